Source: an optimization exercise on an open RTL-to-GDS flow (aim: small area and a short achievable clock period). Production flows keep margins and buffers that such runs may drop. At most, simulation tests tie the RTL to the original design; equivalence was not proved. Order is by start time. A run may have started before the one above it ended, and the first run may already hold edits. Not every run is shown, and edits may drop behaviour that the tests do not exercise. Function not checked in runs 2 to 9, 11, 17 to 22, 24 to 30 and 40: the RTL went through the layout flow alone. Power is estimated from default activity; no workload was simulated.

`flow/config.mk`:
```
export PLATFORM = sky130hd
export DESIGN_NAME = mac_unit
export DESIGN_NICKNAME = mac_unit
export VERILOG_FILES = /design/flow/design.v
export SDC_FILE = /design/flow/constraint.sdc
export NUM_CORES = 4
export LEC_CHECK = 0
export CAP_MARGIN = 20
export CORE_MARGIN = 2
export CORE_UTILIZATION = 40
export SLEW_MARGIN = 20
```
`flow/constraint.sdc`:
```
create_clock -name core_clock -period 7.0 [get_ports {clk}]
set_input_delay 1.4000 -clock core_clock [delete_from_list [all_inputs] [get_ports {clk}]]
set_output_delay 1.4000 -clock core_clock [all_outputs]
set_load 0.01 [all_outputs]
```
`flow/design.v`:
```
module mac_unit #(
    parameter AW = 16,
    parameter BW = 16,
    parameter ACCW = 40,
    parameter SIGNED = 0
)(
    input  wire clk,
    input  wire rst_n,
    input  wire en,
    input  wire valid_in,
    input  wire [AW-1:0] a,
    input  wire [BW-1:0] b,
    output reg  valid_out,
    output reg  [ACCW-1:0] acc_out
);
    localparam MW = AW + BW;
    reg [MW-1:0] prod_reg;
    reg          valid_reg;
    wire [MW-1:0] mult;
    generate
        if (SIGNED) begin
            assign mult = $signed($signed(a)) * $signed($signed(b));
        end else begin
            assign mult = a * b;
        end
    endgenerate
    always @(posedge clk) begin
        if (!rst_n) begin
            prod_reg <= {MW{1'b0}};
            valid_reg <= 1'b0;
        end else begin
            prod_reg <= mult;
            valid_reg <= valid_in;
        end
    end
    always @(posedge clk) begin
        if (!rst_n) begin
            acc_out <= {ACCW{1'b0}};
            valid_out <= 1'b0;
        end else begin
            valid_out <= valid_reg;
            if (en && valid_reg) begin
                if (MW <= ACCW) begin
                    if (SIGNED)
                        acc_out <= $signed(acc_out) + $signed({{(ACCW-MW){prod_reg[MW-1]}}, prod_reg});
                    else
                        acc_out <= acc_out + {{(ACCW-MW){1'b0}}, prod_reg};
                end else begin
                    acc_out <= acc_out + prod_reg[MW-1 -: ACCW];
                end
            end
        end
    end
endmodule
```
`flow/run.sh`:
```
#!/bin/bash
# synth_recipe.tcl (not shown) runs the flow's synth.tcl, then flattens the netlist and writes it again
# the make line also repeats each setting of config.mk as NAME=value (left out here)
make -C /OpenROAD-flow-scripts/flow DESIGN_CONFIG=/design/flow/config.mk WORK_HOME=/design/flow/orfs CLKGATE_MAP_FILE= SYNTH_SCRIPT=/design/flow/synth_recipe.tcl finish
```
==> flow_summary.yaml, run 1 <==
run_status:
  outcome: "finished clean"
sta:
  period_share: 0.9718
  setup_violations: 0
  rsz0062_at_grt: "false"
  slew_viol_final: 0
  skew_ns: 0.007263
  worst_slew_pin_slew_ns: 0.8250
  fmax_mhz: 147.0
  fin_crit_ns: 6.802
  max_slew_margin: 0.4487
  hold_violations: 0
  hold_ws_ns: 0.4732
  fin_ws_ns: 0.1977
worst_setup_path:
  critPathCaptureType: "flop"
  startpoint_type: "input port"
  path_class: "input port to flop"
  worst-path-max-fanout: 5
  crit_required_ns: 7.23
  reg2reg_depth: 8
  r2r_slack_ns: 4.08
  cp.arrival_ns: 7.03
floorplan:
  die_area_sq_mm: 0.03394
  start_util: 0.4025
  ios: 77
  core_area_sq_mm: 0.03229
  die_w_microns: 184.2
  rows: 66
  dieHeight_microns: 184.2
final_layout:
  diodes: 0
  drive_above_1_share: 0.1070
  largest_reg_flops: 40
  design_area_sq_mm: 0.01544
  stdcell_count: 2153
  area_delta_synth_final_pct: 18.79
  nets: 2073
grt:
  grt_pass1_wl_mm: 55.23
  grt_max_degree: 46
  overflow: 0
  grt_pass1_vias: 11084
  track_usage: 0.2010
  grt_antenna_before_repair: 0
yosys:
  synth-edff-count: 0
  synthCells: 1550
  ys_seq_area_frac: 0.1140
  synth_cell_types: 63
  yosys-top-cells-area: "fa_1 (30%), ha_1 (13%), dfxtp_1 (11%), and2_1 (6.9%), inv_1 (6.9%)"
  synth_largest_area_cell: "fa_1"
  syn_area_sq_mm: 0.01299
  ys.warnings.count: 1
  async_flop_share: 0
  ys_seq_elements: 74
  ys.flop_type: "dfxtp_1"
  avgSynthCellArea_sq_um: 8.384
  netlist.area_leader.share: 0.3004
clocking:
  cts_tree: "built"
  clock_latency_ns: 0.34
  clock-sinks: 74
  clk_pin_slew_ns: 0.06
  holdBufCountCts: 0
  clockBufferDepth: 2
  cts-buffers-inserted: 9
  htreeDepth: 3
  root_buffer: "clkbuf_16"
placement:
  dp.cells: 2131
  port_buffers: 76
  pre_cts_ws_ns: -0.6226
  gp_congestion: 0.8665
  hpwlAfterDp_mm: 27.82
  placed_area_sq_mm: 0.01507
routing:
  drtPass1Iterations: 5
  num_vias: 10803
  initialDrtViolationCount: 719
  route.detailed.drc: 0
  vias_per_cell: 5.018
  wire_per_inst_microns: 15.30
  postRouteAntennaNets: 0
  wl_mm: 32.93
min_path:
  whs_path_depth: 2
  hp-class: "flop to flop"
flow_run:
  cap_violations: 0
## critical path, stage by stage
cell and delay, ns:
clkdlybuf4s50_1 0.46, buf_4 0.15, nand2_1 0.07, fa_1 0.45, fa_1 0.49, inv_1 0.05
fa_1 0.52, fa_1 0.44, fa_1 0.49, inv_1 0.05, fa_1 0.47, inv_1 0.04
ha_1 0.30, nand2_2 0.06, or4_1 0.51, or3_1 0.33, o211ai_2 0.10, and2_4 0.20
a41oi_2 0.11, mux2_4 0.32
## repair_timing
| item | CTS | global route |
|---|---|---|
| buffers inserted | 2 | 3 |
| cloned | 1 | 0 |
| resized for setup | 32 | 34 |
| pin swaps | 14 | 6 |
| setup endpoints to repair | 8 | 14 |
## metrics by stage
stage | TNS, ns | utilization
after floorplan | 0 | -
after global placement | -5.013 | 0.4668
after detailed placement | -6.239 | 0.4668
after CTS | 0 | 0.4779
after global routing | 0 | 0.4781
final | 0 | 0.4781
## cells by family (layout without fill, tap and decap cells)
group,Yosys count,in the layout,share of synthesized area
flip-flops,74,74,0.1140
AND/OR/NAND/NOR,532,532,0.1996
XOR/XNOR,33,33,0.02224
AO/OA/AOI/OAI,252,252,0.1283
multiplexers,17,17,0.01348
buffers and inverters,311,472,0.09099
adder cells (fa/ha/maj),331,331,0.4313
## path summary, 6_finish.rpt
kind	from	endpoint
worst max-delay path	a[0]	prod_reg[31]$_SDFF_PN0_
worst min-delay path	acc_out[39]$_SDFFE_PN0P_	acc_out[39]$_SDFFE_PN0P_
worst max register to register	acc_out[6]$_SDFFE_PN0P_	acc_out[39]$_SDFFE_PN0P_
worst min register to register	acc_out[39]$_SDFFE_PN0P_	acc_out[39]$_SDFFE_PN0P_
## metal layers
metal / wire length [microns] / GRT usage / up-vias
met5: 0 / 0 / -
met4: 479 / 0.04224 / 0
met3: 1399 / 0.01996 / 43
met2: 15060 / 0.3343 / 274
met1: 16000 / 0.2843 / 5166
li1: - / - / 5320
## synthesized netlist by cell type, types with 3 or more instances
library cell	count
a211oi_1	14
a21o_1	22
a21oi_1	80
a221o_1	5
a221oi_1	3
a31o_2	3
a31oi_1	7
a41oi_1	8
and2_1	144
and3_1	10
buf_1	3
buf_2	3
buf_4	3
clkbuf_1	62
dfxtp_1	74
fa_1	195
ha_1	136
inv_1	240
mux2i_1	16
nand2_1	211
nand2b_1	15
nand3_1	21
nand3b_1	4
nand4_1	12
nor2_1	68
nor2b_1	9
nor3_1	19
nor4_1	3
o2111a_1	4
o211ai_1	9
o21a_1	17
o21ai_0	44
o21ai_1	4
o21bai_1	3
o311ai_0	3
o31a_1	3
or2_2	3
or3_1	6
xnor2_1	15
xor2_1	18
## area by class of cell
| cell class | count | area [sq um] |
|---|---|---|
| flip-flops and latches | 74 | 1481 |
| well taps | 442 | 553.0 |
| clock inverters | 6 | 91.34 |
| inverters | 240 | 900.9 |
| clock buffers | 10 | 229.0 |
| multi-input cells | 1165 | 10350 |
| fillers | 3197 | 16850 |
| repair buffers | 216 | 1834 |
## cell usage in the layout (no fill, tap or decap), types with 17 or more instances in the layout
| cell type | instances |
|---|---|
| inv_1 | 240 |
| nand2_1 | 211 |
| fa_1 | 193 |
| and2_1 | 143 |
| ha_1 | 136 |
| buf_4 | 132 |
| a21oi_1 | 80 |
| dfxtp_1 | 74 |
| nor2_1 | 68 |
| clkdlybuf4s50_1 | 46 |
| o21ai_0 | 44 |
| a21o_1 | 22 |
| nand3_1 | 21 |
| nor3_1 | 19 |
| xor2_1 | 18 |
| o21a_1 | 17 |
Power of run 1 is not shown: the default activity estimate is doubtful for this run.
--- run 2: outline of the changes from run 1 ---
flow/design.v: 54 -> 1276 lines; modules unchanged: 0
  mac_unit: edited, 54 -> 1267 lines, shown in part
  mac_fa: new, 5 lines
  mac_ha: new, 4 lines
==> module mac_unit, changes in run 2, first 15 of 1293 lines <==
@@ -13,42 +13,1255 @@
     output reg  valid_out,
     output reg  [ACCW-1:0] acc_out
 );
-    localparam MW = AW + BW;
-    reg [MW-1:0] prod_reg;
-    reg          valid_reg;
-    wire [MW-1:0] mult;
-    generate
-        if (SIGNED) begin
-            assign mult = $signed($signed(a)) * $signed($signed(b));
-        end else begin
-            assign mult = a * b;
-        end
-    endgenerate
==> module mac_fa as of run 2 <==
module mac_fa (input wire a, input wire b, input wire ci,
               output wire s, output wire co);
  assign s = a ^ b ^ ci;
  assign co = (a & b) | (a & ci) | (b & ci);
endmodule
==> module mac_ha as of run 2 <==
module mac_ha (input wire a, input wire b, output wire s, output wire co);
  assign s = a ^ b;
  assign co = a & b;
endmodule
--- a/flow/config.mk
+++ b/flow/config.mk
@@ -9,3 +9,5 @@
 export CORE_MARGIN = 2
 export CORE_UTILIZATION = 40
 export SLEW_MARGIN = 20
+export SYNTH_HIERARCHICAL = 1
+export SYNTH_MINIMUM_KEEP_SIZE = 0
==> run 2 against run 1 <==
  * Synthesized area down 20%
  * Cell area decreased by 18%
  * The layout now fails its checks (setup timing)
  * Setup slack got worse by 0.76 ns
  * Global-route usage increased by 2.9 points
  * Cell count decreased by 35%
  * Count of clock-buffer cells in the layout is 1 lower
  * Sequential share of layout area up 4.3 points
  * Die area is 20% lower
  * Maximum frequency down 10%
==> flow_summary.yaml, run 2 <==
sta:
  slew_viol_final: 0
  period_share: 1.080
  fmax_mhz: 132.3
  setup_violations: 23
  max_slew_margin: 0.3572
  fin_ws_ns: -0.5610
  fin_crit_ns: 7.561
  rsz0062_at_grt: "true"
  skew_ns: 0.01475
  worst_slew_pin_slew_ns: 0.9583
  hold_violations: 0
  hold_ws_ns: 0.4710
clocking:
  holdBufCountCts: 0
  clock-sinks: 88
  clock_latency_ns: 0.34
  root_buffer: "clkbuf_16"
  htreeDepth: 3
  clockBufferDepth: 2
  clk_pin_slew_ns: 0.07
  cts_tree: "built"
  cts-buffers-inserted: 9
yosys:
  synthCells: 936
  ys_seq_area_frac: 0.1695
  synth-edff-count: 0
  post-synth-top-count-cell: "and2_1"
  ys.warnings.count: 7
  yosys-top-cells-area: "fa_1 (46%), dfxtp_1 (17%), and2_1 (16%), ha_1 (2.0%), clkbuf_1 (1.6%)"
  ys.flop_type: "dfxtp_1"
  synth_cell_types: 62
  async_flop_share: 0
  ys_seq_elements: 88
  syn_area_sq_mm: 0.01039
  netlist.area_leader.share: 0.4623
  synth_largest_area_cell: "fa_1"
  synthTopCellsByCount: "and2_1 (262), fa_1 (240), dfxtp_1 (88)"
  avgSynthCellArea_sq_um: 11.10
placement:
  gp_congestion: 0.8973
  pre_cts_ws_ns: -0.8135
  placed_area_sq_mm: 0.01209
  hpwlAfterDp_mm: 22.98
  port_buffers: 76
floorplan:
  die_w_microns: 165.2
  core_area_sq_mm: 0.02533
  die_area_sq_mm: 0.02729
  start_util: 0.4103
  rows: 58
  dieHeight_microns: 165.2
  ios: 77
final_layout:
  mostFrequentLayoutCells: "and2_1 (249), fa_1 (206), dfxtp_1 (87), buf_4 (76), clkdlybuf4s50_1 (62)"
  area_delta_synth_final_pct: 22.36
  nets: 1353
  diodes: 0
  fill_cells: 2261
  largest_reg_flops: 46
  fin_util: 0.5021
  final_common_cell: "and2_1"
  drive_above_1_share: 0.1869
  regMostFlops: "pr"
  design_area_sq_mm: 0.01272
worst_setup_path:
  worst-path-max-fanout: 2
  critPathCaptureType: "flop"
  path_class: "flop to flop"
  crit_required_ns: 7.24
  timing.rr.end: "acc_out[31]$_SDFFE_PN0P_"
  startpoint_type: "flop"
  cp.arrival_ns: 7.80
  reg2reg_depth: 23
  r2r_slack_ns: -0.56
  reg2reg_from: "acc_out[1]$_SDFFE_PN0P_"
grt:
  grt_antenna_before_repair: 2
  grt_max_degree: 52
  overflow: 0
  grt_pass1_vias: 8137
  grt_pass1_wl_mm: 46.82
  track_usage: 0.2297
routing:
  postRouteAntennaNets: 0
  vias_per_cell: 5.348
  drtPass1Iterations: 5
  num_vias: 7460
  wl_mm: 29.45
  route.detailed.drc: 0
  wire_per_inst_microns: 21.11
  initialDrtViolationCount: 463
run_status:
  outcome: "complete, but fails checks"
  failed_checks: "setup timing"
power:
  ir_drop_v: 0.0002196
  leakagePower_uw: 0.005171
  power_density_mw_per_mm2: 349.7
min_path:
  whs_endpoint: "acc_out[39]$_SDFFE_PN0P_"
  worstHoldStart: "acc_out[39]$_SDFFE_PN0P_"
  whs_path_depth: 2
  hp-class: "flop to flop"
flow_run:
  cap_violations: 0
-- run 2: cell count changes in the layout (fill, tap and decap cells not counted), sizes merged, moves of 32 or more --
cell | before | now
inv | 240 | 7
nand2 | 212 | 39
ha | 136 | 17
and2 | 144 | 262
a21oi | 80 | 25
buf | 139 | 91
fa | 195 | 240
nor2 | 68 | 28
o21ai | 48 | 16
-- run 2: worst max path at each step --
stage | startpoint | end | depth (start not counted)
2_1_floorplan | acc_out[1]$_SDFFE_PN0P_ | acc_out[31]$_SDFFE_PN0P_ | 23
3_3_place_gp | a[1] | pr[17]$_DFF_P_ | 17
3_5_place_dp | a[1] | pr[17]$_DFF_P_ | 17
4_1_cts | acc_out[1]$_SDFFE_PN0P_ | acc_out[33]$_SDFFE_PN0P_ | 23
5_1_grt | acc_out[1]$_SDFFE_PN0P_ | acc_out[31]$_SDFFE_PN0P_ | 23
6_report | acc_out[1]$_SDFFE_PN0P_ | acc_out[31]$_SDFFE_PN0P_ | 23
-- run 2: layout make-up --
class	count	area (sq um)	area share
Inverter	6	22.52	0.001771
Multi-Input combinational cell	791	8760	0.6889
Sequential cell	88	1763	0.1386
Tap cell	330	412.9	0.03247
Clock buffer	9	225.2	0.01771
Timing Repair Buffer	164	1455	0.1144
Clock inverter	7	77.57	0.006101
-- run 2: critical path, cell delays in order (launching register included) --
cell and delay [ns]:
dfxtp_2 0.33, fa_2 0.38, fa_2 0.35, fa_2 0.35
fa_2 0.35, fa_2 0.35, fa_2 0.35, fa_2 0.34
fa_2 0.34, fa_2 0.34, fa_2 0.35, fa_2 0.35
fa_2 0.35, fa_2 0.34, fa_2 0.35, fa_2 0.36
fa_2 0.36, ha_4 0.18, a211oi_4 0.22, o21ai_1 0.10
o211ai_1 0.19, a211oi_2 0.14, or4_1 0.47, a41o_1 0.23
-- run 2: power by group --
group	internal (uW)	switching, uW	leakage (uW)
Sequential	680	104	0.000729
Combinational	1470	1710	0.00430
Clock	280	205	0.000146
-- run 2: metrics by stage --
step                      power (uW)  setup TNS, ns  std cells
after floorplan                 2852         -4.925        936
final                           4446         -9.167       1395
after global routing            4886         -13.61       1395
after global placement          3662         -11.15       1367
after CTS                       4369         -9.546       1391
after detailed placement        3711         -11.89       1367
-- run 2: timing repair --
action | in CTS | in global routing
buffers inserted | 8 | 4
gates resized for setup | 55 | 35
pin swaps | 28 | 22
endpoints found under the setup margin | 24 | 26
-- run 2: kinds of logic (layout without fill, tap and decap cells) --
logic type	Yosys count	count (layout)	synth area share
AO/OA/AOI/OAI	108	108	0.07164
multiplexers	8	8	0.007706
adder cells (fa/ha/maj)	257	257	0.4828
AND/OR/NAND/NOR	399	399	0.2288
flip-flops	88	88	0.1695
XOR/XNOR	19	19	0.01601
buffers and inverters	57	186	0.02360
-- run 2: Yosys stat by module, one instance, submodules excluded --
module / cells inside / flops+latches
mac_unit: 696 / 88
mac_fa: 1 / 0
-- run 2: layer usage --
metal  GRT usage  wire length, microns
met2      0.3695                 13610
met1      0.3202                 13350
met4     0.08024                   847
met3     0.03097                  1640
met5           0                     0
## Run 3: large edit since run 2, in outline
flow/design.v: 1276 -> 947 lines; modules unchanged: 2
  mac_unit: edited, 1267 -> 938 lines, shown in part
==> module mac_unit as of run 3, first 65 of 938 lines <==
module mac_unit #(
    parameter AW = 16,
    parameter BW = 16,
    parameter ACCW = 40,
    parameter SIGNED = 0
)(
    input  wire clk,
    input  wire rst_n,
    input  wire en,
    input  wire valid_in,
    input  wire [AW-1:0] a,
    input  wire [BW-1:0] b,
    output reg  valid_out,
    output reg  [ACCW-1:0] acc_out
);
  reg [42:0] pr;
  reg valid_reg;
  wire one1;
  wire two2;
  wire neg3;
  wire q4;
  wire q5;
  wire q6;
  wire q7;
  wire q8;
  wire q9;
  wire q10;
  wire q11;
  wire q12;
  wire q13;
  wire q14;
  wire q15;
  wire q16;
  wire q17;
  wire q18;
  wire q19;
  wire q20;
  wire nn21;
  wire one22;
  wire two23;
  wire neg24;
  wire q25;
  wire q26;
  wire q27;
  wire q28;
  wire q29;
  wire q30;
  wire q31;
  wire q32;
  wire q33;
  wire q34;
  wire q35;
  wire q36;
  wire q37;
  wire q38;
  wire q39;
  wire q40;
  wire q41;
  wire nn42;
  wire one43;
  wire two44;
  wire neg45;
  wire q46;
  wire q47;
  wire q48;
==> run 3 against run 2 <==
  * Setup slack improved by 0.048 ns
  * Sequential power is 3.3% lower
  * Count of clock-buffer cells in the layout up 5
  * Wire length increased by 23%
  * Cell area grew 14%
  * Register-to-register slack improved by 0.05 ns
  * Sequential share of layout area fell by 2.3 points
  * Total power fell by 11%
  * Still fails the layout checks on setup timing
  * Maximum frequency increased by 0.64%
  * Combinational power shrank 13%
==> flow_summary.yaml, run 3 <==
placement:
  gp_congestion: 0.8765
  port_buffers: 76
  hpwlAfterDp_mm: 27.48
routing:
  initialDrtViolationCount: 1173
  postRouteAntennaNets: 0
  wl_mm: 36.26
  num_vias: 11197
  drtPass1Iterations: 5
  wire_per_inst_microns: 18.56
  vias_per_cell: 5.730
  route.detailed.drc: 0
yosys:
  synth_cell_types: 54
  ys.flop_type: "dfxtp_1"
  post-synth-top-count-cell: "a21oi_1"
  synth-edff-count: 0
  netlist.area_leader.share: 0.2784
  synth-xor-area-share: 0.02367
  synthCells: 1537
  synth_top_family_by_area: "adder cells"
  yosys.area_share.adder: 0.3719
  synth_compound_area_frac: 0.2519
  ys_seq_elements: 84
  post_synth_and_or_nand_nor_area_fraction: 0.1546
  async_flop_share: 0
  synth_mux_area_frac: 0.0007955
  yosys-top-cells-area: "fa_1 (28%), dfxtp_1 (13%), a21oi_1 (9.6%), maj3_1 (8.4%), o31ai_1 (5.5%)"
  syn_area_sq_mm: 0.01258
  ys.warnings.count: 7
  ys_seq_area_frac: 0.1336
  synthTopCellsByCount: "a21oi_1 (241), nand2_1 (185), fa_1 (175)"
  synth_largest_area_cell: "fa_1"
  avgSynthCellArea_sq_um: 8.187
worst_setup_path:
  critPathCaptureType: "flop"
  startpoint_type: "flop"
  crit_required_ns: 7.26
  worst-path-max-fanout: 3
  path_class: "flop to flop"
  cp.arrival_ns: 7.77
final_layout:
  largest_reg_flops: 42
  nets: 1774
  diodes: 0
  area_delta_synth_final_pct: 15.20
  final_common_cell: "a21oi_1"
  regMostFlops: "pr"
  mostFrequentLayoutCells: "a21oi_1 (237), nand2_1 (179), fa_1 (146), nor2b_1 (105), maj3_1 (105)"
  drive_above_1_share: 0.1232
clocking:
  holdBufCountCts: 0
  htreeDepth: 3
  cts-buffers-inserted: 9
  cts_tree: "built"
  clock_latency_ns: 0.34
  clock-sinks: 84
  clk_pin_slew_ns: 0.06
  root_buffer: "clkbuf_16"
  clockBufferDepth: 2
sta:
  skew_ns: 0.008051
  fin_crit_ns: 7.513
  setup_violations: 20
  period_share: 1.073
  fin_ws_ns: -0.5133
  max_slew_margin: 0.3654
  slew_viol_final: 0
  finalSetupTns_ns: -6.917
  rsz0062_at_grt: "true"
  fmax_mhz: 133.1
  hold_violations: 0
  worst_slew_pin_slew_ns: 0.9519
power:
  ir_drop_v: 0.0001757
  leakagePower_uw: 0.005098
  power_density_mw_per_mm2: 272.3
  total_power_uw: 3947
floorplan:
  die_w_microns: 181.4
  dieHeight_microns: 181.4
  ios: 77
  rows: 64
  die_area_sq_mm: 0.03289
  start_util: 0.4092
  core_area_sq_mm: 0.03075
flow_run:
  cap_violations: 0
min_path:
  hp-class: "flop to flop"
run_status:
  outcome: "complete, but fails checks"
  failed_checks: "setup timing"
grt:
  grt_pass1_vias: 10442
  overflow: 0
  track_usage: 0.2213
  grt_pass1_wl_mm: 58.26
  grt_antenna_before_repair: 0
  grt_max_degree: 96
## run 3: cell count changes in the layout (fill, tap and decap cells not counted), sizes merged, moves of 105 or more
cell and delta:
a21oi +217, and2 -241, maj3 +105, nand2 +146, nor2b +107, o22ai +106
## run 3: worst paths after layout
kind                            from                       end  slack, ns  depth (start not counted)
min                valid_reg$_DFF_P_      valid_out$_SDFF_PN0_       0.48                          1
min reg2reg        valid_reg$_DFF_P_      valid_out$_SDFF_PN0_       0.48                          1
max reg2reg  acc_out[0]$_SDFFE_PN0P_  acc_out[36]$_SDFFE_PN0P_      -0.51                         24
max          acc_out[0]$_SDFFE_PN0P_  acc_out[36]$_SDFFE_PN0P_      -0.51                         24
## run 3: layout make-up
| class | count | area [sq um] |
|---|---|---|
| well taps | 396 | 495.5 |
| clock buffers | 14 | 254.0 |
| inverters | 18 | 68.82 |
| repair buffers | 172 | 1579 |
| clock inverters | 2 | 10.01 |
| flip-flops and latches | 84 | 1683 |
| multi-input cells | 1268 | 10410 |
| fillers | 2967 | 16250 |
## run 3: cell families after synthesis
group,count (synthesis)
xor gates and xnor gates,34
and+or+nand+nor,405
other,2
AOI/OAI and AO/OA,521
muxes,1
buffers and inverters,200
adders and majority gates,290
DFF,84
## run 3: stage by stage
step                      hold slack [ns]    util  cell area (sq um)  setup slack [ns]  cells
after floorplan                    0.4484       -              12790           -0.2965   1552
after CTS                          0.4940  0.4673              14370           -0.5200   1951
after global placement             0.4636  0.4553              14000           -0.4939   1929
after global routing               0.5086  0.4714              14500           -0.7033   1954
final                              0.4844  0.4714              14500           -0.5133   1954
after detailed placement           0.4777  0.4562              14030           -0.5244   1930
## run 3: worst max-delay path: stages, from the launching register on
cell	delay, ns
dfxtp_2	0.33
fa_2	0.38
fa_2	0.35
fa_2	0.35
fa_2	0.34
fa_2	0.34
fa_2	0.35
fa_2	0.35
fa_2	0.36
fa_2	0.35
fa_2	0.36
fa_2	0.35
fa_2	0.35
fa_2	0.35
fa_2	0.35
fa_2	0.35
fa_2	0.36
ha_4	0.18
ha_4	0.16
a311oi_4	0.30
o311ai_4	0.17
a31oi_4	0.24
a21oi_2	0.08
xnor2_1	0.13
a211oi_2	0.22
## run 3: Yosys stat by module (local to each module, per instance)
module    flip-flops and latches  cells
mac_fa                         0      1
mac_unit                      84   1362
## run 3: power breakdown
group	total [uW]	internal [uW]	switching, uW
clock network	424	249	175
registers	758	663	94.4
logic	2770	1240	1520
## run 3: per-layer routing
layer,global-route usage,part of all wire
met5,0,0
met1,0.3293,0.48
met4,0.07740,0.029
met2,0.3309,0.44
met3,0.02560,0.056
## run 3: what timing repair did
item | 4_1_cts | 5_1_grt
gates resized for setup | 18 | 25
setup endpoints to repair | 21 | 22
buffers inserted | 7 | 4
pin swaps | 30 | 17
==> run 4: too many edits to list; what changed since run 3 <==
flow/design.v: 947 -> 947 lines; modules unchanged: 2
  mac_unit: edited, 938 -> 938 lines, shown in part
==> module mac_unit as of run 4, first 65 of 938 lines <==
module mac_unit #(
    parameter AW = 16,
    parameter BW = 16,
    parameter ACCW = 40,
    parameter SIGNED = 0
)(
    input  wire clk,
    input  wire rst_n,
    input  wire en,
    input  wire valid_in,
    input  wire [AW-1:0] a,
    input  wire [BW-1:0] b,
    output reg  valid_out,
    output reg  [ACCW-1:0] acc_out
);
  reg [64:0] pr;
  reg valid_reg;
  wire one1;
  wire two2;
  wire neg3;
  wire q4;
  wire q5;
  wire q6;
  wire q7;
  wire q8;
  wire q9;
  wire q10;
  wire q11;
  wire q12;
  wire q13;
  wire q14;
  wire q15;
  wire q16;
  wire q17;
  wire q18;
  wire q19;
  wire q20;
  wire nn21;
  wire one22;
  wire two23;
  wire neg24;
  wire q25;
  wire q26;
  wire q27;
  wire q28;
  wire q29;
  wire q30;
  wire q31;
  wire q32;
  wire q33;
  wire q34;
  wire q35;
  wire q36;
  wire q37;
  wire q38;
  wire q39;
  wire q40;
  wire q41;
  wire nn42;
  wire one43;
  wire two44;
  wire neg45;
  wire q46;
  wire q47;
  wire q48;
==> run 4 against run 3 <==
  * The run now finishes clean
  * Clock power grew 26%
  * First-iteration DRC count shrank 8.2%
  * Setup slack gained 2.3 ns
  * Critical endpoint is now pr[38]$_DFF_P_
  * Largest power group unchanged
==> flow_summary.yaml, run 4 <==
run_status:
  outcome: "finished clean"
clocking:
  clk_pin_slew_ns: 0.08
  holdBufCountCts: 0
  cts-buffers-inserted: 9
  clock-sinks: 106
  clockBufferDepth: 2
  clock_latency_ns: 0.36
  post-cts-setup-buffer-count: 0
  root_buffer: "clkbuf_16"
  htreeDepth: 3
  cts_tree: "built"
  ctsResizeCount: 0
grt:
  grt_max_degree: 93
  use_met1: 0.3306
  grt_use_met2: 0.3690
  overflow: 0
  use_met3: 0.02882
  grt_antenna_before_repair: 1
  grt_pass1_vias: 12175
  track_usage: 0.2323
  grt_pass1_wl_mm: 67.23
  grt_busiest_layer: "met2"
final_layout:
  largest_reg_flops: 64
  design_area_sq_mm: 0.01536
  diodes: 0
  mostFrequentLayoutCells: "a21oi_1 (271), nand2_1 (197), fa_1 (145), nor2b_1 (107), dfxtp_1 (106)"
  area_delta_synth_final_pct: 9.597
  fill_cells: 3506
  regMostFlops: "pr"
  final_common_cell: "a21oi_1"
  drive_above_1_share: 0.05239
  nets: 1964
yosys:
  yosys-top-cells-area: "fa_1 (21%), dfxtp_1 (15%), a21oi_1 (9.7%), maj3_1 (7.5%), ha_1 (6.2%)"
  netlist.area_leader.share: 0.2071
  synthCells: 1745
  syn_area_sq_mm: 0.01402
  async_flop_share: 0
  synthTopCellsByCount: "a21oi_1 (271), nand2_1 (197), clkbuf_1 (170)"
  synth-edff-count: 0
  ys.warnings.count: 7
  synth_cell_types: 58
  post-synth-top-count-cell: "a21oi_1"
  synth_largest_area_cell: "fa_1"
  ys.flop_type: "dfxtp_1"
  avgSynthCellArea_sq_um: 8.032
  ys_seq_area_frac: 0.1514
  ys_seq_elements: 106
routing:
  postRouteAntennaNets: 0
  route.detailed.drc: 0
  drtPass1Iterations: 6
  wire_per_inst_microns: 19.10
  initialDrtViolationCount: 1077
  wl_mm: 41.51
  vias_per_cell: 5.829
  num_vias: 12667
floorplan:
  core_area_sq_mm: 0.03454
  start_util: 0.4058
  ios: 77
  die_area_sq_mm: 0.03655
  rows: 68
  die_w_microns: 191.2
  dieHeight_microns: 191.2
sta:
  period_share: 0.7472
  hold_violations: 0
  fmax_mhz: 191.2
  max_slew_margin: 0.2636
  slew_viol_final: 0
  setup_violations: 0
  finalSetupTns_ns: 0
  fin_crit_ns: 5.230
  worst_slew_pin_slew_ns: 1.101
  rsz0062_at_grt: "false"
  skew_ns: 0.01434
worst_setup_path:
  startpoint_type: "input port"
  worst-path-max-fanout: 34
  critPathCaptureType: "flop"
  path_class: "input port to flop"
  crit_required_ns: 7.24
  cp.arrival_ns: 5.47
min_path:
  hp-class: "flop to flop"
power:
  total_power_uw: 5624
  ir_drop_v: 0.0001934
  power_density_mw_per_mm2: 366.1
  leakagePower_uw: 0.005786
placement:
  placed_area_sq_mm: 0.01505
  gp_congestion: 0.8751
  hpwlAfterDp_mm: 30.35
  port_buffers: 76
flow_run:
  cap_violations: 0
-- run 4: cell types whose count changed after synthesis, sizes merged, moves of 9 or more --
| cell | delta |
|---|---|
| ha | +60 |
| clkbuf | +33 |
| a21oi | +32 |
| fa | -30 |
| buf | -26 |
| o21ai | +25 |
| a21o | +23 |
| dfxtp | +22 |
| nand2 | +12 |
| xnor2 | +11 |
| nor2 | +9 |
-- run 4: Yosys stat by module (local to each module, per instance) --
module / copies in the design / flops+latches
mac_fa: 144 / 0
mac_ha: 31 / 0
mac_unit: 1 / 106
-- run 4: logic make-up (layout without fill, tap and decap cells) --
group / after synthesis / count (layout) / synth area share
AO/OA/AOI/OAI: 606 / 606 / 0.2620
XOR/XNOR: 46 / 46 / 0.02875
adder cells (fa/ha/maj): 320 / 320 / 0.3446
buffers and inverters: 213 / 171 / 0.05758
flip-flops: 106 / 106 / 0.1514
multiplexers: 2 / 2 / 0.001428
other: 2 / 17 / 0.0005358
AND/OR/NAND/NOR: 450 / 450 / 0.1537
-- run 4: routing by layer --
metal / part of all wire / vias up
met1: 0.47 / 6103
met4: 0.021 / 0
met3: 0.060 / 50
met5: 0 / -
met2: 0.45 / 379
li1: - / 6135
-- run 4: layout make-up --
class | instances | area, sq um | share of cell area
Tap cell | 455 | 569.3 | 0.03706
Inverter | 25 | 93.84 | 0.006109
Timing Repair Buffer | 130 | 1121 | 0.07298
Multi-Input combinational cell | 1441 | 11140 | 0.7254
Clock buffer | 10 | 239.0 | 0.01556
Clock inverter | 6 | 72.57 | 0.004724
Sequential cell | 106 | 2122 | 0.1381
-- run 4: final timing paths --
path	start	endpoint	slack, ns	cells after the start
setup / recovery	b[6]	pr[38]$_DFF_P_	1.77	12
hold / removal	acc_out[1]$_SDFFE_PN0P_	acc_out[1]$_SDFFE_PN0P_	0.48	2
setup reg to reg	acc_out[10]$_SDFFE_PN0P_	acc_out[26]$_SDFFE_PN0P_	3.66	11
hold reg to reg	acc_out[1]$_SDFFE_PN0P_	acc_out[1]$_SDFFE_PN0P_	0.48	2
-- run 4: per-stage QoR --
stage	instances	setup WS [ns]	utilization	hold slack, ns
detailed placement	2157	1.416	0.4358	0.4702
finish	2173	1.770	0.4447	0.4791
CTS	2173	1.812	0.4448	0.4847
floorplan	1760	2.277	-	0.4483
global route	2173	1.517	0.4447	0.5010
global placement	2157	1.461	0.4358	0.4605
-- run 4: worst max-delay path: stages --
cell             delay, ns
clkdlybuf4s50_1       0.46
buf_4                 0.33
clkinv_1              0.51
nor2_1                0.21
buf_4                 0.24
a21oi_1               0.09
o22ai_1               0.16
a21oi_1               0.09
fa_1                  0.60
fa_1                  0.43
fa_1                  0.52
fa_1                  0.43
-- run 4: report_power, final --
part           leakage [uW]  total [uW]  internal, uW  switching, uW
clock              0.000150         533           291            242
sequential         0.000881        1040           852            187
combinational       0.00475        4050          1750           2310
==> run 5: too many edits to list; what changed since run 4 <==
flow/design.v: 947 -> 1276 lines; modules unchanged: 2
  mac_unit: edited, 938 -> 1267 lines, shown in part
==> module mac_unit as of run 5, first 67 of 1267 lines <==
module mac_unit #(
    parameter AW = 16,
    parameter BW = 16,
    parameter ACCW = 40,
    parameter SIGNED = 0
)(
    input  wire clk,
    input  wire rst_n,
    input  wire en,
    input  wire valid_in,
    input  wire [AW-1:0] a,
    input  wire [BW-1:0] b,
    output reg  valid_out,
    output reg  [ACCW-1:0] acc_out
);
  reg [60:0] pr;
  reg valid_reg;
  wire p1;
  wire p2;
  wire p3;
  wire p4;
  wire p5;
  wire p6;
  wire p7;
  wire p8;
  wire p9;
  wire p10;
  wire p11;
  wire p12;
  wire p13;
  wire p14;
  wire p15;
  wire p16;
  wire p17;
  wire p18;
  wire p19;
  wire p20;
  wire p21;
  wire p22;
  wire p23;
  wire p24;
  wire p25;
  wire p26;
  wire p27;
  wire p28;
  wire p29;
  wire p30;
  wire p31;
  wire p32;
  wire p33;
  wire p34;
  wire p35;
  wire p36;
  wire p37;
  wire p38;
  wire p39;
  wire p40;
  wire p41;
  wire p42;
  wire p43;
  wire p44;
  wire p45;
  wire p46;
  wire p47;
  wire p48;
  wire p49;
  wire p50;
==> run 5 against run 4 <==
  * Flip-flop and latch count down 3
  * Non-clock buffer count down 53
  * Critical path type unchanged
  * Hold slack worse by 0.0050 ns
  * Cell count fell by 33%
  * Total power is 14% lower
  * Combinational power shrank 16%
  * Sequential power is 8% lower
  * Wire length fell by 32%
  * First-iteration DRC count shrank 63%
  * Utilization grew 0.57 points
==> flow_summary.yaml, run 5 <==
worst_setup_path:
  reg2reg_from: "acc_out[15]$_SDFFE_PN0P_"
  crit_path_cell_trace: "clkdlybuf4s50_1 > and2_1 > fa_1 > fa_1 > fa_1 > fa_1 > fa_1 > fa_1"
  crit_required_ns: 7.23
  startpoint_type: "input port"
  timing.rr.end: "acc_out[26]$_SDFFE_PN0P_"
  reg2reg_depth: 11
  cpMaxStageDelayCell: "clkdlybuf4s50_1"
  path_class: "input port to flop"
  crit_top_cell: "fa_1"
  crit_end: "pr[34]$_DFF_P_"
  critPathCaptureType: "flop"
  critical_path.startpoint: "a[6]"
  max_stage_delay_ns: 0.76
  cp.arrival_ns: 5.31
  worst-path-max-fanout: 16
  r2r_slack_ns: 3.69
grt:
  grt_antenna_before_repair: 0
  overflow: 0
  track_usage: 0.2033
  grt_max_degree: 61
  grt_pass1_wl_mm: 44.79
  grt_pass1_vias: 7971
floorplan:
  rows: 61
  core_area_sq_mm: 0.02755
  die_area_sq_mm: 0.02913
  dieHeight_microns: 170.7
  ios: 77
  start_util: 0.4033
  die_w_microns: 170.7
routing:
  vias_per_cell: 5.152
  wl_mm: 28.05
  postRouteAntennaNets: 0
  initialDrtViolationCount: 394
  wire_per_inst_microns: 19.37
  num_vias: 7460
  route.detailed.drc: 0
  drtPass1Iterations: 7
final_layout:
  stdcell_count: 1448
  regMostFlops: "pr"
  nets: 1373
  final-seq-area_sq_mm: 0.002062
  fill_cells: 2607
  area_delta_synth_final_pct: 11.69
  design_area_sq_mm: 0.01241
  final_common_cell: "and2_1"
  multi_input_area_sq_mm: 0.008758
  mostFrequentLayoutCells: "and2_1 (286), fa_1 (225), dfxtp_1 (103), clkdlybuf4s50_1 (75), nand2_1 (61)"
  drive_above_1_share: 0.03929
  largest_reg_flops: 61
  fin_util: 0.4504
yosys:
  ys_seq_area_frac: 0.1856
  netlist.area_leader.share: 0.4054
  synth_cell_types: 60
  ys.flop_type: "dfxtp_1"
  yosys-top-cells-area: "fa_1 (41%), dfxtp_1 (19%), and2_1 (16%), ha_1 (5.4%), nand2_1 (2.1%)"
  synthTopCellsByCount: "and2_1 (286), fa_1 (225), dfxtp_1 (103)"
  synthCells: 1031
  avgSynthCellArea_sq_um: 10.78
  ys_seq_elements: 103
  ys.warnings.count: 7
  async_flop_share: 0
  syn_area_sq_mm: 0.01111
  post-synth-top-count-cell: "and2_1"
  synth-edff-count: 0
  synth_largest_area_cell: "fa_1"
placement:
  placed_area_sq_mm: 0.01211
  port_buffers: 76
  gp_congestion: 0.8494
  dp.cells: 1431
  pre_cts_ws_ns: 1.591
  hpwlAfterDp_mm: 21.57
sta:
  fin_crit_ns: 5.087
  fmax_mhz: 196.6
  worst_slew_pin_slew_ns: 0.9367
  skew_ns: 0.01231
  max_slew_margin: 0.3755
  finalSetupTns_ns: 0
  period_share: 0.7267
  rsz0062_at_grt: "false"
  slew_viol_final: 0
  setup_violations: 0
  hold_violations: 0
  fin_ws_ns: 1.913
clocking:
  cts_tree: "built"
  post-cts-setup-buffer-count: 0
  clock-sinks: 103
  clock_latency_ns: 0.36
  htreeDepth: 3
  root_buffer: "clkbuf_16"
  ctsResizeCount: 0
  clockBufferDepth: 2
  cts-buffers-inserted: 9
  clk_pin_slew_ns: 0.08
  holdBufCountCts: 0
power:
  power_density_mw_per_mm2: 390.6
  leakagePower_uw: 0.005190
  ir_drop_v: 0.0002480
flow_run:
  cap_violations: 0
run_status:
  outcome: "finished clean"
min_path:
  hp-class: "flop to flop"
-- run 5: changes by cell type after synthesis, sizes merged, moves of 80 or more --
cell,delta
clkbuf,-127
o31ai,-89
o22ai,-104
nand2,-135
and2,+268
nor2b,-102
maj3,-105
fa,+80
a21oi,-236
-- run 5: critical path, delay by kind of cell --
family	cells	cell delay [ns]
AND/OR/NAND/NOR	1	0.36
adder cells (fa/ha/maj)	6	2.78
buffers and inverters	1	0.76
-- run 5: through the flow --
stage	power [uW]	hold slack, ns
floorplan	3462	0.4484
global route	5334	0.5106
finish	4847	0.4741
detailed placement	4377	0.4694
global placement	4332	0.4520
CTS	4899	0.4803
-- run 5: per-module statistics from Yosys (local to each module, per instance) --
module | flops+latches | cells | area [sq um]
mac_fa | 0 | 1 | 20.02
mac_ha | 0 | 1 | 12.51
mac_unit | 103 | 791 | 6427
-- run 5: area by class of cell --
type	instances	area share
clock buffer	9	0.01815
tap	378	0.03811
inverter	15	0.004537
antenna	1	0.0002016
timing repair buffer	77	0.06150
multi-input combinational	858	0.7057
sequential	103	0.1661
clock inverter	7	0.005646
-- run 5: worst min path at each step --
stage,cells after the start,start,end,slack [ns]
2_1_floorplan,1,valid_reg$_DFF_P_,valid_out$_SDFF_PN0_,0.45
3_3_place_gp,2,acc_out[39]$_SDFFE_PN0P_,acc_out[39]$_SDFFE_PN0P_,0.45
3_5_place_dp,2,acc_out[39]$_SDFFE_PN0P_,acc_out[39]$_SDFFE_PN0P_,0.47
4_1_cts,2,acc_out[39]$_SDFFE_PN0P_,acc_out[39]$_SDFFE_PN0P_,0.48
5_1_grt,2,acc_out[39]$_SDFFE_PN0P_,acc_out[39]$_SDFFE_PN0P_,0.51
6_report,2,acc_out[39]$_SDFFE_PN0P_,acc_out[39]$_SDFFE_PN0P_,0.47
-- run 5: kinds of logic after synthesis --
logic type / after synthesis / synth area share
mux: 2 / 0.001802
xor+xnor: 26 / 0.02049
simple gates: 421 / 0.2218
fa+ha+maj: 273 / 0.4594
flops: 103 / 0.1856
buf+inv: 70 / 0.02691
compound gates: 136 / 0.08400
-- run 5: power breakdown --
group / switching [uW] / internal (uW)
clock: 249 / 252
sequential: 159 / 799
combinational: 1920 / 1460
total: 2330 / 2510
-- run 5: routing by layer --
layer | global-route usage | wire length, microns | share of wire
met5 | 0 | 0 | 0
met1 | 0.2695 | 12460 | 0.44
met2 | 0.3570 | 14390 | 0.51
met4 | 0.04496 | 442 | 0.016
met3 | 0.02475 | 764 | 0.027
==> run 6, diff against run 5 <==
--- a/flow/config.mk
+++ b/flow/config.mk
@@ -8,6 +8,7 @@
 export CAP_MARGIN = 20
 export CORE_MARGIN = 2
 export CORE_UTILIZATION = 40
+export SETUP_SLACK_MARGIN = 2
 export SLEW_MARGIN = 20
 export SYNTH_HIERARCHICAL = 1
 export SYNTH_MINIMUM_KEEP_SIZE = 0
==> run 6 against run 5 <==
  * Global-route usage about the same
  * Largest cell class unchanged
  * Cell area up 0.22%
  * Maximum frequency up 4.6%
  * Hold slack better by 0.0029 ns
  * Die area unchanged
==> flow_summary.yaml, run 6 <==
sta:
  period_share: 0.6949
  fmax_mhz: 205.6
  worst_slew_pin_slew_ns: 0.9509
  rsz0062_at_grt: "false"
  max_slew_margin: 0.3661
  setup_violations: 0
  finalSetupTns_ns: 0
  hold_violations: 0
  slew_viol_final: 0
  hold_ws_ns: 0.4769
  skew_ns: 0.01234
  fin_ws_ns: 2.136
  fin_crit_ns: 4.864
yosys:
  ys_seq_elements: 103
  post-synth-top-count-cell: "and2_1"
  synth_top_family_by_area: "adder cells"
  yosys-top-cells-area: "fa_1 (41%), dfxtp_1 (19%), and2_1 (16%), ha_1 (5.4%), nand2_1 (2.1%)"
  synthTopCellsByCount: "and2_1 (286), fa_1 (225), dfxtp_1 (103)"
  avgSynthCellArea_sq_um: 10.78
  synthCells: 1031
  synth_compound_area_frac: 0.08400
  ys_seq_area_frac: 0.1856
  async_flop_share: 0
  synth_cell_types: 60
  yosys.area_share.adder: 0.4594
  netlist.area_leader.share: 0.4054
  ys.flop_type: "dfxtp_1"
  ys.warnings.count: 7
  syn_area_sq_mm: 0.01111
  synth-edff-count: 0
  post_synth_and_or_nand_nor_area_fraction: 0.2218
  synth-xor-area-share: 0.02049
  synth_mux_area_frac: 0.001802
  synth_largest_area_cell: "fa_1"
floorplan:
  rows: 61
  die_w_microns: 170.7
  ios: 77
  die_area_sq_mm: 0.02913
  core_area_sq_mm: 0.02755
  start_util: 0.4033
  dieHeight_microns: 170.7
placement:
  placed_area_sq_mm: 0.01211
  gp_congestion: 0.8494
  pre_cts_ws_ns: 1.591
  port_buffers: 76
  hpwlAfterDp_mm: 21.57
clocking:
  htreeDepth: 3
  post-cts-setup-buffer-count: 0
  clock_latency_ns: 0.36
  holdBufCountCts: 0
  clock-sinks: 103
  clk_pin_slew_ns: 0.08
  ctsResizeCount: 2
  cts_tree: "built"
  clockBufferDepth: 2
  root_buffer: "clkbuf_16"
  cts-buffers-inserted: 9
final_layout:
  final_common_cell: "and2_1"
  multi_input_area_sq_mm: 0.008758
  area_delta_synth_final_pct: 11.94
  mostFrequentLayoutCells: "and2_1 (286), fa_1 (225), dfxtp_1 (103), nand2_1 (61), clkdlybuf4s50_1 (60)"
  final-seq-area_sq_mm: 0.002062
  design_area_sq_mm: 0.01244
  drive_above_1_share: 0.03929
  regMostFlops: "pr"
  diodes: 0
  largest_reg_flops: 61
  nets: 1373
  fill_cells: 2603
worst_setup_path:
  critPathCaptureType: "flop"
  startpoint_type: "input port"
  reg2reg_depth: 11
  crit_required_ns: 7.23
  worst-path-max-fanout: 16
  path_class: "input port to flop"
  cp.arrival_ns: 5.10
routing:
  vias_per_cell: 5.159
  postRouteAntennaNets: 0
  route.detailed.drc: 0
  initialDrtViolationCount: 346
  num_vias: 7465
  wire_per_inst_microns: 19.36
  drtPass1Iterations: 6
  wl_mm: 28.01
grt:
  grt_pass1_wl_mm: 44.81
  overflow: 0
  grt_antenna_before_repair: 0
  grt_max_degree: 61
  grt_pass1_vias: 7971
  track_usage: 0.2034
power:
  power_density_mw_per_mm2: 389.7
  leakagePower_uw: 0.005312
  ir_drop_v: 0.0002494
flow_run:
  cap_violations: 0
min_path:
  hp-class: "flop to flop"
  whs_path_depth: 2
run_status:
  outcome: "finished clean"
==> run 6: cell count changes in the layout (fill, tap and decap cells not counted) <==
cell             delta
diode_2             -1
clkdlybuf4s50_1    -15
dlygate4sd2_1       +2
dlymetal6s2s_1     +13
==> run 6: power breakdown <==
group	internal, uW	switching (uW)
Sequential	799	159
Clock	252	248
Combinational	1460	1930
==> run 6: critical path, cell delays in order <==
cell	delay, ns
clkdlybuf4s50_1	0.76
and2_1	0.31
ha_1	0.31
fa_1	0.57
fa_1	0.43
fa_1	0.39
fa_1	0.52
fa_1	0.41
==> run 6: path summary, 6_finish.rpt <==
| path | startpoint | end | slack [ns] |
|---|---|---|---|
| setup / recovery | b[4] | pr[32]$_DFF_P_ | 2.14 |
| hold / removal | acc_out[39]$_SDFFE_PN0P_ | acc_out[39]$_SDFFE_PN0P_ | 0.48 |
| setup reg to reg | acc_out[15]$_SDFFE_PN0P_ | acc_out[26]$_SDFFE_PN0P_ | 3.67 |
| hold reg to reg | acc_out[39]$_SDFFE_PN0P_ | acc_out[39]$_SDFFE_PN0P_ | 0.48 |
==> run 6: routing by layer <==
| metal | routed length [microns] | track usage |
|---|---|---|
| met1 | 12380 | 0.2697 |
| met2 | 14320 | 0.3570 |
| met3 | 863 | 0.02475 |
| met4 | 445 | 0.04496 |
| met5 | 0 | 0 |
==> run 6: cell type report <==
class,instances,share of cell area
Clock buffer,9,0.01811
Clock inverter,7,0.005633
Inverter,15,0.004527
Multi-Input combinational cell,858,0.7042
Sequential cell,103,0.1658
Tap cell,378,0.03802
Timing Repair Buffer,77,0.06378
==> run 6: cell families (layout without fill, tap and decap cells) <==
logic type,Yosys count,in the layout
xor gates and xnor gates,26,26
buffers and inverters,70,108
DFF,103,103
muxes,2,2
and+or+nand+nor,421,421
adders and majority gates,273,273
AOI/OAI and AO/OA,136,136
==> run 6: stage by stage <==
step,utilization,total power (uW),std cells
final,0.4514,4847,1447
after global routing,0.4514,5333,1447
after CTS,0.4501,4899,1447
after detailed placement,0.4394,4377,1431
after global placement,0.4394,4332,1431
after floorplan,-,3462,1031
==> run 6: per-module statistics from Yosys (local to each module, per instance) <==
module / area, sq um / flops+latches / times used
mac_unit: 6427 / 103 / 1
mac_fa: 20.02 / 0 / 224
mac_ha: 12.51 / 0 / 16
==> run 7, diff against run 6 <==
--- a/flow/config.mk
+++ b/flow/config.mk
@@ -8,7 +8,7 @@
 export CAP_MARGIN = 20
 export CORE_MARGIN = 2
 export CORE_UTILIZATION = 40
-export SETUP_SLACK_MARGIN = 2
+export SETUP_SLACK_MARGIN = 3
 export SLEW_MARGIN = 20
 export SYNTH_HIERARCHICAL = 1
 export SYNTH_MINIMUM_KEEP_SIZE = 0
==> run 7 against run 6 <==
  * Setup slack improved by 0.66 ns
  * Clock power is 3% lower
  * First-iteration DRC count decreased by 23%
  * Clock skew fell by 0.0047 ns
  * Sequential share of layout area fell by 0.27 points
  * Synthesized cell count unchanged
  * Global-route usage about the same
  * Cell count grew 0.48%
  * Non-clock buffer count rose by 7
  * Utilization up 0.75 points
  * Register-to-register slack better by 0.05 ns
  * Critical path type unchanged
==> flow_summary.yaml, run 7 <==
final_layout:
  nets: 1380
  regMostFlops: "pr"
  diodes: 0
  drive_above_1_share: 0.1375
  largest_reg_flops: 61
  area_delta_synth_final_pct: 13.80
  fin_util: 0.4590
  stdcell_count: 1454
  mostFrequentLayoutCells: "and2_1 (266), fa_1 (179), dfxtp_1 (103), nand2_1 (61), ha_1 (47)"
  design_area_sq_mm: 0.01265
  final_common_cell: "and2_1"
clocking:
  holdBufCountCts: 0
  htreeDepth: 3
  clk_pin_slew_ns: 0.07
  clock_latency_ns: 0.36
  cts_tree: "built"
  clockBufferDepth: 2
  cts-buffers-inserted: 9
  root_buffer: "clkbuf_16"
  clock-sinks: 103
yosys:
  synthCells: 1031
  avgSynthCellArea_sq_um: 10.78
  syn_area_sq_mm: 0.01111
  ys_seq_elements: 103
  synth_mux_area_frac: 0.001802
  synth_compound_area_frac: 0.08400
  ys.warnings.count: 7
  synthTopCellsByCount: "and2_1 (286), fa_1 (225), dfxtp_1 (103)"
  yosys-top-cells-area: "fa_1 (41%), dfxtp_1 (19%), and2_1 (16%), ha_1 (5.4%), nand2_1 (2.1%)"
  post_synth_and_or_nand_nor_area_fraction: 0.2218
  async_flop_share: 0
  synth_largest_area_cell: "fa_1"
  synth_cell_types: 60
  synth-edff-count: 0
  ys_seq_area_frac: 0.1856
  ys.flop_type: "dfxtp_1"
  netlist.area_leader.share: 0.4054
  yosys.area_share.adder: 0.4594
  synth_top_family_by_area: "adder cells"
  post-synth-top-count-cell: "and2_1"
  synth-xor-area-share: 0.02049
grt:
  grt_max_degree: 61
  grt_use_met2: 0.3545
  grt_pass1_wl_mm: 45.02
  use_met1: 0.2707
  overflow: 0
  use_met3: 0.02845
  track_usage: 0.2037
  grt_busiest_layer: "met2"
  grt_antenna_before_repair: 0
  grt_pass1_vias: 8096
placement:
  gp_congestion: 0.8773
  port_buffers: 76
  placed_area_sq_mm: 0.01224
  dp.cells: 1430
  hpwlAfterDp_mm: 21.04
worst_setup_path:
  reg2reg_from: "acc_out[16]$_SDFFE_PN0P_"
  cp_num_buf_inv: 1
  crit_required_ns: 7.24
  path_class: "input port to flop"
  crit_path_cell_trace: "buf_12 > and2_4 > fa_2 > fa_1 > fa_1 > fa_2 > fa_1 > fa_2"
  reg2reg_depth: 11
  timing.rr.end: "acc_out[26]$_SDFFE_PN0P_"
  startpoint_type: "input port"
  crit_cells: 8
  cp_top_family: "adder cells"
  cpMaxStageDelayCell: "fa_2"
  max_stage_delay_ns: 0.56
  cp.arrival_ns: 4.45
  r2r_slack_ns: 3.72
  critPathCaptureType: "flop"
  worst-path-max-fanout: 5
power:
  leakagePower_uw: 0.005256
  power_density_mw_per_mm2: 385.6
  total_power_uw: 4877
  ir_drop_v: 0.0002490
floorplan:
  dieHeight_microns: 170.7
  die_w_microns: 170.7
  start_util: 0.4033
  rows: 61
  die_area_sq_mm: 0.02913
  ios: 77
  core_area_sq_mm: 0.02755
sta:
  max_slew_margin: 0.3670
  finalSetupTns_ns: 0
  rsz0062_at_grt: "true"
  setup_violations: 0
  slew_viol_final: 0
  period_share: 0.6012
  worst_slew_pin_slew_ns: 0.9495
  skew_ns: 0.007651
  fin_crit_ns: 4.208
  hold_violations: 0
  fmax_mhz: 237.6
routing:
  route.detailed.drc: 0
  num_vias: 7466
  drtPass1Iterations: 5
  initialDrtViolationCount: 265
  wl_mm: 27.89
  vias_per_cell: 5.135
  postRouteAntennaNets: 0
  wire_per_inst_microns: 19.18
min_path:
  whs_path_depth: 2
  hp-class: "flop to flop"
  whs_endpoint: "acc_out[39]$_SDFFE_PN0P_"
  worstHoldStart: "acc_out[39]$_SDFFE_PN0P_"
flow_run:
  cap_violations: 0
run_status:
  outcome: "finished clean"
-- run 7: cell type report --
cell class                 instances  area (sq um)
tap                              378         473.0
clock buffer                       9         225.2
inverter                          15         56.30
sequential                       103          2062
timing repair buffer              84         842.1
multi-input combinational        858          8931
fill                            2626         14910
clock inverter                     7         56.30
-- run 7: worst max path at each step --
| stage | startpoint | endpoint |
|---|---|---|
| 2_1_floorplan | a[6] | pr[32]$_DFF_P_ |
| 3_3_place_gp | a[6] | pr[32]$_DFF_P_ |
| 3_5_place_dp | b[10] | pr[36]$_DFF_P_ |
| 4_1_cts | b[9] | pr[32]$_DFF_P_ |
| 5_1_grt | b[9] | pr[32]$_DFF_P_ |
| 6_report | b[9] | pr[32]$_DFF_P_ |
-- run 7: report_power, final --
part / internal [uW] / switching (uW) / total (uW) / leakage [uW]
combinational: 1520 / 1920 / 3440 / 0.00427
clock: 246 / 238 / 484 / 0.000137
sequential: 799 / 158 / 957 / 0.000853
-- run 7: layer usage --
| metal | vias to the layer above | share of wire |
|---|---|---|
| li1 | 3416 | - |
| met1 | 3864 | 0.44 |
| met2 | 147 | 0.51 |
| met3 | 39 | 0.031 |
| met4 | 0 | 0.018 |
| met5 | - | 0 |
-- run 7: per-module statistics from Yosys (local to each module, per instance) --
| module | times used | cells inside | flops+latches |
|---|---|---|---|
| mac_fa | 224 | 1 | 0 |
| mac_unit | 1 | 791 | 103 |
| mac_ha | 16 | 1 | 0 |
-- run 7: worst register-to-register path, cell delays in order, from the launching register on --
cell and delay, ns:
dfxtp_1 0.41, fa_1 0.46, ha_1 0.41, a21o_1 0.21, a21oi_1 0.22, nand3_1 0.14, a211oi_1 0.40, a21oi_1 0.16
a31oi_1 0.36, xor2_1 0.18, o21ai_0 0.08, and2_1 0.16
-- run 7: per-stage QoR --
step | hold slack [ns] | setup WS, ns
after detailed placement | 0.4602 | 1.592
after global placement | 0.4524 | 1.640
after CTS | 0.4708 | 2.758
after global routing | 0.5011 | 2.773
after floorplan | 0.4484 | 2.535
final | 0.4679 | 2.792
-- run 7: kinds of logic after synthesis --
kind of cell    Yosys count
compound gates          136
xor+xnor                 26
fa+ha+maj               273
buf+inv                  70
flops                   103
mux                       2
simple gates            421
-- run 7: timing repair --
item                       in CTS  in global routing
setup buffers                   7                  0
pin swaps                      11                  7
gates resized for setup       216                 15
setup endpoints to repair      40                 13
==> run 8, diff against run 7 <==
--- a/flow/config.mk
+++ b/flow/config.mk
@@ -8,7 +8,7 @@
 export CAP_MARGIN = 20
 export CORE_MARGIN = 2
 export CORE_UTILIZATION = 40
-export SETUP_SLACK_MARGIN = 3
+export SETUP_SLACK_MARGIN = 4
 export SLEW_MARGIN = 20
 export SYNTH_HIERARCHICAL = 1
 export SYNTH_MINIMUM_KEEP_SIZE = 0
==> run 8 against run 7 <==
  * Count of clock-buffer cells in the layout is the same
  * Largest cell class unchanged
  * Highest routed layer unchanged
  * Synthesized area unchanged
  * Maximum frequency fell by 2.0%
  * Clock power is 2% higher
  * Still clean
  * Synthesized cell count is the same
  * Setup slack got worse by 0.088 ns
  * Critical endpoint is now pr[36]$_DFF_P_
  * Wire length is 4.9% higher
==> flow_summary.yaml, run 8 <==
power:
  p_int_uw: 3083
  total_power_uw: 5750
  combPwrFrac: 0.747
  ir_drop_v: 0.0002900
  power.share.clock: 0.086
  switching_share: 0.4638
  switchingPower_uw: 2667
  power_density_mw_per_mm2: 418.3
  leakagePower_uw: 0.005475
  pwr-share-seq: 0.168
clocking:
  holdBufCountCts: 0
  clock_latency_ns: 0.36
  root_buffer: "clkbuf_16"
  clock-sinks: 103
  clk_pin_slew_ns: 0.07
  cts_tree: "built"
  htreeDepth: 3
  cts-buffers-inserted: 9
  clockBufferDepth: 2
floorplan:
  dieHeight_microns: 170.7
  start_util: 0.4033
  die_w_microns: 170.7
  core_area_sq_mm: 0.02755
  rows: 61
  ios: 77
  die_area_sq_mm: 0.02913
final_layout:
  mostFrequentLayoutCells: "and2_1 (238), fa_1 (133), fa_2 (92), dfxtp_1 (85), nand2_1 (59)"
  drive_above_1_share: 0.2959
  regMostFlops: "pr"
  final_common_cell: "and2_1"
  largest_reg_flops: 61
  design_area_sq_mm: 0.01374
  stdcell_count: 1491
  nets: 1416
  area_delta_synth_final_pct: 23.69
  fill_cells: 2486
yosys:
  async_flop_share: 0
  yosys-top-cells-area: "fa_1 (41%), dfxtp_1 (19%), and2_1 (16%), ha_1 (5.4%), nand2_1 (2.1%)"
  synthCells: 1031
  synth-edff-count: 0
  ys.flop_type: "dfxtp_1"
  netlist.area_leader.share: 0.4054
  ys.warnings.count: 7
  synth_cell_types: 60
  synth_largest_area_cell: "fa_1"
  ys_seq_area_frac: 0.1856
  avgSynthCellArea_sq_um: 10.78
  synthTopCellsByCount: "and2_1 (286), fa_1 (225), dfxtp_1 (103)"
  post-synth-top-count-cell: "and2_1"
  syn_area_sq_mm: 0.01111
  ys_seq_elements: 103
routing:
  num_vias: 7716
  wl_mm: 29.25
  initialDrtViolationCount: 390
  drtPass1Iterations: 5
  vias_per_cell: 5.175
  route.detailed.drc: 0
  wire_per_inst_microns: 19.62
  postRouteAntennaNets: 0
sta:
  slew_viol_final: 0
  worst_slew_pin_slew_ns: 0.9440
  setup_violations: 0
  fmax_mhz: 232.8
  fin_crit_ns: 4.296
  rsz0062_at_grt: "true"
  hold_violations: 0
  skew_ns: 0.009239
  finalSetupTns_ns: 0
  period_share: 0.6138
  fin_ws_ns: 2.704
  max_slew_margin: 0.3707
placement:
  port_buffers: 76
  placed_area_sq_mm: 0.01239
  pre_cts_ws_ns: 1.550
  dp.cells: 1431
  gp_congestion: 0.8264
  hpwlAfterDp_mm: 21.44
worst_setup_path:
  reg2reg_depth: 12
  cpMaxStageDelayCell: "fa_2"
  worst-path-max-fanout: 6
  timing.rr.end: "acc_out[33]$_SDFFE_PN0P_"
  max_stage_delay_ns: 0.55
  cp_num_buf_inv: 2
  critical_path.startpoint: "b[9]"
  crit_end: "pr[36]$_DFF_P_"
  cp_top_family: "adder cells"
  startpoint_type: "input port"
  cp.arrival_ns: 4.54
  crit_top_cell: "fa_2"
  path_class: "input port to flop"
  reg2reg_from: "acc_out[4]$_SDFFE_PN0P_"
  crit_path_cell_trace: "buf_12 > buf_8 > and2_4 > fa_2 > fa_2 > fa_2 > fa_2 > fa_2 > fa_2"
  crit_cells: 9
  r2r_slack_ns: 3.96
  critPathCaptureType: "flop"
  crit_required_ns: 7.24
grt:
  grt_max_degree: 61
  grt_antenna_before_repair: 1
  grt_pass1_wl_mm: 45.90
  grt_pass1_vias: 8302
  overflow: 0
  track_usage: 0.2088
flow_run:
  cap_violations: 0
min_path:
  hp-class: "flop to flop"
run_status:
  outcome: "finished clean"
[run 8: changes by cell type in the layout (fill, tap and decap cells not counted), moves of 16 or more]
cell	previous run	this run
fa_1	179	133
fa_2	46	92
and2_1	266	238
and2_4	21	48
buf_4	15	39
ha_1	47	24
ha_4	1	21
dfxtp_1	103	85
buf_6	9	25
dfxtp_2	0	16
[run 8: area by class of cell]
type,count,area (sq um),area share
multi-input combinational,858,9628,0.7005
tap,378,473.0,0.03441
inverter,15,56.30,0.004097
sequential,103,2090,0.1520
timing repair buffer,120,1207,0.08785
clock inverter,7,62.56,0.004552
clock buffer,9,225.2,0.01639
antenna,1,2.502,0.0001821
[run 8: Yosys stat by module, one instance, submodules excluded]
module / flip-flops and latches / times used / area, sq um
mac_fa: 0 / 224 / 20.02
mac_unit: 103 / 1 / 6427
mac_ha: 0 / 16 / 12.51
[run 8: worst register-to-register path, stage by stage (launching register included)]
cell	delay (ns)
dfxtp_4	0.36
fa_1	0.52
ha_4	0.35
nand3_1	0.10
nand2_2	0.11
o211ai_4	0.09
nand4_1	0.19
a21oi_2	0.11
o31ai_4	0.33
a22oi_2	0.10
buf_6	0.15
or4b_1	0.49
nand2_1	0.07
[run 8: cells by family after synthesis]
| logic type | after synthesis | synth area share |
|---|---|---|
| buffers and inverters | 70 | 0.02691 |
| AND/OR/NAND/NOR | 421 | 0.2218 |
| XOR/XNOR | 26 | 0.02049 |
| multiplexers | 2 | 0.001802 |
| flip-flops | 103 | 0.1856 |
| adder cells (fa/ha/maj) | 273 | 0.4594 |
| AO/OA/AOI/OAI | 136 | 0.08400 |
[run 8: power by group through the flow]
stage	Combinational, uW	Clock, uW	Sequential (uW)
final	4290	492	965
after CTS	3820	510	966
after detailed placement	3470	0	975
after floorplan	2590	0	940
after global routing	4740	531	995
after global placement	3440	0	972
[run 8: worst min path at each step]
stage                                   from                       end  slack, ns  depth (start not counted)
floorplan                  valid_reg$_DFF_P_      valid_out$_SDFF_PN0_       0.45                          1
global placement    acc_out[39]$_SDFFE_PN0P_  acc_out[39]$_SDFFE_PN0P_       0.45                          2
detailed placement  acc_out[37]$_SDFFE_PN0P_  acc_out[37]$_SDFFE_PN0P_       0.49                          2
CTS                 acc_out[37]$_SDFFE_PN0P_  acc_out[37]$_SDFFE_PN0P_       0.50                          2
global route        acc_out[38]$_SDFFE_PN0P_  acc_out[38]$_SDFFE_PN0P_       0.52                          2
finish               acc_out[2]$_SDFFE_PN0P_   acc_out[2]$_SDFFE_PN0P_       0.49                          2
[run 8: stage by stage]
| stage | util | hold slack, ns |
|---|---|---|
| floorplan | - | 0.4484 |
| global placement | 0.4496 | 0.4527 |
| detailed placement | 0.4496 | 0.4851 |
| CTS | 0.4785 | 0.4952 |
| global route | 0.4988 | 0.5182 |
| finish | 0.4988 | 0.4874 |
[run 8: repair_timing]
action,CTS,global route
hold endpoints to repair,0,0
pin swaps,65,85
setup buffers,23,20
resized for setup,287,98
cloned,0,0
endpoints found under the setup margin,73,66
[run 8: routing by layer]
layer  GRT usage  share of wire
met5           0              0
met4     0.06726          0.025
met3     0.02290          0.027
met2      0.3654           0.52
met1      0.2709           0.43
==> run 9, diff against run 8 <==
--- a/flow/config.mk
+++ b/flow/config.mk
@@ -8,7 +8,7 @@
 export CAP_MARGIN = 20
 export CORE_MARGIN = 2
 export CORE_UTILIZATION = 40
-export SETUP_SLACK_MARGIN = 4
+export SETUP_SLACK_MARGIN = 5
 export SLEW_MARGIN = 20
 export SYNTH_HIERARCHICAL = 1
 export SYNTH_MINIMUM_KEEP_SIZE = 0
==> run 9 against run 8 <==
  * Global-route usage up 2.7 points
  * Setup slack gained 0.12 ns
  * Synthesized cell count unchanged
  * Cell area grew 11%
  * Sequential share of layout area down 0.92 points
  * Hold slack got worse by 0.0071 ns
  * Register-to-register slack improved by 0.05 ns
  * Cell count is 5.8% higher
  * Combinational power rose by 21%
  * Via count grew 6.3%
  * Clock power is 1% higher
  * Critical path depth shrank 1
==> flow_summary.yaml, run 9 <==
yosys:
  synth-xor-area-share: 0.02049
  synthTopCellsByCount: "and2_1 (286), fa_1 (225), dfxtp_1 (103)"
  post_synth_and_or_nand_nor_area_fraction: 0.2218
  synth_mux_area_frac: 0.001802
  avgSynthCellArea_sq_um: 10.78
  post-synth-top-count-cell: "and2_1"
  synth_largest_area_cell: "fa_1"
  syn_area_sq_mm: 0.01111
  netlist.area_leader.share: 0.4054
  yosys.area_share.adder: 0.4594
  yosys-top-cells-area: "fa_1 (41%), dfxtp_1 (19%), and2_1 (16%), ha_1 (5.4%), nand2_1 (2.1%)"
  synth_compound_area_frac: 0.08400
  synth_cell_types: 60
  ys_seq_elements: 103
  ys_seq_area_frac: 0.1856
  synthCells: 1031
  synth-edff-count: 0
  ys.flop_type: "dfxtp_1"
  ys.warnings.count: 7
  synth_top_family_by_area: "adder cells"
  async_flop_share: 0
worst_setup_path:
  worst-path-max-fanout: 5
  crit_top_cell: "fa_2"
  cp_top_family: "adder cells"
  cpMaxStageDelayCell: "fa_2"
  critical_path.startpoint: "b[9]"
  crit_path_cell_trace: "buf_12 > and2_4 > fa_2 > fa_2 > fa_2 > fa_2 > fa_2 > fa_2"
  crit_required_ns: 7.24
  max_stage_delay_ns: 0.54
  cp.arrival_ns: 4.42
  critPathCaptureType: "flop"
  cp_num_buf_inv: 1
  path_class: "input port to flop"
  reg2reg_from: "pr[44]$_DFF_P_"
  startpoint_type: "input port"
power:
  combPwrFrac: 0.779
  switching_share: 0.4507
  power.share.clock: 0.075
  switchingPower_uw: 3003
  pwr-share-seq: 0.147
  leakagePower_uw: 0.006291
  p_int_uw: 3660
  power_density_mw_per_mm2: 435.0
  ir_drop_v: 0.0002952
sta:
  hold_violations: 0
  fin_crit_ns: 4.177
  period_share: 0.5967
  rsz0062_at_grt: "true"
  hold_ws_ns: 0.4803
  slew_viol_final: 0
  finalSetupTns_ns: 0
  skew_ns: 0.01286
  max_slew_margin: 0.5378
  setup_violations: 0
  fmax_mhz: 239.4
  worst_slew_pin_slew_ns: 0.6923
grt:
  grt_max_degree: 57
  grt_pass1_wl_mm: 51.22
  grt_pass1_vias: 8723
  track_usage: 0.2360
  grt_antenna_before_repair: 0
  overflow: 0
final_layout:
  fill_cells: 2327
  regMostFlops: "pr"
  largest_reg_flops: 61
  mostFrequentLayoutCells: "and2_1 (224), fa_1 (123), fa_2 (102), buf_6 (92), buf_4 (73)"
  final_common_cell: "and2_1"
  area_delta_synth_final_pct: 37.86
  nets: 1504
  diodes: 0
  drive_above_1_share: 0.4508
floorplan:
  dieHeight_microns: 170.7
  rows: 61
  die_w_microns: 170.7
  ios: 77
  die_area_sq_mm: 0.02913
  start_util: 0.4033
  core_area_sq_mm: 0.02755
clocking:
  root_buffer: "clkbuf_16"
  htreeDepth: 3
  holdBufCountCts: 0
  clk_pin_slew_ns: 0.08
  cts_tree: "built"
  clockBufferDepth: 2
  clock-sinks: 103
  clock_latency_ns: 0.36
  cts-buffers-inserted: 9
routing:
  num_vias: 8201
  route.detailed.drc: 0
  initialDrtViolationCount: 523
  wl_mm: 33.27
  vias_per_cell: 5.197
  postRouteAntennaNets: 0
  drtPass1Iterations: 5
  wire_per_inst_microns: 21.08
min_path:
  hp-class: "flop to flop"
  worstHoldStart: "acc_out[39]$_SDFFE_PN0P_"
flow_run:
  cap_violations: 0
placement:
  port_buffers: 76
  gp_congestion: 0.8593
  hpwlAfterDp_mm: 22.83
run_status:
  outcome: "finished clean"
run 9: cell counts after synthesis:
Identical to the previous run, type by type.
run 9: Yosys stat by module, one instance, submodules excluded:
module    flip-flops and latches  area (sq um)  times used  cells
mac_unit                     103          6427           1    791
mac_fa                         0         20.02         224      1
mac_ha                         0         12.51          16      1
run 9: layout make-up:
class | instances | area, sq um | share of cell area
multi-input cells | 860 | 9960 | 0.6502
clock inverters | 7 | 61.31 | 0.004002
flip-flops and latches | 103 | 2188 | 0.1429
inverters | 15 | 56.30 | 0.003676
clock buffers | 9 | 225.2 | 0.01470
repair buffers | 206 | 2355 | 0.1537
well taps | 378 | 473.0 | 0.03087
run 9: logic make-up (layout without fill, tap and decap cells):
group	count (synthesis)	after routing
adders and majority gates	273	273
and+or+nand+nor	421	423
muxes	2	2
buffers and inverters	70	237
xor gates and xnor gates	26	26
AOI/OAI and AO/OA	136	136
DFF	103	103
run 9: tightest hold or removal path, cell delays in order (launching register included):
cell	delay [ns]
dfxtp_2	0.33
nand2_1	0.05
mux2i_1	0.06
run 9: power groups by stage:
| stage | clock network [uW] | logic, uW | registers (uW) |
|---|---|---|---|
| 2_1_floorplan | 0 | 2870 | 951 |
| 3_3_place_gp | 0 | 3650 | 994 |
| 3_5_place_dp | 0 | 3670 | 993 |
| 4_1_cts | 512 | 4560 | 981 |
| 5_1_grt | 534 | 5650 | 1000 |
| 6_report | 497 | 5190 | 978 |
run 9: final timing paths:
path	endpoint	slack [ns]	cells after the start
min	acc_out[39]$_SDFFE_PN0P_	0.48	2
min reg2reg	acc_out[39]$_SDFFE_PN0P_	0.48	2
max	pr[36]$_DFF_P_	2.82	8
max reg2reg	acc_out[29]$_SDFFE_PN0P_	4.01	12
run 9: what timing repair did:
item                                   4_1_cts  5_1_grt
setup buffers                               76       49
endpoints found under the hold margin        0        0
setup endpoints to repair                  142      132
resized for setup                          664       80
gates cloned                                 4        2
pin swaps                                   83       74
run 9: per-stage QoR:
| step | std cells | util | power, uW | area (sq um) | worst slack (ns) |
|---|---|---|---|---|---|
| CTS | 1527 | 0.5283 | 6055 | 14560 | 2.843 |
| global placement | 1431 | 0.4599 | 4643 | 12670 | 1.664 |
| finish | 1578 | 0.5560 | 6663 | 15320 | 2.823 |
| detailed placement | 1431 | 0.4599 | 4667 | 12670 | 1.582 |
| floorplan | 1031 | - | 3824 | 11960 | 2.535 |
| global route | 1578 | 0.5560 | 7186 | 15320 | 2.780 |
run 9: routing by layer:
metal  part of all wire  global-route usage
met2               0.48              0.3832
met3              0.052             0.03886
met1               0.45              0.3330
met4              0.017             0.05277
met5                  0                   0
## Run 10: large edit since run 9, in outline
flow/design.v: 1276 -> 1277 lines; modules unchanged: 2
  mac_unit: edited, 1267 -> 1268 lines, shown in part
==> module mac_unit as of run 10, first 41 of 1268 lines <==
module mac_unit #(
    parameter AW = 16,
    parameter BW = 16,
    parameter ACCW = 40,
    parameter SIGNED = 0
)(
    input  wire clk,
    input  wire rst_n,
    input  wire en,
    input  wire valid_in,
    input  wire [AW-1:0] a,
    input  wire [BW-1:0] b,
    output reg  valid_out,
    output reg  [ACCW-1:0] acc_out
);
  reg [87:0] pr;
  reg valid_reg;
  wire [39:0] nacc = ~acc_out;
  wire p1;
  wire p2;
  wire p3;
  wire p4;
  wire p5;
  wire p6;
  wire p7;
  wire p8;
  wire p9;
  wire p10;
  wire p11;
  wire p12;
  wire p13;
  wire p14;
  wire p15;
  wire p16;
  wire p17;
  wire p18;
  wire p19;
  wire p20;
  wire p21;
  wire p22;
  wire p23;
--- a/flow/config.mk
+++ b/flow/config.mk
@@ -8,7 +8,7 @@
 export CAP_MARGIN = 20
 export CORE_MARGIN = 2
 export CORE_UTILIZATION = 40
-export SETUP_SLACK_MARGIN = 5
+export SETUP_SLACK_MARGIN = 3
 export SLEW_MARGIN = 20
 export SYNTH_HIERARCHICAL = 1
 export SYNTH_MINIMUM_KEEP_SIZE = 0
==> run 10 against run 9 <==
  * Cell area decreased by 15%
  * Critical path depth decreased by 1
  * Non-clock buffer count decreased by 120
  * Maximum frequency increased by 6.0%
  * Synthesized area increased by 1.7%
  * Register-to-register slack got worse by 0.84 ns
  * Utilization decreased by 9.0 points
  * Hold slack got worse by 0.0035 ns
  * Global-route usage decreased by 1.5 points
  * Largest cell class unchanged
  * Still clean
==> flow_summary.yaml, run 10 <==
run_status:
  outcome: "finished clean"
worst_setup_path:
  cpMaxStageDelayCell: "fa_1"
  crit_required_ns: 7.29
  reg2reg_from: "acc_out[11]$_SDFFE_PN0P_"
  max_stage_delay_ns: 0.52
  worst-path-max-fanout: 16
  startpoint_type: "input port"
  cp.arrival_ns: 4.23
  critical_path.startpoint: "b[11]"
  path_class: "input port to flop"
  crit_path_cell_trace: "clkdlybuf4s18_2 > nand2_1 > fa_1 > fa_1 > fa_2 > fa_2 > fa_1"
  crit_top_cell: "fa_1"
  critPathCaptureType: "flop"
floorplan:
  die_area_sq_mm: 0.02962
  start_util: 0.4068
  core_area_sq_mm: 0.02778
  rows: 61
  dieHeight_microns: 172.1
  die_w_microns: 172.1
  ios: 77
grt:
  grt_antenna_before_repair: 0
  track_usage: 0.2209
  grt_max_degree: 56
  grt_pass1_wl_mm: 48.69
  grt_pass1_vias: 8572
  overflow: 0
clocking:
  clk_pin_slew_ns: 0.06
  clock-sinks: 130
  clock_latency_ns: 0.42
  cts_tree: "built"
  holdBufCountCts: 0
  htreeDepth: 4
  clockBufferDepth: 2
  cts-buffers-inserted: 17
  root_buffer: "clkbuf_16"
routing:
  wire_per_inst_microns: 19.80
  wl_mm: 30.71
  postRouteAntennaNets: 0
  num_vias: 8165
  route.detailed.drc: 0
  initialDrtViolationCount: 595
  vias_per_cell: 5.264
  drtPass1Iterations: 5
sta:
  worst_slew_pin_slew_ns: 1.036
  period_share: 0.5629
  hold_violations: 0
  slew_viol_final: 0
  setup_violations: 0
  rsz0062_at_grt: "true"
  fmax_mhz: 253.8
  finalSetupTns_ns: 0
  max_slew_margin: 0.3086
  skew_ns: 0.007626
  fin_crit_ns: 3.941
placement:
  gp_congestion: 0.8928
  hpwlAfterDp_mm: 22.95
  port_buffers: 76
yosys:
  ys.warnings.count: 7
  synthTopCellsByCount: "nand2_1 (294), fa_1 (241), dfxtp_1 (130)"
  ys.flop_type: "dfxtp_1"
  avgSynthCellArea_sq_um: 10.03
  synth_largest_area_cell: "fa_1"
  yosys-top-cells-area: "fa_1 (43%), dfxtp_1 (23%), nand2_1 (9.8%), ha_1 (3.5%), clkbuf_1 (2.8%)"
  syn_area_sq_mm: 0.01130
  post-synth-top-count-cell: "nand2_1"
  netlist.area_leader.share: 0.4269
  ys_seq_area_frac: 0.2303
  ys_seq_elements: 130
  async_flop_share: 0
  synthCells: 1127
  synth_cell_types: 58
  synth-edff-count: 0
min_path:
  hp-class: "flop to flop"
  worstHoldStart: "valid_reg$_DFF_P_"
final_layout:
  final-seq-area_sq_mm: 0.002603
  regMostFlops: "pr"
  diodes: 0
  area_delta_synth_final_pct: 14.61
  drive_above_1_share: 0.08184
  final_common_cell: "nand2_1"
  fill_cells: 2621
  multi_input_area_sq_mm: 0.008307
  nets: 1469
  mostFrequentLayoutCells: "nand2_1 (292), fa_1 (230), dfxtp_1 (130), a21oi_1 (52)"
  largest_reg_flops: 88
flow_run:
  cap_violations: 0
==> run 10: cell types whose count changed after synthesis, moves of 9 or more <==
cell / delta
and2_1: -280
nand2_1: +232
clkbuf_1: +42
nor2_1: +32
inv_1: +29
dfxtp_1: +27
a21oi_1: +18
fa_1: +16
ha_1: -16
a211oi_1: +14
nand3_1: -12
nor3_1: +9
==> run 10: Yosys stat by module, one instance, submodules excluded <==
module,flip-flops and latches,times used,cells
mac_fa,0,240,1
mac_unit,130,1,887
==> run 10: repair_timing <==
| action | in CTS | in global routing |
|---|---|---|
| pin swaps | 4 | 1 |
| gates resized for setup | 108 | 22 |
| buffers inserted | 6 | 1 |
| endpoints found under the setup margin | 41 | 18 |
==> run 10: critical path: cells and delay by family <==
family / cells / cell delay, ns
buffers and inverters: 1 / 0.44
adders and majority gates: 5 / 2.25
and+or+nand+nor: 1 / 0.14
==> run 10: through the flow <==
stage / util / cell area, sq um / hold slack, ns / setup slack [ns] / std cells
6_report: 0.4663 / 12950 / 0.4768 / 3.059 / 1551
5_1_grt: 0.4663 / 12950 / 0.5053 / 2.996 / 1551
4_1_cts: 0.4675 / 12990 / 0.4772 / 3.001 / 1550
3_5_place_dp: 0.4435 / 12320 / 0.4660 / 1.924 / 1512
3_3_place_gp: 0.4435 / 12320 / 0.4613 / 2.002 / 1512
2_1_floorplan: - / 11670 / 0.4484 / 2.919 / 1142
==> run 10: worst paths after layout <==
kind	end	slack, ns	cells after the start
setup / recovery	pr[53]$_DFF_P_	3.06	7
hold / removal	valid_out$_SDFF_PN0_	0.48	1
setup reg to reg	acc_out[32]$_SDFFE_PN0P_	3.17	12
hold reg to reg	valid_out$_SDFF_PN0_	0.48	1
==> run 10: routing by layer <==
metal	global-route usage	vias to the layer above	share of wire
met5	0	-	0
met4	0.05590	0	0.014
met3	0.04234	43	0.070
met2	0.3447	325	0.46
met1	0.3183	4133	0.46
li1	-	3664	-
==> run 10: cell type report <==
cell class,instances,area share
Clock buffer,17,0.03284
Clock inverter,15,0.01526
Inverter,44,0.01275
Multi-Input combinational cell,881,0.6413
Sequential cell,130,0.2009
Tap cell,378,0.03651
Timing Repair Buffer,86,0.06047
==> run 10: kinds of logic after synthesis <==
| group | count (synthesis) | share of synthesized area |
|---|---|---|
| adders and majority gates | 273 | 0.4623 |
| buffers and inverters | 131 | 0.04395 |
| muxes | 3 | 0.002657 |
| and+or+nand+nor | 392 | 0.1428 |
| xor gates and xnor gates | 27 | 0.02092 |
| other | 1 | 0.0003318 |
| AOI/OAI and AO/OA | 170 | 0.09676 |
| DFF | 130 | 0.2303 |
Power of run 10 is not shown: the default activity estimate is doubtful for this run.
==> run 11, diff against run 10 <==
--- a/flow/design.v
+++ b/flow/design.v
@@ -13,7 +13,7 @@
     output reg  valid_out,
     output reg  [ACCW-1:0] acc_out
 );
-  reg [87:0] pr;
+  reg [60:0] pr;
   reg valid_reg;
   wire [39:0] nacc = ~acc_out;
   wire p1;
@@ -1190,69 +1190,69 @@
   mac_fa fa166 (.a(c560), .b(s563), .ci(c562), .s(s615), .co(c616));
   mac_fa fa167 (.a(p253), .b(c564), .ci(s567), .s(s617), .co(c618));
   mac_fa fa168 (.a(p224), .b(p239), .ci(p254), .s(s619), .co(c620));
-  mac_fa ha15 (.a(nacc[2]), .b(pr[3]), .ci(1'b1), .s(s621), .co(c622));
-  mac_fa fa169 (.a(nacc[3]), .b(pr[6]), .ci(pr[7]), .s(s623), .co(c624));
-  mac_fa fa170 (.a(nacc[4]), .b(pr[10]), .ci(pr[11]), .s(s625), .co(c626));
-  mac_fa fa171 (.a(nacc[5]), .b(pr[12]), .ci(pr[13]), .s(s627), .co(c628));
-  mac_fa fa172 (.a(nacc[6]), .b(pr[15]), .ci(pr[16]), .s(s629), .co(c630));
-  mac_fa fa173 (.a(nacc[7]), .b(pr[18]), .ci(pr[19]), .s(s631), .co(c632));
-  mac_fa fa174 (.a(nacc[8]), .b(pr[21]), .ci(pr[22]), .s(s633), .co(c634));
-  mac_fa fa175 (.a(nacc[9]), .b(pr[24]), .ci(pr[25]), .s(s635), .co(c636));
-  mac_fa fa176 (.a(nacc[10]), .b(pr[27]), .ci(pr[28]), .s(s637), .co(c638));
-  mac_fa fa177 (.a(nacc[11]), .b(pr[30]), .ci(pr[31]), .s(s639), .co(c640));
-  mac_fa fa178 (.a(nacc[12]), .b(pr[33]), .ci(pr[34]), .s(s641), .co(c642));
-  mac_fa fa179 (.a(nacc[13]), .b(pr[36]), .ci(pr[37]), .s(s643), .co(c644));
-  mac_fa fa180 (.a(nacc[14]), .b(pr[39]), .ci(pr[40]), .s(s645), .co(c646));
-  mac_fa fa181 (.a(nacc[15]), .b(pr[42]), .ci(pr[43]), .s(s647), .co(c648));
-  mac_fa fa182 (.a(nacc[16]), .b(pr[45]), .ci(pr[46]), .s(s649), .co(c650));
-  mac_fa fa183 (.a(nacc[17]), .b(pr[48]), .ci(pr[49]), .s(s651), .co(c652));
-  mac_fa fa184 (.a(nacc[18]), .b(pr[51]), .ci(pr[52]), .s(s653), .co(c654));
-  mac_fa fa185 (.a(nacc[19]), .b(pr[54]), .ci(pr[55]), .s(s655), .co(c656));
-  mac_fa fa186 (.a(nacc[20]), .b(pr[57]), .ci(pr[58]), .s(s657), .co(c658));
-  mac_fa fa187 (.a(nacc[21]), .b(pr[60]), .ci(pr[61]), .s(s659), .co(c660));
-  mac_fa fa188 (.a(nacc[22]), .b(pr[63]), .ci(pr[64]), .s(s661), .co(c662));
-  mac_fa fa189 (.a(nacc[23]), .b(pr[66]), .ci(pr[67]), .s(s663), .co(c664));
-  mac_fa fa190 (.a(nacc[24]), .b(pr[69]), .ci(pr[70]), .s(s665), .co(c666));
-  mac_fa fa191 (.a(nacc[25]), .b(pr[72]), .ci(pr[73]), .s(s667), .co(c668));
-  mac_fa fa192 (.a(nacc[26]), .b(pr[75]), .ci(pr[76]), .s(s669), .co(c670));
-  mac_fa fa193 (.a(nacc[27]), .b(pr[78]), .ci(pr[79]), .s(s671), .co(c672));
-  mac_fa fa194 (.a(nacc[28]), .b(pr[81]), .ci(pr[82]), .s(s673), .co(c674));
-  mac_fa fa195 (.a(nacc[29]), .b(pr[84]), .ci(pr[85]), .s(s675), .co(c676));
+  mac_fa ha15 (.a(p18), .b(p3), .ci(1'b1), .s(s621), .co(c622));
+  mac_fa fa169 (.a(p4), .b(p49), .ci(s569), .s(s623), .co(c624));
+  mac_fa fa170 (.a(c570), .b(s477), .ci(s571), .s(s625), .co(c626));
+  mac_fa fa171 (.a(c572), .b(s479), .ci(s573), .s(s627), .co(c628));
+  mac_fa fa172 (.a(c574), .b(s485), .ci(s575), .s(s629), .co(c630));
+  mac_fa fa173 (.a(c576), .b(s489), .ci(s577), .s(s631), .co(c632));
+  mac_fa fa174 (.a(s493), .b(c578), .ci(s579), .s(s633), .co(c634));
+  mac_fa fa175 (.a(s497), .b(c580), .ci(s581), .s(s635), .co(c636));
+  mac_fa fa176 (.a(c582), .b(s501), .ci(s583), .s(s637), .co(c638));
+  mac_fa fa177 (.a(s505), .b(c584), .ci(s585), .s(s639), .co(c640));
+  mac_fa fa178 (.a(s509), .b(c586), .ci(s587), .s(s641), .co(c642));
+  mac_fa fa179 (.a(s513), .b(c588), .ci(s589), .s(s643), .co(c644));
+  mac_fa fa180 (.a(s517), .b(c590), .ci(s591), .s(s645), .co(c646));
+  mac_fa fa181 (.a(c592), .b(s521), .ci(s593), .s(s647), .co(c648));
+  mac_fa fa182 (.a(s525), .b(c594), .ci(s595), .s(s649), .co(c650));
+  mac_fa fa183 (.a(s529), .b(c596), .ci(s597), .s(s651), .co(c652));
+  mac_fa fa184 (.a(s533), .b(c598), .ci(s599), .s(s653), .co(c654));
+  mac_fa fa185 (.a(s537), .b(s601), .ci(c600), .s(s655), .co(c656));
+  mac_fa fa186 (.a(s541), .b(c602), .ci(s603), .s(s657), .co(c658));
+  mac_fa fa187 (.a(c542), .b(s605), .ci(c604), .s(s659), .co(c660));
+  mac_fa fa188 (.a(s549), .b(c606), .ci(s607), .s(s661), .co(c662));
+  mac_fa fa189 (.a(s553), .b(c608), .ci(s609), .s(s663), .co(c664));
+  mac_fa fa190 (.a(s557), .b(c610), .ci(s611), .s(s665), .co(c666));
+  mac_fa fa191 (.a(c558), .b(s613), .ci(c612), .s(s667), .co(c668));
+  mac_fa fa192 (.a(s565), .b(c614), .ci(s615), .s(s669), .co(c670));
+  mac_fa fa193 (.a(c566), .b(s617), .ci(c616), .s(s671), .co(c672));
+  mac_fa fa194 (.a(c568), .b(s619), .ci(c618), .s(s673), .co(c674));
+  mac_fa fa195 (.a(p240), .b(p255), .ci(c620), .s(s675), .co(c676));
   mac_fa ha16 (.a(nacc[1]), .b(pr[1]), .ci(1'b1), .s(s677), .co(c678));
-  mac_fa fa196 (.a(pr[4]), .b(pr[5]), .ci(s621), .s(s679), .co(c680));
-  mac_fa fa197 (.a(pr[8]), .b(c622), .ci(s623), .s(s681), .co(c682));
-  mac_fa fa198 (.a(pr[9]), .b(c624), .ci(s625), .s(s683), .co(c684));
-  mac_fa fa199 (.a(pr[14]), .b(c626), .ci(s627), .s(s685), .co(c686));
-  mac_fa fa200 (.a(pr[17]), .b(c628), .ci(s629), .s(s687), .co(c688));
-  mac_fa fa201 (.a(pr[20]), .b(c630), .ci(s631), .s(s689), .co(c690));
-  mac_fa fa202 (.a(pr[23]), .b(c632), .ci(s633), .s(s691), .co(c692));
-  mac_fa fa203 (.a(pr[26]), .b(c634), .ci(s635), .s(s693), .co(c694));
-  mac_fa fa204 (.a(pr[29]), .b(c636), .ci(s637), .s(s695), .co(c696));
-  mac_fa fa205 (.a(pr[32]), .b(c638), .ci(s639), .s(s697), .co(c698));
-  mac_fa fa206 (.a(pr[35]), .b(c640), .ci(s641), .s(s699), .co(c700));
-  mac_fa fa207 (.a(pr[38]), .b(c642), .ci(s643), .s(s701), .co(c702));
-  mac_fa fa208 (.a(pr[41]), .b(c644), .ci(s645), .s(s703), .co(c704));
-  mac_fa fa209 (.a(pr[44]), .b(c646), .ci(s647), .s(s705), .co(c706));
-  mac_fa fa210 (.a(pr[47]), .b(c648), .ci(s649), .s(s707), .co(c708));
-  mac_fa fa211 (.a(pr[50]), .b(c650), .ci(s651), .s(s709), .co(c710));
-  mac_fa fa212 (.a(pr[53]), .b(c652), .ci(s653), .s(s711), .co(c712));
-  mac_fa fa213 (.a(pr[56]), .b(c654), .ci(s655), .s(s713), .co(c714));
-  mac_fa fa214 (.a(pr[59]), .b(c656), .ci(s657), .s(s715), .co(c716));
-  mac_fa fa215 (.a(pr[62]), .b(c658), .ci(s659), .s(s717), .co(c718));
-  mac_fa fa216 (.a(pr[65]), .b(c660), .ci(s661), .s(s719), .co(c720));
-  mac_fa fa217 (.a(pr[68]), .b(c662), .ci(s663), .s(s721), .co(c722));
-  mac_fa fa218 (.a(pr[71]), .b(c664), .ci(s665), .s(s723), .co(c724));
-  mac_fa fa219 (.a(pr[74]), .b(c666), .ci(s667), .s(s725), .co(c726));
-  mac_fa fa220 (.a(pr[77]), .b(c668), .ci(s669), .s(s727), .co(c728));
-  mac_fa fa221 (.a(pr[80]), .b(c670), .ci(s671), .s(s729), .co(c730));
-  mac_fa fa222 (.a(pr[83]), .b(c672), .ci(s673), .s(s731), .co(c732));
-  mac_fa fa223 (.a(pr[86]), .b(c674), .ci(s675), .s(s733), .co(c734));
-  mac_fa fa224 (.a(nacc[30]), .b(pr[87]), .ci(c676), .s(s735), .co(c736));
+  mac_fa fa196 (.a(nacc[2]), .b(pr[3]), .ci(pr[4]), .s(s679), .co(c680));
+  mac_fa fa197 (.a(nacc[3]), .b(pr[5]), .ci(pr[6]), .s(s681), .co(c682));
+  mac_fa fa198 (.a(nacc[4]), .b(pr[7]), .ci(pr[8]), .s(s683), .co(c684));
+  mac_fa fa199 (.a(nacc[5]), .b(pr[10]), .ci(pr[9]), .s(s685), .co(c686));
+  mac_fa fa200 (.a(nacc[6]), .b(pr[11]), .ci(pr[12]), .s(s687), .co(c688));
+  mac_fa fa201 (.a(nacc[7]), .b(pr[13]), .ci(pr[14]), .s(s689), .co(c690));
+  mac_fa fa202 (.a(nacc[8]), .b(pr[15]), .ci(pr[16]), .s(s691), .co(c692));
+  mac_fa fa203 (.a(nacc[9]), .b(pr[17]), .ci(pr[18]), .s(s693), .co(c694));
+  mac_fa fa204 (.a(nacc[10]), .b(pr[19]), .ci(pr[20]), .s(s695), .co(c696));
+  mac_fa fa205 (.a(nacc[11]), .b(pr[21]), .ci(pr[22]), .s(s697), .co(c698));
+  mac_fa fa206 (.a(nacc[12]), .b(pr[23]), .ci(pr[24]), .s(s699), .co(c700));
+  mac_fa fa207 (.a(nacc[13]), .b(pr[25]), .ci(pr[26]), .s(s701), .co(c702));
+  mac_fa fa208 (.a(nacc[14]), .b(pr[27]), .ci(pr[28]), .s(s703), .co(c704));
+  mac_fa fa209 (.a(nacc[15]), .b(pr[29]), .ci(pr[30]), .s(s705), .co(c706));
+  mac_fa fa210 (.a(nacc[16]), .b(pr[31]), .ci(pr[32]), .s(s707), .co(c708));
+  mac_fa fa211 (.a(nacc[17]), .b(pr[33]), .ci(pr[34]), .s(s709), .co(c710));
+  mac_fa fa212 (.a(nacc[18]), .b(pr[35]), .ci(pr[36]), .s(s711), .co(c712));
+  mac_fa fa213 (.a(nacc[19]), .b(pr[37]), .ci(pr[38]), .s(s713), .co(c714));
+  mac_fa fa214 (.a(nacc[20]), .b(pr[39]), .ci(pr[40]), .s(s715), .co(c716));
+  mac_fa fa215 (.a(nacc[21]), .b(pr[41]), .ci(pr[42]), .s(s717), .co(c718));
+  mac_fa fa216 (.a(nacc[22]), .b(pr[43]), .ci(pr[44]), .s(s719), .co(c720));
+  mac_fa fa217 (.a(nacc[23]), .b(pr[45]), .ci(pr[46]), .s(s721), .co(c722));
+  mac_fa fa218 (.a(nacc[24]), .b(pr[47]), .ci(pr[48]), .s(s723), .co(c724));
+  mac_fa fa219 (.a(nacc[25]), .b(pr[49]), .ci(pr[50]), .s(s725), .co(c726));
+  mac_fa fa220 (.a(nacc[26]), .b(pr[51]), .ci(pr[52]), .s(s727), .co(c728));
+  mac_fa fa221 (.a(nacc[27]), .b(pr[53]), .ci(pr[54]), .s(s729), .co(c730));
+  mac_fa fa222 (.a(nacc[28]), .b(pr[55]), .ci(pr[56]), .s(s731), .co(c732));
+  mac_fa fa223 (.a(nacc[29]), .b(pr[57]), .ci(pr[58]), .s(s733), .co(c734));
+  mac_fa fa224 (.a(nacc[30]), .b(pr[59]), .ci(pr[60]), .s(s735), .co(c736));
   wire [39:0] ra = {nacc[39], nacc[38], nacc[37], nacc[36], nacc[35], nacc[34], nacc[33], nacc[32], nacc[31], c734, c732, c730, c728, c726, c724, c722, c720, c718, c716, c714, c712, c710, c708, c706, c704, c702, c700, c698, c696, c694, c692, c690, c688, c686, c684, c682, c680, c678, pr[2], nacc[0]};
   wire [39:0] rb = {1'b1, 1'b1, 1'b1, 1'b1, 1'b1, 1'b1, 1'b1, 1'b1, c736, s735, s733, s731, s729, s727, s725, s723, s721, s719, s717, s715, s713, s711, s709, s707, s705, s703, s701, s699, s697, s695, s693, s691, s689, s687, s685, s683, s681, s679, s677, pr[0]};
   wire [39:0] sum = ~(ra + rb + 40'd1);
   always @(posedge clk) begin
-    pr <= {p256, c620, p255, p240, c618, s619, c568, c616, s617, c566, s615, c614, s565, c612, s613, c558, s611, c610, s557, s609, c608, s553, s607, c606, s549, c604, s605, c542, s603, c602, s541, c600, s601, s537, s599, c598, s533, s597, c596, s529, s595, c594, s525, s593, s521, c592, s591, c590, s517, s589, c588, s513, s587, c586, s509, s585, c584, s505, s583, s501, c582, s581, c580, s497, s579, c578, s493, s577, s489, c576, s575, s485, c574, s573, s479, c572, s571, s477, c570, s569, p49, p4, p33, p3, p18, p2, p17, p1};
+    pr <= {c676, p256, c674, s675, c672, s673, s671, c670, c668, s669, s667, c666, c664, s665, s663, c662, c660, s661, s659, c658, c656, s657, s655, c654, s653, c652, s651, c650, s649, c648, s647, c646, s645, c644, s643, c642, s641, c640, s639, c638, s637, c636, s635, c634, s633, c632, s631, c630, s629, c628, s627, c626, s625, c624, s623, c622, s621, p33, p2, p17, p1};
     valid_reg <= valid_in & rst_n;
   end
   always @(posedge clk) begin
==> run 11 against run 10 <==
  * First-iteration DRC count down 4.7%
  * Highest routed layer unchanged
  * Cell area up 2.1%
  * Critical endpoint is now pr[36]$_DFF_P_
  * Synthesized area down 4.9%
  * Setup slack worse by 0.27 ns
  * Largest cell class unchanged
  * Maximum frequency down 6.4%
  * Still clean
  * Clock skew up 0.0017 ns
  * Count of clock-buffer cells in the layout down 8
  * Flip-flop and latch count down 27
==> flow_summary.yaml, run 11 <==
sta:
  finalSetupTns_ns: 0
  period_share: 0.6017
  skew_ns: 0.009308
  slew_viol_final: 0
  fmax_mhz: 237.4
  hold_violations: 0
  setup_violations: 0
  rsz0062_at_grt: "true"
  worst_slew_pin_slew_ns: 1.036
  max_slew_margin: 0.3094
  fin_crit_ns: 4.212
final_layout:
  fin_util: 0.5046
  mostFrequentLayoutCells: "nand2_1 (247), fa_1 (155), dfxtp_1 (103), fa_2 (86)"
  drive_above_1_share: 0.2226
  final_common_cell: "nand2_1"
  regMostFlops: "pr"
  nets: 1463
  diodes: 0
  largest_reg_flops: 61
  area_delta_synth_final_pct: 23.04
clocking:
  htreeDepth: 3
  root_buffer: "clkbuf_16"
  cts-buffers-inserted: 9
  holdBufCountCts: 0
  clk_pin_slew_ns: 0.07
  cts_tree: "built"
  clockBufferDepth: 2
  clock_latency_ns: 0.36
  clock-sinks: 103
placement:
  port_buffers: 76
  hpwlAfterDp_mm: 22.51
  gp_congestion: 0.8856
yosys:
  avgSynthCellArea_sq_um: 9.978
  yosys-top-cells-area: "fa_1 (45%), dfxtp_1 (19%), nand2_1 (10%), ha_1 (3.7%), clkbuf_1 (2.7%)"
  ys.flop_type: "dfxtp_1"
  synth_cell_types: 63
  ys_seq_area_frac: 0.1919
  ys_seq_elements: 103
  synth_largest_area_cell: "fa_1"
  synthCells: 1077
  synthTopCellsByCount: "nand2_1 (292), fa_1 (241), dfxtp_1 (103)"
  netlist.area_leader.share: 0.4489
  ys.warnings.count: 7
  synth-edff-count: 0
  async_flop_share: 0
  post-synth-top-count-cell: "nand2_1"
  syn_area_sq_mm: 0.01075
worst_setup_path:
  cp.arrival_ns: 4.45
  reg2reg_from: "acc_out[6]$_SDFFE_PN0P_"
  timing.rr.end: "acc_out[29]$_SDFFE_PN0P_"
  worst-path-max-fanout: 4
  reg2reg_depth: 11
  critPathCaptureType: "flop"
  crit_end: "pr[36]$_DFF_P_"
  r2r_slack_ns: 3.40
  path_class: "input port to flop"
  critical_path.startpoint: "b[9]"
  startpoint_type: "input port"
  crit_required_ns: 7.23
floorplan:
  dieHeight_microns: 167.9
  rows: 59
  die_w_microns: 167.9
  die_area_sq_mm: 0.02819
  core_area_sq_mm: 0.02621
  start_util: 0.4101
  ios: 77
routing:
  route.detailed.drc: 0
  wire_per_inst_microns: 20.19
  vias_per_cell: 5.427
  wl_mm: 30.16
  drtPass1Iterations: 5
  postRouteAntennaNets: 0
  num_vias: 8108
  initialDrtViolationCount: 567
power:
  power_density_mw_per_mm2: 423.0
  switchingPower_uw: 2709
  leakagePower_uw: 0.004766
  p_int_uw: 2884
  ir_drop_v: 0.0002733
  pwr-share-seq: 0.162
  switching_share: 0.4843
  combPwrFrac: 0.739
  power.share.clock: 0.100
flow_run:
  cap_violations: 0
grt:
  overflow: 0
  grt_pass1_vias: 8605
  grt_max_degree: 57
  track_usage: 0.2204
  grt_pass1_wl_mm: 47.39
  grt_antenna_before_repair: 0
run_status:
  outcome: "finished clean"
min_path:
  hp-class: "flop to flop"
run 11: cell types whose count changed in the layout (fill, tap and decap cells not counted), sizes merged, moves of 10 or more:
| cell | delta |
|---|---|
| a21oi | -10 |
| buf | +68 |
| clkdlybuf4s15 | -10 |
| inv | -10 |
| clkbuf | -13 |
| dfxtp | -27 |
run 11: metal layers:
metal,GRT usage,wire length [microns],vias to the layer above
met1,0.2946,12580,4181
met4,0.05595,625,0
met5,0,0,-
li1,-,-,3589
met3,0.03103,1847,40
met2,0.3793,15110,298
run 11: worst min-delay path by stage:
stage	from	endpoint	cells past startpoint
floorplan	valid_reg$_DFF_P_	valid_out$_SDFF_PN0_	1
global placement	acc_out[7]$_SDFFE_PN0P_	acc_out[7]$_SDFFE_PN0P_	2
detailed placement	acc_out[7]$_SDFFE_PN0P_	acc_out[7]$_SDFFE_PN0P_	2
CTS	acc_out[7]$_SDFFE_PN0P_	acc_out[7]$_SDFFE_PN0P_	2
global route	acc_out[1]$_SDFFE_PN0P_	acc_out[1]$_SDFFE_PN0P_	2
finish	acc_out[39]$_SDFFE_PN0P_	acc_out[39]$_SDFFE_PN0P_	2
run 11: layout make-up:
class	count	area (sq um)
Inverter	40	150.1
Timing Repair Buffer	137	1612
Sequential cell	103	2062
Tap cell	335	419.2
Clock buffer	9	225.2
Fill cell	2357	12980
Multi-Input combinational cell	863	8652
Clock inverter	7	102.6
run 11: stage by stage:
stage / setup slack [ns] / instances / hold slack, ns / cell area, sq um / total power (uW)
after floorplan: 2.448 / 1092 / 0.4484 / 11580 / 3969
after global placement: 1.519 / 1432 / 0.4570 / 11960 / 4892
after detailed placement: 1.457 / 1432 / 0.4683 / 11960 / 4952
after CTS: 2.786 / 1478 / 0.4791 / 12770 / 5580
after global routing: 2.755 / 1494 / 0.5025 / 13220 / 6144
final: 2.788 / 1494 / 0.4762 / 13220 / 5593
run 11: power by group through the flow:
stage	Combinational (uW)	Clock [uW]	Sequential (uW)
3_3_place_gp	3960	0	928
6_report	4130	558	905
5_1_grt	4630	594	925
3_5_place_dp	4020	0	927
2_1_floorplan	3080	0	886
4_1_cts	4100	570	913
run 11: timing repair:
action,CTS,global route
resized for setup,260,86
hold endpoints to repair,0,0
gates cloned,0,0
setup buffers,30,16
pin swaps,36,44
setup endpoints to repair,42,16
run 11: kinds of logic (layout without fill, tap and decap cells):
group           Yosys count  in the layout  synth area share
other cells               1             16         0.0003489
buf+inv                 126            193           0.04587
fa+ha+maj               273            273            0.4862
simple gates            388            388            0.1510
mux                       2              2          0.001863
xor+xnor                 28             28           0.02282
flops                   103            103            0.1919
compound gates          156            156            0.1000
run 11: critical path, cell delays in order:
cell and delay [ns]:
buf_12 0.11, buf_4 0.13, nand2_4 0.06, fa_2 0.43, fa_2 0.55, fa_2 0.44
fa_2 0.35, fa_2 0.54, fa_2 0.42
run 11: per-module statistics from Yosys, one instance, submodules excluded:
module    times used  flip-flops and latches
mac_fa           240                       0
mac_unit           1                     103
==> run 12, diff against run 11 <==
==> flow/design.v: back to that of run 10 <==
--- a/flow/config.mk
+++ b/flow/config.mk
@@ -8,7 +8,7 @@
 export CAP_MARGIN = 20
 export CORE_MARGIN = 2
 export CORE_UTILIZATION = 40
-export SETUP_SLACK_MARGIN = 3
+export SETUP_SLACK_MARGIN = 3.4
 export SLEW_MARGIN = 20
 export SYNTH_HIERARCHICAL = 1
 export SYNTH_MINIMUM_KEEP_SIZE = 0
==> run 12 against run 11 <==
  * Still clean
  * Maximum frequency rose by 17%
  * Count of clock-buffer cells in the layout up 9
  * Global-route usage grew 0.11 points
  * Cell count increased by 6.9%
  * Register-to-register slack improved by 0.09 ns
  * Via count increased by 5.1%
  * Wire length up 6.2%
  * Synthesized cell count grew 4.6%
  * Critical path type unchanged
  * Largest cell class unchanged
==> flow_summary.yaml, run 12 <==
run_status:
  outcome: "finished clean"
sta:
  period_share: 0.5149
  finalSetupTns_ns: 0
  hold_violations: 0
  fin_crit_ns: 3.604
  slew_viol_final: 0
  rsz0062_at_grt: "true"
  setup_violations: 0
  fmax_mhz: 277.4
  skew_ns: 0.01309
  max_slew_margin: 0.3152
  worst_slew_pin_slew_ns: 1.027
final_layout:
  largest_reg_flops: 88
  area_delta_synth_final_pct: 24.93
  final-seq-area_sq_mm: 0.002626
  nets: 1515
  design_area_sq_mm: 0.01412
  diodes: 0
  multi_input_area_sq_mm: 0.008803
  mostFrequentLayoutCells: "nand2_1 (277), fa_1 (204), dfxtp_1 (117), buf_4 (57), a21oi_1 (45)"
  regMostFlops: "pr"
  final_common_cell: "nand2_1"
  drive_above_1_share: 0.2002
  fill_cells: 2515
yosys:
  avgSynthCellArea_sq_um: 10.03
  syn_area_sq_mm: 0.01130
  ys.flop_type: "dfxtp_1"
  async_flop_share: 0
  synth_cell_types: 58
  ys_seq_elements: 130
  synth-edff-count: 0
  post-synth-top-count-cell: "nand2_1"
  synthTopCellsByCount: "nand2_1 (294), fa_1 (241), dfxtp_1 (130)"
  synth_largest_area_cell: "fa_1"
  yosys-top-cells-area: "fa_1 (43%), dfxtp_1 (23%), nand2_1 (9.8%), ha_1 (3.5%), clkbuf_1 (2.8%)"
  ys_seq_area_frac: 0.2303
  ys.warnings.count: 7
  netlist.area_leader.share: 0.4269
  synthCells: 1127
grt:
  overflow: 0
  grt_pass1_vias: 8676
  grt_pass1_wl_mm: 49.25
  grt_antenna_before_repair: 0
  track_usage: 0.2215
  grt_max_degree: 56
clocking:
  holdBufCountCts: 0
  clock-sinks: 130
  cts_tree: "built"
  root_buffer: "clkbuf_16"
  clock_latency_ns: 0.42
  htreeDepth: 4
  clk_pin_slew_ns: 0.06
  clockBufferDepth: 2
  cts-buffers-inserted: 17
worst_setup_path:
  critical_path.startpoint: "b[3]"
  reg2reg_from: "acc_out[15]$_SDFFE_PN0P_"
  crit_top_cell: "fa_2"
  path_class: "input port to flop"
  critPathCaptureType: "flop"
  startpoint_type: "input port"
  crit_required_ns: 7.29
  cpMaxStageDelayCell: "fa_1"
  reg2reg_depth: 11
  crit_path_cell_trace: "buf_16 > nand2_4 > fa_1 > fa_2 > fa_2 > fa_2 > fa_1"
  max_stage_delay_ns: 0.56
  timing.rr.end: "acc_out[33]$_SDFFE_PN0P_"
  cp.arrival_ns: 3.89
  r2r_slack_ns: 3.49
  worst-path-max-fanout: 8
  crit_end: "pr[50]$_DFF_P_"
placement:
  placed_area_sq_mm: 0.01243
  port_buffers: 76
  gp_congestion: 0.8815
  hpwlAfterDp_mm: 23.35
floorplan:
  die_area_sq_mm: 0.02962
  dieHeight_microns: 172.1
  core_area_sq_mm: 0.02778
  die_w_microns: 172.1
  start_util: 0.4068
  rows: 61
  ios: 77
routing:
  num_vias: 8519
  wl_mm: 32.04
  route.detailed.drc: 0
  wire_per_inst_microns: 20.06
  vias_per_cell: 5.334
  drtPass1Iterations: 5
  postRouteAntennaNets: 0
  initialDrtViolationCount: 736
flow_run:
  cap_violations: 0
min_path:
  hp-class: "flop to flop"
[run 12: changes by cell type in the layout (fill, tap and decap cells not counted), sizes merged, moves of 6 or more]
cell / before / now
dfxtp: 103 / 130
clkbuf: 9 / 27
buf: 90 / 79
a21oi: 44 / 54
a21o: 21 / 13
o21ai: 28 / 36
a31oi: 3 / 10
nand4: 13 / 6
o21a: 11 / 4
xor2: 12 / 5
clkinv: 0 / 6
xnor2: 16 / 22
[run 12: repair_timing]
item,in CTS,in global routing
resized for setup,247,105
gates cloned,0,1
buffers inserted,5,46
pin swaps,11,40
endpoints found under the setup margin,75,36
[run 12: kinds of logic after synthesis]
kind of cell / after synthesis / synth area share
compound gates: 170 / 0.09676
other cells: 1 / 0.0003318
buf+inv: 131 / 0.04395
flops: 130 / 0.2303
fa+ha+maj: 273 / 0.4623
simple gates: 392 / 0.1428
mux: 3 / 0.002657
xor+xnor: 27 / 0.02092
[run 12: layout make-up]
class	count	share of cell area
Inverter	44	0.01170
Sequential cell	130	0.1860
Multi-Input combinational cell	881	0.6235
Clock buffer	18	0.03110
Tap cell	378	0.03350
Timing Repair Buffer	132	0.09996
Clock inverter	14	0.01427
[run 12: critical path: cells and delay by family]
family	cells	cell delay [ns]
adder cells (fa/ha/maj)	5	2.34
buffers and inverters	1	0.10
AND/OR/NAND/NOR	1	0.05
[run 12: Yosys stat by module (local to each module, per instance)]
module | cell area [sq um] | flops+latches
mac_unit | 6497 | 130
mac_fa | 20.02 | 0
[run 12: how the worst min path moves through the flow]
stage,from,end,depth (start not counted)
after global placement,acc_out[1]$_SDFFE_PN0P_,acc_out[1]$_SDFFE_PN0P_,2
after CTS,acc_out[1]$_SDFFE_PN0P_,acc_out[1]$_SDFFE_PN0P_,2
after floorplan,valid_reg$_DFF_P_,valid_out$_SDFF_PN0_,1
after global routing,valid_reg$_DFF_P_,valid_out$_SDFF_PN0_,1
after detailed placement,acc_out[1]$_SDFFE_PN0P_,acc_out[1]$_SDFFE_PN0P_,2
final,acc_out[1]$_SDFFE_PN0P_,acc_out[1]$_SDFFE_PN0P_,2
[run 12: metrics by stage]
stage / utilization / setup slack, ns / hold slack [ns] / std cells
after floorplan: - / 2.927 / 0.4484 / 1142
after global placement: 0.4475 / 2.014 / 0.4732 / 1513
after detailed placement: 0.4475 / 1.958 / 0.4699 / 1513
after CTS: 0.4765 / 3.370 / 0.4784 / 1550
after global routing: 0.5082 / 3.354 / 0.5244 / 1597
final: 0.5082 / 3.396 / 0.4775 / 1597
[run 12: routing by layer]
metal | global-route usage | share of wire | wire (microns)
met5 | 0 | 0 | 0
met4 | 0.06102 | 0.021 | 671
met3 | 0.03799 | 0.069 | 2208
met2 | 0.3538 | 0.47 | 15030
met1 | 0.3130 | 0.44 | 14130
Power of run 12 is not shown: the default activity estimate is doubtful for this run.
==> run 13, diff against run 12 <==
--- a/flow/config.mk
+++ b/flow/config.mk
@@ -8,7 +8,7 @@
 export CAP_MARGIN = 20
 export CORE_MARGIN = 2
 export CORE_UTILIZATION = 40
-export SETUP_SLACK_MARGIN = 3.4
+export SETUP_SLACK_MARGIN = 3.7
 export SLEW_MARGIN = 20
 export SYNTH_HIERARCHICAL = 1
 export SYNTH_MINIMUM_KEEP_SIZE = 0
==> run 13 against run 12 <==
  * Hold slack better by 0.0021 ns
  * Setup slack worse by 0.029 ns
  * Global-route usage is 1.7 points higher
  * Wire length is 5.6% higher
  * Critical path depth is 1 higher
  * Synthesized cell count stayed put
  * First-iteration DRC count is 6.0% lower
  * Clock skew is 0.0028 ns higher
  * Critical path type unchanged
  * Largest cell class unchanged
  * Highest routed layer unchanged
==> flow_summary.yaml, run 13 <==
worst_setup_path:
  max_stage_delay_ns: 0.53
  reg2reg_from: "acc_out[12]$_SDFFE_PN0P_"
  crit_required_ns: 7.36
  crit_path_cell_trace: "buf_12 > buf_12 > nand2_4 > fa_2 > fa_1 > fa_2 > fa_2 > fa_2"
  cp.arrival_ns: 3.99
  r2r_slack_ns: 3.55
  startpoint_type: "input port"
  worst-path-max-fanout: 6
  timing.rr.end: "acc_out[36]$_SDFFE_PN0P_"
  cp_num_buf_inv: 2
  cp_top_family: "adder cells"
  path_class: "input port to flop"
  crit_top_cell: "fa_2"
  critPathCaptureType: "flop"
  reg2reg_depth: 14
  cpMaxStageDelayCell: "fa_1"
final_layout:
  fill_cells: 2443
  multi_input_area_sq_mm: 0.009513
  mostFrequentLayoutCells: "nand2_1 (253), fa_1 (167), dfxtp_1 (107), buf_4 (75), fa_2 (74)"
  final-seq-area_sq_mm: 0.002639
  drive_above_1_share: 0.3254
  area_delta_synth_final_pct: 34.12
  regMostFlops: "pr"
  fin_util: 0.5456
  largest_reg_flops: 88
  nets: 1550
  final_common_cell: "nand2_1"
  diodes: 0
grt:
  grt_antenna_before_repair: 0
  overflow: 0
  grt_max_degree: 56
  track_usage: 0.2388
  grt_pass1_wl_mm: 52.79
  grt_pass1_vias: 9289
sta:
  max_slew_margin: 0.2998
  rsz0062_at_grt: "true"
  fin_crit_ns: 3.634
  period_share: 0.5191
  setup_violations: 0
  hold_violations: 0
  worst_slew_pin_slew_ns: 1.050
  finalSetupTns_ns: 0
  fin_ws_ns: 3.366
  slew_viol_final: 0
  fmax_mhz: 275.2
  skew_ns: 0.01592
floorplan:
  core_area_sq_mm: 0.02778
  die_area_sq_mm: 0.02962
  dieHeight_microns: 172.1
  die_w_microns: 172.1
  rows: 61
  start_util: 0.4068
  ios: 77
yosys:
  synthCells: 1127
  yosys-top-cells-area: "fa_1 (43%), dfxtp_1 (23%), nand2_1 (9.8%), ha_1 (3.5%), clkbuf_1 (2.8%)"
  yosys.area_share.adder: 0.4623
  synth_top_family_by_area: "adder cells"
  synth-xor-area-share: 0.02092
  synth_cell_types: 58
  synth_largest_area_cell: "fa_1"
  post-synth-top-count-cell: "nand2_1"
  ys_seq_elements: 130
  synth_compound_area_frac: 0.09676
  synthTopCellsByCount: "nand2_1 (294), fa_1 (241), dfxtp_1 (130)"
  synth_mux_area_frac: 0.002657
  syn_area_sq_mm: 0.01130
  netlist.area_leader.share: 0.4269
  synth-edff-count: 0
  ys.warnings.count: 7
  ys.flop_type: "dfxtp_1"
  async_flop_share: 0
  ys_seq_area_frac: 0.2303
  post_synth_and_or_nand_nor_area_fraction: 0.1428
  avgSynthCellArea_sq_um: 10.03
run_status:
  outcome: "finished clean"
routing:
  vias_per_cell: 5.319
  initialDrtViolationCount: 692
  drtPass1Iterations: 5
  postRouteAntennaNets: 0
  route.detailed.drc: 0
  wl_mm: 33.82
  num_vias: 8681
  wire_per_inst_microns: 20.72
placement:
  gp_congestion: 0.8803
  port_buffers: 76
  hpwlAfterDp_mm: 23.97
  pre_cts_ws_ns: 1.899
min_path:
  worstHoldStart: "acc_out[1]$_SDFFE_PN0P_"
  hp-class: "flop to flop"
  whs_path_depth: 2
  whs_endpoint: "acc_out[1]$_SDFFE_PN0P_"
flow_run:
  cap_violations: 0
clocking:
  cts-buffers-inserted: 17
  root_buffer: "clkbuf_16"
  clock_latency_ns: 0.43
  htreeDepth: 4
  cts_tree: "built"
  clock-sinks: 130
  clk_pin_slew_ns: 0.06
  clockBufferDepth: 2
run 13: cell counts after synthesis:
No cell type changed its count.
run 13: area by class of cell:
class	instances	share of cell area
Multi-Input combinational cell	881	0.6276
Sequential cell	130	0.1741
Timing Repair Buffer	166	0.1184
Tap cell	378	0.03120
Clock buffer	21	0.03038
Inverter	44	0.01114
Clock inverter	11	0.006851
Timing Repair inverter	1	0.0003302
run 13: metal layers:
metal | part of all wire | GRT usage | vias to the layer above
met5 | 0 | 0 | -
met4 | 0.026 | 0.06357 | 0
met3 | 0.062 | 0.04486 | 64
met2 | 0.47 | 0.3873 | 329
met1 | 0.44 | 0.3309 | 4446
li1 | - | - | 3842
run 13: per-module statistics from Yosys (local to each module, per instance):
module	times used	flip-flops and latches
mac_unit	1	130
mac_fa	240	0
run 13: tightest hold or removal path, delay by kind of cell (launching register included):
| family | cells | cell delay (ns) |
|---|---|---|
| AO/OA/AOI/OAI | 1 | 0.06 |
| flip-flops | 1 | 0.32 |
| AND/OR/NAND/NOR | 1 | 0.06 |
run 13: worst max-delay path by stage:
stage | startpoint | end | slack [ns] | cells after the start
after floorplan | a[8] | pr[50]$_DFF_P_ | 2.93 | 8
after global placement | a[6] | pr[50]$_DFF_P_ | 1.95 | 8
after detailed placement | a[6] | pr[50]$_DFF_P_ | 1.90 | 8
after CTS | a[6] | pr[50]$_DFF_P_ | 3.34 | 8
after global routing | a[6] | pr[50]$_DFF_P_ | 3.33 | 8
final | a[6] | pr[50]$_DFF_P_ | 3.37 | 8
run 13: repair_timing:
item,CTS,global route
hold buffers,0,0
pin swaps,74,87
buffers inserted,64,19
gates resized for setup,417,85
endpoints found under the setup margin,89,54
cloned,1,1
run 13: kinds of logic after synthesis:
| family | after synthesis |
|---|---|
| flip-flops | 130 |
| XOR/XNOR | 27 |
| multiplexers | 3 |
| other | 1 |
| AO/OA/AOI/OAI | 170 |
| AND/OR/NAND/NOR | 392 |
| adder cells (fa/ha/maj) | 273 |
| buffers and inverters | 131 |
run 13: stage by stage:
| step | instances | hold WS, ns | instance area, sq um |
|---|---|---|---|
| 2_1_floorplan | 1142 | 0.4484 | 12390 |
| 6_report | 1632 | 0.4796 | 15160 |
| 3_5_place_dp | 1515 | 0.4764 | 12670 |
| 5_1_grt | 1632 | 0.5039 | 15160 |
| 4_1_cts | 1612 | 0.4839 | 14600 |
| 3_3_place_gp | 1515 | 0.4630 | 12670 |
Power of run 13 is not shown: the default activity estimate is doubtful for this run.
==> run 14, diff against run 13 <==
--- a/flow/config.mk
+++ b/flow/config.mk
@@ -5,10 +5,11 @@
 export SDC_FILE = /design/flow/constraint.sdc
 export NUM_CORES = 4
 export LEC_CHECK = 0
+export ABC_AREA = 1
 export CAP_MARGIN = 20
 export CORE_MARGIN = 2
 export CORE_UTILIZATION = 40
-export SETUP_SLACK_MARGIN = 3.7
+export SETUP_SLACK_MARGIN = 3
 export SLEW_MARGIN = 20
 export SYNTH_HIERARCHICAL = 1
 export SYNTH_MINIMUM_KEEP_SIZE = 0
==> run 14 against run 13 <==
  * Still clean on timing, DRC and antenna
  * Hold slack got worse by 0.032 ns
  * Cell count rose by 19%
  * Count of clock-buffer cells in the layout fell by 4
  * Setup slack got worse by 0.34 ns
  * Die area rose by 9.6%
  * Synthesized area rose by 9.9%
  * Clock skew fell by 0.0020 ns
  * Cell area fell by 7.1%
  * Utilization fell by 8.5 points
  * Largest cell class unchanged
==> flow_summary.yaml, run 14 <==
yosys:
  yosys-top-cells-area: "fa_1 (39%), dfxtp_1 (21%), nand2_1 (16%), inv_1 (6.1%), ha_1 (3.2%)"
  ys.warnings.count: 7
  avgSynthCellArea_sq_um: 8.344
  synthTopCellsByCount: "nand2_1 (536), fa_1 (241), inv_1 (203)"
  synth_largest_area_cell: "fa_1"
  ys.flop_type: "dfxtp_1"
  async_flop_share: 0
  post-synth-top-count-cell: "nand2_1"
  ys_seq_elements: 130
  synthCells: 1488
  ys_seq_area_frac: 0.2096
  netlist.area_leader.share: 0.3886
  synth-edff-count: 0
  syn_area_sq_mm: 0.01242
  synth_cell_types: 31
routing:
  wire_per_inst_microns: 18.11
  drtPass1Iterations: 5
  vias_per_cell: 4.937
  postRouteAntennaNets: 0
  route.detailed.drc: 0
  num_vias: 9603
  initialDrtViolationCount: 703
  wl_mm: 35.23
worst_setup_path:
  startpoint_type: "input port"
  r2r_slack_ns: 3.86
  critPathCaptureType: "flop"
  cp.arrival_ns: 4.27
  crit_required_ns: 7.30
  path_class: "input port to flop"
  worst-path-max-fanout: 16
clocking:
  cts_tree: "built"
  cts-buffers-inserted: 17
  holdBufCountCts: 0
  clock-sinks: 130
  htreeDepth: 4
  clk_pin_slew_ns: 0.07
  clock_latency_ns: 0.43
  root_buffer: "clkbuf_16"
  clockBufferDepth: 2
sta:
  worst_slew_pin_slew_ns: 0.6735
  period_share: 0.5682
  setup_violations: 0
  skew_ns: 0.01388
  slew_viol_final: 0
  fin_crit_ns: 3.978
  finalSetupTns_ns: 0
  rsz0062_at_grt: "true"
  hold_violations: 0
  fmax_mhz: 251.4
  hold_ws_ns: 0.4480
  max_slew_margin: 0.5503
floorplan:
  core_area_sq_mm: 0.03059
  die_area_sq_mm: 0.03246
  rows: 64
  start_util: 0.4059
  ios: 77
  die_w_microns: 180.2
  dieHeight_microns: 180.2
final_layout:
  drive_above_1_share: 0.1039
  regMostFlops: "pr"
  diodes: 0
  mostFrequentLayoutCells: "nand2_1 (533), fa_1 (230), inv_1 (202), dfxtp_1 (130), a21oi_1 (61)"
  fill_cells: 3016
  final_common_cell: "nand2_1"
  area_delta_synth_final_pct: 13.43
  nets: 1845
  largest_reg_flops: 88
grt:
  grt_antenna_before_repair: 0
  grt_pass1_wl_mm: 56.50
  track_usage: 0.2274
  grt_max_degree: 53
  overflow: 0
  grt_pass1_vias: 10022
run_status:
  outcome: "finished clean"
placement:
  port_buffers: 76
  gp_congestion: 0.9211
  hpwlAfterDp_mm: 27.44
min_path:
  hp-class: "flop to flop"
flow_run:
  cap_violations: 0
-- run 14: cell count changes after synthesis, sizes merged, moves of 6 or more --
cell    previous run  this run
o21ai             36        25
a21oi             54        61
o31ai              6         0
nor2              42        70
a21o              13         0
inv               44       211
nand3              7        47
nand2            295       566
a211oi            16         0
xnor2             22        12
clkbuf            85        69
a31oi             10         0
-- run 14: kinds of logic after synthesis --
| group | after synthesis | synth area share |
|---|---|---|
| simple gates | 696 | 0.2369 |
| buf+inv | 288 | 0.08778 |
| fa+ha+maj | 273 | 0.4208 |
| flops | 130 | 0.2096 |
| compound gates | 86 | 0.03467 |
| xor+xnor | 14 | 0.009876 |
| other cells | 1 | 0.0003020 |
-- run 14: layout make-up --
cell class	instances	area, sq um	share of cell area
clock buffer	17	425.4	0.03021
inverter	213	799.5	0.05677
sequential	130	2603	0.1848
clock inverter	15	138.9	0.009861
timing repair buffer	89	802.0	0.05695
tap	396	495.5	0.03518
multi-input combinational	1085	8820	0.6262
-- run 14: path summary, 6_finish.rpt --
kind	endpoint	from	cells after the start
worst min-delay path	valid_out$_SDFF_PN0_	valid_reg$_DFF_P_	2
worst min register to register	valid_out$_SDFF_PN0_	valid_reg$_DFF_P_	2
worst max-delay path	pr[47]$_DFF_P_	a[11]	7
worst max register to register	acc_out[26]$_SDFFE_PN0P_	acc_out[20]$_SDFFE_PN0P_	16
-- run 14: per-stage QoR --
stage	worst slack, ns	cell area [sq um]	cells	util
detailed placement	1.889	13520	1906	0.4421
finish	3.022	14080	1945	0.4604
global placement	1.918	13520	1906	0.4421
CTS	2.966	14180	1945	0.4635
global route	2.984	14080	1945	0.4604
floorplan	2.919	12790	1503	-
-- run 14: timing repair --
action | 4_1_cts | 5_1_grt
resized for setup | 81 | 43
setup buffers | 7 | 0
setup endpoints to repair | 38 | 22
pin swaps | 3 | 6
cloned | 0 | 0
-- run 14: per-layer routing --
layer | share of wire | GRT usage | vias up
met4 | 0.018 | 0.05613 | 0
li1 | - | - | 4475
met2 | 0.46 | 0.3736 | 337
met1 | 0.45 | 0.3085 | 4744
met3 | 0.071 | 0.04729 | 47
met5 | 0 | 0 | -
-- run 14: modules after synthesis, one instance, submodules excluded --
module	flops+latches	cells inside	cell area (sq um)	copies in the design
mac_unit	130	1248	7611	1
mac_fa	0	1	20.02	240
-- run 14: worst max-delay path, cell delays in order --
cell and delay, ns:
clkdlybuf4s18_2 0.45, nand2_1 0.13, fa_1 0.47, fa_1 0.58
fa_1 0.45, fa_2 0.35, fa_1 0.44
Power of run 14 is not shown: the default activity estimate is doubtful for this run.
==> run 15, diff against run 14 <==
--- a/flow/config.mk
+++ b/flow/config.mk
@@ -5,10 +5,9 @@
 export SDC_FILE = /design/flow/constraint.sdc
 export NUM_CORES = 4
 export LEC_CHECK = 0
-export ABC_AREA = 1
 export CAP_MARGIN = 20
 export CORE_MARGIN = 2
-export CORE_UTILIZATION = 40
+export CORE_UTILIZATION = 65
 export SETUP_SLACK_MARGIN = 3
 export SLEW_MARGIN = 20
 export SYNTH_HIERARCHICAL = 1
==> run 15 against run 14 <==
  * Setup slack improved by 0.018 ns
  * Die area is 43% lower
  * Via count down 14%
  * Register-to-register slack worse by 0.71 ns
  * Cell area shrank 11%
  * Wire length is 19% lower
  * Synthesized cell count shrank 24%
  * First-iteration DRC count down 1.6%
  * Cell count fell by 28%
  * Utilization is 27 points higher
  * Flip-flop and latch count stayed put
  * Non-clock buffer count is 9 lower
==> flow_summary.yaml, run 15 <==
grt:
  track_usage: 0.3357
  overflow: 0
  grt_pass1_vias: 8459
  grt_antenna_before_repair: 0
  grt_max_degree: 56
  grt_pass1_wl_mm: 45.81
floorplan:
  start_util: 0.6580
  dieHeight_microns: 135.9
  core_area_sq_mm: 0.01718
  ios: 77
  die_w_microns: 135.9
  rows: 48
  die_area_sq_mm: 0.01846
final_layout:
  nets: 1463
  design_area_sq_mm: 0.01259
  fin_util: 0.7330
  drive_above_1_share: 0.07969
  multi_input_area_sq_mm: 0.008313
  mostFrequentLayoutCells: "nand2_1 (291), fa_1 (230), dfxtp_1 (130), a21oi_1 (51)"
  fill_cells: 1299
  largest_reg_flops: 88
  final_common_cell: "nand2_1"
  area_delta_synth_final_pct: 11.39
  diodes: 0
  stdcell_count: 1392
  regMostFlops: "pr"
  final-seq-area_sq_mm: 0.002603
worst_setup_path:
  cpMaxStageDelayCell: "fa_1"
  path_class: "input port to flop"
  crit_required_ns: 7.30
  worst-path-max-fanout: 16
  max_stage_delay_ns: 0.58
  startpoint_type: "input port"
  crit_top_cell: "fa_2"
  cp.arrival_ns: 4.26
  crit_path_cell_trace: "buf_2 > nand2_2 > fa_1 > fa_2 > fa_2 > fa_2 > fa_1"
  critPathCaptureType: "flop"
sta:
  worst_slew_pin_slew_ns: 0.9728
  max_slew_margin: 0.3515
  skew_ns: 0.01222
  period_share: 0.5656
  fin_crit_ns: 3.959
  finalSetupTns_ns: 0
  setup_violations: 0
  hold_violations: 0
  rsz0062_at_grt: "true"
  fmax_mhz: 252.6
  slew_viol_final: 0
routing:
  initialDrtViolationCount: 692
  wl_mm: 28.45
  route.detailed.drc: 0
  num_vias: 8257
  drtPass1Iterations: 5
  wire_per_inst_microns: 20.44
  postRouteAntennaNets: 0
  vias_per_cell: 5.932
placement:
  dp.cells: 1358
  placed_area_sq_mm: 0.01212
  port_buffers: 76
  gp_congestion: 0.9342
  hpwlAfterDp_mm: 21.29
flow_run:
  cap_violations: 0
clocking:
  clk_pin_slew_ns: 0.06
  clock-sinks: 130
  cts_tree: "built"
  clock_latency_ns: 0.43
  root_buffer: "clkbuf_16"
  htreeDepth: 4
  holdBufCountCts: 0
  clockBufferDepth: 2
  cts-buffers-inserted: 17
yosys:
  post-synth-top-count-cell: "nand2_1"
  ys.flop_type: "dfxtp_1"
  ys_seq_elements: 130
  syn_area_sq_mm: 0.01130
  synth-edff-count: 0
  ys.warnings.count: 7
  synth_largest_area_cell: "fa_1"
  avgSynthCellArea_sq_um: 10.03
  async_flop_share: 0
  ys_seq_area_frac: 0.2303
  synthCells: 1127
  netlist.area_leader.share: 0.4269
  synthTopCellsByCount: "nand2_1 (294), fa_1 (241), dfxtp_1 (130)"
  yosys-top-cells-area: "fa_1 (43%), dfxtp_1 (23%), nand2_1 (9.8%), ha_1 (3.5%), clkbuf_1 (2.8%)"
  synth_cell_types: 58
min_path:
  hp-class: "flop to flop"
run_status:
  outcome: "finished clean"
-- run 15: changes by cell type in the layout (fill, tap and decap cells not counted), sizes merged, moves of 10 or more --
| cell | before | now |
|---|---|---|
| a21o | 0 | 13 |
| nand3 | 47 | 7 |
| inv | 220 | 52 |
| xnor2 | 12 | 22 |
| a31oi | 0 | 10 |
| nand2 | 566 | 295 |
| nor2 | 70 | 42 |
| a211oi | 0 | 16 |
| o21ai | 25 | 36 |
-- run 15: cell type report --
type,instances,area share
multi-input cells,881,0.6603
flip-flops and latches,130,0.2067
clock inverters,15,0.009640
inverters,44,0.01312
repair buffers,80,0.05406
well taps,225,0.02236
clock buffers,17,0.03379
-- run 15: per-layer routing --
metal,part of all wire,GRT usage,up-vias
met3,0.084,0.07196,48
met5,0,0,-
met1,0.43,0.4817,4148
li1,-,-,3657
met2,0.47,0.5241,404
met4,0.019,0.09664,0
-- run 15: metrics by stage --
stage	hold WS (ns)	setup WS, ns
floorplan	0.4484	2.919
global placement	0.4577	2.076
detailed placement	0.4598	2.011
CTS	0.4779	2.986
global route	0.5242	2.976
finish	0.4801	3.041
-- run 15: kinds of logic after synthesis --
group           after synthesis  share of synthesized area
xor+xnor                     27                    0.02092
other cells                   1                  0.0003318
buf+inv                     131                    0.04395
simple gates                392                     0.1428
flops                       130                     0.2303
mux                           3                   0.002657
compound gates              170                    0.09676
fa+ha+maj                   273                     0.4623
-- run 15: what timing repair did --
action / 4_1_cts / 5_1_grt
cloned: 0 / 0
pin swaps: 5 / 0
resized for setup: 83 / 45
setup endpoints to repair: 39 / 19
setup buffers: 2 / 0
-- run 15: final timing paths --
path	from	cells after the start	end	slack [ns]
worst max-delay path	b[4]	7	pr[50]$_DFF_P_	3.04
worst min-delay path	valid_reg$_DFF_P_	1	valid_out$_SDFF_PN0_	0.48
worst max register to register	acc_out[3]$_SDFFE_PN0P_	12	acc_out[33]$_SDFFE_PN0P_	3.15
worst min register to register	valid_reg$_DFF_P_	1	valid_out$_SDFF_PN0_	0.48
-- run 15: critical path, delay by kind of cell --
kind,cells,cell delay [ns]
buf+inv,1,0.36
simple gates,1,0.10
fa+ha+maj,5,2.37
-- run 15: Yosys stat by module (local to each module, per instance) --
module / cells / flops+latches / times used / cell area (sq um)
mac_fa: 1 / 0 / 240 / 20.02
mac_unit: 887 / 130 / 1 / 6497
Power of run 15 is not shown: the default activity estimate is doubtful for this run.
==> run 16, diff against run 15 <==
--- a/flow/config.mk
+++ b/flow/config.mk
@@ -8,6 +8,7 @@
 export CAP_MARGIN = 20
 export CORE_MARGIN = 2
 export CORE_UTILIZATION = 65
+export CTS_BUF_LIST = sky130_fd_sc_hd__clkbuf_4 sky130_fd_sc_hd__clkbuf_8
 export SETUP_SLACK_MARGIN = 3
 export SLEW_MARGIN = 20
 export SYNTH_HIERARCHICAL = 1
==> run 16 against run 15 <==
  * Die area did not move
  * Utilization fell by 0.82 points
  * Cell area fell by 1.1%
  * Setup slack got worse by 0.021 ns
  * Via count fell by 0.51%
  * Global-route usage fell by 0.32 points
  * First-iteration DRC count fell by 12%
  * Wire length fell by 0.11%
  * Critical path type unchanged
  * Largest cell class unchanged
==> flow_summary.yaml, run 16 <==
routing:
  drtPass1Iterations: 5
  route.detailed.drc: 0
  wire_per_inst_microns: 20.41
  postRouteAntennaNets: 0
  wl_mm: 28.42
  num_vias: 8215
  initialDrtViolationCount: 608
  vias_per_cell: 5.902
yosys:
  ys_seq_elements: 130
  async_flop_share: 0
  synth_largest_area_cell: "fa_1"
  synth_cell_types: 58
  ys_seq_area_frac: 0.2303
  ys.flop_type: "dfxtp_1"
  ys.warnings.count: 7
  avgSynthCellArea_sq_um: 10.03
  post-synth-top-count-cell: "nand2_1"
  synthCells: 1127
  synthTopCellsByCount: "nand2_1 (294), fa_1 (241), dfxtp_1 (130)"
  synth-edff-count: 0
  netlist.area_leader.share: 0.4269
  yosys-top-cells-area: "fa_1 (43%), dfxtp_1 (23%), nand2_1 (9.8%), ha_1 (3.5%), clkbuf_1 (2.8%)"
  syn_area_sq_mm: 0.01130
final_layout:
  mostFrequentLayoutCells: "nand2_1 (291), fa_1 (230), dfxtp_1 (130), a21oi_1 (51)"
  regMostFlops: "pr"
  largest_reg_flops: 88
  area_delta_synth_final_pct: 10.15
  nets: 1463
  drive_above_1_share: 0.07798
  stdcell_count: 1392
  diodes: 0
  final_common_cell: "nand2_1"
clocking:
  cts-buffers-inserted: 17
  clock_latency_ns: 0.46
  clock-sinks: 130
  clk_pin_slew_ns: 0.08
  clockBufferDepth: 2
  cts_tree: "built"
  root_buffer: "clkbuf_8"
  htreeDepth: 4
worst_setup_path:
  crit_top_cell: "fa_2"
  cp_num_buf_inv: 1
  cp.arrival_ns: 4.31
  cp_top_family: "adder cells"
  startpoint_type: "input port"
  critPathCaptureType: "flop"
  worst-path-max-fanout: 16
  max_stage_delay_ns: 0.56
  reg2reg_depth: 12
  cpMaxStageDelayCell: "fa_1"
  reg2reg_from: "acc_out[10]$_SDFFE_PN0P_"
  timing.rr.end: "acc_out[32]$_SDFFE_PN0P_"
  path_class: "input port to flop"
  r2r_slack_ns: 3.14
  crit_required_ns: 7.33
  crit_path_cell_trace: "clkdlybuf4s18_2 > nand2_2 > fa_1 > fa_2 > fa_2 > fa_2 > fa_1"
placement:
  hpwlAfterDp_mm: 21.29
  dp.cells: 1358
  port_buffers: 76
  gp_congestion: 0.9342
sta:
  worst_slew_pin_slew_ns: 0.9742
  setup_violations: 0
  fmax_mhz: 251.2
  fin_crit_ns: 3.981
  max_slew_margin: 0.3506
  skew_ns: 0.01604
  period_share: 0.5687
  slew_viol_final: 0
  finalSetupTns_ns: 0
  rsz0062_at_grt: "true"
  hold_violations: 0
floorplan:
  rows: 48
  dieHeight_microns: 135.9
  start_util: 0.6580
  core_area_sq_mm: 0.01718
  die_area_sq_mm: 0.01846
  ios: 77
  die_w_microns: 135.9
grt:
  grt_pass1_vias: 8441
  grt_busiest_layer: "met2"
  grt_pass1_wl_mm: 45.53
  use_met3: 0.07122
  grt_max_degree: 56
  overflow: 0
  track_usage: 0.3325
  grt_use_met2: 0.5191
  use_met1: 0.4769
  grt_antenna_before_repair: 0
min_path:
  worstHoldStart: "acc_out[1]$_SDFFE_PN0P_"
  whs_path_depth: 2
  whs_endpoint: "acc_out[1]$_SDFFE_PN0P_"
  hp-class: "flop to flop"
run_status:
  outcome: "finished clean"
flow_run:
  cap_violations: 0
## run 16: worst min-delay path: cells and delay by family, from the launching register on
kind,cells,cell delay (ns)
simple gates,1,0.06
flops,1,0.33
compound gates,1,0.06
## run 16: logic make-up (layout without fill, tap and decap cells)
family                   count (synthesis)  count (layout)  synth area share
other                                    1              16         0.0003318
multiplexers                             3               3          0.002657
adder cells (fa/ha/maj)                273             273            0.4623
AO/OA/AOI/OAI                          170             170           0.09676
buffers and inverters                  131             156           0.04395
AND/OR/NAND/NOR                        392             392            0.1428
flip-flops                             130             130            0.2303
XOR/XNOR                                27              27           0.02092
## run 16: worst max-delay path by stage
stage,slack [ns],end,cells past startpoint,from
after floorplan,2.92,pr[47]$_DFF_P_,8,a[12]
after global placement,2.08,pr[50]$_DFF_P_,7,b[4]
after detailed placement,2.01,pr[50]$_DFF_P_,7,b[8]
after CTS,3.00,pr[50]$_DFF_P_,8,a[12]
after global routing,2.95,acc_out[32]$_SDFFE_PN0P_,12,acc_out[10]$_SDFFE_PN0P_
final,3.02,pr[50]$_DFF_P_,7,b[3]
## run 16: metal layers
layer  part of all wire  up-vias
met2               0.47      407
met5                  0        -
met1               0.43     4107
met3              0.087       51
li1                   -     3650
met4              0.020        0
## run 16: Yosys stat by module, one instance, submodules excluded
module	cell area, sq um	copies in the design
mac_unit	6497	1
mac_fa	20.02	240
## run 16: area by class of cell
| class | count | area, sq um |
|---|---|---|
| repair buffers | 80 | 726.9 |
| inverters | 44 | 165.2 |
| multi-input cells | 881 | 8318 |
| well taps | 225 | 281.5 |
| fillers | 1313 | 4727 |
| clock buffers | 17 | 234.0 |
| flip-flops and latches | 130 | 2603 |
| clock inverters | 15 | 121.4 |
## run 16: through the flow
| stage | hold WS, ns | utilization | setup WS [ns] | instance area (sq um) |
|---|---|---|---|---|
| after global routing | 0.5282 | 0.7248 | 2.952 | 12450 |
| after CTS | 0.4830 | 0.7284 | 2.998 | 12510 |
| after floorplan | 0.4484 | - | 2.919 | 11670 |
| after global placement | 0.4577 | 0.7058 | 2.076 | 12120 |
| after detailed placement | 0.4598 | 0.7058 | 2.011 | 12120 |
| final | 0.4875 | 0.7248 | 3.019 | 12450 |
## run 16: what timing repair did
item,CTS,global route
pin swaps,2,6
resized for setup,72,43
hold buffers,0,0
setup endpoints to repair,37,18
hold endpoints to repair,0,0
cloned,0,0
setup buffers,2,0
Power of run 16 is not shown: the default activity estimate is doubtful for this run.
--- run 17: outline of the changes from run 16 ---
flow/design.v: 1277 -> 1286 lines; modules unchanged: 1
  mac_unit: edited, 1268 -> 1268 lines, not shown
  mac_fx: new, 7 lines, not shown
  mac_xor: new, 3 lines
  mac_mux: new, 3 lines
  removed: mac_ha
==> module mac_xor as of run 17 <==
module mac_xor (input wire a, input wire b, output wire y);
  assign y = a ^ b;
endmodule
==> module mac_mux as of run 17 <==
module mac_mux (input wire s, input wire d0, input wire d1, output wire y);
  assign y = s ? d1 : d0;
endmodule
--- a/flow/config.mk
+++ b/flow/config.mk
@@ -8,8 +8,7 @@
 export CAP_MARGIN = 20
 export CORE_MARGIN = 2
 export CORE_UTILIZATION = 65
-export CTS_BUF_LIST = sky130_fd_sc_hd__clkbuf_4 sky130_fd_sc_hd__clkbuf_8
-export SETUP_SLACK_MARGIN = 3
+export SETUP_SLACK_MARGIN = 3.4
 export SLEW_MARGIN = 20
 export SYNTH_HIERARCHICAL = 1
 export SYNTH_MINIMUM_KEEP_SIZE = 0
==> run 17 against run 16 <==
  * Still clean
  * Flip-flop and latch count down 27
  * Wire length grew 49%
  * Synthesized area is 2.8% higher
  * Utilization grew 16 points
  * Via count rose by 27%
  * Sequential share of layout area fell by 7.5 points
  * Register-to-register slack improved by 0.41 ns
  * Die area up 2.8%
==> flow_summary.yaml, run 17 <==
run_status:
  outcome: "finished clean"
grt:
  grt_antenna_before_repair: 2
  overflow: 0
  grt_pass1_wl_mm: 50.38
  track_usage: 0.3545
  grt_max_degree: 62
  grt_pass1_vias: 9657
yosys:
  ys.flop_type: "dfxtp_1"
  async_flop_share: 0
  netlist.area_leader.share: 0.2945
  synth_cell_types: 65
  synth_largest_area_cell: "fa_1"
  synth-edff-count: 0
  syn_area_sq_mm: 0.01162
  ys.warnings.count: 7
  avgSynthCellArea_sq_um: 9.519
  synthTopCellsByCount: "nand2_1 (306), fa_1 (171), xor2_1 (149)"
  synthCells: 1221
  yosys-top-cells-area: "fa_1 (29%), dfxtp_1 (18%), xor2_1 (11%), nand2_1 (9.9%), mux2_4 (9.0%)"
  ys_seq_elements: 103
  post-synth-top-count-cell: "nand2_1"
  ys_seq_area_frac: 0.1774
clocking:
  clk_pin_slew_ns: 0.08
  clockBufferDepth: 2
  root_buffer: "clkbuf_16"
  clock_latency_ns: 0.36
  htreeDepth: 3
  clock-sinks: 103
  cts-buffers-inserted: 9
  cts_tree: "built"
routing:
  wl_mm: 42.20
  num_vias: 10404
  postRouteAntennaNets: 0
  route.detailed.drc: 0
  wire_per_inst_microns: 26.68
  vias_per_cell: 6.576
  drtPass1Iterations: 6
  initialDrtViolationCount: 1224
final_layout:
  fill_cells: 725
  stdcell_count: 1582
  largest_reg_flops: 61
  final_common_cell: "nand2_1"
  area_delta_synth_final_pct: 32.22
  drive_above_1_share: 0.3220
  diodes: 0
  regMostFlops: "pr"
  nets: 1592
  mostFrequentLayoutCells: "nand2_1 (247), fa_1 (133), dfxtp_1 (103), buf_4 (90), mux2_4 (70)"
sta:
  finalSetupTns_ns: 0
  worst_slew_pin_slew_ns: 1.131
  setup_violations: 0
  fmax_mhz: 228.1
  slew_viol_final: 0
  rsz0062_at_grt: "true"
  period_share: 0.6262
  hold_violations: 0
  max_slew_margin: 0.2462
  skew_ns: 0.01262
  fin_crit_ns: 4.383
worst_setup_path:
  max_stage_delay_ns: 0.64
  path_class: "input port to flop"
  cp_top_family: "XOR/XNOR gates"
  critPathCaptureType: "flop"
  crit_top_cell: "xor2_1"
  cp.arrival_ns: 4.64
  cp_num_buf_inv: 2
  crit_path_cell_trace: "buf_16 > buf_4 > nand2_1 > fa_1 > xor2_1 > xor2_1 > xor2_1 > xor2_1 > xor2_1 > xor2_1 > mux2_4"
  startpoint_type: "input port"
  worst-path-max-fanout: 9
  cpMaxStageDelayCell: "fa_1"
  crit_required_ns: 7.25
placement:
  gp_congestion: 0.9348
  hpwlAfterDp_mm: 21.96
  port_buffers: 76
  dp.cells: 1460
floorplan:
  rows: 48
  core_area_sq_mm: 0.01742
  ios: 77
  die_w_microns: 137.7
  die_area_sq_mm: 0.01897
  dieHeight_microns: 137.7
  start_util: 0.6673
flow_run:
  cap_violations: 0
min_path:
  hp-class: "flop to flop"
-- run 17: cell count changes after synthesis, moves of 4 or more --
cell      delta
a21oi_1      -7
mux2_4      +70
o31ai_1      -6
dfxtp_1     -27
nand2_1     +12
and4_1       -4
o21ai_0     -10
buf_1        +4
fa_1        -70
a31oi_1      -7
nor3_1       -9
xor2_1     +144
clkbuf_1    -10
-- run 17: final timing paths --
path / startpoint / to / slack, ns / cells past startpoint
worst min-delay path: valid_reg$_DFF_P_ / valid_out$_SDFF_PN0_ / 0.48 / 1
worst max-delay path: b[6] / pr[26]$_DFF_P_ / 2.62 / 11
worst max register to register: acc_out[24]$_SDFFE_PN0P_ / acc_out[34]$_SDFFE_PN0P_ / 3.55 / 11
worst min register to register: valid_reg$_DFF_P_ / valid_out$_SDFF_PN0_ / 0.48 / 1
-- run 17: layout make-up --
| type | count | area, sq um | share of cell area |
|---|---|---|---|
| clock buffer | 9 | 225.2 | 0.01466 |
| timing repair buffer | 191 | 2096 | 0.1364 |
| inverter | 46 | 173.9 | 0.01132 |
| tap | 225 | 281.5 | 0.01832 |
| clock inverter | 6 | 53.80 | 0.003501 |
| sequential | 103 | 2062 | 0.1342 |
| multi-input combinational | 1002 | 10480 | 0.6816 |
-- run 17: through the flow --
stage / util / setup WS (ns) / area [sq um] / hold WS [ns]
floorplan: - / 2.593 / 12900 / 0.4484
global placement: 0.7420 / 1.581 / 12920 / 0.4578
detailed placement: 0.7420 / 1.442 / 12920 / 0.4669
CTS: 0.8279 / 2.928 / 14420 / 0.4818
global route: 0.8823 / 2.566 / 15370 / 0.5108
finish: 0.8823 / 2.617 / 15370 / 0.4787
-- run 17: cell families after synthesis --
family,share of synthesized area
other,0.0003227
adders and majority gates,0.3290
buffers and inverters,0.04457
DFF,0.1774
xor gates and xnor gates,0.1266
and+or+nand+nor,0.1364
muxes,0.09484
AOI/OAI and AO/OA,0.09086
-- run 17: timing repair --
item	4_1_cts	5_1_grt
hold buffers	0	0
gates resized for setup	342	109
buffers inserted	72	35
setup endpoints to repair	68	39
cloned	0	0
pin swaps	97	77
-- run 17: per-module statistics from Yosys (local to each module, per instance), a selection --
module,copies in the design,cells inside,flip-flops and latches
mac_mux,70,1,0
mac_xor,140,1,0
mac_fa,170,1,0
mac_unit,1,841,103
-- run 17: layer usage --
metal	GRT usage	share of wire	wire, microns
met1	0.4484	0.34	14300
met2	0.6006	0.47	19800
met3	0.07800	0.11	4676
met4	0.1304	0.080	3390
met5	0	0.00073	31
Power of run 17 is not shown: the default activity estimate is doubtful for this run.
--- run 18: outline of the changes from run 17 ---
flow/design.v: 1286 -> 1286 lines; modules unchanged: 4
  mac_unit: edited, 1268 -> 1268 lines, shown in part
==> module mac_unit, changes in run 18, first 16 of 472 lines <==
@@ -13,7 +13,7 @@
     output reg  valid_out,
     output reg  [ACCW-1:0] acc_out
 );
-  reg [60:0] pr;
+  reg [67:0] pr;
   reg valid_reg;
   wire [39:0] nacc = ~acc_out;
   wire p1;
@@ -1019,240 +1019,240 @@
   mac_fa ha4 (.a(p197), .b(p212), .ci(1'b1), .s(s273), .co(c274));
   mac_fa fa6 (.a(p108), .b(p123), .ci(p138), .s(s275), .co(c276));
   mac_fa fa7 (.a(p153), .b(p168), .ci(p183), .s(s277), .co(c278));
-  mac_fx fx1 (.a(p109), .b(p124), .ci(p139), .s(s279), .co(c280));
+  mac_fa fa8 (.a(p109), .b(p124), .ci(p139), .s(s279), .co(c280));
   mac_fa ha5 (.a(p10), .b(p100), .ci(1'b1), .s(s281), .co(c282));
--- a/flow/config.mk
+++ b/flow/config.mk
@@ -8,7 +8,7 @@
 export CAP_MARGIN = 20
 export CORE_MARGIN = 2
 export CORE_UTILIZATION = 65
-export SETUP_SLACK_MARGIN = 3.4
+export SETUP_SLACK_MARGIN = 3
 export SLEW_MARGIN = 20
 export SYNTH_HIERARCHICAL = 1
 export SYNTH_MINIMUM_KEEP_SIZE = 0
==> run 18 against run 17 <==
  * First-iteration DRC count down 41%
  * Critical path type unchanged
  * Flip-flop and latch count grew 7
  * Critical path depth is 4 lower
  * Maximum frequency up 11%
  * Count of clock-buffer cells in the layout stayed put
  * Utilization is 16 points lower
  * Global-route usage fell by 2.3 points
  * Die area decreased by 6.2%
  * Hold slack improved by 0.00072 ns
  * Critical endpoint is now pr[23]$_DFF_P_
  * Synthesized area fell by 6.4%
  * Wire length shrank 35%
  * Highest routed layer is now met4
  * Sequential share of layout area rose by 5.0 points
==> flow_summary.yaml, run 18 <==
run_status:
  outcome: "finished clean"
placement:
  gp_congestion: 0.9521
  hpwlAfterDp_mm: 20.91
  port_buffers: 76
  dp.cells: 1318
grt:
  grt_pass1_vias: 8579
  use_met1: 0.4704
  track_usage: 0.3318
  grt_pass1_wl_mm: 45.22
  grt_busiest_layer: "met2"
  grt_max_degree: 62
  overflow: 0
  grt_use_met2: 0.5315
  grt_antenna_before_repair: 0
  use_met3: 0.06469
yosys:
  ys_seq_elements: 110
  yosys-top-cells-area: "fa_1 (44%), dfxtp_1 (20%), nand2_1 (10%), ha_1 (3.7%), clkbuf_1 (2.7%)"
  synthCells: 1092
  ys_seq_area_frac: 0.2024
  synth-edff-count: 0
  netlist.area_leader.share: 0.4435
  async_flop_share: 0
  synthTopCellsByCount: "nand2_1 (299), fa_1 (241), dfxtp_1 (110)"
  synth_cell_types: 60
  ys.warnings.count: 7
  syn_area_sq_mm: 0.01088
  post-synth-top-count-cell: "nand2_1"
  synth_largest_area_cell: "fa_1"
  ys.flop_type: "dfxtp_1"
  avgSynthCellArea_sq_um: 9.961
clocking:
  clk_pin_slew_ns: 0.08
  htreeDepth: 3
  clockBufferDepth: 2
  cts-buffers-inserted: 9
  post-cts-setup-buffer-count: 0
  clock_latency_ns: 0.36
  root_buffer: "clkbuf_16"
  cts_tree: "built"
  clock-sinks: 110
min_path:
  hp-class: "flop to flop"
  worstHoldStart: "acc_out[39]$_SDFFE_PN0P_"
final_layout:
  nets: 1419
  largest_reg_flops: 68
  multi_input_area_sq_mm: 0.008324
  fill_cells: 1273
  final-seq-area_sq_mm: 0.002202
  regMostFlops: "pr"
  stdcell_count: 1335
  area_delta_synth_final_pct: 9.719
  final_common_cell: "nand2_1"
  drive_above_1_share: 0.08789
  diodes: 0
  mostFrequentLayoutCells: "nand2_1 (298), fa_1 (214), dfxtp_1 (110), a21oi_1 (46), clkdlybuf4s50_1 (44)"
routing:
  initialDrtViolationCount: 726
  wire_per_inst_microns: 20.43
  wl_mm: 27.27
  postRouteAntennaNets: 0
  num_vias: 7980
  drtPass1Iterations: 7
  route.detailed.drc: 0
  vias_per_cell: 5.978
worst_setup_path:
  worst-path-max-fanout: 16
  critPathCaptureType: "flop"
  path_class: "input port to flop"
  crit_required_ns: 7.23
  startpoint_type: "input port"
  critical_path.startpoint: "b[1]"
  reg2reg_from: "pr[39]$_DFF_P_"
  cp.arrival_ns: 4.20
flow_run:
  cap_violations: 0
sta:
  slew_viol_final: 0
  period_share: 0.5665
  fmax_mhz: 252.2
  finalSetupTns_ns: 0
  worst_slew_pin_slew_ns: 0.9582
  fin_crit_ns: 3.966
  setup_violations: 0
  skew_ns: 0.01466
  max_slew_margin: 0.3605
  hold_violations: 0
  rsz0062_at_grt: "true"
floorplan:
  core_area_sq_mm: 0.01647
  dieHeight_microns: 133.4
  ios: 77
  start_util: 0.6606
  rows: 47
  die_area_sq_mm: 0.01779
  die_w_microns: 133.4
==> run 18: logic make-up (layout without fill, tap and decap cells) <==
family                     count (synthesis)  count (layout)  synth area share
DFF                                      110             110            0.2024
adders and majority gates                273             273            0.4803
buffers and inverters                    121             129           0.04405
xor gates and xnor gates                  30              30           0.02415
other                                      1              16         0.0003447
muxes                                      2               2          0.001840
and+or+nand+nor                          394             394            0.1496
AOI/OAI and AO/OA                        161             161           0.09719
==> run 18: layer usage <==
layer	vias up	routed length, microns
met1	3953	11400
met5	-	0
met4	0	643
li1	3508	-
met2	448	12710
met3	71	2517
==> run 18: path summary, 6_finish.rpt <==
check                           slack (ns)  cells after the start                  endpoint
worst max-delay path                  3.03                      7            pr[23]$_DFF_P_
worst min-delay path                  0.48                      2  acc_out[39]$_SDFFE_PN0P_
worst max register to register        3.66                     11  acc_out[30]$_SDFFE_PN0P_
worst min register to register        0.48                      2  acc_out[39]$_SDFFE_PN0P_
==> run 18: Yosys stat by module, one instance, submodules excluded <==
| module | cells inside | times used |
|---|---|---|
| mac_fa | 1 | 240 |
| mac_unit | 852 | 1 |
==> run 18: area by class of cell <==
type | instances | share of cell area
Timing Repair Buffer | 77 | 0.05818
Clock buffer | 9 | 0.01887
Tap cell | 220 | 0.02306
Sequential cell | 110 | 0.1845
Multi-Input combinational cell | 876 | 0.6975
Clock inverter | 7 | 0.006604
Inverter | 36 | 0.01132
==> run 18: stage by stage <==
step / area [sq um] / hold WS [ns] / util / setup slack (ns)
after floorplan: 11510 / 0.4484 / - / 2.860
after global placement: 11700 / 0.4556 / 0.7104 / 1.966
after detailed placement: 11700 / 0.4653 / 0.7104 / 1.903
after CTS: 11890 / 0.4763 / 0.7223 / 3.002
after global routing: 11940 / 0.4976 / 0.7248 / 2.962
final: 11940 / 0.4794 / 0.7248 / 3.034
==> run 18: critical path: stages <==
cell     delay [ns]
buf_2          0.31
nand2_1        0.14
fa_2           0.60
fa_2           0.44
fa_2           0.35
fa_1           0.53
fa_1           0.42
==> run 18: timing repair <==
action / CTS / global route
resized for setup: 149 / 27
setup endpoints to repair: 50 / 17
hold buffers: 0 / 0
Power of run 18 is not shown: the default activity estimate is doubtful for this run.
==> run 19, diff against run 18 <==
--- a/flow/design.v
+++ b/flow/design.v
@@ -1250,7 +1250,9 @@
   mac_fa fa224 (.a(pr[66]), .b(pr[67]), .ci(nacc[30]), .s(s735), .co(c736));
   wire [39:0] ra = {nacc[39], nacc[38], nacc[37], nacc[36], nacc[35], nacc[34], nacc[33], nacc[32], nacc[31], c734, c732, c730, c728, c726, c724, c722, s721, s719, c714, c710, c706, c702, c698, c694, c690, s687, c684, c682, c680, c678, c676, c674, c672, c670, c668, c666, c664, c662, nacc[1], pr[0]};
   wire [39:0] rb = {1'b1, 1'b1, 1'b1, 1'b1, 1'b1, 1'b1, 1'b1, 1'b1, c736, s735, s733, s731, s729, s727, s725, s723, c720, c718, s717, s713, s709, s705, s701, s697, s693, s689, s685, s683, s681, s679, s677, s675, s673, s671, s669, s667, s665, s663, s661, nacc[0]};
-  wire [39:0] sum = ~(ra + rb + 40'd1);
+  wire [33:0] lo = {1'b0, ra[32:0]} + {1'b0, rb[32:0]} + 34'd1;
+  wire [6:0] hi_inc = acc_out[39:33] + 7'd1;
+  wire [39:0] sum = {lo[33] ? acc_out[39:33] : hi_inc, ~lo[32:0]};
   always @(posedge clk) begin
     pr <= {c660, p256, c658, s659, c656, s657, c654, s655, c652, s653, c650, s651, s649, c648, s647, c646, s645, c604, s605, c542, c602, s603, c538, s601, c600, s537, s599, c598, s533, s597, c596, s529, s595, c594, s525, s593, s521, c592, c644, s517, s591, c590, s643, c642, s641, c640, s639, c638, s637, c636, s635, c634, s633, c632, s631, c630, s629, c628, s627, c626, s625, c624, s623, c622, s621, p2, p17, p1};
     valid_reg <= valid_in & rst_n;
==> run 19 against run 18 <==
  * Via count shrank 1.2%
  * Non-clock buffer count is the same
  * Register-to-register slack got worse by 0.32 ns
  * Still clean
  * Utilization fell by 0.16 points
  * Synthesized area shrank 0.58%
  * Critical endpoint is now pr[29]$_DFF_P_
==> flow_summary.yaml, run 19 <==
placement:
  port_buffers: 76
  gp_congestion: 0.9019
  dp.cells: 1304
  hpwlAfterDp_mm: 20.61
min_path:
  worstHoldStart: "acc_out[2]$_SDFFE_PN0P_"
  hp-class: "flop to flop"
  whs_endpoint: "acc_out[2]$_SDFFE_PN0P_"
  whs_path_depth: 2
routing:
  num_vias: 7882
  drtPass1Iterations: 6
  wire_per_inst_microns: 20.17
  initialDrtViolationCount: 547
  route.detailed.drc: 0
  wl_mm: 26.64
  vias_per_cell: 5.967
  postRouteAntennaNets: 0
worst_setup_path:
  reg2reg_depth: 12
  critPathCaptureType: "flop"
  reg2reg_from: "pr[33]$_DFF_P_"
  timing.rr.end: "acc_out[31]$_SDFFE_PN0P_"
  worst-path-max-fanout: 16
  cp.arrival_ns: 4.18
  path_class: "input port to flop"
  crit_required_ns: 7.22
  startpoint_type: "input port"
  r2r_slack_ns: 3.34
yosys:
  ys_seq_area_frac: 0.2036
  yosys.area_share.adder: 0.4843
  synth_largest_area_cell: "fa_1"
  ys_seq_elements: 110
  ys.flop_type: "dfxtp_1"
  synth-edff-count: 0
  post_synth_and_or_nand_nor_area_fraction: 0.1445
  synth_compound_area_frac: 0.09857
  synthTopCellsByCount: "nand2_1 (285), fa_1 (241), dfxtp_1 (110)"
  synth_cell_types: 54
  yosys-top-cells-area: "fa_1 (45%), dfxtp_1 (20%), nand2_1 (9.9%), ha_1 (3.8%), clkbuf_1 (2.8%)"
  synth_mux_area_frac: 0.001851
  syn_area_sq_mm: 0.01082
  synthCells: 1080
  avgSynthCellArea_sq_um: 10.01
  synth-xor-area-share: 0.02186
  post-synth-top-count-cell: "nand2_1"
  netlist.area_leader.share: 0.4461
  async_flop_share: 0
  synth_top_family_by_area: "adder cells"
  ys.warnings.count: 7
sta:
  hold_ws_ns: 0.4803
  setup_violations: 0
  worst_slew_pin_slew_ns: 0.9744
  finalSetupTns_ns: 0
  fin_crit_ns: 3.960
  hold_violations: 0
  max_slew_margin: 0.3504
  slew_viol_final: 0
  rsz0062_at_grt: "true"
  period_share: 0.5657
  skew_ns: 0.009660
  fmax_mhz: 252.5
final_layout:
  stdcell_count: 1321
  area_delta_synth_final_pct: 9.718
  diodes: 0
  nets: 1406
  mostFrequentLayoutCells: "nand2_1 (282), fa_1 (215), dfxtp_1 (110), a21oi_1 (49), clkdlybuf4s50_1 (44)"
  regMostFlops: "pr"
  final_common_cell: "nand2_1"
  largest_reg_flops: 68
  drive_above_1_share: 0.08447
clocking:
  htreeDepth: 3
  clockBufferDepth: 2
  clock-sinks: 110
  clock_latency_ns: 0.36
  root_buffer: "clkbuf_16"
  cts-buffers-inserted: 9
  cts_tree: "built"
  clk_pin_slew_ns: 0.07
  holdBufCountCts: 0
flow_run:
  cap_violations: 0
floorplan:
  rows: 47
  ios: 77
  die_area_sq_mm: 0.01769
  core_area_sq_mm: 0.01641
  die_w_microns: 133.0
  dieHeight_microns: 133.0
  start_util: 0.6592
grt:
  grt_max_degree: 55
  grt_antenna_before_repair: 0
  grt_pass1_wl_mm: 42.94
  overflow: 0
  track_usage: 0.3199
  grt_pass1_vias: 8079
run_status:
  outcome: "finished clean"
-- run 19: cell count changes in the layout (fill, tap and decap cells not counted), sizes merged, moves of 3 or more --
cell	delta
clkinv	-3
a31oi	-5
o21a	+5
inv	+4
nor2	-6
a211oi	+4
a21o	+5
o21ai	-6
nand2	-15
a31o	-3
or3	+5
-- run 19: worst max-delay path by stage --
stage	startpoint	endpoint	slack (ns)	depth (start not counted)
CTS	b[8]	pr[38]$_DFF_P_	2.98	7
global route	a[12]	pr[41]$_DFF_P_	2.99	7
finish	a[2]	pr[29]$_DFF_P_	3.04	7
detailed placement	b[5]	pr[38]$_DFF_P_	1.87	7
floorplan	b[11]	pr[25]$_DFF_P_	2.86	8
global placement	b[0]	pr[25]$_DFF_P_	1.96	7
-- run 19: critical path, cell delays in order --
cell and delay [ns]:
buf_2 0.34, nand2_1 0.15, fa_1 0.49, fa_2 0.41
fa_1 0.53, fa_1 0.42, fa_1 0.43
-- run 19: kinds of logic (layout without fill, tap and decap cells) --
logic type	Yosys count	after routing
and+or+nand+nor	378	378
adders and majority gates	274	274
AOI/OAI and AO/OA	161	161
buffers and inverters	127	133
DFF	110	110
xor gates and xnor gates	27	27
muxes	2	2
other	1	16
-- run 19: metrics by stage --
| step | worst slack, ns | cell area [sq um] | util |
|---|---|---|---|
| after detailed placement | 1.866 | 11640 | 0.7098 |
| after global routing | 2.989 | 11870 | 0.7233 |
| after floorplan | 2.859 | 11420 | - |
| after global placement | 1.955 | 11640 | 0.7098 |
| final | 3.040 | 11870 | 0.7233 |
| after CTS | 2.980 | 11830 | 0.7208 |
-- run 19: modules after synthesis, one instance, submodules excluded --
module | times used | flops+latches
mac_fa | 240 | 0
mac_unit | 1 | 110
-- run 19: what timing repair did --
item / 4_1_cts / 5_1_grt
buffers inserted: 0 / 0
endpoints found under the setup margin: 49 / 21
endpoints found under the hold margin: 0 / 0
gates resized for setup: 147 / 26
-- run 19: cell type report --
| cell class | count | area [sq um] |
|---|---|---|
| Clock buffer | 12 | 256.5 |
| Clock inverter | 4 | 35.03 |
| Fill cell | 1248 | 4541 |
| Inverter | 40 | 150.1 |
| Multi-Input combinational cell | 858 | 8257 |
| Sequential cell | 110 | 2202 |
| Tap cell | 220 | 275.3 |
| Timing Repair Buffer | 77 | 690.7 |
-- run 19: per-layer routing --
layer  vias up  GRT usage  wire length (microns)  part of all wire
li1       3453          -                      -                 -
met1      4001     0.4367                  10750              0.40
met2       368     0.5032                  12650              0.47
met3        60    0.09195                   2543             0.095
met4         0    0.09976                    702             0.026
met5         -          0                      0                 0
Power of run 19 is not shown: the default activity estimate is doubtful for this run.
==> run 20: too many edits to list; what changed since run 19 <==
flow/design.v: 1288 -> 1298 lines; modules unchanged: 4
  mac_unit: edited, 1270 -> 1270 lines, not shown
  mac_hai: new, 4 lines
  mac_xnor: new, 3 lines
  mac_or: new, 3 lines
==> module mac_hai as of run 20 <==
module mac_hai (input wire a, input wire b, output wire s, output wire co);
  mac_xnor x0 (.a(a), .b(b), .y(s));
  mac_or o0 (.a(a), .b(b), .y(co));
endmodule
==> module mac_xnor as of run 20 <==
module mac_xnor (input wire a, input wire b, output wire y);
  assign y = ~(a ^ b);
endmodule
==> module mac_or as of run 20 <==
module mac_or (input wire a, input wire b, output wire y);
  assign y = a | b;
endmodule
==> run 20 against run 19 <==
  * Critical path depth is the same
  * First-iteration DRC count grew 36%
  * Register-to-register slack gained 0.06 ns
  * Sequential share of layout area grew 0.25 points
  * Cell area shrank 1.3%
  * Flip-flop and latch count is the same
  * Die area shrank 0.75%
  * Hold slack gained 0.0039 ns
==> flow_summary.yaml, run 20 <==
yosys:
  ys_seq_area_frac: 0.2052
  synth_cell_types: 53
  netlist.area_leader.share: 0.4197
  synth_largest_area_cell: "fa_1"
  ys.warnings.count: 7
  synth-edff-count: 0
  async_flop_share: 0
  post-synth-top-count-cell: "nand2_1"
  ys.flop_type: "dfxtp_1"
  avgSynthCellArea_sq_um: 9.800
  synthTopCellsByCount: "nand2_1 (285), fa_1 (225), dfxtp_1 (110)"
  synth_compound_area_frac: 0.09934
  synth_mux_area_frac: 0.001865
  yosys-top-cells-area: "fa_1 (42%), dfxtp_1 (21%), nand2_1 (10%), ha_1 (3.8%), clkbuf_1 (2.8%)"
  ys_seq_elements: 110
  post_synth_and_or_nand_nor_area_fraction: 0.1549
  synth_top_family_by_area: "adder cells"
  synthCells: 1095
  yosys.area_share.adder: 0.4582
  syn_area_sq_mm: 0.01073
  synth-xor-area-share: 0.03509
clocking:
  htreeDepth: 3
  cts-buffers-inserted: 9
  root_buffer: "clkbuf_16"
  cts_tree: "built"
  clock-sinks: 110
  clock_latency_ns: 0.37
  clk_pin_slew_ns: 0.08
  ctsResizeCount: 131
  post-cts-setup-buffer-count: 0
  clockBufferDepth: 2
  holdBufCountCts: 0
min_path:
  hp-class: "flop to flop"
  worstHoldStart: "acc_out[0]$_SDFFE_PN0P_"
  whs_endpoint: "acc_out[0]$_SDFFE_PN0P_"
  whs_path_depth: 2
sta:
  setup_violations: 0
  max_slew_margin: 0.3585
  fin_crit_ns: 3.948
  finalSetupTns_ns: 0
  slew_viol_final: 0
  skew_ns: 0.009590
  fmax_mhz: 253.3
  period_share: 0.5640
  hold_violations: 0
  worst_slew_pin_slew_ns: 0.9622
  rsz0062_at_grt: "true"
final_layout:
  area_delta_synth_final_pct: 9.105
  diodes: 0
  mostFrequentLayoutCells: "nand2_1 (284), fa_1 (201), dfxtp_1 (110), a21oi_1 (49), clkdlybuf4s50_1 (44)"
  regMostFlops: "pr"
  final_common_cell: "nand2_1"
  nets: 1390
  fin_util: 0.7318
  drive_above_1_share: 0.08174
  largest_reg_flops: 68
  stdcell_count: 1317
placement:
  dp.cells: 1300
  gp_congestion: 0.9251
  port_buffers: 76
  hpwlAfterDp_mm: 20.55
grt:
  grt_busiest_layer: "met2"
  grt_pass1_vias: 8094
  use_met1: 0.4245
  grt_max_degree: 55
  grt_pass1_wl_mm: 42.24
  grt_antenna_before_repair: 0
  overflow: 0
  use_met3: 0.09617
  track_usage: 0.3144
  grt_use_met2: 0.4960
floorplan:
  rows: 46
  dieHeight_microns: 132.5
  die_area_sq_mm: 0.01755
  ios: 77
  die_w_microns: 132.5
  core_area_sq_mm: 0.01600
  start_util: 0.6707
worst_setup_path:
  cpMaxStageDelayCell: "fa_1"
  crit_path_cell_trace: "buf_2 > nand2_1 > fa_1 > fa_1 > fa_1 > fa_2 > fa_1"
  path_class: "input port to flop"
  cp_top_family: "adder cells"
  cp_num_buf_inv: 1
  critPathCaptureType: "flop"
  r2r_slack_ns: 3.40
  worst-path-max-fanout: 16
  reg2reg_depth: 12
  timing.rr.end: "acc_out[37]$_SDFFE_PN0P_"
  max_stage_delay_ns: 0.53
  crit_required_ns: 7.25
  reg2reg_from: "pr[39]$_DFF_P_"
  crit_top_cell: "fa_1"
  startpoint_type: "input port"
  cp.arrival_ns: 4.19
routing:
  vias_per_cell: 5.970
  drtPass1Iterations: 5
  num_vias: 7862
  wl_mm: 26.40
  wire_per_inst_microns: 20.04
  postRouteAntennaNets: 0
  initialDrtViolationCount: 742
  route.detailed.drc: 0
run_status:
  outcome: "finished clean"
flow_run:
  cap_violations: 0
[run 20: cell types whose count changed in the layout (fill, tap and decap cells not counted), sizes merged, moves of 2 or more]
cell    change
buf         +6
conb       -16
or2        +16
inv         +2
xnor2      +16
fa         -16
clkbuf      -8
[run 20: metrics by stage]
stage	hold WS [ns]	worst slack [ns]	area, sq um
after floorplan	0.4484	2.880	11210
after global placement	0.4581	2.000	11490
after detailed placement	0.4620	1.950	11490
after CTS	0.4820	2.996	11740
after global routing	0.5045	2.995	11710
final	0.4842	3.052	11710
[run 20: area by class of cell]
type / count / area (sq um)
inverters: 40 / 150.1
clock inverters: 7 / 83.83
fillers: 1246 / 4292
multi-input cells: 858 / 8107
clock buffers: 9 / 225.2
flip-flops and latches: 110 / 2202
well taps: 216 / 270.3
repair buffers: 77 / 670.6
[run 20: worst reg2reg max path, delay by kind of cell, from the launching register on]
kind                       cells  cell delay [ns]
DFF                            1             0.32
adders and majority gates      3             1.35
AOI/OAI and AO/OA              8             1.38
and+or+nand+nor                1             0.49
[run 20: Yosys stat by module (local to each module, per instance), a selection]
module    cell area [sq um]  copies in the design
mac_unit               6007                     1
mac_fa                20.02                   224
mac_xnor              8.758                    16
mac_or                6.256                    16
[run 20: layer usage]
layer | vias to the layer above | wire length (microns)
met5 | - | 0
met4 | 0 | 633
met3 | 60 | 2890
met2 | 420 | 12450
met1 | 3900 | 10420
li1 | 3482 | -
[run 20: how the worst max path moves through the flow]
stage	start	end	slack, ns	depth (start not counted)
floorplan	b[12]	pr[25]$_DFF_P_	2.88	8
global placement	a[6]	pr[23]$_DFF_P_	2.00	7
detailed placement	a[6]	pr[23]$_DFF_P_	1.95	7
CTS	a[10]	pr[23]$_DFF_P_	3.00	7
global route	a[10]	pr[23]$_DFF_P_	2.99	7
finish	b[13]	pr[51]$_DFF_P_	3.05	7
[run 20: cell families (layout without fill, tap and decap cells)]
| logic type | after synthesis | after routing |
|---|---|---|
| buf+inv | 127 | 133 |
| xor+xnor | 43 | 43 |
| mux | 2 | 2 |
| compound gates | 161 | 161 |
| simple gates | 394 | 394 |
| fa+ha+maj | 258 | 258 |
| flops | 110 | 110 |
Power of run 20 is not shown: the default activity estimate is doubtful for this run.
## Run 21: large edit since run 20, in outline
flow/design.v: 1298 -> 1298 lines; modules unchanged: 7
  mac_unit: edited, 1270 -> 1270 lines, shown in part
==> module mac_unit, changes in run 21, first 16 of 194 lines <==
@@ -13,7 +13,7 @@
     output reg  valid_out,
     output reg  [ACCW-1:0] acc_out
 );
-  reg [67:0] pr;
+  reg [81:0] pr;
   reg valid_reg;
   wire [39:0] nacc = ~acc_out;
   wire p1;
@@ -1164,97 +1164,97 @@
   mac_fa fa141 (.a(p192), .b(p207), .ci(p222), .s(s563), .co(c564));
   mac_fa fa142 (.a(p237), .b(p252), .ci(c476), .s(s565), .co(c566));
   mac_fa fa143 (.a(p208), .b(p223), .ci(p238), .s(s567), .co(c568));
-  mac_hai ha14 (.a(p19), .b(p34), .s(s569), .co(c570));
-  mac_fa fa144 (.a(p5), .b(p50), .ci(p65), .s(s571), .co(c572));
-  mac_fa fa145 (.a(p81), .b(c478), .ci(s481), .s(s573), .co(c574));
--- a/flow/config.mk
+++ b/flow/config.mk
@@ -8,7 +8,7 @@
 export CAP_MARGIN = 20
 export CORE_MARGIN = 2
 export CORE_UTILIZATION = 65
-export SETUP_SLACK_MARGIN = 3
+export SETUP_SLACK_MARGIN = 3.3
 export SLEW_MARGIN = 20
 export SYNTH_HIERARCHICAL = 1
 export SYNTH_MINIMUM_KEEP_SIZE = 0
==> run 21 against run 20 <==
  * Still clean
  * Register-to-register slack got worse by 0.12 ns
  * Global-route usage rose by 1.4 points
  * Flip-flop and latch count rose by 14
  * Die area rose by 1.6%
  * Setup slack improved by 0.23 ns
==> flow_summary.yaml, run 21 <==
sta:
  fin_crit_ns: 3.722
  max_slew_margin: 0.2894
  period_share: 0.5317
  finalSetupTns_ns: 0
  worst_slew_pin_slew_ns: 1.066
  setup_violations: 0
  skew_ns: 0.01064
  hold_violations: 0
  fmax_mhz: 268.7
  slew_viol_final: 0
  rsz0062_at_grt: "true"
yosys:
  syn_area_sq_mm: 0.01090
  yosys-top-cells-area: "fa_1 (41%), dfxtp_1 (23%), nand2_1 (9.7%), ha_1 (3.8%), xnor2_1 (2.9%)"
  ys_seq_elements: 124
  avgSynthCellArea_sq_um: 10.00
  synth_largest_area_cell: "fa_1"
  synthTopCellsByCount: "nand2_1 (283), fa_1 (225), dfxtp_1 (124)"
  ys_seq_area_frac: 0.2277
  synth-edff-count: 0
  async_flop_share: 0
  post-synth-top-count-cell: "nand2_1"
  synthCells: 1090
  ys.warnings.count: 7
  synth_cell_types: 55
  ys.flop_type: "dfxtp_1"
  netlist.area_leader.share: 0.4131
floorplan:
  dieHeight_microns: 133.5
  ios: 77
  core_area_sq_mm: 0.01647
  rows: 47
  die_w_microns: 133.5
  start_util: 0.6622
  die_area_sq_mm: 0.01783
worst_setup_path:
  timing.rr.end: "acc_out[39]$_SDFFE_PN0P_"
  startpoint_type: "flop"
  worst-path-max-fanout: 6
  path_class: "flop to flop"
  crit_end: "acc_out[39]$_SDFFE_PN0P_"
  critical_path.startpoint: "pr[35]$_DFF_P_"
  crit_cells: 12
  crit_path_cell_trace: "fa_2 > fa_1 > fa_1 > ha_4 > nand2_2 > o21ai_1 > a41oi_2 > or2_4 > nor4_4 > o31a_1 > or3_4 > mux2i_1"
  reg2reg_depth: 12
  cp_num_buf_inv: 0
  max_stage_delay_ns: 0.51
  critPathCaptureType: "flop"
  crit_required_ns: 7.34
  crit_top_cell: "fa_1"
  cp.arrival_ns: 4.06
  cp_top_family: "adder cells"
  reg2reg_from: "pr[35]$_DFF_P_"
  cpMaxStageDelayCell: "fa_1"
  r2r_slack_ns: 3.28
flow_run:
  cap_violations: 0
clocking:
  root_buffer: "clkbuf_16"
  cts_tree: "built"
  cts-buffers-inserted: 17
  holdBufCountCts: 0
  htreeDepth: 4
  clk_pin_slew_ns: 0.06
  clockBufferDepth: 2
  clock-sinks: 124
  clock_latency_ns: 0.42
placement:
  port_buffers: 76
  gp_congestion: 0.9193
  dp.cells: 1306
  hpwlAfterDp_mm: 19.76
  placed_area_sq_mm: 0.01166
routing:
  drtPass1Iterations: 5
  route.detailed.drc: 0
  num_vias: 8102
  wire_per_inst_microns: 20.33
  postRouteAntennaNets: 0
  wl_mm: 27.44
  initialDrtViolationCount: 609
  vias_per_cell: 6.001
final_layout:
  regMostFlops: "pr"
  mostFrequentLayoutCells: "nand2_1 (280), fa_1 (219), dfxtp_1 (123), clkdlybuf4s50_1 (44), inv_1 (41)"
  stdcell_count: 1350
  final_common_cell: "nand2_1"
  diodes: 0
  area_delta_synth_final_pct: 15.25
  drive_above_1_share: 0.1097
  fill_cells: 1161
  design_area_sq_mm: 0.01257
  fin_util: 0.7631
  nets: 1411
  largest_reg_flops: 82
grt:
  grt_antenna_before_repair: 0
  track_usage: 0.3280
  grt_pass1_wl_mm: 44.44
  overflow: 0
  grt_max_degree: 57
  grt_pass1_vias: 8460
run_status:
  outcome: "finished clean"
min_path:
  hp-class: "flop to flop"
[run 21: tightest hold or removal path, stage by stage, from the launching register on]
cell,delay (ns)
dfxtp_1,0.32
nand2_1,0.05
mux2i_1,0.05
[run 21: routing by layer]
layer,vias to the layer above,global-route usage,wire length [microns]
met5,-,0,0
met4,0,0.08983,610
met3,64,0.09932,2658
met2,402,0.5229,12810
met1,4092,0.4437,11360
li1,3544,-,-
[run 21: worst min-delay path by stage]
stage,startpoint,to,depth (start not counted)
4_1_cts,acc_out[2]$_SDFFE_PN0P_,acc_out[2]$_SDFFE_PN0P_,2
3_3_place_gp,acc_out[39]$_SDFFE_PN0P_,acc_out[39]$_SDFFE_PN0P_,2
6_report,acc_out[36]$_SDFFE_PN0P_,acc_out[36]$_SDFFE_PN0P_,2
2_1_floorplan,valid_reg$_DFF_P_,valid_out$_SDFF_PN0_,1
3_5_place_dp,acc_out[2]$_SDFFE_PN0P_,acc_out[2]$_SDFFE_PN0P_,2
5_1_grt,acc_out[0]$_SDFFE_PN0P_,acc_out[0]$_SDFFE_PN0P_,2
[run 21: per-stage QoR]
step / hold slack, ns / worst slack [ns]
floorplan: 0.4624 / 3.241
global placement: 0.4549 / 2.331
detailed placement: 0.4710 / 2.234
CTS: 0.4790 / 3.137
global route: 0.5130 / 3.178
finish: 0.4752 / 3.278
[run 21: cell type report]
type | instances | area [sq um] | share of cell area
Clock buffer | 22 | 474.2 | 0.03774
Sequential cell | 124 | 2484 | 0.1976
Tap cell | 220 | 275.3 | 0.02191
Clock inverter | 10 | 161.4 | 0.01284
Inverter | 42 | 158.9 | 0.01265
Timing Repair Buffer | 88 | 795.8 | 0.06333
Multi-Input combinational cell | 844 | 8217 | 0.6539
[run 21: cell families after synthesis]
logic type,count (synthesis),synth area share
AOI/OAI and AO/OA,148,0.09101
xor gates and xnor gates,44,0.03535
adders and majority gates,258,0.4510
buffers and inverters,122,0.04200
DFF,124,0.2277
muxes,4,0.003672
and+or+nand+nor,390,0.1493
[run 21: modules after synthesis (local to each module, per instance), a selection]
module / cell area [sq um] / flops+latches / copies in the design / cells inside
mac_unit: 6178 / 124 / 1 / 834
mac_fa: 20.02 / 0 / 224 / 1
mac_xnor: 8.758 / 0 / 16 / 1
mac_or: 6.256 / 0 / 16 / 1
[run 21: timing repair]
item	in CTS	in global routing
pin swaps	21	27
cloned	0	0
gates resized for setup	114	67
setup buffers	6	6
setup endpoints to repair	73	34
Power of run 21 is not shown: the default activity estimate is doubtful for this run.
==> run 22, diff against run 21 <==
--- a/flow/design.v
+++ b/flow/design.v
@@ -13,7 +13,7 @@
     output reg  valid_out,
     output reg  [ACCW-1:0] acc_out
 );
-  reg [81:0] pr;
+  reg [78:0] pr;
   reg valid_reg;
   wire [39:0] nacc = ~acc_out;
   wire p1;
@@ -1180,81 +1180,81 @@
   mac_fa fa157 (.a(c492), .b(s495), .ci(c494), .s(s595), .co(c596));
   mac_fa fa158 (.a(s497), .b(c592), .ci(s595), .s(s597), .co(c598));
   mac_fa fa159 (.a(c496), .b(s499), .ci(c498), .s(s599), .co(c600));
-  mac_fa fa160 (.a(c500), .b(s503), .ci(c502), .s(s601), .co(c602));
-  mac_fa fa161 (.a(c504), .b(s507), .ci(c506), .s(s603), .co(c604));
-  mac_fa fa162 (.a(c508), .b(s511), .ci(c510), .s(s605), .co(c606));
-  mac_fa fa163 (.a(c512), .b(s515), .ci(c514), .s(s607), .co(c608));
-  mac_fa fa164 (.a(s547), .b(c544), .ci(c546), .s(s609), .co(c610));
-  mac_fa fa165 (.a(c548), .b(s551), .ci(c550), .s(s611), .co(c612));
-  mac_fa fa166 (.a(s555), .b(c552), .ci(s557), .s(s613), .co(c614));
-  mac_fa fa167 (.a(s559), .b(c556), .ci(s561), .s(s615), .co(c616));
-  mac_fa fa168 (.a(c560), .b(s563), .ci(s565), .s(s617), .co(c618));
-  mac_fa fa169 (.a(c562), .b(s617), .ci(c616), .s(s619), .co(c620));
-  mac_fa fa170 (.a(p253), .b(c564), .ci(s567), .s(s621), .co(c622));
-  mac_fa fa171 (.a(c566), .b(s621), .ci(c618), .s(s623), .co(c624));
-  mac_fa fa172 (.a(p224), .b(p239), .ci(p254), .s(s625), .co(c626));
-  mac_fa fa173 (.a(c568), .b(s625), .ci(c622), .s(s627), .co(c628));
-  mac_fa fa174 (.a(p240), .b(p255), .ci(c626), .s(s629), .co(c630));
-  mac_hai ha14 (.a(pr[1]), .b(pr[2]), .s(s631), .co(c632));
-  mac_hai ha15 (.a(pr[3]), .b(nacc[2]), .s(s633), .co(c634));
-  mac_hai ha16 (.a(pr[4]), .b(nacc[3]), .s(s635), .co(c636));
-  mac_fa fa175 (.a(pr[5]), .b(pr[6]), .ci(nacc[4]), .s(s637), .co(c638));
-  mac_fa fa176 (.a(pr[7]), .b(pr[8]), .ci(nacc[5]), .s(s639), .co(c640));
-  mac_fa fa177 (.a(pr[10]), .b(pr[9]), .ci(nacc[6]), .s(s641), .co(c642));
-  mac_fa fa178 (.a(pr[11]), .b(pr[12]), .ci(nacc[7]), .s(s643), .co(c644));
-  mac_fa fa179 (.a(pr[13]), .b(pr[14]), .ci(nacc[8]), .s(s645), .co(c646));
-  mac_fa fa180 (.a(pr[15]), .b(pr[16]), .ci(nacc[9]), .s(s647), .co(c648));
-  mac_fa fa181 (.a(pr[17]), .b(pr[18]), .ci(pr[19]), .s(s649), .co(c650));
-  mac_fa fa182 (.a(pr[20]), .b(nacc[10]), .ci(c648), .s(s651), .co(c652));
-  mac_fa fa183 (.a(pr[21]), .b(pr[22]), .ci(pr[23]), .s(s653), .co(c654));
-  mac_fa fa184 (.a(nacc[11]), .b(c650), .ci(s653), .s(s655), .co(c656));
-  mac_fa fa185 (.a(pr[24]), .b(pr[25]), .ci(pr[26]), .s(s657), .co(c658));
-  mac_fa fa186 (.a(nacc[12]), .b(c654), .ci(s657), .s(s659), .co(c660));
-  mac_fa fa187 (.a(pr[27]), .b(pr[28]), .ci(pr[29]), .s(s661), .co(c662));
-  mac_fa fa188 (.a(nacc[13]), .b(c658), .ci(s661), .s(s663), .co(c664));
-  mac_fa fa189 (.a(pr[30]), .b(pr[31]), .ci(pr[32]), .s(s665), .co(c666));
-  mac_fa fa190 (.a(nacc[14]), .b(c662), .ci(s665), .s(s667), .co(c668));
-  mac_fa fa191 (.a(pr[33]), .b(pr[34]), .ci(pr[35]), .s(s669), .co(c670));
-  mac_fa fa192 (.a(pr[36]), .b(pr[37]), .ci(nacc[15]), .s(s671), .co(c672));
-  mac_fa fa193 (.a(c666), .b(s669), .ci(s671), .s(s673), .co(c674));
-  mac_fa fa194 (.a(pr[38]), .b(pr[39]), .ci(pr[40]), .s(s675), .co(c676));
-  mac_fa fa195 (.a(pr[41]), .b(nacc[16]), .ci(c670), .s(s677), .co(c678));
-  mac_fa fa196 (.a(c672), .b(s675), .ci(s677), .s(s679), .co(c680));
-  mac_fa fa197 (.a(pr[42]), .b(pr[43]), .ci(pr[44]), .s(s681), .co(c682));
-  mac_fa fa198 (.a(pr[45]), .b(nacc[17]), .ci(c676), .s(s683), .co(c684));
-  mac_fa fa199 (.a(s681), .b(c678), .ci(s683), .s(s685), .co(c686));
-  mac_fa fa200 (.a(pr[46]), .b(pr[47]), .ci(pr[48]), .s(s687), .co(c688));
-  mac_fa fa201 (.a(pr[49]), .b(nacc[18]), .ci(c682), .s(s689), .co(c690));
-  mac_fa fa202 (.a(s687), .b(c684), .ci(s689), .s(s691), .co(c692));
-  mac_fa fa203 (.a(pr[50]), .b(pr[51]), .ci(pr[52]), .s(s693), .co(c694));
-  mac_fa fa204 (.a(pr[53]), .b(nacc[19]), .ci(c688), .s(s695), .co(c696));
-  mac_fa fa205 (.a(s693), .b(c690), .ci(s695), .s(s697), .co(c698));
-  mac_fa fa206 (.a(pr[54]), .b(pr[55]), .ci(pr[56]), .s(s699), .co(c700));
-  mac_fa fa207 (.a(pr[57]), .b(nacc[20]), .ci(c694), .s(s701), .co(c702));
-  mac_fa fa208 (.a(s699), .b(c696), .ci(s701), .s(s703), .co(c704));
-  mac_fa fa209 (.a(pr[58]), .b(pr[59]), .ci(pr[60]), .s(s705), .co(c706));
-  mac_fa fa210 (.a(pr[61]), .b(nacc[21]), .ci(c700), .s(s707), .co(c708));
-  mac_fa fa211 (.a(s705), .b(c702), .ci(s707), .s(s709), .co(c710));
-  mac_fa fa212 (.a(pr[62]), .b(pr[63]), .ci(nacc[22]), .s(s711), .co(c712));
-  mac_fa fa213 (.a(c706), .b(s711), .ci(c708), .s(s713), .co(c714));
-  mac_fa fa214 (.a(pr[64]), .b(pr[65]), .ci(pr[66]), .s(s715), .co(c716));
+  mac_fa fa160 (.a(c596), .b(s501), .ci(s599), .s(s601), .co(c602));
+  mac_fa fa161 (.a(c500), .b(s503), .ci(c502), .s(s603), .co(c604));
+  mac_fa fa162 (.a(c504), .b(s507), .ci(c506), .s(s605), .co(c606));
+  mac_fa fa163 (.a(c508), .b(s511), .ci(c510), .s(s607), .co(c608));
+  mac_fa fa164 (.a(c512), .b(s515), .ci(c514), .s(s609), .co(c610));
+  mac_fa fa165 (.a(c516), .b(s519), .ci(c518), .s(s611), .co(c612));
+  mac_fa fa166 (.a(s543), .b(c540), .ci(s545), .s(s613), .co(c614));
+  mac_fa fa167 (.a(s547), .b(c544), .ci(c546), .s(s615), .co(c616));
+  mac_fa fa168 (.a(c548), .b(s551), .ci(c550), .s(s617), .co(c618));
+  mac_fa fa169 (.a(s555), .b(c552), .ci(s557), .s(s619), .co(c620));
+  mac_fa fa170 (.a(s559), .b(c556), .ci(s561), .s(s621), .co(c622));
+  mac_fa fa171 (.a(c560), .b(s563), .ci(s565), .s(s623), .co(c624));
+  mac_fa fa172 (.a(c562), .b(s623), .ci(c622), .s(s625), .co(c626));
+  mac_fa fa173 (.a(p253), .b(c564), .ci(s567), .s(s627), .co(c628));
+  mac_fa fa174 (.a(c566), .b(s627), .ci(c624), .s(s629), .co(c630));
+  mac_fa fa175 (.a(p224), .b(p239), .ci(p254), .s(s631), .co(c632));
+  mac_fa fa176 (.a(c568), .b(s631), .ci(c628), .s(s633), .co(c634));
+  mac_fa fa177 (.a(p240), .b(p255), .ci(c632), .s(s635), .co(c636));
+  mac_hai ha14 (.a(pr[1]), .b(pr[2]), .s(s637), .co(c638));
+  mac_hai ha15 (.a(pr[3]), .b(nacc[2]), .s(s639), .co(c640));
+  mac_hai ha16 (.a(pr[4]), .b(nacc[3]), .s(s641), .co(c642));
+  mac_fa fa178 (.a(pr[5]), .b(pr[6]), .ci(nacc[4]), .s(s643), .co(c644));
+  mac_fa fa179 (.a(pr[7]), .b(pr[8]), .ci(nacc[5]), .s(s645), .co(c646));
+  mac_fa fa180 (.a(pr[10]), .b(pr[9]), .ci(nacc[6]), .s(s647), .co(c648));
+  mac_fa fa181 (.a(pr[11]), .b(pr[12]), .ci(nacc[7]), .s(s649), .co(c650));
+  mac_fa fa182 (.a(pr[13]), .b(pr[14]), .ci(nacc[8]), .s(s651), .co(c652));
+  mac_fa fa183 (.a(pr[15]), .b(pr[16]), .ci(nacc[9]), .s(s653), .co(c654));
+  mac_fa fa184 (.a(pr[17]), .b(pr[18]), .ci(nacc[10]), .s(s655), .co(c656));
+  mac_fa fa185 (.a(pr[19]), .b(pr[20]), .ci(pr[21]), .s(s657), .co(c658));
+  mac_fa fa186 (.a(pr[22]), .b(nacc[11]), .ci(c656), .s(s659), .co(c660));
+  mac_fa fa187 (.a(pr[23]), .b(pr[24]), .ci(pr[25]), .s(s661), .co(c662));
+  mac_fa fa188 (.a(nacc[12]), .b(c658), .ci(s661), .s(s663), .co(c664));
+  mac_fa fa189 (.a(pr[26]), .b(pr[27]), .ci(pr[28]), .s(s665), .co(c666));
+  mac_fa fa190 (.a(nacc[13]), .b(c662), .ci(s665), .s(s667), .co(c668));
+  mac_fa fa191 (.a(pr[29]), .b(pr[30]), .ci(pr[31]), .s(s669), .co(c670));
+  mac_fa fa192 (.a(nacc[14]), .b(c666), .ci(s669), .s(s671), .co(c672));
+  mac_fa fa193 (.a(pr[32]), .b(pr[33]), .ci(pr[34]), .s(s673), .co(c674));
+  mac_fa fa194 (.a(nacc[15]), .b(c670), .ci(s673), .s(s675), .co(c676));
+  mac_fa fa195 (.a(pr[35]), .b(pr[36]), .ci(pr[37]), .s(s677), .co(c678));
+  mac_fa fa196 (.a(pr[38]), .b(pr[39]), .ci(nacc[16]), .s(s679), .co(c680));
+  mac_fa fa197 (.a(c674), .b(s677), .ci(s679), .s(s681), .co(c682));
+  mac_fa fa198 (.a(pr[40]), .b(pr[41]), .ci(pr[42]), .s(s683), .co(c684));
+  mac_fa fa199 (.a(pr[43]), .b(nacc[17]), .ci(c678), .s(s685), .co(c686));
+  mac_fa fa200 (.a(c680), .b(s683), .ci(s685), .s(s687), .co(c688));
+  mac_fa fa201 (.a(pr[44]), .b(pr[45]), .ci(pr[46]), .s(s689), .co(c690));
+  mac_fa fa202 (.a(pr[47]), .b(nacc[18]), .ci(c684), .s(s691), .co(c692));
+  mac_fa fa203 (.a(s689), .b(c686), .ci(s691), .s(s693), .co(c694));
+  mac_fa fa204 (.a(pr[48]), .b(pr[49]), .ci(pr[50]), .s(s695), .co(c696));
+  mac_fa fa205 (.a(pr[51]), .b(nacc[19]), .ci(c690), .s(s697), .co(c698));
+  mac_fa fa206 (.a(s695), .b(c692), .ci(s697), .s(s699), .co(c700));
+  mac_fa fa207 (.a(pr[52]), .b(pr[53]), .ci(pr[54]), .s(s701), .co(c702));
+  mac_fa fa208 (.a(pr[55]), .b(nacc[20]), .ci(c696), .s(s703), .co(c704));
+  mac_fa fa209 (.a(s701), .b(c698), .ci(s703), .s(s705), .co(c706));
+  mac_fa fa210 (.a(pr[56]), .b(pr[57]), .ci(nacc[21]), .s(s707), .co(c708));
+  mac_fa fa211 (.a(c702), .b(s707), .ci(c704), .s(s709), .co(c710));
+  mac_fa fa212 (.a(pr[58]), .b(pr[59]), .ci(pr[60]), .s(s711), .co(c712));
+  mac_fa fa213 (.a(nacc[22]), .b(c708), .ci(s711), .s(s713), .co(c714));
+  mac_fa fa214 (.a(pr[61]), .b(pr[62]), .ci(pr[63]), .s(s715), .co(c716));
   mac_fa fa215 (.a(nacc[23]), .b(c712), .ci(s715), .s(s717), .co(c718));
-  mac_fa fa216 (.a(pr[67]), .b(pr[68]), .ci(pr[69]), .s(s719), .co(c720));
+  mac_fa fa216 (.a(pr[64]), .b(pr[65]), .ci(pr[66]), .s(s719), .co(c720));
   mac_fa fa217 (.a(nacc[24]), .b(c716), .ci(s719), .s(s721), .co(c722));
-  mac_fa fa218 (.a(pr[70]), .b(pr[71]), .ci(pr[72]), .s(s723), .co(c724));
+  mac_fa fa218 (.a(pr[67]), .b(pr[68]), .ci(pr[69]), .s(s723), .co(c724));
   mac_fa fa219 (.a(nacc[25]), .b(c720), .ci(s723), .s(s725), .co(c726));
-  mac_fa fa220 (.a(pr[73]), .b(nacc[26]), .ci(c724), .s(s727), .co(c728));
-  mac_fa fa221 (.a(pr[74]), .b(pr[75]), .ci(nacc[27]), .s(s729), .co(c730));
-  mac_fa fa222 (.a(pr[76]), .b(pr[77]), .ci(nacc[28]), .s(s731), .co(c732));
-  mac_fa fa223 (.a(pr[78]), .b(pr[79]), .ci(nacc[29]), .s(s733), .co(c734));
-  mac_fa fa224 (.a(pr[80]), .b(pr[81]), .ci(nacc[30]), .s(s735), .co(c736));
-  wire [39:0] ra = {nacc[39], nacc[38], nacc[37], nacc[36], nacc[35], nacc[34], nacc[33], nacc[32], nacc[31], c734, c732, c730, s729, s727, c722, c718, s717, c710, c704, c698, c692, c686, c680, c674, c668, c664, c660, c656, c652, s649, c646, c644, c642, c640, c638, c636, c634, c632, nacc[1], pr[0]};
-  wire [39:0] rb = {1'b1, 1'b1, 1'b1, 1'b1, 1'b1, 1'b1, 1'b1, 1'b1, c736, s735, s733, s731, c728, c726, s725, s721, c714, s713, s709, s703, s697, s691, s685, s679, s673, s667, s663, s659, s655, s651, s647, s645, s643, s641, s639, s637, s635, s633, s631, nacc[0]};
+  mac_fa fa220 (.a(pr[70]), .b(nacc[26]), .ci(c724), .s(s727), .co(c728));
+  mac_fa fa221 (.a(pr[71]), .b(pr[72]), .ci(nacc[27]), .s(s729), .co(c730));
+  mac_fa fa222 (.a(pr[73]), .b(pr[74]), .ci(nacc[28]), .s(s731), .co(c732));
+  mac_fa fa223 (.a(pr[75]), .b(pr[76]), .ci(nacc[29]), .s(s733), .co(c734));
+  mac_fa fa224 (.a(pr[77]), .b(pr[78]), .ci(nacc[30]), .s(s735), .co(c736));
+  wire [39:0] ra = {nacc[39], nacc[38], nacc[37], nacc[36], nacc[35], nacc[34], nacc[33], nacc[32], nacc[31], c734, c732, c730, s729, s727, c722, c718, c714, s713, c706, c700, c694, c688, c682, c676, c672, c668, c664, c660, s657, c654, c652, c650, c648, c646, c644, c642, c640, c638, nacc[1], pr[0]};
+  wire [39:0] rb = {1'b1, 1'b1, 1'b1, 1'b1, 1'b1, 1'b1, 1'b1, 1'b1, c736, s735, s733, s731, c728, c726, s725, s721, s717, c710, s709, s705, s699, s693, s687, s681, s675, s671, s667, s663, s659, s655, s653, s651, s649, s647, s645, s643, s641, s639, s637, nacc[0]};
   wire [33:0] lo = {1'b0, ra[32:0]} + {1'b0, rb[32:0]} + 34'd1;
   wire [6:0] hi_inc = acc_out[39:33] + 7'd1;
   wire [39:0] sum = {lo[33] ? acc_out[39:33] : hi_inc, ~lo[32:0]};
   always @(posedge clk) begin
-    pr <= {c630, p256, c628, s629, c624, s627, c620, s623, s619, c614, s615, c558, c612, s613, c554, s611, c610, s553, s609, s549, c542, s545, c540, s543, c538, s541, s539, c536, s537, c534, s535, c532, s533, c530, s531, c528, s529, c526, s527, c524, s525, c522, s523, c520, s521, c608, c518, s519, c516, s607, c606, s517, s605, c604, s513, s603, c602, s509, s601, c600, s505, c598, s599, s501, c596, s597, c594, s593, c590, s589, c586, s585, c582, s581, c578, s577, c574, s573, s569, p2, p17, p1};
+    pr <= {c636, p256, c634, s635, c630, s633, c626, s629, s625, c620, s621, c558, c618, s619, c554, s617, c616, s553, s615, c614, s549, s613, c542, c538, s541, s539, c536, s537, c534, s535, c532, s533, c530, s531, c528, s529, c526, s527, c524, c612, s525, c522, s523, c520, s611, s521, c610, s609, c608, s517, s607, c606, s513, s605, c604, s509, c602, s603, c600, s505, s601, c598, s597, c594, s593, c590, s589, c586, s585, c582, s581, c578, s577, c574, s573, s569, p2, p17, p1};
     valid_reg <= valid_in & rst_n;
   end
   always @(posedge clk) begin
==> run 22 against run 21 <==
  * Critical path depth did not move
  * Hold slack improved by 0.0017 ns
  * Setup slack got worse by 0.0084 ns
  * Largest cell class unchanged
  * First-iteration DRC count rose by 22%
  * Cell count fell by 0.52%
  * Utilization fell by 1.4 points
  * Non-clock buffer count fell by 4
==> flow_summary.yaml, run 22 <==
floorplan:
  die_area_sq_mm: 0.01773
  ios: 77
  core_area_sq_mm: 0.01647
  die_w_microns: 133.2
  dieHeight_microns: 133.2
  start_util: 0.6585
  rows: 47
sta:
  finalSetupTns_ns: 0
  fin_crit_ns: 3.731
  rsz0062_at_grt: "true"
  skew_ns: 0.009436
  fmax_mhz: 268.1
  max_slew_margin: 0.2997
  period_share: 0.5329
  slew_viol_final: 0
  worst_slew_pin_slew_ns: 1.050
  setup_violations: 0
  hold_violations: 0
grt:
  overflow: 0
  track_usage: 0.3293
  grt_pass1_vias: 8374
  grt_pass1_wl_mm: 44.57
  grt_antenna_before_repair: 0
  grt_max_degree: 57
worst_setup_path:
  critPathCaptureType: "flop"
  max_stage_delay_ns: 0.57
  crit_path_cell_trace: "fa_2 > fa_1 > fa_1 > ha_4 > a21o_1 > a21oi_2 > nor2b_2 > o22ai_2 > o21ai_2 > o31a_1 > or4_1 > a21oi_2"
  cp_top_family: "adder cells"
  worst-path-max-fanout: 4
  cpMaxStageDelayCell: "fa_1"
  cp_num_buf_inv: 0
  path_class: "flop to flop"
  crit_required_ns: 7.35
  cp.arrival_ns: 4.08
  startpoint_type: "flop"
final_layout:
  final_common_cell: "nand2_1"
  largest_reg_flops: 79
  nets: 1404
  diodes: 0
  drive_above_1_share: 0.1104
  mostFrequentLayoutCells: "nand2_1 (278), fa_1 (215), dfxtp_1 (120), clkdlybuf4s50_1 (44), inv_1 (41)"
  regMostFlops: "pr"
  area_delta_synth_final_pct: 13.84
yosys:
  ys.flop_type: "dfxtp_1"
  netlist.area_leader.share: 0.4154
  synthTopCellsByCount: "nand2_1 (283), fa_1 (225), dfxtp_1 (121)"
  synth_largest_area_cell: "fa_1"
  synth_cell_types: 55
  post-synth-top-count-cell: "nand2_1"
  async_flop_share: 0
  syn_area_sq_mm: 0.01084
  ys.warnings.count: 7
  avgSynthCellArea_sq_um: 9.975
  ys_seq_elements: 121
  yosys-top-cells-area: "fa_1 (42%), dfxtp_1 (22%), nand2_1 (9.8%), ha_1 (3.8%), xnor2_1 (2.9%)"
  synth-edff-count: 0
  ys_seq_area_frac: 0.2234
  synthCells: 1087
clocking:
  clock_latency_ns: 0.43
  clock-sinks: 121
  cts-buffers-inserted: 17
  holdBufCountCts: 0
  clockBufferDepth: 2
  htreeDepth: 4
  cts_tree: "built"
  root_buffer: "clkbuf_16"
  clk_pin_slew_ns: 0.06
flow_run:
  cap_violations: 0
routing:
  initialDrtViolationCount: 741
  drtPass1Iterations: 5
  wire_per_inst_microns: 20.37
  postRouteAntennaNets: 0
  route.detailed.drc: 0
  num_vias: 8008
  wl_mm: 27.36
  vias_per_cell: 5.963
placement:
  gp_congestion: 0.9054
  hpwlAfterDp_mm: 20.08
  port_buffers: 76
run_status:
  outcome: "finished clean"
min_path:
  hp-class: "flop to flop"
## run 22: changes by cell type after synthesis, sizes merged
| cell | change |
|---|---|
| dfxtp | -3 |
## run 22: final timing paths
check	startpoint	end	slack, ns	cells after the start
max	pr[42]$_DFF_P_	acc_out[38]$_SDFFE_PN0P_	3.27	12
min	acc_out[2]$_SDFFE_PN0P_	acc_out[2]$_SDFFE_PN0P_	0.48	2
max reg2reg	pr[42]$_DFF_P_	acc_out[38]$_SDFFE_PN0P_	3.27	12
min reg2reg	acc_out[2]$_SDFFE_PN0P_	acc_out[2]$_SDFFE_PN0P_	0.48	2
## run 22: layout make-up
class / instances / area [sq um]
Fill cell: 1158 / 4123
Multi-Input combinational cell: 844 / 8182
Inverter: 42 / 161.4
Timing Repair Buffer: 84 / 703.2
Clock buffer: 19 / 452.9
Clock inverter: 13 / 145.1
Sequential cell: 121 / 2424
Tap cell: 220 / 275.3
## run 22: cells by family after synthesis
group	count (synthesis)	share of synthesized area
AND/OR/NAND/NOR	390	0.1501
AO/OA/AOI/OAI	148	0.09151
XOR/XNOR	44	0.03554
flip-flops	121	0.2234
adder cells (fa/ha/maj)	258	0.4535
buffers and inverters	122	0.04223
multiplexers	4	0.003693
## run 22: per-layer routing
metal  up-vias  global-route usage  share of wire
li1       3519                   -              -
met4         0             0.08215          0.016
met3        50             0.08409          0.092
met2       401              0.5138           0.47
met5         -                   0              0
met1      4038              0.4718           0.43
## run 22: modules after synthesis (local to each module, per instance), excerpt
module	times used	flops+latches
mac_fa	224	0
mac_unit	1	121
mac_xnor	16	0
mac_or	16	0
## run 22: worst reg2reg max path, cell delays in order, from the launching register on
cell     delay [ns]
dfxtp_2        0.32
fa_2           0.40
fa_1           0.57
fa_1           0.46
ha_4           0.27
a21o_1         0.18
a21oi_2        0.13
nor2b_2        0.07
o22ai_2        0.13
o21ai_2        0.10
o31a_1         0.36
or4_1          0.51
a21oi_2        0.14
## run 22: what timing repair did
item | CTS | global route
resized for setup | 108 | 82
pin swaps | 3 | 17
endpoints found under the hold margin | 0 | 0
setup endpoints to repair | 74 | 44
setup buffers | 3 | 5
## run 22: stage by stage
stage	hold WS (ns)	std cells	util	setup slack, ns	cell area (sq um)
floorplan	0.4624	1087	-	3.217	11390
global placement	0.4547	1303	0.7060	2.336	11620
detailed placement	0.4670	1303	0.7060	2.299	11620
CTS	0.4745	1338	0.7497	3.302	12340
global route	0.4904	1343	0.7496	3.159	12340
finish	0.4769	1343	0.7496	3.269	12340
Power of run 22 is not shown: the default activity estimate is doubtful for this run.
==> run 23, diff against run 22 <==
--- a/flow/design.v
+++ b/flow/design.v
@@ -1283,16 +1283,3 @@
 module mac_or (input wire a, input wire b, output wire y);
   assign y = a | b;
 endmodule
-module mac_fx (input wire a, input wire b, input wire ci,
-               output wire s, output wire co);
-  wire t;
-  mac_xor x0 (.a(a), .b(b), .y(t));
-  mac_xor x1 (.a(t), .b(ci), .y(s));
-  mac_mux m0 (.s(t), .d0(a), .d1(ci), .y(co));
-endmodule
-module mac_xor (input wire a, input wire b, output wire y);
-  assign y = a ^ b;
-endmodule
-module mac_mux (input wire s, input wire d0, input wire d1, output wire y);
-  assign y = s ? d1 : d0;
-endmodule
==> run 23 against run 22 <==
  * First-iteration DRC count unchanged
  * Clock skew unchanged
  * Non-clock buffer count unchanged
  * Critical path depth unchanged
  * Cell area unchanged
  * Die area unchanged
==> flow_summary.yaml, run 23 <==
clocking:
  root_buffer: "clkbuf_16"
  clock-sinks: 121
  clk_pin_slew_ns: 0.06
  htreeDepth: 4
  clock_latency_ns: 0.43
  clockBufferDepth: 2
  cts-buffers-inserted: 17
  cts_tree: "built"
  holdBufCountCts: 0
min_path:
  hp-class: "flop to flop"
  whs_path_depth: 2
  whs_endpoint: "acc_out[2]$_SDFFE_PN0P_"
  worstHoldStart: "acc_out[2]$_SDFFE_PN0P_"
grt:
  overflow: 0
  grt_pass1_vias: 8374
  track_usage: 0.3293
  grt_antenna_before_repair: 0
  grt_max_degree: 57
  grt_pass1_wl_mm: 44.57
floorplan:
  rows: 47
  start_util: 0.6585
  die_w_microns: 133.2
  dieHeight_microns: 133.2
  core_area_sq_mm: 0.01647
  die_area_sq_mm: 0.01773
  ios: 77
yosys:
  netlist.area_leader.share: 0.4154
  ys_seq_area_frac: 0.2234
  async_flop_share: 0
  synth-edff-count: 0
  synthCells: 1087
  post-synth-top-count-cell: "nand2_1"
  ys_seq_elements: 121
  synth_cell_types: 55
  ys.flop_type: "dfxtp_1"
  synthTopCellsByCount: "nand2_1 (283), fa_1 (225), dfxtp_1 (121)"
  syn_area_sq_mm: 0.01084
  synth_largest_area_cell: "fa_1"
  ys.warnings.count: 7
  avgSynthCellArea_sq_um: 9.975
  yosys-top-cells-area: "fa_1 (42%), dfxtp_1 (22%), nand2_1 (9.8%), ha_1 (3.8%), xnor2_1 (2.9%)"
final_layout:
  diodes: 0
  fill_cells: 1158
  regMostFlops: "pr"
  mostFrequentLayoutCells: "nand2_1 (278), fa_1 (215), dfxtp_1 (120), clkdlybuf4s50_1 (44), inv_1 (41)"
  area_delta_synth_final_pct: 13.84
  drive_above_1_share: 0.1104
  largest_reg_flops: 79
  final_common_cell: "nand2_1"
  nets: 1404
worst_setup_path:
  worst-path-max-fanout: 4
  startpoint_type: "flop"
  critPathCaptureType: "flop"
  reg2reg_depth: 12
  cp.arrival_ns: 4.08
  timing.rr.end: "acc_out[38]$_SDFFE_PN0P_"
  reg2reg_from: "pr[42]$_DFF_P_"
  path_class: "flop to flop"
  r2r_slack_ns: 3.27
  crit_required_ns: 7.35
sta:
  max_slew_margin: 0.2997
  rsz0062_at_grt: "true"
  finalSetupTns_ns: 0
  period_share: 0.5329
  fmax_mhz: 268.1
  slew_viol_final: 0
  fin_crit_ns: 3.731
  setup_violations: 0
  worst_slew_pin_slew_ns: 1.050
  skew_ns: 0.009436
  hold_violations: 0
routing:
  vias_per_cell: 5.963
  initialDrtViolationCount: 741
  num_vias: 8008
  postRouteAntennaNets: 0
  route.detailed.drc: 0
  drtPass1Iterations: 5
  wl_mm: 27.36
  wire_per_inst_microns: 20.37
placement:
  port_buffers: 76
  gp_congestion: 0.9054
  hpwlAfterDp_mm: 20.08
run_status:
  outcome: "finished clean"
flow_run:
  cap_violations: 0
run 23: worst max path at each step:
stage / slack, ns / to / start
after floorplan: 3.22 / pr[34]$_DFF_P_ / a[7]
after global placement: 2.34 / pr[39]$_DFF_P_ / b[4]
after detailed placement: 2.30 / pr[39]$_DFF_P_ / b[4]
after CTS: 3.30 / acc_out[38]$_SDFFE_PN0P_ / pr[40]$_DFF_P_
after global routing: 3.16 / acc_out[38]$_SDFFE_PN0P_ / pr[42]$_DFF_P_
final: 3.27 / acc_out[38]$_SDFFE_PN0P_ / pr[42]$_DFF_P_
run 23: cells by family after synthesis:
group / count (synthesis) / share of synthesized area
fa+ha+maj: 258 / 0.4535
buf+inv: 122 / 0.04223
xor+xnor: 44 / 0.03554
compound gates: 148 / 0.09151
simple gates: 390 / 0.1501
mux: 4 / 0.003693
flops: 121 / 0.2234
run 23: through the flow:
stage | area, sq um | util | hold WS (ns) | worst slack (ns) | cells
floorplan | 11390 | - | 0.4624 | 3.217 | 1087
global placement | 11620 | 0.7060 | 0.4547 | 2.336 | 1303
detailed placement | 11620 | 0.7060 | 0.4670 | 2.299 | 1303
CTS | 12340 | 0.7497 | 0.4745 | 3.302 | 1338
global route | 12340 | 0.7496 | 0.4904 | 3.159 | 1343
finish | 12340 | 0.7496 | 0.4769 | 3.269 | 1343
run 23: area by class of cell:
type / instances / area (sq um) / share of cell area
Clock inverter: 13 / 145.1 / 0.01176
Clock buffer: 19 / 452.9 / 0.03670
Multi-Input combinational cell: 844 / 8182 / 0.6628
Tap cell: 220 / 275.3 / 0.02230
Sequential cell: 121 / 2424 / 0.1964
Timing Repair Buffer: 84 / 703.2 / 0.05697
Inverter: 42 / 161.4 / 0.01308
run 23: worst max-delay path: stages, from the launching register on:
cell and delay [ns]:
dfxtp_2 0.32, fa_2 0.40, fa_1 0.57, fa_1 0.46, ha_4 0.27, a21o_1 0.18, a21oi_2 0.13, nor2b_2 0.07
o22ai_2 0.13, o21ai_2 0.10, o31a_1 0.36, or4_1 0.51, a21oi_2 0.14
run 23: what timing repair did:
item                                    in CTS  in global routing
pin swaps                                    3                 17
resized for setup                          108                 82
endpoints found under the setup margin      74                 44
hold endpoints to repair                     0                  0
setup buffers                                3                  5
run 23: modules after synthesis, one instance, submodules excluded, a selection:
module    area [sq um]  copies in the design
mac_unit          6118                     1
mac_fa           20.02                   224
mac_or           6.256                    16
mac_xnor         8.758                    16
run 23: layer usage:
metal  wire (microns)  global-route usage  share of wire  up-vias
met3             2525             0.08409          0.092       50
met1            11660              0.4718           0.43     4038
met2            12750              0.5138           0.47      401
met4              427             0.08215          0.016        0
li1                 -                   -              -     3519
met5                0                   0              0        -
Power of run 23 is not shown: the default activity estimate is doubtful for this run.
==> run 24, diff against run 23 <==
--- a/flow/design.v
+++ b/flow/design.v
@@ -1283,3 +1283,16 @@
 module mac_or (input wire a, input wire b, output wire y);
   assign y = a | b;
 endmodule
+module mac_fx (input wire a, input wire b, input wire ci,
+               output wire s, output wire co);
+  wire t;
+  mac_xor x0 (.a(a), .b(b), .y(t));
+  mac_xor x1 (.a(t), .b(ci), .y(s));
+  mac_mux m0 (.s(t), .d0(a), .d1(ci), .y(co));
+endmodule
+module mac_xor (input wire a, input wire b, output wire y);
+  assign y = a ^ b;
+endmodule
+module mac_mux (input wire s, input wire d0, input wire d1, output wire y);
+  assign y = s ? d1 : d0;
+endmodule
--- a/flow/config.mk
+++ b/flow/config.mk
@@ -8,6 +8,7 @@
 export CAP_MARGIN = 20
 export CORE_MARGIN = 2
 export CORE_UTILIZATION = 65
+export CTS_BUF_LIST = sky130_fd_sc_hd__clkbuf_4 sky130_fd_sc_hd__clkbuf_8
 export SETUP_SLACK_MARGIN = 3.3
 export SLEW_MARGIN = 20
 export SYNTH_HIERARCHICAL = 1
==> run 24 against run 23 <==
  * Critical path depth is 6 lower
  * Via count about the same
  * Flip-flop and latch count unchanged
  * Utilization fell by 0.25 points
  * Clock skew grew 0.0038 ns
  * Setup slack better by 0.083 ns
  * Wire length is 1.4% lower
  * Register-to-register slack improved by 0.11 ns
  * Critical endpoint is now pr[57]$_DFF_P_
  * Highest routed layer unchanged
==> flow_summary.yaml, run 24 <==
run_status:
  outcome: "finished clean"
routing:
  vias_per_cell: 5.966
  postRouteAntennaNets: 0
  num_vias: 8012
  route.detailed.drc: 0
  initialDrtViolationCount: 782
  drtPass1Iterations: 6
  wire_per_inst_microns: 20.09
  wl_mm: 26.98
worst_setup_path:
  critPathCaptureType: "flop"
  cp.arrival_ns: 3.98
  path_class: "input port to flop"
  startpoint_type: "input port"
  worst-path-max-fanout: 16
  crit_required_ns: 7.34
final_layout:
  area_delta_synth_final_pct: 13.45
  nets: 1404
  multi_input_area_sq_mm: 0.008218
  regMostFlops: "pr"
  diodes: 0
  largest_reg_flops: 79
  final-seq-area_sq_mm: 0.002425
  final_common_cell: "nand2_1"
  fill_cells: 1173
  mostFrequentLayoutCells: "nand2_1 (278), fa_1 (215), dfxtp_1 (119), clkdlybuf4s50_1 (44), inv_1 (41)"
  drive_above_1_share: 0.1158
yosys:
  synth_largest_area_cell: "fa_1"
  yosys-top-cells-area: "fa_1 (42%), dfxtp_1 (22%), nand2_1 (9.8%), ha_1 (3.8%), xnor2_1 (2.9%)"
  synthCells: 1087
  post-synth-top-count-cell: "nand2_1"
  ys_seq_area_frac: 0.2234
  synth-edff-count: 0
  synthTopCellsByCount: "nand2_1 (283), fa_1 (225), dfxtp_1 (121)"
  ys.warnings.count: 7
  ys.flop_type: "dfxtp_1"
  async_flop_share: 0
  syn_area_sq_mm: 0.01084
  avgSynthCellArea_sq_um: 9.975
  ys_seq_elements: 121
  synth_cell_types: 55
  netlist.area_leader.share: 0.4154
min_path:
  hp-class: "flop to flop"
sta:
  finalSetupTns_ns: 0
  skew_ns: 0.01323
  setup_violations: 0
  period_share: 0.5211
  worst_slew_pin_slew_ns: 1.028
  rsz0062_at_grt: "true"
  hold_violations: 0
  max_slew_margin: 0.3146
  slew_viol_final: 0
  fin_crit_ns: 3.648
  fmax_mhz: 274.2
clocking:
  clock_latency_ns: 0.46
  root_buffer: "clkbuf_8"
  cts-buffers-inserted: 17
  htreeDepth: 4
  clockBufferDepth: 2
  clock-sinks: 121
  clk_pin_slew_ns: 0.07
  cts_tree: "built"
flow_run:
  cap_violations: 0
grt:
  grt_max_degree: 57
  grt_antenna_before_repair: 0
  grt_pass1_vias: 8170
  overflow: 0
  track_usage: 0.3254
  grt_pass1_wl_mm: 43.81
floorplan:
  ios: 77
  die_w_microns: 133.2
  dieHeight_microns: 133.2
  rows: 47
  start_util: 0.6585
  core_area_sq_mm: 0.01647
  die_area_sq_mm: 0.01773
placement:
  port_buffers: 76
  hpwlAfterDp_mm: 20.08
  gp_congestion: 0.9054
==> run 24: cells by family after synthesis <==
| kind of cell | count (synthesis) | synth area share |
|---|---|---|
| adders and majority gates | 258 | 0.4535 |
| DFF | 121 | 0.2234 |
| buffers and inverters | 122 | 0.04223 |
| AOI/OAI and AO/OA | 148 | 0.09151 |
| muxes | 4 | 0.003693 |
| xor gates and xnor gates | 44 | 0.03554 |
| and+or+nand+nor | 390 | 0.1501 |
==> run 24: cell type report <==
type,count,area share
clock buffer,19,0.02126
clock inverter,13,0.01180
inverter,42,0.01312
multi-input combinational,844,0.6680
sequential,121,0.1971
tap,220,0.02238
timing repair buffer,84,0.06631
==> run 24: final timing paths <==
path                            cells after the start  slack (ns)                  endpoint                     from
worst min-delay path                                2        0.48   acc_out[2]$_SDFFE_PN0P_  acc_out[2]$_SDFFE_PN0P_
worst min register to register                      2        0.48   acc_out[2]$_SDFFE_PN0P_  acc_out[2]$_SDFFE_PN0P_
worst max-delay path                                6        3.35            pr[57]$_DFF_P_                    a[11]
worst max register to register                     10        3.38  acc_out[31]$_SDFFE_PN0P_           pr[26]$_DFF_P_
==> run 24: worst max-delay path, cell delays in order <==
cell,delay (ns)
clkdlybuf4s15_2,0.47
nand2_1,0.16
fa_1,0.59
fa_1,0.43
fa_1,0.52
fa_1,0.41
==> run 24: Yosys stat by module, one instance, submodules excluded, excerpt <==
module | cells | area, sq um | times used
mac_fa | 1 | 20.02 | 224
mac_xnor | 1 | 8.758 | 16
mac_or | 1 | 6.256 | 16
mac_unit | 831 | 6118 | 1
==> run 24: what timing repair did <==
item,4_1_cts,5_1_grt
setup endpoints to repair,64,34
gates resized for setup,107,56
buffers inserted,3,5
hold buffers,0,0
pin swaps,3,20
==> run 24: stage by stage <==
step                      cell area, sq um  setup WS, ns    util  cells  hold WS, ns
after global routing                 12300         3.219  0.7471   1343       0.4937
after floorplan                      11390         3.217       -   1087       0.4624
after detailed placement             11620         2.299  0.7060   1303       0.4670
after global placement               11620         2.336  0.7060   1303       0.4547
final                                12300         3.352  0.7471   1343       0.4775
after CTS                            12150         3.307  0.7380   1338       0.4768
==> run 24: routing by layer <==
layer | global-route usage | up-vias | share of wire
li1 | - | 3523 | -
met2 | 0.4997 | 441 | 0.47
met1 | 0.4715 | 4006 | 0.42
met3 | 0.08447 | 42 | 0.11
met5 | 0 | - | 0
met4 | 0.08274 | 0 | 0.013
Power of run 24 is not shown: the default activity estimate is doubtful for this run.
==> run 25, diff against run 24 <==
--- a/flow/design.v
+++ b/flow/design.v
@@ -1251,23 +1251,35 @@
   wire [39:0] ra = {nacc[39], nacc[38], nacc[37], nacc[36], nacc[35], nacc[34], nacc[33], nacc[32], nacc[31], c734, c732, c730, s729, s727, c722, c718, c714, s713, c706, c700, c694, c688, c682, c676, c672, c668, c664, c660, s657, c654, c652, c650, c648, c646, c644, c642, c640, c638, nacc[1], pr[0]};
   wire [39:0] rb = {1'b1, 1'b1, 1'b1, 1'b1, 1'b1, 1'b1, 1'b1, 1'b1, c736, s735, s733, s731, c728, c726, s725, s721, s717, c710, s709, s705, s699, s693, s687, s681, s675, s671, s667, s663, s659, s655, s653, s651, s649, s647, s645, s643, s641, s639, s637, nacc[0]};
   wire [33:0] lo = {1'b0, ra[32:0]} + {1'b0, rb[32:0]} + 34'd1;
-  wire [6:0] hi_inc = acc_out[39:33] + 7'd1;
-  wire [39:0] sum = {lo[33] ? acc_out[39:33] : hi_inc, ~lo[32:0]};
+  wire [6:0] hi_next;
+  mac_hi #(.N(7)) hi (.acc(acc_out[39:33]), .cn(lo[33]), .sel(en & valid_reg), .rst_n(rst_n), .d(hi_next));
+  wire [32:0] sum = ~lo[32:0];
   always @(posedge clk) begin
     pr <= {c636, p256, c634, s635, c630, s633, c626, s629, s625, c620, s621, c558, c618, s619, c554, s617, c616, s553, s615, c614, s549, s613, c542, c538, s541, s539, c536, s537, c534, s535, c532, s533, c530, s531, c528, s529, c526, s527, c524, c612, s525, c522, s523, c520, s611, s521, c610, s609, c608, s517, s607, c606, s513, s605, c604, s509, c602, s603, c600, s505, s601, c598, s597, c594, s593, c590, s589, c586, s585, c582, s581, c578, s577, c574, s573, s569, p2, p17, p1};
     valid_reg <= valid_in & rst_n;
   end
   always @(posedge clk) begin
     if (!rst_n) begin
-      acc_out <= 40'd0;
+      acc_out[32:0] <= 33'd0;
       valid_out <= 1'b0;
     end else begin
       valid_out <= valid_reg;
       if (en && valid_reg)
-        acc_out <= sum;
+        acc_out[32:0] <= sum;
     end
+    acc_out[39:33] <= hi_next;
   end
 endmodule
+module mac_hi #(parameter N = 7) (
+    input  wire [N-1:0] acc,
+    input  wire cn,        
+    input  wire sel,       
+    input  wire rst_n,
+    output wire [N-1:0] d
+);
+  wire [N-1:0] inc = acc + 1'b1;
+  assign d = !rst_n ? {N{1'b0}} : (sel & ~cn) ? inc : acc;
+endmodule
 module mac_fa (input wire a, input wire b, input wire ci,
                output wire s, output wire co);
   assign s = a ^ b ^ ci;
@@ -1283,16 +1295,3 @@
 module mac_or (input wire a, input wire b, output wire y);
   assign y = a | b;
 endmodule
-module mac_fx (input wire a, input wire b, input wire ci,
-               output wire s, output wire co);
-  wire t;
-  mac_xor x0 (.a(a), .b(b), .y(t));
-  mac_xor x1 (.a(t), .b(ci), .y(s));
-  mac_mux m0 (.s(t), .d0(a), .d1(ci), .y(co));
-endmodule
-module mac_xor (input wire a, input wire b, output wire y);
-  assign y = a ^ b;
-endmodule
-module mac_mux (input wire s, input wire d0, input wire d1, output wire y);
-  assign y = s ? d1 : d0;
-endmodule
--- a/flow/config.mk
+++ b/flow/config.mk
@@ -9,7 +9,7 @@
 export CORE_MARGIN = 2
 export CORE_UTILIZATION = 65
 export CTS_BUF_LIST = sky130_fd_sc_hd__clkbuf_4 sky130_fd_sc_hd__clkbuf_8
-export SETUP_SLACK_MARGIN = 3.3
+export SETUP_SLACK_MARGIN = 3.4
 export SLEW_MARGIN = 20
 export SYNTH_HIERARCHICAL = 1
 export SYNTH_MINIMUM_KEEP_SIZE = 0
==> run 25 against run 24 <==
  * Flip-flop and latch count unchanged
  * Global-route usage up 1.3 points
  * Non-clock buffer count up 12
  * Cell area up 1.7%
  * Setup slack worse by 0.035 ns
  * Maximum frequency down 0.96%
  * Synthesized area up 0.97%
  * Largest cell class unchanged
  * Utilization up 0.98 points
  * Cell count up 3.5%
  * Critical path depth up 5
==> flow_summary.yaml, run 25 <==
run_status:
  outcome: "finished clean"
clocking:
  htreeDepth: 4
  clockBufferDepth: 2
  clock_latency_ns: 0.46
  clock-sinks: 121
  clk_pin_slew_ns: 0.08
  cts_tree: "built"
  cts-buffers-inserted: 17
  root_buffer: "clkbuf_8"
  holdBufCountCts: 0
routing:
  wire_per_inst_microns: 20.54
  initialDrtViolationCount: 738
  num_vias: 8404
  drtPass1Iterations: 5
  vias_per_cell: 6.046
  wl_mm: 28.55
  route.detailed.drc: 0
  postRouteAntennaNets: 0
min_path:
  worstHoldStart: "valid_reg$_DFF_P_"
  whs_endpoint: "valid_out$_SDFF_PN0_"
  hp-class: "flop to flop"
  whs_path_depth: 1
sta:
  hold_violations: 0
  skew_ns: 0.01295
  setup_violations: 0
  fmax_mhz: 271.5
  fin_crit_ns: 3.683
  rsz0062_at_grt: "true"
  slew_viol_final: 0
  finalSetupTns_ns: 0
  max_slew_margin: 0.4656
  period_share: 0.5261
  hold_ws_ns: 0.4532
  worst_slew_pin_slew_ns: 0.8005
yosys:
  synth-edff-count: 0
  syn_area_sq_mm: 0.01095
  synth_largest_area_cell: "fa_1"
  ys.warnings.count: 7
  netlist.area_leader.share: 0.4114
  ys.flop_type: "dfxtp_1"
  synthTopCellsByCount: "nand2_1 (302), fa_1 (225), dfxtp_1 (121)"
  synthCells: 1119
  avgSynthCellArea_sq_um: 9.784
  ys_seq_elements: 121
  yosys-top-cells-area: "fa_1 (41%), dfxtp_1 (22%), nand2_1 (10%), ha_1 (3.8%), clkbuf_1 (2.5%)"
  synth_cell_types: 58
  ys_seq_area_frac: 0.2213
  post-synth-top-count-cell: "nand2_1"
  async_flop_share: 0
worst_setup_path:
  reg2reg_depth: 11
  reg2reg_from: "pr[48]$_DFF_P_"
  critPathCaptureType: "flop"
  startpoint_type: "flop"
  timing.rr.end: "acc_out[27]$_SDFFE_PN0P_"
  r2r_slack_ns: 3.32
  cp.arrival_ns: 4.02
  crit_required_ns: 7.34
  path_class: "flop to flop"
  worst-path-max-fanout: 3
placement:
  port_buffers: 76
  gp_congestion: 0.9249
  hpwlAfterDp_mm: 21.26
grt:
  track_usage: 0.3383
  use_met1: 0.4888
  grt_antenna_before_repair: 0
  overflow: 0
  grt_busiest_layer: "met2"
  grt_max_degree: 49
  grt_use_met2: 0.5151
  grt_pass1_vias: 8558
  use_met3: 0.09033
  grt_pass1_wl_mm: 46.09
final_layout:
  diodes: 0
  final_common_cell: "nand2_1"
  mostFrequentLayoutCells: "nand2_1 (291), fa_1 (192), dfxtp_1 (118), inv_1 (45), clkdlybuf4s50_1 (44)"
  drive_above_1_share: 0.1444
  nets: 1451
  regMostFlops: "pr"
  largest_reg_flops: 79
  area_delta_synth_final_pct: 14.25
flow_run:
  cap_violations: 0
floorplan:
  die_area_sq_mm: 0.01790
  rows: 47
  die_w_microns: 133.8
  ios: 77
  start_util: 0.6625
  core_area_sq_mm: 0.01652
  dieHeight_microns: 133.8
run 25: changes by cell type in the layout (fill, tap and decap cells not counted), sizes merged, moves of 4 or more:
cell and change:
nand3 -5, clkdlybuf4s18 -9, clkdlybuf4s15 -15, o21ai +6, a211oi -7, buf +33, a21boi +5, inv +9
o21bai +5, nor3 +5, xnor2 -6, nand2 +18, a21o -4
run 25: how the worst max path moves through the flow:
stage,start,end,slack (ns),depth (start not counted)
6_report,pr[48]$_DFF_P_,acc_out[27]$_SDFFE_PN0P_,3.32,11
5_1_grt,pr[35]$_DFF_P_,acc_out[32]$_SDFFE_PN0P_,3.18,11
4_1_cts,pr[48]$_DFF_P_,acc_out[27]$_SDFFE_PN0P_,3.31,11
3_5_place_dp,a[2],pr[18]$_DFF_P_,2.27,6
3_3_place_gp,a[2],pr[18]$_DFF_P_,2.34,6
2_1_floorplan,a[7],pr[34]$_DFF_P_,3.22,8
run 25: logic make-up after synthesis:
group           count (synthesis)  synth area share
flops                         121            0.2213
fa+ha+maj                     258            0.4491
xor+xnor                       39           0.03120
simple gates                  413            0.1589
mux                             3          0.002743
compound gates                162           0.09429
buf+inv                       123           0.04251
run 25: repair_timing:
action,CTS,global route
buffers inserted,15,4
resized for setup,134,87
setup endpoints to repair,74,30
pin swaps,10,20
run 25: through the flow:
step,area [sq um],util,cells,worst slack (ns)
after global placement,11810,0.7148,1339,2.339
after floorplan,11660,-,1119,3.217
after global routing,12510,0.7569,1390,3.179
after CTS,12530,0.7583,1386,3.305
final,12510,0.7569,1390,3.317
after detailed placement,11810,0.7148,1339,2.266
run 25: layout make-up:
cell class / count / area [sq um]
Clock buffer: 18 / 241.5
Clock inverter: 14 / 187.7
Fill cell: 1207 / 4016
Inverter: 46 / 172.7
Multi-Input combinational cell: 875 / 8428
Sequential cell: 121 / 2426
Tap cell: 220 / 275.3
Timing Repair Buffer: 96 / 777.0
run 25: layer usage:
metal / vias to the layer above / part of all wire
li1: 3658 / -
met5: - / 0
met4: 0 / 0.024
met3: 65 / 0.10
met2: 478 / 0.46
met1: 4203 / 0.41
run 25: worst max-delay path: stages (launching register included):
cell and delay [ns]:
dfxtp_2 0.33, fa_2 0.37, fa_1 0.50, fa_1 0.45, ha_4 0.32, nand2_4 0.05
or4_4 0.53, or3b_1 0.35, o211ai_1 0.25, o21ai_1 0.15, xnor2_1 0.18, o21ai_1 0.08
run 25: per-module statistics from Yosys, one instance, submodules excluded, a selection:
module / flops+latches / cells / copies in the design / cell area (sq um)
mac_fa: 0 / 1 / 224 / 20.02
mac_or: 0 / 1 / 16 / 6.256
mac_xnor: 0 / 1 / 16 / 8.758
mac_unit: 121 / 837 / 1 / 6038
Power of run 25 is left out: the tool's default activity adds up to more than one toggle a clock period on the data nets, which glitch-free logic cannot reach.
==> run 26, diff against run 25 <==
==> flow/design.v: back to that of run 22 <==
--- a/flow/config.mk
+++ b/flow/config.mk
@@ -9,7 +9,7 @@
 export CORE_MARGIN = 2
 export CORE_UTILIZATION = 65
 export CTS_BUF_LIST = sky130_fd_sc_hd__clkbuf_4 sky130_fd_sc_hd__clkbuf_8
-export SETUP_SLACK_MARGIN = 3.4
+export SETUP_SLACK_MARGIN = 3.5
 export SLEW_MARGIN = 20
 export SYNTH_HIERARCHICAL = 1
 export SYNTH_MINIMUM_KEEP_SIZE = 0
==> run 26 against run 25 <==
  * Sequential share of layout area decreased by 0.26 points
  * Utilization increased by 1.4 points
  * Wire length decreased by 3.6%
  * Critical path depth increased by 2
==> flow_summary.yaml, run 26 <==
run_status:
  outcome: "finished clean"
worst_setup_path:
  reg2reg_depth: 13
  reg2reg_from: "pr[35]$_DFF_P_"
  worst-path-max-fanout: 5
  r2r_slack_ns: 3.34
  crit_required_ns: 7.37
  crit_end: "acc_out[33]$_SDFFE_PN0P_"
  startpoint_type: "flop"
  path_class: "flop to flop"
  critical_path.startpoint: "pr[35]$_DFF_P_"
  critPathCaptureType: "flop"
  cp.arrival_ns: 4.03
  timing.rr.end: "acc_out[33]$_SDFFE_PN0P_"
routing:
  postRouteAntennaNets: 0
  route.detailed.drc: 0
  num_vias: 8093
  initialDrtViolationCount: 666
  wire_per_inst_microns: 20.25
  drtPass1Iterations: 5
  wl_mm: 27.54
  vias_per_cell: 5.951
yosys:
  ys_seq_area_frac: 0.2234
  netlist.area_leader.share: 0.4154
  synthCells: 1087
  avgSynthCellArea_sq_um: 9.975
  ys_seq_elements: 121
  ys.warnings.count: 7
  async_flop_share: 0
  synth_cell_types: 55
  syn_area_sq_mm: 0.01084
  synth_largest_area_cell: "fa_1"
  post-synth-top-count-cell: "nand2_1"
  yosys-top-cells-area: "fa_1 (42%), dfxtp_1 (22%), nand2_1 (9.8%), ha_1 (3.8%), xnor2_1 (2.9%)"
  synth-edff-count: 0
  ys.flop_type: "dfxtp_1"
  synthTopCellsByCount: "nand2_1 (283), fa_1 (225), dfxtp_1 (121)"
placement:
  hpwlAfterDp_mm: 19.82
  gp_congestion: 0.8999
  port_buffers: 76
  pre_cts_ws_ns: 2.265
clocking:
  clock-sinks: 121
  clockBufferDepth: 2
  htreeDepth: 4
  clock_latency_ns: 0.45
  holdBufCountCts: 0
  clk_pin_slew_ns: 0.07
  cts-buffers-inserted: 17
  root_buffer: "clkbuf_8"
  cts_tree: "built"
grt:
  grt_antenna_before_repair: 0
  grt_pass1_wl_mm: 44.39
  overflow: 0
  track_usage: 0.3300
  grt_max_degree: 57
  grt_pass1_vias: 8359
final_layout:
  final_common_cell: "nand2_1"
  nets: 1421
  regMostFlops: "pr"
  drive_above_1_share: 0.1886
  area_delta_synth_final_pct: 17.12
  fin_util: 0.7713
  mostFrequentLayoutCells: "nand2_1 (267), fa_1 (180), dfxtp_1 (117), fa_2 (45), clkdlybuf4s50_1 (44)"
  diodes: 0
  largest_reg_flops: 79
floorplan:
  rows: 47
  die_w_microns: 133.2
  core_area_sq_mm: 0.01647
  start_util: 0.6585
  ios: 77
  dieHeight_microns: 133.2
  die_area_sq_mm: 0.01773
sta:
  max_slew_margin: 0.3265
  worst_slew_pin_slew_ns: 1.010
  fmax_mhz: 273.5
  fin_crit_ns: 3.657
  hold_ws_ns: 0.4694
  setup_violations: 0
  fin_ws_ns: 3.343
  finalSetupTns_ns: 0
  period_share: 0.5224
  rsz0062_at_grt: "true"
  slew_viol_final: 0
  hold_violations: 0
  skew_ns: 0.008328
min_path:
  hp-class: "flop to flop"
flow_run:
  cap_violations: 0
run 26: cell count changes after synthesis, moves of 4 or more:
cell      delta
a21boi_1     -4
nor3_1       -5
o21bai_1     -5
nand2_1     -19
a21o_1       +4
nand3_1      +5
o21ai_1      -6
inv_1        -4
a211oi_1     +7
clkbuf_1     +6
xnor2_1      +6
run 26: per-layer routing:
metal	vias to the layer above	part of all wire	GRT usage
li1	3555	-	-
met1	4012	0.42	0.4752
met2	455	0.46	0.5078
met3	71	0.10	0.08181
met4	0	0.025	0.09634
met5	-	0	0
run 26: critical path, stage by stage, from the launching register on:
cell	delay [ns]
dfxtp_1	0.32
fa_2	0.41
fa_2	0.55
fa_1	0.45
ha_4	0.21
a21o_1	0.20
a21oi_4	0.13
nor2b_2	0.06
o22ai_2	0.15
o21ai_2	0.10
o31a_1	0.39
buf_6	0.16
or3_4	0.32
a21oi_2	0.13
run 26: how the worst min path moves through the flow:
stage | start | endpoint | slack [ns] | cells after the start
floorplan | valid_reg$_DFF_P_ | valid_out$_SDFF_PN0_ | 0.46 | 1
global placement | acc_out[39]$_SDFFE_PN0P_ | acc_out[39]$_SDFFE_PN0P_ | 0.45 | 2
detailed placement | acc_out[39]$_SDFFE_PN0P_ | acc_out[39]$_SDFFE_PN0P_ | 0.46 | 2
CTS | acc_out[39]$_SDFFE_PN0P_ | acc_out[39]$_SDFFE_PN0P_ | 0.48 | 2
finish | acc_out[39]$_SDFFE_PN0P_ | acc_out[39]$_SDFFE_PN0P_ | 0.47 | 2
global route | acc_out[17]$_SDFFE_PN0P_ | acc_out[17]$_SDFFE_PN0P_ | 0.51 | 2
run 26: layout make-up:
| type | instances | area (sq um) |
|---|---|---|
| multi-input combinational | 844 | 8506 |
| fill | 1155 | 3766 |
| sequential | 121 | 2430 |
| timing repair buffer | 101 | 915.9 |
| tap | 220 | 275.3 |
| clock buffer | 20 | 269.0 |
| inverter | 42 | 161.4 |
| clock inverter | 12 | 142.6 |
run 26: through the flow:
| step | cells | cell area (sq um) |
|---|---|---|
| 2_1_floorplan | 1087 | 11640 |
| 3_3_place_gp | 1304 | 11760 |
| 3_5_place_dp | 1304 | 11760 |
| 4_1_cts | 1350 | 12410 |
| 5_1_grt | 1360 | 12700 |
| 6_report | 1360 | 12700 |
run 26: cell families after synthesis:
kind of cell	share of synthesized area
AO/OA/AOI/OAI	0.09151
XOR/XNOR	0.03554
adder cells (fa/ha/maj)	0.4535
buffers and inverters	0.04223
flip-flops	0.2234
multiplexers	0.003693
AND/OR/NAND/NOR	0.1501
run 26: Yosys stat by module, one instance, submodules excluded, a selection:
module / times used / flip-flops and latches
mac_fa: 224 / 0
mac_or: 16 / 0
mac_unit: 1 / 121
mac_xnor: 16 / 0
run 26: repair_timing:
action	4_1_cts	5_1_grt
buffers inserted	13	10
setup endpoints to repair	82	50
gates resized for setup	207	71
cloned	1	0
pin swaps	29	27
Power of run 26 is left out for the same reason.
==> run 27: too many edits to list; what changed since run 26 <==
flow/design.v: 1298 -> 1970 lines; modules unchanged: 5
  mac_unit: edited, 1270 -> 1930 lines, not shown
  mac_hi: new, 10 lines, not shown
  mac_aoi21: new, 3 lines, not shown
  mac_nand2: new, 3 lines
  mac_nor2: new, 3 lines
  mac_oai21: new, 3 lines, not shown
  removed: mac_fx, mac_mux
==> module mac_nand2 as of run 27 <==
module mac_nand2 (input wire a, input wire b, output wire y);
  assign y = ~(a & b);
endmodule
==> module mac_nor2 as of run 27 <==
module mac_nor2 (input wire a, input wire b, output wire y);
  assign y = ~(a | b);
endmodule
--- a/flow/config.mk
+++ b/flow/config.mk
@@ -9,7 +9,7 @@
 export CORE_MARGIN = 2
 export CORE_UTILIZATION = 65
 export CTS_BUF_LIST = sky130_fd_sc_hd__clkbuf_4 sky130_fd_sc_hd__clkbuf_8
-export SETUP_SLACK_MARGIN = 3.5
+export SETUP_SLACK_MARGIN = 3.6
 export SLEW_MARGIN = 20
 export SYNTH_HIERARCHICAL = 1
 export SYNTH_MINIMUM_KEEP_SIZE = 0
==> run 27 against run 26 <==
  * Still clean
  * Hold slack better by 0.029 ns
  * Cell area increased by 1.8%
  * Cell count grew 7.1%
  * Critical endpoint is now acc_out[38]$_DFF_P_
  * Largest cell class unchanged
  * Highest routed layer unchanged
==> flow_summary.yaml, run 27 <==
run_status:
  outcome: "finished clean"
sta:
  period_share: 0.4944
  skew_ns: 0.009930
  max_slew_margin: 0.3990
  setup_violations: 0
  fin_crit_ns: 3.460
  finalSetupTns_ns: 0
  slew_viol_final: 0
  worst_slew_pin_slew_ns: 0.8990
  hold_violations: 0
  rsz0062_at_grt: "true"
  fmax_mhz: 289.0
yosys:
  ys_seq_area_frac: 0.2144
  ys.warnings.count: 7
  syn_area_sq_mm: 0.01130
  synth_mux_area_frac: 0.001772
  avgSynthCellArea_sq_um: 9.524
  async_flop_share: 0
  synth_top_family_by_area: "adder cells"
  synth_largest_area_cell: "fa_1"
  synth-edff-count: 0
  post-synth-top-count-cell: "nand2_1"
  ys.flop_type: "dfxtp_1"
  synthCells: 1186
  synth_compound_area_frac: 0.1177
  netlist.area_leader.share: 0.3970
  synth-xor-area-share: 0.06436
  post_synth_and_or_nand_nor_area_fraction: 0.1570
  synth_cell_types: 33
  yosys-top-cells-area: "fa_1 (40%), dfxtp_1 (21%), nand2_1 (11%), a21oi_2 (6.0%), xor2_1 (4.3%)"
  ys_seq_elements: 121
  yosys.area_share.adder: 0.3981
  synthTopCellsByCount: "nand2_1 (335), fa_1 (224), dfxtp_1 (121)"
worst_setup_path:
  critPathCaptureType: "flop"
  crit_path_cell_trace: "fa_2 > fa_1 > fa_1 > xor2_2 > nand2_2 > o21ai_2 > a21oi_2 > o21ai_2 > a21oi_2 > o21ai_1 > inv_1 > nand4b_4 > or3_1 > a21boi_1"
  path_class: "flop to flop"
  cp_top_family: "adder cells"
  cp.arrival_ns: 3.83
  worst-path-max-fanout: 6
  cp_num_buf_inv: 1
  max_stage_delay_ns: 0.61
  cpMaxStageDelayCell: "fa_1"
  startpoint_type: "flop"
  crit_required_ns: 7.37
clocking:
  cts_tree: "built"
  root_buffer: "clkbuf_8"
  clock-sinks: 121
  clk_pin_slew_ns: 0.07
  htreeDepth: 4
  clockBufferDepth: 2
  cts-buffers-inserted: 17
  clock_latency_ns: 0.44
placement:
  port_buffers: 76
  placed_area_sq_mm: 0.01221
  hpwlAfterDp_mm: 22.98
  dp.cells: 1414
  gp_congestion: 0.9703
grt:
  grt_pass1_vias: 9086
  grt_max_degree: 36
  grt_pass1_wl_mm: 48.64
  track_usage: 0.3531
  overflow: 0
  grt_antenna_before_repair: 0
routing:
  wl_mm: 30.17
  postRouteAntennaNets: 0
  initialDrtViolationCount: 568
  drtPass1Iterations: 5
  num_vias: 8586
  wire_per_inst_microns: 20.72
  vias_per_cell: 5.897
  route.detailed.drc: 0
floorplan:
  start_util: 0.6599
  die_area_sq_mm: 0.01845
  core_area_sq_mm: 0.01712
  dieHeight_microns: 135.8
  rows: 48
  die_w_microns: 135.8
  ios: 77
final_layout:
  mostFrequentLayoutCells: "nand2_1 (317), fa_1 (183), dfxtp_1 (119), a21oi_2 (77), nor2_1 (66)"
  final_common_cell: "nand2_1"
  nets: 1480
  diodes: 0
  design_area_sq_mm: 0.01292
  largest_reg_flops: 79
  regMostFlops: "pr"
  stdcell_count: 1456
  area_delta_synth_final_pct: 14.42
  drive_above_1_share: 0.2104
flow_run:
  cap_violations: 0
min_path:
  hp-class: "flop to flop"
run 27: changes by cell type after synthesis, sizes merged, moves of 12 or more:
cell	delta
a211oi	-12
a21o	-12
a21oi	+45
buf	+43
clkbuf	-47
ha	-32
nand2	+51
nor2	+45
o21ai	+29
o22ai	+20
xor2	+47
run 27: kinds of logic after synthesis:
logic type | count (synthesis)
flip-flops | 121
AO/OA/AOI/OAI | 186
multiplexers | 2
AND/OR/NAND/NOR | 448
XOR/XNOR | 83
buffers and inverters | 120
other | 1
adder cells (fa/ha/maj) | 225
run 27: per-layer routing:
| metal | share of wire | wire, microns | global-route usage |
|---|---|---|---|
| met5 | 0 | 0 | 0 |
| met4 | 0.034 | 1020 | 0.1412 |
| met3 | 0.096 | 2899 | 0.1085 |
| met2 | 0.47 | 14190 | 0.5474 |
| met1 | 0.40 | 12050 | 0.4700 |
run 27: repair_timing:
item	CTS	global route
pin swaps	19	13
gates cloned	0	0
hold buffers	0	0
gates resized for setup	209	44
setup buffers	10	1
endpoints found under the setup margin	74	25
run 27: metrics by stage:
stage               hold WS, ns  utilization  setup slack (ns)
floorplan                0.5010            -             3.244
global placement         0.4694       0.7133             2.334
detailed placement       0.4785       0.7133             2.264
CTS                      0.4952       0.7445             3.465
global route             0.5051       0.7551             3.362
finish                   0.4985       0.7551             3.540
run 27: path summary, 6_finish.rpt:
| check | from | to | slack (ns) | depth (start not counted) |
|---|---|---|---|---|
| min | acc_out[29]$_SDFFE_PN0P_ | acc_out[29]$_SDFFE_PN0P_ | 0.50 | 2 |
| max | pr[44]$_DFF_P_ | acc_out[38]$_DFF_P_ | 3.54 | 14 |
| max reg2reg | pr[44]$_DFF_P_ | acc_out[38]$_DFF_P_ | 3.54 | 14 |
| min reg2reg | acc_out[29]$_SDFFE_PN0P_ | acc_out[29]$_SDFFE_PN0P_ | 0.50 | 2 |
run 27: layout make-up:
cell class,instances,area (sq um)
sequential,121,2425
clock inverter,11,192.7
multi-input combinational,946,8732
clock buffer,20,275.3
fill,1324,4192
inverter,44,165.2
timing repair buffer,89,853.3
tap,225,281.5
run 27: per-module statistics from Yosys, one instance, submodules excluded, a selection:
module     flops+latches  cells inside  times used
mac_nor2               0             1          79
mac_unit             121           600           1
mac_or                 0             1          16
mac_fa                 0             1         224
mac_oai21              0             1          57
mac_nand2              0             1          57
mac_xnor               0             1          16
mac_aoi21              0             1          78
mac_xor                0             1          33
run 27: worst register-to-register path, stage by stage (launching register included):
cell	delay, ns
dfxtp_1	0.32
fa_2	0.39
fa_1	0.47
fa_1	0.61
xor2_2	0.19
nand2_2	0.12
o21ai_2	0.20
a21oi_2	0.09
o21ai_2	0.14
a21oi_2	0.04
o21ai_1	0.08
inv_1	0.08
nand4b_4	0.19
or3_1	0.34
a21boi_1	0.14
Power of run 27 is not shown: the default activity estimate is doubtful for this run.
==> run 28, diff against run 27 <==
--- a/flow/config.mk
+++ b/flow/config.mk
@@ -9,7 +9,7 @@
 export CORE_MARGIN = 2
 export CORE_UTILIZATION = 65
 export CTS_BUF_LIST = sky130_fd_sc_hd__clkbuf_4 sky130_fd_sc_hd__clkbuf_8
-export SETUP_SLACK_MARGIN = 3.6
+export SETUP_SLACK_MARGIN = 3.4
 export SLEW_MARGIN = 20
 export SYNTH_HIERARCHICAL = 1
 export SYNTH_MINIMUM_KEEP_SIZE = 0
==> run 28 against run 27 <==
  * Sequential share of layout area up 0.46 points
  * Wire length down 0.45%
  * Non-clock buffer count down 3
  * Die area unchanged
  * Global-route usage down 0.34 points
  * Critical path type is now input port to flop
  * Still clean
==> flow_summary.yaml, run 28 <==
min_path:
  worstHoldStart: "acc_out[32]$_SDFFE_PN0P_"
  whs_endpoint: "acc_out[32]$_SDFFE_PN0P_"
  hp-class: "flop to flop"
  whs_path_depth: 2
grt:
  grt_antenna_before_repair: 0
  grt_max_degree: 36
  grt_pass1_wl_mm: 47.78
  track_usage: 0.3497
  overflow: 0
  grt_pass1_vias: 8931
yosys:
  synthCells: 1186
  ys.warnings.count: 7
  async_flop_share: 0
  ys_seq_elements: 121
  synthTopCellsByCount: "nand2_1 (335), fa_1 (224), dfxtp_1 (121)"
  netlist.area_leader.share: 0.3970
  syn_area_sq_mm: 0.01130
  synth_cell_types: 33
  synth-edff-count: 0
  ys.flop_type: "dfxtp_1"
  yosys-top-cells-area: "fa_1 (40%), dfxtp_1 (21%), nand2_1 (11%), a21oi_2 (6.0%), xor2_1 (4.3%)"
  ys_seq_area_frac: 0.2144
  avgSynthCellArea_sq_um: 9.524
  synth_largest_area_cell: "fa_1"
  post-synth-top-count-cell: "nand2_1"
sta:
  setup_violations: 0
  fmax_mhz: 279.2
  rsz0062_at_grt: "true"
  period_share: 0.5116
  max_slew_margin: 0.4253
  hold_violations: 0
  finalSetupTns_ns: 0
  fin_crit_ns: 3.581
  worst_slew_pin_slew_ns: 0.8596
  slew_viol_final: 0
  skew_ns: 0.01245
routing:
  wire_per_inst_microns: 20.65
  drtPass1Iterations: 5
  route.detailed.drc: 0
  wl_mm: 30.03
  num_vias: 8582
  initialDrtViolationCount: 532
  vias_per_cell: 5.902
  postRouteAntennaNets: 0
clocking:
  cts_tree: "built"
  clock_latency_ns: 0.45
  clockBufferDepth: 2
  cts-buffers-inserted: 17
  htreeDepth: 4
  clock-sinks: 121
  clk_pin_slew_ns: 0.08
  root_buffer: "clkbuf_8"
  holdBufCountCts: 0
final_layout:
  fill_cells: 1311
  multi_input_area_sq_mm: 0.008594
  final_common_cell: "nand2_1"
  nets: 1477
  mostFrequentLayoutCells: "nand2_1 (327), fa_1 (199), dfxtp_1 (120), a21oi_2 (76), nor2_1 (75)"
  final-seq-area_sq_mm: 0.002424
  area_delta_synth_final_pct: 11.64
  regMostFlops: "pr"
  largest_reg_flops: 79
  drive_above_1_share: 0.1766
  diodes: 0
worst_setup_path:
  reg2reg_from: "pr[40]$_DFF_P_"
  critical_path.startpoint: "a[14]"
  crit_required_ns: 7.33
  path_class: "input port to flop"
  r2r_slack_ns: 3.46
  worst-path-max-fanout: 16
  startpoint_type: "input port"
  timing.rr.end: "acc_out[37]$_DFF_P_"
  cp.arrival_ns: 3.91
  critPathCaptureType: "flop"
  reg2reg_depth: 15
run_status:
  outcome: "finished clean"
floorplan:
  core_area_sq_mm: 0.01712
  rows: 48
  die_area_sq_mm: 0.01845
  die_w_microns: 135.8
  ios: 77
  dieHeight_microns: 135.8
  start_util: 0.6599
flow_run:
  cap_violations: 0
placement:
  gp_congestion: 0.9393
  hpwlAfterDp_mm: 22.58
  port_buffers: 76
run 28: worst max-delay path by stage:
stage / slack, ns / cells after the start / end
floorplan: 3.24 / 8 / pr[34]$_DFF_P_
global placement: 2.32 / 7 / pr[34]$_DFF_P_
detailed placement: 2.23 / 7 / pr[34]$_DFF_P_
CTS: 3.38 / 7 / pr[34]$_DFF_P_
global route: 3.29 / 15 / acc_out[37]$_DFF_P_
finish: 3.42 / 6 / pr[34]$_DFF_P_
run 28: cell type report:
type / count / share of cell area
clock buffers: 19 / 0.02074
clock inverters: 13 / 0.01320
inverters: 44 / 0.01310
multi-input cells: 946 / 0.6815
flip-flops and latches: 121 / 0.1922
well taps: 225 / 0.02232
repair buffers: 86 / 0.05695
run 28: Yosys stat by module (local to each module, per instance), excerpt:
module	copies in the design	cell area, sq um	cells inside	flip-flops and latches
mac_xnor	16	8.758	1	0
mac_nor2	79	3.754	1	0
mac_unit	1	4618	600	121
mac_oai21	57	5.005	1	0
mac_xor	33	8.758	1	0
mac_or	16	6.256	1	0
mac_aoi21	78	8.758	1	0
mac_fa	224	20.02	1	0
mac_nand2	57	3.754	1	0
run 28: worst max-delay path, stage by stage:
cell and delay [ns]:
clkdlybuf4s18_2 0.48, nand2_1 0.16, fa_1 0.44, fa_1 0.54, fa_1 0.44, fa_1 0.46
run 28: timing repair:
item / 4_1_cts / 5_1_grt
pin swaps: 9 / 9
endpoints found under the setup margin: 69 / 19
buffers inserted: 7 / 1
resized for setup: 128 / 67
endpoints found under the hold margin: 0 / 0
run 28: layer usage:
layer / part of all wire / vias to the layer above / global-route usage
li1: - / 3769 / -
met1: 0.40 / 4270 / 0.4720
met2: 0.47 / 453 / 0.5502
met3: 0.089 / 90 / 0.08277
met4: 0.040 / 0 / 0.1470
met5: 0 / - / 0
run 28: through the flow:
step                      cell area [sq um]  cells    util  setup slack (ns)  hold slack [ns]
after floorplan                       11830   1187       -             3.244           0.5010
after global placement                12070   1414  0.7054             2.320           0.4731
after detailed placement              12070   1414  0.7054             2.232           0.4758
after CTS                             12650   1453  0.7390             3.377           0.4912
after global routing                  12610   1454  0.7368             3.290           0.5077
final                                 12610   1454  0.7368             3.419           0.4915
run 28: kinds of logic (layout without fill, tap and decap cells):
kind of cell               Yosys count  count (layout)  synth area share
muxes                                2               2          0.001772
DFF                                121             121            0.2144
and+or+nand+nor                    448             448            0.1570
buffers and inverters              120             162           0.04630
adders and majority gates          225             225            0.3981
AOI/OAI and AO/OA                  186             186            0.1177
other                                1               2         0.0003320
xor gates and xnor gates            83              83           0.06436
Power of run 28 is not shown: the default activity estimate is doubtful for this run.
==> run 29, diff against run 28 <==
--- a/flow/design.v
+++ b/flow/design.v
@@ -1875,57 +1875,183 @@
   mac_nand2 uks_y311 (.a(ks_y289), .b(ks_y257), .y(ks_y311));
   wire ks_y312;
   mac_oai21 uks_y312 (.a1(ks_y311), .a2(ks_n130), .b1(ks_y310), .y(ks_y312));
-  assign ks_s[0] = ks_y2;
-  assign ks_s[1] = ks_y4 ^ ks_y1;
-  assign ks_s[2] = ~ks_y6 ^ ks_y67;
-  assign ks_s[3] = ks_y8 ^ ks_y131;
-  assign ks_s[4] = ks_y10 ^ ks_y132;
-  assign ks_s[5] = ~ks_y12 ^ ks_y191;
-  assign ks_s[6] = ~ks_y14 ^ ks_y193;
-  assign ks_s[7] = ~ks_y16 ^ ks_y194;
-  assign ks_s[8] = ~ks_y18 ^ ks_y195;
-  assign ks_s[9] = ks_y20 ^ ks_y246;
-  assign ks_s[10] = ks_y22 ^ ks_y247;
-  assign ks_s[11] = ks_y24 ^ ks_y249;
-  assign ks_s[12] = ks_y26 ^ ks_y251;
-  assign ks_s[13] = ks_y28 ^ ks_y252;
-  assign ks_s[14] = ks_y30 ^ ks_y253;
-  assign ks_s[15] = ks_y32 ^ ks_y254;
-  assign ks_s[16] = ks_y34 ^ ks_y255;
-  assign ks_s[17] = ~ks_y36 ^ ks_y290;
-  assign ks_s[18] = ~ks_y38 ^ ks_y291;
-  assign ks_s[19] = ~ks_y40 ^ ks_y292;
-  assign ks_s[20] = ~ks_y42 ^ ks_y293;
-  assign ks_s[21] = ~ks_y44 ^ ks_y295;
-  assign ks_s[22] = ~ks_y46 ^ ks_y297;
-  assign ks_s[23] = ~ks_y48 ^ ks_y299;
-  assign ks_s[24] = ~ks_y50 ^ ks_y301;
-  assign ks_s[25] = ~ks_y52 ^ ks_y302;
-  assign ks_s[26] = ~ks_y54 ^ ks_y303;
-  assign ks_s[27] = ~ks_y56 ^ ks_y304;
-  assign ks_s[28] = ~ks_y58 ^ ks_y305;
-  assign ks_s[29] = ~ks_y60 ^ ks_y306;
-  assign ks_s[30] = ~ks_y62 ^ ks_y307;
-  assign ks_s[31] = ~ks_y64 ^ ks_y308;
-  assign ks_s[32] = ~ks_y66 ^ ks_y309;
-  wire [33:0] lo = ~{ks_y312, ks_s};
+  wire acc_sel = en & valid_reg;
+  wire [32:0] lo_next;
+  assign lo_next[0] = rst_n & (acc_sel ? ks_y2 : acc_out[0]);
+  wire ks_d0n313;
+  wire ks_d1n314;
+  assign ks_d0n313 = ~(rst_n & (acc_sel ? ks_y4 : acc_out[1]));
+  assign ks_d1n314 = ~(rst_n & (acc_sel ? ~ks_y4 : acc_out[1]));
+  mac_muxi um1 (.s(ks_y1), .d0(ks_d0n313), .d1(ks_d1n314), .y(lo_next[1]));
+  wire ks_d0n315;
+  wire ks_d1n316;
+  assign ks_d0n315 = ~(rst_n & (acc_sel ? ks_y6 : acc_out[2]));
+  assign ks_d1n316 = ~(rst_n & (acc_sel ? ~ks_y6 : acc_out[2]));
+  mac_muxi um2 (.s(ks_y67), .d0(ks_d1n316), .d1(ks_d0n315), .y(lo_next[2]));
+  wire ks_d0n317;
+  wire ks_d1n318;
+  assign ks_d0n317 = ~(rst_n & (acc_sel ? ks_y8 : acc_out[3]));
+  assign ks_d1n318 = ~(rst_n & (acc_sel ? ~ks_y8 : acc_out[3]));
+  mac_muxi um3 (.s(ks_y131), .d0(ks_d0n317), .d1(ks_d1n318), .y(lo_next[3]));
+  wire ks_d0n319;
+  wire ks_d1n320;
+  assign ks_d0n319 = ~(rst_n & (acc_sel ? ks_y10 : acc_out[4]));
+  assign ks_d1n320 = ~(rst_n & (acc_sel ? ~ks_y10 : acc_out[4]));
+  mac_muxi um4 (.s(ks_y132), .d0(ks_d0n319), .d1(ks_d1n320), .y(lo_next[4]));
+  wire ks_d0n321;
+  wire ks_d1n322;
+  assign ks_d0n321 = ~(rst_n & (acc_sel ? ks_y12 : acc_out[5]));
+  assign ks_d1n322 = ~(rst_n & (acc_sel ? ~ks_y12 : acc_out[5]));
+  mac_muxi um5 (.s(ks_y191), .d0(ks_d1n322), .d1(ks_d0n321), .y(lo_next[5]));
+  wire ks_d0n323;
+  wire ks_d1n324;
+  assign ks_d0n323 = ~(rst_n & (acc_sel ? ks_y14 : acc_out[6]));
+  assign ks_d1n324 = ~(rst_n & (acc_sel ? ~ks_y14 : acc_out[6]));
+  mac_muxi um6 (.s(ks_y193), .d0(ks_d1n324), .d1(ks_d0n323), .y(lo_next[6]));
+  wire ks_d0n325;
+  wire ks_d1n326;
+  assign ks_d0n325 = ~(rst_n & (acc_sel ? ks_y16 : acc_out[7]));
+  assign ks_d1n326 = ~(rst_n & (acc_sel ? ~ks_y16 : acc_out[7]));
+  mac_muxi um7 (.s(ks_y194), .d0(ks_d1n326), .d1(ks_d0n325), .y(lo_next[7]));
+  wire ks_d0n327;
+  wire ks_d1n328;
+  assign ks_d0n327 = ~(rst_n & (acc_sel ? ks_y18 : acc_out[8]));
+  assign ks_d1n328 = ~(rst_n & (acc_sel ? ~ks_y18 : acc_out[8]));
+  mac_muxi um8 (.s(ks_y195), .d0(ks_d1n328), .d1(ks_d0n327), .y(lo_next[8]));
+  wire ks_d0n329;
+  wire ks_d1n330;
+  assign ks_d0n329 = ~(rst_n & (acc_sel ? ks_y20 : acc_out[9]));
+  assign ks_d1n330 = ~(rst_n & (acc_sel ? ~ks_y20 : acc_out[9]));
+  mac_muxi um9 (.s(ks_y246), .d0(ks_d0n329), .d1(ks_d1n330), .y(lo_next[9]));
+  wire ks_d0n331;
+  wire ks_d1n332;
+  assign ks_d0n331 = ~(rst_n & (acc_sel ? ks_y22 : acc_out[10]));
+  assign ks_d1n332 = ~(rst_n & (acc_sel ? ~ks_y22 : acc_out[10]));
+  mac_muxi um10 (.s(ks_y247), .d0(ks_d0n331), .d1(ks_d1n332), .y(lo_next[10]));
+  wire ks_d0n333;
+  wire ks_d1n334;
+  assign ks_d0n333 = ~(rst_n & (acc_sel ? ks_y24 : acc_out[11]));
+  assign ks_d1n334 = ~(rst_n & (acc_sel ? ~ks_y24 : acc_out[11]));
+  mac_muxi um11 (.s(ks_y249), .d0(ks_d0n333), .d1(ks_d1n334), .y(lo_next[11]));
+  wire ks_d0n335;
+  wire ks_d1n336;
+  assign ks_d0n335 = ~(rst_n & (acc_sel ? ks_y26 : acc_out[12]));
+  assign ks_d1n336 = ~(rst_n & (acc_sel ? ~ks_y26 : acc_out[12]));
+  mac_muxi um12 (.s(ks_y251), .d0(ks_d0n335), .d1(ks_d1n336), .y(lo_next[12]));
+  wire ks_d0n337;
+  wire ks_d1n338;
+  assign ks_d0n337 = ~(rst_n & (acc_sel ? ks_y28 : acc_out[13]));
+  assign ks_d1n338 = ~(rst_n & (acc_sel ? ~ks_y28 : acc_out[13]));
+  mac_muxi um13 (.s(ks_y252), .d0(ks_d0n337), .d1(ks_d1n338), .y(lo_next[13]));
+  wire ks_d0n339;
+  wire ks_d1n340;
+  assign ks_d0n339 = ~(rst_n & (acc_sel ? ks_y30 : acc_out[14]));
+  assign ks_d1n340 = ~(rst_n & (acc_sel ? ~ks_y30 : acc_out[14]));
+  mac_muxi um14 (.s(ks_y253), .d0(ks_d0n339), .d1(ks_d1n340), .y(lo_next[14]));
+  wire ks_d0n341;
+  wire ks_d1n342;
+  assign ks_d0n341 = ~(rst_n & (acc_sel ? ks_y32 : acc_out[15]));
+  assign ks_d1n342 = ~(rst_n & (acc_sel ? ~ks_y32 : acc_out[15]));
+  mac_muxi um15 (.s(ks_y254), .d0(ks_d0n341), .d1(ks_d1n342), .y(lo_next[15]));
+  wire ks_d0n343;
+  wire ks_d1n344;
+  assign ks_d0n343 = ~(rst_n & (acc_sel ? ks_y34 : acc_out[16]));
+  assign ks_d1n344 = ~(rst_n & (acc_sel ? ~ks_y34 : acc_out[16]));
+  mac_muxi um16 (.s(ks_y255), .d0(ks_d0n343), .d1(ks_d1n344), .y(lo_next[16]));
+  wire ks_d0n345;
+  wire ks_d1n346;
+  assign ks_d0n345 = ~(rst_n & (acc_sel ? ks_y36 : acc_out[17]));
+  assign ks_d1n346 = ~(rst_n & (acc_sel ? ~ks_y36 : acc_out[17]));
+  mac_muxi um17 (.s(ks_y290), .d0(ks_d1n346), .d1(ks_d0n345), .y(lo_next[17]));
+  wire ks_d0n347;
+  wire ks_d1n348;
+  assign ks_d0n347 = ~(rst_n & (acc_sel ? ks_y38 : acc_out[18]));
+  assign ks_d1n348 = ~(rst_n & (acc_sel ? ~ks_y38 : acc_out[18]));
+  mac_muxi um18 (.s(ks_y291), .d0(ks_d1n348), .d1(ks_d0n347), .y(lo_next[18]));
+  wire ks_d0n349;
+  wire ks_d1n350;
+  assign ks_d0n349 = ~(rst_n & (acc_sel ? ks_y40 : acc_out[19]));
+  assign ks_d1n350 = ~(rst_n & (acc_sel ? ~ks_y40 : acc_out[19]));
+  mac_muxi um19 (.s(ks_y292), .d0(ks_d1n350), .d1(ks_d0n349), .y(lo_next[19]));
+  wire ks_d0n351;
+  wire ks_d1n352;
+  assign ks_d0n351 = ~(rst_n & (acc_sel ? ks_y42 : acc_out[20]));
+  assign ks_d1n352 = ~(rst_n & (acc_sel ? ~ks_y42 : acc_out[20]));
+  mac_muxi um20 (.s(ks_y293), .d0(ks_d1n352), .d1(ks_d0n351), .y(lo_next[20]));
+  wire ks_d0n353;
+  wire ks_d1n354;
+  assign ks_d0n353 = ~(rst_n & (acc_sel ? ks_y44 : acc_out[21]));
+  assign ks_d1n354 = ~(rst_n & (acc_sel ? ~ks_y44 : acc_out[21]));
+  mac_muxi um21 (.s(ks_y295), .d0(ks_d1n354), .d1(ks_d0n353), .y(lo_next[21]));
+  wire ks_d0n355;
+  wire ks_d1n356;
+  assign ks_d0n355 = ~(rst_n & (acc_sel ? ks_y46 : acc_out[22]));
+  assign ks_d1n356 = ~(rst_n & (acc_sel ? ~ks_y46 : acc_out[22]));
+  mac_muxi um22 (.s(ks_y297), .d0(ks_d1n356), .d1(ks_d0n355), .y(lo_next[22]));
+  wire ks_d0n357;
+  wire ks_d1n358;
+  assign ks_d0n357 = ~(rst_n & (acc_sel ? ks_y48 : acc_out[23]));
+  assign ks_d1n358 = ~(rst_n & (acc_sel ? ~ks_y48 : acc_out[23]));
+  mac_muxi um23 (.s(ks_y299), .d0(ks_d1n358), .d1(ks_d0n357), .y(lo_next[23]));
+  wire ks_d0n359;
+  wire ks_d1n360;
+  assign ks_d0n359 = ~(rst_n & (acc_sel ? ks_y50 : acc_out[24]));
+  assign ks_d1n360 = ~(rst_n & (acc_sel ? ~ks_y50 : acc_out[24]));
+  mac_muxi um24 (.s(ks_y301), .d0(ks_d1n360), .d1(ks_d0n359), .y(lo_next[24]));
+  wire ks_d0n361;
+  wire ks_d1n362;
+  assign ks_d0n361 = ~(rst_n & (acc_sel ? ks_y52 : acc_out[25]));
+  assign ks_d1n362 = ~(rst_n & (acc_sel ? ~ks_y52 : acc_out[25]));
+  mac_muxi um25 (.s(ks_y302), .d0(ks_d1n362), .d1(ks_d0n361), .y(lo_next[25]));
+  wire ks_d0n363;
+  wire ks_d1n364;
+  assign ks_d0n363 = ~(rst_n & (acc_sel ? ks_y54 : acc_out[26]));
+  assign ks_d1n364 = ~(rst_n & (acc_sel ? ~ks_y54 : acc_out[26]));
+  mac_muxi um26 (.s(ks_y303), .d0(ks_d1n364), .d1(ks_d0n363), .y(lo_next[26]));
+  wire ks_d0n365;
+  wire ks_d1n366;
+  assign ks_d0n365 = ~(rst_n & (acc_sel ? ks_y56 : acc_out[27]));
+  assign ks_d1n366 = ~(rst_n & (acc_sel ? ~ks_y56 : acc_out[27]));
+  mac_muxi um27 (.s(ks_y304), .d0(ks_d1n366), .d1(ks_d0n365), .y(lo_next[27]));
+  wire ks_d0n367;
+  wire ks_d1n368;
+  assign ks_d0n367 = ~(rst_n & (acc_sel ? ks_y58 : acc_out[28]));
+  assign ks_d1n368 = ~(rst_n & (acc_sel ? ~ks_y58 : acc_out[28]));
+  mac_muxi um28 (.s(ks_y305), .d0(ks_d1n368), .d1(ks_d0n367), .y(lo_next[28]));
+  wire ks_d0n369;
+  wire ks_d1n370;
+  assign ks_d0n369 = ~(rst_n & (acc_sel ? ks_y60 : acc_out[29]));
+  assign ks_d1n370 = ~(rst_n & (acc_sel ? ~ks_y60 : acc_out[29]));
+  mac_muxi um29 (.s(ks_y306), .d0(ks_d1n370), .d1(ks_d0n369), .y(lo_next[29]));
+  wire ks_d0n371;
+  wire ks_d1n372;
+  assign ks_d0n371 = ~(rst_n & (acc_sel ? ks_y62 : acc_out[30]));
+  assign ks_d1n372 = ~(rst_n & (acc_sel ? ~ks_y62 : acc_out[30]));
+  mac_muxi um30 (.s(ks_y307), .d0(ks_d1n372), .d1(ks_d0n371), .y(lo_next[30]));
+  wire ks_d0n373;
+  wire ks_d1n374;
+  assign ks_d0n373 = ~(rst_n & (acc_sel ? ks_y64 : acc_out[31]));
+  assign ks_d1n374 = ~(rst_n & (acc_sel ? ~ks_y64 : acc_out[31]));
+  mac_muxi um31 (.s(ks_y308), .d0(ks_d1n374), .d1(ks_d0n373), .y(lo_next[31]));
+  wire ks_d0n375;
+  wire ks_d1n376;
+  assign ks_d0n375 = ~(rst_n & (acc_sel ? ks_y66 : acc_out[32]));
+  assign ks_d1n376 = ~(rst_n & (acc_sel ? ~ks_y66 : acc_out[32]));
+  mac_muxi um32 (.s(ks_y309), .d0(ks_d1n376), .d1(ks_d0n375), .y(lo_next[32]));
+  wire [33:0] lo = {~ks_y312, 33'd0};
   wire [6:0] hi_next;
-  mac_hi #(.N(7)) hi (.acc(acc_out[39:33]), .cn(lo[33]), .sel(en & valid_reg), .rst_n(rst_n), .d(hi_next));
-  wire [32:0] sum = ~lo[32:0];
+  mac_hi2 #(.N(7)) hi (.acc(acc_out[39:33]), .cn(lo[33]), .sel(en & valid_reg), .rst_n(rst_n), .d(hi_next));
   always @(posedge clk) begin
     pr <= {c636, p256, c634, s635, c630, s633, c626, s629, s625, c620, s621, c558, c618, s619, c554, s617, c616, s553, s615, c614, s549, s613, c542, c538, s541, s539, c536, s537, c534, s535, c532, s533, c530, s531, c528, s529, c526, s527, c524, c612, s525, c522, s523, c520, s611, s521, c610, s609, c608, s517, s607, c606, s513, s605, c604, s509, c602, s603, c600, s505, s601, c598, s597, c594, s593, c590, s589, c586, s585, c582, s581, c578, s577, c574, s573, s569, p2, p17, p1};
     valid_reg <= valid_in & rst_n;
   end
   always @(posedge clk) begin
     if (!rst_n) begin
-      acc_out[32:0] <= 33'd0;
       valid_out <= 1'b0;
     end else begin
       valid_out <= valid_reg;
-      if (en && valid_reg)
-        acc_out[32:0] <= sum;
     end
-    acc_out[39:33] <= hi_next;
+    acc_out <= {hi_next, lo_next};
   end
 endmodule
 module mac_hi #(parameter N = 7) (
@@ -1938,6 +2064,26 @@
   wire [N-1:0] inc = acc + 1'b1;
   assign d = !rst_n ? {N{1'b0}} : (sel & ~cn) ? inc : acc;
 endmodule
+module mac_hi2 #(parameter N = 7) (
+    input  wire [N-1:0] acc,
+    input  wire cn,        
+    input  wire sel,       
+    input  wire rst_n,
+    output wire [N-1:0] d
+);
+  wire [N-1:0] inc = acc + 1'b1;
+  wire [N-1:0] xn = ~(!rst_n ? {N{1'b0}} : sel ? inc : acc);
+  wire [N-1:0] yn = ~(!rst_n ? {N{1'b0}} : acc);
+  genvar i;
+  generate
+    for (i = 0; i < N; i = i + 1) begin : m
+      mac_muxi mx (.s(cn), .d0(xn[i]), .d1(yn[i]), .y(d[i]));
+    end
+  endgenerate
+endmodule
+module mac_muxi (input wire s, input wire d0, input wire d1, output wire y);
+  assign y = ~(s ? d1 : d0);
+endmodule
 module mac_fa (input wire a, input wire b, input wire ci,
                output wire s, output wire co);
   assign s = a ^ b ^ ci;
--- a/flow/config.mk
+++ b/flow/config.mk
@@ -9,7 +9,7 @@
 export CORE_MARGIN = 2
 export CORE_UTILIZATION = 65
 export CTS_BUF_LIST = sky130_fd_sc_hd__clkbuf_4 sky130_fd_sc_hd__clkbuf_8
-export SETUP_SLACK_MARGIN = 3.4
+export SETUP_SLACK_MARGIN = 3.6
 export SLEW_MARGIN = 20
 export SYNTH_HIERARCHICAL = 1
 export SYNTH_MINIMUM_KEEP_SIZE = 0
==> run 29 against run 28 <==
  * Non-clock buffer count is 3 lower
  * Wire length up 6.7%
  * Sequential share of layout area is 0.95 points lower
  * Global-route usage is 0.30 points lower
  * Synthesized area is 6.3% higher
  * Critical endpoint is now pr[43]$_DFF_P_
  * Highest routed layer unchanged
  * Utilization down 0.069 points
  * Setup slack better by 0.21 ns
==> flow_summary.yaml, run 29 <==
worst_setup_path:
  cpMaxStageDelayCell: "fa_1"
  cp_top_family: "adder cells"
  crit_required_ns: 7.35
  cp.arrival_ns: 3.72
  max_stage_delay_ns: 0.58
  crit_top_cell: "fa_2"
  worst-path-max-fanout: 16
  crit_path_cell_trace: "buf_4 > nand2_4 > fa_1 > fa_2 > fa_2 > fa_2"
  path_class: "input port to flop"
  critPathCaptureType: "flop"
  cp_num_buf_inv: 1
  startpoint_type: "input port"
final_layout:
  drive_above_1_share: 0.1723
  stdcell_count: 1529
  final_common_cell: "nand2_1"
  multi_input_area_sq_mm: 0.009220
  diodes: 0
  final-seq-area_sq_mm: 0.002424
  design_area_sq_mm: 0.01327
  fill_cells: 1375
  area_delta_synth_final_pct: 10.50
  largest_reg_flops: 79
  mostFrequentLayoutCells: "nand2_1 (314), fa_1 (187), dfxtp_1 (120), a21oi_2 (78), nor2_1 (75)"
  nets: 1548
  regMostFlops: "pr"
grt:
  grt_antenna_before_repair: 0
  grt_pass1_wl_mm: 52.70
  overflow: 0
  grt_pass1_vias: 9917
  grt_max_degree: 68
  track_usage: 0.3467
floorplan:
  die_area_sq_mm: 0.01957
  die_w_microns: 139.9
  rows: 49
  ios: 77
  core_area_sq_mm: 0.01802
  start_util: 0.6661
  dieHeight_microns: 139.9
run_status:
  outcome: "finished clean"
clocking:
  clock_latency_ns: 0.46
  cts_tree: "built"
  holdBufCountCts: 0
  clk_pin_slew_ns: 0.08
  clockBufferDepth: 2
  clock-sinks: 121
  cts-buffers-inserted: 17
  htreeDepth: 4
  root_buffer: "clkbuf_8"
yosys:
  ys_seq_area_frac: 0.2018
  synth-edff-count: 0
  post-synth-top-count-cell: "nand2_1"
  async_flop_share: 0
  ys_seq_elements: 121
  synth_mux_area_frac: 0.03345
  ys.warnings.count: 7
  synth_largest_area_cell: "fa_1"
  ys.flop_type: "dfxtp_1"
  yosys.area_share.adder: 0.3745
  synthCells: 1280
  synthTopCellsByCount: "nand2_1 (329), fa_1 (224), dfxtp_1 (121)"
  avgSynthCellArea_sq_um: 9.380
  post_synth_and_or_nand_nor_area_fraction: 0.1784
  syn_area_sq_mm: 0.01201
  synth_cell_types: 30
  yosys-top-cells-area: "fa_1 (37%), dfxtp_1 (20%), nand2_1 (10%), a21oi_2 (5.7%), mux2i_1 (3.3%)"
  synth_top_family_by_area: "adder cells"
  synth-xor-area-share: 0.03866
  netlist.area_leader.share: 0.3735
  synth_compound_area_frac: 0.1196
sta:
  fin_ws_ns: 3.629
  skew_ns: 0.01334
  worst_slew_pin_slew_ns: 0.9664
  hold_violations: 0
  slew_viol_final: 0
  max_slew_margin: 0.3557
  setup_violations: 0
  rsz0062_at_grt: "true"
  period_share: 0.4816
  finalSetupTns_ns: 0
  fmax_mhz: 296.6
  fin_crit_ns: 3.371
routing:
  postRouteAntennaNets: 0
  initialDrtViolationCount: 634
  num_vias: 9480
  vias_per_cell: 6.200
  routed-wl-met3_mm: 3.397
  drtPass1Iterations: 5
  wl_met2_mm: 15.12
  wl_met1_mm: 12.62
  top_layer: "met4"
  wire_per_inst_microns: 20.96
  route.detailed.drc: 0
  wl_mm: 32.05
min_path:
  hp-class: "flop to flop"
placement:
  hpwlAfterDp_mm: 24.11
  port_buffers: 76
  pre_cts_ws_ns: 2.237
  placed_area_sq_mm: 0.01274
  dp.cells: 1493
  gp_congestion: 0.9670
flow_run:
  cap_violations: 0
==> run 29: cell count changes in the layout (fill, tap and decap cells not counted), sizes merged, moves of 11 or more <==
cell / before / now
o22ai: 21 / 0
mux2i: 2 / 39
and4: 0 / 32
nand3: 4 / 30
xor2: 55 / 34
a21oi: 90 / 78
o211ai: 0 / 30
a211oi: 11 / 0
a31oi: 0 / 34
==> run 29: Yosys stat by module (local to each module, per instance), excerpt <==
module     cell area, sq um  flops+latches  cells inside
mac_nand2             3.754              0             1
mac_oai21             5.005              0             1
mac_muxi              10.01              0             1
mac_nor2              3.754              0             1
mac_fa                20.02              0             1
mac_aoi21             8.758              0             1
mac_xnor              8.758              0             1
==> run 29: timing repair <==
item | CTS | global route
pin swaps | 1 | 5
buffers inserted | 0 | 4
endpoints found under the setup margin | 73 | 15
gates resized for setup | 198 | 37
==> run 29: final timing paths <==
check                             end  slack (ns)  depth (start not counted)                from
setup / recovery       pr[43]$_DFF_P_        3.63                          6               b[11]
hold / removal     acc_out[0]$_DFF_P_        0.48                          2  acc_out[0]$_DFF_P_
setup reg to reg  acc_out[33]$_DFF_P_        3.77                         12      pr[48]$_DFF_P_
hold reg to reg    acc_out[0]$_DFF_P_        0.48                          2  acc_out[0]$_DFF_P_
==> run 29: layer usage <==
metal,GRT usage,vias to the layer above
met3,0.1138,82
met5,0,-
met1,0.4504,4700
met4,0.1237,0
met2,0.5522,513
li1,-,4185
==> run 29: layout make-up <==
class / instances / area share
multi-input cells: 1021 / 0.6949
flip-flops and latches: 121 / 0.1827
repair buffers: 83 / 0.05932
well taps: 229 / 0.02160
clock buffers: 17 / 0.01763
inverters: 43 / 0.01235
clock inverters: 15 / 0.01151
==> run 29: kinds of logic (layout without fill, tap and decap cells) <==
family                     after synthesis  in the layout
AOI/OAI and AO/OA                      204            204
xor gates and xnor gates                53             53
adders and majority gates              225            225
buffers and inverters                  139            158
DFF                                    121            121
muxes                                   40             40
other                                    1              2
and+or+nand+nor                        497            497
==> run 29: per-stage QoR <==
stage	utilization	hold slack [ns]
floorplan	-	0.4846
global placement	0.7066	0.4529
detailed placement	0.7066	0.4655
CTS	0.7258	0.4755
global route	0.7361	0.5206
finish	0.7361	0.4750
==> run 29: tightest hold or removal path: stages, from the launching register on <==
cell     delay (ns)
dfxtp_1        0.33
nand2_1        0.06
o21ai_1        0.05
Power of run 29 is not shown: the default activity estimate is doubtful for this run.
==> run 30, diff against run 29 <==
--- a/flow/design.v
+++ b/flow/design.v
@@ -1875,183 +1875,57 @@
   mac_nand2 uks_y311 (.a(ks_y289), .b(ks_y257), .y(ks_y311));
   wire ks_y312;
   mac_oai21 uks_y312 (.a1(ks_y311), .a2(ks_n130), .b1(ks_y310), .y(ks_y312));
-  wire acc_sel = en & valid_reg;
-  wire [32:0] lo_next;
-  assign lo_next[0] = rst_n & (acc_sel ? ks_y2 : acc_out[0]);
-  wire ks_d0n313;
-  wire ks_d1n314;
-  assign ks_d0n313 = ~(rst_n & (acc_sel ? ks_y4 : acc_out[1]));
-  assign ks_d1n314 = ~(rst_n & (acc_sel ? ~ks_y4 : acc_out[1]));
-  mac_muxi um1 (.s(ks_y1), .d0(ks_d0n313), .d1(ks_d1n314), .y(lo_next[1]));
-  wire ks_d0n315;
-  wire ks_d1n316;
-  assign ks_d0n315 = ~(rst_n & (acc_sel ? ks_y6 : acc_out[2]));
-  assign ks_d1n316 = ~(rst_n & (acc_sel ? ~ks_y6 : acc_out[2]));
-  mac_muxi um2 (.s(ks_y67), .d0(ks_d1n316), .d1(ks_d0n315), .y(lo_next[2]));
-  wire ks_d0n317;
-  wire ks_d1n318;
-  assign ks_d0n317 = ~(rst_n & (acc_sel ? ks_y8 : acc_out[3]));
-  assign ks_d1n318 = ~(rst_n & (acc_sel ? ~ks_y8 : acc_out[3]));
-  mac_muxi um3 (.s(ks_y131), .d0(ks_d0n317), .d1(ks_d1n318), .y(lo_next[3]));
-  wire ks_d0n319;
-  wire ks_d1n320;
-  assign ks_d0n319 = ~(rst_n & (acc_sel ? ks_y10 : acc_out[4]));
-  assign ks_d1n320 = ~(rst_n & (acc_sel ? ~ks_y10 : acc_out[4]));
-  mac_muxi um4 (.s(ks_y132), .d0(ks_d0n319), .d1(ks_d1n320), .y(lo_next[4]));
-  wire ks_d0n321;
-  wire ks_d1n322;
-  assign ks_d0n321 = ~(rst_n & (acc_sel ? ks_y12 : acc_out[5]));
-  assign ks_d1n322 = ~(rst_n & (acc_sel ? ~ks_y12 : acc_out[5]));
-  mac_muxi um5 (.s(ks_y191), .d0(ks_d1n322), .d1(ks_d0n321), .y(lo_next[5]));
-  wire ks_d0n323;
-  wire ks_d1n324;
-  assign ks_d0n323 = ~(rst_n & (acc_sel ? ks_y14 : acc_out[6]));
-  assign ks_d1n324 = ~(rst_n & (acc_sel ? ~ks_y14 : acc_out[6]));
-  mac_muxi um6 (.s(ks_y193), .d0(ks_d1n324), .d1(ks_d0n323), .y(lo_next[6]));
-  wire ks_d0n325;
-  wire ks_d1n326;
-  assign ks_d0n325 = ~(rst_n & (acc_sel ? ks_y16 : acc_out[7]));
-  assign ks_d1n326 = ~(rst_n & (acc_sel ? ~ks_y16 : acc_out[7]));
-  mac_muxi um7 (.s(ks_y194), .d0(ks_d1n326), .d1(ks_d0n325), .y(lo_next[7]));
-  wire ks_d0n327;
-  wire ks_d1n328;
-  assign ks_d0n327 = ~(rst_n & (acc_sel ? ks_y18 : acc_out[8]));
-  assign ks_d1n328 = ~(rst_n & (acc_sel ? ~ks_y18 : acc_out[8]));
-  mac_muxi um8 (.s(ks_y195), .d0(ks_d1n328), .d1(ks_d0n327), .y(lo_next[8]));
-  wire ks_d0n329;
-  wire ks_d1n330;
-  assign ks_d0n329 = ~(rst_n & (acc_sel ? ks_y20 : acc_out[9]));
-  assign ks_d1n330 = ~(rst_n & (acc_sel ? ~ks_y20 : acc_out[9]));
-  mac_muxi um9 (.s(ks_y246), .d0(ks_d0n329), .d1(ks_d1n330), .y(lo_next[9]));
-  wire ks_d0n331;
-  wire ks_d1n332;
-  assign ks_d0n331 = ~(rst_n & (acc_sel ? ks_y22 : acc_out[10]));
-  assign ks_d1n332 = ~(rst_n & (acc_sel ? ~ks_y22 : acc_out[10]));
-  mac_muxi um10 (.s(ks_y247), .d0(ks_d0n331), .d1(ks_d1n332), .y(lo_next[10]));
-  wire ks_d0n333;
-  wire ks_d1n334;
-  assign ks_d0n333 = ~(rst_n & (acc_sel ? ks_y24 : acc_out[11]));
-  assign ks_d1n334 = ~(rst_n & (acc_sel ? ~ks_y24 : acc_out[11]));
-  mac_muxi um11 (.s(ks_y249), .d0(ks_d0n333), .d1(ks_d1n334), .y(lo_next[11]));
-  wire ks_d0n335;
-  wire ks_d1n336;
-  assign ks_d0n335 = ~(rst_n & (acc_sel ? ks_y26 : acc_out[12]));
-  assign ks_d1n336 = ~(rst_n & (acc_sel ? ~ks_y26 : acc_out[12]));
-  mac_muxi um12 (.s(ks_y251), .d0(ks_d0n335), .d1(ks_d1n336), .y(lo_next[12]));
-  wire ks_d0n337;
-  wire ks_d1n338;
-  assign ks_d0n337 = ~(rst_n & (acc_sel ? ks_y28 : acc_out[13]));
-  assign ks_d1n338 = ~(rst_n & (acc_sel ? ~ks_y28 : acc_out[13]));
-  mac_muxi um13 (.s(ks_y252), .d0(ks_d0n337), .d1(ks_d1n338), .y(lo_next[13]));
-  wire ks_d0n339;
-  wire ks_d1n340;
-  assign ks_d0n339 = ~(rst_n & (acc_sel ? ks_y30 : acc_out[14]));
-  assign ks_d1n340 = ~(rst_n & (acc_sel ? ~ks_y30 : acc_out[14]));
-  mac_muxi um14 (.s(ks_y253), .d0(ks_d0n339), .d1(ks_d1n340), .y(lo_next[14]));
-  wire ks_d0n341;
-  wire ks_d1n342;
-  assign ks_d0n341 = ~(rst_n & (acc_sel ? ks_y32 : acc_out[15]));
-  assign ks_d1n342 = ~(rst_n & (acc_sel ? ~ks_y32 : acc_out[15]));
-  mac_muxi um15 (.s(ks_y254), .d0(ks_d0n341), .d1(ks_d1n342), .y(lo_next[15]));
-  wire ks_d0n343;
-  wire ks_d1n344;
-  assign ks_d0n343 = ~(rst_n & (acc_sel ? ks_y34 : acc_out[16]));
-  assign ks_d1n344 = ~(rst_n & (acc_sel ? ~ks_y34 : acc_out[16]));
-  mac_muxi um16 (.s(ks_y255), .d0(ks_d0n343), .d1(ks_d1n344), .y(lo_next[16]));
-  wire ks_d0n345;
-  wire ks_d1n346;
-  assign ks_d0n345 = ~(rst_n & (acc_sel ? ks_y36 : acc_out[17]));
-  assign ks_d1n346 = ~(rst_n & (acc_sel ? ~ks_y36 : acc_out[17]));
-  mac_muxi um17 (.s(ks_y290), .d0(ks_d1n346), .d1(ks_d0n345), .y(lo_next[17]));
-  wire ks_d0n347;
-  wire ks_d1n348;
-  assign ks_d0n347 = ~(rst_n & (acc_sel ? ks_y38 : acc_out[18]));
-  assign ks_d1n348 = ~(rst_n & (acc_sel ? ~ks_y38 : acc_out[18]));
-  mac_muxi um18 (.s(ks_y291), .d0(ks_d1n348), .d1(ks_d0n347), .y(lo_next[18]));
-  wire ks_d0n349;
-  wire ks_d1n350;
-  assign ks_d0n349 = ~(rst_n & (acc_sel ? ks_y40 : acc_out[19]));
-  assign ks_d1n350 = ~(rst_n & (acc_sel ? ~ks_y40 : acc_out[19]));
-  mac_muxi um19 (.s(ks_y292), .d0(ks_d1n350), .d1(ks_d0n349), .y(lo_next[19]));
-  wire ks_d0n351;
-  wire ks_d1n352;
-  assign ks_d0n351 = ~(rst_n & (acc_sel ? ks_y42 : acc_out[20]));
-  assign ks_d1n352 = ~(rst_n & (acc_sel ? ~ks_y42 : acc_out[20]));
-  mac_muxi um20 (.s(ks_y293), .d0(ks_d1n352), .d1(ks_d0n351), .y(lo_next[20]));
-  wire ks_d0n353;
-  wire ks_d1n354;
-  assign ks_d0n353 = ~(rst_n & (acc_sel ? ks_y44 : acc_out[21]));
-  assign ks_d1n354 = ~(rst_n & (acc_sel ? ~ks_y44 : acc_out[21]));
-  mac_muxi um21 (.s(ks_y295), .d0(ks_d1n354), .d1(ks_d0n353), .y(lo_next[21]));
-  wire ks_d0n355;
-  wire ks_d1n356;
-  assign ks_d0n355 = ~(rst_n & (acc_sel ? ks_y46 : acc_out[22]));
-  assign ks_d1n356 = ~(rst_n & (acc_sel ? ~ks_y46 : acc_out[22]));
-  mac_muxi um22 (.s(ks_y297), .d0(ks_d1n356), .d1(ks_d0n355), .y(lo_next[22]));
-  wire ks_d0n357;
-  wire ks_d1n358;
-  assign ks_d0n357 = ~(rst_n & (acc_sel ? ks_y48 : acc_out[23]));
-  assign ks_d1n358 = ~(rst_n & (acc_sel ? ~ks_y48 : acc_out[23]));
-  mac_muxi um23 (.s(ks_y299), .d0(ks_d1n358), .d1(ks_d0n357), .y(lo_next[23]));
-  wire ks_d0n359;
-  wire ks_d1n360;
-  assign ks_d0n359 = ~(rst_n & (acc_sel ? ks_y50 : acc_out[24]));
-  assign ks_d1n360 = ~(rst_n & (acc_sel ? ~ks_y50 : acc_out[24]));
-  mac_muxi um24 (.s(ks_y301), .d0(ks_d1n360), .d1(ks_d0n359), .y(lo_next[24]));
-  wire ks_d0n361;
-  wire ks_d1n362;
-  assign ks_d0n361 = ~(rst_n & (acc_sel ? ks_y52 : acc_out[25]));
-  assign ks_d1n362 = ~(rst_n & (acc_sel ? ~ks_y52 : acc_out[25]));
-  mac_muxi um25 (.s(ks_y302), .d0(ks_d1n362), .d1(ks_d0n361), .y(lo_next[25]));
-  wire ks_d0n363;
-  wire ks_d1n364;
-  assign ks_d0n363 = ~(rst_n & (acc_sel ? ks_y54 : acc_out[26]));
-  assign ks_d1n364 = ~(rst_n & (acc_sel ? ~ks_y54 : acc_out[26]));
-  mac_muxi um26 (.s(ks_y303), .d0(ks_d1n364), .d1(ks_d0n363), .y(lo_next[26]));
-  wire ks_d0n365;
-  wire ks_d1n366;
-  assign ks_d0n365 = ~(rst_n & (acc_sel ? ks_y56 : acc_out[27]));
-  assign ks_d1n366 = ~(rst_n & (acc_sel ? ~ks_y56 : acc_out[27]));
-  mac_muxi um27 (.s(ks_y304), .d0(ks_d1n366), .d1(ks_d0n365), .y(lo_next[27]));
-  wire ks_d0n367;
-  wire ks_d1n368;
-  assign ks_d0n367 = ~(rst_n & (acc_sel ? ks_y58 : acc_out[28]));
-  assign ks_d1n368 = ~(rst_n & (acc_sel ? ~ks_y58 : acc_out[28]));
-  mac_muxi um28 (.s(ks_y305), .d0(ks_d1n368), .d1(ks_d0n367), .y(lo_next[28]));
-  wire ks_d0n369;
-  wire ks_d1n370;
-  assign ks_d0n369 = ~(rst_n & (acc_sel ? ks_y60 : acc_out[29]));
-  assign ks_d1n370 = ~(rst_n & (acc_sel ? ~ks_y60 : acc_out[29]));
-  mac_muxi um29 (.s(ks_y306), .d0(ks_d1n370), .d1(ks_d0n369), .y(lo_next[29]));
-  wire ks_d0n371;
-  wire ks_d1n372;
-  assign ks_d0n371 = ~(rst_n & (acc_sel ? ks_y62 : acc_out[30]));
-  assign ks_d1n372 = ~(rst_n & (acc_sel ? ~ks_y62 : acc_out[30]));
-  mac_muxi um30 (.s(ks_y307), .d0(ks_d1n372), .d1(ks_d0n371), .y(lo_next[30]));
-  wire ks_d0n373;
-  wire ks_d1n374;
-  assign ks_d0n373 = ~(rst_n & (acc_sel ? ks_y64 : acc_out[31]));
-  assign ks_d1n374 = ~(rst_n & (acc_sel ? ~ks_y64 : acc_out[31]));
-  mac_muxi um31 (.s(ks_y308), .d0(ks_d1n374), .d1(ks_d0n373), .y(lo_next[31]));
-  wire ks_d0n375;
-  wire ks_d1n376;
-  assign ks_d0n375 = ~(rst_n & (acc_sel ? ks_y66 : acc_out[32]));
-  assign ks_d1n376 = ~(rst_n & (acc_sel ? ~ks_y66 : acc_out[32]));
-  mac_muxi um32 (.s(ks_y309), .d0(ks_d1n376), .d1(ks_d0n375), .y(lo_next[32]));
-  wire [33:0] lo = {~ks_y312, 33'd0};
+  assign ks_s[0] = ks_y2;
+  assign ks_s[1] = ks_y4 ^ ks_y1;
+  assign ks_s[2] = ~ks_y6 ^ ks_y67;
+  assign ks_s[3] = ks_y8 ^ ks_y131;
+  assign ks_s[4] = ks_y10 ^ ks_y132;
+  assign ks_s[5] = ~ks_y12 ^ ks_y191;
+  assign ks_s[6] = ~ks_y14 ^ ks_y193;
+  assign ks_s[7] = ~ks_y16 ^ ks_y194;
+  assign ks_s[8] = ~ks_y18 ^ ks_y195;
+  assign ks_s[9] = ks_y20 ^ ks_y246;
+  assign ks_s[10] = ks_y22 ^ ks_y247;
+  assign ks_s[11] = ks_y24 ^ ks_y249;
+  assign ks_s[12] = ks_y26 ^ ks_y251;
+  assign ks_s[13] = ks_y28 ^ ks_y252;
+  assign ks_s[14] = ks_y30 ^ ks_y253;
+  assign ks_s[15] = ks_y32 ^ ks_y254;
+  assign ks_s[16] = ks_y34 ^ ks_y255;
+  assign ks_s[17] = ~ks_y36 ^ ks_y290;
+  assign ks_s[18] = ~ks_y38 ^ ks_y291;
+  assign ks_s[19] = ~ks_y40 ^ ks_y292;
+  assign ks_s[20] = ~ks_y42 ^ ks_y293;
+  assign ks_s[21] = ~ks_y44 ^ ks_y295;
+  assign ks_s[22] = ~ks_y46 ^ ks_y297;
+  assign ks_s[23] = ~ks_y48 ^ ks_y299;
+  assign ks_s[24] = ~ks_y50 ^ ks_y301;
+  assign ks_s[25] = ~ks_y52 ^ ks_y302;
+  assign ks_s[26] = ~ks_y54 ^ ks_y303;
+  assign ks_s[27] = ~ks_y56 ^ ks_y304;
+  assign ks_s[28] = ~ks_y58 ^ ks_y305;
+  assign ks_s[29] = ~ks_y60 ^ ks_y306;
+  assign ks_s[30] = ~ks_y62 ^ ks_y307;
+  assign ks_s[31] = ~ks_y64 ^ ks_y308;
+  assign ks_s[32] = ~ks_y66 ^ ks_y309;
+  wire [33:0] lo = ~{ks_y312, ks_s};
   wire [6:0] hi_next;
   mac_hi2 #(.N(7)) hi (.acc(acc_out[39:33]), .cn(lo[33]), .sel(en & valid_reg), .rst_n(rst_n), .d(hi_next));
+  wire [32:0] sum = ~lo[32:0];
   always @(posedge clk) begin
     pr <= {c636, p256, c634, s635, c630, s633, c626, s629, s625, c620, s621, c558, c618, s619, c554, s617, c616, s553, s615, c614, s549, s613, c542, c538, s541, s539, c536, s537, c534, s535, c532, s533, c530, s531, c528, s529, c526, s527, c524, c612, s525, c522, s523, c520, s611, s521, c610, s609, c608, s517, s607, c606, s513, s605, c604, s509, c602, s603, c600, s505, s601, c598, s597, c594, s593, c590, s589, c586, s585, c582, s581, c578, s577, c574, s573, s569, p2, p17, p1};
     valid_reg <= valid_in & rst_n;
   end
   always @(posedge clk) begin
     if (!rst_n) begin
+      acc_out[32:0] <= 33'd0;
       valid_out <= 1'b0;
     end else begin
       valid_out <= valid_reg;
+      if (en && valid_reg)
+        acc_out[32:0] <= sum;
     end
-    acc_out <= {hi_next, lo_next};
+    acc_out[39:33] <= hi_next;
   end
 endmodule
 module mac_hi #(parameter N = 7) (
==> run 30 against run 29 <==
  * Still clean
  * Utilization up 0.74 points
  * Hold slack better by 0.020 ns
  * Cell area shrank 3.8%
  * Wire length fell by 6.3%
  * Clock skew barely moved
  * Via count fell by 9.1%
  * Largest cell class unchanged
  * Highest routed layer is now met5
==> flow_summary.yaml, run 30 <==
run_status:
  outcome: "finished clean"
floorplan:
  core_area_sq_mm: 0.01718
  rows: 48
  start_util: 0.6613
  dieHeight_microns: 136.2
  die_w_microns: 136.2
  die_area_sq_mm: 0.01855
  ios: 77
worst_setup_path:
  cp.arrival_ns: 3.70
  crit_required_ns: 7.34
  worst-path-max-fanout: 16
  reg2reg_from: "pr[44]$_DFF_P_"
  path_class: "input port to flop"
  critical_path.startpoint: "b[14]"
  startpoint_type: "input port"
  critPathCaptureType: "flop"
final_layout:
  largest_reg_flops: 79
  mostFrequentLayoutCells: "nand2_1 (334), fa_1 (189), dfxtp_1 (121), a21oi_2 (78), nor2_1 (73)"
  multi_input_area_sq_mm: 0.008660
  drive_above_1_share: 0.1838
  nets: 1483
  area_delta_synth_final_pct: 12.41
  final_common_cell: "nand2_1"
  fin_util: 0.7434
  fill_cells: 1305
  regMostFlops: "pr"
  diodes: 0
  final-seq-area_sq_mm: 0.002422
clocking:
  htreeDepth: 4
  root_buffer: "clkbuf_8"
  clock-sinks: 121
  cts-buffers-inserted: 17
  holdBufCountCts: 0
  clock_latency_ns: 0.46
  clockBufferDepth: 2
  cts_tree: "built"
  clk_pin_slew_ns: 0.08
grt:
  overflow: 0
  grt_pass1_vias: 8916
  grt_pass1_wl_mm: 47.14
  grt_max_degree: 40
  grt_antenna_before_repair: 1
  track_usage: 0.3452
yosys:
  synthTopCellsByCount: "nand2_1 (349), fa_1 (224), dfxtp_1 (121)"
  ys.warnings.count: 7
  post-synth-top-count-cell: "nand2_1"
  ys.flop_type: "dfxtp_1"
  syn_area_sq_mm: 0.01136
  synthCells: 1198
  synth_largest_area_cell: "fa_1"
  async_flop_share: 0
  ys_seq_elements: 121
  ys_seq_area_frac: 0.2132
  synth-edff-count: 0
  synth_cell_types: 29
  avgSynthCellArea_sq_um: 9.482
  yosys-top-cells-area: "fa_1 (39%), dfxtp_1 (21%), nand2_1 (12%), a21oi_2 (6.0%), xor2_1 (4.2%)"
  netlist.area_leader.share: 0.3948
sta:
  hold_ws_ns: 0.4953
  skew_ns: 0.01359
  period_share: 0.4804
  fin_ws_ns: 3.637
  fin_crit_ns: 3.363
  hold_violations: 0
  fmax_mhz: 297.4
  setup_violations: 0
  finalSetupTns_ns: 0
  max_slew_margin: 0.3962
  rsz0062_at_grt: "false"
  slew_viol_final: 0
  worst_slew_pin_slew_ns: 0.9032
routing:
  num_vias: 8619
  wire_per_inst_microns: 20.57
  initialDrtViolationCount: 558
  drtPass1Iterations: 7
  route.detailed.drc: 0
  wl_mm: 30.03
  postRouteAntennaNets: 0
  vias_per_cell: 5.903
min_path:
  hp-class: "flop to flop"
  worstHoldStart: "acc_out[31]$_SDFFE_PN0P_"
placement:
  port_buffers: 76
  hpwlAfterDp_mm: 22.87
  pre_cts_ws_ns: 2.259
  gp_congestion: 0.9739
flow_run:
  cap_violations: 0
run 30: cell count changes in the layout (fill, tap and decap cells not counted), sizes merged, moves of 11 or more:
cell    before  now
a31oi       34    0
and4        32    0
mux2i       39    7
o211ai      30    0
nand3       30    2
o22ai        0   21
xor2        34   55
nand2      330  349
a21oi       78   90
a211oi       0   11
xnor2       19   30
run 30: cell families after synthesis:
group / count (synthesis) / share of synthesized area
AO/OA/AOI/OAI: 184 / 0.1160
XOR/XNOR: 85 / 0.06554
adder cells (fa/ha/maj): 225 / 0.3959
buffers and inverters: 120 / 0.04604
flip-flops: 121 / 0.2132
multiplexers: 8 / 0.007160
other: 1 / 0.0003301
AND/OR/NAND/NOR: 454 / 0.1559
run 30: routing by layer:
metal	track usage	up-vias	part of all wire	routed length [microns]
met4	0.1510	2	0.039	1167
met2	0.5553	452	0.47	14260
met3	0.07979	87	0.088	2657
met1	0.4521	4284	0.40	11930
li1	-	3794	-	-
met5	0	-	0.00043	13
run 30: final cells by class:
type | count | area share
flip-flops and latches | 121 | 0.1897
well taps | 225 | 0.02205
inverters | 43 | 0.01264
clock inverters | 11 | 0.01323
multi-input cells | 958 | 0.6781
clock buffers | 21 | 0.02214
repair buffers | 81 | 0.06212
run 30: worst paths after layout:
check | end | slack (ns) | cells past startpoint
worst max register to register | acc_out[28]$_SDFFE_PN0P_ | 3.73 | 11
worst max-delay path | pr[34]$_DFF_P_ | 3.64 | 7
worst min register to register | acc_out[31]$_SDFFE_PN0P_ | 0.50 | 2
worst min-delay path | acc_out[31]$_SDFFE_PN0P_ | 0.50 | 2
run 30: modules after synthesis (local to each module, per instance), excerpt:
module | area [sq um] | flops+latches
mac_fa | 20.02 | 0
mac_nand2 | 3.754 | 0
mac_or | 6.256 | 0
mac_nor2 | 3.754 | 0
mac_xor | 8.758 | 0
mac_aoi21 | 8.758 | 0
mac_oai21 | 5.005 | 0
mac_xnor | 8.758 | 0
mac_muxi | 10.01 | 0
run 30: timing repair:
action | in CTS | in global routing
pin swaps | 0 | 5
endpoints found under the setup margin | 73 | 25
buffers inserted | 0 | 3
resized for setup | 196 | 39
run 30: worst max-delay path: stages:
cell and delay, ns:
buf_4 0.22, nand2_1 0.12, xnor2_1 0.23, fa_1 0.47, fa_1 0.46, fa_2 0.35, fa_1 0.45
run 30: per-stage QoR:
stage,cells,area (sq um)
6_report,1460,12770
5_1_grt,1460,12770
4_1_cts,1457,12610
3_5_place_dp,1425,12200
3_3_place_gp,1425,12200
2_1_floorplan,1199,12020
Power of run 30 is not shown: the default activity estimate is doubtful for this run.
==> run 31, diff against run 30 <==
--- a/flow/design.v
+++ b/flow/design.v
@@ -1928,16 +1928,6 @@
     acc_out[39:33] <= hi_next;
   end
 endmodule
-module mac_hi #(parameter N = 7) (
-    input  wire [N-1:0] acc,
-    input  wire cn,        
-    input  wire sel,       
-    input  wire rst_n,
-    output wire [N-1:0] d
-);
-  wire [N-1:0] inc = acc + 1'b1;
-  assign d = !rst_n ? {N{1'b0}} : (sel & ~cn) ? inc : acc;
-endmodule
 module mac_hi2 #(parameter N = 7) (
     input  wire [N-1:0] acc,
     input  wire cn,        
==> run 31 against run 30 <==
  * Setup slack did not move
  * Flip-flop and latch count unchanged
  * Die area unchanged
==> flow_summary.yaml, run 31 <==
yosys:
  ys_seq_elements: 121
  post-synth-top-count-cell: "nand2_1"
  synth_cell_types: 29
  ys.flop_type: "dfxtp_1"
  ys.warnings.count: 7
  synth_largest_area_cell: "fa_1"
  async_flop_share: 0
  synthCells: 1198
  avgSynthCellArea_sq_um: 9.482
  netlist.area_leader.share: 0.3948
  synth-edff-count: 0
  ys_seq_area_frac: 0.2132
  syn_area_sq_mm: 0.01136
  synthTopCellsByCount: "nand2_1 (349), fa_1 (224), dfxtp_1 (121)"
  yosys-top-cells-area: "fa_1 (39%), dfxtp_1 (21%), nand2_1 (12%), a21oi_2 (6.0%), xor2_1 (4.2%)"
grt:
  grt_pass1_wl_mm: 47.14
  grt_antenna_before_repair: 1
  overflow: 0
  grt_max_degree: 40
  grt_pass1_vias: 8916
  track_usage: 0.3452
worst_setup_path:
  critPathCaptureType: "flop"
  path_class: "input port to flop"
  startpoint_type: "input port"
  cp.arrival_ns: 3.70
  worst-path-max-fanout: 16
  crit_required_ns: 7.34
placement:
  gp_congestion: 0.9739
  pre_cts_ws_ns: 2.259
  hpwlAfterDp_mm: 22.87
  port_buffers: 76
run_status:
  outcome: "finished clean"
floorplan:
  core_area_sq_mm: 0.01718
  start_util: 0.6613
  die_w_microns: 136.2
  die_area_sq_mm: 0.01855
  dieHeight_microns: 136.2
  ios: 77
  rows: 48
clocking:
  htreeDepth: 4
  cts_tree: "built"
  root_buffer: "clkbuf_8"
  clockBufferDepth: 2
  clock_latency_ns: 0.46
  clock-sinks: 121
  holdBufCountCts: 0
  clk_pin_slew_ns: 0.08
  cts-buffers-inserted: 17
sta:
  finalSetupTns_ns: 0
  setup_violations: 0
  period_share: 0.4804
  worst_slew_pin_slew_ns: 0.9032
  rsz0062_at_grt: "false"
  slew_viol_final: 0
  fin_crit_ns: 3.363
  max_slew_margin: 0.3962
  fin_ws_ns: 3.637
  fmax_mhz: 297.4
  skew_ns: 0.01359
  hold_violations: 0
routing:
  vias_per_cell: 5.903
  num_vias: 8619
  initialDrtViolationCount: 558
  route.detailed.drc: 0
  postRouteAntennaNets: 0
  drtPass1Iterations: 7
  wl_mm: 30.03
  wire_per_inst_microns: 20.57
final_layout:
  largest_reg_flops: 79
  mostFrequentLayoutCells: "nand2_1 (334), fa_1 (189), dfxtp_1 (121), a21oi_2 (78), nor2_1 (73)"
  final_common_cell: "nand2_1"
  area_delta_synth_final_pct: 12.41
  nets: 1483
  regMostFlops: "pr"
  drive_above_1_share: 0.1838
  diodes: 0
flow_run:
  cap_violations: 0
min_path:
  hp-class: "flop to flop"
run 31: cell counts after synthesis:
Identical to the previous run, type by type.
run 31: cells by family after synthesis:
family,count (synthesis),share of synthesized area
compound gates,184,0.1160
simple gates,454,0.1559
mux,8,0.007160
flops,121,0.2132
fa+ha+maj,225,0.3959
xor+xnor,85,0.06554
other cells,1,0.0003301
buf+inv,120,0.04604
run 31: metal layers:
| layer | vias to the layer above | routed length (microns) | track usage |
|---|---|---|---|
| met5 | - | 13 | 0 |
| met4 | 2 | 1167 | 0.1510 |
| met3 | 87 | 2657 | 0.07979 |
| met2 | 452 | 14260 | 0.5553 |
| met1 | 4284 | 11930 | 0.4521 |
| li1 | 3794 | - | - |
run 31: layout make-up:
cell class / count / area, sq um
inverters: 43 / 161.4
well taps: 225 / 281.5
multi-input cells: 958 / 8660
clock buffers: 21 / 282.8
flip-flops and latches: 121 / 2422
fillers: 1305 / 4407
repair buffers: 81 / 793.3
clock inverters: 11 / 168.9
run 31: final timing paths:
kind	from	end	slack, ns	cells after the start
max	b[14]	pr[34]$_DFF_P_	3.64	7
min	acc_out[31]$_SDFFE_PN0P_	acc_out[31]$_SDFFE_PN0P_	0.50	2
min reg2reg	acc_out[31]$_SDFFE_PN0P_	acc_out[31]$_SDFFE_PN0P_	0.50	2
max reg2reg	pr[44]$_DFF_P_	acc_out[28]$_SDFFE_PN0P_	3.73	11
run 31: Yosys stat by module (local to each module, per instance), excerpt:
module	flops+latches	area [sq um]	cells inside	copies in the design
mac_aoi21	0	8.758	1	78
mac_fa	0	20.02	1	224
mac_muxi	0	10.01	1	7
mac_nand2	0	3.754	1	57
mac_nor2	0	3.754	1	79
mac_oai21	0	5.005	1	57
mac_or	0	6.256	1	16
mac_unit	121	4618	600	1
mac_xnor	0	8.758	1	16
mac_xor	0	8.758	1	33
run 31: stage by stage:
| stage | utilization | hold WS, ns | cell area (sq um) | std cells |
|---|---|---|---|---|
| 2_1_floorplan | - | 0.5039 | 12020 | 1199 |
| 3_3_place_gp | 0.7104 | 0.4818 | 12200 | 1425 |
| 3_5_place_dp | 0.7104 | 0.4838 | 12200 | 1425 |
| 4_1_cts | 0.7343 | 0.4969 | 12610 | 1457 |
| 5_1_grt | 0.7434 | 0.5126 | 12770 | 1460 |
| 6_report | 0.7434 | 0.4953 | 12770 | 1460 |
run 31: critical path: stages:
cell and delay, ns:
buf_4 0.22, nand2_1 0.12, xnor2_1 0.23, fa_1 0.47, fa_1 0.46, fa_2 0.35
fa_1 0.45
run 31: what timing repair did:
item / CTS / global route
pin swaps: 0 / 5
resized for setup: 196 / 39
endpoints found under the setup margin: 73 / 25
buffers inserted: 0 / 3
Power of run 31 is not shown: the default activity estimate is doubtful for this run.
--- run 32: outline of the changes from run 31 ---
flow/design.v: 1980 -> 1980 lines; modules unchanged: 11
  mac_unit: edited, 1930 -> 1930 lines, not shown
removed: flow/run.sh
==> flow/flow/run.sh (new file) <==
#!/bin/bash
# The standard layout (standard.sh, all steps), with the port
# buffers inserted as the smallest buffer cell; the flow's repair steps
# resize the ones on critical paths.
set -e
cp standard.sh standard_sh.txt
export BUFFER_PORTS_ARGS="-buffer_cell sky130_fd_sc_hd__buf_1"
bash standard.sh > standard.log 2>&1
==> flow/standard.sh (new file) <==
#!/bin/bash
# synth_recipe.tcl (not shown) runs the flow's synth.tcl, then flattens the netlist and writes it again
# the make line also repeats each setting of config.mk as NAME=value (left out here)
make -C /OpenROAD-flow-scripts/flow DESIGN_CONFIG=/design/flow/config.mk WORK_HOME=/design/flow/orfs CLKGATE_MAP_FILE= SYNTH_SCRIPT=/design/flow/synth_recipe.tcl "${@:-finish}"
--- a/flow/config.mk
+++ b/flow/config.mk
@@ -9,7 +9,7 @@
 export CORE_MARGIN = 2
 export CORE_UTILIZATION = 65
 export CTS_BUF_LIST = sky130_fd_sc_hd__clkbuf_4 sky130_fd_sc_hd__clkbuf_8
-export SETUP_SLACK_MARGIN = 3.6
+export SETUP_SLACK_MARGIN = 3.7
 export SLEW_MARGIN = 20
 export SYNTH_HIERARCHICAL = 1
 export SYNTH_MINIMUM_KEEP_SIZE = 0
==> run 32 against run 31 <==
  * Flip-flop and latch count increased by 2
  * Die area increased by 0.34%
  * Critical path depth decreased by 1
  * Critical path type unchanged
  * Highest routed layer is now met4
  * First-iteration DRC count increased by 15%
  * Global-route usage decreased by 0.70 points
  * Setup slack improved by 0.036 ns
  * Wire length increased by 4.6%
  * Clock skew decreased by 0.0014 ns
  * Register-to-register slack about the same
  * Synthesized cell count increased by 0.17%
  * Still clean
  * Synthesized area increased by 0.35%
==> flow_summary.yaml, run 32 <==
run_status:
  outcome: "finished clean"
routing:
  postRouteAntennaNets: 0
  wire_per_inst_microns: 21.11
  wl_mm: 31.42
  route.detailed.drc: 0
  num_vias: 8828
  drtPass1Iterations: 7
  vias_per_cell: 5.933
  initialDrtViolationCount: 642
worst_setup_path:
  max_stage_delay_ns: 0.51
  worst-path-max-fanout: 16
  cp.arrival_ns: 3.65
  cp_top_family: "adder cells"
  crit_required_ns: 7.32
  crit_path_cell_trace: "buf_6 > nand2_1 > fa_1 > fa_1 > fa_1 > fa_1"
  critPathCaptureType: "flop"
  startpoint_type: "input port"
  cp_num_buf_inv: 1
  crit_top_cell: "fa_1"
  cpMaxStageDelayCell: "fa_1"
  path_class: "input port to flop"
grt:
  grt_busiest_layer: "met2"
  use_met3: 0.09955
  grt_antenna_before_repair: 0
  overflow: 0
  grt_use_met2: 0.5472
  use_met1: 0.4403
  grt_pass1_wl_mm: 46.40
  grt_max_degree: 40
  grt_pass1_vias: 8865
  track_usage: 0.3382
clocking:
  clk_pin_slew_ns: 0.08
  clockBufferDepth: 2
  htreeDepth: 4
  clock_latency_ns: 0.45
  cts-buffers-inserted: 17
  cts_tree: "built"
  root_buffer: "clkbuf_8"
  clock-sinks: 123
final_layout:
  final-seq-area_sq_mm: 0.002465
  area_delta_synth_final_pct: 15.03
  stdcell_count: 1488
  mostFrequentLayoutCells: "nand2_1 (317), fa_1 (186), dfxtp_1 (121), a21oi_2 (77), nor2_1 (66)"
  multi_input_area_sq_mm: 0.008855
  fill_cells: 1199
  nets: 1512
  regMostFlops: "pr"
  drive_above_1_share: 0.2304
  diodes: 0
  design_area_sq_mm: 0.01311
  final_common_cell: "nand2_1"
  largest_reg_flops: 81
yosys:
  ys_seq_elements: 123
  syn_area_sq_mm: 0.01140
  synth-edff-count: 0
  synthTopCellsByCount: "nand2_1 (349), fa_1 (224), dfxtp_1 (123)"
  netlist.area_leader.share: 0.3934
  post-synth-top-count-cell: "nand2_1"
  yosys-top-cells-area: "fa_1 (39%), dfxtp_1 (22%), nand2_1 (11%), a21oi_2 (6.0%), xor2_1 (4.2%)"
  avgSynthCellArea_sq_um: 9.500
  synth_cell_types: 29
  ys.warnings.count: 7
  ys.flop_type: "dfxtp_1"
  synthCells: 1200
  synth_largest_area_cell: "fa_1"
  async_flop_share: 0
  ys_seq_area_frac: 0.2160
sta:
  setup_violations: 0
  skew_ns: 0.01216
  fin_crit_ns: 3.327
  worst_slew_pin_slew_ns: 0.9023
  hold_violations: 0
  hold_ws_ns: 0.4940
  rsz0062_at_grt: "true"
  slew_viol_final: 0
  max_slew_margin: 0.3968
  period_share: 0.4752
  finalSetupTns_ns: 0
  fmax_mhz: 300.6
min_path:
  hp-class: "flop to flop"
floorplan:
  start_util: 0.6614
  rows: 48
  ios: 77
  die_w_microns: 136.4
  dieHeight_microns: 136.4
  core_area_sq_mm: 0.01724
  die_area_sq_mm: 0.01861
placement:
  port_buffers: 76
  dp.cells: 1427
  hpwlAfterDp_mm: 22.40
  gp_congestion: 0.9097
  placed_area_sq_mm: 0.01178
flow_run:
  cap_violations: 0
-- run 32: what timing repair did --
item	4_1_cts	5_1_grt
pin swaps	2	24
hold buffers	0	0
setup buffers	2	28
endpoints found under the setup margin	87	40
resized for setup	160	118
-- run 32: path summary, 6_finish.rpt --
check / start / endpoint / slack (ns) / depth (start not counted)
max: b[7] / pr[59]$_DFF_P_ / 3.67 / 6
min: acc_out[31]$_SDFFE_PN0P_ / acc_out[31]$_SDFFE_PN0P_ / 0.49 / 2
max reg2reg: pr[33]$_DFF_P_ / acc_out[21]$_SDFFE_PN0P_ / 3.74 / 12
min reg2reg: acc_out[31]$_SDFFE_PN0P_ / acc_out[31]$_SDFFE_PN0P_ / 0.49 / 2
-- run 32: metrics by stage --
| stage | utilization | setup slack (ns) |
|---|---|---|
| 2_1_floorplan | - | 3.313 |
| 3_3_place_gp | 0.6836 | 2.644 |
| 3_5_place_dp | 0.6836 | 2.538 |
| 4_1_cts | 0.7183 | 3.677 |
| 5_1_grt | 0.7607 | 3.588 |
| 6_report | 0.7607 | 3.673 |
-- run 32: area by class of cell --
cell class              count  share of cell area
clock inverters            11             0.01107
inverters                  43             0.01231
clock buffers              20             0.02004
flip-flops and latches    123              0.1880
repair buffers            108             0.07185
well taps                 225             0.02147
multi-input cells         958              0.6753
-- run 32: cell families (layout without fill, tap and decap cells) --
kind of cell,count (synthesis),after routing,synth area share
compound gates,184,184,0.1156
buf+inv,120,182,0.04588
other cells,1,2,0.0003290
fa+ha+maj,225,225,0.3945
xor+xnor,85,85,0.06531
flops,123,123,0.2160
mux,8,8,0.007134
simple gates,454,454,0.1553
-- run 32: per-module statistics from Yosys (local to each module, per instance), excerpt --
module	cell area, sq um	flops+latches	cells inside	times used
mac_aoi21	8.758	0	1	78
mac_fa	20.02	0	1	224
mac_muxi	10.01	0	1	7
mac_nand2	3.754	0	1	57
mac_nor2	3.754	0	1	79
mac_oai21	5.005	0	1	57
mac_or	6.256	0	1	16
mac_unit	4658	123	602	1
mac_xnor	8.758	0	1	16
mac_xor	8.758	0	1	33
-- run 32: routing by layer --
metal / part of all wire / up-vias
met5: 0 / -
met1: 0.38 / 4317
li1: - / 3862
met2: 0.48 / 548
met3: 0.096 / 101
met4: 0.036 / 0
-- run 32: worst register-to-register path: cells and delay by family, from the launching register on --
kind	cells	cell delay, ns
AOI/OAI and AO/OA	6	0.85
xor gates and xnor gates	2	0.40
buffers and inverters	1	0.15
adders and majority gates	3	1.38
DFF	1	0.33
Power of run 32 is not shown: the default activity estimate is doubtful for this run.
==> run 33, diff against run 32 <==
==> flow/run.sh (new file) <==
#!/bin/bash
# synth_recipe.tcl (not shown) runs the flow's synth.tcl, then flattens the netlist and writes it again
# the make line also repeats each setting of config.mk as NAME=value (left out here)
make -C /OpenROAD-flow-scripts/flow DESIGN_CONFIG=/design/flow/config.mk WORK_HOME=/design/flow/orfs CLKGATE_MAP_FILE= SYNTH_SCRIPT=/design/flow/synth_recipe.tcl finish
removed: flow/flow/run.sh
removed: flow/standard.sh
==> run 33 against run 32 <==
  * Still clean on timing, DRC and antenna
  * Cell area is 0.94% lower
  * Non-clock buffer count shrank 26
  * Register-to-register slack improved by 0.02 ns
  * Maximum frequency increased by 1.1%
==> flow_summary.yaml, run 33 <==
yosys:
  synth-edff-count: 0
  ys_seq_area_frac: 0.2160
  avgSynthCellArea_sq_um: 9.500
  syn_area_sq_mm: 0.01140
  synth_cell_types: 29
  post-synth-top-count-cell: "nand2_1"
  ys_seq_elements: 123
  async_flop_share: 0
  ys.warnings.count: 7
  synthTopCellsByCount: "nand2_1 (349), fa_1 (224), dfxtp_1 (123)"
  netlist.area_leader.share: 0.3934
  yosys-top-cells-area: "fa_1 (39%), dfxtp_1 (22%), nand2_1 (11%), a21oi_2 (6.0%), xor2_1 (4.2%)"
  synthCells: 1200
  synth_largest_area_cell: "fa_1"
  ys.flop_type: "dfxtp_1"
sta:
  setup_violations: 0
  period_share: 0.4699
  fin_crit_ns: 3.289
  hold_ws_ns: 0.4872
  max_slew_margin: 0.3948
  worst_slew_pin_slew_ns: 0.9052
  fin_ws_ns: 3.711
  rsz0062_at_grt: "true"
  hold_violations: 0
  skew_ns: 0.01992
  slew_viol_final: 0
  fmax_mhz: 304.0
  finalSetupTns_ns: 0
worst_setup_path:
  worst-path-max-fanout: 16
  startpoint_type: "input port"
  crit_required_ns: 7.33
  path_class: "input port to flop"
  cp.arrival_ns: 3.62
  critPathCaptureType: "flop"
placement:
  port_buffers: 76
  hpwlAfterDp_mm: 22.32
  gp_congestion: 0.8982
  pre_cts_ws_ns: 2.288
routing:
  vias_per_cell: 5.870
  wl_mm: 29.19
  postRouteAntennaNets: 0
  num_vias: 8588
  wire_per_inst_microns: 19.95
  drtPass1Iterations: 5
  route.detailed.drc: 0
  initialDrtViolationCount: 548
floorplan:
  rows: 48
  ios: 77
  dieHeight_microns: 136.4
  start_util: 0.6614
  core_area_sq_mm: 0.01724
  die_w_microns: 136.4
  die_area_sq_mm: 0.01861
grt:
  grt_use_met2: 0.5408
  grt_antenna_before_repair: 0
  grt_busiest_layer: "met2"
  track_usage: 0.3388
  overflow: 0
  use_met3: 0.07942
  grt_max_degree: 40
  use_met1: 0.4528
  grt_pass1_wl_mm: 46.80
  grt_pass1_vias: 9068
clocking:
  clock_latency_ns: 0.45
  htreeDepth: 4
  clockBufferDepth: 2
  root_buffer: "clkbuf_8"
  clock-sinks: 123
  cts-buffers-inserted: 17
  clk_pin_slew_ns: 0.08
  holdBufCountCts: 0
  cts_tree: "built"
min_path:
  hp-class: "flop to flop"
final_layout:
  final_common_cell: "nand2_1"
  area_delta_synth_final_pct: 13.94
  largest_reg_flops: 81
  drive_above_1_share: 0.2084
  diodes: 0
  nets: 1486
  regMostFlops: "pr"
  mostFrequentLayoutCells: "nand2_1 (325), fa_1 (184), dfxtp_1 (123), a21oi_2 (75), nor2_1 (67)"
flow_run:
  cap_violations: 0
run_status:
  outcome: "finished clean"
run 33: cell types whose count changed in the layout (fill, tap and decap cells not counted), moves of 4 or more:
| cell | before | now |
|---|---|---|
| buf_12 | 7 | 1 |
| clkinv_4 | 1 | 5 |
| clkdlybuf4s50_1 | 0 | 43 |
| nand2_2 | 26 | 19 |
| buf_4 | 33 | 15 |
| nand2_1 | 317 | 325 |
| buf_16 | 7 | 0 |
| buf_1 | 44 | 0 |
run 33: metrics by stage:
| stage | utilization | instances | cell area, sq um |
|---|---|---|---|
| 2_1_floorplan | - | 1201 | 12060 |
| 3_3_place_gp | 0.7111 | 1427 | 12260 |
| 3_5_place_dp | 0.7111 | 1427 | 12260 |
| 4_1_cts | 0.7371 | 1462 | 12700 |
| 5_1_grt | 0.7536 | 1463 | 12990 |
| 6_report | 0.7536 | 1463 | 12990 |
run 33: area by class of cell:
type                    instances  area, sq um
clock inverters                14        183.9
clock buffers                  18        247.7
fillers                      1283         4248
multi-input cells             958         8810
inverters                      43        161.4
flip-flops and latches        123         2462
repair buffers                 82        842.1
well taps                     225        281.5
run 33: logic make-up (layout without fill, tap and decap cells):
logic type	count (synthesis)	in the layout	share of synthesized area
and+or+nand+nor	454	454	0.1553
adders and majority gates	225	225	0.3945
AOI/OAI and AO/OA	184	184	0.1156
DFF	123	123	0.2160
buffers and inverters	120	157	0.04588
xor gates and xnor gates	85	85	0.06531
muxes	8	8	0.007134
other	1	2	0.0003290
run 33: repair_timing:
item,in CTS,in global routing
buffers inserted,3,1
endpoints found under the setup margin,89,38
endpoints found under the hold margin,0,0
pin swaps,3,13
gates resized for setup,208,69
run 33: metal layers:
layer | up-vias | routed length [microns]
met3 | 70 | 2500
met4 | 0 | 936
met1 | 4303 | 11740
met2 | 432 | 14010
met5 | - | 0
li1 | 3783 | -
run 33: per-module statistics from Yosys (local to each module, per instance), excerpt:
module / times used / cells
mac_aoi21: 78 / 1
mac_oai21: 57 / 1
mac_nand2: 57 / 1
mac_or: 16 / 1
mac_nor2: 79 / 1
mac_xnor: 16 / 1
mac_xor: 33 / 1
mac_fa: 224 / 1
mac_unit: 1 / 602
run 33: critical path, cell delays in order:
cell and delay [ns]:
buf_4 0.22, nand2_1 0.11, fa_1 0.51, fa_2 0.40
fa_1 0.53, fa_2 0.44
run 33: worst paths after layout:
check | from | to | slack, ns | cells after the start
worst min register to register | acc_out[30]$_SDFFE_PN0P_ | acc_out[30]$_SDFFE_PN0P_ | 0.49 | 2
worst min-delay path | acc_out[30]$_SDFFE_PN0P_ | acc_out[30]$_SDFFE_PN0P_ | 0.49 | 2
worst max-delay path | b[1] | pr[32]$_DFF_P_ | 3.71 | 6
worst max register to register | pr[33]$_DFF_P_ | acc_out[38]$_DFF_P_ | 3.76 | 12
Power of run 33 is not shown: the default activity estimate is doubtful for this run.
==> run 34, diff against run 33 <==
--- a/flow/config.mk
+++ b/flow/config.mk
@@ -9,7 +9,7 @@
 export CORE_MARGIN = 2
 export CORE_UTILIZATION = 65
 export CTS_BUF_LIST = sky130_fd_sc_hd__clkbuf_4 sky130_fd_sc_hd__clkbuf_8
-export SETUP_SLACK_MARGIN = 3.7
+export SETUP_SLACK_MARGIN = 3.9
 export SLEW_MARGIN = 20
 export SYNTH_HIERARCHICAL = 1
 export SYNTH_MINIMUM_KEEP_SIZE = 0
==> run 34 against run 33 <==
  * Still clean
  * Flip-flop and latch count did not move
  * Non-clock buffer count increased by 112
  * Setup slack got worse by 0.18 ns
  * Die area did not move
  * Hold slack improved by 0.0041 ns
  * Count of clock-buffer cells in the layout is 1 lower
  * Global-route usage rose by 4.8 points
  * Wire length increased by 47%
  * First-iteration DRC count grew 150%
  * Synthesized area did not move
  * Utilization is 12 points higher
  * Critical endpoint is now acc_out[26]$_SDFFE_PN0P_
==> flow_summary.yaml, run 34 <==
sta:
  skew_ns: 0.01786
  fmax_mhz: 288.1
  hold_violations: 0
  slew_viol_final: 0
  setup_violations: 0
  period_share: 0.4958
  worst_slew_pin_slew_ns: 0.6115
  rsz0062_at_grt: "true"
  max_slew_margin: 0.5918
  finalSetupTns_ns: 0
  fin_crit_ns: 3.471
final_layout:
  regMostFlops: "pr"
  diodes: 0
  nets: 1598
  area_delta_synth_final_pct: 32.58
  drive_above_1_share: 0.3719
  mostFrequentLayoutCells: "nand2_1 (268), fa_1 (130), dfxtp_1 (120), fa_2 (94), buf_4 (91)"
  final_common_cell: "nand2_1"
  largest_reg_flops: 81
grt:
  grt_pass1_wl_mm: 53.13
  track_usage: 0.3871
  grt_max_degree: 40
  grt_pass1_vias: 10000
  overflow: 0
  grt_antenna_before_repair: 0
yosys:
  post-synth-top-count-cell: "nand2_1"
  synth-edff-count: 0
  avgSynthCellArea_sq_um: 9.500
  ys.flop_type: "dfxtp_1"
  async_flop_share: 0
  synthCells: 1200
  synthTopCellsByCount: "nand2_1 (349), fa_1 (224), dfxtp_1 (123)"
  synth_largest_area_cell: "fa_1"
  yosys-top-cells-area: "fa_1 (39%), dfxtp_1 (22%), nand2_1 (11%), a21oi_2 (6.0%), xor2_1 (4.2%)"
  netlist.area_leader.share: 0.3934
  ys_seq_elements: 123
  ys.warnings.count: 7
  ys_seq_area_frac: 0.2160
  syn_area_sq_mm: 0.01140
  synth_cell_types: 29
clocking:
  cts_tree: "built"
  htreeDepth: 4
  holdBufCountCts: 0
  cts-buffers-inserted: 17
  clockBufferDepth: 2
  clock_latency_ns: 0.48
  root_buffer: "clkbuf_8"
  clock-sinks: 123
  clk_pin_slew_ns: 0.08
worst_setup_path:
  crit_path_cell_trace: "fa_1 > fa_1 > fa_1 > xor2_4 > nand2_2 > nor2_2 > nand2_1 > nor2_1 > a21oi_2 > xor2_1 > o22ai_1"
  crit_top_cell: "fa_1"
  path_class: "flop to flop"
  cpMaxStageDelayCell: "fa_1"
  critPathCaptureType: "flop"
  startpoint_type: "flop"
  crit_required_ns: 7.37
  max_stage_delay_ns: 0.63
  cp.arrival_ns: 3.84
  worst-path-max-fanout: 4
routing:
  initialDrtViolationCount: 1358
  vias_per_cell: 6.520
  route.detailed.drc: 0
  num_vias: 10269
  postRouteAntennaNets: 0
  drtPass1Iterations: 8
  wl_mm: 42.87
  wire_per_inst_microns: 27.22
min_path:
  hp-class: "flop to flop"
flow_run:
  cap_violations: 0
floorplan:
  die_area_sq_mm: 0.01861
  rows: 48
  start_util: 0.6614
  dieHeight_microns: 136.4
  core_area_sq_mm: 0.01724
  ios: 77
  die_w_microns: 136.4
placement:
  gp_congestion: 0.9158
  hpwlAfterDp_mm: 22.45
  port_buffers: 76
run_status:
  outcome: "finished clean"
## run 34: cell counts after synthesis
No cell type changed its count.
## run 34: cells by family after synthesis
| logic type | count (synthesis) | share of synthesized area |
|---|---|---|
| other cells | 1 | 0.0003290 |
| flops | 123 | 0.2160 |
| compound gates | 184 | 0.1156 |
| buf+inv | 120 | 0.04588 |
| xor+xnor | 85 | 0.06531 |
| fa+ha+maj | 225 | 0.3945 |
| mux | 8 | 0.007134 |
| simple gates | 454 | 0.1553 |
## run 34: area by class of cell
type | count | area (sq um)
well taps | 225 | 281.5
flip-flops and latches | 123 | 2466
inverters | 43 | 161.4
clock inverters | 15 | 187.7
multi-input cells | 958 | 9423
repair buffers | 194 | 2360
clock buffers | 17 | 234.0
fillers | 747 | 2123
## run 34: Yosys stat by module, one instance, submodules excluded, excerpt
module,cells inside,copies in the design,flops+latches,cell area (sq um)
mac_nand2,1,57,0,3.754
mac_nor2,1,79,0,3.754
mac_aoi21,1,78,0,8.758
mac_oai21,1,57,0,5.005
mac_muxi,1,7,0,10.01
mac_fa,1,224,0,20.02
mac_xor,1,33,0,8.758
mac_xnor,1,16,0,8.758
## run 34: metal layers
metal / global-route usage / up-vias / routed length, microns
met5: 0 / - / 34
met4: 0.2130 / 2 / 3952
met3: 0.1063 / 366 / 5311
met2: 0.6072 / 940 / 19280
met1: 0.4897 / 4912 / 14290
li1: - / 4049 / -
## run 34: through the flow
stage | std cells | setup WS (ns) | util | area [sq um] | hold slack, ns
2_1_floorplan | 1201 | 3.313 | - | 12420 | 0.5039
3_3_place_gp | 1428 | 2.273 | 0.7246 | 12490 | 0.4780
6_report | 1575 | 3.529 | 0.8768 | 15110 | 0.4913
4_1_cts | 1525 | 3.761 | 0.8194 | 14120 | 0.4905
3_5_place_dp | 1428 | 2.247 | 0.7246 | 12490 | 0.4774
5_1_grt | 1575 | 3.430 | 0.8768 | 15110 | 0.5093
## run 34: timing repair
| action | in CTS | in global routing |
|---|---|---|
| resized for setup | 361 | 123 |
| pin swaps | 48 | 78 |
| gates cloned | 3 | 4 |
| buffers inserted | 62 | 46 |
| endpoints found under the setup margin | 101 | 58 |
## run 34: critical path, delay by kind of cell, from the launching register on
kind	cells	cell delay, ns
AOI/OAI and AO/OA	2	0.32
xor gates and xnor gates	2	0.50
adders and majority gates	3	1.56
DFF	1	0.33
and+or+nand+nor	4	0.66
## run 34: worst paths after layout
path	endpoint	from	cells past startpoint	slack [ns]
worst max-delay path	acc_out[26]$_SDFFE_PN0P_	pr[42]$_DFF_P_	11	3.53
worst min-delay path	acc_out[30]$_SDFFE_PN0P_	acc_out[30]$_SDFFE_PN0P_	2	0.49
worst max register to register	acc_out[26]$_SDFFE_PN0P_	pr[42]$_DFF_P_	11	3.53
worst min register to register	acc_out[30]$_SDFFE_PN0P_	acc_out[30]$_SDFFE_PN0P_	2	0.49
Power of run 34 is not shown: the default activity estimate is doubtful for this run.
==> run 35, diff against run 34 <==
--- a/flow/config.mk
+++ b/flow/config.mk
@@ -7,9 +7,10 @@
 export LEC_CHECK = 0
 export CAP_MARGIN = 20
 export CORE_MARGIN = 2
-export CORE_UTILIZATION = 65
+export CORE_UTILIZATION = 80
 export CTS_BUF_LIST = sky130_fd_sc_hd__clkbuf_4 sky130_fd_sc_hd__clkbuf_8
-export SETUP_SLACK_MARGIN = 3.9
+export PLACE_DENSITY = 0.8
+export SETUP_SLACK_MARGIN = 3.7
 export SLEW_MARGIN = 20
 export SYNTH_HIERARCHICAL = 1
 export SYNTH_MINIMUM_KEEP_SIZE = 0
==> run 35 against run 34 <==
  * The flow now stops in 5_1_grt
  * Synthesized cell count did not move
  * Synthesized area is the same
==> flow_summary.yaml, run 35 <==
run_status:
  error_line: "[ERROR DPL-0038] Utilization greater than 100%, impossible to legalize"
  stop_stage: "5_1_grt"
  outcome: "did not finish"
floorplan:
  start_util: 0.8213
  die_w_microns: 123.4
  dieHeight_microns: 123.4
  rows: 43
  ios: 77
yosys:
  synth_cell_types: 29
  synth_compound_area_frac: 0.1156
  synthCells: 1200
  post_synth_and_or_nand_nor_area_fraction: 0.1553
  synth-xor-area-share: 0.06531
  syn_area_sq_mm: 0.01140
  yosys.area_share.adder: 0.3945
  synth_largest_area_cell: "fa_1"
  ys.warnings.count: 7
  avgSynthCellArea_sq_um: 9.500
  ys_seq_area_frac: 0.2160
  post-synth-top-count-cell: "nand2_1"
  async_flop_share: 0
  ys.flop_type: "dfxtp_1"
  ys_seq_elements: 123
  synth_top_family_by_area: "adder cells"
  synth-edff-count: 0
  synth_mux_area_frac: 0.007134
  yosys-top-cells-area: "fa_1 (39%), dfxtp_1 (22%), nand2_1 (11%), a21oi_2 (6.0%), xor2_1 (4.2%)"
  synthTopCellsByCount: "nand2_1 (349), fa_1 (224), dfxtp_1 (123)"
  netlist.area_leader.share: 0.3934
sta:
  crit_endpoint: "acc_out[25]$_SDFFE_PN0P_/D"
  worstEndpointType: "register input"
placement:
  pre_cts_ws_ns: 2.217
  gp_congestion: 0.9629
  hpwlAfterDp_mm: 25.66
  port_buffers: 76
clocking:
  cts-buffers-inserted: 17
  htreeDepth: 4
  clockBufferDepth: 2
  root_buffer: "clkbuf_8"
  clock-sinks: 123
grt:
  grt_max_degree: 40
==> run 35: cell counts after synthesis <==
No cell type changed its count.
==> run 35: modules after synthesis, one instance, submodules excluded, excerpt <==
module | copies in the design | cells inside | flops+latches
mac_unit | 1 | 602 | 123
mac_xor | 33 | 1 | 0
mac_aoi21 | 78 | 1 | 0
mac_fa | 224 | 1 | 0
mac_nor2 | 79 | 1 | 0
mac_nand2 | 57 | 1 | 0
mac_xnor | 16 | 1 | 0
mac_or | 16 | 1 | 0
mac_muxi | 7 | 1 | 0
mac_oai21 | 57 | 1 | 0
==> run 35: logic make-up after synthesis <==
group / after synthesis
AND/OR/NAND/NOR: 454
adder cells (fa/ha/maj): 225
AO/OA/AOI/OAI: 184
flip-flops: 123
buffers and inverters: 120
XOR/XNOR: 85
multiplexers: 8
other: 1
==> run 35: worst max path at each step <==
stage	startpoint	to	cells after the start
floorplan	b[15]	pr[59]$_DFF_P_	7
detailed placement	a[6]	pr[59]$_DFF_P_	6
global placement	a[6]	pr[59]$_DFF_P_	6
CTS	pr[33]$_DFF_P_	acc_out[30]$_SDFFE_PN0P_	12
==> run 35: through the flow <==
stage / utilization / hold slack [ns] / cell area [sq um] / instances
2_1_floorplan: - / 0.5039 / 12060 / 1201
4_1_cts: 0.9229 / 0.5003 / 12810 / 1424
3_5_place_dp: 0.8789 / 0.4872 / 12200 / 1382
3_3_place_gp: 0.8789 / 0.4740 / 12200 / 1382
==> run 35: what timing repair did <==
item | CTS
endpoints found under the setup margin | 95
pin swaps | 9
gates resized for setup | 233
hold buffers | 0
hold endpoints to repair | 0
buffers inserted | 11
==> run 36, diff against run 35 <==
--- a/flow/config.mk
+++ b/flow/config.mk
@@ -7,10 +7,9 @@
 export LEC_CHECK = 0
 export CAP_MARGIN = 20
 export CORE_MARGIN = 2
-export CORE_UTILIZATION = 80
+export CORE_UTILIZATION = 65
 export CTS_BUF_LIST = sky130_fd_sc_hd__clkbuf_4 sky130_fd_sc_hd__clkbuf_8
-export PLACE_DENSITY = 0.8
-export SETUP_SLACK_MARGIN = 3.7
+export SETUP_SLACK_MARGIN = 3.75
 export SLEW_MARGIN = 20
 export SYNTH_HIERARCHICAL = 1
 export SYNTH_MINIMUM_KEEP_SIZE = 0
==> run 36 against run 35 <==
  * Synthesized area unchanged
  * The run now finishes clean
  * Synthesized cell count is the same
==> flow_summary.yaml, run 36 <==
final_layout:
  mostFrequentLayoutCells: "nand2_1 (308), fa_1 (171), dfxtp_1 (122), a21oi_2 (75), nor2_1 (63)"
  largest_reg_flops: 81
  area_delta_synth_final_pct: 19.53
  regMostFlops: "pr"
  diodes: 0
  fin_util: 0.7905
  final_common_cell: "nand2_1"
  drive_above_1_share: 0.2602
  design_area_sq_mm: 0.01363
  nets: 1520
placement:
  port_buffers: 76
  hpwlAfterDp_mm: 22.30
  pre_cts_ws_ns: 2.244
  placed_area_sq_mm: 0.01232
  gp_congestion: 0.9257
floorplan:
  core_area_sq_mm: 0.01724
  die_area_sq_mm: 0.01861
  start_util: 0.6614
  rows: 48
  die_w_microns: 136.4
  ios: 77
  dieHeight_microns: 136.4
sta:
  worst_slew_pin_slew_ns: 0.9151
  setup_violations: 0
  fin_ws_ns: 3.681
  skew_ns: 0.01182
  rsz0062_at_grt: "true"
  period_share: 0.4742
  hold_violations: 0
  fin_crit_ns: 3.319
  slew_viol_final: 0
  fmax_mhz: 301.3
  finalSetupTns_ns: 0
  max_slew_margin: 0.3882
worst_setup_path:
  cp.arrival_ns: 3.64
  worst-path-max-fanout: 6
  r2r_slack_ns: 3.71
  reg2reg_from: "pr[35]$_DFF_P_"
  crit_required_ns: 7.32
  critPathCaptureType: "flop"
  reg2reg_depth: 11
  startpoint_type: "input port"
  path_class: "input port to flop"
  timing.rr.end: "acc_out[17]$_SDFFE_PN0P_"
yosys:
  synth-edff-count: 0
  netlist.area_leader.share: 0.3934
  ys_seq_area_frac: 0.2160
  post-synth-top-count-cell: "nand2_1"
  avgSynthCellArea_sq_um: 9.500
  ys_seq_elements: 123
  synthTopCellsByCount: "nand2_1 (349), fa_1 (224), dfxtp_1 (123)"
  ys.flop_type: "dfxtp_1"
  synth_largest_area_cell: "fa_1"
  syn_area_sq_mm: 0.01140
  yosys-top-cells-area: "fa_1 (39%), dfxtp_1 (22%), nand2_1 (11%), a21oi_2 (6.0%), xor2_1 (4.2%)"
  synthCells: 1200
  synth_cell_types: 29
  async_flop_share: 0
  ys.warnings.count: 7
clocking:
  cts_tree: "built"
  cts-buffers-inserted: 17
  root_buffer: "clkbuf_8"
  clk_pin_slew_ns: 0.08
  clockBufferDepth: 2
  clock-sinks: 123
  htreeDepth: 4
  clock_latency_ns: 0.46
grt:
  grt_pass1_wl_mm: 47.17
  grt_antenna_before_repair: 0
  overflow: 0
  track_usage: 0.3414
  grt_pass1_vias: 9032
  grt_max_degree: 40
routing:
  drtPass1Iterations: 5
  num_vias: 8940
  vias_per_cell: 5.972
  wl_met2_mm: 14.99
  top_layer: "met4"
  wire_per_inst_microns: 20.70
  initialDrtViolationCount: 763
  route.detailed.drc: 0
  wl_mm: 30.99
  postRouteAntennaNets: 0
  wl_met1_mm: 11.75
  routed-wl-met3_mm: 2.896
min_path:
  whs_path_depth: 2
  whs_endpoint: "acc_out[30]$_SDFFE_PN0P_"
  worstHoldStart: "acc_out[30]$_SDFFE_PN0P_"
  hp-class: "flop to flop"
flow_run:
  cap_violations: 0
run_status:
  outcome: "finished clean"
[run 36: cell type report]
type	instances	area [sq um]
Multi-Input combinational cell	958	8986
Fill cell	1109	3611
Sequential cell	123	2464
Timing Repair Buffer	116	1318
Tap cell	225	281.5
Clock buffer	20	275.3
Inverter	43	163.9
Clock inverter	12	137.6
[run 36: worst max-delay path by stage]
stage,slack [ns],start,endpoint
floorplan,3.31,b[15],pr[59]$_DFF_P_
global placement,2.33,a[6],pr[59]$_DFF_P_
detailed placement,2.24,b[6],pr[41]$_DFF_P_
CTS,3.71,pr[38]$_DFF_P_,acc_out[28]$_SDFFE_PN0P_
global route,3.59,pr[35]$_DFF_P_,acc_out[17]$_SDFFE_PN0P_
finish,3.68,a[6],pr[45]$_DFF_P_
[run 36: timing repair]
action / CTS / global route
gates cloned: 0 / 1
hold buffers: 0 / 0
endpoints found under the setup margin: 95 / 44
setup buffers: 8 / 28
pin swaps: 7 / 35
resized for setup: 228 / 121
[run 36: routing by layer]
layer  vias to the layer above  track usage
met5                         -            0
met1                      4428       0.4378
li1                       3874            -
met3                       124      0.07718
met2                       514       0.5600
met4                         0       0.1493
[run 36: cells by family after synthesis]
logic type | Yosys count | synth area share
simple gates | 454 | 0.1553
fa+ha+maj | 225 | 0.3945
compound gates | 184 | 0.1156
flops | 123 | 0.2160
buf+inv | 120 | 0.04588
xor+xnor | 85 | 0.06531
mux | 8 | 0.007134
other cells | 1 | 0.0003290
[run 36: critical path, stage by stage]
cell and delay [ns]:
buf_16 0.10, buf_4 0.11, nand2_2 0.06, fa_1 0.58, fa_1 0.46, fa_1 0.51
fa_1 0.41
[run 36: stage by stage]
stage	std cells	hold WS, ns
4_1_cts	1468	0.4915
3_3_place_gp	1428	0.4738
5_1_grt	1497	0.5222
6_report	1497	0.4902
2_1_floorplan	1201	0.5039
3_5_place_dp	1428	0.4815
[run 36: Yosys stat by module (local to each module, per instance), a selection]
module	times used	area, sq um	cells inside	flops+latches
mac_unit	1	4658	602	123
mac_fa	224	20.02	1	0
mac_muxi	7	10.01	1	0
mac_aoi21	78	8.758	1	0
mac_xnor	16	8.758	1	0
mac_xor	33	8.758	1	0
mac_or	16	6.256	1	0
mac_oai21	57	5.005	1	0
mac_nand2	57	3.754	1	0
mac_nor2	79	3.754	1	0
Power of run 36 is not shown: the default activity estimate is doubtful for this run.
==> run 37, diff against run 36 <==
--- a/flow/config.mk
+++ b/flow/config.mk
@@ -7,9 +7,9 @@
 export LEC_CHECK = 0
 export CAP_MARGIN = 20
 export CORE_MARGIN = 2
-export CORE_UTILIZATION = 65
+export CORE_UTILIZATION = 72
 export CTS_BUF_LIST = sky130_fd_sc_hd__clkbuf_4 sky130_fd_sc_hd__clkbuf_8
-export SETUP_SLACK_MARGIN = 3.75
+export SETUP_SLACK_MARGIN = 3.7
 export SLEW_MARGIN = 20
 export SYNTH_HIERARCHICAL = 1
 export SYNTH_MINIMUM_KEEP_SIZE = 0
==> run 37 against run 36 <==
  * Still clean on timing, DRC and antenna
  * Setup slack got worse by 0.18 ns
  * Synthesized cell count is the same
  * Die area is 9.4% lower
  * Flip-flop and latch count is the same
  * Critical endpoint is now acc_out[19]$_SDFFE_PN0P_
  * Highest routed layer is now met5
==> flow_summary.yaml, run 37 <==
run_status:
  outcome: "finished clean"
final_layout:
  regMostFlops: "pr"
  fin_util: 0.8656
  stdcell_count: 1462
  mostFrequentLayoutCells: "nand2_1 (320), fa_1 (182), dfxtp_1 (121), a21oi_2 (75), nor2_1 (65)"
  area_delta_synth_final_pct: 16.29
  final_common_cell: "nand2_1"
  drive_above_1_share: 0.2270
  largest_reg_flops: 81
  nets: 1499
  fill_cells: 810
  diodes: 0
  design_area_sq_mm: 0.01326
yosys:
  ys.flop_type: "dfxtp_1"
  syn_area_sq_mm: 0.01140
  netlist.area_leader.share: 0.3934
  avgSynthCellArea_sq_um: 9.500
  synth-edff-count: 0
  ys_seq_area_frac: 0.2160
  synthTopCellsByCount: "nand2_1 (349), fa_1 (224), dfxtp_1 (123)"
  synth_cell_types: 29
  synthCells: 1200
  synth_largest_area_cell: "fa_1"
  post-synth-top-count-cell: "nand2_1"
  async_flop_share: 0
  ys.warnings.count: 7
  yosys-top-cells-area: "fa_1 (39%), dfxtp_1 (22%), nand2_1 (11%), a21oi_2 (6.0%), xor2_1 (4.2%)"
  ys_seq_elements: 123
placement:
  gp_congestion: 0.9918
  port_buffers: 76
  dp.cells: 1413
  placed_area_sq_mm: 0.01224
  hpwlAfterDp_mm: 22.83
routing:
  vias_per_cell: 6.443
  route.detailed.drc: 0
  wl_mm: 34.40
  num_vias: 9419
  wire_per_inst_microns: 23.53
  postRouteAntennaNets: 0
  initialDrtViolationCount: 1003
  drtPass1Iterations: 6
worst_setup_path:
  critPathCaptureType: "flop"
  cp.arrival_ns: 3.81
  crit_required_ns: 7.31
  worst-path-max-fanout: 4
  path_class: "flop to flop"
  startpoint_type: "flop"
grt:
  grt_max_degree: 40
  grt_pass1_wl_mm: 51.63
  overflow: 0
  grt_pass1_vias: 9746
  grt_antenna_before_repair: 1
  track_usage: 0.4145
clocking:
  clockBufferDepth: 2
  clock_latency_ns: 0.47
  clock-sinks: 123
  root_buffer: "clkbuf_8"
  cts-buffers-inserted: 17
  clk_pin_slew_ns: 0.08
  htreeDepth: 4
  cts_tree: "built"
  holdBufCountCts: 0
floorplan:
  start_util: 0.7444
  die_w_microns: 129.8
  rows: 45
  core_area_sq_mm: 0.01531
  dieHeight_microns: 129.8
  ios: 77
  die_area_sq_mm: 0.01686
sta:
  slew_viol_final: 0
  fmax_mhz: 286.2
  max_slew_margin: 0.3966
  fin_crit_ns: 3.495
  hold_violations: 0
  skew_ns: 0.01436
  worst_slew_pin_slew_ns: 0.9025
  setup_violations: 0
  rsz0062_at_grt: "true"
  finalSetupTns_ns: 0
  period_share: 0.4992
flow_run:
  cap_violations: 0
min_path:
  hp-class: "flop to flop"
-- run 37: area by class of cell --
| cell class | instances | area [sq um] | share of cell area |
|---|---|---|---|
| Inverter | 43 | 161.4 | 0.01218 |
| Timing Repair Buffer | 95 | 1022 | 0.07711 |
| Sequential cell | 123 | 2465 | 0.1859 |
| Clock buffer | 18 | 247.7 | 0.01869 |
| Multi-Input combinational cell | 958 | 8914 | 0.6724 |
| Clock inverter | 14 | 182.7 | 0.01378 |
| Tap cell | 211 | 264.0 | 0.01991 |
-- run 37: kinds of logic (layout without fill, tap and decap cells) --
logic type | after synthesis | count (layout) | share of synthesized area
simple gates | 454 | 454 | 0.1553
mux | 8 | 8 | 0.007134
compound gates | 184 | 184 | 0.1156
flops | 123 | 123 | 0.2160
buf+inv | 120 | 170 | 0.04588
other cells | 1 | 2 | 0.0003290
fa+ha+maj | 225 | 225 | 0.3945
xor+xnor | 85 | 85 | 0.06531
-- run 37: per-layer routing --
| metal | wire [microns] | track usage |
|---|---|---|
| met5 | 13 | 0 |
| met4 | 2613 | 0.2195 |
| met3 | 4088 | 0.1013 |
| met2 | 16180 | 0.6711 |
| met1 | 11510 | 0.5231 |
-- run 37: through the flow --
stage | setup slack (ns) | hold WS [ns]
floorplan | 3.313 | 0.5039
global placement | 2.370 | 0.4770
detailed placement | 2.271 | 0.4797
CTS | 3.669 | 0.4912
global route | 3.404 | 0.5197
finish | 3.505 | 0.4909
-- run 37: worst max-delay path, cell delays in order, from the launching register on --
cell	delay, ns
dfxtp_1	0.33
fa_1	0.43
fa_1	0.53
fa_2	0.51
xor2_4	0.24
a21oi_2	0.36
o21ai_1	0.20
a21oi_2	0.17
o21ai_1	0.10
a21oi_2	0.16
xor2_1	0.18
o22ai_1	0.11
-- run 37: modules after synthesis, one instance, submodules excluded, excerpt --
module / flip-flops and latches / cells / copies in the design
mac_xor: 0 / 1 / 33
mac_aoi21: 0 / 1 / 78
mac_muxi: 0 / 1 / 7
mac_nand2: 0 / 1 / 57
mac_fa: 0 / 1 / 224
mac_unit: 123 / 602 / 1
mac_oai21: 0 / 1 / 57
mac_xnor: 0 / 1 / 16
mac_nor2: 0 / 1 / 79
mac_or: 0 / 1 / 16
-- run 37: worst paths after layout --
| path | slack (ns) | cells after the start | from | end |
|---|---|---|---|---|
| min reg2reg | 0.49 | 2 | acc_out[32]$_SDFFE_PN0P_ | acc_out[32]$_SDFFE_PN0P_ |
| min | 0.49 | 2 | acc_out[32]$_SDFFE_PN0P_ | acc_out[32]$_SDFFE_PN0P_ |
| max reg2reg | 3.51 | 11 | pr[33]$_DFF_P_ | acc_out[19]$_SDFFE_PN0P_ |
| max | 3.51 | 11 | pr[33]$_DFF_P_ | acc_out[19]$_SDFFE_PN0P_ |
-- run 37: timing repair --
action	CTS	global route
gates resized for setup	207	113
setup buffers	6	11
pin swaps	4	31
endpoints found under the setup margin	93	40
Power of run 37 is not shown: the default activity estimate is doubtful for this run.
==> run 38, diff against run 37 <==
--- a/flow/config.mk
+++ b/flow/config.mk
@@ -7,9 +7,9 @@
 export LEC_CHECK = 0
 export CAP_MARGIN = 20
 export CORE_MARGIN = 2
-export CORE_UTILIZATION = 72
+export CORE_UTILIZATION = 65
 export CTS_BUF_LIST = sky130_fd_sc_hd__clkbuf_4 sky130_fd_sc_hd__clkbuf_8
-export SETUP_SLACK_MARGIN = 3.7
+export SETUP_SLACK_MARGIN = 3.65
 export SLEW_MARGIN = 20
 export SYNTH_HIERARCHICAL = 1
 export SYNTH_MINIMUM_KEEP_SIZE = 0
==> run 38 against run 37 <==
  * Highest routed layer is now met4
  * Critical path type is now input port to flop
  * Global-route usage shrank 6.9 points
  * Count of clock-buffer cells in the layout grew 1
  * Critical path depth shrank 5
  * Setup slack gained 0.16 ns
  * Largest cell class unchanged
  * Critical endpoint is now pr[37]$_DFF_P_
  * Die area grew 10%
  * Still clean on timing, DRC and antenna
==> flow_summary.yaml, run 38 <==
grt:
  track_usage: 0.3455
  grt_pass1_wl_mm: 47.55
  grt_max_degree: 40
  grt_antenna_before_repair: 0
  grt_pass1_vias: 9018
  overflow: 0
final_layout:
  fill_cells: 1251
  diodes: 0
  final-seq-area_sq_mm: 0.002462
  area_delta_synth_final_pct: 14.09
  design_area_sq_mm: 0.01301
  largest_reg_flops: 81
  drive_above_1_share: 0.2090
  stdcell_count: 1464
  multi_input_area_sq_mm: 0.008840
  nets: 1487
  final_common_cell: "nand2_1"
  fin_util: 0.7546
  regMostFlops: "pr"
  mostFrequentLayoutCells: "nand2_1 (325), fa_1 (184), dfxtp_1 (123), a21oi_2 (75), nor2_1 (67)"
sta:
  period_share: 0.4758
  fin_crit_ns: 3.330
  finalSetupTns_ns: 0
  fmax_mhz: 300.3
  setup_violations: 0
  slew_viol_final: 0
  hold_violations: 0
  worst_slew_pin_slew_ns: 0.8536
  rsz0062_at_grt: "true"
  max_slew_margin: 0.4293
  skew_ns: 0.01902
worst_setup_path:
  worst-path-max-fanout: 16
  startpoint_type: "input port"
  critPathCaptureType: "flop"
  path_class: "input port to flop"
  crit_required_ns: 7.31
  cp.arrival_ns: 3.64
  crit_top_cell: "fa_1"
  cpMaxStageDelayCell: "fa_1"
  max_stage_delay_ns: 0.54
  crit_path_cell_trace: "buf_4 > nand2_1 > fa_1 > fa_1 > fa_1 > fa_1"
floorplan:
  dieHeight_microns: 136.4
  ios: 77
  die_w_microns: 136.4
  start_util: 0.6614
  die_area_sq_mm: 0.01861
  core_area_sq_mm: 0.01724
  rows: 48
clocking:
  cts_tree: "built"
  clock_latency_ns: 0.45
  root_buffer: "clkbuf_8"
  clk_pin_slew_ns: 0.07
  holdBufCountCts: 0
  clock-sinks: 123
  htreeDepth: 4
  cts-buffers-inserted: 17
  clockBufferDepth: 2
yosys:
  post-synth-top-count-cell: "nand2_1"
  synthTopCellsByCount: "nand2_1 (349), fa_1 (224), dfxtp_1 (123)"
  ys_seq_area_frac: 0.2160
  ys.flop_type: "dfxtp_1"
  synthCells: 1200
  synth-edff-count: 0
  yosys-top-cells-area: "fa_1 (39%), dfxtp_1 (22%), nand2_1 (11%), a21oi_2 (6.0%), xor2_1 (4.2%)"
  ys_seq_elements: 123
  netlist.area_leader.share: 0.3934
  avgSynthCellArea_sq_um: 9.500
  synth_largest_area_cell: "fa_1"
  syn_area_sq_mm: 0.01140
  ys.warnings.count: 7
  synth_cell_types: 29
  async_flop_share: 0
placement:
  placed_area_sq_mm: 0.01225
  gp_congestion: 0.9241
  hpwlAfterDp_mm: 22.52
  port_buffers: 76
  dp.cells: 1427
routing:
  initialDrtViolationCount: 619
  wl_mm: 30.06
  drtPass1Iterations: 5
  route.detailed.drc: 0
  postRouteAntennaNets: 0
  num_vias: 8673
  wire_per_inst_microns: 20.54
  vias_per_cell: 5.924
run_status:
  outcome: "finished clean"
min_path:
  hp-class: "flop to flop"
flow_run:
  cap_violations: 0
==> run 38: Yosys stat by module (local to each module, per instance), a selection <==
module | cells | cell area (sq um) | copies in the design
mac_unit | 602 | 4658 | 1
mac_fa | 1 | 20.02 | 224
mac_muxi | 1 | 10.01 | 7
mac_aoi21 | 1 | 8.758 | 78
mac_xnor | 1 | 8.758 | 16
mac_xor | 1 | 8.758 | 33
mac_or | 1 | 6.256 | 16
mac_oai21 | 1 | 5.005 | 57
mac_nand2 | 1 | 3.754 | 57
mac_nor2 | 1 | 3.754 | 79
==> run 38: area by class of cell <==
class | count | share of cell area
multi-input combinational | 958 | 0.6797
sequential | 123 | 0.1893
timing repair buffer | 83 | 0.06089
tap | 225 | 0.02165
clock buffer | 19 | 0.01962
clock inverter | 13 | 0.01645
inverter | 43 | 0.01241
==> run 38: logic make-up after synthesis <==
kind of cell               after synthesis  share of synthesized area
DFF                                    123                     0.2160
and+or+nand+nor                        454                     0.1553
buffers and inverters                  120                    0.04588
xor gates and xnor gates                85                    0.06531
adders and majority gates              225                     0.3945
muxes                                    8                   0.007134
other                                    1                  0.0003290
AOI/OAI and AO/OA                      184                     0.1156
==> run 38: stage by stage <==
step / hold slack (ns) / setup WS (ns)
floorplan: 0.5039 / 3.313
global placement: 0.4777 / 2.370
detailed placement: 0.4799 / 2.295
CTS: 0.4936 / 3.610
global route: 0.5211 / 3.586
finish: 0.4933 / 3.670
==> run 38: metal layers <==
| layer | vias up | wire (microns) | GRT usage |
|---|---|---|---|
| met1 | 4300 | 11840 | 0.4638 |
| met4 | 0 | 978 | 0.1238 |
| li1 | 3811 | - | - |
| met2 | 481 | 14280 | 0.5472 |
| met3 | 81 | 2966 | 0.09098 |
| met5 | - | 0 | 0 |
==> run 38: worst paths after layout <==
kind / from / endpoint / slack, ns / cells after the start
worst max-delay path: b[7] / pr[37]$_DFF_P_ / 3.67 / 6
worst min-delay path: acc_out[30]$_SDFFE_PN0P_ / acc_out[30]$_SDFFE_PN0P_ / 0.49 / 2
worst max register to register: pr[40]$_DFF_P_ / acc_out[37]$_DFF_P_ / 3.74 / 12
worst min register to register: acc_out[30]$_SDFFE_PN0P_ / acc_out[30]$_SDFFE_PN0P_ / 0.49 / 2
==> run 38: repair_timing <==
action,in CTS,in global routing
resized for setup,194,74
pin swaps,0,22
setup endpoints to repair,82,33
setup buffers,0,5
==> run 38: critical path: cells and delay by family <==
family | cells | cell delay, ns
adder cells (fa/ha/maj) | 4 | 1.87
buffers and inverters | 1 | 0.23
AND/OR/NAND/NOR | 1 | 0.13
Power of run 38 is not shown: the default activity estimate is doubtful for this run.
==> run 39, diff against run 38 <==
--- a/flow/config.mk
+++ b/flow/config.mk
@@ -9,7 +9,7 @@
 export CORE_MARGIN = 2
 export CORE_UTILIZATION = 65
 export CTS_BUF_LIST = sky130_fd_sc_hd__clkbuf_4 sky130_fd_sc_hd__clkbuf_8
-export SETUP_SLACK_MARGIN = 3.65
+export SETUP_SLACK_MARGIN = 3.6
 export SLEW_MARGIN = 20
 export SYNTH_HIERARCHICAL = 1
 export SYNTH_MINIMUM_KEEP_SIZE = 0
==> run 39 against run 38 <==
  * Sequential share of layout area up 0.30 points
  * Maximum frequency down 1.1%
  * Non-clock buffer count up 2
  * Cell area down 1.5%
  * First-iteration DRC count up 15%
  * Flip-flop and latch count unchanged
  * Register-to-register slack worse by 0.06 ns
  * Setup slack worse by 0.036 ns
  * Global-route usage up 0.35 points
==> flow_summary.yaml, run 39 <==
clocking:
  clock-sinks: 123
  root_buffer: "clkbuf_8"
  clockBufferDepth: 2
  clk_pin_slew_ns: 0.08
  cts_tree: "built"
  clock_latency_ns: 0.46
  htreeDepth: 4
  cts-buffers-inserted: 17
yosys:
  ys.flop_type: "dfxtp_1"
  ys_seq_area_frac: 0.2160
  ys.warnings.count: 7
  syn_area_sq_mm: 0.01140
  yosys-top-cells-area: "fa_1 (39%), dfxtp_1 (22%), nand2_1 (11%), a21oi_2 (6.0%), xor2_1 (4.2%)"
  post-synth-top-count-cell: "nand2_1"
  netlist.area_leader.share: 0.3934
  synthTopCellsByCount: "nand2_1 (349), fa_1 (224), dfxtp_1 (123)"
  synth_cell_types: 29
  ys_seq_elements: 123
  synth-edff-count: 0
  synth_largest_area_cell: "fa_1"
  synthCells: 1200
  async_flop_share: 0
  avgSynthCellArea_sq_um: 9.500
floorplan:
  rows: 48
  die_area_sq_mm: 0.01861
  core_area_sq_mm: 0.01724
  dieHeight_microns: 136.4
  die_w_microns: 136.4
  ios: 77
  start_util: 0.6614
routing:
  route.detailed.drc: 0
  drtPass1Iterations: 4
  wl_mm: 30.12
  postRouteAntennaNets: 0
  wire_per_inst_microns: 20.56
  vias_per_cell: 5.930
  initialDrtViolationCount: 711
  num_vias: 8687
min_path:
  worstHoldStart: "acc_out[31]$_SDFFE_PN0P_"
  hp-class: "flop to flop"
  whs_path_depth: 2
final_layout:
  mostFrequentLayoutCells: "nand2_1 (330), fa_1 (192), dfxtp_1 (123), a21oi_2 (78), nor2_1 (71)"
  final_common_cell: "nand2_1"
  diodes: 0
  largest_reg_flops: 81
  stdcell_count: 1465
  design_area_sq_mm: 0.01281
  regMostFlops: "pr"
  drive_above_1_share: 0.1911
  area_delta_synth_final_pct: 12.34
  nets: 1489
grt:
  grt_antenna_before_repair: 1
  use_met3: 0.1007
  grt_use_met2: 0.5542
  grt_busiest_layer: "met2"
  grt_pass1_vias: 9057
  grt_max_degree: 40
  overflow: 0
  use_met1: 0.4593
  grt_pass1_wl_mm: 48.20
  track_usage: 0.3490
worst_setup_path:
  startpoint_type: "input port"
  timing.rr.end: "acc_out[26]$_SDFFE_PN0P_"
  path_class: "input port to flop"
  cp.arrival_ns: 3.71
  r2r_slack_ns: 3.68
  critPathCaptureType: "flop"
  worst-path-max-fanout: 16
  reg2reg_from: "pr[38]$_DFF_P_"
  critical_path.startpoint: "b[0]"
  reg2reg_depth: 12
  crit_end: "pr[16]$_DFF_P_"
  crit_required_ns: 7.34
placement:
  gp_congestion: 0.9776
  placed_area_sq_mm: 0.01224
  pre_cts_ws_ns: 2.340
  port_buffers: 76
  dp.cells: 1427
  hpwlAfterDp_mm: 22.94
sta:
  fmax_mhz: 297.0
  worst_slew_pin_slew_ns: 0.8880
  hold_violations: 0
  slew_viol_final: 0
  skew_ns: 0.01507
  fin_ws_ns: 3.633
  max_slew_margin: 0.4063
  finalSetupTns_ns: 0
  period_share: 0.4810
  setup_violations: 0
  rsz0062_at_grt: "true"
  fin_crit_ns: 3.367
run_status:
  outcome: "finished clean"
flow_run:
  cap_violations: 0
==> run 39: cell counts after synthesis <==
No cell type changed its count.
==> run 39: critical path, cell delays in order <==
cell and delay [ns]:
buf_2 0.33, nand2_1 0.14, fa_2 0.47, fa_2 0.36
fa_1 0.57, fa_2 0.45
==> run 39: what timing repair did <==
| action | in CTS | in global routing |
|---|---|---|
| pin swaps | 0 | 5 |
| resized for setup | 175 | 49 |
| endpoints found under the setup margin | 77 | 41 |
| hold buffers | 0 | 0 |
| setup buffers | 0 | 7 |
==> run 39: modules after synthesis (local to each module, per instance), a selection <==
| module | cells inside | flops+latches | cell area, sq um | times used |
|---|---|---|---|---|
| mac_aoi21 | 1 | 0 | 8.758 | 78 |
| mac_fa | 1 | 0 | 20.02 | 224 |
| mac_muxi | 1 | 0 | 10.01 | 7 |
| mac_nand2 | 1 | 0 | 3.754 | 57 |
| mac_nor2 | 1 | 0 | 3.754 | 79 |
| mac_oai21 | 1 | 0 | 5.005 | 57 |
| mac_or | 1 | 0 | 6.256 | 16 |
| mac_unit | 602 | 123 | 4658 | 1 |
| mac_xnor | 1 | 0 | 8.758 | 16 |
| mac_xor | 1 | 0 | 8.758 | 33 |
==> run 39: worst min-delay path by stage <==
stage                                    end
detailed placement  acc_out[32]$_SDFFE_PN0P_
floorplan            acc_out[2]$_SDFFE_PN0P_
global placement    acc_out[30]$_SDFFE_PN0P_
global route        acc_out[30]$_SDFFE_PN0P_
finish              acc_out[31]$_SDFFE_PN0P_
CTS                 acc_out[32]$_SDFFE_PN0P_
==> run 39: layout make-up <==
type	count	area, sq um
repair buffers	85	749.5
clock buffers	17	234.0
flip-flops and latches	123	2462
fillers	1299	4431
multi-input cells	958	8697
clock inverters	14	220.2
inverters	43	161.4
well taps	225	281.5
==> run 39: metal layers <==
| metal | wire length [microns] | vias to the layer above |
|---|---|---|
| li1 | - | 3810 |
| met1 | 11990 | 4341 |
| met2 | 14220 | 444 |
| met3 | 2892 | 90 |
| met4 | 1005 | 2 |
| met5 | 12 | - |
==> run 39: cell families after synthesis <==
group,after synthesis,synth area share
and+or+nand+nor,454,0.1553
adders and majority gates,225,0.3945
AOI/OAI and AO/OA,184,0.1156
DFF,123,0.2160
buffers and inverters,120,0.04588
xor gates and xnor gates,85,0.06531
muxes,8,0.007134
other,1,0.0003290
==> run 39: through the flow <==
| stage | utilization | hold WS (ns) |
|---|---|---|
| 2_1_floorplan | - | 0.5039 |
| 3_3_place_gp | 0.7101 | 0.4810 |
| 3_5_place_dp | 0.7101 | 0.4890 |
| 4_1_cts | 0.7317 | 0.5005 |
| 5_1_grt | 0.7430 | 0.5282 |
| 6_report | 0.7430 | 0.4983 |
Power of run 39 is not shown: the default activity estimate is doubtful for this run.
==> run 40, diff against run 39 <==
--- a/flow/design.v
+++ b/flow/design.v
@@ -13,7 +13,7 @@
     output reg  valid_out,
     output reg  [ACCW-1:0] acc_out
 );
-  reg [80:0] pr;
+  reg [81:0] pr;
   reg valid_reg;
   wire [39:0] nacc = ~acc_out;
   wire p1;
@@ -1184,72 +1184,72 @@
   mac_fa fa161 (.a(c504), .b(s507), .ci(c506), .s(s603), .co(c604));
   mac_fa fa162 (.a(c508), .b(s511), .ci(c510), .s(s605), .co(c606));
   mac_fa fa163 (.a(c512), .b(s515), .ci(c514), .s(s607), .co(c608));
-  mac_fa fa164 (.a(s543), .b(c540), .ci(s545), .s(s609), .co(c610));
-  mac_fa fa165 (.a(s547), .b(c544), .ci(c546), .s(s611), .co(c612));
-  mac_fa fa166 (.a(c548), .b(s551), .ci(c550), .s(s613), .co(c614));
-  mac_fa fa167 (.a(s555), .b(c552), .ci(s557), .s(s615), .co(c616));
-  mac_fa fa168 (.a(s559), .b(c556), .ci(s561), .s(s617), .co(c618));
-  mac_fa fa169 (.a(c560), .b(s563), .ci(s565), .s(s619), .co(c620));
-  mac_fa fa170 (.a(c562), .b(s619), .ci(c618), .s(s621), .co(c622));
-  mac_fa fa171 (.a(p253), .b(c564), .ci(s567), .s(s623), .co(c624));
-  mac_fa fa172 (.a(c566), .b(s623), .ci(c620), .s(s625), .co(c626));
-  mac_fa fa173 (.a(p224), .b(p239), .ci(p254), .s(s627), .co(c628));
-  mac_fa fa174 (.a(c568), .b(s627), .ci(c624), .s(s629), .co(c630));
-  mac_fa fa175 (.a(p240), .b(p255), .ci(c628), .s(s631), .co(c632));
-  mac_hai ha14 (.a(pr[1]), .b(pr[2]), .s(s633), .co(c634));
-  mac_hai ha15 (.a(pr[3]), .b(nacc[2]), .s(s635), .co(c636));
-  mac_hai ha16 (.a(pr[4]), .b(nacc[3]), .s(s637), .co(c638));
-  mac_fa fa176 (.a(pr[5]), .b(pr[6]), .ci(nacc[4]), .s(s639), .co(c640));
-  mac_fa fa177 (.a(pr[7]), .b(pr[8]), .ci(nacc[5]), .s(s641), .co(c642));
-  mac_fa fa178 (.a(pr[10]), .b(pr[9]), .ci(nacc[6]), .s(s643), .co(c644));
-  mac_fa fa179 (.a(pr[11]), .b(pr[12]), .ci(nacc[7]), .s(s645), .co(c646));
-  mac_fa fa180 (.a(pr[13]), .b(pr[14]), .ci(nacc[8]), .s(s647), .co(c648));
-  mac_fa fa181 (.a(pr[15]), .b(pr[16]), .ci(nacc[9]), .s(s649), .co(c650));
-  mac_fa fa182 (.a(pr[17]), .b(pr[18]), .ci(pr[19]), .s(s651), .co(c652));
-  mac_fa fa183 (.a(pr[20]), .b(nacc[10]), .ci(c650), .s(s653), .co(c654));
-  mac_fa fa184 (.a(pr[21]), .b(pr[22]), .ci(pr[23]), .s(s655), .co(c656));
-  mac_fa fa185 (.a(nacc[11]), .b(c652), .ci(s655), .s(s657), .co(c658));
-  mac_fa fa186 (.a(pr[24]), .b(pr[25]), .ci(pr[26]), .s(s659), .co(c660));
-  mac_fa fa187 (.a(nacc[12]), .b(c656), .ci(s659), .s(s661), .co(c662));
-  mac_fa fa188 (.a(pr[27]), .b(pr[28]), .ci(pr[29]), .s(s663), .co(c664));
-  mac_fa fa189 (.a(nacc[13]), .b(c660), .ci(s663), .s(s665), .co(c666));
-  mac_fa fa190 (.a(pr[30]), .b(pr[31]), .ci(pr[32]), .s(s667), .co(c668));
-  mac_fa fa191 (.a(nacc[14]), .b(c664), .ci(s667), .s(s669), .co(c670));
-  mac_fa fa192 (.a(pr[33]), .b(pr[34]), .ci(pr[35]), .s(s671), .co(c672));
-  mac_fa fa193 (.a(pr[36]), .b(pr[37]), .ci(nacc[15]), .s(s673), .co(c674));
-  mac_fa fa194 (.a(c668), .b(s671), .ci(s673), .s(s675), .co(c676));
-  mac_fa fa195 (.a(pr[38]), .b(pr[39]), .ci(pr[40]), .s(s677), .co(c678));
-  mac_fa fa196 (.a(pr[41]), .b(nacc[16]), .ci(c672), .s(s679), .co(c680));
-  mac_fa fa197 (.a(c674), .b(s677), .ci(s679), .s(s681), .co(c682));
-  mac_fa fa198 (.a(pr[42]), .b(pr[43]), .ci(pr[44]), .s(s683), .co(c684));
-  mac_fa fa199 (.a(pr[45]), .b(nacc[17]), .ci(c678), .s(s685), .co(c686));
-  mac_fa fa200 (.a(s683), .b(c680), .ci(s685), .s(s687), .co(c688));
-  mac_fa fa201 (.a(pr[46]), .b(pr[47]), .ci(pr[48]), .s(s689), .co(c690));
-  mac_fa fa202 (.a(pr[49]), .b(nacc[18]), .ci(c684), .s(s691), .co(c692));
-  mac_fa fa203 (.a(s689), .b(c686), .ci(s691), .s(s693), .co(c694));
-  mac_fa fa204 (.a(pr[50]), .b(pr[51]), .ci(pr[52]), .s(s695), .co(c696));
-  mac_fa fa205 (.a(pr[53]), .b(nacc[19]), .ci(c690), .s(s697), .co(c698));
-  mac_fa fa206 (.a(s695), .b(c692), .ci(s697), .s(s699), .co(c700));
-  mac_fa fa207 (.a(pr[54]), .b(pr[55]), .ci(pr[56]), .s(s701), .co(c702));
-  mac_fa fa208 (.a(pr[57]), .b(nacc[20]), .ci(c696), .s(s703), .co(c704));
-  mac_fa fa209 (.a(s701), .b(c698), .ci(s703), .s(s705), .co(c706));
-  mac_fa fa210 (.a(pr[58]), .b(pr[59]), .ci(nacc[21]), .s(s707), .co(c708));
-  mac_fa fa211 (.a(c702), .b(s707), .ci(c704), .s(s709), .co(c710));
-  mac_fa fa212 (.a(pr[60]), .b(pr[61]), .ci(pr[62]), .s(s711), .co(c712));
-  mac_fa fa213 (.a(nacc[22]), .b(c708), .ci(s711), .s(s713), .co(c714));
-  mac_fa fa214 (.a(pr[63]), .b(pr[64]), .ci(pr[65]), .s(s715), .co(c716));
+  mac_fa fa164 (.a(s547), .b(c544), .ci(c546), .s(s609), .co(c610));
+  mac_fa fa165 (.a(c548), .b(s551), .ci(c550), .s(s611), .co(c612));
+  mac_fa fa166 (.a(s555), .b(c552), .ci(s557), .s(s613), .co(c614));
+  mac_fa fa167 (.a(s559), .b(c556), .ci(s561), .s(s615), .co(c616));
+  mac_fa fa168 (.a(c560), .b(s563), .ci(s565), .s(s617), .co(c618));
+  mac_fa fa169 (.a(c562), .b(s617), .ci(c616), .s(s619), .co(c620));
+  mac_fa fa170 (.a(p253), .b(c564), .ci(s567), .s(s621), .co(c622));
+  mac_fa fa171 (.a(c566), .b(s621), .ci(c618), .s(s623), .co(c624));
+  mac_fa fa172 (.a(p224), .b(p239), .ci(p254), .s(s625), .co(c626));
+  mac_fa fa173 (.a(c568), .b(s625), .ci(c622), .s(s627), .co(c628));
+  mac_fa fa174 (.a(p240), .b(p255), .ci(c626), .s(s629), .co(c630));
+  mac_hai ha14 (.a(pr[1]), .b(pr[2]), .s(s631), .co(c632));
+  mac_hai ha15 (.a(pr[3]), .b(nacc[2]), .s(s633), .co(c634));
+  mac_hai ha16 (.a(pr[4]), .b(nacc[3]), .s(s635), .co(c636));
+  mac_fa fa175 (.a(pr[5]), .b(pr[6]), .ci(nacc[4]), .s(s637), .co(c638));
+  mac_fa fa176 (.a(pr[7]), .b(pr[8]), .ci(nacc[5]), .s(s639), .co(c640));
+  mac_fa fa177 (.a(pr[10]), .b(pr[9]), .ci(nacc[6]), .s(s641), .co(c642));
+  mac_fa fa178 (.a(pr[11]), .b(pr[12]), .ci(nacc[7]), .s(s643), .co(c644));
+  mac_fa fa179 (.a(pr[13]), .b(pr[14]), .ci(nacc[8]), .s(s645), .co(c646));
+  mac_fa fa180 (.a(pr[15]), .b(pr[16]), .ci(nacc[9]), .s(s647), .co(c648));
+  mac_fa fa181 (.a(pr[17]), .b(pr[18]), .ci(pr[19]), .s(s649), .co(c650));
+  mac_fa fa182 (.a(pr[20]), .b(nacc[10]), .ci(c648), .s(s651), .co(c652));
+  mac_fa fa183 (.a(pr[21]), .b(pr[22]), .ci(pr[23]), .s(s653), .co(c654));
+  mac_fa fa184 (.a(nacc[11]), .b(c650), .ci(s653), .s(s655), .co(c656));
+  mac_fa fa185 (.a(pr[24]), .b(pr[25]), .ci(pr[26]), .s(s657), .co(c658));
+  mac_fa fa186 (.a(nacc[12]), .b(c654), .ci(s657), .s(s659), .co(c660));
+  mac_fa fa187 (.a(pr[27]), .b(pr[28]), .ci(pr[29]), .s(s661), .co(c662));
+  mac_fa fa188 (.a(nacc[13]), .b(c658), .ci(s661), .s(s663), .co(c664));
+  mac_fa fa189 (.a(pr[30]), .b(pr[31]), .ci(pr[32]), .s(s665), .co(c666));
+  mac_fa fa190 (.a(nacc[14]), .b(c662), .ci(s665), .s(s667), .co(c668));
+  mac_fa fa191 (.a(pr[33]), .b(pr[34]), .ci(pr[35]), .s(s669), .co(c670));
+  mac_fa fa192 (.a(pr[36]), .b(pr[37]), .ci(nacc[15]), .s(s671), .co(c672));
+  mac_fa fa193 (.a(c666), .b(s669), .ci(s671), .s(s673), .co(c674));
+  mac_fa fa194 (.a(pr[38]), .b(pr[39]), .ci(pr[40]), .s(s675), .co(c676));
+  mac_fa fa195 (.a(pr[41]), .b(nacc[16]), .ci(c670), .s(s677), .co(c678));
+  mac_fa fa196 (.a(c672), .b(s675), .ci(s677), .s(s679), .co(c680));
+  mac_fa fa197 (.a(pr[42]), .b(pr[43]), .ci(pr[44]), .s(s681), .co(c682));
+  mac_fa fa198 (.a(pr[45]), .b(nacc[17]), .ci(c676), .s(s683), .co(c684));
+  mac_fa fa199 (.a(s681), .b(c678), .ci(s683), .s(s685), .co(c686));
+  mac_fa fa200 (.a(pr[46]), .b(pr[47]), .ci(pr[48]), .s(s687), .co(c688));
+  mac_fa fa201 (.a(pr[49]), .b(nacc[18]), .ci(c682), .s(s689), .co(c690));
+  mac_fa fa202 (.a(s687), .b(c684), .ci(s689), .s(s691), .co(c692));
+  mac_fa fa203 (.a(pr[50]), .b(pr[51]), .ci(pr[52]), .s(s693), .co(c694));
+  mac_fa fa204 (.a(pr[53]), .b(nacc[19]), .ci(c688), .s(s695), .co(c696));
+  mac_fa fa205 (.a(s693), .b(c690), .ci(s695), .s(s697), .co(c698));
+  mac_fa fa206 (.a(pr[54]), .b(pr[55]), .ci(pr[56]), .s(s699), .co(c700));
+  mac_fa fa207 (.a(pr[57]), .b(nacc[20]), .ci(c694), .s(s701), .co(c702));
+  mac_fa fa208 (.a(s699), .b(c696), .ci(s701), .s(s703), .co(c704));
+  mac_fa fa209 (.a(pr[58]), .b(pr[59]), .ci(pr[60]), .s(s705), .co(c706));
+  mac_fa fa210 (.a(pr[61]), .b(nacc[21]), .ci(c700), .s(s707), .co(c708));
+  mac_fa fa211 (.a(s705), .b(c702), .ci(s707), .s(s709), .co(c710));
+  mac_fa fa212 (.a(pr[62]), .b(pr[63]), .ci(nacc[22]), .s(s711), .co(c712));
+  mac_fa fa213 (.a(c706), .b(s711), .ci(c708), .s(s713), .co(c714));
+  mac_fa fa214 (.a(pr[64]), .b(pr[65]), .ci(pr[66]), .s(s715), .co(c716));
   mac_fa fa215 (.a(nacc[23]), .b(c712), .ci(s715), .s(s717), .co(c718));
-  mac_fa fa216 (.a(pr[66]), .b(pr[67]), .ci(pr[68]), .s(s719), .co(c720));
+  mac_fa fa216 (.a(pr[67]), .b(pr[68]), .ci(pr[69]), .s(s719), .co(c720));
   mac_fa fa217 (.a(nacc[24]), .b(c716), .ci(s719), .s(s721), .co(c722));
-  mac_fa fa218 (.a(pr[69]), .b(pr[70]), .ci(pr[71]), .s(s723), .co(c724));
+  mac_fa fa218 (.a(pr[70]), .b(pr[71]), .ci(pr[72]), .s(s723), .co(c724));
   mac_fa fa219 (.a(nacc[25]), .b(c720), .ci(s723), .s(s725), .co(c726));
-  mac_fa fa220 (.a(pr[72]), .b(nacc[26]), .ci(c724), .s(s727), .co(c728));
-  mac_fa fa221 (.a(pr[73]), .b(pr[74]), .ci(nacc[27]), .s(s729), .co(c730));
-  mac_fa fa222 (.a(pr[75]), .b(pr[76]), .ci(nacc[28]), .s(s731), .co(c732));
-  mac_fa fa223 (.a(pr[77]), .b(pr[78]), .ci(nacc[29]), .s(s733), .co(c734));
-  mac_fa fa224 (.a(pr[79]), .b(pr[80]), .ci(nacc[30]), .s(s735), .co(c736));
-  wire [39:0] ra = {nacc[39], nacc[38], nacc[37], nacc[36], nacc[35], nacc[34], nacc[33], nacc[32], nacc[31], c734, c732, c730, s729, s727, c722, c718, c714, s713, c706, c700, c694, c688, c682, c676, c670, c666, c662, c658, c654, s651, c648, c646, c644, c642, c640, c638, c636, c634, nacc[1], pr[0]};
-  wire [39:0] rb = {1'b1, 1'b1, 1'b1, 1'b1, 1'b1, 1'b1, 1'b1, 1'b1, c736, s735, s733, s731, c728, c726, s725, s721, s717, c710, s709, s705, s699, s693, s687, s681, s675, s669, s665, s661, s657, s653, s649, s647, s645, s643, s641, s639, s637, s635, s633, nacc[0]};
+  mac_fa fa220 (.a(pr[73]), .b(nacc[26]), .ci(c724), .s(s727), .co(c728));
+  mac_fa fa221 (.a(pr[74]), .b(pr[75]), .ci(nacc[27]), .s(s729), .co(c730));
+  mac_fa fa222 (.a(pr[76]), .b(pr[77]), .ci(nacc[28]), .s(s731), .co(c732));
+  mac_fa fa223 (.a(pr[78]), .b(pr[79]), .ci(nacc[29]), .s(s733), .co(c734));
+  mac_fa fa224 (.a(pr[80]), .b(pr[81]), .ci(nacc[30]), .s(s735), .co(c736));
+  wire [39:0] ra = {nacc[39], nacc[38], nacc[37], nacc[36], nacc[35], nacc[34], nacc[33], nacc[32], nacc[31], c734, c732, c730, s729, s727, c722, c718, s717, c710, c704, c698, c692, c686, c680, c674, c668, c664, c660, c656, c652, s649, c646, c644, c642, c640, c638, c636, c634, c632, nacc[1], pr[0]};
+  wire [39:0] rb = {1'b1, 1'b1, 1'b1, 1'b1, 1'b1, 1'b1, 1'b1, 1'b1, c736, s735, s733, s731, c728, c726, s725, s721, c714, s713, s709, s703, s697, s691, s685, s679, s673, s667, s663, s659, s655, s651, s647, s645, s643, s641, s639, s637, s635, s633, s631, nacc[0]};
   wire [32:0] ks_s;
   wire ks_y1;
   mac_nor2 uks_y1 (.a(ra[0]), .b(rb[0]), .y(ks_y1));
@@ -1913,7 +1913,7 @@
   mac_hi2 #(.N(7)) hi (.acc(acc_out[39:33]), .cn(lo[33]), .sel(en & valid_reg), .rst_n(rst_n), .d(hi_next));
   wire [32:0] sum = ~lo[32:0];
   always @(posedge clk) begin
-    pr <= {c632, p256, c630, s631, c626, s629, c622, s625, s621, c616, s617, c558, c614, s615, c554, s613, c612, s553, s611, c610, s549, s609, c542, c538, s541, s539, c536, s537, c534, s535, c532, s533, c530, s531, c528, s529, c526, s527, c524, s525, c522, s523, c520, s521, c608, c518, s519, c516, s607, c606, s517, s605, c604, s513, s603, c602, s509, s601, c600, s505, c598, s599, s501, c596, s597, c594, s593, c590, s589, c586, s585, c582, s581, c578, s577, c574, s573, s569, p2, p17, p1};
+    pr <= {c630, p256, c628, s629, c624, s627, c620, s623, s619, c614, s615, c558, c612, s613, c554, s611, c610, s553, s609, s549, c542, s545, c540, s543, c538, s541, s539, c536, s537, c534, s535, c532, s533, c530, s531, c528, s529, c526, s527, c524, s525, c522, s523, c520, s521, c608, c518, s519, c516, s607, c606, s517, s605, c604, s513, s603, c602, s509, s601, c600, s505, c598, s599, s501, c596, s597, c594, s593, c590, s589, c586, s585, c582, s581, c578, s577, c574, s573, s569, p2, p17, p1};
     valid_reg <= valid_in & rst_n;
   end
   always @(posedge clk) begin
--- a/flow/config.mk
+++ b/flow/config.mk
@@ -9,7 +9,7 @@
 export CORE_MARGIN = 2
 export CORE_UTILIZATION = 65
 export CTS_BUF_LIST = sky130_fd_sc_hd__clkbuf_4 sky130_fd_sc_hd__clkbuf_8
-export SETUP_SLACK_MARGIN = 3.6
+export SETUP_SLACK_MARGIN = 3.7
 export SLEW_MARGIN = 20
 export SYNTH_HIERARCHICAL = 1
 export SYNTH_MINIMUM_KEEP_SIZE = 0
==> run 40 against run 39 <==
  * Register-to-register slack got worse by 0.03 ns
  * Critical path type is now flop to flop
  * First-iteration DRC count fell by 11%
  * Sequential share of layout area fell by 0.24 points
  * Critical path depth rose by 6
  * Still clean on timing, DRC and antenna
  * Maximum frequency rose by 0.48%
  * Utilization rose by 1.6 points
  * Synthesized area rose by 0.18%
==> flow_summary.yaml, run 40 <==
run_status:
  outcome: "finished clean"
final_layout:
  mostFrequentLayoutCells: "nand2_1 (320), fa_1 (181), dfxtp_1 (122), a21oi_2 (76), nor2_1 (62)"
  nets: 1487
  fill_cells: 1249
  largest_reg_flops: 82
  area_delta_synth_final_pct: 14.61
  regMostFlops: "pr"
  diodes: 0
  drive_above_1_share: 0.2205
  final_common_cell: "nand2_1"
yosys:
  ys_seq_area_frac: 0.2174
  async_flop_share: 0
  yosys.area_share.adder: 0.3938
  syn_area_sq_mm: 0.01142
  synth_cell_types: 29
  yosys-top-cells-area: "fa_1 (39%), dfxtp_1 (22%), nand2_1 (11%), a21oi_2 (6.0%), xor2_1 (4.2%)"
  post-synth-top-count-cell: "nand2_1"
  synthTopCellsByCount: "nand2_1 (349), fa_1 (224), dfxtp_1 (124)"
  netlist.area_leader.share: 0.3927
  synth_mux_area_frac: 0.007122
  synth_compound_area_frac: 0.1154
  synth_top_family_by_area: "adder cells"
  ys.flop_type: "dfxtp_1"
  ys_seq_elements: 124
  avgSynthCellArea_sq_um: 9.508
  synth-xor-area-share: 0.06519
  post_synth_and_or_nand_nor_area_fraction: 0.1550
  ys.warnings.count: 7
  synth-edff-count: 0
  synth_largest_area_cell: "fa_1"
  synthCells: 1201
placement:
  hpwlAfterDp_mm: 23.11
  gp_congestion: 1.018
  port_buffers: 76
routing:
  wl_mm: 30.89
  postRouteAntennaNets: 0
  num_vias: 8645
  vias_per_cell: 5.909
  drtPass1Iterations: 5
  wire_per_inst_microns: 21.11
  initialDrtViolationCount: 633
  route.detailed.drc: 0
grt:
  overflow: 0
  grt_pass1_vias: 9185
  track_usage: 0.3554
  grt_max_degree: 40
  grt_antenna_before_repair: 0
  grt_pass1_wl_mm: 48.87
worst_setup_path:
  crit_required_ns: 7.31
  cp_top_family: "adder cells"
  cp.arrival_ns: 3.66
  reg2reg_depth: 12
  timing.rr.end: "acc_out[22]$_SDFFE_PN0P_"
  cpMaxStageDelayCell: "fa_1"
  reg2reg_from: "pr[40]$_DFF_P_"
  r2r_slack_ns: 3.65
  crit_path_cell_trace: "fa_2 > fa_1 > fa_2 > xor2_4 > buf_6 > a21oi_4 > o21ai_2 > a21oi_2 > o21ai_1 > a21oi_2 > xor2_1 > o22ai_1"
  startpoint_type: "flop"
  critPathCaptureType: "flop"
  max_stage_delay_ns: 0.54
  path_class: "flop to flop"
  worst-path-max-fanout: 4
  cp_num_buf_inv: 1
clocking:
  cts-buffers-inserted: 17
  htreeDepth: 4
  clk_pin_slew_ns: 0.07
  root_buffer: "clkbuf_8"
  clock_latency_ns: 0.46
  clock-sinks: 124
  clockBufferDepth: 2
  cts_tree: "built"
  holdBufCountCts: 0
sta:
  slew_viol_final: 0
  finalSetupTns_ns: 0
  skew_ns: 0.008156
  hold_violations: 0
  fin_crit_ns: 3.351
  rsz0062_at_grt: "true"
  fmax_mhz: 298.5
  period_share: 0.4786
  worst_slew_pin_slew_ns: 1.013
  setup_violations: 0
  max_slew_margin: 0.3227
min_path:
  hp-class: "flop to flop"
  whs_endpoint: "acc_out[32]$_SDFFE_PN0P_"
  whs_path_depth: 2
  worstHoldStart: "acc_out[32]$_SDFFE_PN0P_"
floorplan:
  dieHeight_microns: 136.5
  core_area_sq_mm: 0.01724
  rows: 48
  die_area_sq_mm: 0.01864
  ios: 77
  die_w_microns: 136.5
  start_util: 0.6625
flow_run:
  cap_violations: 0
-- run 40: how the worst max path moves through the flow --
stage                        start                        to  slack, ns  cells after the start
CTS                 pr[38]$_DFF_P_  acc_out[28]$_SDFFE_PN0P_       3.69                     12
finish              pr[40]$_DFF_P_  acc_out[22]$_SDFFE_PN0P_       3.65                     12
detailed placement            a[6]            pr[45]$_DFF_P_       2.29                      6
global route        pr[35]$_DFF_P_  acc_out[28]$_SDFFE_PN0P_       3.55                     11
floorplan                    b[10]            pr[41]$_DFF_P_       3.31                      7
global placement              a[6]            pr[41]$_DFF_P_       2.36                      6
-- run 40: area by class of cell --
type | instances | area (sq um) | area share
repair buffers | 82 | 808.3 | 0.06176
clock inverters | 6 | 132.6 | 0.01013
clock buffers | 25 | 319.1 | 0.02438
inverters | 43 | 163.9 | 0.01252
multi-input cells | 958 | 8897 | 0.6798
flip-flops and latches | 124 | 2485 | 0.1899
well taps | 225 | 281.5 | 0.02151
-- run 40: metrics by stage --
| step | hold WS [ns] | utilization | std cells | area [sq um] | worst slack [ns] |
|---|---|---|---|---|---|
| finish | 0.4925 | 0.7593 | 1463 | 13090 | 3.649 |
| global route | 0.5301 | 0.7593 | 1463 | 13090 | 3.548 |
| CTS | 0.4961 | 0.7409 | 1462 | 12770 | 3.693 |
| detailed placement | 0.4821 | 0.7136 | 1428 | 12300 | 2.290 |
| global placement | 0.4789 | 0.7136 | 1428 | 12300 | 2.360 |
| floorplan | 0.5039 | - | 1202 | 12130 | 3.313 |
-- run 40: cells by family after synthesis --
family,count (synthesis)
adder cells (fa/ha/maj),225
flip-flops,124
AO/OA/AOI/OAI,184
AND/OR/NAND/NOR,454
XOR/XNOR,85
multiplexers,8
other,1
buffers and inverters,120
-- run 40: per-layer routing --
metal	vias up	share of wire	GRT usage
met3	85	0.086	0.07667
li1	3797	-	-
met2	461	0.48	0.5781
met1	4302	0.40	0.4684
met5	-	0	0
met4	0	0.032	0.1424
-- run 40: repair_timing --
item | in CTS | in global routing
setup buffers | 3 | 1
resized for setup | 210 | 80
setup endpoints to repair | 101 | 35
hold endpoints to repair | 0 | 0
pin swaps | 4 | 30
-- run 40: tightest hold or removal path: stages, from the launching register on --
cell     delay [ns]
dfxtp_1        0.32
nand2_1        0.06
o22ai_1        0.06
-- run 40: modules after synthesis, one instance, submodules excluded, a selection --
module | cell area (sq um) | cells inside
mac_nand2 | 3.754 | 1
mac_xnor | 8.758 | 1
mac_aoi21 | 8.758 | 1
mac_oai21 | 5.005 | 1
mac_muxi | 10.01 | 1
mac_nor2 | 3.754 | 1
mac_or | 6.256 | 1
mac_xor | 8.758 | 1
mac_fa | 20.02 | 1
mac_unit | 4678 | 603
Power of run 40 is not shown: the default activity estimate is doubtful for this run.
==> run 41, diff against run 40 <==
==> flow/design.v: back to that of run 32 <==
--- a/flow/config.mk
+++ b/flow/config.mk
@@ -5,6 +5,7 @@
 export SDC_FILE = /design/flow/constraint.sdc
 export NUM_CORES = 4
 export LEC_CHECK = 0
+export ABC_AREA = 1
 export CAP_MARGIN = 20
 export CORE_MARGIN = 2
 export CORE_UTILIZATION = 65
==> run 41 against run 40 <==
  * Maximum frequency is 2.4% higher
  * Sequential share of layout area down 1.6 points
  * Utilization decreased by 0.41 points
  * Still clean on timing, DRC and antenna
  * Wire length rose by 6.7%
  * Register-to-register slack improved by 0.08 ns
  * Highest routed layer unchanged
  * Cell area up 8.7%
  * Global-route usage fell by 1.4 points
  * Critical endpoint is now acc_out[34]$_DFF_P_
  * Count of clock-buffer cells in the layout decreased by 6
  * Die area rose by 9.7%
==> flow_summary.yaml, run 41 <==
final_layout:
  nets: 1919
  drive_above_1_share: 0.1747
  mostFrequentLayoutCells: "nand2_1 (638), inv_1 (256), fa_1 (185), dfxtp_1 (120), a21oi_2 (102)"
  fill_cells: 1428
  largest_reg_flops: 81
  final-seq-area_sq_mm: 0.002466
  area_delta_synth_final_pct: 13.25
  regMostFlops: "pr"
  final_common_cell: "nand2_1"
  multi_input_area_sq_mm: 0.009131
  diodes: 0
placement:
  gp_congestion: 0.9545
  hpwlAfterDp_mm: 25.19
  pre_cts_ws_ns: 2.275
  port_buffers: 76
routing:
  wire_per_inst_microns: 17.07
  postRouteAntennaNets: 0
  num_vias: 10304
  drtPass1Iterations: 5
  initialDrtViolationCount: 679
  route.detailed.drc: 0
  wl_mm: 32.97
  vias_per_cell: 5.336
worst_setup_path:
  cp_num_buf_inv: 1
  cp.arrival_ns: 3.63
  critPathCaptureType: "flop"
  cp_top_family: "adder cells"
  crit_cells: 14
  path_class: "flop to flop"
  cpMaxStageDelayCell: "fa_1"
  crit_end: "acc_out[34]$_DFF_P_"
  reg2reg_depth: 14
  reg2reg_from: "pr[35]$_DFF_P_"
  critical_path.startpoint: "pr[35]$_DFF_P_"
  startpoint_type: "flop"
  crit_required_ns: 7.35
  crit_path_cell_trace: "fa_2 > fa_1 > fa_1 > nand2_1 > nand2_4 > nand2_4 > nor2_4 > nand2_4 > nor2_4 > nand2_2 > o21ai_4 > clkinvlp_4 > nand2_1 > nand2_1"
  max_stage_delay_ns: 0.56
  timing.rr.end: "acc_out[34]$_DFF_P_"
  worst-path-max-fanout: 7
  r2r_slack_ns: 3.73
grt:
  grt_pass1_vias: 10302
  grt_antenna_before_repair: 0
  grt_pass1_wl_mm: 52.61
  grt_max_degree: 50
  track_usage: 0.3414
  overflow: 0
yosys:
  post_synth_and_or_nand_nor_area_fraction: 0.2333
  synth_largest_area_cell: "fa_1"
  syn_area_sq_mm: 0.01256
  ys.flop_type: "dfxtp_1"
  netlist.area_leader.share: 0.3571
  synth-xor-area-share: 0
  ys_seq_area_frac: 0.1961
  post-synth-top-count-cell: "nand2_1"
  avgSynthCellArea_sq_um: 7.722
  synthCells: 1626
  yosys-top-cells-area: "fa_1 (36%), nand2_1 (20%), dfxtp_1 (20%), inv_1 (7.7%), a21oi_2 (7.5%)"
  async_flop_share: 0
  synth-edff-count: 0
  synth_mux_area_frac: 0
  synth_compound_area_frac: 0.1021
  yosys.area_share.adder: 0.3581
  synth_top_family_by_area: "adder cells"
  synthTopCellsByCount: "nand2_1 (676), inv_1 (257), fa_1 (224)"
  ys.warnings.count: 7
  synth_cell_types: 24
  ys_seq_elements: 123
sta:
  slew_viol_final: 0
  fin_crit_ns: 3.273
  period_share: 0.4676
  fin_ws_ns: 3.727
  setup_violations: 0
  rsz0062_at_grt: "true"
  finalSetupTns_ns: 0
  hold_violations: 0
  skew_ns: 0.01693
  fmax_mhz: 305.5
  worst_slew_pin_slew_ns: 0.9722
  max_slew_margin: 0.3518
clocking:
  cts_tree: "built"
  root_buffer: "clkbuf_8"
  clock-sinks: 123
  clock_latency_ns: 0.46
  clk_pin_slew_ns: 0.08
  htreeDepth: 4
  holdBufCountCts: 0
  cts-buffers-inserted: 17
  clockBufferDepth: 2
run_status:
  outcome: "finished clean"
min_path:
  hp-class: "flop to flop"
floorplan:
  die_w_microns: 143.0
  ios: 77
  die_area_sq_mm: 0.02044
  start_util: 0.6668
  rows: 50
  dieHeight_microns: 143.0
  core_area_sq_mm: 0.01883
flow_run:
  cap_violations: 0
[run 41: cell type report]
type | instances | share of cell area
Timing Repair inverter | 1 | 0.0005279
Timing Repair Buffer | 85 | 0.06054
Tap cell | 260 | 0.02288
Clock buffer | 19 | 0.01839
Inverter | 258 | 0.06881
Sequential cell | 123 | 0.1734
Multi-Input combinational cell | 1172 | 0.6421
Clock inverter | 13 | 0.01329
[run 41: cells by family (layout without fill, tap and decap cells)]
logic type | Yosys count | in the layout
AND/OR/NAND/NOR | 770 | 770
AO/OA/AOI/OAI | 174 | 174
buffers and inverters | 333 | 376
adder cells (fa/ha/maj) | 225 | 225
other | 1 | 3
flip-flops | 123 | 123
[run 41: worst min-delay path by stage]
stage                           end              start  slack [ns]  cells after the start
2_1_floorplan  valid_out$_SDFF_PN0_  valid_reg$_DFF_P_        0.44                      2
3_3_place_gp   valid_out$_SDFF_PN0_  valid_reg$_DFF_P_        0.46                      2
3_5_place_dp   valid_out$_SDFF_PN0_  valid_reg$_DFF_P_        0.47                      2
4_1_cts        valid_out$_SDFF_PN0_  valid_reg$_DFF_P_        0.48                      2
5_1_grt        valid_out$_SDFF_PN0_  valid_reg$_DFF_P_        0.50                      2
6_report       valid_out$_SDFF_PN0_  valid_reg$_DFF_P_        0.47                      2
[run 41: layer usage]
metal  share of wire  global-route usage  wire, microns  up-vias
li1                -                   -              -     4837
met2            0.48              0.5543          15680      522
met1            0.39              0.4456          12910     4855
met3           0.097             0.07881           3187       90
met5               0                   0              0        -
met4           0.036              0.1397           1194        0
[run 41: through the flow]
stage          hold WS, ns  utilization  cells  area [sq um]
6_report            0.4731       0.7552   1931         14220
5_1_grt             0.5004       0.7552   1931         14220
4_1_cts             0.4755       0.7352   1922         13840
3_5_place_dp        0.4668       0.7113   1889         13390
3_3_place_gp        0.4567       0.7113   1889         13390
2_1_floorplan       0.4421            -   1628         13220
[run 41: Yosys stat by module (local to each module, per instance), excerpt]
module	copies in the design	cells	flip-flops and latches	cell area [sq um]
mac_nand2	57	1	0	3.754
mac_oai21	57	1	0	5.005
mac_unit	1	753	123	5115
mac_nor2	79	1	0	3.754
mac_or	16	3	0	11.26
mac_muxi	7	6	0	22.52
mac_xor	33	5	0	18.77
[run 41: tightest hold or removal path, delay by kind of cell, from the launching register on]
kind	cells	cell delay, ns
DFF	1	0.34
and+or+nand+nor	1	0.07
buffers and inverters	1	0.03
[run 41: repair_timing]
item                                    CTS  global route
resized for setup                       215            84
endpoints found under the setup margin   78            31
pin swaps                                 0            41
cloned                                    1             0
buffers inserted                          0             9
Power of run 41 is not shown: the default activity estimate is doubtful for this run.
==> run 42, diff against run 41 <==
--- a/flow/config.mk
+++ b/flow/config.mk
@@ -5,7 +5,6 @@
 export SDC_FILE = /design/flow/constraint.sdc
 export NUM_CORES = 4
 export LEC_CHECK = 0
-export ABC_AREA = 1
 export CAP_MARGIN = 20
 export CORE_MARGIN = 2
 export CORE_UTILIZATION = 65
@@ -14,3 +13,4 @@
 export SLEW_MARGIN = 20
 export SYNTH_HIERARCHICAL = 1
 export SYNTH_MINIMUM_KEEP_SIZE = 0
+export TNS_END_PERCENT = 50
==> run 42 against run 41 <==
  * Still clean
  * Register-to-register slack about the same
  * Largest cell class unchanged
  * Count of clock-buffer cells in the layout decreased by 2
  * Hold slack improved by 0.021 ns
  * Maximum frequency decreased by 1.9%
  * Setup slack got worse by 0.063 ns
  * Critical endpoint is now pr[59]$_DFF_P_
  * Critical path depth decreased by 8
  * Utilization decreased by 0.30 points
==> flow_summary.yaml, run 42 <==
final_layout:
  final_common_cell: "nand2_1"
  stdcell_count: 1467
  area_delta_synth_final_pct: 13.72
  final-seq-area_sq_mm: 0.002464
  drive_above_1_share: 0.2134
  mostFrequentLayoutCells: "nand2_1 (327), fa_1 (186), dfxtp_1 (122), a21oi_2 (74), nor2_1 (65)"
  regMostFlops: "pr"
  nets: 1491
  multi_input_area_sq_mm: 0.008831
  fill_cells: 1267
  diodes: 0
  design_area_sq_mm: 0.01296
  largest_reg_flops: 81
floorplan:
  core_area_sq_mm: 0.01724
  start_util: 0.6614
  ios: 77
  dieHeight_microns: 136.4
  die_area_sq_mm: 0.01861
  die_w_microns: 136.4
  rows: 48
yosys:
  post-synth-top-count-cell: "nand2_1"
  syn_area_sq_mm: 0.01140
  synthCells: 1200
  async_flop_share: 0
  synth-edff-count: 0
  ys_seq_area_frac: 0.2160
  netlist.area_leader.share: 0.3934
  avgSynthCellArea_sq_um: 9.500
  yosys-top-cells-area: "fa_1 (39%), dfxtp_1 (22%), nand2_1 (11%), a21oi_2 (6.0%), xor2_1 (4.2%)"
  synth_largest_area_cell: "fa_1"
  ys_seq_elements: 123
  synthTopCellsByCount: "nand2_1 (349), fa_1 (224), dfxtp_1 (123)"
  synth_cell_types: 29
  ys.flop_type: "dfxtp_1"
  ys.warnings.count: 7
clocking:
  clk_pin_slew_ns: 0.08
  cts-buffers-inserted: 17
  holdBufCountCts: 0
  root_buffer: "clkbuf_8"
  clock_latency_ns: 0.46
  clockBufferDepth: 2
  htreeDepth: 4
  clock-sinks: 123
  cts_tree: "built"
placement:
  port_buffers: 76
  placed_area_sq_mm: 0.01224
  hpwlAfterDp_mm: 22.72
  dp.cells: 1427
  gp_congestion: 0.9604
routing:
  wire_per_inst_microns: 20.51
  initialDrtViolationCount: 636
  wl_met1_mm: 11.84
  num_vias: 8586
  wl_met2_mm: 14.32
  route.detailed.drc: 0
  wl_mm: 30.09
  drtPass1Iterations: 5
  postRouteAntennaNets: 0
  vias_per_cell: 5.853
  top_layer: "met4"
  routed-wl-met3_mm: 2.989
worst_setup_path:
  cpMaxStageDelayCell: "fa_1"
  r2r_slack_ns: 3.74
  max_stage_delay_ns: 0.57
  crit_path_cell_trace: "buf_4 > nand2_1 > fa_1 > fa_1 > fa_1 > fa_1"
  critPathCaptureType: "flop"
  worst-path-max-fanout: 16
  reg2reg_depth: 12
  timing.rr.end: "acc_out[17]$_SDFFE_PN0P_"
  crit_top_cell: "fa_1"
  reg2reg_from: "pr[33]$_DFF_P_"
  path_class: "input port to flop"
  startpoint_type: "input port"
  crit_required_ns: 7.34
  cp.arrival_ns: 3.68
sta:
  fin_crit_ns: 3.336
  max_slew_margin: 0.3997
  period_share: 0.4766
  fmax_mhz: 299.7
  finalSetupTns_ns: 0
  setup_violations: 0
  worst_slew_pin_slew_ns: 0.8980
  rsz0062_at_grt: "true"
  skew_ns: 0.01220
  hold_violations: 0
  slew_viol_final: 0
  hold_ws_ns: 0.4942
grt:
  grt_pass1_vias: 8822
  overflow: 0
  grt_max_degree: 40
  grt_pass1_wl_mm: 47.33
  grt_antenna_before_repair: 0
  track_usage: 0.3457
min_path:
  whs_endpoint: "acc_out[31]$_SDFFE_PN0P_"
  whs_path_depth: 2
  worstHoldStart: "acc_out[31]$_SDFFE_PN0P_"
  hp-class: "flop to flop"
run_status:
  outcome: "finished clean"
flow_run:
  cap_violations: 0
[run 42: timing repair]
item	in CTS	in global routing
pin swaps	2	24
buffers inserted	2	7
resized for setup	199	60
setup endpoints to repair	93	40
[run 42: how the worst max path moves through the flow]
stage	endpoint	slack, ns	depth (start not counted)	from
6_report	pr[59]$_DFF_P_	3.66	6	b[10]
4_1_cts	pr[59]$_DFF_P_	3.68	6	a[6]
3_3_place_gp	pr[59]$_DFF_P_	2.40	6	a[6]
3_5_place_dp	pr[59]$_DFF_P_	2.31	6	a[6]
5_1_grt	acc_out[17]$_SDFFE_PN0P_	3.57	12	pr[33]$_DFF_P_
2_1_floorplan	pr[59]$_DFF_P_	3.31	7	b[15]
[run 42: final cells by class]
type / count / area share
inverter: 43 / 0.01264
clock inverter: 14 / 0.01708
tap: 225 / 0.02172
multi-input combinational: 958 / 0.6812
sequential: 123 / 0.1900
timing repair buffer: 87 / 0.05926
clock buffer: 17 / 0.01805
[run 42: critical path, delay by kind of cell]
family,cells,cell delay [ns]
adders and majority gates,4,1.93
buffers and inverters,1,0.23
and+or+nand+nor,1,0.11
[run 42: through the flow]
step | setup WS, ns | utilization
floorplan | 3.313 | -
global placement | 2.399 | 0.7102
detailed placement | 2.312 | 0.7102
CTS | 3.677 | 0.7355
global route | 3.566 | 0.7521
finish | 3.664 | 0.7521
[run 42: layer usage]
layer  up-vias  global-route usage
li1       3805                   -
met1      4272              0.4569
met2       443              0.5438
met3        66              0.1022
met4         0              0.1302
met5         -                   0
[run 42: per-module statistics from Yosys (local to each module, per instance), excerpt]
module	flip-flops and latches	area, sq um	cells	copies in the design
mac_aoi21	0	8.758	1	78
mac_fa	0	20.02	1	224
mac_muxi	0	10.01	1	7
mac_nand2	0	3.754	1	57
mac_nor2	0	3.754	1	79
mac_oai21	0	5.005	1	57
mac_or	0	6.256	1	16
mac_unit	123	4658	602	1
mac_xnor	0	8.758	1	16
mac_xor	0	8.758	1	33
[run 42: cell families after synthesis]
kind of cell    synth area share
buf+inv                  0.04588
simple gates              0.1553
fa+ha+maj                 0.3945
mux                     0.007134
compound gates            0.1156
flops                     0.2160
xor+xnor                 0.06531
other cells            0.0003290
Power of run 42 is not shown: the default activity estimate is doubtful for this run.
==> run 43, diff against run 42 <==
--- a/flow/config.mk
+++ b/flow/config.mk
@@ -13,4 +13,4 @@
 export SLEW_MARGIN = 20
 export SYNTH_HIERARCHICAL = 1
 export SYNTH_MINIMUM_KEEP_SIZE = 0
-export TNS_END_PERCENT = 50
+export TNS_END_PERCENT = 20
==> run 43 against run 42 <==
  * Cell count shrank 0.34%
  * Sequential share of layout area up 0.41 points
  * Still clean
  * Count of clock-buffer cells in the layout grew 3
  * Cell area decreased by 2.1%
  * Die area is the same
  * First-iteration DRC count rose by 22%
  * Clock skew fell by 0.0040 ns
  * Critical path depth unchanged
  * Non-clock buffer count fell by 6
  * Synthesized cell count did not move
==> flow_summary.yaml, run 43 <==
worst_setup_path:
  crit_path_cell_trace: "buf_4 > nand2_1 > fa_1 > fa_1 > fa_1 > fa_1"
  crit_top_cell: "fa_1"
  worst-path-max-fanout: 16
  startpoint_type: "input port"
  cpMaxStageDelayCell: "fa_1"
  max_stage_delay_ns: 0.57
  cp_num_buf_inv: 1
  critical_path.startpoint: "b[11]"
  path_class: "input port to flop"
  reg2reg_from: "pr[52]$_DFF_P_"
  cp_top_family: "adder cells"
  crit_required_ns: 7.32
  cp.arrival_ns: 3.69
  critPathCaptureType: "flop"
grt:
  grt_pass1_vias: 9332
  overflow: 0
  grt_antenna_before_repair: 0
  grt_max_degree: 40
  track_usage: 0.3581
  grt_pass1_wl_mm: 49.11
yosys:
  synth_largest_area_cell: "fa_1"
  ys.flop_type: "dfxtp_1"
  netlist.area_leader.share: 0.3934
  synth_cell_types: 29
  ys_seq_elements: 123
  synthTopCellsByCount: "nand2_1 (349), fa_1 (224), dfxtp_1 (123)"
  synthCells: 1200
  post-synth-top-count-cell: "nand2_1"
  ys_seq_area_frac: 0.2160
  ys.warnings.count: 7
  avgSynthCellArea_sq_um: 9.500
  synth-edff-count: 0
  async_flop_share: 0
  syn_area_sq_mm: 0.01140
  yosys-top-cells-area: "fa_1 (39%), dfxtp_1 (22%), nand2_1 (11%), a21oi_2 (6.0%), xor2_1 (4.2%)"
min_path:
  hp-class: "flop to flop"
  worstHoldStart: "acc_out[30]$_SDFFE_PN0P_"
floorplan:
  ios: 77
  core_area_sq_mm: 0.01724
  start_util: 0.6614
  rows: 48
  dieHeight_microns: 136.4
  die_w_microns: 136.4
  die_area_sq_mm: 0.01861
final_layout:
  design_area_sq_mm: 0.01269
  nets: 1485
  diodes: 0
  final_common_cell: "nand2_1"
  area_delta_synth_final_pct: 11.34
  mostFrequentLayoutCells: "nand2_1 (341), fa_1 (205), dfxtp_1 (122), a21oi_2 (77), nor2_1 (72)"
  fin_util: 0.7364
  largest_reg_flops: 81
  regMostFlops: "pr"
  drive_above_1_share: 0.1690
sta:
  finalSetupTns_ns: 0
  skew_ns: 0.008217
  fin_crit_ns: 3.371
  max_slew_margin: 0.3802
  period_share: 0.4815
  rsz0062_at_grt: "true"
  fmax_mhz: 296.7
  setup_violations: 0
  slew_viol_final: 0
  hold_violations: 0
  worst_slew_pin_slew_ns: 0.9271
clocking:
  cts_tree: "built"
  clock-sinks: 123
  cts-buffers-inserted: 17
  holdBufCountCts: 0
  clockBufferDepth: 2
  clock_latency_ns: 0.44
  clk_pin_slew_ns: 0.07
  root_buffer: "clkbuf_8"
  htreeDepth: 4
placement:
  hpwlAfterDp_mm: 23.28
  port_buffers: 76
  gp_congestion: 0.9449
  placed_area_sq_mm: 0.01215
routing:
  vias_per_cell: 5.898
  drtPass1Iterations: 5
  route.detailed.drc: 0
  postRouteAntennaNets: 0
  num_vias: 8623
  wire_per_inst_microns: 21.14
  wl_mm: 30.91
  initialDrtViolationCount: 773
run_status:
  outcome: "finished clean"
flow_run:
  cap_violations: 0
run 43: timing repair:
action,CTS,global route
pin swaps,0,11
buffers inserted,0,3
gates resized for setup,203,24
endpoints found under the hold margin,0,0
endpoints found under the setup margin,92,45
run 43: path summary, 6_finish.rpt:
| check | endpoint | slack [ns] | cells after the start |
|---|---|---|---|
| setup / recovery | pr[45]$_DFF_P_ | 3.63 | 6 |
| hold / removal | acc_out[30]$_SDFFE_PN0P_ | 0.49 | 2 |
| setup reg to reg | acc_out[36]$_DFF_P_ | 3.73 | 12 |
| hold reg to reg | acc_out[30]$_SDFFE_PN0P_ | 0.49 | 2 |
run 43: cell families (layout without fill, tap and decap cells):
family / after synthesis / in the layout / synth area share
flip-flops: 123 / 123 / 0.2160
other: 1 / 2 / 0.0003290
AO/OA/AOI/OAI: 184 / 184 / 0.1156
buffers and inverters: 120 / 156 / 0.04588
adder cells (fa/ha/maj): 225 / 225 / 0.3945
AND/OR/NAND/NOR: 454 / 454 / 0.1553
XOR/XNOR: 85 / 85 / 0.06531
multiplexers: 8 / 8 / 0.007134
run 43: cell type report:
class,count,area [sq um]
Tap cell,225,281.5
Clock inverter,12,170.2
Multi-Input combinational cell,958,8618
Sequential cell,123,2464
Fill cell,1319,4544
Timing Repair Buffer,81,728.2
Clock buffer,20,269.0
Inverter,43,161.4
run 43: tightest hold or removal path, delay by kind of cell (launching register included):
family,cells,cell delay (ns)
flops,1,0.33
simple gates,1,0.06
compound gates,1,0.06
run 43: Yosys stat by module, one instance, submodules excluded, excerpt:
module	cells inside	cell area, sq um	copies in the design
mac_aoi21	1	8.758	78
mac_fa	1	20.02	224
mac_muxi	1	10.01	7
mac_nand2	1	3.754	57
mac_nor2	1	3.754	79
mac_oai21	1	5.005	57
mac_or	1	6.256	16
mac_unit	602	4658	1
mac_xnor	1	8.758	16
mac_xor	1	8.758	33
run 43: routing by layer:
metal | vias up | part of all wire | global-route usage
li1 | 3788 | - | -
met1 | 4293 | 0.40 | 0.4573
met2 | 457 | 0.48 | 0.5860
met3 | 85 | 0.093 | 0.09806
met4 | 0 | 0.033 | 0.1366
met5 | - | 0 | 0
run 43: through the flow:
step / std cells / setup slack, ns / hold WS (ns)
CTS: 1459 / 3.657 / 0.4930
finish: 1462 / 3.629 / 0.4920
detailed placement: 1427 / 2.303 / 0.4819
global route: 1462 / 3.565 / 0.5177
floorplan: 1201 / 3.313 / 0.5039
global placement: 1427 / 2.360 / 0.4785
Power of run 43 is not shown: the default activity estimate is doubtful for this run.
==> run 44, diff against run 43 <==
==> flow/config.mk (replaced) <==
export PLATFORM = sky130hd
export DESIGN_NAME = mac_unit
export DESIGN_NICKNAME = mac_unit
export VERILOG_FILES = /design/flow/design.v
export SDC_FILE = /design/flow/constraint.sdc
export NUM_CORES = 4
export LEC_CHECK = 0
export CAP_MARGIN = 5
export CORE_MARGIN = 2
export CORE_UTILIZATION = 65
export CTS_BUF_LIST = sky130_fd_sc_hd__clkbuf_4 sky130_fd_sc_hd__clkbuf_8
export SETUP_SLACK_MARGIN = 3.7
export SLEW_MARGIN = 5
export SYNTH_HIERARCHICAL = 1
export SYNTH_MINIMUM_KEEP_SIZE = 0
==> run 44 against run 43 <==
  * Flip-flop and latch count did not move
  * Highest routed layer unchanged
  * Critical path type unchanged
  * Die area stayed put
  * Setup slack improved by 0.081 ns
  * Global-route usage down 1.9 points
  * Count of clock-buffer cells in the layout is 2 lower
  * Wire length shrank 5.6%
  * Non-clock buffer count rose by 1
  * Synthesized area is the same
  * Cell count about the same
  * Via count shrank 0.41%
  * Critical path depth did not move
  * Register-to-register slack improved by 0.03 ns
  * Critical endpoint is now pr[32]$_DFF_P_
==> flow_summary.yaml, run 44 <==
floorplan:
  die_area_sq_mm: 0.01861
  die_w_microns: 136.4
  dieHeight_microns: 136.4
  ios: 77
  rows: 48
  start_util: 0.6614
  core_area_sq_mm: 0.01724
yosys:
  synth_largest_area_cell: "fa_1"
  syn_area_sq_mm: 0.01140
  netlist.area_leader.share: 0.3934
  ys.warnings.count: 7
  ys_seq_area_frac: 0.2160
  synth-edff-count: 0
  ys.flop_type: "dfxtp_1"
  synthCells: 1200
  ys_seq_elements: 123
  synthTopCellsByCount: "nand2_1 (349), fa_1 (224), dfxtp_1 (123)"
  async_flop_share: 0
  yosys-top-cells-area: "fa_1 (39%), dfxtp_1 (22%), nand2_1 (11%), a21oi_2 (6.0%), xor2_1 (4.2%)"
  synth_cell_types: 29
  post-synth-top-count-cell: "nand2_1"
  avgSynthCellArea_sq_um: 9.500
final_layout:
  diodes: 0
  stdcell_count: 1463
  mostFrequentLayoutCells: "nand2_1 (325), fa_1 (184), dfxtp_1 (123), a21oi_2 (75), nor2_1 (67)"
  nets: 1486
  final_common_cell: "nand2_1"
  regMostFlops: "pr"
  final-seq-area_sq_mm: 0.002462
  drive_above_1_share: 0.2084
  largest_reg_flops: 81
  area_delta_synth_final_pct: 13.94
  multi_input_area_sq_mm: 0.008810
  fill_cells: 1283
sta:
  fmax_mhz: 304.0
  setup_violations: 0
  max_slew_margin: 0.3948
  rsz0062_at_grt: "true"
  period_share: 0.4699
  hold_violations: 0
  fin_crit_ns: 3.289
  fin_ws_ns: 3.711
  worst_slew_pin_slew_ns: 0.9052
  finalSetupTns_ns: 0
  skew_ns: 0.01992
  slew_viol_final: 0
routing:
  initialDrtViolationCount: 548
  route.detailed.drc: 0
  num_vias: 8588
  drtPass1Iterations: 5
  postRouteAntennaNets: 0
  vias_per_cell: 5.870
  wl_mm: 29.19
  wire_per_inst_microns: 19.95
clocking:
  holdBufCountCts: 0
  cts_tree: "built"
  clock-sinks: 123
  htreeDepth: 4
  clockBufferDepth: 2
  root_buffer: "clkbuf_8"
  clock_latency_ns: 0.45
  clk_pin_slew_ns: 0.08
  cts-buffers-inserted: 17
run_status:
  outcome: "finished clean"
grt:
  grt_use_met2: 0.5408
  overflow: 0
  use_met1: 0.4528
  grt_antenna_before_repair: 0
  track_usage: 0.3388
  grt_busiest_layer: "met2"
  grt_pass1_wl_mm: 46.80
  grt_pass1_vias: 9068
  grt_max_degree: 40
  use_met3: 0.07942
worst_setup_path:
  cpMaxStageDelayCell: "fa_1"
  startpoint_type: "input port"
  cp_top_family: "adder cells"
  timing.rr.end: "acc_out[38]$_DFF_P_"
  crit_required_ns: 7.33
  reg2reg_from: "pr[33]$_DFF_P_"
  reg2reg_depth: 12
  path_class: "input port to flop"
  worst-path-max-fanout: 16
  cp_num_buf_inv: 1
  max_stage_delay_ns: 0.53
  crit_path_cell_trace: "buf_4 > nand2_1 > fa_1 > fa_2 > fa_1 > fa_2"
  r2r_slack_ns: 3.76
  cp.arrival_ns: 3.62
  critPathCaptureType: "flop"
placement:
  dp.cells: 1427
  gp_congestion: 0.8982
  hpwlAfterDp_mm: 22.32
  port_buffers: 76
  pre_cts_ws_ns: 2.288
min_path:
  worstHoldStart: "acc_out[30]$_SDFFE_PN0P_"
  whs_path_depth: 2
  hp-class: "flop to flop"
  whs_endpoint: "acc_out[30]$_SDFFE_PN0P_"
flow_run:
  cap_violations: 0
## run 44: cell types whose count changed in the layout (fill, tap and decap cells not counted), sizes merged
cell           previous run  this run
clkdlybuf4s50            44        43
dlymetal6s2s              0         1
bufinv                    4         3
clkbuf                   20        19
inv                      43        47
clkinv                    7         5
clkinvlp                  1         2
## run 44: modules after synthesis (local to each module, per instance), excerpt
module	cells	flops+latches	times used	area, sq um
mac_or	1	0	16	6.256
mac_xor	1	0	33	8.758
mac_xnor	1	0	16	8.758
mac_aoi21	1	0	78	8.758
mac_nand2	1	0	57	3.754
mac_fa	1	0	224	20.02
mac_nor2	1	0	79	3.754
mac_unit	602	123	1	4658
mac_oai21	1	0	57	5.005
## run 44: final cells by class
type,instances,area share
Clock buffer,18,0.01907
Inverter,43,0.01243
Clock inverter,14,0.01416
Tap cell,225,0.02167
Sequential cell,123,0.1896
Multi-Input combinational cell,958,0.6783
Timing Repair Buffer,82,0.06483
## run 44: worst min-delay path, cell delays in order, from the launching register on
cell and delay [ns]:
dfxtp_1 0.32, nand2_1 0.05, o22ai_1 0.06
## run 44: per-layer routing
metal | part of all wire | up-vias | wire length, microns
met5 | 0 | - | 0
met1 | 0.40 | 4303 | 11740
li1 | - | 3783 | -
met2 | 0.48 | 432 | 14010
met4 | 0.032 | 0 | 936
met3 | 0.086 | 70 | 2500
## run 44: through the flow
stage / area [sq um] / utilization / hold slack, ns
floorplan: 12060 / - / 0.5039
global placement: 12260 / 0.7111 / 0.4740
detailed placement: 12260 / 0.7111 / 0.4816
CTS: 12700 / 0.7371 / 0.4926
global route: 12990 / 0.7536 / 0.5090
finish: 12990 / 0.7536 / 0.4872
## run 44: worst max-delay path by stage
stage | from | endpoint | slack, ns | cells past startpoint
global route | pr[33]$_DFF_P_ | acc_out[19]$_SDFFE_PN0P_ | 3.59 | 11
global placement | a[6] | pr[59]$_DFF_P_ | 2.36 | 6
finish | b[1] | pr[32]$_DFF_P_ | 3.71 | 6
detailed placement | b[11] | pr[59]$_DFF_P_ | 2.29 | 6
CTS | b[11] | pr[59]$_DFF_P_ | 3.66 | 6
floorplan | b[15] | pr[59]$_DFF_P_ | 3.31 | 7
## run 44: logic make-up (layout without fill, tap and decap cells)
family | count (synthesis) | in the layout | synth area share
other cells | 1 | 2 | 0.0003290
simple gates | 454 | 454 | 0.1553
flops | 123 | 123 | 0.2160
compound gates | 184 | 184 | 0.1156
buf+inv | 120 | 157 | 0.04588
mux | 8 | 8 | 0.007134
xor+xnor | 85 | 85 | 0.06531
fa+ha+maj | 225 | 225 | 0.3945
## run 44: repair_timing
item,4_1_cts,5_1_grt
endpoints found under the setup margin,89,38
pin swaps,3,13
cloned,0,0
setup buffers,3,1
gates resized for setup,208,69
Power of run 44 is not shown: the default activity estimate is doubtful for this run.
==> run 45, diff against run 44 <==
--- a/flow/config.mk
+++ b/flow/config.mk
@@ -5,11 +5,12 @@
 export SDC_FILE = /design/flow/constraint.sdc
 export NUM_CORES = 4
 export LEC_CHECK = 0
-export CAP_MARGIN = 5
+export CAP_MARGIN = 20
 export CORE_MARGIN = 2
 export CORE_UTILIZATION = 65
 export CTS_BUF_LIST = sky130_fd_sc_hd__clkbuf_4 sky130_fd_sc_hd__clkbuf_8
+export GPL_ROUTABILITY_DRIVEN = 0
 export SETUP_SLACK_MARGIN = 3.7
-export SLEW_MARGIN = 5
+export SLEW_MARGIN = 20
 export SYNTH_HIERARCHICAL = 1
 export SYNTH_MINIMUM_KEEP_SIZE = 0
==> run 45 against run 44 <==
  * Cell area grew 0.52%
  * Global-route usage grew 0.29 points
  * Clock skew shrank 0.0084 ns
  * Critical endpoint is now pr[37]$_DFF_P_
==> flow_summary.yaml, run 45 <==
run_status:
  outcome: "finished clean"
routing:
  drtPass1Iterations: 8
  num_vias: 8656
  wire_per_inst_microns: 20.50
  wl_mm: 30.03
  route.detailed.drc: 0
  vias_per_cell: 5.909
  initialDrtViolationCount: 636
  postRouteAntennaNets: 0
placement:
  placed_area_sq_mm: 0.01226
  port_buffers: 76
  hpwlAfterDp_mm: 22.88
min_path:
  whs_path_depth: 2
  hp-class: "flop to flop"
worst_setup_path:
  reg2reg_depth: 11
  path_class: "input port to flop"
  critPathCaptureType: "flop"
  crit_required_ns: 7.32
  startpoint_type: "input port"
  cp.arrival_ns: 3.60
  worst-path-max-fanout: 16
clocking:
  htreeDepth: 4
  cts-buffers-inserted: 17
  clock-sinks: 123
  clk_pin_slew_ns: 0.08
  clockBufferDepth: 2
  clock_latency_ns: 0.45
  cts_tree: "built"
  root_buffer: "clkbuf_8"
  holdBufCountCts: 0
sta:
  period_share: 0.4679
  fin_crit_ns: 3.275
  setup_violations: 0
  hold_violations: 0
  fmax_mhz: 305.3
  worst_slew_pin_slew_ns: 0.8893
  max_slew_margin: 0.4055
  rsz0062_at_grt: "true"
  skew_ns: 0.01151
  finalSetupTns_ns: 0
  slew_viol_final: 0
floorplan:
  ios: 77
  rows: 48
  start_util: 0.6614
  dieHeight_microns: 136.4
  die_area_sq_mm: 0.01861
  core_area_sq_mm: 0.01724
  die_w_microns: 136.4
yosys:
  synthTopCellsByCount: "nand2_1 (349), fa_1 (224), dfxtp_1 (123)"
  post-synth-top-count-cell: "nand2_1"
  async_flop_share: 0
  synth_cell_types: 29
  synth_largest_area_cell: "fa_1"
  avgSynthCellArea_sq_um: 9.500
  yosys-top-cells-area: "fa_1 (39%), dfxtp_1 (22%), nand2_1 (11%), a21oi_2 (6.0%), xor2_1 (4.2%)"
  ys_seq_elements: 123
  ys.flop_type: "dfxtp_1"
  ys.warnings.count: 7
  syn_area_sq_mm: 0.01140
  synth-edff-count: 0
  netlist.area_leader.share: 0.3934
  synthCells: 1200
  ys_seq_area_frac: 0.2160
final_layout:
  regMostFlops: "pr"
  nets: 1489
  final_common_cell: "nand2_1"
  diodes: 0
  mostFrequentLayoutCells: "nand2_1 (322), fa_1 (187), dfxtp_1 (123), a21oi_2 (76), nor2_1 (67)"
  drive_above_1_share: 0.2121
  largest_reg_flops: 81
  area_delta_synth_final_pct: 14.53
  design_area_sq_mm: 0.01306
flow_run:
  cap_violations: 0
grt:
  track_usage: 0.3417
  grt_max_degree: 40
  overflow: 0
  grt_pass1_wl_mm: 47.01
  grt_antenna_before_repair: 0
  grt_pass1_vias: 9071
==> run 45: cell count changes in the layout (fill, tap and decap cells not counted), sizes merged <==
cell	before	now
inv	47	45
buf	37	40
bufinv	3	4
==> run 45: path summary, 6_finish.rpt <==
check	slack (ns)	start	endpoint
max	3.72	b[9]	pr[37]$_DFF_P_
min	0.49	acc_out[32]$_SDFFE_PN0P_	acc_out[32]$_SDFFE_PN0P_
max reg2reg	3.76	pr[42]$_DFF_P_	acc_out[28]$_SDFFE_PN0P_
min reg2reg	0.49	acc_out[32]$_SDFFE_PN0P_	acc_out[32]$_SDFFE_PN0P_
==> run 45: cell families after synthesis <==
logic type                 Yosys count  synth area share
muxes                                8          0.007134
AOI/OAI and AO/OA                  184            0.1156
xor gates and xnor gates            85           0.06531
DFF                                123            0.2160
other                                1         0.0003290
and+or+nand+nor                    454            0.1553
adders and majority gates          225            0.3945
buffers and inverters              120           0.04588
==> run 45: Yosys stat by module, one instance, submodules excluded, a selection <==
| module | cells | area, sq um | copies in the design | flops+latches |
|---|---|---|---|---|
| mac_xnor | 1 | 8.758 | 16 | 0 |
| mac_fa | 1 | 20.02 | 224 | 0 |
| mac_nand2 | 1 | 3.754 | 57 | 0 |
| mac_xor | 1 | 8.758 | 33 | 0 |
| mac_unit | 602 | 4658 | 1 | 123 |
| mac_nor2 | 1 | 3.754 | 79 | 0 |
| mac_oai21 | 1 | 5.005 | 57 | 0 |
| mac_or | 1 | 6.256 | 16 | 0 |
| mac_aoi21 | 1 | 8.758 | 78 | 0 |
| mac_muxi | 1 | 10.01 | 7 | 0 |
==> run 45: timing repair <==
action,CTS,global route
gates resized for setup,202,83
endpoints found under the setup margin,86,35
pin swaps,1,7
hold endpoints to repair,0,0
buffers inserted,1,5
==> run 45: final cells by class <==
cell class,instances,area (sq um)
clock inverter,13,192.7
inverter,43,161.4
timing repair buffer,85,863.3
fill,1243,4180
tap,225,281.5
clock buffer,18,247.7
multi-input combinational,958,8847
sequential,123,2462
==> run 45: layer usage <==
layer  track usage  vias to the layer above  routed length (microns)
li1              -                     3807                        -
met1        0.4462                     4298                    11610
met2        0.5486                      466                    14460
met3       0.08688                       85                     2807
met4        0.1406                        0                     1157
met5             0                        -                        0
==> run 45: metrics by stage <==
step	hold slack (ns)	setup slack, ns	std cells	utilization
after floorplan	0.5039	3.313	1201	-
after global placement	0.4768	2.355	1428	0.7115
after detailed placement	0.4795	2.327	1428	0.7115
after CTS	0.4929	3.691	1460	0.7362
after global routing	0.5171	3.570	1465	0.7575
final	0.4897	3.725	1465	0.7575
==> run 45: worst max-delay path, stage by stage <==
cell	delay, ns
buf_6	0.17
nand2_2	0.09
fa_1	0.55
fa_1	0.42
fa_1	0.54
fa_1	0.41
Power of run 45 is not shown: the default activity estimate is doubtful for this run.

what the ideal ports hide:
How much do the figures lean on ideal ports? The routed layouts below were timed once more, with nothing changed but the port constraints. Step 1: set_driving_cell puts a clkbuf_16 on clk and a buf_2 on each other input, an assumption about the parent block. Step 2 also shifts input and output timing later by t, the mid clock arrival at the registers, as if the neighbouring blocks saw the same clock. Three values: ideal, step 1, step 2; two values: the first two.
run	shift t [ns]	setup slack, ns	worst slew at a driven data input, ns	pins driven straight from the clock port
run 1	0.378	0.198 / 0.186 / -0.192	0.07	1
run 2	0.378	-0.561 / -0.561 / -0.561	0.04	1
run 3	0.381	-0.513 / -0.513 / -0.513	0.06	1
run 4	0.408	1.770 / 1.799 / 1.391	0.05	1
run 5	0.395	1.913 / 1.933 / 1.538	0.03	1
run 6	0.394	2.136 / 2.152 / 1.758	0.03	1
run 7	0.396	2.792 / 2.788 / 2.392	0.06	1
run 8	0.403	2.704 / 2.702 / 2.299	0.06	1
run 9	0.394	2.823 / 2.786 / 2.392	0.16	1
run 10	0.452	3.059 / 3.067 / 2.615	0.05	1
run 11	0.402	2.788 / 2.783 / 2.380	0.09	1
run 12	0.461	3.396 / 3.354 / 2.893	0.12	1
run 13	0.471	3.366 / 3.363 / 2.892	0.08	1
run 14	0.470	3.022 / 3.048 / 2.578	0.04	1
run 15	0.471	3.041 / 3.059 / 2.588	0.04	1
run 16	0.491	3.019 / 3.013 / 2.522	0.04	1
run 17	0.398	2.617 / 2.567 / 2.169	0.11	1
run 18	0.397	3.034 / 3.055 / 2.659	0.04	1
run 19	0.395	3.040 / 3.059 / 2.664	0.05	1
run 20	0.401	3.052 / 3.069 / 2.668	0.05	1
run 21	0.465	3.278 / 3.278 / 2.876	0.06	1
run 22	0.461	3.269 / 3.269 / 2.914	0.06	1
run 23	0.461	3.269 / 3.269 / 2.914	0.06	1
run 24	0.486	3.352 / 3.348 / 2.862	0.06	1
run 25	0.486	3.317 / 3.317 / 2.970	0.04	1
run 26	0.482	3.343 / 3.343 / 3.060	0.03	1
run 27	0.475	3.540 / 3.540 / 3.143	0.06	1
run 28	0.488	3.419 / 3.428 / 2.940	0.07	1
run 29	0.495	3.629 / 3.638 / 3.142	0.04	1
run 30	0.487	3.637 / 3.639 / 3.152	0.04	1
run 31	0.487	3.637 / 3.639 / 3.152	0.04	1
run 32	0.481	3.673 / 3.632 / 3.150	0.10	1
run 33	0.482	3.711 / 3.727 / 3.245	0.06	1
run 34	0.501	3.529 / 3.529 / 3.035	0.24	1
run 36	0.487	3.681 / 3.582 / 3.095	0.14	1
run 37	0.502	3.505 / 3.505 / 3.136	0.08	1
run 38	0.484	3.670 / 3.673 / 3.189	0.05	1
run 39	0.488	3.633 / 3.645 / 3.156	0.04	1
run 40	0.499	3.649 / 3.649 / 3.218	0.05	1
run 41	0.492	3.727 / 3.725 / 3.232	0.06	1
run 42	0.489	3.664 / 3.679 / 3.190	0.04	1
run 43	0.473	3.629 / 3.644 / 3.171	0.04	1
run 44	0.482	3.711 / 3.727 / 3.245	0.06	1
run 45	0.480	3.725 / 3.727 / 3.246	0.05	1
With both steps, setup timing fails in run 1, where it was met with ideal ports. The setup slack of run 36, which loses most, moves by -0.099 ns with the drivers and by -0.586 ns with both steps.
